This is an optimization exercise on Yosys and OpenROAD, whose aim is small area, a short achievable clock period and few clock cycles per item, not a production implementation.
Only simulation tests tie the RTL to the original design; equivalence was not proved.
The runs stand in the order in which they began. Some may have run side by side, so a run need not build on the results above it, and the first need not be the original design.
The series may have gaps, and a smaller design here may also do less where the tests do not look.

==> flow/run.sh <==
#!/bin/bash
# synth_recipe.tcl (not shown) runs the flow's synth.tcl, then flattens the netlist and writes it again
# the make line also repeats each setting of config.mk as NAME=value (left out here)
make -C /OpenROAD-flow-scripts/flow DESIGN_CONFIG=/design/flow/config.mk WORK_HOME=/design/flow/orfs CLKGATE_MAP_FILE= SYNTH_SCRIPT=/design/flow/synth_recipe.tcl finish
==> flow/config.mk <==
export PLATFORM = sky130hd
export DESIGN_NAME = vector_multiplier
export DESIGN_NICKNAME = vector_multiplier
export VERILOG_FILES = /design/flow/design.v
export SDC_FILE = /design/flow/constraint.sdc
export NUM_CORES = 4
export LEC_CHECK = 0
export CAP_MARGIN = 20
export CORE_MARGIN = 2
export CORE_UTILIZATION = 40
export SETUP_SLACK_MARGIN = 0.2
export SLEW_MARGIN = 20
==> flow/constraint.sdc <==
create_clock -name core_clock -period 12.0 [get_ports {clk}]
set_input_delay 2.4000 -clock core_clock [delete_from_list [all_inputs] [get_ports {clk}]]
set_output_delay 2.4000 -clock core_clock [all_outputs]
set_load 0.01 [all_outputs]
==> flow/design.v <==
module vmul_lane (
    input  logic [31:0] a,
    input  logic [31:0] b,
    input  logic [63:0] r,
    input  logic        sm,
    input  logic        m8,
    input  logic        m16,
    input  logic        s0,
    input  logic        s1,
    output logic [63:0] f
);
    logic [15:0] mx, my;
    assign mx = s0 ? b[31:16] : b[15:0];
    assign my = s0 ? b[15:0]  : b[31:16];
    logic nm8, sm8, sm16, ss0, ss1;
    assign nm8  = ~m8;
    assign sm8  = sm & m8;
    assign sm16 = sm & m16;
    assign ss0  = sm & s0;
    assign ss1  = sm & s1;
    wire px_0_0 = a[0] & mx[0];
    wire px_0_1 = a[0] & mx[1];
    wire px_0_2 = a[0] & mx[2];
    wire px_0_3 = a[0] & mx[3];
    wire px_0_4 = a[0] & mx[4];
    wire px_0_5 = a[0] & mx[5];
    wire px_0_6 = a[0] & mx[6];
    wire px_0_7 = (a[0] & mx[7]) ^ (sm8);
    wire px_0_8 = a[0] & mx[8] & nm8;
    wire px_0_9 = a[0] & mx[9] & nm8;
    wire px_0_10 = a[0] & mx[10] & nm8;
    wire px_0_11 = a[0] & mx[11] & nm8;
    wire px_0_12 = a[0] & mx[12] & nm8;
    wire px_0_13 = a[0] & mx[13] & nm8;
    wire px_0_14 = a[0] & mx[14] & nm8;
    wire px_0_15 = (a[0] & mx[15] & nm8) ^ (sm16 | ss0);
    wire px_1_0 = a[1] & mx[0];
    wire px_1_1 = a[1] & mx[1];
    wire px_1_2 = a[1] & mx[2];
    wire px_1_3 = a[1] & mx[3];
    wire px_1_4 = a[1] & mx[4];
    wire px_1_5 = a[1] & mx[5];
    wire px_1_6 = a[1] & mx[6];
    wire px_1_7 = (a[1] & mx[7]) ^ (sm8);
    wire px_1_8 = a[1] & mx[8] & nm8;
    wire px_1_9 = a[1] & mx[9] & nm8;
    wire px_1_10 = a[1] & mx[10] & nm8;
    wire px_1_11 = a[1] & mx[11] & nm8;
    wire px_1_12 = a[1] & mx[12] & nm8;
    wire px_1_13 = a[1] & mx[13] & nm8;
    wire px_1_14 = a[1] & mx[14] & nm8;
    wire px_1_15 = (a[1] & mx[15] & nm8) ^ (sm16 | ss0);
    wire px_2_0 = a[2] & mx[0];
    wire px_2_1 = a[2] & mx[1];
    wire px_2_2 = a[2] & mx[2];
    wire px_2_3 = a[2] & mx[3];
    wire px_2_4 = a[2] & mx[4];
    wire px_2_5 = a[2] & mx[5];
    wire px_2_6 = a[2] & mx[6];
    wire px_2_7 = (a[2] & mx[7]) ^ (sm8);
    wire px_2_8 = a[2] & mx[8] & nm8;
    wire px_2_9 = a[2] & mx[9] & nm8;
    wire px_2_10 = a[2] & mx[10] & nm8;
    wire px_2_11 = a[2] & mx[11] & nm8;
    wire px_2_12 = a[2] & mx[12] & nm8;
    wire px_2_13 = a[2] & mx[13] & nm8;
    wire px_2_14 = a[2] & mx[14] & nm8;
    wire px_2_15 = (a[2] & mx[15] & nm8) ^ (sm16 | ss0);
    wire px_3_0 = a[3] & mx[0];
    wire px_3_1 = a[3] & mx[1];
    wire px_3_2 = a[3] & mx[2];
    wire px_3_3 = a[3] & mx[3];
    wire px_3_4 = a[3] & mx[4];
    wire px_3_5 = a[3] & mx[5];
    wire px_3_6 = a[3] & mx[6];
    wire px_3_7 = (a[3] & mx[7]) ^ (sm8);
    wire px_3_8 = a[3] & mx[8] & nm8;
    wire px_3_9 = a[3] & mx[9] & nm8;
    wire px_3_10 = a[3] & mx[10] & nm8;
    wire px_3_11 = a[3] & mx[11] & nm8;
    wire px_3_12 = a[3] & mx[12] & nm8;
    wire px_3_13 = a[3] & mx[13] & nm8;
    wire px_3_14 = a[3] & mx[14] & nm8;
    wire px_3_15 = (a[3] & mx[15] & nm8) ^ (sm16 | ss0);
    wire px_4_0 = a[4] & mx[0];
    wire px_4_1 = a[4] & mx[1];
    wire px_4_2 = a[4] & mx[2];
    wire px_4_3 = a[4] & mx[3];
    wire px_4_4 = a[4] & mx[4];
    wire px_4_5 = a[4] & mx[5];
    wire px_4_6 = a[4] & mx[6];
    wire px_4_7 = (a[4] & mx[7]) ^ (sm8);
    wire px_4_8 = a[4] & mx[8] & nm8;
    wire px_4_9 = a[4] & mx[9] & nm8;
    wire px_4_10 = a[4] & mx[10] & nm8;
    wire px_4_11 = a[4] & mx[11] & nm8;
    wire px_4_12 = a[4] & mx[12] & nm8;
    wire px_4_13 = a[4] & mx[13] & nm8;
    wire px_4_14 = a[4] & mx[14] & nm8;
    wire px_4_15 = (a[4] & mx[15] & nm8) ^ (sm16 | ss0);
    wire px_5_0 = a[5] & mx[0];
    wire px_5_1 = a[5] & mx[1];
    wire px_5_2 = a[5] & mx[2];
    wire px_5_3 = a[5] & mx[3];
    wire px_5_4 = a[5] & mx[4];
    wire px_5_5 = a[5] & mx[5];
    wire px_5_6 = a[5] & mx[6];
    wire px_5_7 = (a[5] & mx[7]) ^ (sm8);
    wire px_5_8 = a[5] & mx[8] & nm8;
    wire px_5_9 = a[5] & mx[9] & nm8;
    wire px_5_10 = a[5] & mx[10] & nm8;
    wire px_5_11 = a[5] & mx[11] & nm8;
    wire px_5_12 = a[5] & mx[12] & nm8;
    wire px_5_13 = a[5] & mx[13] & nm8;
    wire px_5_14 = a[5] & mx[14] & nm8;
    wire px_5_15 = (a[5] & mx[15] & nm8) ^ (sm16 | ss0);
    wire px_6_0 = a[6] & mx[0];
    wire px_6_1 = a[6] & mx[1];
    wire px_6_2 = a[6] & mx[2];
    wire px_6_3 = a[6] & mx[3];
    wire px_6_4 = a[6] & mx[4];
    wire px_6_5 = a[6] & mx[5];
    wire px_6_6 = a[6] & mx[6];
    wire px_6_7 = (a[6] & mx[7]) ^ (sm8);
    wire px_6_8 = a[6] & mx[8] & nm8;
    wire px_6_9 = a[6] & mx[9] & nm8;
    wire px_6_10 = a[6] & mx[10] & nm8;
    wire px_6_11 = a[6] & mx[11] & nm8;
    wire px_6_12 = a[6] & mx[12] & nm8;
    wire px_6_13 = a[6] & mx[13] & nm8;
    wire px_6_14 = a[6] & mx[14] & nm8;
    wire px_6_15 = (a[6] & mx[15] & nm8) ^ (sm16 | ss0);
    wire px_7_0 = (a[7] & mx[0]) ^ (sm8);
    wire px_7_1 = (a[7] & mx[1]) ^ (sm8);
    wire px_7_2 = (a[7] & mx[2]) ^ (sm8);
    wire px_7_3 = (a[7] & mx[3]) ^ (sm8);
    wire px_7_4 = (a[7] & mx[4]) ^ (sm8);
    wire px_7_5 = (a[7] & mx[5]) ^ (sm8);
    wire px_7_6 = (a[7] & mx[6]) ^ (sm8);
    wire px_7_7 = a[7] & mx[7];
    wire px_7_8 = a[7] & mx[8] & nm8;
    wire px_7_9 = a[7] & mx[9] & nm8;
    wire px_7_10 = a[7] & mx[10] & nm8;
    wire px_7_11 = a[7] & mx[11] & nm8;
    wire px_7_12 = a[7] & mx[12] & nm8;
    wire px_7_13 = a[7] & mx[13] & nm8;
    wire px_7_14 = a[7] & mx[14] & nm8;
    wire px_7_15 = (a[7] & mx[15] & nm8) ^ (sm16 | ss0);
    wire px_8_0 = a[8] & mx[0] & nm8;
    wire px_8_1 = a[8] & mx[1] & nm8;
    wire px_8_2 = a[8] & mx[2] & nm8;
    wire px_8_3 = a[8] & mx[3] & nm8;
    wire px_8_4 = a[8] & mx[4] & nm8;
    wire px_8_5 = a[8] & mx[5] & nm8;
    wire px_8_6 = a[8] & mx[6] & nm8;
    wire px_8_7 = a[8] & mx[7] & nm8;
    wire px_8_8 = a[8] & mx[8];
    wire px_8_9 = a[8] & mx[9];
    wire px_8_10 = a[8] & mx[10];
    wire px_8_11 = a[8] & mx[11];
    wire px_8_12 = a[8] & mx[12];
    wire px_8_13 = a[8] & mx[13];
    wire px_8_14 = a[8] & mx[14];
    wire px_8_15 = (a[8] & mx[15]) ^ (sm8 | sm16 | ss0);
    wire px_9_0 = a[9] & mx[0] & nm8;
    wire px_9_1 = a[9] & mx[1] & nm8;
    wire px_9_2 = a[9] & mx[2] & nm8;
    wire px_9_3 = a[9] & mx[3] & nm8;
    wire px_9_4 = a[9] & mx[4] & nm8;
    wire px_9_5 = a[9] & mx[5] & nm8;
    wire px_9_6 = a[9] & mx[6] & nm8;
    wire px_9_7 = a[9] & mx[7] & nm8;
    wire px_9_8 = a[9] & mx[8];
    wire px_9_9 = a[9] & mx[9];
    wire px_9_10 = a[9] & mx[10];
    wire px_9_11 = a[9] & mx[11];
    wire px_9_12 = a[9] & mx[12];
    wire px_9_13 = a[9] & mx[13];
    wire px_9_14 = a[9] & mx[14];
    wire px_9_15 = (a[9] & mx[15]) ^ (sm8 | sm16 | ss0);
    wire px_10_0 = a[10] & mx[0] & nm8;
    wire px_10_1 = a[10] & mx[1] & nm8;
    wire px_10_2 = a[10] & mx[2] & nm8;
    wire px_10_3 = a[10] & mx[3] & nm8;
    wire px_10_4 = a[10] & mx[4] & nm8;
    wire px_10_5 = a[10] & mx[5] & nm8;
    wire px_10_6 = a[10] & mx[6] & nm8;
    wire px_10_7 = a[10] & mx[7] & nm8;
    wire px_10_8 = a[10] & mx[8];
    wire px_10_9 = a[10] & mx[9];
    wire px_10_10 = a[10] & mx[10];
    wire px_10_11 = a[10] & mx[11];
    wire px_10_12 = a[10] & mx[12];
    wire px_10_13 = a[10] & mx[13];
    wire px_10_14 = a[10] & mx[14];
    wire px_10_15 = (a[10] & mx[15]) ^ (sm8 | sm16 | ss0);
    wire px_11_0 = a[11] & mx[0] & nm8;
    wire px_11_1 = a[11] & mx[1] & nm8;
    wire px_11_2 = a[11] & mx[2] & nm8;
    wire px_11_3 = a[11] & mx[3] & nm8;
    wire px_11_4 = a[11] & mx[4] & nm8;
    wire px_11_5 = a[11] & mx[5] & nm8;
    wire px_11_6 = a[11] & mx[6] & nm8;
    wire px_11_7 = a[11] & mx[7] & nm8;
    wire px_11_8 = a[11] & mx[8];
    wire px_11_9 = a[11] & mx[9];
    wire px_11_10 = a[11] & mx[10];
    wire px_11_11 = a[11] & mx[11];
    wire px_11_12 = a[11] & mx[12];
    wire px_11_13 = a[11] & mx[13];
    wire px_11_14 = a[11] & mx[14];
    wire px_11_15 = (a[11] & mx[15]) ^ (sm8 | sm16 | ss0);
    wire px_12_0 = a[12] & mx[0] & nm8;
    wire px_12_1 = a[12] & mx[1] & nm8;
    wire px_12_2 = a[12] & mx[2] & nm8;
    wire px_12_3 = a[12] & mx[3] & nm8;
    wire px_12_4 = a[12] & mx[4] & nm8;
    wire px_12_5 = a[12] & mx[5] & nm8;
    wire px_12_6 = a[12] & mx[6] & nm8;
    wire px_12_7 = a[12] & mx[7] & nm8;
    wire px_12_8 = a[12] & mx[8];
    wire px_12_9 = a[12] & mx[9];
    wire px_12_10 = a[12] & mx[10];
    wire px_12_11 = a[12] & mx[11];
    wire px_12_12 = a[12] & mx[12];
    wire px_12_13 = a[12] & mx[13];
    wire px_12_14 = a[12] & mx[14];
    wire px_12_15 = (a[12] & mx[15]) ^ (sm8 | sm16 | ss0);
    wire px_13_0 = a[13] & mx[0] & nm8;
    wire px_13_1 = a[13] & mx[1] & nm8;
    wire px_13_2 = a[13] & mx[2] & nm8;
    wire px_13_3 = a[13] & mx[3] & nm8;
    wire px_13_4 = a[13] & mx[4] & nm8;
    wire px_13_5 = a[13] & mx[5] & nm8;
    wire px_13_6 = a[13] & mx[6] & nm8;
    wire px_13_7 = a[13] & mx[7] & nm8;
    wire px_13_8 = a[13] & mx[8];
    wire px_13_9 = a[13] & mx[9];
    wire px_13_10 = a[13] & mx[10];
    wire px_13_11 = a[13] & mx[11];
    wire px_13_12 = a[13] & mx[12];
    wire px_13_13 = a[13] & mx[13];
    wire px_13_14 = a[13] & mx[14];
    wire px_13_15 = (a[13] & mx[15]) ^ (sm8 | sm16 | ss0);
    wire px_14_0 = a[14] & mx[0] & nm8;
    wire px_14_1 = a[14] & mx[1] & nm8;
    wire px_14_2 = a[14] & mx[2] & nm8;
    wire px_14_3 = a[14] & mx[3] & nm8;
    wire px_14_4 = a[14] & mx[4] & nm8;
    wire px_14_5 = a[14] & mx[5] & nm8;
    wire px_14_6 = a[14] & mx[6] & nm8;
    wire px_14_7 = a[14] & mx[7] & nm8;
    wire px_14_8 = a[14] & mx[8];
    wire px_14_9 = a[14] & mx[9];
    wire px_14_10 = a[14] & mx[10];
    wire px_14_11 = a[14] & mx[11];
    wire px_14_12 = a[14] & mx[12];
    wire px_14_13 = a[14] & mx[13];
    wire px_14_14 = a[14] & mx[14];
    wire px_14_15 = (a[14] & mx[15]) ^ (sm8 | sm16 | ss0);
    wire px_15_0 = (a[15] & mx[0] & nm8) ^ (sm16);
    wire px_15_1 = (a[15] & mx[1] & nm8) ^ (sm16);
    wire px_15_2 = (a[15] & mx[2] & nm8) ^ (sm16);
    wire px_15_3 = (a[15] & mx[3] & nm8) ^ (sm16);
    wire px_15_4 = (a[15] & mx[4] & nm8) ^ (sm16);
    wire px_15_5 = (a[15] & mx[5] & nm8) ^ (sm16);
    wire px_15_6 = (a[15] & mx[6] & nm8) ^ (sm16);
    wire px_15_7 = (a[15] & mx[7] & nm8) ^ (sm16);
    wire px_15_8 = (a[15] & mx[8]) ^ (sm8 | sm16);
    wire px_15_9 = (a[15] & mx[9]) ^ (sm8 | sm16);
    wire px_15_10 = (a[15] & mx[10]) ^ (sm8 | sm16);
    wire px_15_11 = (a[15] & mx[11]) ^ (sm8 | sm16);
    wire px_15_12 = (a[15] & mx[12]) ^ (sm8 | sm16);
    wire px_15_13 = (a[15] & mx[13]) ^ (sm8 | sm16);
    wire px_15_14 = (a[15] & mx[14]) ^ (sm8 | sm16);
    wire px_15_15 = (a[15] & mx[15]) ^ (ss0);
    wire py_0_0 = a[16] & my[0];
    wire py_0_1 = a[16] & my[1];
    wire py_0_2 = a[16] & my[2];
    wire py_0_3 = a[16] & my[3];
    wire py_0_4 = a[16] & my[4];
    wire py_0_5 = a[16] & my[5];
    wire py_0_6 = a[16] & my[6];
    wire py_0_7 = (a[16] & my[7]) ^ (sm8);
    wire py_0_8 = a[16] & my[8] & nm8;
    wire py_0_9 = a[16] & my[9] & nm8;
    wire py_0_10 = a[16] & my[10] & nm8;
    wire py_0_11 = a[16] & my[11] & nm8;
    wire py_0_12 = a[16] & my[12] & nm8;
    wire py_0_13 = a[16] & my[13] & nm8;
    wire py_0_14 = a[16] & my[14] & nm8;
    wire py_0_15 = (a[16] & my[15] & nm8) ^ (sm16 | ss1);
    wire py_1_0 = a[17] & my[0];
    wire py_1_1 = a[17] & my[1];
    wire py_1_2 = a[17] & my[2];
    wire py_1_3 = a[17] & my[3];
    wire py_1_4 = a[17] & my[4];
    wire py_1_5 = a[17] & my[5];
    wire py_1_6 = a[17] & my[6];
    wire py_1_7 = (a[17] & my[7]) ^ (sm8);
    wire py_1_8 = a[17] & my[8] & nm8;
    wire py_1_9 = a[17] & my[9] & nm8;
    wire py_1_10 = a[17] & my[10] & nm8;
    wire py_1_11 = a[17] & my[11] & nm8;
    wire py_1_12 = a[17] & my[12] & nm8;
    wire py_1_13 = a[17] & my[13] & nm8;
    wire py_1_14 = a[17] & my[14] & nm8;
    wire py_1_15 = (a[17] & my[15] & nm8) ^ (sm16 | ss1);
    wire py_2_0 = a[18] & my[0];
    wire py_2_1 = a[18] & my[1];
    wire py_2_2 = a[18] & my[2];
    wire py_2_3 = a[18] & my[3];
    wire py_2_4 = a[18] & my[4];
    wire py_2_5 = a[18] & my[5];
    wire py_2_6 = a[18] & my[6];
    wire py_2_7 = (a[18] & my[7]) ^ (sm8);
    wire py_2_8 = a[18] & my[8] & nm8;
    wire py_2_9 = a[18] & my[9] & nm8;
    wire py_2_10 = a[18] & my[10] & nm8;
    wire py_2_11 = a[18] & my[11] & nm8;
    wire py_2_12 = a[18] & my[12] & nm8;
    wire py_2_13 = a[18] & my[13] & nm8;
    wire py_2_14 = a[18] & my[14] & nm8;
    wire py_2_15 = (a[18] & my[15] & nm8) ^ (sm16 | ss1);
    wire py_3_0 = a[19] & my[0];
    wire py_3_1 = a[19] & my[1];
    wire py_3_2 = a[19] & my[2];
    wire py_3_3 = a[19] & my[3];
    wire py_3_4 = a[19] & my[4];
    wire py_3_5 = a[19] & my[5];
    wire py_3_6 = a[19] & my[6];
    wire py_3_7 = (a[19] & my[7]) ^ (sm8);
    wire py_3_8 = a[19] & my[8] & nm8;
    wire py_3_9 = a[19] & my[9] & nm8;
    wire py_3_10 = a[19] & my[10] & nm8;
    wire py_3_11 = a[19] & my[11] & nm8;
    wire py_3_12 = a[19] & my[12] & nm8;
    wire py_3_13 = a[19] & my[13] & nm8;
    wire py_3_14 = a[19] & my[14] & nm8;
    wire py_3_15 = (a[19] & my[15] & nm8) ^ (sm16 | ss1);
    wire py_4_0 = a[20] & my[0];
    wire py_4_1 = a[20] & my[1];
    wire py_4_2 = a[20] & my[2];
    wire py_4_3 = a[20] & my[3];
    wire py_4_4 = a[20] & my[4];
    wire py_4_5 = a[20] & my[5];
    wire py_4_6 = a[20] & my[6];
    wire py_4_7 = (a[20] & my[7]) ^ (sm8);
    wire py_4_8 = a[20] & my[8] & nm8;
    wire py_4_9 = a[20] & my[9] & nm8;
    wire py_4_10 = a[20] & my[10] & nm8;
    wire py_4_11 = a[20] & my[11] & nm8;
    wire py_4_12 = a[20] & my[12] & nm8;
    wire py_4_13 = a[20] & my[13] & nm8;
    wire py_4_14 = a[20] & my[14] & nm8;
    wire py_4_15 = (a[20] & my[15] & nm8) ^ (sm16 | ss1);
    wire py_5_0 = a[21] & my[0];
    wire py_5_1 = a[21] & my[1];
    wire py_5_2 = a[21] & my[2];
    wire py_5_3 = a[21] & my[3];
    wire py_5_4 = a[21] & my[4];
    wire py_5_5 = a[21] & my[5];
    wire py_5_6 = a[21] & my[6];
    wire py_5_7 = (a[21] & my[7]) ^ (sm8);
    wire py_5_8 = a[21] & my[8] & nm8;
    wire py_5_9 = a[21] & my[9] & nm8;
    wire py_5_10 = a[21] & my[10] & nm8;
    wire py_5_11 = a[21] & my[11] & nm8;
    wire py_5_12 = a[21] & my[12] & nm8;
    wire py_5_13 = a[21] & my[13] & nm8;
    wire py_5_14 = a[21] & my[14] & nm8;
    wire py_5_15 = (a[21] & my[15] & nm8) ^ (sm16 | ss1);
    wire py_6_0 = a[22] & my[0];
    wire py_6_1 = a[22] & my[1];
    wire py_6_2 = a[22] & my[2];
    wire py_6_3 = a[22] & my[3];
    wire py_6_4 = a[22] & my[4];
    wire py_6_5 = a[22] & my[5];
    wire py_6_6 = a[22] & my[6];
    wire py_6_7 = (a[22] & my[7]) ^ (sm8);
    wire py_6_8 = a[22] & my[8] & nm8;
    wire py_6_9 = a[22] & my[9] & nm8;
    wire py_6_10 = a[22] & my[10] & nm8;
    wire py_6_11 = a[22] & my[11] & nm8;
    wire py_6_12 = a[22] & my[12] & nm8;
    wire py_6_13 = a[22] & my[13] & nm8;
    wire py_6_14 = a[22] & my[14] & nm8;
    wire py_6_15 = (a[22] & my[15] & nm8) ^ (sm16 | ss1);
    wire py_7_0 = (a[23] & my[0]) ^ (sm8);
    wire py_7_1 = (a[23] & my[1]) ^ (sm8);
    wire py_7_2 = (a[23] & my[2]) ^ (sm8);
    wire py_7_3 = (a[23] & my[3]) ^ (sm8);
    wire py_7_4 = (a[23] & my[4]) ^ (sm8);
    wire py_7_5 = (a[23] & my[5]) ^ (sm8);
    wire py_7_6 = (a[23] & my[6]) ^ (sm8);
    wire py_7_7 = a[23] & my[7];
    wire py_7_8 = a[23] & my[8] & nm8;
    wire py_7_9 = a[23] & my[9] & nm8;
    wire py_7_10 = a[23] & my[10] & nm8;
    wire py_7_11 = a[23] & my[11] & nm8;
    wire py_7_12 = a[23] & my[12] & nm8;
    wire py_7_13 = a[23] & my[13] & nm8;
    wire py_7_14 = a[23] & my[14] & nm8;
    wire py_7_15 = (a[23] & my[15] & nm8) ^ (sm16 | ss1);
    wire py_8_0 = a[24] & my[0] & nm8;
    wire py_8_1 = a[24] & my[1] & nm8;
    wire py_8_2 = a[24] & my[2] & nm8;
    wire py_8_3 = a[24] & my[3] & nm8;
    wire py_8_4 = a[24] & my[4] & nm8;
    wire py_8_5 = a[24] & my[5] & nm8;
    wire py_8_6 = a[24] & my[6] & nm8;
    wire py_8_7 = a[24] & my[7] & nm8;
    wire py_8_8 = a[24] & my[8];
    wire py_8_9 = a[24] & my[9];
    wire py_8_10 = a[24] & my[10];
    wire py_8_11 = a[24] & my[11];
    wire py_8_12 = a[24] & my[12];
    wire py_8_13 = a[24] & my[13];
    wire py_8_14 = a[24] & my[14];
    wire py_8_15 = (a[24] & my[15]) ^ (sm8 | sm16 | ss1);
    wire py_9_0 = a[25] & my[0] & nm8;
    wire py_9_1 = a[25] & my[1] & nm8;
    wire py_9_2 = a[25] & my[2] & nm8;
    wire py_9_3 = a[25] & my[3] & nm8;
    wire py_9_4 = a[25] & my[4] & nm8;
    wire py_9_5 = a[25] & my[5] & nm8;
    wire py_9_6 = a[25] & my[6] & nm8;
    wire py_9_7 = a[25] & my[7] & nm8;
    wire py_9_8 = a[25] & my[8];
    wire py_9_9 = a[25] & my[9];
    wire py_9_10 = a[25] & my[10];
    wire py_9_11 = a[25] & my[11];
    wire py_9_12 = a[25] & my[12];
    wire py_9_13 = a[25] & my[13];
    wire py_9_14 = a[25] & my[14];
    wire py_9_15 = (a[25] & my[15]) ^ (sm8 | sm16 | ss1);
    wire py_10_0 = a[26] & my[0] & nm8;
    wire py_10_1 = a[26] & my[1] & nm8;
    wire py_10_2 = a[26] & my[2] & nm8;
    wire py_10_3 = a[26] & my[3] & nm8;
    wire py_10_4 = a[26] & my[4] & nm8;
    wire py_10_5 = a[26] & my[5] & nm8;
    wire py_10_6 = a[26] & my[6] & nm8;
    wire py_10_7 = a[26] & my[7] & nm8;
    wire py_10_8 = a[26] & my[8];
    wire py_10_9 = a[26] & my[9];
    wire py_10_10 = a[26] & my[10];
    wire py_10_11 = a[26] & my[11];
    wire py_10_12 = a[26] & my[12];
    wire py_10_13 = a[26] & my[13];
    wire py_10_14 = a[26] & my[14];
    wire py_10_15 = (a[26] & my[15]) ^ (sm8 | sm16 | ss1);
    wire py_11_0 = a[27] & my[0] & nm8;
    wire py_11_1 = a[27] & my[1] & nm8;
    wire py_11_2 = a[27] & my[2] & nm8;
    wire py_11_3 = a[27] & my[3] & nm8;
    wire py_11_4 = a[27] & my[4] & nm8;
    wire py_11_5 = a[27] & my[5] & nm8;
    wire py_11_6 = a[27] & my[6] & nm8;
    wire py_11_7 = a[27] & my[7] & nm8;
    wire py_11_8 = a[27] & my[8];
    wire py_11_9 = a[27] & my[9];
    wire py_11_10 = a[27] & my[10];
    wire py_11_11 = a[27] & my[11];
    wire py_11_12 = a[27] & my[12];
    wire py_11_13 = a[27] & my[13];
    wire py_11_14 = a[27] & my[14];
    wire py_11_15 = (a[27] & my[15]) ^ (sm8 | sm16 | ss1);
    wire py_12_0 = a[28] & my[0] & nm8;
    wire py_12_1 = a[28] & my[1] & nm8;
    wire py_12_2 = a[28] & my[2] & nm8;
    wire py_12_3 = a[28] & my[3] & nm8;
    wire py_12_4 = a[28] & my[4] & nm8;
    wire py_12_5 = a[28] & my[5] & nm8;
    wire py_12_6 = a[28] & my[6] & nm8;
    wire py_12_7 = a[28] & my[7] & nm8;
    wire py_12_8 = a[28] & my[8];
    wire py_12_9 = a[28] & my[9];
    wire py_12_10 = a[28] & my[10];
    wire py_12_11 = a[28] & my[11];
    wire py_12_12 = a[28] & my[12];
    wire py_12_13 = a[28] & my[13];
    wire py_12_14 = a[28] & my[14];
    wire py_12_15 = (a[28] & my[15]) ^ (sm8 | sm16 | ss1);
    wire py_13_0 = a[29] & my[0] & nm8;
    wire py_13_1 = a[29] & my[1] & nm8;
    wire py_13_2 = a[29] & my[2] & nm8;
    wire py_13_3 = a[29] & my[3] & nm8;
    wire py_13_4 = a[29] & my[4] & nm8;
    wire py_13_5 = a[29] & my[5] & nm8;
    wire py_13_6 = a[29] & my[6] & nm8;
    wire py_13_7 = a[29] & my[7] & nm8;
    wire py_13_8 = a[29] & my[8];
    wire py_13_9 = a[29] & my[9];
    wire py_13_10 = a[29] & my[10];
    wire py_13_11 = a[29] & my[11];
    wire py_13_12 = a[29] & my[12];
    wire py_13_13 = a[29] & my[13];
    wire py_13_14 = a[29] & my[14];
    wire py_13_15 = (a[29] & my[15]) ^ (sm8 | sm16 | ss1);
    wire py_14_0 = a[30] & my[0] & nm8;
    wire py_14_1 = a[30] & my[1] & nm8;
    wire py_14_2 = a[30] & my[2] & nm8;
    wire py_14_3 = a[30] & my[3] & nm8;
    wire py_14_4 = a[30] & my[4] & nm8;
    wire py_14_5 = a[30] & my[5] & nm8;
    wire py_14_6 = a[30] & my[6] & nm8;
    wire py_14_7 = a[30] & my[7] & nm8;
    wire py_14_8 = a[30] & my[8];
    wire py_14_9 = a[30] & my[9];
    wire py_14_10 = a[30] & my[10];
    wire py_14_11 = a[30] & my[11];
    wire py_14_12 = a[30] & my[12];
    wire py_14_13 = a[30] & my[13];
    wire py_14_14 = a[30] & my[14];
    wire py_14_15 = (a[30] & my[15]) ^ (sm8 | sm16 | ss1);
    wire py_15_0 = (a[31] & my[0] & nm8) ^ (sm16 | ss0 | ss1);
    wire py_15_1 = (a[31] & my[1] & nm8) ^ (sm16 | ss0 | ss1);
    wire py_15_2 = (a[31] & my[2] & nm8) ^ (sm16 | ss0 | ss1);
    wire py_15_3 = (a[31] & my[3] & nm8) ^ (sm16 | ss0 | ss1);
    wire py_15_4 = (a[31] & my[4] & nm8) ^ (sm16 | ss0 | ss1);
    wire py_15_5 = (a[31] & my[5] & nm8) ^ (sm16 | ss0 | ss1);
    wire py_15_6 = (a[31] & my[6] & nm8) ^ (sm16 | ss0 | ss1);
    wire py_15_7 = (a[31] & my[7] & nm8) ^ (sm16 | ss0 | ss1);
    wire py_15_8 = (a[31] & my[8]) ^ (sm8 | sm16 | ss0 | ss1);
    wire py_15_9 = (a[31] & my[9]) ^ (sm8 | sm16 | ss0 | ss1);
    wire py_15_10 = (a[31] & my[10]) ^ (sm8 | sm16 | ss0 | ss1);
    wire py_15_11 = (a[31] & my[11]) ^ (sm8 | sm16 | ss0 | ss1);
    wire py_15_12 = (a[31] & my[12]) ^ (sm8 | sm16 | ss0 | ss1);
    wire py_15_13 = (a[31] & my[13]) ^ (sm8 | sm16 | ss0 | ss1);
    wire py_15_14 = (a[31] & my[14]) ^ (sm8 | sm16 | ss0 | ss1);
    wire py_15_15 = (a[31] & my[15]) ^ (ss0);
    wire rr0_0 = r[0] & s1;
    wire rr0_1 = r[1] & s1;
    wire rr0_2 = r[2] & s1;
    wire rr0_3 = r[3] & s1;
    wire rr0_4 = r[4] & s1;
    wire rr0_5 = r[5] & s1;
    wire rr0_6 = r[6] & s1;
    wire rr0_7 = r[7] & s1;
    wire rr0_8 = r[8] & s1;
    wire rr0_9 = r[9] & s1;
    wire rr0_10 = r[10] & s1;
    wire rr0_11 = r[11] & s1;
    wire rr0_12 = r[12] & s1;
    wire rr0_13 = r[13] & s1;
    wire rr0_14 = r[14] & s1;
    wire rr0_15 = r[15] & s1;
    wire rr0_16 = r[16] & s1;
    wire rr0_17 = r[17] & s1;
    wire rr0_18 = r[18] & s1;
    wire rr0_19 = r[19] & s1;
    wire rr0_20 = r[20] & s1;
    wire rr0_21 = r[21] & s1;
    wire rr0_22 = r[22] & s1;
    wire rr0_23 = r[23] & s1;
    wire rr0_24 = r[24] & s1;
    wire rr0_25 = r[25] & s1;
    wire rr0_26 = r[26] & s1;
    wire rr0_27 = r[27] & s1;
    wire rr0_28 = r[28] & s1;
    wire rr0_29 = r[29] & s1;
    wire rr0_30 = r[30] & s1;
    wire rr0_31 = (r[31] ^ sm) & s1;
    wire rr1_0 = r[32] & s1;
    wire rr1_1 = r[33] & s1;
    wire rr1_2 = r[34] & s1;
    wire rr1_3 = r[35] & s1;
    wire rr1_4 = r[36] & s1;
    wire rr1_5 = r[37] & s1;
    wire rr1_6 = r[38] & s1;
    wire rr1_7 = r[39] & s1;
    wire rr1_8 = r[40] & s1;
    wire rr1_9 = r[41] & s1;
    wire rr1_10 = r[42] & s1;
    wire rr1_11 = r[43] & s1;
    wire rr1_12 = r[44] & s1;
    wire rr1_13 = r[45] & s1;
    wire rr1_14 = r[46] & s1;
    wire rr1_15 = r[47] & s1;
    wire rr1_16 = r[48] & s1;
    wire rr1_17 = r[49] & s1;
    wire rr1_18 = r[50] & s1;
    wire rr1_19 = r[51] & s1;
    wire rr1_20 = r[52] & s1;
    wire rr1_21 = r[53] & s1;
    wire rr1_22 = r[54] & s1;
    wire rr1_23 = r[55] & s1;
    wire rr1_24 = r[56] & s1;
    wire rr1_25 = r[57] & s1;
    wire rr1_26 = r[58] & s1;
    wire rr1_27 = r[59] & s1;
    wire rr1_28 = r[60] & s1;
    wire rr1_29 = r[61] & s1;
    wire rr1_30 = r[62] & s1;
    wire rr1_31 = (r[63] ^ sm) & s1;
    wire k_8 = sm8;
    wire k_15 = sm8 | ss0;
    wire k_16 = sm16;
    wire k_24 = sm8;
    wire k_31 = sm8 | sm16 | ss0;
    wire k_40 = sm8;
    wire k_47 = sm8 | ss0;
    wire k_48 = sm16;
    wire k_56 = sm8;
    wire k_63 = sm8 | sm16 | ss0 | ss1;
    logic e16, e32;
    assign e16 = nm8;
    assign e32 = s1;
    wire fs_1, fc_2;
    assign fs_1 = px_0_2 ^ px_1_1 ^ px_2_0;
    assign fc_2 = (px_0_2 & px_1_1) | (px_0_2 & px_2_0) | (px_1_1 & px_2_0);
    wire fs_3, fc_4;
    assign fs_3 = px_0_3 ^ px_1_2 ^ px_2_1;
    assign fc_4 = (px_0_3 & px_1_2) | (px_0_3 & px_2_1) | (px_1_2 & px_2_1);
    wire fs_5, fc_6;
    assign fs_5 = px_3_0 ^ fc_2 ^ fs_3;
    assign fc_6 = (px_3_0 & fc_2) | (px_3_0 & fs_3) | (fc_2 & fs_3);
    wire fs_7, fc_8;
    assign fs_7 = px_0_4 ^ px_1_3 ^ px_2_2;
    assign fc_8 = (px_0_4 & px_1_3) | (px_0_4 & px_2_2) | (px_1_3 & px_2_2);
    wire fs_9, fc_10;
    assign fs_9 = px_3_1 ^ px_4_0 ^ fc_4;
    assign fc_10 = (px_3_1 & px_4_0) | (px_3_1 & fc_4) | (px_4_0 & fc_4);
    wire fs_11, fc_12;
    assign fs_11 = fs_7 ^ fc_6 ^ fs_9;
    assign fc_12 = (fs_7 & fc_6) | (fs_7 & fs_9) | (fc_6 & fs_9);
    wire fs_13, fc_14;
    assign fs_13 = px_0_5 ^ px_1_4 ^ px_2_3;
    assign fc_14 = (px_0_5 & px_1_4) | (px_0_5 & px_2_3) | (px_1_4 & px_2_3);
    wire fs_15, fc_16;
    assign fs_15 = px_3_2 ^ px_4_1 ^ px_5_0;
    assign fc_16 = (px_3_2 & px_4_1) | (px_3_2 & px_5_0) | (px_4_1 & px_5_0);
    wire fs_17, fc_18;
    assign fs_17 = fc_8 ^ fs_13 ^ fs_15;
    assign fc_18 = (fc_8 & fs_13) | (fc_8 & fs_15) | (fs_13 & fs_15);
    wire fs_19, fc_20;
    assign fs_19 = fc_10 ^ fs_17 ^ fc_12;
    assign fc_20 = (fc_10 & fs_17) | (fc_10 & fc_12) | (fs_17 & fc_12);
    wire fs_21, fc_22;
    assign fs_21 = px_0_6 ^ px_1_5 ^ px_2_4;
    assign fc_22 = (px_0_6 & px_1_5) | (px_0_6 & px_2_4) | (px_1_5 & px_2_4);
    wire fs_23, fc_24;
    assign fs_23 = px_3_3 ^ px_4_2 ^ px_5_1;
    assign fc_24 = (px_3_3 & px_4_2) | (px_3_3 & px_5_1) | (px_4_2 & px_5_1);
    wire fs_25, fc_26;
    assign fs_25 = px_6_0 ^ fc_14 ^ fc_16;
    assign fc_26 = (px_6_0 & fc_14) | (px_6_0 & fc_16) | (fc_14 & fc_16);
    wire fs_27, fc_28;
    assign fs_27 = fs_21 ^ fs_23 ^ fc_18;
    assign fc_28 = (fs_21 & fs_23) | (fs_21 & fc_18) | (fs_23 & fc_18);
    wire fs_29, fc_30;
    assign fs_29 = fs_25 ^ fs_27 ^ fc_20;
    assign fc_30 = (fs_25 & fs_27) | (fs_25 & fc_20) | (fs_27 & fc_20);
    wire fs_31, fc_32;
    assign fs_31 = px_1_6 ^ px_2_5 ^ px_3_4;
    assign fc_32 = (px_1_6 & px_2_5) | (px_1_6 & px_3_4) | (px_2_5 & px_3_4);
    wire fs_33, fc_34;
    assign fs_33 = px_4_3 ^ px_5_2 ^ px_6_1;
    assign fc_34 = (px_4_3 & px_5_2) | (px_4_3 & px_6_1) | (px_5_2 & px_6_1);
    wire fs_35, fc_36;
    assign fs_35 = px_0_7 ^ px_7_0 ^ fc_22;
    assign fc_36 = (px_0_7 & px_7_0) | (px_0_7 & fc_22) | (px_7_0 & fc_22);
    wire fs_37, fc_38;
    assign fs_37 = fc_24 ^ fs_31 ^ fs_33;
    assign fc_38 = (fc_24 & fs_31) | (fc_24 & fs_33) | (fs_31 & fs_33);
    wire fs_39, fc_40;
    assign fs_39 = fc_26 ^ fs_35 ^ fs_37;
    assign fc_40 = (fc_26 & fs_35) | (fc_26 & fs_37) | (fs_35 & fs_37);
    wire fs_41, fc_42;
    assign fs_41 = fc_28 ^ fs_39 ^ fc_30;
    assign fc_42 = (fc_28 & fs_39) | (fc_28 & fc_30) | (fs_39 & fc_30);
    wire fs_43, fc_44;
    assign fs_43 = k_8 ^ px_0_8 ^ px_2_6;
    assign fc_44 = (k_8 & px_0_8) | (k_8 & px_2_6) | (px_0_8 & px_2_6);
    wire fs_45, fc_46;
    assign fs_45 = px_3_5 ^ px_4_4 ^ px_5_3;
    assign fc_46 = (px_3_5 & px_4_4) | (px_3_5 & px_5_3) | (px_4_4 & px_5_3);
    wire fs_47, fc_48;
    assign fs_47 = px_6_2 ^ px_8_0 ^ px_1_7;
    assign fc_48 = (px_6_2 & px_8_0) | (px_6_2 & px_1_7) | (px_8_0 & px_1_7);
    wire fs_49, fc_50;
    assign fs_49 = px_7_1 ^ fc_32 ^ fc_34;
    assign fc_50 = (px_7_1 & fc_32) | (px_7_1 & fc_34) | (fc_32 & fc_34);
    wire fs_51, fc_52;
    assign fs_51 = fs_43 ^ fs_45 ^ fs_47;
    assign fc_52 = (fs_43 & fs_45) | (fs_43 & fs_47) | (fs_45 & fs_47);
    wire fs_53, fc_54;
    assign fs_53 = fc_36 ^ fc_38 ^ fs_49;
    assign fc_54 = (fc_36 & fc_38) | (fc_36 & fs_49) | (fc_38 & fs_49);
    wire fs_55, fc_56;
    assign fs_55 = fs_51 ^ fc_40 ^ fs_53;
    assign fc_56 = (fs_51 & fc_40) | (fs_51 & fs_53) | (fc_40 & fs_53);
    wire fs_57, fc_58;
    assign fs_57 = px_0_9 ^ px_1_8 ^ px_3_6;
    assign fc_58 = (px_0_9 & px_1_8) | (px_0_9 & px_3_6) | (px_1_8 & px_3_6);
    wire fs_59, fc_60;
    assign fs_59 = px_4_5 ^ px_5_4 ^ px_6_3;
    assign fc_60 = (px_4_5 & px_5_4) | (px_4_5 & px_6_3) | (px_5_4 & px_6_3);
    wire fs_61, fc_62;
    assign fs_61 = px_8_1 ^ px_9_0 ^ px_2_7;
    assign fc_62 = (px_8_1 & px_9_0) | (px_8_1 & px_2_7) | (px_9_0 & px_2_7);
    wire fs_63, fc_64;
    assign fs_63 = px_7_2 ^ fc_44 ^ fc_46;
    assign fc_64 = (px_7_2 & fc_44) | (px_7_2 & fc_46) | (fc_44 & fc_46);
    wire fs_65, fc_66;
    assign fs_65 = fs_57 ^ fs_59 ^ fc_48;
    assign fc_66 = (fs_57 & fs_59) | (fs_57 & fc_48) | (fs_59 & fc_48);
    wire fs_67, fc_68;
    assign fs_67 = fs_61 ^ fc_50 ^ fs_63;
    assign fc_68 = (fs_61 & fc_50) | (fs_61 & fs_63) | (fc_50 & fs_63);
    wire fs_69, fc_70;
    assign fs_69 = fc_52 ^ fs_65 ^ fc_54;
    assign fc_70 = (fc_52 & fs_65) | (fc_52 & fc_54) | (fs_65 & fc_54);
    wire fs_71, fc_72;
    assign fs_71 = fs_67 ^ fs_69 ^ fc_56;
    assign fc_72 = (fs_67 & fs_69) | (fs_67 & fc_56) | (fs_69 & fc_56);
    wire fs_73, fc_74;
    assign fs_73 = px_0_10 ^ px_1_9 ^ px_2_8;
    assign fc_74 = (px_0_10 & px_1_9) | (px_0_10 & px_2_8) | (px_1_9 & px_2_8);
    wire fs_75, fc_76;
    assign fs_75 = px_4_6 ^ px_5_5 ^ px_6_4;
    assign fc_76 = (px_4_6 & px_5_5) | (px_4_6 & px_6_4) | (px_5_5 & px_6_4);
    wire fs_77, fc_78;
    assign fs_77 = px_8_2 ^ px_9_1 ^ px_10_0;
    assign fc_78 = (px_8_2 & px_9_1) | (px_8_2 & px_10_0) | (px_9_1 & px_10_0);
    wire fs_79, fc_80;
    assign fs_79 = px_3_7 ^ px_7_3 ^ fc_58;
    assign fc_80 = (px_3_7 & px_7_3) | (px_3_7 & fc_58) | (px_7_3 & fc_58);
    wire fs_81, fc_82;
    assign fs_81 = fc_60 ^ fs_73 ^ fs_75;
    assign fc_82 = (fc_60 & fs_73) | (fc_60 & fs_75) | (fs_73 & fs_75);
    wire fs_83, fc_84;
    assign fs_83 = fs_77 ^ fc_62 ^ fc_64;
    assign fc_84 = (fs_77 & fc_62) | (fs_77 & fc_64) | (fc_62 & fc_64);
    wire fs_85, fc_86;
    assign fs_85 = fs_79 ^ fs_81 ^ fc_66;
    assign fc_86 = (fs_79 & fs_81) | (fs_79 & fc_66) | (fs_81 & fc_66);
    wire fs_87, fc_88;
    assign fs_87 = fc_68 ^ fs_83 ^ fs_85;
    assign fc_88 = (fc_68 & fs_83) | (fc_68 & fs_85) | (fs_83 & fs_85);
    wire fs_89, fc_90;
    assign fs_89 = fc_70 ^ fs_87 ^ fc_72;
    assign fc_90 = (fc_70 & fs_87) | (fc_70 & fc_72) | (fs_87 & fc_72);
    wire fs_91, fc_92;
    assign fs_91 = px_0_11 ^ px_1_10 ^ px_2_9;
    assign fc_92 = (px_0_11 & px_1_10) | (px_0_11 & px_2_9) | (px_1_10 & px_2_9);
    wire fs_93, fc_94;
    assign fs_93 = px_3_8 ^ px_5_6 ^ px_6_5;
    assign fc_94 = (px_3_8 & px_5_6) | (px_3_8 & px_6_5) | (px_5_6 & px_6_5);
    wire fs_95, fc_96;
    assign fs_95 = px_8_3 ^ px_9_2 ^ px_10_1;
    assign fc_96 = (px_8_3 & px_9_2) | (px_8_3 & px_10_1) | (px_9_2 & px_10_1);
    wire fs_97, fc_98;
    assign fs_97 = px_11_0 ^ px_4_7 ^ px_7_4;
    assign fc_98 = (px_11_0 & px_4_7) | (px_11_0 & px_7_4) | (px_4_7 & px_7_4);
    wire fs_99, fc_100;
    assign fs_99 = fc_74 ^ fc_76 ^ fc_78;
    assign fc_100 = (fc_74 & fc_76) | (fc_74 & fc_78) | (fc_76 & fc_78);
    wire fs_101, fc_102;
    assign fs_101 = fs_91 ^ fs_93 ^ fs_95;
    assign fc_102 = (fs_91 & fs_93) | (fs_91 & fs_95) | (fs_93 & fs_95);
    wire fs_103, fc_104;
    assign fs_103 = fs_97 ^ fc_80 ^ fc_82;
    assign fc_104 = (fs_97 & fc_80) | (fs_97 & fc_82) | (fc_80 & fc_82);
    wire fs_105, fc_106;
    assign fs_105 = fs_99 ^ fs_101 ^ fc_84;
    assign fc_106 = (fs_99 & fs_101) | (fs_99 & fc_84) | (fs_101 & fc_84);
    wire fs_107, fc_108;
    assign fs_107 = fs_103 ^ fc_86 ^ fs_105;
    assign fc_108 = (fs_103 & fc_86) | (fs_103 & fs_105) | (fc_86 & fs_105);
    wire fs_109, fc_110;
    assign fs_109 = fc_88 ^ fs_107 ^ fc_90;
    assign fc_110 = (fc_88 & fs_107) | (fc_88 & fc_90) | (fs_107 & fc_90);
    wire fs_111, fc_112;
    assign fs_111 = px_0_12 ^ px_1_11 ^ px_2_10;
    assign fc_112 = (px_0_12 & px_1_11) | (px_0_12 & px_2_10) | (px_1_11 & px_2_10);
    wire fs_113, fc_114;
    assign fs_113 = px_3_9 ^ px_4_8 ^ px_6_6;
    assign fc_114 = (px_3_9 & px_4_8) | (px_3_9 & px_6_6) | (px_4_8 & px_6_6);
    wire fs_115, fc_116;
    assign fs_115 = px_8_4 ^ px_9_3 ^ px_10_2;
    assign fc_116 = (px_8_4 & px_9_3) | (px_8_4 & px_10_2) | (px_9_3 & px_10_2);
    wire fs_117, fc_118;
    assign fs_117 = px_11_1 ^ px_12_0 ^ px_5_7;
    assign fc_118 = (px_11_1 & px_12_0) | (px_11_1 & px_5_7) | (px_12_0 & px_5_7);
    wire fs_119, fc_120;
    assign fs_119 = px_7_5 ^ fc_92 ^ fc_94;
    assign fc_120 = (px_7_5 & fc_92) | (px_7_5 & fc_94) | (fc_92 & fc_94);
    wire fs_121, fc_122;
    assign fs_121 = fc_96 ^ fs_111 ^ fs_113;
    assign fc_122 = (fc_96 & fs_111) | (fc_96 & fs_113) | (fs_111 & fs_113);
    wire fs_123, fc_124;
    assign fs_123 = fs_115 ^ fc_98 ^ fs_117;
    assign fc_124 = (fs_115 & fc_98) | (fs_115 & fs_117) | (fc_98 & fs_117);
    wire fs_125, fc_126;
    assign fs_125 = fc_100 ^ fc_102 ^ fs_119;
    assign fc_126 = (fc_100 & fc_102) | (fc_100 & fs_119) | (fc_102 & fs_119);
    wire fs_127, fc_128;
    assign fs_127 = fs_121 ^ fs_123 ^ fc_104;
    assign fc_128 = (fs_121 & fs_123) | (fs_121 & fc_104) | (fs_123 & fc_104);
    wire fs_129, fc_130;
    assign fs_129 = fs_125 ^ fc_106 ^ fs_127;
    assign fc_130 = (fs_125 & fc_106) | (fs_125 & fs_127) | (fc_106 & fs_127);
    wire fs_131, fc_132;
    assign fs_131 = fc_108 ^ fs_129 ^ fc_110;
    assign fc_132 = (fc_108 & fs_129) | (fc_108 & fc_110) | (fs_129 & fc_110);
    wire fs_133, fc_134;
    assign fs_133 = px_0_13 ^ px_1_12 ^ px_2_11;
    assign fc_134 = (px_0_13 & px_1_12) | (px_0_13 & px_2_11) | (px_1_12 & px_2_11);
    wire fs_135, fc_136;
    assign fs_135 = px_3_10 ^ px_4_9 ^ px_5_8;
    assign fc_136 = (px_3_10 & px_4_9) | (px_3_10 & px_5_8) | (px_4_9 & px_5_8);
    wire fs_137, fc_138;
    assign fs_137 = px_8_5 ^ px_9_4 ^ px_10_3;
    assign fc_138 = (px_8_5 & px_9_4) | (px_8_5 & px_10_3) | (px_9_4 & px_10_3);
    wire fs_139, fc_140;
    assign fs_139 = px_11_2 ^ px_12_1 ^ px_13_0;
    assign fc_140 = (px_11_2 & px_12_1) | (px_11_2 & px_13_0) | (px_12_1 & px_13_0);
    wire fs_141, fc_142;
    assign fs_141 = px_6_7 ^ px_7_6 ^ fc_112;
    assign fc_142 = (px_6_7 & px_7_6) | (px_6_7 & fc_112) | (px_7_6 & fc_112);
    wire fs_143, fc_144;
    assign fs_143 = fc_114 ^ fc_116 ^ fs_133;
    assign fc_144 = (fc_114 & fc_116) | (fc_114 & fs_133) | (fc_116 & fs_133);
    wire fs_145, fc_146;
    assign fs_145 = fs_135 ^ fs_137 ^ fs_139;
    assign fc_146 = (fs_135 & fs_137) | (fs_135 & fs_139) | (fs_137 & fs_139);
    wire fs_147, fc_148;
    assign fs_147 = fc_118 ^ fc_120 ^ fc_122;
    assign fc_148 = (fc_118 & fc_120) | (fc_118 & fc_122) | (fc_120 & fc_122);
    wire fs_149, fc_150;
    assign fs_149 = fs_141 ^ fs_143 ^ fs_145;
    assign fc_150 = (fs_141 & fs_143) | (fs_141 & fs_145) | (fs_143 & fs_145);
    wire fs_151, fc_152;
    assign fs_151 = fc_124 ^ fc_126 ^ fs_147;
    assign fc_152 = (fc_124 & fc_126) | (fc_124 & fs_147) | (fc_126 & fs_147);
    wire fs_153, fc_154;
    assign fs_153 = fs_149 ^ fc_128 ^ fs_151;
    assign fc_154 = (fs_149 & fc_128) | (fs_149 & fs_151) | (fc_128 & fs_151);
    wire fs_155, fc_156;
    assign fs_155 = fc_130 ^ fs_153 ^ fc_132;
    assign fc_156 = (fc_130 & fs_153) | (fc_130 & fc_132) | (fs_153 & fc_132);
    wire fs_157, fc_158;
    assign fs_157 = px_0_14 ^ px_1_13 ^ px_2_12;
    assign fc_158 = (px_0_14 & px_1_13) | (px_0_14 & px_2_12) | (px_1_13 & px_2_12);
    wire fs_159, fc_160;
    assign fs_159 = px_3_11 ^ px_4_10 ^ px_5_9;
    assign fc_160 = (px_3_11 & px_4_10) | (px_3_11 & px_5_9) | (px_4_10 & px_5_9);
    wire fs_161, fc_162;
    assign fs_161 = px_6_8 ^ px_7_7 ^ px_8_6;
    assign fc_162 = (px_6_8 & px_7_7) | (px_6_8 & px_8_6) | (px_7_7 & px_8_6);
    wire fs_163, fc_164;
    assign fs_163 = px_9_5 ^ px_10_4 ^ px_11_3;
    assign fc_164 = (px_9_5 & px_10_4) | (px_9_5 & px_11_3) | (px_10_4 & px_11_3);
    wire fs_165, fc_166;
    assign fs_165 = px_12_2 ^ px_13_1 ^ px_14_0;
    assign fc_166 = (px_12_2 & px_13_1) | (px_12_2 & px_14_0) | (px_13_1 & px_14_0);
    wire fs_167, fc_168;
    assign fs_167 = fc_134 ^ fc_136 ^ fc_138;
    assign fc_168 = (fc_134 & fc_136) | (fc_134 & fc_138) | (fc_136 & fc_138);
    wire fs_169, fc_170;
    assign fs_169 = fc_140 ^ fs_157 ^ fs_159;
    assign fc_170 = (fc_140 & fs_157) | (fc_140 & fs_159) | (fs_157 & fs_159);
    wire fs_171, fc_172;
    assign fs_171 = fs_161 ^ fs_163 ^ fs_165;
    assign fc_172 = (fs_161 & fs_163) | (fs_161 & fs_165) | (fs_163 & fs_165);
    wire fs_173, fc_174;
    assign fs_173 = fc_142 ^ fc_144 ^ fc_146;
    assign fc_174 = (fc_142 & fc_144) | (fc_142 & fc_146) | (fc_144 & fc_146);
    wire fs_175, fc_176;
    assign fs_175 = fs_167 ^ fs_169 ^ fs_171;
    assign fc_176 = (fs_167 & fs_169) | (fs_167 & fs_171) | (fs_169 & fs_171);
    wire fs_177, fc_178;
    assign fs_177 = fc_148 ^ fc_150 ^ fs_173;
    assign fc_178 = (fc_148 & fc_150) | (fc_148 & fs_173) | (fc_150 & fs_173);
    wire fs_179, fc_180;
    assign fs_179 = fs_175 ^ fc_152 ^ fs_177;
    assign fc_180 = (fs_175 & fc_152) | (fs_175 & fs_177) | (fc_152 & fs_177);
    wire fs_181, fc_182;
    assign fs_181 = fc_154 ^ fs_179 ^ fc_156;
    assign fc_182 = (fc_154 & fs_179) | (fc_154 & fc_156) | (fs_179 & fc_156);
    wire fs_183, fc_184;
    assign fs_183 = k_15 ^ px_1_14 ^ px_2_13;
    assign fc_184 = (k_15 & px_1_14) | (k_15 & px_2_13) | (px_1_14 & px_2_13);
    wire fg_185 = fc_184 & e16;
    wire fs_186, fc_187;
    assign fs_186 = px_3_12 ^ px_4_11 ^ px_5_10;
    assign fc_187 = (px_3_12 & px_4_11) | (px_3_12 & px_5_10) | (px_4_11 & px_5_10);
    wire fg_188 = fc_187 & e16;
    wire fs_189, fc_190;
    assign fs_189 = px_6_9 ^ px_7_8 ^ px_8_7;
    assign fc_190 = (px_6_9 & px_7_8) | (px_6_9 & px_8_7) | (px_7_8 & px_8_7);
    wire fg_191 = fc_190 & e16;
    wire fs_192, fc_193;
    assign fs_192 = px_9_6 ^ px_10_5 ^ px_11_4;
    assign fc_193 = (px_9_6 & px_10_5) | (px_9_6 & px_11_4) | (px_10_5 & px_11_4);
    wire fg_194 = fc_193 & e16;
    wire fs_195, fc_196;
    assign fs_195 = px_12_3 ^ px_13_2 ^ px_14_1;
    assign fc_196 = (px_12_3 & px_13_2) | (px_12_3 & px_14_1) | (px_13_2 & px_14_1);
    wire fg_197 = fc_196 & e16;
    wire fs_198, fc_199;
    assign fs_198 = px_0_15 ^ px_15_0 ^ fc_158;
    assign fc_199 = (px_0_15 & px_15_0) | (px_0_15 & fc_158) | (px_15_0 & fc_158);
    wire fg_200 = fc_199 & e16;
    wire fs_201, fc_202;
    assign fs_201 = fc_160 ^ fc_162 ^ fc_164;
    assign fc_202 = (fc_160 & fc_162) | (fc_160 & fc_164) | (fc_162 & fc_164);
    wire fg_203 = fc_202 & e16;
    wire fs_204, fc_205;
    assign fs_204 = fc_166 ^ fs_183 ^ fs_186;
    assign fc_205 = (fc_166 & fs_183) | (fc_166 & fs_186) | (fs_183 & fs_186);
    wire fg_206 = fc_205 & e16;
    wire fs_207, fc_208;
    assign fs_207 = fs_189 ^ fs_192 ^ fs_195;
    assign fc_208 = (fs_189 & fs_192) | (fs_189 & fs_195) | (fs_192 & fs_195);
    wire fg_209 = fc_208 & e16;
    wire fs_210, fc_211;
    assign fs_210 = fc_168 ^ fc_170 ^ fc_172;
    assign fc_211 = (fc_168 & fc_170) | (fc_168 & fc_172) | (fc_170 & fc_172);
    wire fg_212 = fc_211 & e16;
    wire fs_213, fc_214;
    assign fs_213 = fs_198 ^ fs_201 ^ fs_204;
    assign fc_214 = (fs_198 & fs_201) | (fs_198 & fs_204) | (fs_201 & fs_204);
    wire fg_215 = fc_214 & e16;
    wire fs_216, fc_217;
    assign fs_216 = fs_207 ^ fc_174 ^ fc_176;
    assign fc_217 = (fs_207 & fc_174) | (fs_207 & fc_176) | (fc_174 & fc_176);
    wire fg_218 = fc_217 & e16;
    wire fs_219, fc_220;
    assign fs_219 = fs_210 ^ fs_213 ^ fc_178;
    assign fc_220 = (fs_210 & fs_213) | (fs_210 & fc_178) | (fs_213 & fc_178);
    wire fg_221 = fc_220 & e16;
    wire fs_222, fc_223;
    assign fs_222 = fs_216 ^ fc_180 ^ fs_219;
    assign fc_223 = (fs_216 & fc_180) | (fs_216 & fs_219) | (fc_180 & fs_219);
    wire fg_224 = fc_223 & e16;
    wire fs_225, fc_226;
    assign fs_225 = k_16 ^ rr0_0 ^ rr1_0;
    assign fc_226 = (k_16 & rr0_0) | (k_16 & rr1_0) | (rr0_0 & rr1_0);
    wire fs_227, fc_228;
    assign fs_227 = px_2_14 ^ px_3_13 ^ px_4_12;
    assign fc_228 = (px_2_14 & px_3_13) | (px_2_14 & px_4_12) | (px_3_13 & px_4_12);
    wire fs_229, fc_230;
    assign fs_229 = px_5_11 ^ px_6_10 ^ px_7_9;
    assign fc_230 = (px_5_11 & px_6_10) | (px_5_11 & px_7_9) | (px_6_10 & px_7_9);
    wire fs_231, fc_232;
    assign fs_231 = px_8_8 ^ px_9_7 ^ px_10_6;
    assign fc_232 = (px_8_8 & px_9_7) | (px_8_8 & px_10_6) | (px_9_7 & px_10_6);
    wire fs_233, fc_234;
    assign fs_233 = px_11_5 ^ px_12_4 ^ px_13_3;
    assign fc_234 = (px_11_5 & px_12_4) | (px_11_5 & px_13_3) | (px_12_4 & px_13_3);
    wire fs_235, fc_236;
    assign fs_235 = px_14_2 ^ px_1_15 ^ px_15_1;
    assign fc_236 = (px_14_2 & px_1_15) | (px_14_2 & px_15_1) | (px_1_15 & px_15_1);
    wire fs_237, fc_238;
    assign fs_237 = fs_225 ^ fs_227 ^ fs_229;
    assign fc_238 = (fs_225 & fs_227) | (fs_225 & fs_229) | (fs_227 & fs_229);
    wire fs_239, fc_240;
    assign fs_239 = fs_231 ^ fs_233 ^ fg_185;
    assign fc_240 = (fs_231 & fs_233) | (fs_231 & fg_185) | (fs_233 & fg_185);
    wire fs_241, fc_242;
    assign fs_241 = fg_188 ^ fg_191 ^ fg_194;
    assign fc_242 = (fg_188 & fg_191) | (fg_188 & fg_194) | (fg_191 & fg_194);
    wire fs_243, fc_244;
    assign fs_243 = fg_197 ^ fs_235 ^ fs_237;
    assign fc_244 = (fg_197 & fs_235) | (fg_197 & fs_237) | (fs_235 & fs_237);
    wire fs_245, fc_246;
    assign fs_245 = fg_200 ^ fg_203 ^ fg_206;
    assign fc_246 = (fg_200 & fg_203) | (fg_200 & fg_206) | (fg_203 & fg_206);
    wire fs_247, fc_248;
    assign fs_247 = fg_209 ^ fs_239 ^ fs_241;
    assign fc_248 = (fg_209 & fs_239) | (fg_209 & fs_241) | (fs_239 & fs_241);
    wire fs_249, fc_250;
    assign fs_249 = fs_243 ^ fg_212 ^ fg_215;
    assign fc_250 = (fs_243 & fg_212) | (fs_243 & fg_215) | (fg_212 & fg_215);
    wire fs_251, fc_252;
    assign fs_251 = fs_245 ^ fs_247 ^ fg_218;
    assign fc_252 = (fs_245 & fs_247) | (fs_245 & fg_218) | (fs_247 & fg_218);
    wire fs_253, fc_254;
    assign fs_253 = fs_249 ^ fg_221 ^ fs_251;
    assign fc_254 = (fs_249 & fg_221) | (fs_249 & fs_251) | (fg_221 & fs_251);
    wire fs_255, fc_256;
    assign fs_255 = rr0_1 ^ rr1_1 ^ px_3_14;
    assign fc_256 = (rr0_1 & rr1_1) | (rr0_1 & px_3_14) | (rr1_1 & px_3_14);
    wire fs_257, fc_258;
    assign fs_257 = px_4_13 ^ px_5_12 ^ px_6_11;
    assign fc_258 = (px_4_13 & px_5_12) | (px_4_13 & px_6_11) | (px_5_12 & px_6_11);
    wire fs_259, fc_260;
    assign fs_259 = px_7_10 ^ px_8_9 ^ px_9_8;
    assign fc_260 = (px_7_10 & px_8_9) | (px_7_10 & px_9_8) | (px_8_9 & px_9_8);
    wire fs_261, fc_262;
    assign fs_261 = px_10_7 ^ px_11_6 ^ px_12_5;
    assign fc_262 = (px_10_7 & px_11_6) | (px_10_7 & px_12_5) | (px_11_6 & px_12_5);
    wire fs_263, fc_264;
    assign fs_263 = px_13_4 ^ px_14_3 ^ px_2_15;
    assign fc_264 = (px_13_4 & px_14_3) | (px_13_4 & px_2_15) | (px_14_3 & px_2_15);
    wire fs_265, fc_266;
    assign fs_265 = px_15_2 ^ fc_226 ^ fc_228;
    assign fc_266 = (px_15_2 & fc_226) | (px_15_2 & fc_228) | (fc_226 & fc_228);
    wire fs_267, fc_268;
    assign fs_267 = fc_230 ^ fc_232 ^ fc_234;
    assign fc_268 = (fc_230 & fc_232) | (fc_230 & fc_234) | (fc_232 & fc_234);
    wire fs_269, fc_270;
    assign fs_269 = fs_255 ^ fs_257 ^ fs_259;
    assign fc_270 = (fs_255 & fs_257) | (fs_255 & fs_259) | (fs_257 & fs_259);
    wire fs_271, fc_272;
    assign fs_271 = fs_261 ^ fc_236 ^ fs_263;
    assign fc_272 = (fs_261 & fc_236) | (fs_261 & fs_263) | (fc_236 & fs_263);
    wire fs_273, fc_274;
    assign fs_273 = fc_238 ^ fs_265 ^ fs_267;
    assign fc_274 = (fc_238 & fs_265) | (fc_238 & fs_267) | (fs_265 & fs_267);
    wire fs_275, fc_276;
    assign fs_275 = fs_269 ^ fc_240 ^ fc_242;
    assign fc_276 = (fs_269 & fc_240) | (fs_269 & fc_242) | (fc_240 & fc_242);
    wire fs_277, fc_278;
    assign fs_277 = fs_271 ^ fc_244 ^ fs_273;
    assign fc_278 = (fs_271 & fc_244) | (fs_271 & fs_273) | (fc_244 & fs_273);
    wire fs_279, fc_280;
    assign fs_279 = fc_246 ^ fc_248 ^ fs_275;
    assign fc_280 = (fc_246 & fc_248) | (fc_246 & fs_275) | (fc_248 & fs_275);
    wire fs_281, fc_282;
    assign fs_281 = fs_277 ^ fc_250 ^ fs_279;
    assign fc_282 = (fs_277 & fc_250) | (fs_277 & fs_279) | (fc_250 & fs_279);
    wire fs_283, fc_284;
    assign fs_283 = fc_252 ^ fs_281 ^ fc_254;
    assign fc_284 = (fc_252 & fs_281) | (fc_252 & fc_254) | (fs_281 & fc_254);
    wire fs_285, fc_286;
    assign fs_285 = rr0_2 ^ rr1_2 ^ px_4_14;
    assign fc_286 = (rr0_2 & rr1_2) | (rr0_2 & px_4_14) | (rr1_2 & px_4_14);
    wire fs_287, fc_288;
    assign fs_287 = px_5_13 ^ px_6_12 ^ px_7_11;
    assign fc_288 = (px_5_13 & px_6_12) | (px_5_13 & px_7_11) | (px_6_12 & px_7_11);
    wire fs_289, fc_290;
    assign fs_289 = px_8_10 ^ px_9_9 ^ px_10_8;
    assign fc_290 = (px_8_10 & px_9_9) | (px_8_10 & px_10_8) | (px_9_9 & px_10_8);
    wire fs_291, fc_292;
    assign fs_291 = px_11_7 ^ px_12_6 ^ px_13_5;
    assign fc_292 = (px_11_7 & px_12_6) | (px_11_7 & px_13_5) | (px_12_6 & px_13_5);
    wire fs_293, fc_294;
    assign fs_293 = px_14_4 ^ px_3_15 ^ px_15_3;
    assign fc_294 = (px_14_4 & px_3_15) | (px_14_4 & px_15_3) | (px_3_15 & px_15_3);
    wire fs_295, fc_296;
    assign fs_295 = fc_256 ^ fc_258 ^ fc_260;
    assign fc_296 = (fc_256 & fc_258) | (fc_256 & fc_260) | (fc_258 & fc_260);
    wire fs_297, fc_298;
    assign fs_297 = fc_262 ^ fs_285 ^ fs_287;
    assign fc_298 = (fc_262 & fs_285) | (fc_262 & fs_287) | (fs_285 & fs_287);
    wire fs_299, fc_300;
    assign fs_299 = fs_289 ^ fs_291 ^ fc_264;
    assign fc_300 = (fs_289 & fs_291) | (fs_289 & fc_264) | (fs_291 & fc_264);
    wire fs_301, fc_302;
    assign fs_301 = fs_293 ^ fc_266 ^ fc_268;
    assign fc_302 = (fs_293 & fc_266) | (fs_293 & fc_268) | (fc_266 & fc_268);
    wire fs_303, fc_304;
    assign fs_303 = fc_270 ^ fs_295 ^ fs_297;
    assign fc_304 = (fc_270 & fs_295) | (fc_270 & fs_297) | (fs_295 & fs_297);
    wire fs_305, fc_306;
    assign fs_305 = fc_272 ^ fs_299 ^ fc_274;
    assign fc_306 = (fc_272 & fs_299) | (fc_272 & fc_274) | (fs_299 & fc_274);
    wire fs_307, fc_308;
    assign fs_307 = fs_301 ^ fc_276 ^ fs_303;
    assign fc_308 = (fs_301 & fc_276) | (fs_301 & fs_303) | (fc_276 & fs_303);
    wire fs_309, fc_310;
    assign fs_309 = fs_305 ^ fc_278 ^ fc_280;
    assign fc_310 = (fs_305 & fc_278) | (fs_305 & fc_280) | (fc_278 & fc_280);
    wire fs_311, fc_312;
    assign fs_311 = fs_307 ^ fs_309 ^ fc_282;
    assign fc_312 = (fs_307 & fs_309) | (fs_307 & fc_282) | (fs_309 & fc_282);
    wire fs_313, fc_314;
    assign fs_313 = rr0_3 ^ rr1_3 ^ px_5_14;
    assign fc_314 = (rr0_3 & rr1_3) | (rr0_3 & px_5_14) | (rr1_3 & px_5_14);
    wire fs_315, fc_316;
    assign fs_315 = px_6_13 ^ px_7_12 ^ px_8_11;
    assign fc_316 = (px_6_13 & px_7_12) | (px_6_13 & px_8_11) | (px_7_12 & px_8_11);
    wire fs_317, fc_318;
    assign fs_317 = px_9_10 ^ px_10_9 ^ px_11_8;
    assign fc_318 = (px_9_10 & px_10_9) | (px_9_10 & px_11_8) | (px_10_9 & px_11_8);
    wire fs_319, fc_320;
    assign fs_319 = px_12_7 ^ px_13_6 ^ px_14_5;
    assign fc_320 = (px_12_7 & px_13_6) | (px_12_7 & px_14_5) | (px_13_6 & px_14_5);
    wire fs_321, fc_322;
    assign fs_321 = px_4_15 ^ px_15_4 ^ fc_286;
    assign fc_322 = (px_4_15 & px_15_4) | (px_4_15 & fc_286) | (px_15_4 & fc_286);
    wire fs_323, fc_324;
    assign fs_323 = fc_288 ^ fc_290 ^ fc_292;
    assign fc_324 = (fc_288 & fc_290) | (fc_288 & fc_292) | (fc_290 & fc_292);
    wire fs_325, fc_326;
    assign fs_325 = fs_313 ^ fs_315 ^ fs_317;
    assign fc_326 = (fs_313 & fs_315) | (fs_313 & fs_317) | (fs_315 & fs_317);
    wire fs_327, fc_328;
    assign fs_327 = fs_319 ^ fc_294 ^ fc_296;
    assign fc_328 = (fs_319 & fc_294) | (fs_319 & fc_296) | (fc_294 & fc_296);
    wire fs_329, fc_330;
    assign fs_329 = fc_298 ^ fs_321 ^ fs_323;
    assign fc_330 = (fc_298 & fs_321) | (fc_298 & fs_323) | (fs_321 & fs_323);
    wire fs_331, fc_332;
    assign fs_331 = fs_325 ^ fc_300 ^ fc_302;
    assign fc_332 = (fs_325 & fc_300) | (fs_325 & fc_302) | (fc_300 & fc_302);
    wire fs_333, fc_334;
    assign fs_333 = fs_327 ^ fc_304 ^ fs_329;
    assign fc_334 = (fs_327 & fc_304) | (fs_327 & fs_329) | (fc_304 & fs_329);
    wire fs_335, fc_336;
    assign fs_335 = fc_306 ^ fs_331 ^ fc_308;
    assign fc_336 = (fc_306 & fs_331) | (fc_306 & fc_308) | (fs_331 & fc_308);
    wire fs_337, fc_338;
    assign fs_337 = fs_333 ^ fc_310 ^ fs_335;
    assign fc_338 = (fs_333 & fc_310) | (fs_333 & fs_335) | (fc_310 & fs_335);
    wire fs_339, fc_340;
    assign fs_339 = rr0_4 ^ rr1_4 ^ px_6_14;
    assign fc_340 = (rr0_4 & rr1_4) | (rr0_4 & px_6_14) | (rr1_4 & px_6_14);
    wire fs_341, fc_342;
    assign fs_341 = px_7_13 ^ px_8_12 ^ px_9_11;
    assign fc_342 = (px_7_13 & px_8_12) | (px_7_13 & px_9_11) | (px_8_12 & px_9_11);
    wire fs_343, fc_344;
    assign fs_343 = px_10_10 ^ px_11_9 ^ px_12_8;
    assign fc_344 = (px_10_10 & px_11_9) | (px_10_10 & px_12_8) | (px_11_9 & px_12_8);
    wire fs_345, fc_346;
    assign fs_345 = px_13_7 ^ px_14_6 ^ px_5_15;
    assign fc_346 = (px_13_7 & px_14_6) | (px_13_7 & px_5_15) | (px_14_6 & px_5_15);
    wire fs_347, fc_348;
    assign fs_347 = px_15_5 ^ fc_314 ^ fc_316;
    assign fc_348 = (px_15_5 & fc_314) | (px_15_5 & fc_316) | (fc_314 & fc_316);
    wire fs_349, fc_350;
    assign fs_349 = fc_318 ^ fc_320 ^ fs_339;
    assign fc_350 = (fc_318 & fc_320) | (fc_318 & fs_339) | (fc_320 & fs_339);
    wire fs_351, fc_352;
    assign fs_351 = fs_341 ^ fs_343 ^ fs_345;
    assign fc_352 = (fs_341 & fs_343) | (fs_341 & fs_345) | (fs_343 & fs_345);
    wire fs_353, fc_354;
    assign fs_353 = fc_322 ^ fc_324 ^ fc_326;
    assign fc_354 = (fc_322 & fc_324) | (fc_322 & fc_326) | (fc_324 & fc_326);
    wire fs_355, fc_356;
    assign fs_355 = fs_347 ^ fs_349 ^ fs_351;
    assign fc_356 = (fs_347 & fs_349) | (fs_347 & fs_351) | (fs_349 & fs_351);
    wire fs_357, fc_358;
    assign fs_357 = fc_328 ^ fc_330 ^ fs_353;
    assign fc_358 = (fc_328 & fc_330) | (fc_328 & fs_353) | (fc_330 & fs_353);
    wire fs_359, fc_360;
    assign fs_359 = fs_355 ^ fc_332 ^ fc_334;
    assign fc_360 = (fs_355 & fc_332) | (fs_355 & fc_334) | (fc_332 & fc_334);
    wire fs_361, fc_362;
    assign fs_361 = fs_357 ^ fc_336 ^ fs_359;
    assign fc_362 = (fs_357 & fc_336) | (fs_357 & fs_359) | (fc_336 & fs_359);
    wire fs_363, fc_364;
    assign fs_363 = rr0_5 ^ rr1_5 ^ px_7_14;
    assign fc_364 = (rr0_5 & rr1_5) | (rr0_5 & px_7_14) | (rr1_5 & px_7_14);
    wire fs_365, fc_366;
    assign fs_365 = px_8_13 ^ px_9_12 ^ px_10_11;
    assign fc_366 = (px_8_13 & px_9_12) | (px_8_13 & px_10_11) | (px_9_12 & px_10_11);
    wire fs_367, fc_368;
    assign fs_367 = px_11_10 ^ px_12_9 ^ px_13_8;
    assign fc_368 = (px_11_10 & px_12_9) | (px_11_10 & px_13_8) | (px_12_9 & px_13_8);
    wire fs_369, fc_370;
    assign fs_369 = px_14_7 ^ px_6_15 ^ px_15_6;
    assign fc_370 = (px_14_7 & px_6_15) | (px_14_7 & px_15_6) | (px_6_15 & px_15_6);
    wire fs_371, fc_372;
    assign fs_371 = fc_340 ^ fc_342 ^ fc_344;
    assign fc_372 = (fc_340 & fc_342) | (fc_340 & fc_344) | (fc_342 & fc_344);
    wire fs_373, fc_374;
    assign fs_373 = fs_363 ^ fs_365 ^ fs_367;
    assign fc_374 = (fs_363 & fs_365) | (fs_363 & fs_367) | (fs_365 & fs_367);
    wire fs_375, fc_376;
    assign fs_375 = fc_346 ^ fs_369 ^ fc_348;
    assign fc_376 = (fc_346 & fs_369) | (fc_346 & fc_348) | (fs_369 & fc_348);
    wire fs_377, fc_378;
    assign fs_377 = fc_350 ^ fs_371 ^ fs_373;
    assign fc_378 = (fc_350 & fs_371) | (fc_350 & fs_373) | (fs_371 & fs_373);
    wire fs_379, fc_380;
    assign fs_379 = fc_352 ^ fc_354 ^ fs_375;
    assign fc_380 = (fc_352 & fc_354) | (fc_352 & fs_375) | (fc_354 & fs_375);
    wire fs_381, fc_382;
    assign fs_381 = fs_377 ^ fc_356 ^ fs_379;
    assign fc_382 = (fs_377 & fc_356) | (fs_377 & fs_379) | (fc_356 & fs_379);
    wire fs_383, fc_384;
    assign fs_383 = fc_358 ^ fc_360 ^ fs_381;
    assign fc_384 = (fc_358 & fc_360) | (fc_358 & fs_381) | (fc_360 & fs_381);
    wire fs_385, fc_386;
    assign fs_385 = rr0_6 ^ rr1_6 ^ px_8_14;
    assign fc_386 = (rr0_6 & rr1_6) | (rr0_6 & px_8_14) | (rr1_6 & px_8_14);
    wire fs_387, fc_388;
    assign fs_387 = px_9_13 ^ px_10_12 ^ px_11_11;
    assign fc_388 = (px_9_13 & px_10_12) | (px_9_13 & px_11_11) | (px_10_12 & px_11_11);
    wire fs_389, fc_390;
    assign fs_389 = px_12_10 ^ px_13_9 ^ px_14_8;
    assign fc_390 = (px_12_10 & px_13_9) | (px_12_10 & px_14_8) | (px_13_9 & px_14_8);
    wire fs_391, fc_392;
    assign fs_391 = px_7_15 ^ px_15_7 ^ fc_364;
    assign fc_392 = (px_7_15 & px_15_7) | (px_7_15 & fc_364) | (px_15_7 & fc_364);
    wire fs_393, fc_394;
    assign fs_393 = fc_366 ^ fc_368 ^ fs_385;
    assign fc_394 = (fc_366 & fc_368) | (fc_366 & fs_385) | (fc_368 & fs_385);
    wire fs_395, fc_396;
    assign fs_395 = fs_387 ^ fs_389 ^ fc_370;
    assign fc_396 = (fs_387 & fs_389) | (fs_387 & fc_370) | (fs_389 & fc_370);
    wire fs_397, fc_398;
    assign fs_397 = fc_372 ^ fc_374 ^ fs_391;
    assign fc_398 = (fc_372 & fc_374) | (fc_372 & fs_391) | (fc_374 & fs_391);
    wire fs_399, fc_400;
    assign fs_399 = fs_393 ^ fs_395 ^ fc_376;
    assign fc_400 = (fs_393 & fs_395) | (fs_393 & fc_376) | (fs_395 & fc_376);
    wire fs_401, fc_402;
    assign fs_401 = fc_378 ^ fs_397 ^ fc_380;
    assign fc_402 = (fc_378 & fs_397) | (fc_378 & fc_380) | (fs_397 & fc_380);
    wire fs_403, fc_404;
    assign fs_403 = fs_399 ^ fc_382 ^ fs_401;
    assign fc_404 = (fs_399 & fc_382) | (fs_399 & fs_401) | (fc_382 & fs_401);
    wire fs_405, fc_406;
    assign fs_405 = rr0_7 ^ rr1_7 ^ px_9_14;
    assign fc_406 = (rr0_7 & rr1_7) | (rr0_7 & px_9_14) | (rr1_7 & px_9_14);
    wire fs_407, fc_408;
    assign fs_407 = px_10_13 ^ px_11_12 ^ px_12_11;
    assign fc_408 = (px_10_13 & px_11_12) | (px_10_13 & px_12_11) | (px_11_12 & px_12_11);
    wire fs_409, fc_410;
    assign fs_409 = px_13_10 ^ px_14_9 ^ px_8_15;
    assign fc_410 = (px_13_10 & px_14_9) | (px_13_10 & px_8_15) | (px_14_9 & px_8_15);
    wire fs_411, fc_412;
    assign fs_411 = px_15_8 ^ fc_386 ^ fc_388;
    assign fc_412 = (px_15_8 & fc_386) | (px_15_8 & fc_388) | (fc_386 & fc_388);
    wire fs_413, fc_414;
    assign fs_413 = fc_390 ^ fs_405 ^ fs_407;
    assign fc_414 = (fc_390 & fs_405) | (fc_390 & fs_407) | (fs_405 & fs_407);
    wire fs_415, fc_416;
    assign fs_415 = fs_409 ^ fc_392 ^ fc_394;
    assign fc_416 = (fs_409 & fc_392) | (fs_409 & fc_394) | (fc_392 & fc_394);
    wire fs_417, fc_418;
    assign fs_417 = fs_411 ^ fs_413 ^ fc_396;
    assign fc_418 = (fs_411 & fs_413) | (fs_411 & fc_396) | (fs_413 & fc_396);
    wire fs_419, fc_420;
    assign fs_419 = fc_398 ^ fs_415 ^ fs_417;
    assign fc_420 = (fc_398 & fs_415) | (fc_398 & fs_417) | (fs_415 & fs_417);
    wire fs_421, fc_422;
    assign fs_421 = fc_400 ^ fs_419 ^ fc_402;
    assign fc_422 = (fc_400 & fs_419) | (fc_400 & fc_402) | (fs_419 & fc_402);
    wire fs_423, fc_424;
    assign fs_423 = k_24 ^ rr0_8 ^ rr1_8;
    assign fc_424 = (k_24 & rr0_8) | (k_24 & rr1_8) | (rr0_8 & rr1_8);
    wire fs_425, fc_426;
    assign fs_425 = px_10_14 ^ px_11_13 ^ px_12_12;
    assign fc_426 = (px_10_14 & px_11_13) | (px_10_14 & px_12_12) | (px_11_13 & px_12_12);
    wire fs_427, fc_428;
    assign fs_427 = px_13_11 ^ px_14_10 ^ px_9_15;
    assign fc_428 = (px_13_11 & px_14_10) | (px_13_11 & px_9_15) | (px_14_10 & px_9_15);
    wire fs_429, fc_430;
    assign fs_429 = px_15_9 ^ fc_406 ^ fc_408;
    assign fc_430 = (px_15_9 & fc_406) | (px_15_9 & fc_408) | (fc_406 & fc_408);
    wire fs_431, fc_432;
    assign fs_431 = fs_423 ^ fs_425 ^ fc_410;
    assign fc_432 = (fs_423 & fs_425) | (fs_423 & fc_410) | (fs_425 & fc_410);
    wire fs_433, fc_434;
    assign fs_433 = fs_427 ^ fc_412 ^ fc_414;
    assign fc_434 = (fs_427 & fc_412) | (fs_427 & fc_414) | (fc_412 & fc_414);
    wire fs_435, fc_436;
    assign fs_435 = fs_429 ^ fs_431 ^ fc_416;
    assign fc_436 = (fs_429 & fs_431) | (fs_429 & fc_416) | (fs_431 & fc_416);
    wire fs_437, fc_438;
    assign fs_437 = fs_433 ^ fc_418 ^ fs_435;
    assign fc_438 = (fs_433 & fc_418) | (fs_433 & fs_435) | (fc_418 & fs_435);
    wire fs_439, fc_440;
    assign fs_439 = fc_420 ^ fs_437 ^ fc_422;
    assign fc_440 = (fc_420 & fs_437) | (fc_420 & fc_422) | (fs_437 & fc_422);
    wire fs_441, fc_442;
    assign fs_441 = rr0_9 ^ rr1_9 ^ px_11_14;
    assign fc_442 = (rr0_9 & rr1_9) | (rr0_9 & px_11_14) | (rr1_9 & px_11_14);
    wire fs_443, fc_444;
    assign fs_443 = px_12_13 ^ px_13_12 ^ px_14_11;
    assign fc_444 = (px_12_13 & px_13_12) | (px_12_13 & px_14_11) | (px_13_12 & px_14_11);
    wire fs_445, fc_446;
    assign fs_445 = px_10_15 ^ px_15_10 ^ fc_424;
    assign fc_446 = (px_10_15 & px_15_10) | (px_10_15 & fc_424) | (px_15_10 & fc_424);
    wire fs_447, fc_448;
    assign fs_447 = fc_426 ^ fs_441 ^ fs_443;
    assign fc_448 = (fc_426 & fs_441) | (fc_426 & fs_443) | (fs_441 & fs_443);
    wire fs_449, fc_450;
    assign fs_449 = fc_428 ^ fc_430 ^ fs_445;
    assign fc_450 = (fc_428 & fc_430) | (fc_428 & fs_445) | (fc_430 & fs_445);
    wire fs_451, fc_452;
    assign fs_451 = fs_447 ^ fc_432 ^ fc_434;
    assign fc_452 = (fs_447 & fc_432) | (fs_447 & fc_434) | (fc_432 & fc_434);
    wire fs_453, fc_454;
    assign fs_453 = fs_449 ^ fc_436 ^ fs_451;
    assign fc_454 = (fs_449 & fc_436) | (fs_449 & fs_451) | (fc_436 & fs_451);
    wire fs_455, fc_456;
    assign fs_455 = fc_438 ^ fs_453 ^ fc_440;
    assign fc_456 = (fc_438 & fs_453) | (fc_438 & fc_440) | (fs_453 & fc_440);
    wire fs_457, fc_458;
    assign fs_457 = rr0_10 ^ rr1_10 ^ px_12_14;
    assign fc_458 = (rr0_10 & rr1_10) | (rr0_10 & px_12_14) | (rr1_10 & px_12_14);
    wire fs_459, fc_460;
    assign fs_459 = px_13_13 ^ px_14_12 ^ px_11_15;
    assign fc_460 = (px_13_13 & px_14_12) | (px_13_13 & px_11_15) | (px_14_12 & px_11_15);
    wire fs_461, fc_462;
    assign fs_461 = px_15_11 ^ fc_442 ^ fc_444;
    assign fc_462 = (px_15_11 & fc_442) | (px_15_11 & fc_444) | (fc_442 & fc_444);
    wire fs_463, fc_464;
    assign fs_463 = fs_457 ^ fs_459 ^ fc_446;
    assign fc_464 = (fs_457 & fs_459) | (fs_457 & fc_446) | (fs_459 & fc_446);
    wire fs_465, fc_466;
    assign fs_465 = fc_448 ^ fs_461 ^ fc_450;
    assign fc_466 = (fc_448 & fs_461) | (fc_448 & fc_450) | (fs_461 & fc_450);
    wire fs_467, fc_468;
    assign fs_467 = fs_463 ^ fc_452 ^ fs_465;
    assign fc_468 = (fs_463 & fc_452) | (fs_463 & fs_465) | (fc_452 & fs_465);
    wire fs_469, fc_470;
    assign fs_469 = fc_454 ^ fs_467 ^ fc_456;
    assign fc_470 = (fc_454 & fs_467) | (fc_454 & fc_456) | (fs_467 & fc_456);
    wire fs_471, fc_472;
    assign fs_471 = rr0_11 ^ rr1_11 ^ px_13_14;
    assign fc_472 = (rr0_11 & rr1_11) | (rr0_11 & px_13_14) | (rr1_11 & px_13_14);
    wire fs_473, fc_474;
    assign fs_473 = px_14_13 ^ px_12_15 ^ px_15_12;
    assign fc_474 = (px_14_13 & px_12_15) | (px_14_13 & px_15_12) | (px_12_15 & px_15_12);
    wire fs_475, fc_476;
    assign fs_475 = fc_458 ^ fs_471 ^ fc_460;
    assign fc_476 = (fc_458 & fs_471) | (fc_458 & fc_460) | (fs_471 & fc_460);
    wire fs_477, fc_478;
    assign fs_477 = fs_473 ^ fc_462 ^ fs_475;
    assign fc_478 = (fs_473 & fc_462) | (fs_473 & fs_475) | (fc_462 & fs_475);
    wire fs_479, fc_480;
    assign fs_479 = fc_464 ^ fs_477 ^ fc_466;
    assign fc_480 = (fc_464 & fs_477) | (fc_464 & fc_466) | (fs_477 & fc_466);
    wire fs_481, fc_482;
    assign fs_481 = fc_468 ^ fs_479 ^ fc_470;
    assign fc_482 = (fc_468 & fs_479) | (fc_468 & fc_470) | (fs_479 & fc_470);
    wire fs_483, fc_484;
    assign fs_483 = rr0_12 ^ rr1_12 ^ px_14_14;
    assign fc_484 = (rr0_12 & rr1_12) | (rr0_12 & px_14_14) | (rr1_12 & px_14_14);
    wire fs_485, fc_486;
    assign fs_485 = px_13_15 ^ px_15_13 ^ fc_472;
    assign fc_486 = (px_13_15 & px_15_13) | (px_13_15 & fc_472) | (px_15_13 & fc_472);
    wire fs_487, fc_488;
    assign fs_487 = fs_483 ^ fc_474 ^ fs_485;
    assign fc_488 = (fs_483 & fc_474) | (fs_483 & fs_485) | (fc_474 & fs_485);
    wire fs_489, fc_490;
    assign fs_489 = fc_476 ^ fs_487 ^ fc_478;
    assign fc_490 = (fc_476 & fs_487) | (fc_476 & fc_478) | (fs_487 & fc_478);
    wire fs_491, fc_492;
    assign fs_491 = fs_489 ^ fc_480 ^ fc_482;
    assign fc_492 = (fs_489 & fc_480) | (fs_489 & fc_482) | (fc_480 & fc_482);
    wire fs_493, fc_494;
    assign fs_493 = rr0_13 ^ rr1_13 ^ px_14_15;
    assign fc_494 = (rr0_13 & rr1_13) | (rr0_13 & px_14_15) | (rr1_13 & px_14_15);
    wire fs_495, fc_496;
    assign fs_495 = px_15_14 ^ fc_484 ^ fs_493;
    assign fc_496 = (px_15_14 & fc_484) | (px_15_14 & fs_493) | (fc_484 & fs_493);
    wire fs_497, fc_498;
    assign fs_497 = fc_486 ^ fs_495 ^ fc_488;
    assign fc_498 = (fc_486 & fs_495) | (fc_486 & fc_488) | (fs_495 & fc_488);
    wire fs_499, fc_500;
    assign fs_499 = fs_497 ^ fc_490 ^ fc_492;
    assign fc_500 = (fs_497 & fc_490) | (fs_497 & fc_492) | (fc_490 & fc_492);
    wire fs_501, fc_502;
    assign fs_501 = rr0_14 ^ rr1_14 ^ px_15_15;
    assign fc_502 = (rr0_14 & rr1_14) | (rr0_14 & px_15_15) | (rr1_14 & px_15_15);
    wire fs_503, fc_504;
    assign fs_503 = fc_494 ^ fs_501 ^ fc_496;
    assign fc_504 = (fc_494 & fs_501) | (fc_494 & fc_496) | (fs_501 & fc_496);
    wire fs_505, fc_506;
    assign fs_505 = fs_503 ^ fc_498 ^ fc_500;
    assign fc_506 = (fs_503 & fc_498) | (fs_503 & fc_500) | (fc_498 & fc_500);
    wire fs_507, fc_508;
    assign fs_507 = k_31 ^ rr0_15 ^ rr1_15;
    assign fc_508 = (k_31 & rr0_15) | (k_31 & rr1_15) | (rr0_15 & rr1_15);
    wire fg_509 = fc_508 & e32;
    wire fs_510, fc_511;
    assign fs_510 = fs_507 ^ fc_502 ^ fc_504;
    assign fc_511 = (fs_507 & fc_502) | (fs_507 & fc_504) | (fc_502 & fc_504);
    wire fg_512 = fc_511 & e32;
    wire fs_513, fc_514;
    assign fs_513 = rr0_16 ^ rr1_16 ^ py_0_0;
    assign fc_514 = (rr0_16 & rr1_16) | (rr0_16 & py_0_0) | (rr1_16 & py_0_0);
    wire fs_515, fc_516;
    assign fs_515 = fs_513 ^ fg_509 ^ fg_512;
    assign fc_516 = (fs_513 & fg_509) | (fs_513 & fg_512) | (fg_509 & fg_512);
    wire fs_517, fc_518;
    assign fs_517 = rr0_17 ^ rr1_17 ^ py_0_1;
    assign fc_518 = (rr0_17 & rr1_17) | (rr0_17 & py_0_1) | (rr1_17 & py_0_1);
    wire fs_519, fc_520;
    assign fs_519 = py_1_0 ^ fc_514 ^ fs_517;
    assign fc_520 = (py_1_0 & fc_514) | (py_1_0 & fs_517) | (fc_514 & fs_517);
    wire fs_521, fc_522;
    assign fs_521 = rr0_18 ^ rr1_18 ^ py_0_2;
    assign fc_522 = (rr0_18 & rr1_18) | (rr0_18 & py_0_2) | (rr1_18 & py_0_2);
    wire fs_523, fc_524;
    assign fs_523 = py_1_1 ^ py_2_0 ^ fc_518;
    assign fc_524 = (py_1_1 & py_2_0) | (py_1_1 & fc_518) | (py_2_0 & fc_518);
    wire fs_525, fc_526;
    assign fs_525 = fs_521 ^ fc_520 ^ fs_523;
    assign fc_526 = (fs_521 & fc_520) | (fs_521 & fs_523) | (fc_520 & fs_523);
    wire fs_527, fc_528;
    assign fs_527 = rr0_19 ^ rr1_19 ^ py_0_3;
    assign fc_528 = (rr0_19 & rr1_19) | (rr0_19 & py_0_3) | (rr1_19 & py_0_3);
    wire fs_529, fc_530;
    assign fs_529 = py_1_2 ^ py_2_1 ^ py_3_0;
    assign fc_530 = (py_1_2 & py_2_1) | (py_1_2 & py_3_0) | (py_2_1 & py_3_0);
    wire fs_531, fc_532;
    assign fs_531 = fc_522 ^ fs_527 ^ fs_529;
    assign fc_532 = (fc_522 & fs_527) | (fc_522 & fs_529) | (fs_527 & fs_529);
    wire fs_533, fc_534;
    assign fs_533 = fc_524 ^ fs_531 ^ fc_526;
    assign fc_534 = (fc_524 & fs_531) | (fc_524 & fc_526) | (fs_531 & fc_526);
    wire fs_535, fc_536;
    assign fs_535 = rr0_20 ^ rr1_20 ^ py_0_4;
    assign fc_536 = (rr0_20 & rr1_20) | (rr0_20 & py_0_4) | (rr1_20 & py_0_4);
    wire fs_537, fc_538;
    assign fs_537 = py_1_3 ^ py_2_2 ^ py_3_1;
    assign fc_538 = (py_1_3 & py_2_2) | (py_1_3 & py_3_1) | (py_2_2 & py_3_1);
    wire fs_539, fc_540;
    assign fs_539 = py_4_0 ^ fc_528 ^ fc_530;
    assign fc_540 = (py_4_0 & fc_528) | (py_4_0 & fc_530) | (fc_528 & fc_530);
    wire fs_541, fc_542;
    assign fs_541 = fs_535 ^ fs_537 ^ fc_532;
    assign fc_542 = (fs_535 & fs_537) | (fs_535 & fc_532) | (fs_537 & fc_532);
    wire fs_543, fc_544;
    assign fs_543 = fs_539 ^ fs_541 ^ fc_534;
    assign fc_544 = (fs_539 & fs_541) | (fs_539 & fc_534) | (fs_541 & fc_534);
    wire fs_545, fc_546;
    assign fs_545 = rr0_21 ^ rr1_21 ^ py_0_5;
    assign fc_546 = (rr0_21 & rr1_21) | (rr0_21 & py_0_5) | (rr1_21 & py_0_5);
    wire fs_547, fc_548;
    assign fs_547 = py_1_4 ^ py_2_3 ^ py_3_2;
    assign fc_548 = (py_1_4 & py_2_3) | (py_1_4 & py_3_2) | (py_2_3 & py_3_2);
    wire fs_549, fc_550;
    assign fs_549 = py_4_1 ^ py_5_0 ^ fc_536;
    assign fc_550 = (py_4_1 & py_5_0) | (py_4_1 & fc_536) | (py_5_0 & fc_536);
    wire fs_551, fc_552;
    assign fs_551 = fc_538 ^ fs_545 ^ fs_547;
    assign fc_552 = (fc_538 & fs_545) | (fc_538 & fs_547) | (fs_545 & fs_547);
    wire fs_553, fc_554;
    assign fs_553 = fc_540 ^ fs_549 ^ fs_551;
    assign fc_554 = (fc_540 & fs_549) | (fc_540 & fs_551) | (fs_549 & fs_551);
    wire fs_555, fc_556;
    assign fs_555 = fc_542 ^ fs_553 ^ fc_544;
    assign fc_556 = (fc_542 & fs_553) | (fc_542 & fc_544) | (fs_553 & fc_544);
    wire fs_557, fc_558;
    assign fs_557 = rr0_22 ^ rr1_22 ^ py_0_6;
    assign fc_558 = (rr0_22 & rr1_22) | (rr0_22 & py_0_6) | (rr1_22 & py_0_6);
    wire fs_559, fc_560;
    assign fs_559 = py_1_5 ^ py_2_4 ^ py_3_3;
    assign fc_560 = (py_1_5 & py_2_4) | (py_1_5 & py_3_3) | (py_2_4 & py_3_3);
    wire fs_561, fc_562;
    assign fs_561 = py_4_2 ^ py_5_1 ^ py_6_0;
    assign fc_562 = (py_4_2 & py_5_1) | (py_4_2 & py_6_0) | (py_5_1 & py_6_0);
    wire fs_563, fc_564;
    assign fs_563 = fc_546 ^ fc_548 ^ fs_557;
    assign fc_564 = (fc_546 & fc_548) | (fc_546 & fs_557) | (fc_548 & fs_557);
    wire fs_565, fc_566;
    assign fs_565 = fs_559 ^ fs_561 ^ fc_550;
    assign fc_566 = (fs_559 & fs_561) | (fs_559 & fc_550) | (fs_561 & fc_550);
    wire fs_567, fc_568;
    assign fs_567 = fc_552 ^ fs_563 ^ fs_565;
    assign fc_568 = (fc_552 & fs_563) | (fc_552 & fs_565) | (fs_563 & fs_565);
    wire fs_569, fc_570;
    assign fs_569 = fc_554 ^ fs_567 ^ fc_556;
    assign fc_570 = (fc_554 & fs_567) | (fc_554 & fc_556) | (fs_567 & fc_556);
    wire fs_571, fc_572;
    assign fs_571 = rr0_23 ^ rr1_23 ^ py_1_6;
    assign fc_572 = (rr0_23 & rr1_23) | (rr0_23 & py_1_6) | (rr1_23 & py_1_6);
    wire fs_573, fc_574;
    assign fs_573 = py_2_5 ^ py_3_4 ^ py_4_3;
    assign fc_574 = (py_2_5 & py_3_4) | (py_2_5 & py_4_3) | (py_3_4 & py_4_3);
    wire fs_575, fc_576;
    assign fs_575 = py_5_2 ^ py_6_1 ^ py_0_7;
    assign fc_576 = (py_5_2 & py_6_1) | (py_5_2 & py_0_7) | (py_6_1 & py_0_7);
    wire fs_577, fc_578;
    assign fs_577 = py_7_0 ^ fc_558 ^ fc_560;
    assign fc_578 = (py_7_0 & fc_558) | (py_7_0 & fc_560) | (fc_558 & fc_560);
    wire fs_579, fc_580;
    assign fs_579 = fc_562 ^ fs_571 ^ fs_573;
    assign fc_580 = (fc_562 & fs_571) | (fc_562 & fs_573) | (fs_571 & fs_573);
    wire fs_581, fc_582;
    assign fs_581 = fs_575 ^ fc_564 ^ fs_577;
    assign fc_582 = (fs_575 & fc_564) | (fs_575 & fs_577) | (fc_564 & fs_577);
    wire fs_583, fc_584;
    assign fs_583 = fs_579 ^ fc_566 ^ fs_581;
    assign fc_584 = (fs_579 & fc_566) | (fs_579 & fs_581) | (fc_566 & fs_581);
    wire fs_585, fc_586;
    assign fs_585 = fc_568 ^ fs_583 ^ fc_570;
    assign fc_586 = (fc_568 & fs_583) | (fc_568 & fc_570) | (fs_583 & fc_570);
    wire fs_587, fc_588;
    assign fs_587 = k_40 ^ rr0_24 ^ rr1_24;
    assign fc_588 = (k_40 & rr0_24) | (k_40 & rr1_24) | (rr0_24 & rr1_24);
    wire fs_589, fc_590;
    assign fs_589 = py_0_8 ^ py_2_6 ^ py_3_5;
    assign fc_590 = (py_0_8 & py_2_6) | (py_0_8 & py_3_5) | (py_2_6 & py_3_5);
    wire fs_591, fc_592;
    assign fs_591 = py_4_4 ^ py_5_3 ^ py_6_2;
    assign fc_592 = (py_4_4 & py_5_3) | (py_4_4 & py_6_2) | (py_5_3 & py_6_2);
    wire fs_593, fc_594;
    assign fs_593 = py_8_0 ^ py_1_7 ^ py_7_1;
    assign fc_594 = (py_8_0 & py_1_7) | (py_8_0 & py_7_1) | (py_1_7 & py_7_1);
    wire fs_595, fc_596;
    assign fs_595 = fc_572 ^ fc_574 ^ fs_587;
    assign fc_596 = (fc_572 & fc_574) | (fc_572 & fs_587) | (fc_574 & fs_587);
    wire fs_597, fc_598;
    assign fs_597 = fs_589 ^ fs_591 ^ fc_576;
    assign fc_598 = (fs_589 & fs_591) | (fs_589 & fc_576) | (fs_591 & fc_576);
    wire fs_599, fc_600;
    assign fs_599 = fs_593 ^ fc_578 ^ fc_580;
    assign fc_600 = (fs_593 & fc_578) | (fs_593 & fc_580) | (fc_578 & fc_580);
    wire fs_601, fc_602;
    assign fs_601 = fs_595 ^ fs_597 ^ fc_582;
    assign fc_602 = (fs_595 & fs_597) | (fs_595 & fc_582) | (fs_597 & fc_582);
    wire fs_603, fc_604;
    assign fs_603 = fs_599 ^ fs_601 ^ fc_584;
    assign fc_604 = (fs_599 & fs_601) | (fs_599 & fc_584) | (fs_601 & fc_584);
    wire fs_605, fc_606;
    assign fs_605 = rr0_25 ^ rr1_25 ^ py_0_9;
    assign fc_606 = (rr0_25 & rr1_25) | (rr0_25 & py_0_9) | (rr1_25 & py_0_9);
    wire fs_607, fc_608;
    assign fs_607 = py_1_8 ^ py_3_6 ^ py_4_5;
    assign fc_608 = (py_1_8 & py_3_6) | (py_1_8 & py_4_5) | (py_3_6 & py_4_5);
    wire fs_609, fc_610;
    assign fs_609 = py_5_4 ^ py_6_3 ^ py_8_1;
    assign fc_610 = (py_5_4 & py_6_3) | (py_5_4 & py_8_1) | (py_6_3 & py_8_1);
    wire fs_611, fc_612;
    assign fs_611 = py_9_0 ^ py_2_7 ^ py_7_2;
    assign fc_612 = (py_9_0 & py_2_7) | (py_9_0 & py_7_2) | (py_2_7 & py_7_2);
    wire fs_613, fc_614;
    assign fs_613 = fc_588 ^ fc_590 ^ fc_592;
    assign fc_614 = (fc_588 & fc_590) | (fc_588 & fc_592) | (fc_590 & fc_592);
    wire fs_615, fc_616;
    assign fs_615 = fs_605 ^ fs_607 ^ fs_609;
    assign fc_616 = (fs_605 & fs_607) | (fs_605 & fs_609) | (fs_607 & fs_609);
    wire fs_617, fc_618;
    assign fs_617 = fc_594 ^ fs_611 ^ fc_596;
    assign fc_618 = (fc_594 & fs_611) | (fc_594 & fc_596) | (fs_611 & fc_596);
    wire fs_619, fc_620;
    assign fs_619 = fs_613 ^ fs_615 ^ fc_598;
    assign fc_620 = (fs_613 & fs_615) | (fs_613 & fc_598) | (fs_615 & fc_598);
    wire fs_621, fc_622;
    assign fs_621 = fc_600 ^ fs_617 ^ fs_619;
    assign fc_622 = (fc_600 & fs_617) | (fc_600 & fs_619) | (fs_617 & fs_619);
    wire fs_623, fc_624;
    assign fs_623 = fc_602 ^ fs_621 ^ fc_604;
    assign fc_624 = (fc_602 & fs_621) | (fc_602 & fc_604) | (fs_621 & fc_604);
    wire fs_625, fc_626;
    assign fs_625 = rr0_26 ^ rr1_26 ^ py_0_10;
    assign fc_626 = (rr0_26 & rr1_26) | (rr0_26 & py_0_10) | (rr1_26 & py_0_10);
    wire fs_627, fc_628;
    assign fs_627 = py_1_9 ^ py_2_8 ^ py_4_6;
    assign fc_628 = (py_1_9 & py_2_8) | (py_1_9 & py_4_6) | (py_2_8 & py_4_6);
    wire fs_629, fc_630;
    assign fs_629 = py_5_5 ^ py_6_4 ^ py_8_2;
    assign fc_630 = (py_5_5 & py_6_4) | (py_5_5 & py_8_2) | (py_6_4 & py_8_2);
    wire fs_631, fc_632;
    assign fs_631 = py_9_1 ^ py_10_0 ^ py_3_7;
    assign fc_632 = (py_9_1 & py_10_0) | (py_9_1 & py_3_7) | (py_10_0 & py_3_7);
    wire fs_633, fc_634;
    assign fs_633 = py_7_3 ^ fc_606 ^ fc_608;
    assign fc_634 = (py_7_3 & fc_606) | (py_7_3 & fc_608) | (fc_606 & fc_608);
    wire fs_635, fc_636;
    assign fs_635 = fc_610 ^ fs_625 ^ fs_627;
    assign fc_636 = (fc_610 & fs_625) | (fc_610 & fs_627) | (fs_625 & fs_627);
    wire fs_637, fc_638;
    assign fs_637 = fs_629 ^ fc_612 ^ fs_631;
    assign fc_638 = (fs_629 & fc_612) | (fs_629 & fs_631) | (fc_612 & fs_631);
    wire fs_639, fc_640;
    assign fs_639 = fc_614 ^ fc_616 ^ fs_633;
    assign fc_640 = (fc_614 & fc_616) | (fc_614 & fs_633) | (fc_616 & fs_633);
    wire fs_641, fc_642;
    assign fs_641 = fs_635 ^ fs_637 ^ fc_618;
    assign fc_642 = (fs_635 & fs_637) | (fs_635 & fc_618) | (fs_637 & fc_618);
    wire fs_643, fc_644;
    assign fs_643 = fs_639 ^ fc_620 ^ fs_641;
    assign fc_644 = (fs_639 & fc_620) | (fs_639 & fs_641) | (fc_620 & fs_641);
    wire fs_645, fc_646;
    assign fs_645 = fc_622 ^ fs_643 ^ fc_624;
    assign fc_646 = (fc_622 & fs_643) | (fc_622 & fc_624) | (fs_643 & fc_624);
    wire fs_647, fc_648;
    assign fs_647 = rr0_27 ^ rr1_27 ^ py_0_11;
    assign fc_648 = (rr0_27 & rr1_27) | (rr0_27 & py_0_11) | (rr1_27 & py_0_11);
    wire fs_649, fc_650;
    assign fs_649 = py_1_10 ^ py_2_9 ^ py_3_8;
    assign fc_650 = (py_1_10 & py_2_9) | (py_1_10 & py_3_8) | (py_2_9 & py_3_8);
    wire fs_651, fc_652;
    assign fs_651 = py_5_6 ^ py_6_5 ^ py_8_3;
    assign fc_652 = (py_5_6 & py_6_5) | (py_5_6 & py_8_3) | (py_6_5 & py_8_3);
    wire fs_653, fc_654;
    assign fs_653 = py_9_2 ^ py_10_1 ^ py_11_0;
    assign fc_654 = (py_9_2 & py_10_1) | (py_9_2 & py_11_0) | (py_10_1 & py_11_0);
    wire fs_655, fc_656;
    assign fs_655 = py_4_7 ^ py_7_4 ^ fc_626;
    assign fc_656 = (py_4_7 & py_7_4) | (py_4_7 & fc_626) | (py_7_4 & fc_626);
    wire fs_657, fc_658;
    assign fs_657 = fc_628 ^ fc_630 ^ fs_647;
    assign fc_658 = (fc_628 & fc_630) | (fc_628 & fs_647) | (fc_630 & fs_647);
    wire fs_659, fc_660;
    assign fs_659 = fs_649 ^ fs_651 ^ fs_653;
    assign fc_660 = (fs_649 & fs_651) | (fs_649 & fs_653) | (fs_651 & fs_653);
    wire fs_661, fc_662;
    assign fs_661 = fc_632 ^ fc_634 ^ fc_636;
    assign fc_662 = (fc_632 & fc_634) | (fc_632 & fc_636) | (fc_634 & fc_636);
    wire fs_663, fc_664;
    assign fs_663 = fs_655 ^ fs_657 ^ fs_659;
    assign fc_664 = (fs_655 & fs_657) | (fs_655 & fs_659) | (fs_657 & fs_659);
    wire fs_665, fc_666;
    assign fs_665 = fc_638 ^ fc_640 ^ fs_661;
    assign fc_666 = (fc_638 & fc_640) | (fc_638 & fs_661) | (fc_640 & fs_661);
    wire fs_667, fc_668;
    assign fs_667 = fs_663 ^ fc_642 ^ fs_665;
    assign fc_668 = (fs_663 & fc_642) | (fs_663 & fs_665) | (fc_642 & fs_665);
    wire fs_669, fc_670;
    assign fs_669 = fc_644 ^ fs_667 ^ fc_646;
    assign fc_670 = (fc_644 & fs_667) | (fc_644 & fc_646) | (fs_667 & fc_646);
    wire fs_671, fc_672;
    assign fs_671 = rr0_28 ^ rr1_28 ^ py_0_12;
    assign fc_672 = (rr0_28 & rr1_28) | (rr0_28 & py_0_12) | (rr1_28 & py_0_12);
    wire fs_673, fc_674;
    assign fs_673 = py_1_11 ^ py_2_10 ^ py_3_9;
    assign fc_674 = (py_1_11 & py_2_10) | (py_1_11 & py_3_9) | (py_2_10 & py_3_9);
    wire fs_675, fc_676;
    assign fs_675 = py_4_8 ^ py_6_6 ^ py_8_4;
    assign fc_676 = (py_4_8 & py_6_6) | (py_4_8 & py_8_4) | (py_6_6 & py_8_4);
    wire fs_677, fc_678;
    assign fs_677 = py_9_3 ^ py_10_2 ^ py_11_1;
    assign fc_678 = (py_9_3 & py_10_2) | (py_9_3 & py_11_1) | (py_10_2 & py_11_1);
    wire fs_679, fc_680;
    assign fs_679 = py_12_0 ^ py_5_7 ^ py_7_5;
    assign fc_680 = (py_12_0 & py_5_7) | (py_12_0 & py_7_5) | (py_5_7 & py_7_5);
    wire fs_681, fc_682;
    assign fs_681 = fc_648 ^ fc_650 ^ fc_652;
    assign fc_682 = (fc_648 & fc_650) | (fc_648 & fc_652) | (fc_650 & fc_652);
    wire fs_683, fc_684;
    assign fs_683 = fc_654 ^ fs_671 ^ fs_673;
    assign fc_684 = (fc_654 & fs_671) | (fc_654 & fs_673) | (fs_671 & fs_673);
    wire fs_685, fc_686;
    assign fs_685 = fs_675 ^ fs_677 ^ fs_679;
    assign fc_686 = (fs_675 & fs_677) | (fs_675 & fs_679) | (fs_677 & fs_679);
    wire fs_687, fc_688;
    assign fs_687 = fc_656 ^ fc_658 ^ fc_660;
    assign fc_688 = (fc_656 & fc_658) | (fc_656 & fc_660) | (fc_658 & fc_660);
    wire fs_689, fc_690;
    assign fs_689 = fs_681 ^ fs_683 ^ fs_685;
    assign fc_690 = (fs_681 & fs_683) | (fs_681 & fs_685) | (fs_683 & fs_685);
    wire fs_691, fc_692;
    assign fs_691 = fc_662 ^ fc_664 ^ fs_687;
    assign fc_692 = (fc_662 & fc_664) | (fc_662 & fs_687) | (fc_664 & fs_687);
    wire fs_693, fc_694;
    assign fs_693 = fs_689 ^ fc_666 ^ fs_691;
    assign fc_694 = (fs_689 & fc_666) | (fs_689 & fs_691) | (fc_666 & fs_691);
    wire fs_695, fc_696;
    assign fs_695 = fc_668 ^ fs_693 ^ fc_670;
    assign fc_696 = (fc_668 & fs_693) | (fc_668 & fc_670) | (fs_693 & fc_670);
    wire fs_697, fc_698;
    assign fs_697 = rr0_29 ^ rr1_29 ^ py_0_13;
    assign fc_698 = (rr0_29 & rr1_29) | (rr0_29 & py_0_13) | (rr1_29 & py_0_13);
    wire fs_699, fc_700;
    assign fs_699 = py_1_12 ^ py_2_11 ^ py_3_10;
    assign fc_700 = (py_1_12 & py_2_11) | (py_1_12 & py_3_10) | (py_2_11 & py_3_10);
    wire fs_701, fc_702;
    assign fs_701 = py_4_9 ^ py_5_8 ^ py_8_5;
    assign fc_702 = (py_4_9 & py_5_8) | (py_4_9 & py_8_5) | (py_5_8 & py_8_5);
    wire fs_703, fc_704;
    assign fs_703 = py_9_4 ^ py_10_3 ^ py_11_2;
    assign fc_704 = (py_9_4 & py_10_3) | (py_9_4 & py_11_2) | (py_10_3 & py_11_2);
    wire fs_705, fc_706;
    assign fs_705 = py_12_1 ^ py_13_0 ^ py_6_7;
    assign fc_706 = (py_12_1 & py_13_0) | (py_12_1 & py_6_7) | (py_13_0 & py_6_7);
    wire fs_707, fc_708;
    assign fs_707 = py_7_6 ^ fc_672 ^ fc_674;
    assign fc_708 = (py_7_6 & fc_672) | (py_7_6 & fc_674) | (fc_672 & fc_674);
    wire fs_709, fc_710;
    assign fs_709 = fc_676 ^ fc_678 ^ fs_697;
    assign fc_710 = (fc_676 & fc_678) | (fc_676 & fs_697) | (fc_678 & fs_697);
    wire fs_711, fc_712;
    assign fs_711 = fs_699 ^ fs_701 ^ fs_703;
    assign fc_712 = (fs_699 & fs_701) | (fs_699 & fs_703) | (fs_701 & fs_703);
    wire fs_713, fc_714;
    assign fs_713 = fc_680 ^ fs_705 ^ fc_682;
    assign fc_714 = (fc_680 & fs_705) | (fc_680 & fc_682) | (fs_705 & fc_682);
    wire fs_715, fc_716;
    assign fs_715 = fc_684 ^ fs_707 ^ fs_709;
    assign fc_716 = (fc_684 & fs_707) | (fc_684 & fs_709) | (fs_707 & fs_709);
    wire fs_717, fc_718;
    assign fs_717 = fs_711 ^ fc_686 ^ fc_688;
    assign fc_718 = (fs_711 & fc_686) | (fs_711 & fc_688) | (fc_686 & fc_688);
    wire fs_719, fc_720;
    assign fs_719 = fs_713 ^ fs_715 ^ fc_690;
    assign fc_720 = (fs_713 & fs_715) | (fs_713 & fc_690) | (fs_715 & fc_690);
    wire fs_721, fc_722;
    assign fs_721 = fs_717 ^ fc_692 ^ fs_719;
    assign fc_722 = (fs_717 & fc_692) | (fs_717 & fs_719) | (fc_692 & fs_719);
    wire fs_723, fc_724;
    assign fs_723 = fc_694 ^ fs_721 ^ fc_696;
    assign fc_724 = (fc_694 & fs_721) | (fc_694 & fc_696) | (fs_721 & fc_696);
    wire fs_725, fc_726;
    assign fs_725 = rr0_30 ^ rr1_30 ^ py_0_14;
    assign fc_726 = (rr0_30 & rr1_30) | (rr0_30 & py_0_14) | (rr1_30 & py_0_14);
    wire fs_727, fc_728;
    assign fs_727 = py_1_13 ^ py_2_12 ^ py_3_11;
    assign fc_728 = (py_1_13 & py_2_12) | (py_1_13 & py_3_11) | (py_2_12 & py_3_11);
    wire fs_729, fc_730;
    assign fs_729 = py_4_10 ^ py_5_9 ^ py_6_8;
    assign fc_730 = (py_4_10 & py_5_9) | (py_4_10 & py_6_8) | (py_5_9 & py_6_8);
    wire fs_731, fc_732;
    assign fs_731 = py_7_7 ^ py_8_6 ^ py_9_5;
    assign fc_732 = (py_7_7 & py_8_6) | (py_7_7 & py_9_5) | (py_8_6 & py_9_5);
    wire fs_733, fc_734;
    assign fs_733 = py_10_4 ^ py_11_3 ^ py_12_2;
    assign fc_734 = (py_10_4 & py_11_3) | (py_10_4 & py_12_2) | (py_11_3 & py_12_2);
    wire fs_735, fc_736;
    assign fs_735 = py_13_1 ^ py_14_0 ^ fc_698;
    assign fc_736 = (py_13_1 & py_14_0) | (py_13_1 & fc_698) | (py_14_0 & fc_698);
    wire fs_737, fc_738;
    assign fs_737 = fc_700 ^ fc_702 ^ fc_704;
    assign fc_738 = (fc_700 & fc_702) | (fc_700 & fc_704) | (fc_702 & fc_704);
    wire fs_739, fc_740;
    assign fs_739 = fs_725 ^ fs_727 ^ fs_729;
    assign fc_740 = (fs_725 & fs_727) | (fs_725 & fs_729) | (fs_727 & fs_729);
    wire fs_741, fc_742;
    assign fs_741 = fs_731 ^ fs_733 ^ fc_706;
    assign fc_742 = (fs_731 & fs_733) | (fs_731 & fc_706) | (fs_733 & fc_706);
    wire fs_743, fc_744;
    assign fs_743 = fc_708 ^ fc_710 ^ fc_712;
    assign fc_744 = (fc_708 & fc_710) | (fc_708 & fc_712) | (fc_710 & fc_712);
    wire fs_745, fc_746;
    assign fs_745 = fs_735 ^ fs_737 ^ fs_739;
    assign fc_746 = (fs_735 & fs_737) | (fs_735 & fs_739) | (fs_737 & fs_739);
    wire fs_747, fc_748;
    assign fs_747 = fs_741 ^ fc_714 ^ fc_716;
    assign fc_748 = (fs_741 & fc_714) | (fs_741 & fc_716) | (fc_714 & fc_716);
    wire fs_749, fc_750;
    assign fs_749 = fs_743 ^ fs_745 ^ fc_718;
    assign fc_750 = (fs_743 & fs_745) | (fs_743 & fc_718) | (fs_745 & fc_718);
    wire fs_751, fc_752;
    assign fs_751 = fs_747 ^ fc_720 ^ fs_749;
    assign fc_752 = (fs_747 & fc_720) | (fs_747 & fs_749) | (fc_720 & fs_749);
    wire fs_753, fc_754;
    assign fs_753 = fc_722 ^ fs_751 ^ fc_724;
    assign fc_754 = (fc_722 & fs_751) | (fc_722 & fc_724) | (fs_751 & fc_724);
    wire fs_755, fc_756;
    assign fs_755 = k_47 ^ rr0_31 ^ rr1_31;
    assign fc_756 = (k_47 & rr0_31) | (k_47 & rr1_31) | (rr0_31 & rr1_31);
    wire fg_757 = fc_756 & e16;
    wire fs_758, fc_759;
    assign fs_758 = py_1_14 ^ py_2_13 ^ py_3_12;
    assign fc_759 = (py_1_14 & py_2_13) | (py_1_14 & py_3_12) | (py_2_13 & py_3_12);
    wire fg_760 = fc_759 & e16;
    wire fs_761, fc_762;
    assign fs_761 = py_4_11 ^ py_5_10 ^ py_6_9;
    assign fc_762 = (py_4_11 & py_5_10) | (py_4_11 & py_6_9) | (py_5_10 & py_6_9);
    wire fg_763 = fc_762 & e16;
    wire fs_764, fc_765;
    assign fs_764 = py_7_8 ^ py_8_7 ^ py_9_6;
    assign fc_765 = (py_7_8 & py_8_7) | (py_7_8 & py_9_6) | (py_8_7 & py_9_6);
    wire fg_766 = fc_765 & e16;
    wire fs_767, fc_768;
    assign fs_767 = py_10_5 ^ py_11_4 ^ py_12_3;
    assign fc_768 = (py_10_5 & py_11_4) | (py_10_5 & py_12_3) | (py_11_4 & py_12_3);
    wire fg_769 = fc_768 & e16;
    wire fs_770, fc_771;
    assign fs_770 = py_13_2 ^ py_14_1 ^ py_0_15;
    assign fc_771 = (py_13_2 & py_14_1) | (py_13_2 & py_0_15) | (py_14_1 & py_0_15);
    wire fg_772 = fc_771 & e16;
    wire fs_773, fc_774;
    assign fs_773 = py_15_0 ^ fc_726 ^ fc_728;
    assign fc_774 = (py_15_0 & fc_726) | (py_15_0 & fc_728) | (fc_726 & fc_728);
    wire fg_775 = fc_774 & e16;
    wire fs_776, fc_777;
    assign fs_776 = fc_730 ^ fc_732 ^ fc_734;
    assign fc_777 = (fc_730 & fc_732) | (fc_730 & fc_734) | (fc_732 & fc_734);
    wire fg_778 = fc_777 & e16;
    wire fs_779, fc_780;
    assign fs_779 = fs_755 ^ fs_758 ^ fs_761;
    assign fc_780 = (fs_755 & fs_758) | (fs_755 & fs_761) | (fs_758 & fs_761);
    wire fg_781 = fc_780 & e16;
    wire fs_782, fc_783;
    assign fs_782 = fs_764 ^ fs_767 ^ fs_770;
    assign fc_783 = (fs_764 & fs_767) | (fs_764 & fs_770) | (fs_767 & fs_770);
    wire fg_784 = fc_783 & e16;
    wire fs_785, fc_786;
    assign fs_785 = fc_736 ^ fc_738 ^ fc_740;
    assign fc_786 = (fc_736 & fc_738) | (fc_736 & fc_740) | (fc_738 & fc_740);
    wire fg_787 = fc_786 & e16;
    wire fs_788, fc_789;
    assign fs_788 = fs_773 ^ fs_776 ^ fs_779;
    assign fc_789 = (fs_773 & fs_776) | (fs_773 & fs_779) | (fs_776 & fs_779);
    wire fg_790 = fc_789 & e16;
    wire fs_791, fc_792;
    assign fs_791 = fc_742 ^ fs_782 ^ fc_744;
    assign fc_792 = (fc_742 & fs_782) | (fc_742 & fc_744) | (fs_782 & fc_744);
    wire fg_793 = fc_792 & e16;
    wire fs_794, fc_795;
    assign fs_794 = fc_746 ^ fs_785 ^ fs_788;
    assign fc_795 = (fc_746 & fs_785) | (fc_746 & fs_788) | (fs_785 & fs_788);
    wire fg_796 = fc_795 & e16;
    wire fs_797, fc_798;
    assign fs_797 = fc_748 ^ fs_791 ^ fs_794;
    assign fc_798 = (fc_748 & fs_791) | (fc_748 & fs_794) | (fs_791 & fs_794);
    wire fg_799 = fc_798 & e16;
    wire fs_800, fc_801;
    assign fs_800 = fc_750 ^ fs_797 ^ fc_752;
    assign fc_801 = (fc_750 & fs_797) | (fc_750 & fc_752) | (fs_797 & fc_752);
    wire fg_802 = fc_801 & e16;
    wire fs_803, fc_804;
    assign fs_803 = k_48 ^ py_2_14 ^ py_3_13;
    assign fc_804 = (k_48 & py_2_14) | (k_48 & py_3_13) | (py_2_14 & py_3_13);
    wire fs_805, fc_806;
    assign fs_805 = py_4_12 ^ py_5_11 ^ py_6_10;
    assign fc_806 = (py_4_12 & py_5_11) | (py_4_12 & py_6_10) | (py_5_11 & py_6_10);
    wire fs_807, fc_808;
    assign fs_807 = py_7_9 ^ py_8_8 ^ py_9_7;
    assign fc_808 = (py_7_9 & py_8_8) | (py_7_9 & py_9_7) | (py_8_8 & py_9_7);
    wire fs_809, fc_810;
    assign fs_809 = py_10_6 ^ py_11_5 ^ py_12_4;
    assign fc_810 = (py_10_6 & py_11_5) | (py_10_6 & py_12_4) | (py_11_5 & py_12_4);
    wire fs_811, fc_812;
    assign fs_811 = py_13_3 ^ py_14_2 ^ py_1_15;
    assign fc_812 = (py_13_3 & py_14_2) | (py_13_3 & py_1_15) | (py_14_2 & py_1_15);
    wire fs_813, fc_814;
    assign fs_813 = py_15_1 ^ fs_803 ^ fs_805;
    assign fc_814 = (py_15_1 & fs_803) | (py_15_1 & fs_805) | (fs_803 & fs_805);
    wire fs_815, fc_816;
    assign fs_815 = fs_807 ^ fs_809 ^ fg_757;
    assign fc_816 = (fs_807 & fs_809) | (fs_807 & fg_757) | (fs_809 & fg_757);
    wire fs_817, fc_818;
    assign fs_817 = fg_760 ^ fg_763 ^ fg_766;
    assign fc_818 = (fg_760 & fg_763) | (fg_760 & fg_766) | (fg_763 & fg_766);
    wire fs_819, fc_820;
    assign fs_819 = fg_769 ^ fs_811 ^ fg_772;
    assign fc_820 = (fg_769 & fs_811) | (fg_769 & fg_772) | (fs_811 & fg_772);
    wire fs_821, fc_822;
    assign fs_821 = fs_813 ^ fg_775 ^ fg_778;
    assign fc_822 = (fs_813 & fg_775) | (fs_813 & fg_778) | (fg_775 & fg_778);
    wire fs_823, fc_824;
    assign fs_823 = fs_815 ^ fg_781 ^ fs_817;
    assign fc_824 = (fs_815 & fg_781) | (fs_815 & fs_817) | (fg_781 & fs_817);
    wire fs_825, fc_826;
    assign fs_825 = fg_784 ^ fs_819 ^ fg_787;
    assign fc_826 = (fg_784 & fs_819) | (fg_784 & fg_787) | (fs_819 & fg_787);
    wire fs_827, fc_828;
    assign fs_827 = fs_821 ^ fg_790 ^ fs_823;
    assign fc_828 = (fs_821 & fg_790) | (fs_821 & fs_823) | (fg_790 & fs_823);
    wire fs_829, fc_830;
    assign fs_829 = fg_793 ^ fs_825 ^ fg_796;
    assign fc_830 = (fg_793 & fs_825) | (fg_793 & fg_796) | (fs_825 & fg_796);
    wire fs_831, fc_832;
    assign fs_831 = fs_827 ^ fg_799 ^ fs_829;
    assign fc_832 = (fs_827 & fg_799) | (fs_827 & fs_829) | (fg_799 & fs_829);
    wire fs_833, fc_834;
    assign fs_833 = py_3_14 ^ py_4_13 ^ py_5_12;
    assign fc_834 = (py_3_14 & py_4_13) | (py_3_14 & py_5_12) | (py_4_13 & py_5_12);
    wire fs_835, fc_836;
    assign fs_835 = py_6_11 ^ py_7_10 ^ py_8_9;
    assign fc_836 = (py_6_11 & py_7_10) | (py_6_11 & py_8_9) | (py_7_10 & py_8_9);
    wire fs_837, fc_838;
    assign fs_837 = py_9_8 ^ py_10_7 ^ py_11_6;
    assign fc_838 = (py_9_8 & py_10_7) | (py_9_8 & py_11_6) | (py_10_7 & py_11_6);
    wire fs_839, fc_840;
    assign fs_839 = py_12_5 ^ py_13_4 ^ py_14_3;
    assign fc_840 = (py_12_5 & py_13_4) | (py_12_5 & py_14_3) | (py_13_4 & py_14_3);
    wire fs_841, fc_842;
    assign fs_841 = py_2_15 ^ py_15_2 ^ fc_804;
    assign fc_842 = (py_2_15 & py_15_2) | (py_2_15 & fc_804) | (py_15_2 & fc_804);
    wire fs_843, fc_844;
    assign fs_843 = fc_806 ^ fc_808 ^ fc_810;
    assign fc_844 = (fc_806 & fc_808) | (fc_806 & fc_810) | (fc_808 & fc_810);
    wire fs_845, fc_846;
    assign fs_845 = fs_833 ^ fs_835 ^ fs_837;
    assign fc_846 = (fs_833 & fs_835) | (fs_833 & fs_837) | (fs_835 & fs_837);
    wire fs_847, fc_848;
    assign fs_847 = fs_839 ^ fc_812 ^ fc_814;
    assign fc_848 = (fs_839 & fc_812) | (fs_839 & fc_814) | (fc_812 & fc_814);
    wire fs_849, fc_850;
    assign fs_849 = fs_841 ^ fs_843 ^ fs_845;
    assign fc_850 = (fs_841 & fs_843) | (fs_841 & fs_845) | (fs_843 & fs_845);
    wire fs_851, fc_852;
    assign fs_851 = fc_816 ^ fc_818 ^ fc_820;
    assign fc_852 = (fc_816 & fc_818) | (fc_816 & fc_820) | (fc_818 & fc_820);
    wire fs_853, fc_854;
    assign fs_853 = fs_847 ^ fc_822 ^ fs_849;
    assign fc_854 = (fs_847 & fc_822) | (fs_847 & fs_849) | (fc_822 & fs_849);
    wire fs_855, fc_856;
    assign fs_855 = fc_824 ^ fs_851 ^ fc_826;
    assign fc_856 = (fc_824 & fs_851) | (fc_824 & fc_826) | (fs_851 & fc_826);
    wire fs_857, fc_858;
    assign fs_857 = fs_853 ^ fc_828 ^ fs_855;
    assign fc_858 = (fs_853 & fc_828) | (fs_853 & fs_855) | (fc_828 & fs_855);
    wire fs_859, fc_860;
    assign fs_859 = fc_830 ^ fs_857 ^ fc_832;
    assign fc_860 = (fc_830 & fs_857) | (fc_830 & fc_832) | (fs_857 & fc_832);
    wire fs_861, fc_862;
    assign fs_861 = py_4_14 ^ py_5_13 ^ py_6_12;
    assign fc_862 = (py_4_14 & py_5_13) | (py_4_14 & py_6_12) | (py_5_13 & py_6_12);
    wire fs_863, fc_864;
    assign fs_863 = py_7_11 ^ py_8_10 ^ py_9_9;
    assign fc_864 = (py_7_11 & py_8_10) | (py_7_11 & py_9_9) | (py_8_10 & py_9_9);
    wire fs_865, fc_866;
    assign fs_865 = py_10_8 ^ py_11_7 ^ py_12_6;
    assign fc_866 = (py_10_8 & py_11_7) | (py_10_8 & py_12_6) | (py_11_7 & py_12_6);
    wire fs_867, fc_868;
    assign fs_867 = py_13_5 ^ py_14_4 ^ py_3_15;
    assign fc_868 = (py_13_5 & py_14_4) | (py_13_5 & py_3_15) | (py_14_4 & py_3_15);
    wire fs_869, fc_870;
    assign fs_869 = py_15_3 ^ fc_834 ^ fc_836;
    assign fc_870 = (py_15_3 & fc_834) | (py_15_3 & fc_836) | (fc_834 & fc_836);
    wire fs_871, fc_872;
    assign fs_871 = fc_838 ^ fc_840 ^ fs_861;
    assign fc_872 = (fc_838 & fc_840) | (fc_838 & fs_861) | (fc_840 & fs_861);
    wire fs_873, fc_874;
    assign fs_873 = fs_863 ^ fs_865 ^ fs_867;
    assign fc_874 = (fs_863 & fs_865) | (fs_863 & fs_867) | (fs_865 & fs_867);
    wire fs_875, fc_876;
    assign fs_875 = fc_842 ^ fc_844 ^ fc_846;
    assign fc_876 = (fc_842 & fc_844) | (fc_842 & fc_846) | (fc_844 & fc_846);
    wire fs_877, fc_878;
    assign fs_877 = fs_869 ^ fs_871 ^ fs_873;
    assign fc_878 = (fs_869 & fs_871) | (fs_869 & fs_873) | (fs_871 & fs_873);
    wire fs_879, fc_880;
    assign fs_879 = fc_848 ^ fc_850 ^ fs_875;
    assign fc_880 = (fc_848 & fc_850) | (fc_848 & fs_875) | (fc_850 & fs_875);
    wire fs_881, fc_882;
    assign fs_881 = fc_852 ^ fs_877 ^ fc_854;
    assign fc_882 = (fc_852 & fs_877) | (fc_852 & fc_854) | (fs_877 & fc_854);
    wire fs_883, fc_884;
    assign fs_883 = fs_879 ^ fc_856 ^ fs_881;
    assign fc_884 = (fs_879 & fc_856) | (fs_879 & fs_881) | (fc_856 & fs_881);
    wire fs_885, fc_886;
    assign fs_885 = fc_858 ^ fs_883 ^ fc_860;
    assign fc_886 = (fc_858 & fs_883) | (fc_858 & fc_860) | (fs_883 & fc_860);
    wire fs_887, fc_888;
    assign fs_887 = py_5_14 ^ py_6_13 ^ py_7_12;
    assign fc_888 = (py_5_14 & py_6_13) | (py_5_14 & py_7_12) | (py_6_13 & py_7_12);
    wire fs_889, fc_890;
    assign fs_889 = py_8_11 ^ py_9_10 ^ py_10_9;
    assign fc_890 = (py_8_11 & py_9_10) | (py_8_11 & py_10_9) | (py_9_10 & py_10_9);
    wire fs_891, fc_892;
    assign fs_891 = py_11_8 ^ py_12_7 ^ py_13_6;
    assign fc_892 = (py_11_8 & py_12_7) | (py_11_8 & py_13_6) | (py_12_7 & py_13_6);
    wire fs_893, fc_894;
    assign fs_893 = py_14_5 ^ py_4_15 ^ py_15_4;
    assign fc_894 = (py_14_5 & py_4_15) | (py_14_5 & py_15_4) | (py_4_15 & py_15_4);
    wire fs_895, fc_896;
    assign fs_895 = fc_862 ^ fc_864 ^ fc_866;
    assign fc_896 = (fc_862 & fc_864) | (fc_862 & fc_866) | (fc_864 & fc_866);
    wire fs_897, fc_898;
    assign fs_897 = fs_887 ^ fs_889 ^ fs_891;
    assign fc_898 = (fs_887 & fs_889) | (fs_887 & fs_891) | (fs_889 & fs_891);
    wire fs_899, fc_900;
    assign fs_899 = fc_868 ^ fs_893 ^ fc_870;
    assign fc_900 = (fc_868 & fs_893) | (fc_868 & fc_870) | (fs_893 & fc_870);
    wire fs_901, fc_902;
    assign fs_901 = fc_872 ^ fs_895 ^ fs_897;
    assign fc_902 = (fc_872 & fs_895) | (fc_872 & fs_897) | (fs_895 & fs_897);
    wire fs_903, fc_904;
    assign fs_903 = fc_874 ^ fc_876 ^ fs_899;
    assign fc_904 = (fc_874 & fc_876) | (fc_874 & fs_899) | (fc_876 & fs_899);
    wire fs_905, fc_906;
    assign fs_905 = fs_901 ^ fc_878 ^ fs_903;
    assign fc_906 = (fs_901 & fc_878) | (fs_901 & fs_903) | (fc_878 & fs_903);
    wire fs_907, fc_908;
    assign fs_907 = fc_880 ^ fs_905 ^ fc_882;
    assign fc_908 = (fc_880 & fs_905) | (fc_880 & fc_882) | (fs_905 & fc_882);
    wire fs_909, fc_910;
    assign fs_909 = fc_884 ^ fs_907 ^ fc_886;
    assign fc_910 = (fc_884 & fs_907) | (fc_884 & fc_886) | (fs_907 & fc_886);
    wire fs_911, fc_912;
    assign fs_911 = py_6_14 ^ py_7_13 ^ py_8_12;
    assign fc_912 = (py_6_14 & py_7_13) | (py_6_14 & py_8_12) | (py_7_13 & py_8_12);
    wire fs_913, fc_914;
    assign fs_913 = py_9_11 ^ py_10_10 ^ py_11_9;
    assign fc_914 = (py_9_11 & py_10_10) | (py_9_11 & py_11_9) | (py_10_10 & py_11_9);
    wire fs_915, fc_916;
    assign fs_915 = py_12_8 ^ py_13_7 ^ py_14_6;
    assign fc_916 = (py_12_8 & py_13_7) | (py_12_8 & py_14_6) | (py_13_7 & py_14_6);
    wire fs_917, fc_918;
    assign fs_917 = py_5_15 ^ py_15_5 ^ fc_888;
    assign fc_918 = (py_5_15 & py_15_5) | (py_5_15 & fc_888) | (py_15_5 & fc_888);
    wire fs_919, fc_920;
    assign fs_919 = fc_890 ^ fc_892 ^ fs_911;
    assign fc_920 = (fc_890 & fc_892) | (fc_890 & fs_911) | (fc_892 & fs_911);
    wire fs_921, fc_922;
    assign fs_921 = fs_913 ^ fs_915 ^ fc_894;
    assign fc_922 = (fs_913 & fs_915) | (fs_913 & fc_894) | (fs_915 & fc_894);
    wire fs_923, fc_924;
    assign fs_923 = fc_896 ^ fc_898 ^ fs_917;
    assign fc_924 = (fc_896 & fc_898) | (fc_896 & fs_917) | (fc_898 & fs_917);
    wire fs_925, fc_926;
    assign fs_925 = fs_919 ^ fs_921 ^ fc_900;
    assign fc_926 = (fs_919 & fs_921) | (fs_919 & fc_900) | (fs_921 & fc_900);
    wire fs_927, fc_928;
    assign fs_927 = fc_902 ^ fs_923 ^ fc_904;
    assign fc_928 = (fc_902 & fs_923) | (fc_902 & fc_904) | (fs_923 & fc_904);
    wire fs_929, fc_930;
    assign fs_929 = fs_925 ^ fc_906 ^ fs_927;
    assign fc_930 = (fs_925 & fc_906) | (fs_925 & fs_927) | (fc_906 & fs_927);
    wire fs_931, fc_932;
    assign fs_931 = fs_929 ^ fc_908 ^ fc_910;
    assign fc_932 = (fs_929 & fc_908) | (fs_929 & fc_910) | (fc_908 & fc_910);
    wire fs_933, fc_934;
    assign fs_933 = py_7_14 ^ py_8_13 ^ py_9_12;
    assign fc_934 = (py_7_14 & py_8_13) | (py_7_14 & py_9_12) | (py_8_13 & py_9_12);
    wire fs_935, fc_936;
    assign fs_935 = py_10_11 ^ py_11_10 ^ py_12_9;
    assign fc_936 = (py_10_11 & py_11_10) | (py_10_11 & py_12_9) | (py_11_10 & py_12_9);
    wire fs_937, fc_938;
    assign fs_937 = py_13_8 ^ py_14_7 ^ py_6_15;
    assign fc_938 = (py_13_8 & py_14_7) | (py_13_8 & py_6_15) | (py_14_7 & py_6_15);
    wire fs_939, fc_940;
    assign fs_939 = py_15_6 ^ fc_912 ^ fc_914;
    assign fc_940 = (py_15_6 & fc_912) | (py_15_6 & fc_914) | (fc_912 & fc_914);
    wire fs_941, fc_942;
    assign fs_941 = fc_916 ^ fs_933 ^ fs_935;
    assign fc_942 = (fc_916 & fs_933) | (fc_916 & fs_935) | (fs_933 & fs_935);
    wire fs_943, fc_944;
    assign fs_943 = fs_937 ^ fc_918 ^ fc_920;
    assign fc_944 = (fs_937 & fc_918) | (fs_937 & fc_920) | (fc_918 & fc_920);
    wire fs_945, fc_946;
    assign fs_945 = fs_939 ^ fs_941 ^ fc_922;
    assign fc_946 = (fs_939 & fs_941) | (fs_939 & fc_922) | (fs_941 & fc_922);
    wire fs_947, fc_948;
    assign fs_947 = fc_924 ^ fs_943 ^ fs_945;
    assign fc_948 = (fc_924 & fs_943) | (fc_924 & fs_945) | (fs_943 & fs_945);
    wire fs_949, fc_950;
    assign fs_949 = fc_926 ^ fs_947 ^ fc_928;
    assign fc_950 = (fc_926 & fs_947) | (fc_926 & fc_928) | (fs_947 & fc_928);
    wire fs_951, fc_952;
    assign fs_951 = fc_930 ^ fs_949 ^ fc_932;
    assign fc_952 = (fc_930 & fs_949) | (fc_930 & fc_932) | (fs_949 & fc_932);
    wire fs_953, fc_954;
    assign fs_953 = py_8_14 ^ py_9_13 ^ py_10_12;
    assign fc_954 = (py_8_14 & py_9_13) | (py_8_14 & py_10_12) | (py_9_13 & py_10_12);
    wire fs_955, fc_956;
    assign fs_955 = py_11_11 ^ py_12_10 ^ py_13_9;
    assign fc_956 = (py_11_11 & py_12_10) | (py_11_11 & py_13_9) | (py_12_10 & py_13_9);
    wire fs_957, fc_958;
    assign fs_957 = py_14_8 ^ py_7_15 ^ py_15_7;
    assign fc_958 = (py_14_8 & py_7_15) | (py_14_8 & py_15_7) | (py_7_15 & py_15_7);
    wire fs_959, fc_960;
    assign fs_959 = fc_934 ^ fc_936 ^ fs_953;
    assign fc_960 = (fc_934 & fc_936) | (fc_934 & fs_953) | (fc_936 & fs_953);
    wire fs_961, fc_962;
    assign fs_961 = fs_955 ^ fc_938 ^ fs_957;
    assign fc_962 = (fs_955 & fc_938) | (fs_955 & fs_957) | (fc_938 & fs_957);
    wire fs_963, fc_964;
    assign fs_963 = fc_940 ^ fc_942 ^ fs_959;
    assign fc_964 = (fc_940 & fc_942) | (fc_940 & fs_959) | (fc_942 & fs_959);
    wire fs_965, fc_966;
    assign fs_965 = fs_961 ^ fc_944 ^ fc_946;
    assign fc_966 = (fs_961 & fc_944) | (fs_961 & fc_946) | (fc_944 & fc_946);
    wire fs_967, fc_968;
    assign fs_967 = fs_963 ^ fc_948 ^ fs_965;
    assign fc_968 = (fs_963 & fc_948) | (fs_963 & fs_965) | (fc_948 & fs_965);
    wire fs_969, fc_970;
    assign fs_969 = fs_967 ^ fc_950 ^ fc_952;
    assign fc_970 = (fs_967 & fc_950) | (fs_967 & fc_952) | (fc_950 & fc_952);
    wire fs_971, fc_972;
    assign fs_971 = py_9_14 ^ py_10_13 ^ py_11_12;
    assign fc_972 = (py_9_14 & py_10_13) | (py_9_14 & py_11_12) | (py_10_13 & py_11_12);
    wire fs_973, fc_974;
    assign fs_973 = py_12_11 ^ py_13_10 ^ py_14_9;
    assign fc_974 = (py_12_11 & py_13_10) | (py_12_11 & py_14_9) | (py_13_10 & py_14_9);
    wire fs_975, fc_976;
    assign fs_975 = py_8_15 ^ py_15_8 ^ fc_954;
    assign fc_976 = (py_8_15 & py_15_8) | (py_8_15 & fc_954) | (py_15_8 & fc_954);
    wire fs_977, fc_978;
    assign fs_977 = fc_956 ^ fs_971 ^ fs_973;
    assign fc_978 = (fc_956 & fs_971) | (fc_956 & fs_973) | (fs_971 & fs_973);
    wire fs_979, fc_980;
    assign fs_979 = fc_958 ^ fc_960 ^ fs_975;
    assign fc_980 = (fc_958 & fc_960) | (fc_958 & fs_975) | (fc_960 & fs_975);
    wire fs_981, fc_982;
    assign fs_981 = fs_977 ^ fc_962 ^ fc_964;
    assign fc_982 = (fs_977 & fc_962) | (fs_977 & fc_964) | (fc_962 & fc_964);
    wire fs_983, fc_984;
    assign fs_983 = fs_979 ^ fs_981 ^ fc_966;
    assign fc_984 = (fs_979 & fs_981) | (fs_979 & fc_966) | (fs_981 & fc_966);
    wire fs_985, fc_986;
    assign fs_985 = fc_968 ^ fs_983 ^ fc_970;
    assign fc_986 = (fc_968 & fs_983) | (fc_968 & fc_970) | (fs_983 & fc_970);
    wire fs_987, fc_988;
    assign fs_987 = k_56 ^ py_10_14 ^ py_11_13;
    assign fc_988 = (k_56 & py_10_14) | (k_56 & py_11_13) | (py_10_14 & py_11_13);
    wire fs_989, fc_990;
    assign fs_989 = py_12_12 ^ py_13_11 ^ py_14_10;
    assign fc_990 = (py_12_12 & py_13_11) | (py_12_12 & py_14_10) | (py_13_11 & py_14_10);
    wire fs_991, fc_992;
    assign fs_991 = py_9_15 ^ py_15_9 ^ fc_972;
    assign fc_992 = (py_9_15 & py_15_9) | (py_9_15 & fc_972) | (py_15_9 & fc_972);
    wire fs_993, fc_994;
    assign fs_993 = fc_974 ^ fs_987 ^ fs_989;
    assign fc_994 = (fc_974 & fs_987) | (fc_974 & fs_989) | (fs_987 & fs_989);
    wire fs_995, fc_996;
    assign fs_995 = fc_976 ^ fc_978 ^ fs_991;
    assign fc_996 = (fc_976 & fc_978) | (fc_976 & fs_991) | (fc_978 & fs_991);
    wire fs_997, fc_998;
    assign fs_997 = fs_993 ^ fc_980 ^ fs_995;
    assign fc_998 = (fs_993 & fc_980) | (fs_993 & fs_995) | (fc_980 & fs_995);
    wire fs_999, fc_1000;
    assign fs_999 = fc_982 ^ fs_997 ^ fc_984;
    assign fc_1000 = (fc_982 & fs_997) | (fc_982 & fc_984) | (fs_997 & fc_984);
    wire fs_1001, fc_1002;
    assign fs_1001 = py_11_14 ^ py_12_13 ^ py_13_12;
    assign fc_1002 = (py_11_14 & py_12_13) | (py_11_14 & py_13_12) | (py_12_13 & py_13_12);
    wire fs_1003, fc_1004;
    assign fs_1003 = py_14_11 ^ py_10_15 ^ py_15_10;
    assign fc_1004 = (py_14_11 & py_10_15) | (py_14_11 & py_15_10) | (py_10_15 & py_15_10);
    wire fs_1005, fc_1006;
    assign fs_1005 = fc_988 ^ fc_990 ^ fs_1001;
    assign fc_1006 = (fc_988 & fc_990) | (fc_988 & fs_1001) | (fc_990 & fs_1001);
    wire fs_1007, fc_1008;
    assign fs_1007 = fs_1003 ^ fc_992 ^ fc_994;
    assign fc_1008 = (fs_1003 & fc_992) | (fs_1003 & fc_994) | (fc_992 & fc_994);
    wire fs_1009, fc_1010;
    assign fs_1009 = fs_1005 ^ fc_996 ^ fs_1007;
    assign fc_1010 = (fs_1005 & fc_996) | (fs_1005 & fs_1007) | (fc_996 & fs_1007);
    wire fs_1011, fc_1012;
    assign fs_1011 = fc_998 ^ fs_1009 ^ fc_1000;
    assign fc_1012 = (fc_998 & fs_1009) | (fc_998 & fc_1000) | (fs_1009 & fc_1000);
    wire fs_1013, fc_1014;
    assign fs_1013 = py_12_14 ^ py_13_13 ^ py_14_12;
    assign fc_1014 = (py_12_14 & py_13_13) | (py_12_14 & py_14_12) | (py_13_13 & py_14_12);
    wire fs_1015, fc_1016;
    assign fs_1015 = py_11_15 ^ py_15_11 ^ fc_1002;
    assign fc_1016 = (py_11_15 & py_15_11) | (py_11_15 & fc_1002) | (py_15_11 & fc_1002);
    wire fs_1017, fc_1018;
    assign fs_1017 = fs_1013 ^ fc_1004 ^ fc_1006;
    assign fc_1018 = (fs_1013 & fc_1004) | (fs_1013 & fc_1006) | (fc_1004 & fc_1006);
    wire fs_1019, fc_1020;
    assign fs_1019 = fs_1015 ^ fc_1008 ^ fs_1017;
    assign fc_1020 = (fs_1015 & fc_1008) | (fs_1015 & fs_1017) | (fc_1008 & fs_1017);
    wire fs_1021, fc_1022;
    assign fs_1021 = fc_1010 ^ fs_1019 ^ fc_1012;
    assign fc_1022 = (fc_1010 & fs_1019) | (fc_1010 & fc_1012) | (fs_1019 & fc_1012);
    wire fs_1023, fc_1024;
    assign fs_1023 = py_13_14 ^ py_14_13 ^ py_12_15;
    assign fc_1024 = (py_13_14 & py_14_13) | (py_13_14 & py_12_15) | (py_14_13 & py_12_15);
    wire fs_1025, fc_1026;
    assign fs_1025 = py_15_12 ^ fc_1014 ^ fs_1023;
    assign fc_1026 = (py_15_12 & fc_1014) | (py_15_12 & fs_1023) | (fc_1014 & fs_1023);
    wire fs_1027, fc_1028;
    assign fs_1027 = fc_1016 ^ fs_1025 ^ fc_1018;
    assign fc_1028 = (fc_1016 & fs_1025) | (fc_1016 & fc_1018) | (fs_1025 & fc_1018);
    wire fs_1029, fc_1030;
    assign fs_1029 = fs_1027 ^ fc_1020 ^ fc_1022;
    assign fc_1030 = (fs_1027 & fc_1020) | (fs_1027 & fc_1022) | (fc_1020 & fc_1022);
    wire fs_1031, fc_1032;
    assign fs_1031 = py_14_14 ^ py_13_15 ^ py_15_13;
    assign fc_1032 = (py_14_14 & py_13_15) | (py_14_14 & py_15_13) | (py_13_15 & py_15_13);
    wire fs_1033, fc_1034;
    assign fs_1033 = fc_1024 ^ fs_1031 ^ fc_1026;
    assign fc_1034 = (fc_1024 & fs_1031) | (fc_1024 & fc_1026) | (fs_1031 & fc_1026);
    wire fs_1035, fc_1036;
    assign fs_1035 = fs_1033 ^ fc_1028 ^ fc_1030;
    assign fc_1036 = (fs_1033 & fc_1028) | (fs_1033 & fc_1030) | (fc_1028 & fc_1030);
    wire fs_1037, fc_1038;
    assign fs_1037 = py_14_15 ^ py_15_14 ^ fc_1032;
    assign fc_1038 = (py_14_15 & py_15_14) | (py_14_15 & fc_1032) | (py_15_14 & fc_1032);
    wire fs_1039, fc_1040;
    assign fs_1039 = fs_1037 ^ fc_1034 ^ fc_1036;
    assign fc_1040 = (fs_1037 & fc_1034) | (fs_1037 & fc_1036) | (fc_1034 & fc_1036);
    wire fs_1041, fc_1042;
    assign fs_1041 = py_15_15 ^ fc_1038 ^ fc_1040;
    assign fc_1042 = (py_15_15 & fc_1038) | (py_15_15 & fc_1040) | (fc_1038 & fc_1040);
    logic [66:0] op, oq, os;
    assign op = {k_63, fs_1041, fs_1039, fs_1035, fs_1029, fs_1021, fs_1011, fc_986, fs_985, fs_969, fs_951, fs_931, fs_909, fs_885, fs_859, fg_802, e16, fc_754, fs_753, fs_723, fs_695, fs_669, fs_645, fs_623, fc_586, fs_585, fs_569, fs_555, fs_543, fs_533, fs_525, fc_516, fs_515, e32, fc_506, fs_505, fs_499, fs_491, fs_481, fs_469, fs_455, fs_439, fc_404, fc_384, fc_362, fc_338, fc_312, fc_284, fs_283, fg_224, e16, fc_182, fs_181, fs_155, fs_131, fs_109, fs_89, fs_71, fc_42, fs_41, fs_29, fs_19, fs_11, fs_5, fs_1, px_0_1, px_0_0};
    assign oq = {fc_1042, 1'b0, 1'b0, 1'b0, 1'b0, 1'b0, 1'b0, fs_999, 1'b0, 1'b0, 1'b0, 1'b0, 1'b0, 1'b0, 1'b0, fs_831, 1'b0, fs_800, 1'b0, 1'b0, 1'b0, 1'b0, 1'b0, 1'b0, fs_603, 1'b0, 1'b0, 1'b0, 1'b0, 1'b0, 1'b0, fs_519, 1'b0, 1'b0, fs_510, 1'b0, 1'b0, 1'b0, 1'b0, 1'b0, 1'b0, 1'b0, fs_421, fs_403, fs_383, fs_361, fs_337, fs_311, 1'b0, fs_253, 1'b0, fs_222, 1'b0, 1'b0, 1'b0, 1'b0, 1'b0, 1'b0, fs_55, 1'b0, 1'b0, 1'b0, 1'b0, 1'b0, 1'b0, px_1_0, 1'b0};
    assign os = op + oq;
    assign f = {os[66:51], os[49:34], os[32:17], os[15:0]};
endmodule
module vector_multiplier (
    input  logic         clk,
    input  logic         reset,
    input  logic         start,
    input  logic [1:0]   sew,
    input  logic         signed_mode,
    input  logic [127:0] data_in_A,
    input  logic [127:0] data_in_B,
    output logic         mult_done,
    output logic [255:0] product
);
    logic         busy2;
    logic [255:0] r;
    logic [255:0] f;
    logic m8, m16, m32, s0, s1;
    assign m32 = (sew == 2'b10);
    assign m16 = (sew == 2'b01);
    assign m8  = ~m32 & ~m16;
    assign s0  = m32 & ~busy2;
    assign s1  = m32 & busy2;
    always_ff @(posedge clk) begin
        if (!reset) busy2 <= 1'b0;
        else        busy2 <= start & s0;
    end
    always_ff @(posedge clk) r <= f;
    assign mult_done = (start & ~m32) | busy2;
    assign product   = f;
    genvar l;
    generate
        for (l = 0; l < 4; l++) begin : g_lane
            vmul_lane u_lane (
                .a  (data_in_A[32*l +: 32]),
                .b  (data_in_B[32*l +: 32]),
                .r  (r[64*l +: 64]),
                .sm (signed_mode),
                .m8 (m8),
                .m16(m16),
                .s0 (s0),
                .s1 (s1),
                .f  (f[64*l +: 64])
            );
        end
    endgenerate
endmodule
==> results of run 1 <==
[through the flow]
step,setup TNS [ns],setup slack [ns],cells
after global placement,-365.09,-2.28,13371
after CTS,-207.06,-1.49,13566
after floorplan,-54.23,-0.846,8697
after global routing,-217.71,-1.69,13763
after detailed placement,-375.08,-2.40,13371
final,-181.18,-1.48,13767
[worst paths after layout]
path,from,to,slack (ns),cells after the start
max reg2reg,busy2,r[125],3.13,36
min reg2reg,busy2,busy2,1.0,4
max,sew[0],product[126],-1.48,38
min,busy2,busy2,1.0,4
[layout make-up]
cell class | instances | area share, %
Sequential cell | 257 | 4.71
Tap cell | 2624 | 3.01
Multi-Input combinational cell | 6230 | 63.3
Timing Repair Buffer | 2690 | 21.2
Clock inverter | 25 | 0.292
Inverter | 1834 | 6.33
Antenna cell | 56 | 0.128
Clock buffer | 51 | 1.02
[kinds of logic (layout without fill, tap and decap cells)]
| logic type | count (synthesis) | in the layout | share of synthesized area [%] |
|---|---|---|---|
| AND/OR/NAND/NOR | 3080 | 3080 | 18.5 |
| buffers and inverters | 2210 | 4600 | 10.6 |
| adder cells (fa/ha/maj) | 2086 | 2086 | 52.4 |
| XOR/XNOR | 610 | 610 | 6.78 |
| flip-flops | 257 | 257 | 6.53 |
| multiplexers | 233 | 233 | 3.14 |
| AO/OA/AOI/OAI | 221 | 221 | 1.98 |
| other | 0 | 56 | 0 |
[critical path, delay by kind of cell]
family | cells | cell delay [ns]
fa+ha+maj | 13 | 5.07
buf+inv | 14 | 1.50
simple gates | 6 | 1.05
compound gates | 3 | 0.51
mux | 1 | 0.34
xor+xnor | 1 | 0.16
[sequential cells by signal, indices dropped and copies added, names as in the netlist]
name and flops:
busy2 1, r 256
[layer usage]
metal | part of all wire, % | vias up | GRT usage [%]
li1 | - | 29890 | -
met1 | 41 | 36040 | 47.6
met2 | 44 | 2963 | 51.7
met3 | 8.7 | 646 | 6.95
met4 | 5.8 | 6 | 17.0
met5 | 0.013 | - | 0
[timing repair]
action                     CTS  global route
buffers inserted           109           141
resized for setup          675           667
setup endpoints to repair  208           200
gates cloned                10             4
hold endpoints to repair     0             0
pin swaps                  185           287
[cell usage in the layout, fill, tap and decap left out, types with 240 or more instances in the layout]
master	synthesis	layout
nor2b_1	251	240
buf_4	5	1981
clkdlybuf4s50_1	0	338
dfxtp_1	257	256
and2_1	484	448
xnor2_1	386	313
nand2_1	1133	1099
nor2_1	736	683
fa_1	2016	1799
inv_1	1833	1782
[cell usage after synthesis, types with 15 or more instances]
library cell,count
clkbuf_1,297
a21oi_1,45
buf_2,53
and2_1,484
nor2b_1,251
fa_1,2016
nand3_1,99
nor2_1,736
o21ai_0,39
buf_1,20
nor3_1,25
mux2_2,112
a31oi_1,15
ha_1,70
or2_2,40
mux2i_1,121
nand2b_1,39
nand2_1,1133
and3_1,183
inv_1,1833
nor3b_1,16
dfxtp_1,257
a21o_1,29
nand4_1,21
xnor2_1,386
xor2_1,224
==> out/metrics.cfg, run 1 <==
[synth]
ys_warn_count=1
syn_area_sq_mm=0.0787
async_flop_share_pct=0
ys_ff_latch=257
synth-main-ff-cell=dfxtp_1
synth.distinct_cells=80
syn_inst=8697
synthDominantCellAreaShare_pct=51.3
synth-edff-count=0
yosysTopAreaCell=fa_1
synth_seq_area_share_pct=6.53
synth.area.top_cells=fa_1, inv_1, dfxtp_1
avgSynthCellArea_sq_um=9.05

[final_layout]
fin_area_sq_mm=0.109
final.fill_count=17721
post-route-util_pct=56.0
drive_gt1_share_pct=29.7
syn_to_final_growth_pct=38.8
fin_nets=13402
area.sequential_sq_mm=0.00515
multi_input_area_sq_mm=0.0692

[routing]
via_count=69545
routedWlPerCell_microns=24.9
dr.first_iter.drc_count=5893
drt-total-wl_microns=343000
vias_per_cell=5.05
drtPass1Iterations=8
drc_errors=0
detail-route-antenna-nets=0

[clock_tree]
root_buffer=clkbuf_16
clock_path_buffers=3
cts_tree=built
clkTransAtPathRegs_ns=0.06
ctsHoldBuffers=0
numCtsBuffers=41
htreeDepth=2
clkSinkCount=257
clock_latency_ns=0.70

[grt]
grt-ovfl-total=0
first_global_vias=74616
grt_first_pass_wirelength_microns=497000
grt_max_degree=59
grt.total_usage_pct=34.5
antenna_found_initial=70

[flow_run]
drv_cap=0

[sta]
hold-worst-slack_ns=1.00
hold_violations=0
slew_headroom_pct=44.7
rsz0062_at_grt=true
min_period_ns=13.48
finalSetupViolCount=193
timing.final.ws_setup_ns=-1.48
drv_slew=0
clock.fmax_mhz=74.2
worst_pin_slew_ns=0.829
period_share_pct=112
skew_ns=0.0383

[worst_hold_path]
hold_path_class=reg2reg

[setup_path]
cp_max_fo=6
timing.critical_path.mode_cell=fa_2
startpoint_type=input pin
critPathArrivalTime_ns=11.08
cp-end-kind=output pin
path_class=in2out
critPathMaxStageDelay_ns=0.52
required_ns=9.60
crit_slowest_cell=fa_1

[placement]
portBuffers=518
dpl_cell_area_sq_mm=0.102
dpl.hpwl_microns=295000
gp_congestion=1.08

[floorplanning]
die_w_microns=448
die_y_microns=448
start_util_pct=40.3
num_rows=162
io_pins=519
dieArea_sq_mm=0.200
core_sq_mm=0.195

[run_status]
status=failed layout checks
violations=negative setup slack

Testbench counts, summed over its fixed seeds: cycles 6,369, items 4,800.
Power of run 1 is not shown: default switching activity piles up to over one toggle a cycle in this logic, so the estimate is an artifact.
## Run 2: large edit since run 1, in outline
flow/design.v: 2206 -> 2174 lines; modules unchanged: 0
  vmul_fa: new, 4 lines
  vmul_ha: new, 4 lines
  vmul_lane: edited, 2162 -> 2127 lines, shown in part
  vector_multiplier: edited, 44 -> 39 lines
==> module vmul_fa as of run 2 <==
module vmul_fa (input logic a, input logic b, input logic c, output logic s, output logic co);
    assign s  = a ^ b ^ c;
    assign co = (a & b) | (a & c) | (b & c);
endmodule
==> module vmul_ha as of run 2 <==
module vmul_ha (input logic a, input logic b, output logic s, output logic co);
    assign s  = a ^ b;
    assign co = a & b;
endmodule
==> module vmul_lane, changes in run 2, first 52 of 3534 lines <==
@@ -3,17 +3,22 @@
     input  logic [31:0] b,
     input  logic [63:0] r,
     input  logic        sm,
-    input  logic        m8,
-    input  logic        m16,
-    input  logic        s0,
-    input  logic        s1,
+    input  logic [1:0]  sew,
+    input  logic        busy2,
     output logic [63:0] f
 );
-    logic [15:0] mx, my;
-    assign mx = s0 ? b[31:16] : b[15:0];
-    assign my = s0 ? b[15:0]  : b[31:16];
+    logic m8, m16, s0, s1;
+    assign m16 = ~sew[1] & sew[0];
+    assign m8  = ~sew[1] & ~sew[0];
+    assign s0  = sew[1] & ~busy2;
+    assign s1  = sew[1] & busy2;
     logic nm8, sm8, sm16, ss0, ss1;
     assign nm8  = ~m8;
+    logic [15:0] mx, my, mx_o, my_o;
+    assign mx = s0 ? b[31:16] : b[15:0];
+    assign my = s0 ? b[15:0]  : b[31:16];
+    assign mx_o = mx & {16{nm8}};
+    assign my_o = my & {16{nm8}};
     assign sm8  = sm & m8;
     assign sm16 = sm & m16;
     assign ss0  = sm & s0;
@@ -26,14 +31,14 @@
     wire px_0_5 = a[0] & mx[5];
     wire px_0_6 = a[0] & mx[6];
     wire px_0_7 = (a[0] & mx[7]) ^ (sm8);
-    wire px_0_8 = a[0] & mx[8] & nm8;
-    wire px_0_9 = a[0] & mx[9] & nm8;
-    wire px_0_10 = a[0] & mx[10] & nm8;
-    wire px_0_11 = a[0] & mx[11] & nm8;
-    wire px_0_12 = a[0] & mx[12] & nm8;
-    wire px_0_13 = a[0] & mx[13] & nm8;
-    wire px_0_14 = a[0] & mx[14] & nm8;
-    wire px_0_15 = (a[0] & mx[15] & nm8) ^ (sm16 | ss0);
+    wire px_0_8 = a[0] & mx_o[8];
+    wire px_0_9 = a[0] & mx_o[9];
+    wire px_0_10 = a[0] & mx_o[10];
+    wire px_0_11 = a[0] & mx_o[11];
+    wire px_0_12 = a[0] & mx_o[12];
+    wire px_0_13 = a[0] & mx_o[13];
+    wire px_0_14 = a[0] & mx_o[14];
+    wire px_0_15 = (a[0] & mx_o[15]) ^ (sm16 | ss0);
     wire px_1_0 = a[1] & mx[0];
     wire px_1_1 = a[1] & mx[1];
==> module vector_multiplier as of run 2 <==
module vector_multiplier (
    input  logic         clk,
    input  logic         reset,
    input  logic         start,
    input  logic [1:0]   sew,
    input  logic         signed_mode,
    input  logic [127:0] data_in_A,
    input  logic [127:0] data_in_B,
    output logic         mult_done,
    output logic [255:0] product
);
    logic         busy2;
    logic [255:0] r;
    logic [255:0] f;
    logic m32, s0;
    assign m32 = sew[1];
    assign s0  = m32 & ~busy2;
    always_ff @(posedge clk) begin
        if (!reset) busy2 <= 1'b0;
        else        busy2 <= start & s0;
    end
    always_ff @(posedge clk) r <= f;
    assign mult_done = (start & ~m32) | busy2;
    assign product   = f;
    genvar l;
    generate
        for (l = 0; l < 4; l++) begin : g_lane
            vmul_lane u_lane (
                .a  (data_in_A[32*l +: 32]),
                .b  (data_in_B[32*l +: 32]),
                .r  (r[64*l +: 64]),
                .sm (signed_mode),
                .sew(sew),
                .busy2(busy2),
                .f  (f[64*l +: 64])
            );
        end
    endgenerate
endmodule
--- a/flow/config.mk
+++ b/flow/config.mk
@@ -8,5 +8,8 @@
 export CAP_MARGIN = 20
 export CORE_MARGIN = 2
 export CORE_UTILIZATION = 40
+export GPL_TIMING_DRIVEN = 0
 export SETUP_SLACK_MARGIN = 0.2
 export SLEW_MARGIN = 20
+export SYNTH_HIERARCHICAL = 1
+export SYNTH_MINIMUM_KEEP_SIZE = 0
==> run 2 against run 1 <==
  * The layout still fails its checks (negative setup slack)
  * Clock-buffer cell count fell by 2
  * Critical path depth is 9 lower
  * Global-route usage shrank 5.3 points
  * Flip-flop and latch count stayed put
  * Clock skew increased by 0.0069 ns
  * Setup slack better by 1.4 ns
  * Utilization decreased by 4.9 points
  * Fmax increased by 11%
  * Non-clock buffer count decreased by 1381
  * Routed wire length is 18% lower
  * Final cell count shrank 22%
  * Critical path type unchanged
  * Highest routed layer is now met4
==> out/metrics.cfg, run 2 <==
[flow_run]
drv_cap=0  ; unchanged

[grt]
grt.total_usage_pct=29.2  ; -5.3 points
grt_max_degree=14  ; -76%
grt-ovfl-total=0  ; unchanged
grt_first_pass_wirelength_microns=420000  ; -15%
use_met3_pct=4.82  ; -2.1 points
use_met2_pct=47.1  ; -4.5 points
antenna_found_initial=22  ; -69%
gr-usage-met1_pct=38.2  ; -9.4 points
top_usage_layer=met2
first_global_vias=65098  ; -13%

[synth]
synth-main-ff-cell=dfxtp_1
synthDominantCellAreaShare_pct=48.9  ; -2.4 points
syn_area_sq_mm=0.0759  ; -3.6%
async_flop_share_pct=0  ; unchanged
synth-edff-count=0  ; unchanged
ys_ff_latch=257  ; unchanged
synth.area.top_cells=fa_1, nor2b_1, and2_1
ys_warn_count=7  ; +6
synth_seq_area_share_pct=6.78  ; +0.25 points
syn_inst=7136  ; -18%
synthMostInstantiatedCell=fa_1
yosysTopAreaCell=fa_1
yosys-top-cells-count=fa_1, nor2b_1, and2_1
avgSynthCellArea_sq_um=10.6  ; +17%
synth.distinct_cells=57  ; -29%

[placement]
dpl_cell_area_sq_mm=0.0848  ; -17%
dpl.hpwl_microns=225000  ; -24%
gp_congestion=0.952  ; -12%
portBuffers=518  ; unchanged
dp.cells=10166  ; -24%

[sta]
hold_violations=0  ; unchanged
clock.fmax_mhz=82.5  ; +11%
drv_slew=0  ; unchanged
worst_pin_slew_ns=1.04  ; +0.207 ns
rsz0062_at_grt=true
slew_headroom_pct=30.5  ; -14 points
period_share_pct=101  ; -11 points
timing.final.ws_setup_ns=-0.119  ; +1.36 ns
finalSetupViolCount=7  ; -96%
skew_ns=0.0452  ; +0.00689 ns
min_period_ns=12.12  ; -1.36 ns

[setup_path]
crit_end=product[63]
timing.rr.start=busy2
cp_max_fo=7  ; +1
required_ns=9.60  ; about the same
r2r-end=r[254]
reg2reg_depth=24  ; -33%
critPathMaxStageDelay_ns=0.60  ; +0.08 ns
setup.worst_path.start=sew[1]
startpoint_type=input pin
path_class=in2out
crit_slowest_cell=fa_1
critPathArrivalTime_ns=9.72  ; -1.36 ns
cp-end-kind=output pin
r2r_slack_ns=3.95  ; +0.82 ns

[floorplanning]
die_w_microns=440  ; -1.8%
die_y_microns=440  ; -1.8%
num_rows=159  ; -1.9%
io_pins=519  ; unchanged
dieArea_sq_mm=0.193  ; -3.6%
start_util_pct=40.3  ; about the same
core_sq_mm=0.188  ; -3.6%

[clock_tree]
clkTransAtPathRegs_ns=0.07  ; about the same
ctsHoldBuffers=0  ; unchanged
clock_path_buffers=3  ; unchanged
clock_latency_ns=0.66  ; -0.04 ns
cts_tree=built
numCtsBuffers=39  ; -4.9%
htreeDepth=2  ; unchanged
clkSinkCount=257  ; unchanged
root_buffer=clkbuf_16

[routing]
dr.first_iter.drc_count=4168  ; -29%
detail-route-antenna-nets=0  ; unchanged
via_count=58718  ; -16%
vias_per_cell=5.47  ; +8.3%
drt-total-wl_microns=281000  ; -18%
drtPass1Iterations=5  ; -3
drc_errors=0  ; unchanged
routedWlPerCell_microns=26.2  ; +5.1%

[final_layout]
mostFrequentLayoutCell=fa_1
post-route-util_pct=51.1  ; -4.9 points
area.sequential_sq_mm=0.00515  ; about the same
fin_area_sq_mm=0.0962  ; -12%
multi_input_area_sq_mm=0.0748  ; +8.1%
fin_nets=10744  ; -20%
largest_reg_flops=256  ; unchanged
layout_common_cells=fa_1, nor2b_1, and2_1
drive_gt1_share_pct=19.2  ; -10 points
top_regs=r: 256 flops, busy2: 1 flops
final.fill_count=16805  ; -5.2%
syn_to_final_growth_pct=26.8
regMostFlops=r
fin_cells=10731  ; -22%

[worst_hold_path]
hold_path_class=reg2reg

[run_status]
violations=negative setup slack
status=failed layout checks

## run 2: kinds of logic (layout without fill, tap and decap cells)
group / Yosys count / in the layout / synth area share, %
compound gates: 417 / 417 / 3.90
xor+xnor: 532 / 532 / 6.14
fa+ha+maj: 2288 / 2288 / 56.1
buf+inv: 361 / 1448 / 1.85
flops: 257 / 257 / 6.78
mux: 112 / 112 / 1.48
other cells: 0 / 13 / 0
simple gates: 3169 / 3169 / 23.8
## run 2: layer usage
metal	wire (microns)	part of all wire, %	up-vias
li1	-	-	24944
met1	113000	40	30810
met2	133000	47	2324
met3	19000	6.7	640
met4	16200	5.8	0
met5	0	0	-
## run 2: through the flow
stage                     TNS, ns  setup slack, ns  hold slack [ns]
after detailed placement  -406.75            -2.93             1.06
final                      -0.697           -0.119             1.10
after CTS                  -0.400          -0.0945             1.10
after floorplan                 0            0.267            0.749
after global placement    -905.39            -4.80             1.17
after global routing        -2.19           -0.266             1.12
## run 2: final cells by class
class	count	area share [%]
multi-input cells	6518	77.8
repair buffers	1017	10.0
flip-flops and latches	257	5.35
well taps	2495	3.25
plain buffers	292	1.90
clock buffers	49	1.15
clock inverters	21	0.271
inverters	69	0.269
diodes	13	0.0338
## run 2: what timing repair did
action                                  in CTS  in global routing
setup buffers                              269                202
cloned                                       9                  2
gates resized for setup                   1133                603
endpoints found under the setup margin     216                173
pin swaps                                  142                296
## run 2: Yosys stat by module, one instance, submodules excluded
module / flip-flops and latches / copies in the design
vector_multiplier: 257 / 1
vmul_fa: 0 / 1836
vmul_ha: 0 / 188
vmul_lane: 0 / 4
## run 2: worst min path at each step
| stage | start | endpoint | slack [ns] | depth (start not counted) |
|---|---|---|---|---|
| floorplan | busy2 | busy2 | 0.75 | 1 |
| global placement | r[112] | r[96] | 1.17 | 5 |
| detailed placement | busy2 | busy2 | 1.06 | 2 |
| CTS | busy2 | busy2 | 1.10 | 2 |
| global route | busy2 | busy2 | 1.12 | 2 |
| finish | busy2 | busy2 | 1.10 | 2 |
## run 2: critical path, delay by kind of cell
kind            cells  cell delay [ns]
buf+inv             7             0.96
mux                 1             0.21
simple gates        6             1.42
compound gates      8             1.54
fa+ha+maj           7             3.15
Testbench counts for the RTL of run 2, summed over its fixed seeds: cycles 6,369, items 4,800.
Power of run 2 is left out for the same reason.
==> run 3: changes to the inputs <==
--- a/flow/config.mk
+++ b/flow/config.mk
@@ -7,9 +7,8 @@
 export LEC_CHECK = 0
 export CAP_MARGIN = 20
 export CORE_MARGIN = 2
-export CORE_UTILIZATION = 40
-export GPL_TIMING_DRIVEN = 0
-export SETUP_SLACK_MARGIN = 0.2
+export CORE_UTILIZATION = 55
+export SETUP_SLACK_MARGIN = 0.5
 export SLEW_MARGIN = 20
 export SYNTH_HIERARCHICAL = 1
 export SYNTH_MINIMUM_KEEP_SIZE = 0
==> run 3 against run 2 <==
  * The run now finishes clean
  * Largest cell class unchanged
  * Final area increased by 0.62%
  * Fmax is 3.6% higher
  * Non-clock buffer count increased by 493
  * Critical path type unchanged
  * Routed wire length down 5.2%
  * Flip-flop and latch count unchanged
  * Clock-buffer cell count fell by 1
  * Critical endpoint is now product[191]
==> out/metrics.cfg, run 3 <==
[sta]
min_period_ns=11.70  ; -0.422 ns
slew_headroom_pct=46.1  ; +16 points
clock.fmax_mhz=85.5  ; +3.6%
rsz0062_at_grt=true
hold_violations=0  ; unchanged
tns_ns=0  ; +0.697 ns
worst_pin_slew_ns=0.807  ; -0.229 ns
period_share_pct=97.5  ; -3.5 points
skew_ns=0.0213  ; -0.0238 ns
drv_slew=0  ; unchanged
finalSetupViolCount=0  ; -7

[synth]
ys_warn_count=7  ; unchanged
synthMostInstantiatedCell=fa_1
synth.area.top_cells=fa_1, nor2b_1, and2_1
ys_ff_latch=257  ; unchanged
syn_inst=7136  ; unchanged
synth.distinct_cells=57  ; unchanged
yosys-top-cells-count=fa_1, nor2b_1, and2_1
async_flop_share_pct=0  ; unchanged
yosysTopAreaCell=fa_1
synth-main-ff-cell=dfxtp_1
synthDominantCellAreaShare_pct=48.9  ; unchanged
synth-edff-count=0  ; unchanged
avgSynthCellArea_sq_um=10.6  ; unchanged
syn_area_sq_mm=0.0759  ; unchanged
synth_seq_area_share_pct=6.78  ; unchanged

[setup_path]
startpoint_type=input pin
critPathMaxStageDelay_ns=0.56  ; -0.04 ns
cp-end-kind=output pin
crit_cells=30  ; +3.4%
crit_slowest_cell=fa_1
required_ns=9.60  ; about the same
critPathArrivalTime_ns=9.30  ; -0.42 ns
critical_path_buf_inv_count=10  ; +3
path_class=in2out
crit_family=adder cells
cp_max_fo=6  ; -1
reg2reg_depth=26  ; +8.3%

[routing]
routedWlPerCell_microns=25.4  ; -3.2%
drtPass1Iterations=5  ; unchanged
drc_errors=0  ; unchanged
vias_per_cell=5.76  ; +5.2%
drt-total-wl_microns=267000  ; -5.2%
detail-route-antenna-nets=0  ; unchanged
dr.first_iter.drc_count=4089  ; -1.9%
via_count=60508  ; +3.0%

[clock_tree]
ctsHoldBuffers=0  ; unchanged
htreeDepth=2  ; unchanged
clkSinkCount=257  ; unchanged
clock_path_buffers=3  ; unchanged
clkTransAtPathRegs_ns=0.07  ; about the same
root_buffer=clkbuf_16
numCtsBuffers=39  ; unchanged
cts_tree=built
clock_latency_ns=0.61  ; -0.05 ns

[final_layout]
regMostFlops=r
top_regs=r: 256 flops, busy2: 1 flops
drive_gt1_share_pct=22.3  ; +3.1 points
fin_cells=10512  ; -2.0%
final.fill_count=10323  ; -39%
fin_area_sq_mm=0.0968  ; +0.62%
mostFrequentLayoutCell=fa_1
fin_nets=11237  ; +4.6%
syn_to_final_growth_pct=27.6
layout_common_cells=fa_1, buf_4, nor2b_1
largest_reg_flops=256  ; unchanged

[worst_hold_path]
whs_path_depth=1  ; -1
hold_path_class=reg2reg

[grt]
grt.total_usage_pct=38.3  ; +9.1 points
grt-ovfl-total=0  ; unchanged
grt_first_pass_wirelength_microns=406000  ; -3.5%
first_global_vias=66538  ; +2.2%
grt_max_degree=72  ; +58
antenna_found_initial=23  ; +4.5%

[floorplanning]
die_y_microns=375  ; -15%
dieArea_sq_mm=0.141  ; -27%
start_util_pct=55.3  ; +15 points
num_rows=136  ; -14%
die_w_microns=375  ; -15%
core_sq_mm=0.137  ; -27%
io_pins=519  ; unchanged

[flow_run]
drv_cap=0  ; unchanged

[placement]
dpl_cell_area_sq_mm=0.0914  ; +7.7%
gp_congestion=0.980  ; +3.0%
dpl.hpwl_microns=221000  ; -1.7%
portBuffers=518  ; unchanged
dp.cells=10313  ; +1.4%

[run_status]
status=timing/DRC/antenna clean

run 3: what timing repair did:
| action | 4_1_cts | 5_1_grt |
|---|---|---|
| buffers inserted | 65 | 57 |
| endpoints found under the setup margin | 163 | 155 |
| pin swaps | 140 | 191 |
| gates resized for setup | 497 | 441 |
| gates cloned | 3 | 2 |
run 3: area by class of cell:
cell class	count	area, sq um	share of cell area [%]
multi-input combinational	6518	72200	74.6
inverter	69	259	0.268
timing repair buffer	1802	15600	16.1
sequential	257	5150	5.32
clock inverter	21	259	0.268
tap	1794	2240	2.32
antenna	3	7.51	0.00776
clock buffer	48	1080	1.12
run 3: per-module statistics from Yosys (local to each module, per instance):
module / area [sq um] / copies in the design / flip-flops and latches / cells
vmul_lane: 7900 / 4 / 0 / 1213
vector_multiplier: 5170 / 1 / 257 / 260
vmul_fa: 20.0 / 1836 / 0 / 1
vmul_ha: 12.5 / 188 / 0 / 1
run 3: cell families (layout without fill, tap and decap cells):
| family | after synthesis | in the layout | share of synthesized area (%) |
|---|---|---|---|
| XOR/XNOR | 532 | 532 | 6.14 |
| AND/OR/NAND/NOR | 3169 | 3169 | 23.8 |
| multiplexers | 112 | 112 | 1.48 |
| AO/OA/AOI/OAI | 417 | 417 | 3.90 |
| other | 0 | 3 | 0 |
| adder cells (fa/ha/maj) | 2288 | 2288 | 56.1 |
| buffers and inverters | 361 | 1940 | 1.85 |
| flip-flops | 257 | 257 | 6.78 |
run 3: worst reg2reg max path: cells and delay by family, from the launching register on:
kind | cells | cell delay, ns
adder cells (fa/ha/maj) | 8 | 3.70
AO/OA/AOI/OAI | 6 | 1.13
buffers and inverters | 6 | 0.89
flip-flops | 1 | 0.82
AND/OR/NAND/NOR | 5 | 0.79
multiplexers | 1 | 0.31
run 3: final timing paths:
path / slack, ns / start / endpoint
worst min register to register: 0.93 / busy2 / busy2
worst min-delay path: 0.93 / busy2 / busy2
worst max-delay path: 0.30 / sew[1] / product[191]
worst max register to register: 4.26 / busy2 / r[61]
run 3: stage by stage:
stage,hold slack [ns],worst slack (ns),util (%)
2_1_floorplan,0.749,0.538,-
3_3_place_gp,0.893,-0.364,66.6
3_5_place_dp,0.887,-0.373,66.6
4_1_cts,0.923,0.320,69.2
5_1_grt,0.947,0.166,70.6
6_report,0.927,0.303,70.6
run 3: metal layers:
layer  track usage [%]  vias to the layer above  wire (microns)
met4              17.1                       34           14500
met1              50.7                    31284          105000
met2              61.4                     2614          125000
met3              7.61                      661           21700
li1                  -                    25915               -
met5                 0                        -             208
Power of run 3 is left out for the same reason.
==> run 4: changes to the inputs <==
--- a/flow/design.v
+++ b/flow/design.v
@@ -6,6 +6,22 @@
     assign s  = a ^ b;
     assign co = a & b;
 endmodule
+module vmul_pg_t (input logic g1, input logic p1, input logic g0, output logic g);
+    assign g = ~(g1 | (p1 & g0));
+endmodule
+module vmul_pgp_t (input logic g1, input logic p1, input logic g0, input logic p0,
+                   output logic g, output logic p);
+    assign g = ~(g1 | (p1 & g0));
+    assign p = ~(p1 & p0);
+endmodule
+module vmul_pg_n (input logic g1, input logic p1, input logic g0, output logic g);
+    assign g = ~(g1 & (p1 | g0));
+endmodule
+module vmul_pgp_n (input logic g1, input logic p1, input logic g0, input logic p0,
+                   output logic g, output logic p);
+    assign g = ~(g1 & (p1 | g0));
+    assign p = ~(p1 | p0);
+endmodule
 module vmul_lane (
     input  logic [31:0] a,
     input  logic [31:0] b,
@@ -1670,467 +1686,492 @@
     logic [66:0] pg, pp;
     assign pg = op & oq;
     assign pp = op ^ oq;
-    wire ag_1045 = pg[1] | (pp[1] & pg[0]);
-    wire ap_1046 = pp[1] & pp[0];
-    wire ag_1047 = pg[3] | (pp[3] & pg[2]);
-    wire ap_1048 = pp[3] & pp[2];
-    wire ag_1049 = pg[5] | (pp[5] & pg[4]);
-    wire ap_1050 = pp[5] & pp[4];
-    wire ag_1051 = pg[7] | (pp[7] & pg[6]);
-    wire ap_1052 = pp[7] & pp[6];
-    wire ag_1053 = pg[9] | (pp[9] & pg[8]);
-    wire ap_1054 = pp[9] & pp[8];
-    wire ag_1055 = pg[11] | (pp[11] & pg[10]);
-    wire ap_1056 = pp[11] & pp[10];
-    wire ag_1057 = pg[13] | (pp[13] & pg[12]);
-    wire ap_1058 = pp[13] & pp[12];
-    wire ag_1059 = pg[15] | (pp[15] & pg[14]);
-    wire ap_1060 = pp[15] & pp[14];
-    wire ag_1061 = pg[17] | (pp[17] & pg[16]);
-    wire ap_1062 = pp[17] & pp[16];
-    wire ag_1063 = pg[19] | (pp[19] & pg[18]);
-    wire ap_1064 = pp[19] & pp[18];
-    wire ag_1065 = pg[21] | (pp[21] & pg[20]);
-    wire ap_1066 = pp[21] & pp[20];
-    wire ag_1067 = pg[23] | (pp[23] & pg[22]);
-    wire ap_1068 = pp[23] & pp[22];
-    wire ag_1069 = pg[25] | (pp[25] & pg[24]);
-    wire ap_1070 = pp[25] & pp[24];
-    wire ag_1071 = pg[27] | (pp[27] & pg[26]);
-    wire ap_1072 = pp[27] & pp[26];
-    wire ag_1073 = pg[29] | (pp[29] & pg[28]);
-    wire ap_1074 = pp[29] & pp[28];
-    wire ag_1075 = pg[31] | (pp[31] & pg[30]);
-    wire ap_1076 = pp[31] & pp[30];
-    wire ag_1077 = pg[33] | (pp[33] & pg[32]);
-    wire ap_1078 = pp[33] & pp[32];
-    wire ag_1079 = pg[35] | (pp[35] & pg[34]);
-    wire ap_1080 = pp[35] & pp[34];
-    wire ag_1081 = pg[37] | (pp[37] & pg[36]);
-    wire ap_1082 = pp[37] & pp[36];
-    wire ag_1083 = pg[39] | (pp[39] & pg[38]);
-    wire ap_1084 = pp[39] & pp[38];
-    wire ag_1085 = pg[41] | (pp[41] & pg[40]);
-    wire ap_1086 = pp[41] & pp[40];
-    wire ag_1087 = pg[43] | (pp[43] & pg[42]);
-    wire ap_1088 = pp[43] & pp[42];
-    wire ag_1089 = pg[45] | (pp[45] & pg[44]);
-    wire ap_1090 = pp[45] & pp[44];
-    wire ag_1091 = pg[47] | (pp[47] & pg[46]);
-    wire ap_1092 = pp[47] & pp[46];
-    wire ag_1093 = pg[49] | (pp[49] & pg[48]);
-    wire ap_1094 = pp[49] & pp[48];
-    wire ag_1095 = pg[51] | (pp[51] & pg[50]);
-    wire ap_1096 = pp[51] & pp[50];
-    wire ag_1097 = pg[53] | (pp[53] & pg[52]);
-    wire ap_1098 = pp[53] & pp[52];
-    wire ag_1099 = pg[55] | (pp[55] & pg[54]);
-    wire ap_1100 = pp[55] & pp[54];
-    wire ag_1101 = pg[57] | (pp[57] & pg[56]);
-    wire ap_1102 = pp[57] & pp[56];
-    wire ag_1103 = pg[59] | (pp[59] & pg[58]);
-    wire ap_1104 = pp[59] & pp[58];
-    wire ag_1105 = pg[61] | (pp[61] & pg[60]);
-    wire ap_1106 = pp[61] & pp[60];
-    wire ag_1107 = pg[63] | (pp[63] & pg[62]);
-    wire ap_1108 = pp[63] & pp[62];
-    wire ag_1109 = pg[65] | (pp[65] & pg[64]);
-    wire ap_1110 = pp[65] & pp[64];
-    wire ag_1111 = pg[2] | (pp[2] & ag_1045);
-    wire ap_1112 = pp[2] & ap_1046;
-    wire ag_1113 = ag_1047 | (ap_1048 & ag_1045);
-    wire ap_1114 = ap_1048 & ap_1046;
-    wire ag_1115 = pg[6] | (pp[6] & ag_1049);
-    wire ap_1116 = pp[6] & ap_1050;
-    wire ag_1117 = ag_1051 | (ap_1052 & ag_1049);
-    wire ap_1118 = ap_1052 & ap_1050;
-    wire ag_1119 = pg[10] | (pp[10] & ag_1053);
-    wire ap_1120 = pp[10] & ap_1054;
-    wire ag_1121 = ag_1055 | (ap_1056 & ag_1053);
-    wire ap_1122 = ap_1056 & ap_1054;
-    wire ag_1123 = pg[14] | (pp[14] & ag_1057);
-    wire ap_1124 = pp[14] & ap_1058;
-    wire ag_1125 = ag_1059 | (ap_1060 & ag_1057);
-    wire ap_1126 = ap_1060 & ap_1058;
-    wire ag_1127 = pg[18] | (pp[18] & ag_1061);
-    wire ap_1128 = pp[18] & ap_1062;
-    wire ag_1129 = ag_1063 | (ap_1064 & ag_1061);
-    wire ap_1130 = ap_1064 & ap_1062;
-    wire ag_1131 = pg[22] | (pp[22] & ag_1065);
-    wire ap_1132 = pp[22] & ap_1066;
-    wire ag_1133 = ag_1067 | (ap_1068 & ag_1065);
-    wire ap_1134 = ap_1068 & ap_1066;
-    wire ag_1135 = pg[26] | (pp[26] & ag_1069);
-    wire ap_1136 = pp[26] & ap_1070;
-    wire ag_1137 = ag_1071 | (ap_1072 & ag_1069);
-    wire ap_1138 = ap_1072 & ap_1070;
-    wire ag_1139 = pg[30] | (pp[30] & ag_1073);
-    wire ap_1140 = pp[30] & ap_1074;
-    wire ag_1141 = ag_1075 | (ap_1076 & ag_1073);
-    wire ap_1142 = ap_1076 & ap_1074;
-    wire ag_1143 = pg[34] | (pp[34] & ag_1077);
-    wire ap_1144 = pp[34] & ap_1078;
-    wire ag_1145 = ag_1079 | (ap_1080 & ag_1077);
-    wire ap_1146 = ap_1080 & ap_1078;
-    wire ag_1147 = pg[38] | (pp[38] & ag_1081);
-    wire ap_1148 = pp[38] & ap_1082;
-    wire ag_1149 = ag_1083 | (ap_1084 & ag_1081);
-    wire ap_1150 = ap_1084 & ap_1082;
-    wire ag_1151 = pg[42] | (pp[42] & ag_1085);
-    wire ap_1152 = pp[42] & ap_1086;
-    wire ag_1153 = ag_1087 | (ap_1088 & ag_1085);
-    wire ap_1154 = ap_1088 & ap_1086;
-    wire ag_1155 = pg[46] | (pp[46] & ag_1089);
-    wire ap_1156 = pp[46] & ap_1090;
-    wire ag_1157 = ag_1091 | (ap_1092 & ag_1089);
-    wire ap_1158 = ap_1092 & ap_1090;
-    wire ag_1159 = pg[50] | (pp[50] & ag_1093);
-    wire ap_1160 = pp[50] & ap_1094;
-    wire ag_1161 = ag_1095 | (ap_1096 & ag_1093);
-    wire ap_1162 = ap_1096 & ap_1094;
-    wire ag_1163 = pg[54] | (pp[54] & ag_1097);
-    wire ap_1164 = pp[54] & ap_1098;
-    wire ag_1165 = ag_1099 | (ap_1100 & ag_1097);
-    wire ap_1166 = ap_1100 & ap_1098;
-    wire ag_1167 = pg[58] | (pp[58] & ag_1101);
-    wire ap_1168 = pp[58] & ap_1102;
-    wire ag_1169 = ag_1103 | (ap_1104 & ag_1101);
-    wire ap_1170 = ap_1104 & ap_1102;
-    wire ag_1171 = pg[62] | (pp[62] & ag_1105);
-    wire ap_1172 = pp[62] & ap_1106;
-    wire ag_1173 = ag_1107 | (ap_1108 & ag_1105);
-    wire ap_1174 = ap_1108 & ap_1106;
-    wire ag_1175 = pg[66] | (pp[66] & ag_1109);
-    wire ap_1176 = pp[66] & ap_1110;
-    wire ag_1177 = pg[4] | (pp[4] & ag_1113);
-    wire ap_1178 = pp[4] & ap_1114;
-    wire ag_1179 = ag_1049 | (ap_1050 & ag_1113);
-    wire ap_1180 = ap_1050 & ap_1114;
-    wire ag_1181 = ag_1115 | (ap_1116 & ag_1113);
-    wire ap_1182 = ap_1116 & ap_1114;
-    wire ag_1183 = ag_1117 | (ap_1118 & ag_1113);
-    wire ap_1184 = ap_1118 & ap_1114;
-    wire ag_1185 = pg[12] | (pp[12] & ag_1121);
-    wire ap_1186 = pp[12] & ap_1122;
-    wire ag_1187 = ag_1057 | (ap_1058 & ag_1121);
-    wire ap_1188 = ap_1058 & ap_1122;
-    wire ag_1189 = ag_1123 | (ap_1124 & ag_1121);
-    wire ap_1190 = ap_1124 & ap_1122;
-    wire ag_1191 = ag_1125 | (ap_1126 & ag_1121);
-    wire ap_1192 = ap_1126 & ap_1122;
-    wire ag_1193 = pg[20] | (pp[20] & ag_1129);
-    wire ap_1194 = pp[20] & ap_1130;
-    wire ag_1195 = ag_1065 | (ap_1066 & ag_1129);
-    wire ap_1196 = ap_1066 & ap_1130;
-    wire ag_1197 = ag_1131 | (ap_1132 & ag_1129);
-    wire ap_1198 = ap_1132 & ap_1130;
-    wire ag_1199 = ag_1133 | (ap_1134 & ag_1129);
-    wire ap_1200 = ap_1134 & ap_1130;
-    wire ag_1201 = pg[28] | (pp[28] & ag_1137);
-    wire ap_1202 = pp[28] & ap_1138;
-    wire ag_1203 = ag_1073 | (ap_1074 & ag_1137);
-    wire ap_1204 = ap_1074 & ap_1138;
-    wire ag_1205 = ag_1139 | (ap_1140 & ag_1137);
-    wire ap_1206 = ap_1140 & ap_1138;
-    wire ag_1207 = ag_1141 | (ap_1142 & ag_1137);
-    wire ap_1208 = ap_1142 & ap_1138;
-    wire ag_1209 = pg[36] | (pp[36] & ag_1145);
-    wire ap_1210 = pp[36] & ap_1146;
-    wire ag_1211 = ag_1081 | (ap_1082 & ag_1145);
-    wire ap_1212 = ap_1082 & ap_1146;
-    wire ag_1213 = ag_1147 | (ap_1148 & ag_1145);
-    wire ap_1214 = ap_1148 & ap_1146;
-    wire ag_1215 = ag_1149 | (ap_1150 & ag_1145);
-    wire ap_1216 = ap_1150 & ap_1146;
-    wire ag_1217 = pg[44] | (pp[44] & ag_1153);
-    wire ap_1218 = pp[44] & ap_1154;
-    wire ag_1219 = ag_1089 | (ap_1090 & ag_1153);
-    wire ap_1220 = ap_1090 & ap_1154;
-    wire ag_1221 = ag_1155 | (ap_1156 & ag_1153);
-    wire ap_1222 = ap_1156 & ap_1154;
-    wire ag_1223 = ag_1157 | (ap_1158 & ag_1153);
-    wire ap_1224 = ap_1158 & ap_1154;
-    wire ag_1225 = pg[52] | (pp[52] & ag_1161);
-    wire ap_1226 = pp[52] & ap_1162;
-    wire ag_1227 = ag_1097 | (ap_1098 & ag_1161);
-    wire ap_1228 = ap_1098 & ap_1162;
-    wire ag_1229 = ag_1163 | (ap_1164 & ag_1161);
-    wire ap_1230 = ap_1164 & ap_1162;
-    wire ag_1231 = ag_1165 | (ap_1166 & ag_1161);
-    wire ap_1232 = ap_1166 & ap_1162;
-    wire ag_1233 = pg[60] | (pp[60] & ag_1169);
-    wire ap_1234 = pp[60] & ap_1170;
-    wire ag_1235 = ag_1105 | (ap_1106 & ag_1169);
-    wire ap_1236 = ap_1106 & ap_1170;
-    wire ag_1237 = ag_1171 | (ap_1172 & ag_1169);
-    wire ap_1238 = ap_1172 & ap_1170;
-    wire ag_1239 = ag_1173 | (ap_1174 & ag_1169);
-    wire ap_1240 = ap_1174 & ap_1170;
-    wire ag_1241 = pg[8] | (pp[8] & ag_1183);
-    wire ap_1242 = pp[8] & ap_1184;
-    wire ag_1243 = ag_1053 | (ap_1054 & ag_1183);
-    wire ap_1244 = ap_1054 & ap_1184;
-    wire ag_1245 = ag_1119 | (ap_1120 & ag_1183);
-    wire ap_1246 = ap_1120 & ap_1184;
-    wire ag_1247 = ag_1121 | (ap_1122 & ag_1183);
-    wire ap_1248 = ap_1122 & ap_1184;
-    wire ag_1249 = ag_1185 | (ap_1186 & ag_1183);
-    wire ap_1250 = ap_1186 & ap_1184;
-    wire ag_1251 = ag_1187 | (ap_1188 & ag_1183);
-    wire ap_1252 = ap_1188 & ap_1184;
-    wire ag_1253 = ag_1189 | (ap_1190 & ag_1183);
-    wire ap_1254 = ap_1190 & ap_1184;
-    wire ag_1255 = ag_1191 | (ap_1192 & ag_1183);
-    wire ap_1256 = ap_1192 & ap_1184;
-    wire ag_1257 = pg[24] | (pp[24] & ag_1199);
-    wire ap_1258 = pp[24] & ap_1200;
-    wire ag_1259 = ag_1069 | (ap_1070 & ag_1199);
-    wire ap_1260 = ap_1070 & ap_1200;
-    wire ag_1261 = ag_1135 | (ap_1136 & ag_1199);
-    wire ap_1262 = ap_1136 & ap_1200;
-    wire ag_1263 = ag_1137 | (ap_1138 & ag_1199);
-    wire ap_1264 = ap_1138 & ap_1200;
-    wire ag_1265 = ag_1201 | (ap_1202 & ag_1199);
-    wire ap_1266 = ap_1202 & ap_1200;
-    wire ag_1267 = ag_1203 | (ap_1204 & ag_1199);
-    wire ap_1268 = ap_1204 & ap_1200;
-    wire ag_1269 = ag_1205 | (ap_1206 & ag_1199);
-    wire ap_1270 = ap_1206 & ap_1200;
-    wire ag_1271 = ag_1207 | (ap_1208 & ag_1199);
-    wire ap_1272 = ap_1208 & ap_1200;
-    wire ag_1273 = pg[40] | (pp[40] & ag_1215);
-    wire ap_1274 = pp[40] & ap_1216;
-    wire ag_1275 = ag_1085 | (ap_1086 & ag_1215);
-    wire ap_1276 = ap_1086 & ap_1216;
-    wire ag_1277 = ag_1151 | (ap_1152 & ag_1215);
-    wire ap_1278 = ap_1152 & ap_1216;
-    wire ag_1279 = ag_1153 | (ap_1154 & ag_1215);
-    wire ap_1280 = ap_1154 & ap_1216;
-    wire ag_1281 = ag_1217 | (ap_1218 & ag_1215);
-    wire ap_1282 = ap_1218 & ap_1216;
-    wire ag_1283 = ag_1219 | (ap_1220 & ag_1215);
-    wire ap_1284 = ap_1220 & ap_1216;
-    wire ag_1285 = ag_1221 | (ap_1222 & ag_1215);
-    wire ap_1286 = ap_1222 & ap_1216;
-    wire ag_1287 = ag_1223 | (ap_1224 & ag_1215);
-    wire ap_1288 = ap_1224 & ap_1216;
-    wire ag_1289 = pg[56] | (pp[56] & ag_1231);
-    wire ap_1290 = pp[56] & ap_1232;
-    wire ag_1291 = ag_1101 | (ap_1102 & ag_1231);
-    wire ap_1292 = ap_1102 & ap_1232;
-    wire ag_1293 = ag_1167 | (ap_1168 & ag_1231);
-    wire ap_1294 = ap_1168 & ap_1232;
-    wire ag_1295 = ag_1169 | (ap_1170 & ag_1231);
-    wire ap_1296 = ap_1170 & ap_1232;
-    wire ag_1297 = ag_1233 | (ap_1234 & ag_1231);
-    wire ap_1298 = ap_1234 & ap_1232;
-    wire ag_1299 = ag_1235 | (ap_1236 & ag_1231);
-    wire ap_1300 = ap_1236 & ap_1232;
-    wire ag_1301 = ag_1237 | (ap_1238 & ag_1231);
-    wire ap_1302 = ap_1238 & ap_1232;
-    wire ag_1303 = ag_1239 | (ap_1240 & ag_1231);
-    wire ap_1304 = ap_1240 & ap_1232;
-    wire ag_1305 = pg[16] | (pp[16] & ag_1255);
-    wire ap_1306 = pp[16] & ap_1256;
-    wire ag_1307 = ag_1061 | (ap_1062 & ag_1255);
-    wire ap_1308 = ap_1062 & ap_1256;
-    wire ag_1309 = ag_1127 | (ap_1128 & ag_1255);
-    wire ap_1310 = ap_1128 & ap_1256;
-    wire ag_1311 = ag_1129 | (ap_1130 & ag_1255);
-    wire ap_1312 = ap_1130 & ap_1256;
-    wire ag_1313 = ag_1193 | (ap_1194 & ag_1255);
-    wire ap_1314 = ap_1194 & ap_1256;
-    wire ag_1315 = ag_1195 | (ap_1196 & ag_1255);
-    wire ap_1316 = ap_1196 & ap_1256;
-    wire ag_1317 = ag_1197 | (ap_1198 & ag_1255);
-    wire ap_1318 = ap_1198 & ap_1256;
-    wire ag_1319 = ag_1199 | (ap_1200 & ag_1255);
-    wire ap_1320 = ap_1200 & ap_1256;
-    wire ag_1321 = ag_1257 | (ap_1258 & ag_1255);
-    wire ap_1322 = ap_1258 & ap_1256;
-    wire ag_1323 = ag_1259 | (ap_1260 & ag_1255);
-    wire ap_1324 = ap_1260 & ap_1256;
-    wire ag_1325 = ag_1261 | (ap_1262 & ag_1255);
-    wire ap_1326 = ap_1262 & ap_1256;
-    wire ag_1327 = ag_1263 | (ap_1264 & ag_1255);
-    wire ap_1328 = ap_1264 & ap_1256;
-    wire ag_1329 = ag_1265 | (ap_1266 & ag_1255);
-    wire ap_1330 = ap_1266 & ap_1256;
-    wire ag_1331 = ag_1267 | (ap_1268 & ag_1255);
-    wire ap_1332 = ap_1268 & ap_1256;
-    wire ag_1333 = ag_1269 | (ap_1270 & ag_1255);
-    wire ap_1334 = ap_1270 & ap_1256;
-    wire ag_1335 = ag_1271 | (ap_1272 & ag_1255);
-    wire ap_1336 = ap_1272 & ap_1256;
-    wire ag_1337 = pg[48] | (pp[48] & ag_1287);
-    wire ap_1338 = pp[48] & ap_1288;
-    wire ag_1339 = ag_1093 | (ap_1094 & ag_1287);
-    wire ap_1340 = ap_1094 & ap_1288;
-    wire ag_1341 = ag_1159 | (ap_1160 & ag_1287);
-    wire ap_1342 = ap_1160 & ap_1288;
-    wire ag_1343 = ag_1161 | (ap_1162 & ag_1287);
-    wire ap_1344 = ap_1162 & ap_1288;
-    wire ag_1345 = ag_1225 | (ap_1226 & ag_1287);
-    wire ap_1346 = ap_1226 & ap_1288;
-    wire ag_1347 = ag_1227 | (ap_1228 & ag_1287);
-    wire ap_1348 = ap_1228 & ap_1288;
-    wire ag_1349 = ag_1229 | (ap_1230 & ag_1287);
-    wire ap_1350 = ap_1230 & ap_1288;
-    wire ag_1351 = ag_1231 | (ap_1232 & ag_1287);
-    wire ap_1352 = ap_1232 & ap_1288;
-    wire ag_1353 = ag_1289 | (ap_1290 & ag_1287);
-    wire ap_1354 = ap_1290 & ap_1288;
-    wire ag_1355 = ag_1291 | (ap_1292 & ag_1287);
-    wire ap_1356 = ap_1292 & ap_1288;
-    wire ag_1357 = ag_1293 | (ap_1294 & ag_1287);
-    wire ap_1358 = ap_1294 & ap_1288;
-    wire ag_1359 = ag_1295 | (ap_1296 & ag_1287);
-    wire ap_1360 = ap_1296 & ap_1288;
-    wire ag_1361 = ag_1297 | (ap_1298 & ag_1287);
-    wire ap_1362 = ap_1298 & ap_1288;
-    wire ag_1363 = ag_1299 | (ap_1300 & ag_1287);
-    wire ap_1364 = ap_1300 & ap_1288;
-    wire ag_1365 = ag_1301 | (ap_1302 & ag_1287);
-    wire ap_1366 = ap_1302 & ap_1288;
-    wire ag_1367 = ag_1303 | (ap_1304 & ag_1287);
-    wire ap_1368 = ap_1304 & ap_1288;
-    wire ag_1369 = pg[32] | (pp[32] & ag_1335);
-    wire ap_1370 = pp[32] & ap_1336;
-    wire ag_1371 = ag_1077 | (ap_1078 & ag_1335);
-    wire ap_1372 = ap_1078 & ap_1336;
-    wire ag_1373 = ag_1143 | (ap_1144 & ag_1335);
-    wire ap_1374 = ap_1144 & ap_1336;
-    wire ag_1375 = ag_1145 | (ap_1146 & ag_1335);
-    wire ap_1376 = ap_1146 & ap_1336;
-    wire ag_1377 = ag_1209 | (ap_1210 & ag_1335);
-    wire ap_1378 = ap_1210 & ap_1336;
-    wire ag_1379 = ag_1211 | (ap_1212 & ag_1335);
-    wire ap_1380 = ap_1212 & ap_1336;
-    wire ag_1381 = ag_1213 | (ap_1214 & ag_1335);
-    wire ap_1382 = ap_1214 & ap_1336;
-    wire ag_1383 = ag_1215 | (ap_1216 & ag_1335);
-    wire ap_1384 = ap_1216 & ap_1336;
-    wire ag_1385 = ag_1273 | (ap_1274 & ag_1335);
-    wire ap_1386 = ap_1274 & ap_1336;
-    wire ag_1387 = ag_1275 | (ap_1276 & ag_1335);
-    wire ap_1388 = ap_1276 & ap_1336;
-    wire ag_1389 = ag_1277 | (ap_1278 & ag_1335);
-    wire ap_1390 = ap_1278 & ap_1336;
-    wire ag_1391 = ag_1279 | (ap_1280 & ag_1335);
-    wire ap_1392 = ap_1280 & ap_1336;
-    wire ag_1393 = ag_1281 | (ap_1282 & ag_1335);
-    wire ap_1394 = ap_1282 & ap_1336;
-    wire ag_1395 = ag_1283 | (ap_1284 & ag_1335);
-    wire ap_1396 = ap_1284 & ap_1336;
-    wire ag_1397 = ag_1285 | (ap_1286 & ag_1335);
-    wire ap_1398 = ap_1286 & ap_1336;
-    wire ag_1399 = ag_1287 | (ap_1288 & ag_1335);
-    wire ap_1400 = ap_1288 & ap_1336;
-    wire ag_1401 = ag_1337 | (ap_1338 & ag_1335);
-    wire ap_1402 = ap_1338 & ap_1336;
-    wire ag_1403 = ag_1339 | (ap_1340 & ag_1335);
-    wire ap_1404 = ap_1340 & ap_1336;
-    wire ag_1405 = ag_1341 | (ap_1342 & ag_1335);
-    wire ap_1406 = ap_1342 & ap_1336;
-    wire ag_1407 = ag_1343 | (ap_1344 & ag_1335);
-    wire ap_1408 = ap_1344 & ap_1336;
-    wire ag_1409 = ag_1345 | (ap_1346 & ag_1335);
-    wire ap_1410 = ap_1346 & ap_1336;
-    wire ag_1411 = ag_1347 | (ap_1348 & ag_1335);
-    wire ap_1412 = ap_1348 & ap_1336;
-    wire ag_1413 = ag_1349 | (ap_1350 & ag_1335);
-    wire ap_1414 = ap_1350 & ap_1336;
-    wire ag_1415 = ag_1351 | (ap_1352 & ag_1335);
-    wire ap_1416 = ap_1352 & ap_1336;
-    wire ag_1417 = ag_1353 | (ap_1354 & ag_1335);
-    wire ap_1418 = ap_1354 & ap_1336;
-    wire ag_1419 = ag_1355 | (ap_1356 & ag_1335);
-    wire ap_1420 = ap_1356 & ap_1336;
-    wire ag_1421 = ag_1357 | (ap_1358 & ag_1335);
-    wire ap_1422 = ap_1358 & ap_1336;
-    wire ag_1423 = ag_1359 | (ap_1360 & ag_1335);
-    wire ap_1424 = ap_1360 & ap_1336;
-    wire ag_1425 = ag_1361 | (ap_1362 & ag_1335);
-    wire ap_1426 = ap_1362 & ap_1336;
-    wire ag_1427 = ag_1363 | (ap_1364 & ag_1335);
-    wire ap_1428 = ap_1364 & ap_1336;
-    wire ag_1429 = ag_1365 | (ap_1366 & ag_1335);
-    wire ap_1430 = ap_1366 & ap_1336;
-    wire ag_1431 = ag_1367 | (ap_1368 & ag_1335);
-    wire ap_1432 = ap_1368 & ap_1336;
-    wire ag_1433 = pg[64] | (pp[64] & ag_1431);
-    wire ap_1434 = pp[64] & ap_1432;
-    wire ag_1435 = ag_1109 | (ap_1110 & ag_1431);
-    wire ap_1436 = ap_1110 & ap_1432;
-    wire ag_1437 = ag_1175 | (ap_1176 & ag_1431);
-    wire ap_1438 = ap_1176 & ap_1432;
+    wire pg_1045;
+    vmul_pg_t u_pg_1045 (.g1(pg[1]), .p1(pp[1]), .g0(pg[0]), .g(pg_1045));
+    wire pg_1046, pp_1047;
+    vmul_pgp_t u_pg_1046 (.g1(pg[3]), .p1(pp[3]), .g0(pg[2]), .p0(pp[2]), .g(pg_1046), .p(pp_1047));
+    wire pg_1048, pp_1049;
+    vmul_pgp_t u_pg_1048 (.g1(pg[5]), .p1(pp[5]), .g0(pg[4]), .p0(pp[4]), .g(pg_1048), .p(pp_1049));
+    wire pg_1050, pp_1051;
+    vmul_pgp_t u_pg_1050 (.g1(pg[7]), .p1(pp[7]), .g0(pg[6]), .p0(pp[6]), .g(pg_1050), .p(pp_1051));
+    wire pg_1052, pp_1053;
+    vmul_pgp_t u_pg_1052 (.g1(pg[9]), .p1(pp[9]), .g0(pg[8]), .p0(pp[8]), .g(pg_1052), .p(pp_1053));
+    wire pg_1054, pp_1055;
+    vmul_pgp_t u_pg_1054 (.g1(pg[11]), .p1(pp[11]), .g0(pg[10]), .p0(pp[10]), .g(pg_1054), .p(pp_1055));
+    wire pg_1056, pp_1057;
+    vmul_pgp_t u_pg_1056 (.g1(pg[13]), .p1(pp[13]), .g0(pg[12]), .p0(pp[12]), .g(pg_1056), .p(pp_1057));
+    wire pg_1058, pp_1059;
+    vmul_pgp_t u_pg_1058 (.g1(pg[15]), .p1(pp[15]), .g0(pg[14]), .p0(pp[14]), .g(pg_1058), .p(pp_1059));
+    wire pg_1060, pp_1061;
+    vmul_pgp_t u_pg_1060 (.g1(pg[17]), .p1(pp[17]), .g0(pg[16]), .p0(pp[16]), .g(pg_1060), .p(pp_1061));
+    wire pg_1062, pp_1063;
+    vmul_pgp_t u_pg_1062 (.g1(pg[19]), .p1(pp[19]), .g0(pg[18]), .p0(pp[18]), .g(pg_1062), .p(pp_1063));
+    wire pg_1064, pp_1065;
+    vmul_pgp_t u_pg_1064 (.g1(pg[21]), .p1(pp[21]), .g0(pg[20]), .p0(pp[20]), .g(pg_1064), .p(pp_1065));
+    wire pg_1066, pp_1067;
+    vmul_pgp_t u_pg_1066 (.g1(pg[23]), .p1(pp[23]), .g0(pg[22]), .p0(pp[22]), .g(pg_1066), .p(pp_1067));
+    wire pg_1068, pp_1069;
+    vmul_pgp_t u_pg_1068 (.g1(pg[25]), .p1(pp[25]), .g0(pg[24]), .p0(pp[24]), .g(pg_1068), .p(pp_1069));
+    wire pg_1070, pp_1071;
+    vmul_pgp_t u_pg_1070 (.g1(pg[27]), .p1(pp[27]), .g0(pg[26]), .p0(pp[26]), .g(pg_1070), .p(pp_1071));
+    wire pg_1072, pp_1073;
+    vmul_pgp_t u_pg_1072 (.g1(pg[29]), .p1(pp[29]), .g0(pg[28]), .p0(pp[28]), .g(pg_1072), .p(pp_1073));
+    wire pg_1074, pp_1075;
+    vmul_pgp_t u_pg_1074 (.g1(pg[31]), .p1(pp[31]), .g0(pg[30]), .p0(pp[30]), .g(pg_1074), .p(pp_1075));
+    wire pg_1076, pp_1077;
+    vmul_pgp_t u_pg_1076 (.g1(pg[33]), .p1(pp[33]), .g0(pg[32]), .p0(pp[32]), .g(pg_1076), .p(pp_1077));
+    wire pg_1078, pp_1079;
+    vmul_pgp_t u_pg_1078 (.g1(pg[35]), .p1(pp[35]), .g0(pg[34]), .p0(pp[34]), .g(pg_1078), .p(pp_1079));
+    wire pg_1080, pp_1081;
+    vmul_pgp_t u_pg_1080 (.g1(pg[37]), .p1(pp[37]), .g0(pg[36]), .p0(pp[36]), .g(pg_1080), .p(pp_1081));
+    wire pg_1082, pp_1083;
+    vmul_pgp_t u_pg_1082 (.g1(pg[39]), .p1(pp[39]), .g0(pg[38]), .p0(pp[38]), .g(pg_1082), .p(pp_1083));
+    wire pg_1084, pp_1085;
+    vmul_pgp_t u_pg_1084 (.g1(pg[41]), .p1(pp[41]), .g0(pg[40]), .p0(pp[40]), .g(pg_1084), .p(pp_1085));
+    wire pg_1086, pp_1087;
+    vmul_pgp_t u_pg_1086 (.g1(pg[43]), .p1(pp[43]), .g0(pg[42]), .p0(pp[42]), .g(pg_1086), .p(pp_1087));
+    wire pg_1088, pp_1089;
+    vmul_pgp_t u_pg_1088 (.g1(pg[45]), .p1(pp[45]), .g0(pg[44]), .p0(pp[44]), .g(pg_1088), .p(pp_1089));
+    wire pg_1090, pp_1091;
+    vmul_pgp_t u_pg_1090 (.g1(pg[47]), .p1(pp[47]), .g0(pg[46]), .p0(pp[46]), .g(pg_1090), .p(pp_1091));
+    wire pg_1092, pp_1093;
+    vmul_pgp_t u_pg_1092 (.g1(pg[49]), .p1(pp[49]), .g0(pg[48]), .p0(pp[48]), .g(pg_1092), .p(pp_1093));
+    wire pg_1094, pp_1095;
+    vmul_pgp_t u_pg_1094 (.g1(pg[51]), .p1(pp[51]), .g0(pg[50]), .p0(pp[50]), .g(pg_1094), .p(pp_1095));
+    wire pg_1096, pp_1097;
+    vmul_pgp_t u_pg_1096 (.g1(pg[53]), .p1(pp[53]), .g0(pg[52]), .p0(pp[52]), .g(pg_1096), .p(pp_1097));
+    wire pg_1098, pp_1099;
+    vmul_pgp_t u_pg_1098 (.g1(pg[55]), .p1(pp[55]), .g0(pg[54]), .p0(pp[54]), .g(pg_1098), .p(pp_1099));
+    wire pg_1100, pp_1101;
+    vmul_pgp_t u_pg_1100 (.g1(pg[57]), .p1(pp[57]), .g0(pg[56]), .p0(pp[56]), .g(pg_1100), .p(pp_1101));
+    wire pg_1102, pp_1103;
+    vmul_pgp_t u_pg_1102 (.g1(pg[59]), .p1(pp[59]), .g0(pg[58]), .p0(pp[58]), .g(pg_1102), .p(pp_1103));
+    wire pg_1104, pp_1105;
+    vmul_pgp_t u_pg_1104 (.g1(pg[61]), .p1(pp[61]), .g0(pg[60]), .p0(pp[60]), .g(pg_1104), .p(pp_1105));
+    wire pg_1106, pp_1107;
+    vmul_pgp_t u_pg_1106 (.g1(pg[63]), .p1(pp[63]), .g0(pg[62]), .p0(pp[62]), .g(pg_1106), .p(pp_1107));
+    wire pg_1108, pp_1109;
+    vmul_pgp_t u_pg_1108 (.g1(pg[65]), .p1(pp[65]), .g0(pg[64]), .p0(pp[64]), .g(pg_1108), .p(pp_1109));
+    wire pg_1110;
+    vmul_pg_n u_pg_1110 (.g1(pg_1046), .p1(pp_1047), .g0(pg_1045), .g(pg_1110));
+    wire pg_1111, pp_1112;
+    vmul_pgp_n u_pg_1111 (.g1(pg_1048), .p1(pp_1049), .g0(pg_1046), .p0(pp_1047), .g(pg_1111), .p(pp_1112));
+    wire pg_1113, pp_1114;
+    vmul_pgp_n u_pg_1113 (.g1(pg_1050), .p1(pp_1051), .g0(pg_1048), .p0(pp_1049), .g(pg_1113), .p(pp_1114));
+    wire pg_1115, pp_1116;
+    vmul_pgp_n u_pg_1115 (.g1(pg_1052), .p1(pp_1053), .g0(pg_1050), .p0(pp_1051), .g(pg_1115), .p(pp_1116));
+    wire pg_1117, pp_1118;
+    vmul_pgp_n u_pg_1117 (.g1(pg_1054), .p1(pp_1055), .g0(pg_1052), .p0(pp_1053), .g(pg_1117), .p(pp_1118));
+    wire pg_1119, pp_1120;
+    vmul_pgp_n u_pg_1119 (.g1(pg_1056), .p1(pp_1057), .g0(pg_1054), .p0(pp_1055), .g(pg_1119), .p(pp_1120));
+    wire pg_1121, pp_1122;
+    vmul_pgp_n u_pg_1121 (.g1(pg_1058), .p1(pp_1059), .g0(pg_1056), .p0(pp_1057), .g(pg_1121), .p(pp_1122));
+    wire pg_1123, pp_1124;
+    vmul_pgp_n u_pg_1123 (.g1(pg_1060), .p1(pp_1061), .g0(pg_1058), .p0(pp_1059), .g(pg_1123), .p(pp_1124));
+    wire pg_1125, pp_1126;
+    vmul_pgp_n u_pg_1125 (.g1(pg_1062), .p1(pp_1063), .g0(pg_1060), .p0(pp_1061), .g(pg_1125), .p(pp_1126));
+    wire pg_1127, pp_1128;
+    vmul_pgp_n u_pg_1127 (.g1(pg_1064), .p1(pp_1065), .g0(pg_1062), .p0(pp_1063), .g(pg_1127), .p(pp_1128));
+    wire pg_1129, pp_1130;
+    vmul_pgp_n u_pg_1129 (.g1(pg_1066), .p1(pp_1067), .g0(pg_1064), .p0(pp_1065), .g(pg_1129), .p(pp_1130));
+    wire pg_1131, pp_1132;
+    vmul_pgp_n u_pg_1131 (.g1(pg_1068), .p1(pp_1069), .g0(pg_1066), .p0(pp_1067), .g(pg_1131), .p(pp_1132));
+    wire pg_1133, pp_1134;
+    vmul_pgp_n u_pg_1133 (.g1(pg_1070), .p1(pp_1071), .g0(pg_1068), .p0(pp_1069), .g(pg_1133), .p(pp_1134));
+    wire pg_1135, pp_1136;
+    vmul_pgp_n u_pg_1135 (.g1(pg_1072), .p1(pp_1073), .g0(pg_1070), .p0(pp_1071), .g(pg_1135), .p(pp_1136));
+    wire pg_1137, pp_1138;
+    vmul_pgp_n u_pg_1137 (.g1(pg_1074), .p1(pp_1075), .g0(pg_1072), .p0(pp_1073), .g(pg_1137), .p(pp_1138));
+    wire pg_1139, pp_1140;
+    vmul_pgp_n u_pg_1139 (.g1(pg_1076), .p1(pp_1077), .g0(pg_1074), .p0(pp_1075), .g(pg_1139), .p(pp_1140));
+    wire pg_1141, pp_1142;
+    vmul_pgp_n u_pg_1141 (.g1(pg_1078), .p1(pp_1079), .g0(pg_1076), .p0(pp_1077), .g(pg_1141), .p(pp_1142));
+    wire pg_1143, pp_1144;
+    vmul_pgp_n u_pg_1143 (.g1(pg_1080), .p1(pp_1081), .g0(pg_1078), .p0(pp_1079), .g(pg_1143), .p(pp_1144));
+    wire pg_1145, pp_1146;
+    vmul_pgp_n u_pg_1145 (.g1(pg_1082), .p1(pp_1083), .g0(pg_1080), .p0(pp_1081), .g(pg_1145), .p(pp_1146));
+    wire pg_1147, pp_1148;
+    vmul_pgp_n u_pg_1147 (.g1(pg_1084), .p1(pp_1085), .g0(pg_1082), .p0(pp_1083), .g(pg_1147), .p(pp_1148));
+    wire pg_1149, pp_1150;
+    vmul_pgp_n u_pg_1149 (.g1(pg_1086), .p1(pp_1087), .g0(pg_1084), .p0(pp_1085), .g(pg_1149), .p(pp_1150));
+    wire pg_1151, pp_1152;
+    vmul_pgp_n u_pg_1151 (.g1(pg_1088), .p1(pp_1089), .g0(pg_1086), .p0(pp_1087), .g(pg_1151), .p(pp_1152));
+    wire pg_1153, pp_1154;
+    vmul_pgp_n u_pg_1153 (.g1(pg_1090), .p1(pp_1091), .g0(pg_1088), .p0(pp_1089), .g(pg_1153), .p(pp_1154));
+    wire pg_1155, pp_1156;
+    vmul_pgp_n u_pg_1155 (.g1(pg_1092), .p1(pp_1093), .g0(pg_1090), .p0(pp_1091), .g(pg_1155), .p(pp_1156));
+    wire pg_1157, pp_1158;
+    vmul_pgp_n u_pg_1157 (.g1(pg_1094), .p1(pp_1095), .g0(pg_1092), .p0(pp_1093), .g(pg_1157), .p(pp_1158));
+    wire pg_1159, pp_1160;
+    vmul_pgp_n u_pg_1159 (.g1(pg_1096), .p1(pp_1097), .g0(pg_1094), .p0(pp_1095), .g(pg_1159), .p(pp_1160));
+    wire pg_1161, pp_1162;
+    vmul_pgp_n u_pg_1161 (.g1(pg_1098), .p1(pp_1099), .g0(pg_1096), .p0(pp_1097), .g(pg_1161), .p(pp_1162));
+    wire pg_1163, pp_1164;
+    vmul_pgp_n u_pg_1163 (.g1(pg_1100), .p1(pp_1101), .g0(pg_1098), .p0(pp_1099), .g(pg_1163), .p(pp_1164));
+    wire pg_1165, pp_1166;
+    vmul_pgp_n u_pg_1165 (.g1(pg_1102), .p1(pp_1103), .g0(pg_1100), .p0(pp_1101), .g(pg_1165), .p(pp_1166));
+    wire pg_1167, pp_1168;
+    vmul_pgp_n u_pg_1167 (.g1(pg_1104), .p1(pp_1105), .g0(pg_1102), .p0(pp_1103), .g(pg_1167), .p(pp_1168));
+    wire pg_1169, pp_1170;
+    vmul_pgp_n u_pg_1169 (.g1(pg_1106), .p1(pp_1107), .g0(pg_1104), .p0(pp_1105), .g(pg_1169), .p(pp_1170));
+    wire pg_1171, pp_1172;
+    vmul_pgp_n u_pg_1171 (.g1(pg_1108), .p1(pp_1109), .g0(pg_1106), .p0(pp_1107), .g(pg_1171), .p(pp_1172));
+    wire pi_1173 = ~pg_1045;
+    wire pg_1174;
+    vmul_pg_t u_pg_1174 (.g1(pg_1111), .p1(pp_1112), .g0(pi_1173), .g(pg_1174));
+    wire pg_1175;
+    vmul_pg_t u_pg_1175 (.g1(pg_1113), .p1(pp_1114), .g0(pg_1110), .g(pg_1175));
+    wire pg_1176, pp_1177;
+    vmul_pgp_t u_pg_1176 (.g1(pg_1115), .p1(pp_1116), .g0(pg_1111), .p0(pp_1112), .g(pg_1176), .p(pp_1177));
+    wire pg_1178, pp_1179;
+    vmul_pgp_t u_pg_1178 (.g1(pg_1117), .p1(pp_1118), .g0(pg_1113), .p0(pp_1114), .g(pg_1178), .p(pp_1179));
+    wire pg_1180, pp_1181;
+    vmul_pgp_t u_pg_1180 (.g1(pg_1119), .p1(pp_1120), .g0(pg_1115), .p0(pp_1116), .g(pg_1180), .p(pp_1181));
+    wire pg_1182, pp_1183;
+    vmul_pgp_t u_pg_1182 (.g1(pg_1121), .p1(pp_1122), .g0(pg_1117), .p0(pp_1118), .g(pg_1182), .p(pp_1183));
+    wire pg_1184, pp_1185;
+    vmul_pgp_t u_pg_1184 (.g1(pg_1123), .p1(pp_1124), .g0(pg_1119), .p0(pp_1120), .g(pg_1184), .p(pp_1185));
+    wire pg_1186, pp_1187;
+    vmul_pgp_t u_pg_1186 (.g1(pg_1125), .p1(pp_1126), .g0(pg_1121), .p0(pp_1122), .g(pg_1186), .p(pp_1187));
+    wire pg_1188, pp_1189;
+    vmul_pgp_t u_pg_1188 (.g1(pg_1127), .p1(pp_1128), .g0(pg_1123), .p0(pp_1124), .g(pg_1188), .p(pp_1189));
+    wire pg_1190, pp_1191;
+    vmul_pgp_t u_pg_1190 (.g1(pg_1129), .p1(pp_1130), .g0(pg_1125), .p0(pp_1126), .g(pg_1190), .p(pp_1191));
+    wire pg_1192, pp_1193;
+    vmul_pgp_t u_pg_1192 (.g1(pg_1131), .p1(pp_1132), .g0(pg_1127), .p0(pp_1128), .g(pg_1192), .p(pp_1193));
+    wire pg_1194, pp_1195;
+    vmul_pgp_t u_pg_1194 (.g1(pg_1133), .p1(pp_1134), .g0(pg_1129), .p0(pp_1130), .g(pg_1194), .p(pp_1195));
+    wire pg_1196, pp_1197;
+    vmul_pgp_t u_pg_1196 (.g1(pg_1135), .p1(pp_1136), .g0(pg_1131), .p0(pp_1132), .g(pg_1196), .p(pp_1197));
+    wire pg_1198, pp_1199;
+    vmul_pgp_t u_pg_1198 (.g1(pg_1137), .p1(pp_1138), .g0(pg_1133), .p0(pp_1134), .g(pg_1198), .p(pp_1199));
+    wire pg_1200, pp_1201;
+    vmul_pgp_t u_pg_1200 (.g1(pg_1139), .p1(pp_1140), .g0(pg_1135), .p0(pp_1136), .g(pg_1200), .p(pp_1201));
+    wire pg_1202, pp_1203;
+    vmul_pgp_t u_pg_1202 (.g1(pg_1141), .p1(pp_1142), .g0(pg_1137), .p0(pp_1138), .g(pg_1202), .p(pp_1203));
+    wire pg_1204, pp_1205;
+    vmul_pgp_t u_pg_1204 (.g1(pg_1143), .p1(pp_1144), .g0(pg_1139), .p0(pp_1140), .g(pg_1204), .p(pp_1205));
+    wire pg_1206, pp_1207;
+    vmul_pgp_t u_pg_1206 (.g1(pg_1145), .p1(pp_1146), .g0(pg_1141), .p0(pp_1142), .g(pg_1206), .p(pp_1207));
+    wire pg_1208, pp_1209;
+    vmul_pgp_t u_pg_1208 (.g1(pg_1147), .p1(pp_1148), .g0(pg_1143), .p0(pp_1144), .g(pg_1208), .p(pp_1209));
+    wire pg_1210, pp_1211;
+    vmul_pgp_t u_pg_1210 (.g1(pg_1149), .p1(pp_1150), .g0(pg_1145), .p0(pp_1146), .g(pg_1210), .p(pp_1211));
+    wire pg_1212, pp_1213;
+    vmul_pgp_t u_pg_1212 (.g1(pg_1151), .p1(pp_1152), .g0(pg_1147), .p0(pp_1148), .g(pg_1212), .p(pp_1213));
+    wire pg_1214, pp_1215;
+    vmul_pgp_t u_pg_1214 (.g1(pg_1153), .p1(pp_1154), .g0(pg_1149), .p0(pp_1150), .g(pg_1214), .p(pp_1215));
+    wire pg_1216, pp_1217;
+    vmul_pgp_t u_pg_1216 (.g1(pg_1155), .p1(pp_1156), .g0(pg_1151), .p0(pp_1152), .g(pg_1216), .p(pp_1217));
+    wire pg_1218, pp_1219;
+    vmul_pgp_t u_pg_1218 (.g1(pg_1157), .p1(pp_1158), .g0(pg_1153), .p0(pp_1154), .g(pg_1218), .p(pp_1219));
+    wire pg_1220, pp_1221;
+    vmul_pgp_t u_pg_1220 (.g1(pg_1159), .p1(pp_1160), .g0(pg_1155), .p0(pp_1156), .g(pg_1220), .p(pp_1221));
+    wire pg_1222, pp_1223;
+    vmul_pgp_t u_pg_1222 (.g1(pg_1161), .p1(pp_1162), .g0(pg_1157), .p0(pp_1158), .g(pg_1222), .p(pp_1223));
+    wire pg_1224, pp_1225;
+    vmul_pgp_t u_pg_1224 (.g1(pg_1163), .p1(pp_1164), .g0(pg_1159), .p0(pp_1160), .g(pg_1224), .p(pp_1225));
+    wire pg_1226, pp_1227;
+    vmul_pgp_t u_pg_1226 (.g1(pg_1165), .p1(pp_1166), .g0(pg_1161), .p0(pp_1162), .g(pg_1226), .p(pp_1227));
+    wire pg_1228, pp_1229;
+    vmul_pgp_t u_pg_1228 (.g1(pg_1167), .p1(pp_1168), .g0(pg_1163), .p0(pp_1164), .g(pg_1228), .p(pp_1229));
+    wire pg_1230, pp_1231;
+    vmul_pgp_t u_pg_1230 (.g1(pg_1169), .p1(pp_1170), .g0(pg_1165), .p0(pp_1166), .g(pg_1230), .p(pp_1231));
+    wire pg_1232, pp_1233;
+    vmul_pgp_t u_pg_1232 (.g1(pg_1171), .p1(pp_1172), .g0(pg_1167), .p0(pp_1168), .g(pg_1232), .p(pp_1233));
+    wire pg_1234;
+    vmul_pg_n u_pg_1234 (.g1(pg_1176), .p1(pp_1177), .g0(pg_1045), .g(pg_1234));
+    wire pi_1235 = ~pg_1110;
+    wire pg_1236;
+    vmul_pg_n u_pg_1236 (.g1(pg_1178), .p1(pp_1179), .g0(pi_1235), .g(pg_1236));
+    wire pg_1237;
+    vmul_pg_n u_pg_1237 (.g1(pg_1180), .p1(pp_1181), .g0(pg_1174), .g(pg_1237));
+    wire pg_1238;
+    vmul_pg_n u_pg_1238 (.g1(pg_1182), .p1(pp_1183), .g0(pg_1175), .g(pg_1238));
+    wire pg_1239, pp_1240;
+    vmul_pgp_n u_pg_1239 (.g1(pg_1184), .p1(pp_1185), .g0(pg_1176), .p0(pp_1177), .g(pg_1239), .p(pp_1240));
+    wire pg_1241, pp_1242;
+    vmul_pgp_n u_pg_1241 (.g1(pg_1186), .p1(pp_1187), .g0(pg_1178), .p0(pp_1179), .g(pg_1241), .p(pp_1242));
+    wire pg_1243, pp_1244;
+    vmul_pgp_n u_pg_1243 (.g1(pg_1188), .p1(pp_1189), .g0(pg_1180), .p0(pp_1181), .g(pg_1243), .p(pp_1244));
+    wire pg_1245, pp_1246;
+    vmul_pgp_n u_pg_1245 (.g1(pg_1190), .p1(pp_1191), .g0(pg_1182), .p0(pp_1183), .g(pg_1245), .p(pp_1246));
+    wire pg_1247, pp_1248;
+    vmul_pgp_n u_pg_1247 (.g1(pg_1192), .p1(pp_1193), .g0(pg_1184), .p0(pp_1185), .g(pg_1247), .p(pp_1248));
+    wire pg_1249, pp_1250;
+    vmul_pgp_n u_pg_1249 (.g1(pg_1194), .p1(pp_1195), .g0(pg_1186), .p0(pp_1187), .g(pg_1249), .p(pp_1250));
+    wire pg_1251, pp_1252;
+    vmul_pgp_n u_pg_1251 (.g1(pg_1196), .p1(pp_1197), .g0(pg_1188), .p0(pp_1189), .g(pg_1251), .p(pp_1252));
+    wire pg_1253, pp_1254;
+    vmul_pgp_n u_pg_1253 (.g1(pg_1198), .p1(pp_1199), .g0(pg_1190), .p0(pp_1191), .g(pg_1253), .p(pp_1254));
+    wire pg_1255, pp_1256;
+    vmul_pgp_n u_pg_1255 (.g1(pg_1200), .p1(pp_1201), .g0(pg_1192), .p0(pp_1193), .g(pg_1255), .p(pp_1256));
+    wire pg_1257, pp_1258;
+    vmul_pgp_n u_pg_1257 (.g1(pg_1202), .p1(pp_1203), .g0(pg_1194), .p0(pp_1195), .g(pg_1257), .p(pp_1258));
+    wire pg_1259, pp_1260;
+    vmul_pgp_n u_pg_1259 (.g1(pg_1204), .p1(pp_1205), .g0(pg_1196), .p0(pp_1197), .g(pg_1259), .p(pp_1260));
+    wire pg_1261, pp_1262;
+    vmul_pgp_n u_pg_1261 (.g1(pg_1206), .p1(pp_1207), .g0(pg_1198), .p0(pp_1199), .g(pg_1261), .p(pp_1262));
+    wire pg_1263, pp_1264;
+    vmul_pgp_n u_pg_1263 (.g1(pg_1208), .p1(pp_1209), .g0(pg_1200), .p0(pp_1201), .g(pg_1263), .p(pp_1264));
+    wire pg_1265, pp_1266;
+    vmul_pgp_n u_pg_1265 (.g1(pg_1210), .p1(pp_1211), .g0(pg_1202), .p0(pp_1203), .g(pg_1265), .p(pp_1266));
+    wire pg_1267, pp_1268;
+    vmul_pgp_n u_pg_1267 (.g1(pg_1212), .p1(pp_1213), .g0(pg_1204), .p0(pp_1205), .g(pg_1267), .p(pp_1268));
+    wire pg_1269, pp_1270;
+    vmul_pgp_n u_pg_1269 (.g1(pg_1214), .p1(pp_1215), .g0(pg_1206), .p0(pp_1207), .g(pg_1269), .p(pp_1270));
+    wire pg_1271, pp_1272;
+    vmul_pgp_n u_pg_1271 (.g1(pg_1216), .p1(pp_1217), .g0(pg_1208), .p0(pp_1209), .g(pg_1271), .p(pp_1272));
+    wire pg_1273, pp_1274;
+    vmul_pgp_n u_pg_1273 (.g1(pg_1218), .p1(pp_1219), .g0(pg_1210), .p0(pp_1211), .g(pg_1273), .p(pp_1274));
+    wire pg_1275, pp_1276;
+    vmul_pgp_n u_pg_1275 (.g1(pg_1220), .p1(pp_1221), .g0(pg_1212), .p0(pp_1213), .g(pg_1275), .p(pp_1276));
+    wire pg_1277, pp_1278;
+    vmul_pgp_n u_pg_1277 (.g1(pg_1222), .p1(pp_1223), .g0(pg_1214), .p0(pp_1215), .g(pg_1277), .p(pp_1278));
+    wire pg_1279, pp_1280;
+    vmul_pgp_n u_pg_1279 (.g1(pg_1224), .p1(pp_1225), .g0(pg_1216), .p0(pp_1217), .g(pg_1279), .p(pp_1280));
+    wire pg_1281, pp_1282;
+    vmul_pgp_n u_pg_1281 (.g1(pg_1226), .p1(pp_1227), .g0(pg_1218), .p0(pp_1219), .g(pg_1281), .p(pp_1282));
+    wire pg_1283, pp_1284;
+    vmul_pgp_n u_pg_1283 (.g1(pg_1228), .p1(pp_1229), .g0(pg_1220), .p0(pp_1221), .g(pg_1283), .p(pp_1284));
+    wire pg_1285, pp_1286;
+    vmul_pgp_n u_pg_1285 (.g1(pg_1230), .p1(pp_1231), .g0(pg_1222), .p0(pp_1223), .g(pg_1285), .p(pp_1286));
+    wire pg_1287, pp_1288;
+    vmul_pgp_n u_pg_1287 (.g1(pg_1232), .p1(pp_1233), .g0(pg_1224), .p0(pp_1225), .g(pg_1287), .p(pp_1288));
+    wire pg_1289;
+    vmul_pg_t u_pg_1289 (.g1(pg_1239), .p1(pp_1240), .g0(pi_1173), .g(pg_1289));
+    wire pg_1290;
+    vmul_pg_t u_pg_1290 (.g1(pg_1241), .p1(pp_1242), .g0(pg_1110), .g(pg_1290));
+    wire pi_1291 = ~pg_1174;
+    wire pg_1292;
+    vmul_pg_t u_pg_1292 (.g1(pg_1243), .p1(pp_1244), .g0(pi_1291), .g(pg_1292));
+    wire pi_1293 = ~pg_1175;
+    wire pg_1294;
+    vmul_pg_t u_pg_1294 (.g1(pg_1245), .p1(pp_1246), .g0(pi_1293), .g(pg_1294));
+    wire pg_1295;
+    vmul_pg_t u_pg_1295 (.g1(pg_1247), .p1(pp_1248), .g0(pg_1234), .g(pg_1295));
+    wire pg_1296;
+    vmul_pg_t u_pg_1296 (.g1(pg_1249), .p1(pp_1250), .g0(pg_1236), .g(pg_1296));
+    wire pg_1297;
+    vmul_pg_t u_pg_1297 (.g1(pg_1251), .p1(pp_1252), .g0(pg_1237), .g(pg_1297));
+    wire pg_1298;
+    vmul_pg_t u_pg_1298 (.g1(pg_1253), .p1(pp_1254), .g0(pg_1238), .g(pg_1298));
+    wire pg_1299, pp_1300;
+    vmul_pgp_t u_pg_1299 (.g1(pg_1255), .p1(pp_1256), .g0(pg_1239), .p0(pp_1240), .g(pg_1299), .p(pp_1300));
+    wire pg_1301, pp_1302;
+    vmul_pgp_t u_pg_1301 (.g1(pg_1257), .p1(pp_1258), .g0(pg_1241), .p0(pp_1242), .g(pg_1301), .p(pp_1302));
+    wire pg_1303, pp_1304;
+    vmul_pgp_t u_pg_1303 (.g1(pg_1259), .p1(pp_1260), .g0(pg_1243), .p0(pp_1244), .g(pg_1303), .p(pp_1304));
+    wire pg_1305, pp_1306;
+    vmul_pgp_t u_pg_1305 (.g1(pg_1261), .p1(pp_1262), .g0(pg_1245), .p0(pp_1246), .g(pg_1305), .p(pp_1306));
+    wire pg_1307, pp_1308;
+    vmul_pgp_t u_pg_1307 (.g1(pg_1263), .p1(pp_1264), .g0(pg_1247), .p0(pp_1248), .g(pg_1307), .p(pp_1308));
+    wire pg_1309, pp_1310;
+    vmul_pgp_t u_pg_1309 (.g1(pg_1265), .p1(pp_1266), .g0(pg_1249), .p0(pp_1250), .g(pg_1309), .p(pp_1310));
+    wire pg_1311, pp_1312;
+    vmul_pgp_t u_pg_1311 (.g1(pg_1267), .p1(pp_1268), .g0(pg_1251), .p0(pp_1252), .g(pg_1311), .p(pp_1312));
+    wire pg_1313, pp_1314;
+    vmul_pgp_t u_pg_1313 (.g1(pg_1269), .p1(pp_1270), .g0(pg_1253), .p0(pp_1254), .g(pg_1313), .p(pp_1314));
+    wire pg_1315, pp_1316;
+    vmul_pgp_t u_pg_1315 (.g1(pg_1271), .p1(pp_1272), .g0(pg_1255), .p0(pp_1256), .g(pg_1315), .p(pp_1316));
+    wire pg_1317, pp_1318;
+    vmul_pgp_t u_pg_1317 (.g1(pg_1273), .p1(pp_1274), .g0(pg_1257), .p0(pp_1258), .g(pg_1317), .p(pp_1318));
+    wire pg_1319, pp_1320;
+    vmul_pgp_t u_pg_1319 (.g1(pg_1275), .p1(pp_1276), .g0(pg_1259), .p0(pp_1260), .g(pg_1319), .p(pp_1320));
+    wire pg_1321, pp_1322;
+    vmul_pgp_t u_pg_1321 (.g1(pg_1277), .p1(pp_1278), .g0(pg_1261), .p0(pp_1262), .g(pg_1321), .p(pp_1322));
+    wire pg_1323, pp_1324;
+    vmul_pgp_t u_pg_1323 (.g1(pg_1279), .p1(pp_1280), .g0(pg_1263), .p0(pp_1264), .g(pg_1323), .p(pp_1324));
+    wire pg_1325, pp_1326;
+    vmul_pgp_t u_pg_1325 (.g1(pg_1281), .p1(pp_1282), .g0(pg_1265), .p0(pp_1266), .g(pg_1325), .p(pp_1326));
+    wire pg_1327, pp_1328;
+    vmul_pgp_t u_pg_1327 (.g1(pg_1283), .p1(pp_1284), .g0(pg_1267), .p0(pp_1268), .g(pg_1327), .p(pp_1328));
+    wire pg_1329, pp_1330;
+    vmul_pgp_t u_pg_1329 (.g1(pg_1285), .p1(pp_1286), .g0(pg_1269), .p0(pp_1270), .g(pg_1329), .p(pp_1330));
+    wire pg_1331, pp_1332;
+    vmul_pgp_t u_pg_1331 (.g1(pg_1287), .p1(pp_1288), .g0(pg_1271), .p0(pp_1272), .g(pg_1331), .p(pp_1332));
+    wire pg_1333;
+    vmul_pg_n u_pg_1333 (.g1(pg_1299), .p1(pp_1300), .g0(pg_1045), .g(pg_1333));
+    wire pg_1334;
+    vmul_pg_n u_pg_1334 (.g1(pg_1301), .p1(pp_1302), .g0(pi_1235), .g(pg_1334));
+    wire pg_1335;
+    vmul_pg_n u_pg_1335 (.g1(pg_1303), .p1(pp_1304), .g0(pg_1174), .g(pg_1335));
+    wire pg_1336;
+    vmul_pg_n u_pg_1336 (.g1(pg_1305), .p1(pp_1306), .g0(pg_1175), .g(pg_1336));
+    wire pi_1337 = ~pg_1234;
+    wire pg_1338;
+    vmul_pg_n u_pg_1338 (.g1(pg_1307), .p1(pp_1308), .g0(pi_1337), .g(pg_1338));
+    wire pi_1339 = ~pg_1236;
+    wire pg_1340;
+    vmul_pg_n u_pg_1340 (.g1(pg_1309), .p1(pp_1310), .g0(pi_1339), .g(pg_1340));
+    wire pi_1341 = ~pg_1237;
+    wire pg_1342;
+    vmul_pg_n u_pg_1342 (.g1(pg_1311), .p1(pp_1312), .g0(pi_1341), .g(pg_1342));
+    wire pi_1343 = ~pg_1238;
+    wire pg_1344;
+    vmul_pg_n u_pg_1344 (.g1(pg_1313), .p1(pp_1314), .g0(pi_1343), .g(pg_1344));
+    wire pg_1345;
+    vmul_pg_n u_pg_1345 (.g1(pg_1315), .p1(pp_1316), .g0(pg_1289), .g(pg_1345));
+    wire pg_1346;
+    vmul_pg_n u_pg_1346 (.g1(pg_1317), .p1(pp_1318), .g0(pg_1290), .g(pg_1346));
+    wire pg_1347;
+    vmul_pg_n u_pg_1347 (.g1(pg_1319), .p1(pp_1320), .g0(pg_1292), .g(pg_1347));
+    wire pg_1348;
+    vmul_pg_n u_pg_1348 (.g1(pg_1321), .p1(pp_1322), .g0(pg_1294), .g(pg_1348));
+    wire pg_1349;
+    vmul_pg_n u_pg_1349 (.g1(pg_1323), .p1(pp_1324), .g0(pg_1295), .g(pg_1349));
+    wire pg_1350;
+    vmul_pg_n u_pg_1350 (.g1(pg_1325), .p1(pp_1326), .g0(pg_1296), .g(pg_1350));
+    wire pg_1351;
+    vmul_pg_n u_pg_1351 (.g1(pg_1327), .p1(pp_1328), .g0(pg_1297), .g(pg_1351));
+    wire pg_1352;
+    vmul_pg_n u_pg_1352 (.g1(pg_1329), .p1(pp_1330), .g0(pg_1298), .g(pg_1352));
+    wire pg_1353, pp_1354;
+    vmul_pgp_n u_pg_1353 (.g1(pg_1331), .p1(pp_1332), .g0(pg_1299), .p0(pp_1300), .g(pg_1353), .p(pp_1354));
+    wire pg_1355;
+    vmul_pg_t u_pg_1355 (.g1(pg_1353), .p1(pp_1354), .g0(pi_1173), .g(pg_1355));
+    wire pg_1356;
+    vmul_pg_t u_pg_1356 (.g1(pg[2]), .p1(pp[2]), .g0(pi_1173), .g(pg_1356));
+    wire pg_1357;
+    vmul_pg_t u_pg_1357 (.g1(pg[4]), .p1(pp[4]), .g0(pg_1110), .g(pg_1357));
+    wire pg_1358;
+    vmul_pg_t u_pg_1358 (.g1(pg[6]), .p1(pp[6]), .g0(pi_1291), .g(pg_1358));
+    wire pg_1359;
+    vmul_pg_t u_pg_1359 (.g1(pg[8]), .p1(pp[8]), .g0(pi_1293), .g(pg_1359));
+    wire pg_1360;
+    vmul_pg_t u_pg_1360 (.g1(pg[10]), .p1(pp[10]), .g0(pg_1234), .g(pg_1360));
+    wire pg_1361;
+    vmul_pg_t u_pg_1361 (.g1(pg[12]), .p1(pp[12]), .g0(pg_1236), .g(pg_1361));
+    wire pg_1362;
+    vmul_pg_t u_pg_1362 (.g1(pg[14]), .p1(pp[14]), .g0(pg_1237), .g(pg_1362));
+    wire pg_1363;
+    vmul_pg_t u_pg_1363 (.g1(pg[16]), .p1(pp[16]), .g0(pg_1238), .g(pg_1363));
+    wire pi_1364 = ~pg_1289;
+    wire pg_1365;
+    vmul_pg_t u_pg_1365 (.g1(pg[18]), .p1(pp[18]), .g0(pi_1364), .g(pg_1365));
+    wire pi_1366 = ~pg_1290;
+    wire pg_1367;
+    vmul_pg_t u_pg_1367 (.g1(pg[20]), .p1(pp[20]), .g0(pi_1366), .g(pg_1367));
+    wire pi_1368 = ~pg_1292;
+    wire pg_1369;
+    vmul_pg_t u_pg_1369 (.g1(pg[22]), .p1(pp[22]), .g0(pi_1368), .g(pg_1369));
+    wire pi_1370 = ~pg_1294;
+    wire pg_1371;
+    vmul_pg_t u_pg_1371 (.g1(pg[24]), .p1(pp[24]), .g0(pi_1370), .g(pg_1371));
+    wire pi_1372 = ~pg_1295;
+    wire pg_1373;
+    vmul_pg_t u_pg_1373 (.g1(pg[26]), .p1(pp[26]), .g0(pi_1372), .g(pg_1373));
+    wire pi_1374 = ~pg_1296;
+    wire pg_1375;
+    vmul_pg_t u_pg_1375 (.g1(pg[28]), .p1(pp[28]), .g0(pi_1374), .g(pg_1375));
+    wire pi_1376 = ~pg_1297;
+    wire pg_1377;
+    vmul_pg_t u_pg_1377 (.g1(pg[30]), .p1(pp[30]), .g0(pi_1376), .g(pg_1377));
+    wire pi_1378 = ~pg_1298;
+    wire pg_1379;
+    vmul_pg_t u_pg_1379 (.g1(pg[32]), .p1(pp[32]), .g0(pi_1378), .g(pg_1379));
+    wire pg_1380;
+    vmul_pg_t u_pg_1380 (.g1(pg[34]), .p1(pp[34]), .g0(pg_1333), .g(pg_1380));
+    wire pg_1381;
+    vmul_pg_t u_pg_1381 (.g1(pg[36]), .p1(pp[36]), .g0(pg_1334), .g(pg_1381));
+    wire pg_1382;
+    vmul_pg_t u_pg_1382 (.g1(pg[38]), .p1(pp[38]), .g0(pg_1335), .g(pg_1382));
+    wire pg_1383;
+    vmul_pg_t u_pg_1383 (.g1(pg[40]), .p1(pp[40]), .g0(pg_1336), .g(pg_1383));
+    wire pg_1384;
+    vmul_pg_t u_pg_1384 (.g1(pg[42]), .p1(pp[42]), .g0(pg_1338), .g(pg_1384));
+    wire pg_1385;
+    vmul_pg_t u_pg_1385 (.g1(pg[44]), .p1(pp[44]), .g0(pg_1340), .g(pg_1385));
+    wire pg_1386;
+    vmul_pg_t u_pg_1386 (.g1(pg[46]), .p1(pp[46]), .g0(pg_1342), .g(pg_1386));
+    wire pg_1387;
+    vmul_pg_t u_pg_1387 (.g1(pg[48]), .p1(pp[48]), .g0(pg_1344), .g(pg_1387));
+    wire pg_1388;
+    vmul_pg_t u_pg_1388 (.g1(pg[50]), .p1(pp[50]), .g0(pg_1345), .g(pg_1388));
+    wire pg_1389;
+    vmul_pg_t u_pg_1389 (.g1(pg[52]), .p1(pp[52]), .g0(pg_1346), .g(pg_1389));
+    wire pg_1390;
+    vmul_pg_t u_pg_1390 (.g1(pg[54]), .p1(pp[54]), .g0(pg_1347), .g(pg_1390));
+    wire pg_1391;
+    vmul_pg_t u_pg_1391 (.g1(pg[56]), .p1(pp[56]), .g0(pg_1348), .g(pg_1391));
+    wire pg_1392;
+    vmul_pg_t u_pg_1392 (.g1(pg[58]), .p1(pp[58]), .g0(pg_1349), .g(pg_1392));
+    wire pg_1393;
+    vmul_pg_t u_pg_1393 (.g1(pg[60]), .p1(pp[60]), .g0(pg_1350), .g(pg_1393));
+    wire pg_1394;
+    vmul_pg_t u_pg_1394 (.g1(pg[62]), .p1(pp[62]), .g0(pg_1351), .g(pg_1394));
+    wire pg_1395;
+    vmul_pg_t u_pg_1395 (.g1(pg[64]), .p1(pp[64]), .g0(pg_1352), .g(pg_1395));
+    wire pi_1396 = ~pg_1355;
+    wire pg_1397;
+    vmul_pg_t u_pg_1397 (.g1(pg[66]), .p1(pp[66]), .g0(pi_1396), .g(pg_1397));
     assign os[0] = pp[0];
     assign os[1] = pp[1] ^ pg[0];
-    assign os[2] = pp[2] ^ ag_1045;
-    assign os[3] = pp[3] ^ ag_1111;
-    assign os[4] = pp[4] ^ ag_1113;
-    assign os[5] = pp[5] ^ ag_1177;
-    assign os[6] = pp[6] ^ ag_1179;
-    assign os[7] = pp[7] ^ ag_1181;
-    assign os[8] = pp[8] ^ ag_1183;
-    assign os[9] = pp[9] ^ ag_1241;
-    assign os[10] = pp[10] ^ ag_1243;
-    assign os[11] = pp[11] ^ ag_1245;
-    assign os[12] = pp[12] ^ ag_1247;
-    assign os[13] = pp[13] ^ ag_1249;
-    assign os[14] = pp[14] ^ ag_1251;
-    assign os[15] = pp[15] ^ ag_1253;
-    assign os[16] = pp[16] ^ ag_1255;
-    assign os[17] = pp[17] ^ ag_1305;
-    assign os[18] = pp[18] ^ ag_1307;
-    assign os[19] = pp[19] ^ ag_1309;
-    assign os[20] = pp[20] ^ ag_1311;
-    assign os[21] = pp[21] ^ ag_1313;
-    assign os[22] = pp[22] ^ ag_1315;
-    assign os[23] = pp[23] ^ ag_1317;
-    assign os[24] = pp[24] ^ ag_1319;
-    assign os[25] = pp[25] ^ ag_1321;
-    assign os[26] = pp[26] ^ ag_1323;
-    assign os[27] = pp[27] ^ ag_1325;
-    assign os[28] = pp[28] ^ ag_1327;
-    assign os[29] = pp[29] ^ ag_1329;
-    assign os[30] = pp[30] ^ ag_1331;
-    assign os[31] = pp[31] ^ ag_1333;
-    assign os[32] = pp[32] ^ ag_1335;
-    assign os[33] = pp[33] ^ ag_1369;
-    assign os[34] = pp[34] ^ ag_1371;
-    assign os[35] = pp[35] ^ ag_1373;
-    assign os[36] = pp[36] ^ ag_1375;
-    assign os[37] = pp[37] ^ ag_1377;
-    assign os[38] = pp[38] ^ ag_1379;
-    assign os[39] = pp[39] ^ ag_1381;
-    assign os[40] = pp[40] ^ ag_1383;
-    assign os[41] = pp[41] ^ ag_1385;
-    assign os[42] = pp[42] ^ ag_1387;
-    assign os[43] = pp[43] ^ ag_1389;
-    assign os[44] = pp[44] ^ ag_1391;
-    assign os[45] = pp[45] ^ ag_1393;
-    assign os[46] = pp[46] ^ ag_1395;
-    assign os[47] = pp[47] ^ ag_1397;
-    assign os[48] = pp[48] ^ ag_1399;
-    assign os[49] = pp[49] ^ ag_1401;
-    assign os[50] = pp[50] ^ ag_1403;
-    assign os[51] = pp[51] ^ ag_1405;
-    assign os[52] = pp[52] ^ ag_1407;
-    assign os[53] = pp[53] ^ ag_1409;
-    assign os[54] = pp[54] ^ ag_1411;
-    assign os[55] = pp[55] ^ ag_1413;
-    assign os[56] = pp[56] ^ ag_1415;
-    assign os[57] = pp[57] ^ ag_1417;
-    assign os[58] = pp[58] ^ ag_1419;
-    assign os[59] = pp[59] ^ ag_1421;
-    assign os[60] = pp[60] ^ ag_1423;
-    assign os[61] = pp[61] ^ ag_1425;
-    assign os[62] = pp[62] ^ ag_1427;
-    assign os[63] = pp[63] ^ ag_1429;
-    assign os[64] = pp[64] ^ ag_1431;
-    assign os[65] = pp[65] ^ ag_1433;
-    assign os[66] = pp[66] ^ ag_1435;
+    assign os[2] = ~(pp[2] ^ pg_1045);
+    assign os[3] = ~(pp[3] ^ pg_1356);
+    assign os[4] = pp[4] ^ pg_1110;
+    assign os[5] = ~(pp[5] ^ pg_1357);
+    assign os[6] = ~(pp[6] ^ pg_1174);
+    assign os[7] = ~(pp[7] ^ pg_1358);
+    assign os[8] = ~(pp[8] ^ pg_1175);
+    assign os[9] = ~(pp[9] ^ pg_1359);
+    assign os[10] = pp[10] ^ pg_1234;
+    assign os[11] = ~(pp[11] ^ pg_1360);
+    assign os[12] = pp[12] ^ pg_1236;
+    assign os[13] = ~(pp[13] ^ pg_1361);
+    assign os[14] = pp[14] ^ pg_1237;
+    assign os[15] = ~(pp[15] ^ pg_1362);
+    assign os[16] = pp[16] ^ pg_1238;
+    assign os[17] = ~(pp[17] ^ pg_1363);
+    assign os[18] = ~(pp[18] ^ pg_1289);
+    assign os[19] = ~(pp[19] ^ pg_1365);
+    assign os[20] = ~(pp[20] ^ pg_1290);
+    assign os[21] = ~(pp[21] ^ pg_1367);
+    assign os[22] = ~(pp[22] ^ pg_1292);
+    assign os[23] = ~(pp[23] ^ pg_1369);
+    assign os[24] = ~(pp[24] ^ pg_1294);
+    assign os[25] = ~(pp[25] ^ pg_1371);
+    assign os[26] = ~(pp[26] ^ pg_1295);
+    assign os[27] = ~(pp[27] ^ pg_1373);
+    assign os[28] = ~(pp[28] ^ pg_1296);
+    assign os[29] = ~(pp[29] ^ pg_1375);
+    assign os[30] = ~(pp[30] ^ pg_1297);
+    assign os[31] = ~(pp[31] ^ pg_1377);
+    assign os[32] = ~(pp[32] ^ pg_1298);
+    assign os[33] = ~(pp[33] ^ pg_1379);
+    assign os[34] = pp[34] ^ pg_1333;
+    assign os[35] = ~(pp[35] ^ pg_1380);
+    assign os[36] = pp[36] ^ pg_1334;
+    assign os[37] = ~(pp[37] ^ pg_1381);
+    assign os[38] = pp[38] ^ pg_1335;
+    assign os[39] = ~(pp[39] ^ pg_1382);
+    assign os[40] = pp[40] ^ pg_1336;
+    assign os[41] = ~(pp[41] ^ pg_1383);
+    assign os[42] = pp[42] ^ pg_1338;
+    assign os[43] = ~(pp[43] ^ pg_1384);
+    assign os[44] = pp[44] ^ pg_1340;
+    assign os[45] = ~(pp[45] ^ pg_1385);
+    assign os[46] = pp[46] ^ pg_1342;
+    assign os[47] = ~(pp[47] ^ pg_1386);
+    assign os[48] = pp[48] ^ pg_1344;
+    assign os[49] = ~(pp[49] ^ pg_1387);
+    assign os[50] = pp[50] ^ pg_1345;
+    assign os[51] = ~(pp[51] ^ pg_1388);
+    assign os[52] = pp[52] ^ pg_1346;
+    assign os[53] = ~(pp[53] ^ pg_1389);
+    assign os[54] = pp[54] ^ pg_1347;
+    assign os[55] = ~(pp[55] ^ pg_1390);
+    assign os[56] = pp[56] ^ pg_1348;
+    assign os[57] = ~(pp[57] ^ pg_1391);
+    assign os[58] = pp[58] ^ pg_1349;
+    assign os[59] = ~(pp[59] ^ pg_1392);
+    assign os[60] = pp[60] ^ pg_1350;
+    assign os[61] = ~(pp[61] ^ pg_1393);
+    assign os[62] = pp[62] ^ pg_1351;
+    assign os[63] = ~(pp[63] ^ pg_1394);
+    assign os[64] = pp[64] ^ pg_1352;
+    assign os[65] = ~(pp[65] ^ pg_1395);
+    assign os[66] = ~(pp[66] ^ pg_1355);
     assign f = {os[66:51], os[49:34], os[32:17], os[15:0]};
 endmodule
 module vector_multiplier (
--- a/flow/config.mk
+++ b/flow/config.mk
@@ -8,7 +8,7 @@
 export CAP_MARGIN = 20
 export CORE_MARGIN = 2
 export CORE_UTILIZATION = 55
-export SETUP_SLACK_MARGIN = 0.5
+export SETUP_SLACK_MARGIN = 0.3
 export SLEW_MARGIN = 20
 export SYNTH_HIERARCHICAL = 1
 export SYNTH_MINIMUM_KEEP_SIZE = 0
==> run 4 against run 3 <==
  * Hold slack improved by 0.28 ns
  * Critical path type unchanged
  * Utilization decreased by 5.7 points
  * Area after synthesis increased by 9.8%
  * Critical path depth decreased by 8
  * Synthesized cell count increased by 13%
  * First-iteration DRC count increased by 33%
  * Sequential share of layout area about the same
  * Critical endpoint is now product[84]
  * Final area increased by 0.69%
  * Via count increased by 8.8%
  * Clock-buffer cell count decreased by 1
==> out/metrics.cfg, run 4 <==
[run_status]
status=timing/DRC/antenna clean

[synth]
ys_warn_count=7  ; unchanged
async_flop_share_pct=0  ; unchanged
syn_area_sq_mm=0.0833  ; +9.8%
synth-simple-area-share_pct=21.9  ; -1.9 points
synth-edff-count=0  ; unchanged
synth.distinct_cells=38  ; -33%
yosysTopAreaCell=fa_1
muxShareOfSynthArea_pct=4.51  ; +3.0 points
synthMostInstantiatedCell=fa_1
yosys-top-cells-count=fa_1, and2_1, nand2_1
avgSynthCellArea_sq_um=10.4  ; -2.5%
synth_top_family_by_area=adder cells
syn_inst=8036  ; +13%
ys_ff_latch=257  ; unchanged
synth.area.top_cells=fa_1, and2_1, ha_1
synthAdderAreaFrac_pct=50.7  ; -5.4 points
synth-xor-area-share_pct=5.51  ; -0.63 points
synthDominantCellAreaShare_pct=44.1  ; -4.7 points
synth_seq_area_share_pct=6.18  ; -0.60 points
synth-main-ff-cell=dfxtp_1
synth-compound-area-share_pct=9.03  ; +5.1 points

[final_layout]
top_regs=r: 256 flops, busy2: 1 flops
fin_nets=11493  ; +2.3%
drive_gt1_share_pct=20.3  ; -1.9 points
syn_to_final_growth_pct=17.0
largest_reg_flops=256  ; unchanged
multi_input_area_sq_mm=0.0775  ; +7.3%
regMostFlops=r
fin_area_sq_mm=0.0975  ; +0.69%
layout_common_cells=fa_1, and2_1, nand2_1
mostFrequentLayoutCell=fa_1
final.fill_count=12295  ; +19%
area.sequential_sq_mm=0.00515  ; unchanged

[sta]
min_period_ns=11.61  ; -0.0873 ns
finalSetupViolCount=0  ; unchanged
rsz0062_at_grt=true
timing.final.ws_setup_ns=0.390  ; +0.0873 ns
slew_headroom_pct=24.1  ; -22 points
period_share_pct=96.7  ; -0.73 points
drv_slew=0  ; unchanged
hold_violations=0  ; unchanged
skew_ns=0.0194  ; -0.00189 ns
worst_pin_slew_ns=1.13  ; +0.324 ns
clock.fmax_mhz=86.1  ; +0.75%
hold-worst-slack_ns=1.20  ; +0.277 ns

[placement]
portBuffers=518  ; unchanged
dpl_cell_area_sq_mm=0.0946  ; +3.6%
pre_cts_ws_ns=-0.184  ; +0.190 ns
gp_congestion=1.01  ; +3.0%
dpl.hpwl_microns=261000  ; +18%

[worst_hold_path]
hold_path_startpoint=r[50]
min_to=r[35]
hold_path_class=reg2reg
whs_path_depth=5  ; +4

[clock_tree]
clkSinkCount=257  ; unchanged
htreeDepth=2  ; unchanged
root_buffer=clkbuf_16
clock_path_buffers=3  ; unchanged
clkTransAtPathRegs_ns=0.06  ; about the same
numCtsBuffers=40  ; +2.6%
clock_latency_ns=0.63  ; +0.02 ns
cts_tree=built

[setup_path]
required_ns=9.60  ; about the same
path_class=in2out
cp_max_fo=5  ; -1
timing.rr.start=busy2
r2r_slack_ns=4.68  ; +0.42 ns
critPathArrivalTime_ns=9.21  ; -0.09 ns
reg2reg_depth=26  ; unchanged
cp-end-kind=output pin
startpoint_type=input pin
r2r-end=r[239]

[routing]
via_count=65816  ; +8.8%
vias_per_cell=5.98  ; +3.9%
dr.first_iter.drc_count=5441  ; +33%
drc_errors=0  ; unchanged
detail-route-antenna-nets=0  ; unchanged
drtPass1Iterations=6  ; +1
drt-total-wl_microns=309000  ; +16%
routedWlPerCell_microns=28.1  ; +11%

[floorplanning]
core_sq_mm=0.150  ; +9.5%
die_w_microns=393  ; +4.7%
io_pins=519  ; unchanged
dieArea_sq_mm=0.155  ; +9.7%
die_y_microns=393  ; +4.7%
start_util_pct=55.5  ; +0.15 points
num_rows=142  ; +4.4%

[grt]
grt.total_usage_pct=40.6  ; +2.3 points
grt-ovfl-total=0  ; unchanged
first_global_vias=71086  ; +6.8%
grt_max_degree=75  ; +4.2%
antenna_found_initial=29  ; +26%
grt_first_pass_wirelength_microns=460000  ; +13%

[flow_run]
drv_cap=0  ; unchanged

run 4: layer usage:
layer  part of all wire, %  global-route usage (%)  up-vias
li1                      -                       -    27742
met1                    40                    54.9    34059
met2                    45                    62.6     3281
met3                   9.6                    9.53      696
met4                   5.2                    17.8       38
met5                 0.074                       0        -
run 4: cell type report:
| class | count | area share (%) |
|---|---|---|
| Sequential cell | 257 | 5.28 |
| Inverter | 65 | 0.250 |
| Clock inverter | 24 | 0.395 |
| Tap cell | 2016 | 2.59 |
| Multi-Input combinational cell | 7402 | 79.5 |
| Antenna cell | 6 | 0.0154 |
| Timing Repair Buffer | 1193 | 10.9 |
| Clock buffer | 47 | 1.12 |
run 4: logic make-up (layout without fill, tap and decap cells):
family,Yosys count,in the layout
DFF,257,257
and+or+nand+nor,3293,3293
xor gates and xnor gates,524,524
buffers and inverters,397,1329
adders and majority gates,2272,2272
muxes,340,340
other,4,30
AOI/OAI and AO/OA,949,949
run 4: worst max-delay path, stage by stage:
cell and delay [ns]:
clkdlybuf4s50_1 0.52, mux2_2 0.31, nand2_1 0.08, o21ai_2 0.12
and2_1 0.21, fa_1 0.58, fa_1 0.46, fa_1 0.49
fa_1 0.48, fa_1 0.52, fa_1 0.43, ha_1 0.33
nand2_1 0.13, buf_4 0.17, nor2_2 0.18, nand2_2 0.15
o21ai_4 0.21, a21oi_4 0.08, inv_1 0.12, a21oi_2 0.06
xnor2_1 0.51, clkdlybuf4s50_1 0.66
run 4: stage by stage:
step	cells	TNS [ns]	utilization (%)
after detailed placement	10918	-1.13	63.0
after floorplan	8056	0	-
after CTS	10992	0	64.2
final	11010	0	64.9
after global placement	10918	-1.83	63.0
after global routing	11006	0	64.9
run 4: how the worst max path moves through the flow:
stage / start / end / slack (ns)
floorplan: sew[0] / product[127] / 1.71
global placement: data_in_B[58] / product[124] / -0.22
detailed placement: sew[1] / product[239] / -0.18
CTS: sew[1] / product[228] / 0.24
global route: data_in_B[90] / product[190] / 0.25
finish: data_in_B[43] / product[84] / 0.39
run 4: modules after synthesis (local to each module, per instance):
| module | cells inside | cell area, sq um | flip-flops and latches | times used |
|---|---|---|---|---|
| vmul_lane | 1104 | 7580 | 0 | 4 |
| vmul_pgp_n | 2 | 12.5 | 0 | 228 |
| vmul_fa | 1 | 20.0 | 0 | 1836 |
| vmul_ha | 1 | 12.5 | 0 | 188 |
| vector_multiplier | 260 | 5170 | 257 | 1 |
| vmul_pg_t | 1 | 8.76 | 0 | 172 |
| vmul_pgp_t | 2 | 12.5 | 0 | 312 |
| vmul_pg_n | 1 | 5.00 | 0 | 84 |
run 4: repair_timing:
| item | in CTS | in global routing |
|---|---|---|
| hold buffers | 0 | 0 |
| gates resized for setup | 71 | 232 |
| buffers inserted | 3 | 10 |
| setup endpoints to repair | 116 | 146 |
| pin swaps | 2 | 17 |
| cloned | 0 | 2 |
Testbench counts for the RTL of run 4, summed over its fixed seeds: cycles 6,369, items 4,800.
Power of run 4 is left out for the same reason.
==> run 5: changes to the inputs <==
--- a/flow/design.v
+++ b/flow/design.v
@@ -22,6 +22,9 @@
     assign g = ~(g1 & (p1 | g0));
     assign p = ~(p1 | p0);
 endmodule
+module vmul_pp (input logic an, input logic bn, output logic p);
+    assign p = ~(an | bn);
+endmodule
 module vmul_lane (
     input  logic [31:0] a,
     input  logic [31:0] b,
@@ -38,527 +41,1133 @@
     assign s1  = sew[1] & busy2;
     logic nm8, sm8, sm16, ss0, ss1;
     assign nm8  = ~m8;
-    logic [15:0] mx, my, mx_o, my_o;
-    assign mx = s0 ? b[31:16] : b[15:0];
-    assign my = s0 ? b[15:0]  : b[31:16];
-    assign mx_o = mx & {16{nm8}};
-    assign my_o = my & {16{nm8}};
+    logic [15:0] mxn, myn, mx_on, my_on;
+    logic [31:0] an;
+    logic sl;
+    assign sl = m16 | s1;
+    assign an = ~a;
+    assign mxn = ~(s0 ? b[31:16] : b[15:0]);
+    assign myn = ~(s0 ? b[15:0]  : b[31:16]);
+    assign mx_on = ~((b[31:16] & {16{s0}}) | (b[15:0] & {16{sl}}));
+    assign my_on = ~((b[15:0] & {16{s0}}) | (b[31:16] & {16{sl}}));
     assign sm8  = sm & m8;
     assign sm16 = sm & m16;
     assign ss0  = sm & s0;
     assign ss1  = sm & s1;
-    wire px_0_0 = a[0] & mx[0];
-    wire px_0_1 = a[0] & mx[1];
-    wire px_0_2 = a[0] & mx[2];
-    wire px_0_3 = a[0] & mx[3];
-    wire px_0_4 = a[0] & mx[4];
-    wire px_0_5 = a[0] & mx[5];
-    wire px_0_6 = a[0] & mx[6];
-    wire px_0_7 = (a[0] & mx[7]) ^ (sm8);
-    wire px_0_8 = a[0] & mx_o[8];
-    wire px_0_9 = a[0] & mx_o[9];
-    wire px_0_10 = a[0] & mx_o[10];
-    wire px_0_11 = a[0] & mx_o[11];
-    wire px_0_12 = a[0] & mx_o[12];
-    wire px_0_13 = a[0] & mx_o[13];
-    wire px_0_14 = a[0] & mx_o[14];
-    wire px_0_15 = (a[0] & mx_o[15]) ^ (sm16 | ss0);
-    wire px_1_0 = a[1] & mx[0];
-    wire px_1_1 = a[1] & mx[1];
-    wire px_1_2 = a[1] & mx[2];
-    wire px_1_3 = a[1] & mx[3];
-    wire px_1_4 = a[1] & mx[4];
-    wire px_1_5 = a[1] & mx[5];
-    wire px_1_6 = a[1] & mx[6];
-    wire px_1_7 = (a[1] & mx[7]) ^ (sm8);
-    wire px_1_8 = a[1] & mx_o[8];
-    wire px_1_9 = a[1] & mx_o[9];
-    wire px_1_10 = a[1] & mx_o[10];
-    wire px_1_11 = a[1] & mx_o[11];
-    wire px_1_12 = a[1] & mx_o[12];
-    wire px_1_13 = a[1] & mx_o[13];
-    wire px_1_14 = a[1] & mx_o[14];
-    wire px_1_15 = (a[1] & mx_o[15]) ^ (sm16 | ss0);
-    wire px_2_0 = a[2] & mx[0];
-    wire px_2_1 = a[2] & mx[1];
-    wire px_2_2 = a[2] & mx[2];
-    wire px_2_3 = a[2] & mx[3];
-    wire px_2_4 = a[2] & mx[4];
-    wire px_2_5 = a[2] & mx[5];
-    wire px_2_6 = a[2] & mx[6];
-    wire px_2_7 = (a[2] & mx[7]) ^ (sm8);
-    wire px_2_8 = a[2] & mx_o[8];
-    wire px_2_9 = a[2] & mx_o[9];
-    wire px_2_10 = a[2] & mx_o[10];
-    wire px_2_11 = a[2] & mx_o[11];
-    wire px_2_12 = a[2] & mx_o[12];
-    wire px_2_13 = a[2] & mx_o[13];
-    wire px_2_14 = a[2] & mx_o[14];
-    wire px_2_15 = (a[2] & mx_o[15]) ^ (sm16 | ss0);
-    wire px_3_0 = a[3] & mx[0];
-    wire px_3_1 = a[3] & mx[1];
-    wire px_3_2 = a[3] & mx[2];
-    wire px_3_3 = a[3] & mx[3];
-    wire px_3_4 = a[3] & mx[4];
-    wire px_3_5 = a[3] & mx[5];
-    wire px_3_6 = a[3] & mx[6];
-    wire px_3_7 = (a[3] & mx[7]) ^ (sm8);
-    wire px_3_8 = a[3] & mx_o[8];
-    wire px_3_9 = a[3] & mx_o[9];
-    wire px_3_10 = a[3] & mx_o[10];
-    wire px_3_11 = a[3] & mx_o[11];
-    wire px_3_12 = a[3] & mx_o[12];
-    wire px_3_13 = a[3] & mx_o[13];
-    wire px_3_14 = a[3] & mx_o[14];
-    wire px_3_15 = (a[3] & mx_o[15]) ^ (sm16 | ss0);
-    wire px_4_0 = a[4] & mx[0];
-    wire px_4_1 = a[4] & mx[1];
-    wire px_4_2 = a[4] & mx[2];
-    wire px_4_3 = a[4] & mx[3];
-    wire px_4_4 = a[4] & mx[4];
-    wire px_4_5 = a[4] & mx[5];
-    wire px_4_6 = a[4] & mx[6];
-    wire px_4_7 = (a[4] & mx[7]) ^ (sm8);
-    wire px_4_8 = a[4] & mx_o[8];
-    wire px_4_9 = a[4] & mx_o[9];
-    wire px_4_10 = a[4] & mx_o[10];
-    wire px_4_11 = a[4] & mx_o[11];
-    wire px_4_12 = a[4] & mx_o[12];
-    wire px_4_13 = a[4] & mx_o[13];
-    wire px_4_14 = a[4] & mx_o[14];
-    wire px_4_15 = (a[4] & mx_o[15]) ^ (sm16 | ss0);
-    wire px_5_0 = a[5] & mx[0];
-    wire px_5_1 = a[5] & mx[1];
-    wire px_5_2 = a[5] & mx[2];
-    wire px_5_3 = a[5] & mx[3];
-    wire px_5_4 = a[5] & mx[4];
-    wire px_5_5 = a[5] & mx[5];
-    wire px_5_6 = a[5] & mx[6];
-    wire px_5_7 = (a[5] & mx[7]) ^ (sm8);
-    wire px_5_8 = a[5] & mx_o[8];
-    wire px_5_9 = a[5] & mx_o[9];
-    wire px_5_10 = a[5] & mx_o[10];
-    wire px_5_11 = a[5] & mx_o[11];
-    wire px_5_12 = a[5] & mx_o[12];
-    wire px_5_13 = a[5] & mx_o[13];
-    wire px_5_14 = a[5] & mx_o[14];
-    wire px_5_15 = (a[5] & mx_o[15]) ^ (sm16 | ss0);
-    wire px_6_0 = a[6] & mx[0];
-    wire px_6_1 = a[6] & mx[1];
-    wire px_6_2 = a[6] & mx[2];
-    wire px_6_3 = a[6] & mx[3];
-    wire px_6_4 = a[6] & mx[4];
-    wire px_6_5 = a[6] & mx[5];
-    wire px_6_6 = a[6] & mx[6];
-    wire px_6_7 = (a[6] & mx[7]) ^ (sm8);
-    wire px_6_8 = a[6] & mx_o[8];
-    wire px_6_9 = a[6] & mx_o[9];
-    wire px_6_10 = a[6] & mx_o[10];
-    wire px_6_11 = a[6] & mx_o[11];
-    wire px_6_12 = a[6] & mx_o[12];
-    wire px_6_13 = a[6] & mx_o[13];
-    wire px_6_14 = a[6] & mx_o[14];
-    wire px_6_15 = (a[6] & mx_o[15]) ^ (sm16 | ss0);
-    wire px_7_0 = (a[7] & mx[0]) ^ (sm8);
-    wire px_7_1 = (a[7] & mx[1]) ^ (sm8);
-    wire px_7_2 = (a[7] & mx[2]) ^ (sm8);
-    wire px_7_3 = (a[7] & mx[3]) ^ (sm8);
-    wire px_7_4 = (a[7] & mx[4]) ^ (sm8);
-    wire px_7_5 = (a[7] & mx[5]) ^ (sm8);
-    wire px_7_6 = (a[7] & mx[6]) ^ (sm8);
-    wire px_7_7 = a[7] & mx[7];
-    wire px_7_8 = a[7] & mx_o[8];
-    wire px_7_9 = a[7] & mx_o[9];
-    wire px_7_10 = a[7] & mx_o[10];
-    wire px_7_11 = a[7] & mx_o[11];
-    wire px_7_12 = a[7] & mx_o[12];
-    wire px_7_13 = a[7] & mx_o[13];
-    wire px_7_14 = a[7] & mx_o[14];
-    wire px_7_15 = (a[7] & mx_o[15]) ^ (sm16 | ss0);
-    wire px_8_0 = a[8] & mx_o[0];
-    wire px_8_1 = a[8] & mx_o[1];
-    wire px_8_2 = a[8] & mx_o[2];
-    wire px_8_3 = a[8] & mx_o[3];
-    wire px_8_4 = a[8] & mx_o[4];
-    wire px_8_5 = a[8] & mx_o[5];
-    wire px_8_6 = a[8] & mx_o[6];
-    wire px_8_7 = a[8] & mx_o[7];
-    wire px_8_8 = a[8] & mx[8];
-    wire px_8_9 = a[8] & mx[9];
-    wire px_8_10 = a[8] & mx[10];
-    wire px_8_11 = a[8] & mx[11];
-    wire px_8_12 = a[8] & mx[12];
-    wire px_8_13 = a[8] & mx[13];
-    wire px_8_14 = a[8] & mx[14];
-    wire px_8_15 = (a[8] & mx[15]) ^ (sm8 | sm16 | ss0);
-    wire px_9_0 = a[9] & mx_o[0];
-    wire px_9_1 = a[9] & mx_o[1];
-    wire px_9_2 = a[9] & mx_o[2];
-    wire px_9_3 = a[9] & mx_o[3];
-    wire px_9_4 = a[9] & mx_o[4];
-    wire px_9_5 = a[9] & mx_o[5];
-    wire px_9_6 = a[9] & mx_o[6];
-    wire px_9_7 = a[9] & mx_o[7];
-    wire px_9_8 = a[9] & mx[8];
-    wire px_9_9 = a[9] & mx[9];
-    wire px_9_10 = a[9] & mx[10];
-    wire px_9_11 = a[9] & mx[11];
-    wire px_9_12 = a[9] & mx[12];
-    wire px_9_13 = a[9] & mx[13];
-    wire px_9_14 = a[9] & mx[14];
-    wire px_9_15 = (a[9] & mx[15]) ^ (sm8 | sm16 | ss0);
-    wire px_10_0 = a[10] & mx_o[0];
-    wire px_10_1 = a[10] & mx_o[1];
-    wire px_10_2 = a[10] & mx_o[2];
-    wire px_10_3 = a[10] & mx_o[3];
-    wire px_10_4 = a[10] & mx_o[4];
-    wire px_10_5 = a[10] & mx_o[5];
-    wire px_10_6 = a[10] & mx_o[6];
-    wire px_10_7 = a[10] & mx_o[7];
-    wire px_10_8 = a[10] & mx[8];
-    wire px_10_9 = a[10] & mx[9];
-    wire px_10_10 = a[10] & mx[10];
-    wire px_10_11 = a[10] & mx[11];
-    wire px_10_12 = a[10] & mx[12];
-    wire px_10_13 = a[10] & mx[13];
-    wire px_10_14 = a[10] & mx[14];
-    wire px_10_15 = (a[10] & mx[15]) ^ (sm8 | sm16 | ss0);
-    wire px_11_0 = a[11] & mx_o[0];
-    wire px_11_1 = a[11] & mx_o[1];
-    wire px_11_2 = a[11] & mx_o[2];
-    wire px_11_3 = a[11] & mx_o[3];
-    wire px_11_4 = a[11] & mx_o[4];
-    wire px_11_5 = a[11] & mx_o[5];
-    wire px_11_6 = a[11] & mx_o[6];
-    wire px_11_7 = a[11] & mx_o[7];
-    wire px_11_8 = a[11] & mx[8];
-    wire px_11_9 = a[11] & mx[9];
-    wire px_11_10 = a[11] & mx[10];
-    wire px_11_11 = a[11] & mx[11];
-    wire px_11_12 = a[11] & mx[12];
-    wire px_11_13 = a[11] & mx[13];
-    wire px_11_14 = a[11] & mx[14];
-    wire px_11_15 = (a[11] & mx[15]) ^ (sm8 | sm16 | ss0);
-    wire px_12_0 = a[12] & mx_o[0];
-    wire px_12_1 = a[12] & mx_o[1];
-    wire px_12_2 = a[12] & mx_o[2];
-    wire px_12_3 = a[12] & mx_o[3];
-    wire px_12_4 = a[12] & mx_o[4];
-    wire px_12_5 = a[12] & mx_o[5];
-    wire px_12_6 = a[12] & mx_o[6];
-    wire px_12_7 = a[12] & mx_o[7];
-    wire px_12_8 = a[12] & mx[8];
-    wire px_12_9 = a[12] & mx[9];
-    wire px_12_10 = a[12] & mx[10];
-    wire px_12_11 = a[12] & mx[11];
-    wire px_12_12 = a[12] & mx[12];
-    wire px_12_13 = a[12] & mx[13];
-    wire px_12_14 = a[12] & mx[14];
-    wire px_12_15 = (a[12] & mx[15]) ^ (sm8 | sm16 | ss0);
-    wire px_13_0 = a[13] & mx_o[0];
-    wire px_13_1 = a[13] & mx_o[1];
-    wire px_13_2 = a[13] & mx_o[2];
-    wire px_13_3 = a[13] & mx_o[3];
-    wire px_13_4 = a[13] & mx_o[4];
-    wire px_13_5 = a[13] & mx_o[5];
-    wire px_13_6 = a[13] & mx_o[6];
-    wire px_13_7 = a[13] & mx_o[7];
-    wire px_13_8 = a[13] & mx[8];
-    wire px_13_9 = a[13] & mx[9];
-    wire px_13_10 = a[13] & mx[10];
-    wire px_13_11 = a[13] & mx[11];
-    wire px_13_12 = a[13] & mx[12];
-    wire px_13_13 = a[13] & mx[13];
-    wire px_13_14 = a[13] & mx[14];
-    wire px_13_15 = (a[13] & mx[15]) ^ (sm8 | sm16 | ss0);
-    wire px_14_0 = a[14] & mx_o[0];
-    wire px_14_1 = a[14] & mx_o[1];
-    wire px_14_2 = a[14] & mx_o[2];
-    wire px_14_3 = a[14] & mx_o[3];
-    wire px_14_4 = a[14] & mx_o[4];
-    wire px_14_5 = a[14] & mx_o[5];
-    wire px_14_6 = a[14] & mx_o[6];
-    wire px_14_7 = a[14] & mx_o[7];
-    wire px_14_8 = a[14] & mx[8];
-    wire px_14_9 = a[14] & mx[9];
-    wire px_14_10 = a[14] & mx[10];
-    wire px_14_11 = a[14] & mx[11];
-    wire px_14_12 = a[14] & mx[12];
-    wire px_14_13 = a[14] & mx[13];
-    wire px_14_14 = a[14] & mx[14];
-    wire px_14_15 = (a[14] & mx[15]) ^ (sm8 | sm16 | ss0);
-    wire px_15_0 = (a[15] & mx_o[0]) ^ (sm16);
-    wire px_15_1 = (a[15] & mx_o[1]) ^ (sm16);
-    wire px_15_2 = (a[15] & mx_o[2]) ^ (sm16);
-    wire px_15_3 = (a[15] & mx_o[3]) ^ (sm16);
-    wire px_15_4 = (a[15] & mx_o[4]) ^ (sm16);
-    wire px_15_5 = (a[15] & mx_o[5]) ^ (sm16);
-    wire px_15_6 = (a[15] & mx_o[6]) ^ (sm16);
-    wire px_15_7 = (a[15] & mx_o[7]) ^ (sm16);
-    wire px_15_8 = (a[15] & mx[8]) ^ (sm8 | sm16);
-    wire px_15_9 = (a[15] & mx[9]) ^ (sm8 | sm16);
-    wire px_15_10 = (a[15] & mx[10]) ^ (sm8 | sm16);
-    wire px_15_11 = (a[15] & mx[11]) ^ (sm8 | sm16);
-    wire px_15_12 = (a[15] & mx[12]) ^ (sm8 | sm16);
-    wire px_15_13 = (a[15] & mx[13]) ^ (sm8 | sm16);
-    wire px_15_14 = (a[15] & mx[14]) ^ (sm8 | sm16);
-    wire px_15_15 = (a[15] & mx[15]) ^ (ss0);
-    wire py_0_0 = a[16] & my[0];
-    wire py_0_1 = a[16] & my[1];
-    wire py_0_2 = a[16] & my[2];
-    wire py_0_3 = a[16] & my[3];
-    wire py_0_4 = a[16] & my[4];
-    wire py_0_5 = a[16] & my[5];
-    wire py_0_6 = a[16] & my[6];
-    wire py_0_7 = (a[16] & my[7]) ^ (sm8);
-    wire py_0_8 = a[16] & my_o[8];
-    wire py_0_9 = a[16] & my_o[9];
-    wire py_0_10 = a[16] & my_o[10];
-    wire py_0_11 = a[16] & my_o[11];
-    wire py_0_12 = a[16] & my_o[12];
-    wire py_0_13 = a[16] & my_o[13];
-    wire py_0_14 = a[16] & my_o[14];
-    wire py_0_15 = (a[16] & my_o[15]) ^ (sm16 | ss1);
-    wire py_1_0 = a[17] & my[0];
-    wire py_1_1 = a[17] & my[1];
-    wire py_1_2 = a[17] & my[2];
-    wire py_1_3 = a[17] & my[3];
-    wire py_1_4 = a[17] & my[4];
-    wire py_1_5 = a[17] & my[5];
-    wire py_1_6 = a[17] & my[6];
-    wire py_1_7 = (a[17] & my[7]) ^ (sm8);
-    wire py_1_8 = a[17] & my_o[8];
-    wire py_1_9 = a[17] & my_o[9];
-    wire py_1_10 = a[17] & my_o[10];
-    wire py_1_11 = a[17] & my_o[11];
-    wire py_1_12 = a[17] & my_o[12];
-    wire py_1_13 = a[17] & my_o[13];
-    wire py_1_14 = a[17] & my_o[14];
-    wire py_1_15 = (a[17] & my_o[15]) ^ (sm16 | ss1);
-    wire py_2_0 = a[18] & my[0];
-    wire py_2_1 = a[18] & my[1];
-    wire py_2_2 = a[18] & my[2];
-    wire py_2_3 = a[18] & my[3];
-    wire py_2_4 = a[18] & my[4];
-    wire py_2_5 = a[18] & my[5];
-    wire py_2_6 = a[18] & my[6];
-    wire py_2_7 = (a[18] & my[7]) ^ (sm8);
-    wire py_2_8 = a[18] & my_o[8];
-    wire py_2_9 = a[18] & my_o[9];
-    wire py_2_10 = a[18] & my_o[10];
-    wire py_2_11 = a[18] & my_o[11];
-    wire py_2_12 = a[18] & my_o[12];
-    wire py_2_13 = a[18] & my_o[13];
-    wire py_2_14 = a[18] & my_o[14];
-    wire py_2_15 = (a[18] & my_o[15]) ^ (sm16 | ss1);
-    wire py_3_0 = a[19] & my[0];
-    wire py_3_1 = a[19] & my[1];
-    wire py_3_2 = a[19] & my[2];
-    wire py_3_3 = a[19] & my[3];
-    wire py_3_4 = a[19] & my[4];
-    wire py_3_5 = a[19] & my[5];
-    wire py_3_6 = a[19] & my[6];
-    wire py_3_7 = (a[19] & my[7]) ^ (sm8);
-    wire py_3_8 = a[19] & my_o[8];
-    wire py_3_9 = a[19] & my_o[9];
-    wire py_3_10 = a[19] & my_o[10];
-    wire py_3_11 = a[19] & my_o[11];
-    wire py_3_12 = a[19] & my_o[12];
-    wire py_3_13 = a[19] & my_o[13];
-    wire py_3_14 = a[19] & my_o[14];
-    wire py_3_15 = (a[19] & my_o[15]) ^ (sm16 | ss1);
-    wire py_4_0 = a[20] & my[0];
-    wire py_4_1 = a[20] & my[1];
-    wire py_4_2 = a[20] & my[2];
-    wire py_4_3 = a[20] & my[3];
-    wire py_4_4 = a[20] & my[4];
-    wire py_4_5 = a[20] & my[5];
-    wire py_4_6 = a[20] & my[6];
-    wire py_4_7 = (a[20] & my[7]) ^ (sm8);
-    wire py_4_8 = a[20] & my_o[8];
-    wire py_4_9 = a[20] & my_o[9];
-    wire py_4_10 = a[20] & my_o[10];
-    wire py_4_11 = a[20] & my_o[11];
-    wire py_4_12 = a[20] & my_o[12];
-    wire py_4_13 = a[20] & my_o[13];
-    wire py_4_14 = a[20] & my_o[14];
-    wire py_4_15 = (a[20] & my_o[15]) ^ (sm16 | ss1);
-    wire py_5_0 = a[21] & my[0];
-    wire py_5_1 = a[21] & my[1];
-    wire py_5_2 = a[21] & my[2];
-    wire py_5_3 = a[21] & my[3];
-    wire py_5_4 = a[21] & my[4];
-    wire py_5_5 = a[21] & my[5];
-    wire py_5_6 = a[21] & my[6];
-    wire py_5_7 = (a[21] & my[7]) ^ (sm8);
-    wire py_5_8 = a[21] & my_o[8];
-    wire py_5_9 = a[21] & my_o[9];
-    wire py_5_10 = a[21] & my_o[10];
-    wire py_5_11 = a[21] & my_o[11];
-    wire py_5_12 = a[21] & my_o[12];
-    wire py_5_13 = a[21] & my_o[13];
-    wire py_5_14 = a[21] & my_o[14];
-    wire py_5_15 = (a[21] & my_o[15]) ^ (sm16 | ss1);
-    wire py_6_0 = a[22] & my[0];
-    wire py_6_1 = a[22] & my[1];
-    wire py_6_2 = a[22] & my[2];
-    wire py_6_3 = a[22] & my[3];
-    wire py_6_4 = a[22] & my[4];
-    wire py_6_5 = a[22] & my[5];
-    wire py_6_6 = a[22] & my[6];
-    wire py_6_7 = (a[22] & my[7]) ^ (sm8);
-    wire py_6_8 = a[22] & my_o[8];
-    wire py_6_9 = a[22] & my_o[9];
-    wire py_6_10 = a[22] & my_o[10];
-    wire py_6_11 = a[22] & my_o[11];
-    wire py_6_12 = a[22] & my_o[12];
-    wire py_6_13 = a[22] & my_o[13];
-    wire py_6_14 = a[22] & my_o[14];
-    wire py_6_15 = (a[22] & my_o[15]) ^ (sm16 | ss1);
-    wire py_7_0 = (a[23] & my[0]) ^ (sm8);
-    wire py_7_1 = (a[23] & my[1]) ^ (sm8);
-    wire py_7_2 = (a[23] & my[2]) ^ (sm8);
-    wire py_7_3 = (a[23] & my[3]) ^ (sm8);
-    wire py_7_4 = (a[23] & my[4]) ^ (sm8);
-    wire py_7_5 = (a[23] & my[5]) ^ (sm8);
-    wire py_7_6 = (a[23] & my[6]) ^ (sm8);
-    wire py_7_7 = a[23] & my[7];
-    wire py_7_8 = a[23] & my_o[8];
-    wire py_7_9 = a[23] & my_o[9];
-    wire py_7_10 = a[23] & my_o[10];
-    wire py_7_11 = a[23] & my_o[11];
-    wire py_7_12 = a[23] & my_o[12];
-    wire py_7_13 = a[23] & my_o[13];
-    wire py_7_14 = a[23] & my_o[14];
-    wire py_7_15 = (a[23] & my_o[15]) ^ (sm16 | ss1);
-    wire py_8_0 = a[24] & my_o[0];
-    wire py_8_1 = a[24] & my_o[1];
-    wire py_8_2 = a[24] & my_o[2];
-    wire py_8_3 = a[24] & my_o[3];
-    wire py_8_4 = a[24] & my_o[4];
-    wire py_8_5 = a[24] & my_o[5];
-    wire py_8_6 = a[24] & my_o[6];
-    wire py_8_7 = a[24] & my_o[7];
-    wire py_8_8 = a[24] & my[8];
-    wire py_8_9 = a[24] & my[9];
-    wire py_8_10 = a[24] & my[10];
-    wire py_8_11 = a[24] & my[11];
-    wire py_8_12 = a[24] & my[12];
-    wire py_8_13 = a[24] & my[13];
-    wire py_8_14 = a[24] & my[14];
-    wire py_8_15 = (a[24] & my[15]) ^ (sm8 | sm16 | ss1);
-    wire py_9_0 = a[25] & my_o[0];
-    wire py_9_1 = a[25] & my_o[1];
-    wire py_9_2 = a[25] & my_o[2];
-    wire py_9_3 = a[25] & my_o[3];
-    wire py_9_4 = a[25] & my_o[4];
-    wire py_9_5 = a[25] & my_o[5];
-    wire py_9_6 = a[25] & my_o[6];
-    wire py_9_7 = a[25] & my_o[7];
-    wire py_9_8 = a[25] & my[8];
-    wire py_9_9 = a[25] & my[9];
-    wire py_9_10 = a[25] & my[10];
-    wire py_9_11 = a[25] & my[11];
-    wire py_9_12 = a[25] & my[12];
-    wire py_9_13 = a[25] & my[13];
-    wire py_9_14 = a[25] & my[14];
-    wire py_9_15 = (a[25] & my[15]) ^ (sm8 | sm16 | ss1);
-    wire py_10_0 = a[26] & my_o[0];
-    wire py_10_1 = a[26] & my_o[1];
-    wire py_10_2 = a[26] & my_o[2];
-    wire py_10_3 = a[26] & my_o[3];
-    wire py_10_4 = a[26] & my_o[4];
-    wire py_10_5 = a[26] & my_o[5];
-    wire py_10_6 = a[26] & my_o[6];
-    wire py_10_7 = a[26] & my_o[7];
-    wire py_10_8 = a[26] & my[8];
-    wire py_10_9 = a[26] & my[9];
-    wire py_10_10 = a[26] & my[10];
-    wire py_10_11 = a[26] & my[11];
-    wire py_10_12 = a[26] & my[12];
-    wire py_10_13 = a[26] & my[13];
-    wire py_10_14 = a[26] & my[14];
-    wire py_10_15 = (a[26] & my[15]) ^ (sm8 | sm16 | ss1);
-    wire py_11_0 = a[27] & my_o[0];
-    wire py_11_1 = a[27] & my_o[1];
-    wire py_11_2 = a[27] & my_o[2];
-    wire py_11_3 = a[27] & my_o[3];
-    wire py_11_4 = a[27] & my_o[4];
-    wire py_11_5 = a[27] & my_o[5];
-    wire py_11_6 = a[27] & my_o[6];
-    wire py_11_7 = a[27] & my_o[7];
-    wire py_11_8 = a[27] & my[8];
-    wire py_11_9 = a[27] & my[9];
-    wire py_11_10 = a[27] & my[10];
-    wire py_11_11 = a[27] & my[11];
-    wire py_11_12 = a[27] & my[12];
-    wire py_11_13 = a[27] & my[13];
-    wire py_11_14 = a[27] & my[14];
-    wire py_11_15 = (a[27] & my[15]) ^ (sm8 | sm16 | ss1);
-    wire py_12_0 = a[28] & my_o[0];
-    wire py_12_1 = a[28] & my_o[1];
-    wire py_12_2 = a[28] & my_o[2];
-    wire py_12_3 = a[28] & my_o[3];
-    wire py_12_4 = a[28] & my_o[4];
-    wire py_12_5 = a[28] & my_o[5];
-    wire py_12_6 = a[28] & my_o[6];
-    wire py_12_7 = a[28] & my_o[7];
-    wire py_12_8 = a[28] & my[8];
-    wire py_12_9 = a[28] & my[9];
-    wire py_12_10 = a[28] & my[10];
-    wire py_12_11 = a[28] & my[11];
-    wire py_12_12 = a[28] & my[12];
-    wire py_12_13 = a[28] & my[13];
-    wire py_12_14 = a[28] & my[14];
-    wire py_12_15 = (a[28] & my[15]) ^ (sm8 | sm16 | ss1);
-    wire py_13_0 = a[29] & my_o[0];
-    wire py_13_1 = a[29] & my_o[1];
-    wire py_13_2 = a[29] & my_o[2];
-    wire py_13_3 = a[29] & my_o[3];
-    wire py_13_4 = a[29] & my_o[4];
-    wire py_13_5 = a[29] & my_o[5];
-    wire py_13_6 = a[29] & my_o[6];
-    wire py_13_7 = a[29] & my_o[7];
-    wire py_13_8 = a[29] & my[8];
-    wire py_13_9 = a[29] & my[9];
-    wire py_13_10 = a[29] & my[10];
-    wire py_13_11 = a[29] & my[11];
-    wire py_13_12 = a[29] & my[12];
-    wire py_13_13 = a[29] & my[13];
-    wire py_13_14 = a[29] & my[14];
-    wire py_13_15 = (a[29] & my[15]) ^ (sm8 | sm16 | ss1);
-    wire py_14_0 = a[30] & my_o[0];
-    wire py_14_1 = a[30] & my_o[1];
-    wire py_14_2 = a[30] & my_o[2];
-    wire py_14_3 = a[30] & my_o[3];
-    wire py_14_4 = a[30] & my_o[4];
-    wire py_14_5 = a[30] & my_o[5];
-    wire py_14_6 = a[30] & my_o[6];
-    wire py_14_7 = a[30] & my_o[7];
-    wire py_14_8 = a[30] & my[8];
-    wire py_14_9 = a[30] & my[9];
-    wire py_14_10 = a[30] & my[10];
-    wire py_14_11 = a[30] & my[11];
-    wire py_14_12 = a[30] & my[12];
-    wire py_14_13 = a[30] & my[13];
-    wire py_14_14 = a[30] & my[14];
-    wire py_14_15 = (a[30] & my[15]) ^ (sm8 | sm16 | ss1);
-    wire py_15_0 = (a[31] & my_o[0]) ^ (sm16 | ss0 | ss1);
-    wire py_15_1 = (a[31] & my_o[1]) ^ (sm16 | ss0 | ss1);
-    wire py_15_2 = (a[31] & my_o[2]) ^ (sm16 | ss0 | ss1);
-    wire py_15_3 = (a[31] & my_o[3]) ^ (sm16 | ss0 | ss1);
-    wire py_15_4 = (a[31] & my_o[4]) ^ (sm16 | ss0 | ss1);
-    wire py_15_5 = (a[31] & my_o[5]) ^ (sm16 | ss0 | ss1);
-    wire py_15_6 = (a[31] & my_o[6]) ^ (sm16 | ss0 | ss1);
-    wire py_15_7 = (a[31] & my_o[7]) ^ (sm16 | ss0 | ss1);
-    wire py_15_8 = (a[31] & my[8]) ^ (sm8 | sm16 | ss0 | ss1);
-    wire py_15_9 = (a[31] & my[9]) ^ (sm8 | sm16 | ss0 | ss1);
-    wire py_15_10 = (a[31] & my[10]) ^ (sm8 | sm16 | ss0 | ss1);
-    wire py_15_11 = (a[31] & my[11]) ^ (sm8 | sm16 | ss0 | ss1);
-    wire py_15_12 = (a[31] & my[12]) ^ (sm8 | sm16 | ss0 | ss1);
-    wire py_15_13 = (a[31] & my[13]) ^ (sm8 | sm16 | ss0 | ss1);
-    wire py_15_14 = (a[31] & my[14]) ^ (sm8 | sm16 | ss0 | ss1);
-    wire py_15_15 = (a[31] & my[15]) ^ (ss0);
+    wire px_0_0;
+    vmul_pp u_px_0_0 (.an(an[0]), .bn(mxn[0]), .p(px_0_0));
+    wire px_0_1;
+    vmul_pp u_px_0_1 (.an(an[0]), .bn(mxn[1]), .p(px_0_1));
+    wire px_0_2;
+    vmul_pp u_px_0_2 (.an(an[0]), .bn(mxn[2]), .p(px_0_2));
+    wire px_0_3;
+    vmul_pp u_px_0_3 (.an(an[0]), .bn(mxn[3]), .p(px_0_3));
+    wire px_0_4;
+    vmul_pp u_px_0_4 (.an(an[0]), .bn(mxn[4]), .p(px_0_4));
+    wire px_0_5;
+    vmul_pp u_px_0_5 (.an(an[0]), .bn(mxn[5]), .p(px_0_5));
+    wire px_0_6;
+    vmul_pp u_px_0_6 (.an(an[0]), .bn(mxn[6]), .p(px_0_6));
+    wire px_0_7_a;
+    vmul_pp u_px_0_7 (.an(an[0]), .bn(mxn[7]), .p(px_0_7_a));
+    wire px_0_7 = px_0_7_a ^ (sm8);
+    wire px_0_8;
+    vmul_pp u_px_0_8 (.an(an[0]), .bn(mx_on[8]), .p(px_0_8));
+    wire px_0_9;
+    vmul_pp u_px_0_9 (.an(an[0]), .bn(mx_on[9]), .p(px_0_9));
+    wire px_0_10;
+    vmul_pp u_px_0_10 (.an(an[0]), .bn(mx_on[10]), .p(px_0_10));
+    wire px_0_11;
+    vmul_pp u_px_0_11 (.an(an[0]), .bn(mx_on[11]), .p(px_0_11));
+    wire px_0_12;
+    vmul_pp u_px_0_12 (.an(an[0]), .bn(mx_on[12]), .p(px_0_12));
+    wire px_0_13;
+    vmul_pp u_px_0_13 (.an(an[0]), .bn(mx_on[13]), .p(px_0_13));
+    wire px_0_14;
+    vmul_pp u_px_0_14 (.an(an[0]), .bn(mx_on[14]), .p(px_0_14));
+    wire px_0_15_a;
+    vmul_pp u_px_0_15 (.an(an[0]), .bn(mx_on[15]), .p(px_0_15_a));
+    wire px_0_15 = px_0_15_a ^ (sm16 | ss0);
+    wire px_1_0;
+    vmul_pp u_px_1_0 (.an(an[1]), .bn(mxn[0]), .p(px_1_0));
+    wire px_1_1;
+    vmul_pp u_px_1_1 (.an(an[1]), .bn(mxn[1]), .p(px_1_1));
+    wire px_1_2;
+    vmul_pp u_px_1_2 (.an(an[1]), .bn(mxn[2]), .p(px_1_2));
+    wire px_1_3;
+    vmul_pp u_px_1_3 (.an(an[1]), .bn(mxn[3]), .p(px_1_3));
+    wire px_1_4;
+    vmul_pp u_px_1_4 (.an(an[1]), .bn(mxn[4]), .p(px_1_4));
+    wire px_1_5;
+    vmul_pp u_px_1_5 (.an(an[1]), .bn(mxn[5]), .p(px_1_5));
+    wire px_1_6;
+    vmul_pp u_px_1_6 (.an(an[1]), .bn(mxn[6]), .p(px_1_6));
+    wire px_1_7_a;
+    vmul_pp u_px_1_7 (.an(an[1]), .bn(mxn[7]), .p(px_1_7_a));
+    wire px_1_7 = px_1_7_a ^ (sm8);
+    wire px_1_8;
+    vmul_pp u_px_1_8 (.an(an[1]), .bn(mx_on[8]), .p(px_1_8));
+    wire px_1_9;
+    vmul_pp u_px_1_9 (.an(an[1]), .bn(mx_on[9]), .p(px_1_9));
+    wire px_1_10;
+    vmul_pp u_px_1_10 (.an(an[1]), .bn(mx_on[10]), .p(px_1_10));
+    wire px_1_11;
+    vmul_pp u_px_1_11 (.an(an[1]), .bn(mx_on[11]), .p(px_1_11));
+    wire px_1_12;
+    vmul_pp u_px_1_12 (.an(an[1]), .bn(mx_on[12]), .p(px_1_12));
+    wire px_1_13;
+    vmul_pp u_px_1_13 (.an(an[1]), .bn(mx_on[13]), .p(px_1_13));
+    wire px_1_14;
+    vmul_pp u_px_1_14 (.an(an[1]), .bn(mx_on[14]), .p(px_1_14));
+    wire px_1_15_a;
+    vmul_pp u_px_1_15 (.an(an[1]), .bn(mx_on[15]), .p(px_1_15_a));
+    wire px_1_15 = px_1_15_a ^ (sm16 | ss0);
+    wire px_2_0;
+    vmul_pp u_px_2_0 (.an(an[2]), .bn(mxn[0]), .p(px_2_0));
+    wire px_2_1;
+    vmul_pp u_px_2_1 (.an(an[2]), .bn(mxn[1]), .p(px_2_1));
+    wire px_2_2;
+    vmul_pp u_px_2_2 (.an(an[2]), .bn(mxn[2]), .p(px_2_2));
+    wire px_2_3;
+    vmul_pp u_px_2_3 (.an(an[2]), .bn(mxn[3]), .p(px_2_3));
+    wire px_2_4;
+    vmul_pp u_px_2_4 (.an(an[2]), .bn(mxn[4]), .p(px_2_4));
+    wire px_2_5;
+    vmul_pp u_px_2_5 (.an(an[2]), .bn(mxn[5]), .p(px_2_5));
+    wire px_2_6;
+    vmul_pp u_px_2_6 (.an(an[2]), .bn(mxn[6]), .p(px_2_6));
+    wire px_2_7_a;
+    vmul_pp u_px_2_7 (.an(an[2]), .bn(mxn[7]), .p(px_2_7_a));
+    wire px_2_7 = px_2_7_a ^ (sm8);
+    wire px_2_8;
+    vmul_pp u_px_2_8 (.an(an[2]), .bn(mx_on[8]), .p(px_2_8));
+    wire px_2_9;
+    vmul_pp u_px_2_9 (.an(an[2]), .bn(mx_on[9]), .p(px_2_9));
+    wire px_2_10;
+    vmul_pp u_px_2_10 (.an(an[2]), .bn(mx_on[10]), .p(px_2_10));
+    wire px_2_11;
+    vmul_pp u_px_2_11 (.an(an[2]), .bn(mx_on[11]), .p(px_2_11));
+    wire px_2_12;
+    vmul_pp u_px_2_12 (.an(an[2]), .bn(mx_on[12]), .p(px_2_12));
+    wire px_2_13;
+    vmul_pp u_px_2_13 (.an(an[2]), .bn(mx_on[13]), .p(px_2_13));
+    wire px_2_14;
+    vmul_pp u_px_2_14 (.an(an[2]), .bn(mx_on[14]), .p(px_2_14));
+    wire px_2_15_a;
+    vmul_pp u_px_2_15 (.an(an[2]), .bn(mx_on[15]), .p(px_2_15_a));
+    wire px_2_15 = px_2_15_a ^ (sm16 | ss0);
+    wire px_3_0;
+    vmul_pp u_px_3_0 (.an(an[3]), .bn(mxn[0]), .p(px_3_0));
+    wire px_3_1;
+    vmul_pp u_px_3_1 (.an(an[3]), .bn(mxn[1]), .p(px_3_1));
+    wire px_3_2;
+    vmul_pp u_px_3_2 (.an(an[3]), .bn(mxn[2]), .p(px_3_2));
+    wire px_3_3;
+    vmul_pp u_px_3_3 (.an(an[3]), .bn(mxn[3]), .p(px_3_3));
+    wire px_3_4;
+    vmul_pp u_px_3_4 (.an(an[3]), .bn(mxn[4]), .p(px_3_4));
+    wire px_3_5;
+    vmul_pp u_px_3_5 (.an(an[3]), .bn(mxn[5]), .p(px_3_5));
+    wire px_3_6;
+    vmul_pp u_px_3_6 (.an(an[3]), .bn(mxn[6]), .p(px_3_6));
+    wire px_3_7_a;
+    vmul_pp u_px_3_7 (.an(an[3]), .bn(mxn[7]), .p(px_3_7_a));
+    wire px_3_7 = px_3_7_a ^ (sm8);
+    wire px_3_8;
+    vmul_pp u_px_3_8 (.an(an[3]), .bn(mx_on[8]), .p(px_3_8));
+    wire px_3_9;
+    vmul_pp u_px_3_9 (.an(an[3]), .bn(mx_on[9]), .p(px_3_9));
+    wire px_3_10;
+    vmul_pp u_px_3_10 (.an(an[3]), .bn(mx_on[10]), .p(px_3_10));
+    wire px_3_11;
+    vmul_pp u_px_3_11 (.an(an[3]), .bn(mx_on[11]), .p(px_3_11));
+    wire px_3_12;
+    vmul_pp u_px_3_12 (.an(an[3]), .bn(mx_on[12]), .p(px_3_12));
+    wire px_3_13;
+    vmul_pp u_px_3_13 (.an(an[3]), .bn(mx_on[13]), .p(px_3_13));
+    wire px_3_14;
+    vmul_pp u_px_3_14 (.an(an[3]), .bn(mx_on[14]), .p(px_3_14));
+    wire px_3_15_a;
+    vmul_pp u_px_3_15 (.an(an[3]), .bn(mx_on[15]), .p(px_3_15_a));
+    wire px_3_15 = px_3_15_a ^ (sm16 | ss0);
+    wire px_4_0;
+    vmul_pp u_px_4_0 (.an(an[4]), .bn(mxn[0]), .p(px_4_0));
+    wire px_4_1;
+    vmul_pp u_px_4_1 (.an(an[4]), .bn(mxn[1]), .p(px_4_1));
+    wire px_4_2;
+    vmul_pp u_px_4_2 (.an(an[4]), .bn(mxn[2]), .p(px_4_2));
+    wire px_4_3;
+    vmul_pp u_px_4_3 (.an(an[4]), .bn(mxn[3]), .p(px_4_3));
+    wire px_4_4;
+    vmul_pp u_px_4_4 (.an(an[4]), .bn(mxn[4]), .p(px_4_4));
+    wire px_4_5;
+    vmul_pp u_px_4_5 (.an(an[4]), .bn(mxn[5]), .p(px_4_5));
+    wire px_4_6;
+    vmul_pp u_px_4_6 (.an(an[4]), .bn(mxn[6]), .p(px_4_6));
+    wire px_4_7_a;
+    vmul_pp u_px_4_7 (.an(an[4]), .bn(mxn[7]), .p(px_4_7_a));
+    wire px_4_7 = px_4_7_a ^ (sm8);
+    wire px_4_8;
+    vmul_pp u_px_4_8 (.an(an[4]), .bn(mx_on[8]), .p(px_4_8));
+    wire px_4_9;
+    vmul_pp u_px_4_9 (.an(an[4]), .bn(mx_on[9]), .p(px_4_9));
+    wire px_4_10;
+    vmul_pp u_px_4_10 (.an(an[4]), .bn(mx_on[10]), .p(px_4_10));
+    wire px_4_11;
+    vmul_pp u_px_4_11 (.an(an[4]), .bn(mx_on[11]), .p(px_4_11));
+    wire px_4_12;
+    vmul_pp u_px_4_12 (.an(an[4]), .bn(mx_on[12]), .p(px_4_12));
+    wire px_4_13;
+    vmul_pp u_px_4_13 (.an(an[4]), .bn(mx_on[13]), .p(px_4_13));
+    wire px_4_14;
+    vmul_pp u_px_4_14 (.an(an[4]), .bn(mx_on[14]), .p(px_4_14));
+    wire px_4_15_a;
+    vmul_pp u_px_4_15 (.an(an[4]), .bn(mx_on[15]), .p(px_4_15_a));
+    wire px_4_15 = px_4_15_a ^ (sm16 | ss0);
+    wire px_5_0;
+    vmul_pp u_px_5_0 (.an(an[5]), .bn(mxn[0]), .p(px_5_0));
+    wire px_5_1;
+    vmul_pp u_px_5_1 (.an(an[5]), .bn(mxn[1]), .p(px_5_1));
+    wire px_5_2;
+    vmul_pp u_px_5_2 (.an(an[5]), .bn(mxn[2]), .p(px_5_2));
+    wire px_5_3;
+    vmul_pp u_px_5_3 (.an(an[5]), .bn(mxn[3]), .p(px_5_3));
+    wire px_5_4;
+    vmul_pp u_px_5_4 (.an(an[5]), .bn(mxn[4]), .p(px_5_4));
+    wire px_5_5;
+    vmul_pp u_px_5_5 (.an(an[5]), .bn(mxn[5]), .p(px_5_5));
+    wire px_5_6;
+    vmul_pp u_px_5_6 (.an(an[5]), .bn(mxn[6]), .p(px_5_6));
+    wire px_5_7_a;
+    vmul_pp u_px_5_7 (.an(an[5]), .bn(mxn[7]), .p(px_5_7_a));
+    wire px_5_7 = px_5_7_a ^ (sm8);
+    wire px_5_8;
+    vmul_pp u_px_5_8 (.an(an[5]), .bn(mx_on[8]), .p(px_5_8));
+    wire px_5_9;
+    vmul_pp u_px_5_9 (.an(an[5]), .bn(mx_on[9]), .p(px_5_9));
+    wire px_5_10;
+    vmul_pp u_px_5_10 (.an(an[5]), .bn(mx_on[10]), .p(px_5_10));
+    wire px_5_11;
+    vmul_pp u_px_5_11 (.an(an[5]), .bn(mx_on[11]), .p(px_5_11));
+    wire px_5_12;
+    vmul_pp u_px_5_12 (.an(an[5]), .bn(mx_on[12]), .p(px_5_12));
+    wire px_5_13;
+    vmul_pp u_px_5_13 (.an(an[5]), .bn(mx_on[13]), .p(px_5_13));
+    wire px_5_14;
+    vmul_pp u_px_5_14 (.an(an[5]), .bn(mx_on[14]), .p(px_5_14));
+    wire px_5_15_a;
+    vmul_pp u_px_5_15 (.an(an[5]), .bn(mx_on[15]), .p(px_5_15_a));
+    wire px_5_15 = px_5_15_a ^ (sm16 | ss0);
+    wire px_6_0;
+    vmul_pp u_px_6_0 (.an(an[6]), .bn(mxn[0]), .p(px_6_0));
+    wire px_6_1;
+    vmul_pp u_px_6_1 (.an(an[6]), .bn(mxn[1]), .p(px_6_1));
+    wire px_6_2;
+    vmul_pp u_px_6_2 (.an(an[6]), .bn(mxn[2]), .p(px_6_2));
+    wire px_6_3;
+    vmul_pp u_px_6_3 (.an(an[6]), .bn(mxn[3]), .p(px_6_3));
+    wire px_6_4;
+    vmul_pp u_px_6_4 (.an(an[6]), .bn(mxn[4]), .p(px_6_4));
+    wire px_6_5;
+    vmul_pp u_px_6_5 (.an(an[6]), .bn(mxn[5]), .p(px_6_5));
+    wire px_6_6;
+    vmul_pp u_px_6_6 (.an(an[6]), .bn(mxn[6]), .p(px_6_6));
+    wire px_6_7_a;
+    vmul_pp u_px_6_7 (.an(an[6]), .bn(mxn[7]), .p(px_6_7_a));
+    wire px_6_7 = px_6_7_a ^ (sm8);
+    wire px_6_8;
+    vmul_pp u_px_6_8 (.an(an[6]), .bn(mx_on[8]), .p(px_6_8));
+    wire px_6_9;
+    vmul_pp u_px_6_9 (.an(an[6]), .bn(mx_on[9]), .p(px_6_9));
+    wire px_6_10;
+    vmul_pp u_px_6_10 (.an(an[6]), .bn(mx_on[10]), .p(px_6_10));
+    wire px_6_11;
+    vmul_pp u_px_6_11 (.an(an[6]), .bn(mx_on[11]), .p(px_6_11));
+    wire px_6_12;
+    vmul_pp u_px_6_12 (.an(an[6]), .bn(mx_on[12]), .p(px_6_12));
+    wire px_6_13;
+    vmul_pp u_px_6_13 (.an(an[6]), .bn(mx_on[13]), .p(px_6_13));
+    wire px_6_14;
+    vmul_pp u_px_6_14 (.an(an[6]), .bn(mx_on[14]), .p(px_6_14));
+    wire px_6_15_a;
+    vmul_pp u_px_6_15 (.an(an[6]), .bn(mx_on[15]), .p(px_6_15_a));
+    wire px_6_15 = px_6_15_a ^ (sm16 | ss0);
+    wire px_7_0_a;
+    vmul_pp u_px_7_0 (.an(an[7]), .bn(mxn[0]), .p(px_7_0_a));
+    wire px_7_0 = px_7_0_a ^ (sm8);
+    wire px_7_1_a;
+    vmul_pp u_px_7_1 (.an(an[7]), .bn(mxn[1]), .p(px_7_1_a));
+    wire px_7_1 = px_7_1_a ^ (sm8);
+    wire px_7_2_a;
+    vmul_pp u_px_7_2 (.an(an[7]), .bn(mxn[2]), .p(px_7_2_a));
+    wire px_7_2 = px_7_2_a ^ (sm8);
+    wire px_7_3_a;
+    vmul_pp u_px_7_3 (.an(an[7]), .bn(mxn[3]), .p(px_7_3_a));
+    wire px_7_3 = px_7_3_a ^ (sm8);
+    wire px_7_4_a;
+    vmul_pp u_px_7_4 (.an(an[7]), .bn(mxn[4]), .p(px_7_4_a));
+    wire px_7_4 = px_7_4_a ^ (sm8);
+    wire px_7_5_a;
+    vmul_pp u_px_7_5 (.an(an[7]), .bn(mxn[5]), .p(px_7_5_a));
+    wire px_7_5 = px_7_5_a ^ (sm8);
+    wire px_7_6_a;
+    vmul_pp u_px_7_6 (.an(an[7]), .bn(mxn[6]), .p(px_7_6_a));
+    wire px_7_6 = px_7_6_a ^ (sm8);
+    wire px_7_7;
+    vmul_pp u_px_7_7 (.an(an[7]), .bn(mxn[7]), .p(px_7_7));
+    wire px_7_8;
+    vmul_pp u_px_7_8 (.an(an[7]), .bn(mx_on[8]), .p(px_7_8));
+    wire px_7_9;
+    vmul_pp u_px_7_9 (.an(an[7]), .bn(mx_on[9]), .p(px_7_9));
+    wire px_7_10;
+    vmul_pp u_px_7_10 (.an(an[7]), .bn(mx_on[10]), .p(px_7_10));
+    wire px_7_11;
+    vmul_pp u_px_7_11 (.an(an[7]), .bn(mx_on[11]), .p(px_7_11));
+    wire px_7_12;
+    vmul_pp u_px_7_12 (.an(an[7]), .bn(mx_on[12]), .p(px_7_12));
+    wire px_7_13;
+    vmul_pp u_px_7_13 (.an(an[7]), .bn(mx_on[13]), .p(px_7_13));
+    wire px_7_14;
+    vmul_pp u_px_7_14 (.an(an[7]), .bn(mx_on[14]), .p(px_7_14));
+    wire px_7_15_a;
+    vmul_pp u_px_7_15 (.an(an[7]), .bn(mx_on[15]), .p(px_7_15_a));
+    wire px_7_15 = px_7_15_a ^ (sm16 | ss0);
+    wire px_8_0;
+    vmul_pp u_px_8_0 (.an(an[8]), .bn(mx_on[0]), .p(px_8_0));
+    wire px_8_1;
+    vmul_pp u_px_8_1 (.an(an[8]), .bn(mx_on[1]), .p(px_8_1));
+    wire px_8_2;
+    vmul_pp u_px_8_2 (.an(an[8]), .bn(mx_on[2]), .p(px_8_2));
+    wire px_8_3;
+    vmul_pp u_px_8_3 (.an(an[8]), .bn(mx_on[3]), .p(px_8_3));
+    wire px_8_4;
+    vmul_pp u_px_8_4 (.an(an[8]), .bn(mx_on[4]), .p(px_8_4));
+    wire px_8_5;
+    vmul_pp u_px_8_5 (.an(an[8]), .bn(mx_on[5]), .p(px_8_5));
+    wire px_8_6;
+    vmul_pp u_px_8_6 (.an(an[8]), .bn(mx_on[6]), .p(px_8_6));
+    wire px_8_7;
+    vmul_pp u_px_8_7 (.an(an[8]), .bn(mx_on[7]), .p(px_8_7));
+    wire px_8_8;
+    vmul_pp u_px_8_8 (.an(an[8]), .bn(mxn[8]), .p(px_8_8));
+    wire px_8_9;
+    vmul_pp u_px_8_9 (.an(an[8]), .bn(mxn[9]), .p(px_8_9));
+    wire px_8_10;
+    vmul_pp u_px_8_10 (.an(an[8]), .bn(mxn[10]), .p(px_8_10));
+    wire px_8_11;
+    vmul_pp u_px_8_11 (.an(an[8]), .bn(mxn[11]), .p(px_8_11));
+    wire px_8_12;
+    vmul_pp u_px_8_12 (.an(an[8]), .bn(mxn[12]), .p(px_8_12));
+    wire px_8_13;
+    vmul_pp u_px_8_13 (.an(an[8]), .bn(mxn[13]), .p(px_8_13));
+    wire px_8_14;
+    vmul_pp u_px_8_14 (.an(an[8]), .bn(mxn[14]), .p(px_8_14));
+    wire px_8_15_a;
+    vmul_pp u_px_8_15 (.an(an[8]), .bn(mxn[15]), .p(px_8_15_a));
+    wire px_8_15 = px_8_15_a ^ (sm8 | sm16 | ss0);
+    wire px_9_0;
+    vmul_pp u_px_9_0 (.an(an[9]), .bn(mx_on[0]), .p(px_9_0));
+    wire px_9_1;
+    vmul_pp u_px_9_1 (.an(an[9]), .bn(mx_on[1]), .p(px_9_1));
+    wire px_9_2;
+    vmul_pp u_px_9_2 (.an(an[9]), .bn(mx_on[2]), .p(px_9_2));
+    wire px_9_3;
+    vmul_pp u_px_9_3 (.an(an[9]), .bn(mx_on[3]), .p(px_9_3));
+    wire px_9_4;
+    vmul_pp u_px_9_4 (.an(an[9]), .bn(mx_on[4]), .p(px_9_4));
+    wire px_9_5;
+    vmul_pp u_px_9_5 (.an(an[9]), .bn(mx_on[5]), .p(px_9_5));
+    wire px_9_6;
+    vmul_pp u_px_9_6 (.an(an[9]), .bn(mx_on[6]), .p(px_9_6));
+    wire px_9_7;
+    vmul_pp u_px_9_7 (.an(an[9]), .bn(mx_on[7]), .p(px_9_7));
+    wire px_9_8;
+    vmul_pp u_px_9_8 (.an(an[9]), .bn(mxn[8]), .p(px_9_8));
+    wire px_9_9;
+    vmul_pp u_px_9_9 (.an(an[9]), .bn(mxn[9]), .p(px_9_9));
+    wire px_9_10;
+    vmul_pp u_px_9_10 (.an(an[9]), .bn(mxn[10]), .p(px_9_10));
+    wire px_9_11;
+    vmul_pp u_px_9_11 (.an(an[9]), .bn(mxn[11]), .p(px_9_11));
+    wire px_9_12;
+    vmul_pp u_px_9_12 (.an(an[9]), .bn(mxn[12]), .p(px_9_12));
+    wire px_9_13;
+    vmul_pp u_px_9_13 (.an(an[9]), .bn(mxn[13]), .p(px_9_13));
+    wire px_9_14;
+    vmul_pp u_px_9_14 (.an(an[9]), .bn(mxn[14]), .p(px_9_14));
+    wire px_9_15_a;
+    vmul_pp u_px_9_15 (.an(an[9]), .bn(mxn[15]), .p(px_9_15_a));
+    wire px_9_15 = px_9_15_a ^ (sm8 | sm16 | ss0);
+    wire px_10_0;
+    vmul_pp u_px_10_0 (.an(an[10]), .bn(mx_on[0]), .p(px_10_0));
+    wire px_10_1;
+    vmul_pp u_px_10_1 (.an(an[10]), .bn(mx_on[1]), .p(px_10_1));
+    wire px_10_2;
+    vmul_pp u_px_10_2 (.an(an[10]), .bn(mx_on[2]), .p(px_10_2));
+    wire px_10_3;
+    vmul_pp u_px_10_3 (.an(an[10]), .bn(mx_on[3]), .p(px_10_3));
+    wire px_10_4;
+    vmul_pp u_px_10_4 (.an(an[10]), .bn(mx_on[4]), .p(px_10_4));
+    wire px_10_5;
+    vmul_pp u_px_10_5 (.an(an[10]), .bn(mx_on[5]), .p(px_10_5));
+    wire px_10_6;
+    vmul_pp u_px_10_6 (.an(an[10]), .bn(mx_on[6]), .p(px_10_6));
+    wire px_10_7;
+    vmul_pp u_px_10_7 (.an(an[10]), .bn(mx_on[7]), .p(px_10_7));
+    wire px_10_8;
+    vmul_pp u_px_10_8 (.an(an[10]), .bn(mxn[8]), .p(px_10_8));
+    wire px_10_9;
+    vmul_pp u_px_10_9 (.an(an[10]), .bn(mxn[9]), .p(px_10_9));
+    wire px_10_10;
+    vmul_pp u_px_10_10 (.an(an[10]), .bn(mxn[10]), .p(px_10_10));
+    wire px_10_11;
+    vmul_pp u_px_10_11 (.an(an[10]), .bn(mxn[11]), .p(px_10_11));
+    wire px_10_12;
+    vmul_pp u_px_10_12 (.an(an[10]), .bn(mxn[12]), .p(px_10_12));
+    wire px_10_13;
+    vmul_pp u_px_10_13 (.an(an[10]), .bn(mxn[13]), .p(px_10_13));
+    wire px_10_14;
+    vmul_pp u_px_10_14 (.an(an[10]), .bn(mxn[14]), .p(px_10_14));
+    wire px_10_15_a;
+    vmul_pp u_px_10_15 (.an(an[10]), .bn(mxn[15]), .p(px_10_15_a));
+    wire px_10_15 = px_10_15_a ^ (sm8 | sm16 | ss0);
+    wire px_11_0;
+    vmul_pp u_px_11_0 (.an(an[11]), .bn(mx_on[0]), .p(px_11_0));
+    wire px_11_1;
+    vmul_pp u_px_11_1 (.an(an[11]), .bn(mx_on[1]), .p(px_11_1));
+    wire px_11_2;
+    vmul_pp u_px_11_2 (.an(an[11]), .bn(mx_on[2]), .p(px_11_2));
+    wire px_11_3;
+    vmul_pp u_px_11_3 (.an(an[11]), .bn(mx_on[3]), .p(px_11_3));
+    wire px_11_4;
+    vmul_pp u_px_11_4 (.an(an[11]), .bn(mx_on[4]), .p(px_11_4));
+    wire px_11_5;
+    vmul_pp u_px_11_5 (.an(an[11]), .bn(mx_on[5]), .p(px_11_5));
+    wire px_11_6;
+    vmul_pp u_px_11_6 (.an(an[11]), .bn(mx_on[6]), .p(px_11_6));
+    wire px_11_7;
+    vmul_pp u_px_11_7 (.an(an[11]), .bn(mx_on[7]), .p(px_11_7));
+    wire px_11_8;
+    vmul_pp u_px_11_8 (.an(an[11]), .bn(mxn[8]), .p(px_11_8));
+    wire px_11_9;
+    vmul_pp u_px_11_9 (.an(an[11]), .bn(mxn[9]), .p(px_11_9));
+    wire px_11_10;
+    vmul_pp u_px_11_10 (.an(an[11]), .bn(mxn[10]), .p(px_11_10));
+    wire px_11_11;
+    vmul_pp u_px_11_11 (.an(an[11]), .bn(mxn[11]), .p(px_11_11));
+    wire px_11_12;
+    vmul_pp u_px_11_12 (.an(an[11]), .bn(mxn[12]), .p(px_11_12));
+    wire px_11_13;
+    vmul_pp u_px_11_13 (.an(an[11]), .bn(mxn[13]), .p(px_11_13));
+    wire px_11_14;
+    vmul_pp u_px_11_14 (.an(an[11]), .bn(mxn[14]), .p(px_11_14));
+    wire px_11_15_a;
+    vmul_pp u_px_11_15 (.an(an[11]), .bn(mxn[15]), .p(px_11_15_a));
+    wire px_11_15 = px_11_15_a ^ (sm8 | sm16 | ss0);
+    wire px_12_0;
+    vmul_pp u_px_12_0 (.an(an[12]), .bn(mx_on[0]), .p(px_12_0));
+    wire px_12_1;
+    vmul_pp u_px_12_1 (.an(an[12]), .bn(mx_on[1]), .p(px_12_1));
+    wire px_12_2;
+    vmul_pp u_px_12_2 (.an(an[12]), .bn(mx_on[2]), .p(px_12_2));
+    wire px_12_3;
+    vmul_pp u_px_12_3 (.an(an[12]), .bn(mx_on[3]), .p(px_12_3));
+    wire px_12_4;
+    vmul_pp u_px_12_4 (.an(an[12]), .bn(mx_on[4]), .p(px_12_4));
+    wire px_12_5;
+    vmul_pp u_px_12_5 (.an(an[12]), .bn(mx_on[5]), .p(px_12_5));
+    wire px_12_6;
+    vmul_pp u_px_12_6 (.an(an[12]), .bn(mx_on[6]), .p(px_12_6));
+    wire px_12_7;
+    vmul_pp u_px_12_7 (.an(an[12]), .bn(mx_on[7]), .p(px_12_7));
+    wire px_12_8;
+    vmul_pp u_px_12_8 (.an(an[12]), .bn(mxn[8]), .p(px_12_8));
+    wire px_12_9;
+    vmul_pp u_px_12_9 (.an(an[12]), .bn(mxn[9]), .p(px_12_9));
+    wire px_12_10;
+    vmul_pp u_px_12_10 (.an(an[12]), .bn(mxn[10]), .p(px_12_10));
+    wire px_12_11;
+    vmul_pp u_px_12_11 (.an(an[12]), .bn(mxn[11]), .p(px_12_11));
+    wire px_12_12;
+    vmul_pp u_px_12_12 (.an(an[12]), .bn(mxn[12]), .p(px_12_12));
+    wire px_12_13;
+    vmul_pp u_px_12_13 (.an(an[12]), .bn(mxn[13]), .p(px_12_13));
+    wire px_12_14;
+    vmul_pp u_px_12_14 (.an(an[12]), .bn(mxn[14]), .p(px_12_14));
+    wire px_12_15_a;
+    vmul_pp u_px_12_15 (.an(an[12]), .bn(mxn[15]), .p(px_12_15_a));
+    wire px_12_15 = px_12_15_a ^ (sm8 | sm16 | ss0);
+    wire px_13_0;
+    vmul_pp u_px_13_0 (.an(an[13]), .bn(mx_on[0]), .p(px_13_0));
+    wire px_13_1;
+    vmul_pp u_px_13_1 (.an(an[13]), .bn(mx_on[1]), .p(px_13_1));
+    wire px_13_2;
+    vmul_pp u_px_13_2 (.an(an[13]), .bn(mx_on[2]), .p(px_13_2));
+    wire px_13_3;
+    vmul_pp u_px_13_3 (.an(an[13]), .bn(mx_on[3]), .p(px_13_3));
+    wire px_13_4;
+    vmul_pp u_px_13_4 (.an(an[13]), .bn(mx_on[4]), .p(px_13_4));
+    wire px_13_5;
+    vmul_pp u_px_13_5 (.an(an[13]), .bn(mx_on[5]), .p(px_13_5));
+    wire px_13_6;
+    vmul_pp u_px_13_6 (.an(an[13]), .bn(mx_on[6]), .p(px_13_6));
+    wire px_13_7;
+    vmul_pp u_px_13_7 (.an(an[13]), .bn(mx_on[7]), .p(px_13_7));
+    wire px_13_8;
+    vmul_pp u_px_13_8 (.an(an[13]), .bn(mxn[8]), .p(px_13_8));
+    wire px_13_9;
+    vmul_pp u_px_13_9 (.an(an[13]), .bn(mxn[9]), .p(px_13_9));
+    wire px_13_10;
+    vmul_pp u_px_13_10 (.an(an[13]), .bn(mxn[10]), .p(px_13_10));
+    wire px_13_11;
+    vmul_pp u_px_13_11 (.an(an[13]), .bn(mxn[11]), .p(px_13_11));
+    wire px_13_12;
+    vmul_pp u_px_13_12 (.an(an[13]), .bn(mxn[12]), .p(px_13_12));
+    wire px_13_13;
+    vmul_pp u_px_13_13 (.an(an[13]), .bn(mxn[13]), .p(px_13_13));
+    wire px_13_14;
+    vmul_pp u_px_13_14 (.an(an[13]), .bn(mxn[14]), .p(px_13_14));
+    wire px_13_15_a;
+    vmul_pp u_px_13_15 (.an(an[13]), .bn(mxn[15]), .p(px_13_15_a));
+    wire px_13_15 = px_13_15_a ^ (sm8 | sm16 | ss0);
+    wire px_14_0;
+    vmul_pp u_px_14_0 (.an(an[14]), .bn(mx_on[0]), .p(px_14_0));
+    wire px_14_1;
+    vmul_pp u_px_14_1 (.an(an[14]), .bn(mx_on[1]), .p(px_14_1));
+    wire px_14_2;
+    vmul_pp u_px_14_2 (.an(an[14]), .bn(mx_on[2]), .p(px_14_2));
+    wire px_14_3;
+    vmul_pp u_px_14_3 (.an(an[14]), .bn(mx_on[3]), .p(px_14_3));
+    wire px_14_4;
+    vmul_pp u_px_14_4 (.an(an[14]), .bn(mx_on[4]), .p(px_14_4));
+    wire px_14_5;
+    vmul_pp u_px_14_5 (.an(an[14]), .bn(mx_on[5]), .p(px_14_5));
+    wire px_14_6;
+    vmul_pp u_px_14_6 (.an(an[14]), .bn(mx_on[6]), .p(px_14_6));
+    wire px_14_7;
+    vmul_pp u_px_14_7 (.an(an[14]), .bn(mx_on[7]), .p(px_14_7));
+    wire px_14_8;
+    vmul_pp u_px_14_8 (.an(an[14]), .bn(mxn[8]), .p(px_14_8));
+    wire px_14_9;
+    vmul_pp u_px_14_9 (.an(an[14]), .bn(mxn[9]), .p(px_14_9));
+    wire px_14_10;
+    vmul_pp u_px_14_10 (.an(an[14]), .bn(mxn[10]), .p(px_14_10));
+    wire px_14_11;
+    vmul_pp u_px_14_11 (.an(an[14]), .bn(mxn[11]), .p(px_14_11));
+    wire px_14_12;
+    vmul_pp u_px_14_12 (.an(an[14]), .bn(mxn[12]), .p(px_14_12));
+    wire px_14_13;
+    vmul_pp u_px_14_13 (.an(an[14]), .bn(mxn[13]), .p(px_14_13));
+    wire px_14_14;
+    vmul_pp u_px_14_14 (.an(an[14]), .bn(mxn[14]), .p(px_14_14));
+    wire px_14_15_a;
+    vmul_pp u_px_14_15 (.an(an[14]), .bn(mxn[15]), .p(px_14_15_a));
+    wire px_14_15 = px_14_15_a ^ (sm8 | sm16 | ss0);
+    wire px_15_0_a;
+    vmul_pp u_px_15_0 (.an(an[15]), .bn(mx_on[0]), .p(px_15_0_a));
+    wire px_15_0 = px_15_0_a ^ (sm16);
+    wire px_15_1_a;
+    vmul_pp u_px_15_1 (.an(an[15]), .bn(mx_on[1]), .p(px_15_1_a));
+    wire px_15_1 = px_15_1_a ^ (sm16);
+    wire px_15_2_a;
+    vmul_pp u_px_15_2 (.an(an[15]), .bn(mx_on[2]), .p(px_15_2_a));
+    wire px_15_2 = px_15_2_a ^ (sm16);
+    wire px_15_3_a;
+    vmul_pp u_px_15_3 (.an(an[15]), .bn(mx_on[3]), .p(px_15_3_a));
+    wire px_15_3 = px_15_3_a ^ (sm16);
+    wire px_15_4_a;
+    vmul_pp u_px_15_4 (.an(an[15]), .bn(mx_on[4]), .p(px_15_4_a));
+    wire px_15_4 = px_15_4_a ^ (sm16);
+    wire px_15_5_a;
+    vmul_pp u_px_15_5 (.an(an[15]), .bn(mx_on[5]), .p(px_15_5_a));
+    wire px_15_5 = px_15_5_a ^ (sm16);
+    wire px_15_6_a;
+    vmul_pp u_px_15_6 (.an(an[15]), .bn(mx_on[6]), .p(px_15_6_a));
+    wire px_15_6 = px_15_6_a ^ (sm16);
+    wire px_15_7_a;
+    vmul_pp u_px_15_7 (.an(an[15]), .bn(mx_on[7]), .p(px_15_7_a));
+    wire px_15_7 = px_15_7_a ^ (sm16);
+    wire px_15_8_a;
+    vmul_pp u_px_15_8 (.an(an[15]), .bn(mxn[8]), .p(px_15_8_a));
+    wire px_15_8 = px_15_8_a ^ (sm8 | sm16);
+    wire px_15_9_a;
+    vmul_pp u_px_15_9 (.an(an[15]), .bn(mxn[9]), .p(px_15_9_a));
+    wire px_15_9 = px_15_9_a ^ (sm8 | sm16);
+    wire px_15_10_a;
+    vmul_pp u_px_15_10 (.an(an[15]), .bn(mxn[10]), .p(px_15_10_a));
+    wire px_15_10 = px_15_10_a ^ (sm8 | sm16);
+    wire px_15_11_a;
+    vmul_pp u_px_15_11 (.an(an[15]), .bn(mxn[11]), .p(px_15_11_a));
+    wire px_15_11 = px_15_11_a ^ (sm8 | sm16);
+    wire px_15_12_a;
+    vmul_pp u_px_15_12 (.an(an[15]), .bn(mxn[12]), .p(px_15_12_a));
+    wire px_15_12 = px_15_12_a ^ (sm8 | sm16);
+    wire px_15_13_a;
+    vmul_pp u_px_15_13 (.an(an[15]), .bn(mxn[13]), .p(px_15_13_a));
+    wire px_15_13 = px_15_13_a ^ (sm8 | sm16);
+    wire px_15_14_a;
+    vmul_pp u_px_15_14 (.an(an[15]), .bn(mxn[14]), .p(px_15_14_a));
+    wire px_15_14 = px_15_14_a ^ (sm8 | sm16);
+    wire px_15_15_a;
+    vmul_pp u_px_15_15 (.an(an[15]), .bn(mxn[15]), .p(px_15_15_a));
+    wire px_15_15 = px_15_15_a ^ (ss0);
+    wire py_0_0;
+    vmul_pp u_py_0_0 (.an(an[16]), .bn(myn[0]), .p(py_0_0));
+    wire py_0_1;
+    vmul_pp u_py_0_1 (.an(an[16]), .bn(myn[1]), .p(py_0_1));
+    wire py_0_2;
+    vmul_pp u_py_0_2 (.an(an[16]), .bn(myn[2]), .p(py_0_2));
+    wire py_0_3;
+    vmul_pp u_py_0_3 (.an(an[16]), .bn(myn[3]), .p(py_0_3));
+    wire py_0_4;
+    vmul_pp u_py_0_4 (.an(an[16]), .bn(myn[4]), .p(py_0_4));
+    wire py_0_5;
+    vmul_pp u_py_0_5 (.an(an[16]), .bn(myn[5]), .p(py_0_5));
+    wire py_0_6;
+    vmul_pp u_py_0_6 (.an(an[16]), .bn(myn[6]), .p(py_0_6));
+    wire py_0_7_a;
+    vmul_pp u_py_0_7 (.an(an[16]), .bn(myn[7]), .p(py_0_7_a));
+    wire py_0_7 = py_0_7_a ^ (sm8);
+    wire py_0_8;
+    vmul_pp u_py_0_8 (.an(an[16]), .bn(my_on[8]), .p(py_0_8));
+    wire py_0_9;
+    vmul_pp u_py_0_9 (.an(an[16]), .bn(my_on[9]), .p(py_0_9));
+    wire py_0_10;
+    vmul_pp u_py_0_10 (.an(an[16]), .bn(my_on[10]), .p(py_0_10));
+    wire py_0_11;
+    vmul_pp u_py_0_11 (.an(an[16]), .bn(my_on[11]), .p(py_0_11));
+    wire py_0_12;
+    vmul_pp u_py_0_12 (.an(an[16]), .bn(my_on[12]), .p(py_0_12));
+    wire py_0_13;
+    vmul_pp u_py_0_13 (.an(an[16]), .bn(my_on[13]), .p(py_0_13));
+    wire py_0_14;
+    vmul_pp u_py_0_14 (.an(an[16]), .bn(my_on[14]), .p(py_0_14));
+    wire py_0_15_a;
+    vmul_pp u_py_0_15 (.an(an[16]), .bn(my_on[15]), .p(py_0_15_a));
+    wire py_0_15 = py_0_15_a ^ (sm16 | ss1);
+    wire py_1_0;
+    vmul_pp u_py_1_0 (.an(an[17]), .bn(myn[0]), .p(py_1_0));
+    wire py_1_1;
+    vmul_pp u_py_1_1 (.an(an[17]), .bn(myn[1]), .p(py_1_1));
+    wire py_1_2;
+    vmul_pp u_py_1_2 (.an(an[17]), .bn(myn[2]), .p(py_1_2));
+    wire py_1_3;
+    vmul_pp u_py_1_3 (.an(an[17]), .bn(myn[3]), .p(py_1_3));
+    wire py_1_4;
+    vmul_pp u_py_1_4 (.an(an[17]), .bn(myn[4]), .p(py_1_4));
+    wire py_1_5;
+    vmul_pp u_py_1_5 (.an(an[17]), .bn(myn[5]), .p(py_1_5));
+    wire py_1_6;
+    vmul_pp u_py_1_6 (.an(an[17]), .bn(myn[6]), .p(py_1_6));
+    wire py_1_7_a;
+    vmul_pp u_py_1_7 (.an(an[17]), .bn(myn[7]), .p(py_1_7_a));
+    wire py_1_7 = py_1_7_a ^ (sm8);
+    wire py_1_8;
+    vmul_pp u_py_1_8 (.an(an[17]), .bn(my_on[8]), .p(py_1_8));
+    wire py_1_9;
+    vmul_pp u_py_1_9 (.an(an[17]), .bn(my_on[9]), .p(py_1_9));
+    wire py_1_10;
+    vmul_pp u_py_1_10 (.an(an[17]), .bn(my_on[10]), .p(py_1_10));
+    wire py_1_11;
+    vmul_pp u_py_1_11 (.an(an[17]), .bn(my_on[11]), .p(py_1_11));
+    wire py_1_12;
+    vmul_pp u_py_1_12 (.an(an[17]), .bn(my_on[12]), .p(py_1_12));
+    wire py_1_13;
+    vmul_pp u_py_1_13 (.an(an[17]), .bn(my_on[13]), .p(py_1_13));
+    wire py_1_14;
+    vmul_pp u_py_1_14 (.an(an[17]), .bn(my_on[14]), .p(py_1_14));
+    wire py_1_15_a;
+    vmul_pp u_py_1_15 (.an(an[17]), .bn(my_on[15]), .p(py_1_15_a));
+    wire py_1_15 = py_1_15_a ^ (sm16 | ss1);
+    wire py_2_0;
+    vmul_pp u_py_2_0 (.an(an[18]), .bn(myn[0]), .p(py_2_0));
+    wire py_2_1;
+    vmul_pp u_py_2_1 (.an(an[18]), .bn(myn[1]), .p(py_2_1));
+    wire py_2_2;
+    vmul_pp u_py_2_2 (.an(an[18]), .bn(myn[2]), .p(py_2_2));
+    wire py_2_3;
+    vmul_pp u_py_2_3 (.an(an[18]), .bn(myn[3]), .p(py_2_3));
+    wire py_2_4;
+    vmul_pp u_py_2_4 (.an(an[18]), .bn(myn[4]), .p(py_2_4));
+    wire py_2_5;
+    vmul_pp u_py_2_5 (.an(an[18]), .bn(myn[5]), .p(py_2_5));
+    wire py_2_6;
+    vmul_pp u_py_2_6 (.an(an[18]), .bn(myn[6]), .p(py_2_6));
+    wire py_2_7_a;
+    vmul_pp u_py_2_7 (.an(an[18]), .bn(myn[7]), .p(py_2_7_a));
+    wire py_2_7 = py_2_7_a ^ (sm8);
+    wire py_2_8;
+    vmul_pp u_py_2_8 (.an(an[18]), .bn(my_on[8]), .p(py_2_8));
+    wire py_2_9;
+    vmul_pp u_py_2_9 (.an(an[18]), .bn(my_on[9]), .p(py_2_9));
+    wire py_2_10;
+    vmul_pp u_py_2_10 (.an(an[18]), .bn(my_on[10]), .p(py_2_10));
+    wire py_2_11;
+    vmul_pp u_py_2_11 (.an(an[18]), .bn(my_on[11]), .p(py_2_11));
+    wire py_2_12;
+    vmul_pp u_py_2_12 (.an(an[18]), .bn(my_on[12]), .p(py_2_12));
+    wire py_2_13;
+    vmul_pp u_py_2_13 (.an(an[18]), .bn(my_on[13]), .p(py_2_13));
+    wire py_2_14;
+    vmul_pp u_py_2_14 (.an(an[18]), .bn(my_on[14]), .p(py_2_14));
+    wire py_2_15_a;
+    vmul_pp u_py_2_15 (.an(an[18]), .bn(my_on[15]), .p(py_2_15_a));
+    wire py_2_15 = py_2_15_a ^ (sm16 | ss1);
+    wire py_3_0;
+    vmul_pp u_py_3_0 (.an(an[19]), .bn(myn[0]), .p(py_3_0));
+    wire py_3_1;
+    vmul_pp u_py_3_1 (.an(an[19]), .bn(myn[1]), .p(py_3_1));
+    wire py_3_2;
+    vmul_pp u_py_3_2 (.an(an[19]), .bn(myn[2]), .p(py_3_2));
+    wire py_3_3;
+    vmul_pp u_py_3_3 (.an(an[19]), .bn(myn[3]), .p(py_3_3));
+    wire py_3_4;
+    vmul_pp u_py_3_4 (.an(an[19]), .bn(myn[4]), .p(py_3_4));
+    wire py_3_5;
+    vmul_pp u_py_3_5 (.an(an[19]), .bn(myn[5]), .p(py_3_5));
+    wire py_3_6;
+    vmul_pp u_py_3_6 (.an(an[19]), .bn(myn[6]), .p(py_3_6));
+    wire py_3_7_a;
+    vmul_pp u_py_3_7 (.an(an[19]), .bn(myn[7]), .p(py_3_7_a));
+    wire py_3_7 = py_3_7_a ^ (sm8);
+    wire py_3_8;
+    vmul_pp u_py_3_8 (.an(an[19]), .bn(my_on[8]), .p(py_3_8));
+    wire py_3_9;
+    vmul_pp u_py_3_9 (.an(an[19]), .bn(my_on[9]), .p(py_3_9));
+    wire py_3_10;
+    vmul_pp u_py_3_10 (.an(an[19]), .bn(my_on[10]), .p(py_3_10));
+    wire py_3_11;
+    vmul_pp u_py_3_11 (.an(an[19]), .bn(my_on[11]), .p(py_3_11));
+    wire py_3_12;
+    vmul_pp u_py_3_12 (.an(an[19]), .bn(my_on[12]), .p(py_3_12));
+    wire py_3_13;
+    vmul_pp u_py_3_13 (.an(an[19]), .bn(my_on[13]), .p(py_3_13));
+    wire py_3_14;
+    vmul_pp u_py_3_14 (.an(an[19]), .bn(my_on[14]), .p(py_3_14));
+    wire py_3_15_a;
+    vmul_pp u_py_3_15 (.an(an[19]), .bn(my_on[15]), .p(py_3_15_a));
+    wire py_3_15 = py_3_15_a ^ (sm16 | ss1);
+    wire py_4_0;
+    vmul_pp u_py_4_0 (.an(an[20]), .bn(myn[0]), .p(py_4_0));
+    wire py_4_1;
+    vmul_pp u_py_4_1 (.an(an[20]), .bn(myn[1]), .p(py_4_1));
+    wire py_4_2;
+    vmul_pp u_py_4_2 (.an(an[20]), .bn(myn[2]), .p(py_4_2));
+    wire py_4_3;
+    vmul_pp u_py_4_3 (.an(an[20]), .bn(myn[3]), .p(py_4_3));
+    wire py_4_4;
+    vmul_pp u_py_4_4 (.an(an[20]), .bn(myn[4]), .p(py_4_4));
+    wire py_4_5;
+    vmul_pp u_py_4_5 (.an(an[20]), .bn(myn[5]), .p(py_4_5));
+    wire py_4_6;
+    vmul_pp u_py_4_6 (.an(an[20]), .bn(myn[6]), .p(py_4_6));
+    wire py_4_7_a;
+    vmul_pp u_py_4_7 (.an(an[20]), .bn(myn[7]), .p(py_4_7_a));
+    wire py_4_7 = py_4_7_a ^ (sm8);
+    wire py_4_8;
+    vmul_pp u_py_4_8 (.an(an[20]), .bn(my_on[8]), .p(py_4_8));
+    wire py_4_9;
+    vmul_pp u_py_4_9 (.an(an[20]), .bn(my_on[9]), .p(py_4_9));
+    wire py_4_10;
+    vmul_pp u_py_4_10 (.an(an[20]), .bn(my_on[10]), .p(py_4_10));
+    wire py_4_11;
+    vmul_pp u_py_4_11 (.an(an[20]), .bn(my_on[11]), .p(py_4_11));
+    wire py_4_12;
+    vmul_pp u_py_4_12 (.an(an[20]), .bn(my_on[12]), .p(py_4_12));
+    wire py_4_13;
+    vmul_pp u_py_4_13 (.an(an[20]), .bn(my_on[13]), .p(py_4_13));
+    wire py_4_14;
+    vmul_pp u_py_4_14 (.an(an[20]), .bn(my_on[14]), .p(py_4_14));
+    wire py_4_15_a;
+    vmul_pp u_py_4_15 (.an(an[20]), .bn(my_on[15]), .p(py_4_15_a));
+    wire py_4_15 = py_4_15_a ^ (sm16 | ss1);
+    wire py_5_0;
+    vmul_pp u_py_5_0 (.an(an[21]), .bn(myn[0]), .p(py_5_0));
+    wire py_5_1;
+    vmul_pp u_py_5_1 (.an(an[21]), .bn(myn[1]), .p(py_5_1));
+    wire py_5_2;
+    vmul_pp u_py_5_2 (.an(an[21]), .bn(myn[2]), .p(py_5_2));
+    wire py_5_3;
+    vmul_pp u_py_5_3 (.an(an[21]), .bn(myn[3]), .p(py_5_3));
+    wire py_5_4;
+    vmul_pp u_py_5_4 (.an(an[21]), .bn(myn[4]), .p(py_5_4));
+    wire py_5_5;
+    vmul_pp u_py_5_5 (.an(an[21]), .bn(myn[5]), .p(py_5_5));
+    wire py_5_6;
+    vmul_pp u_py_5_6 (.an(an[21]), .bn(myn[6]), .p(py_5_6));
+    wire py_5_7_a;
+    vmul_pp u_py_5_7 (.an(an[21]), .bn(myn[7]), .p(py_5_7_a));
+    wire py_5_7 = py_5_7_a ^ (sm8);
+    wire py_5_8;
+    vmul_pp u_py_5_8 (.an(an[21]), .bn(my_on[8]), .p(py_5_8));
+    wire py_5_9;
+    vmul_pp u_py_5_9 (.an(an[21]), .bn(my_on[9]), .p(py_5_9));
+    wire py_5_10;
+    vmul_pp u_py_5_10 (.an(an[21]), .bn(my_on[10]), .p(py_5_10));
+    wire py_5_11;
+    vmul_pp u_py_5_11 (.an(an[21]), .bn(my_on[11]), .p(py_5_11));
+    wire py_5_12;
+    vmul_pp u_py_5_12 (.an(an[21]), .bn(my_on[12]), .p(py_5_12));
+    wire py_5_13;
+    vmul_pp u_py_5_13 (.an(an[21]), .bn(my_on[13]), .p(py_5_13));
+    wire py_5_14;
+    vmul_pp u_py_5_14 (.an(an[21]), .bn(my_on[14]), .p(py_5_14));
+    wire py_5_15_a;
+    vmul_pp u_py_5_15 (.an(an[21]), .bn(my_on[15]), .p(py_5_15_a));
+    wire py_5_15 = py_5_15_a ^ (sm16 | ss1);
+    wire py_6_0;
+    vmul_pp u_py_6_0 (.an(an[22]), .bn(myn[0]), .p(py_6_0));
+    wire py_6_1;
+    vmul_pp u_py_6_1 (.an(an[22]), .bn(myn[1]), .p(py_6_1));
+    wire py_6_2;
+    vmul_pp u_py_6_2 (.an(an[22]), .bn(myn[2]), .p(py_6_2));
+    wire py_6_3;
+    vmul_pp u_py_6_3 (.an(an[22]), .bn(myn[3]), .p(py_6_3));
+    wire py_6_4;
+    vmul_pp u_py_6_4 (.an(an[22]), .bn(myn[4]), .p(py_6_4));
+    wire py_6_5;
+    vmul_pp u_py_6_5 (.an(an[22]), .bn(myn[5]), .p(py_6_5));
+    wire py_6_6;
+    vmul_pp u_py_6_6 (.an(an[22]), .bn(myn[6]), .p(py_6_6));
+    wire py_6_7_a;
+    vmul_pp u_py_6_7 (.an(an[22]), .bn(myn[7]), .p(py_6_7_a));
+    wire py_6_7 = py_6_7_a ^ (sm8);
+    wire py_6_8;
+    vmul_pp u_py_6_8 (.an(an[22]), .bn(my_on[8]), .p(py_6_8));
+    wire py_6_9;
+    vmul_pp u_py_6_9 (.an(an[22]), .bn(my_on[9]), .p(py_6_9));
+    wire py_6_10;
+    vmul_pp u_py_6_10 (.an(an[22]), .bn(my_on[10]), .p(py_6_10));
+    wire py_6_11;
+    vmul_pp u_py_6_11 (.an(an[22]), .bn(my_on[11]), .p(py_6_11));
+    wire py_6_12;
+    vmul_pp u_py_6_12 (.an(an[22]), .bn(my_on[12]), .p(py_6_12));
+    wire py_6_13;
+    vmul_pp u_py_6_13 (.an(an[22]), .bn(my_on[13]), .p(py_6_13));
+    wire py_6_14;
+    vmul_pp u_py_6_14 (.an(an[22]), .bn(my_on[14]), .p(py_6_14));
+    wire py_6_15_a;
+    vmul_pp u_py_6_15 (.an(an[22]), .bn(my_on[15]), .p(py_6_15_a));
+    wire py_6_15 = py_6_15_a ^ (sm16 | ss1);
+    wire py_7_0_a;
+    vmul_pp u_py_7_0 (.an(an[23]), .bn(myn[0]), .p(py_7_0_a));
+    wire py_7_0 = py_7_0_a ^ (sm8);
+    wire py_7_1_a;
+    vmul_pp u_py_7_1 (.an(an[23]), .bn(myn[1]), .p(py_7_1_a));
+    wire py_7_1 = py_7_1_a ^ (sm8);
+    wire py_7_2_a;
+    vmul_pp u_py_7_2 (.an(an[23]), .bn(myn[2]), .p(py_7_2_a));
+    wire py_7_2 = py_7_2_a ^ (sm8);
+    wire py_7_3_a;
+    vmul_pp u_py_7_3 (.an(an[23]), .bn(myn[3]), .p(py_7_3_a));
+    wire py_7_3 = py_7_3_a ^ (sm8);
+    wire py_7_4_a;
+    vmul_pp u_py_7_4 (.an(an[23]), .bn(myn[4]), .p(py_7_4_a));
+    wire py_7_4 = py_7_4_a ^ (sm8);
+    wire py_7_5_a;
+    vmul_pp u_py_7_5 (.an(an[23]), .bn(myn[5]), .p(py_7_5_a));
+    wire py_7_5 = py_7_5_a ^ (sm8);
+    wire py_7_6_a;
+    vmul_pp u_py_7_6 (.an(an[23]), .bn(myn[6]), .p(py_7_6_a));
+    wire py_7_6 = py_7_6_a ^ (sm8);
+    wire py_7_7;
+    vmul_pp u_py_7_7 (.an(an[23]), .bn(myn[7]), .p(py_7_7));
+    wire py_7_8;
+    vmul_pp u_py_7_8 (.an(an[23]), .bn(my_on[8]), .p(py_7_8));
+    wire py_7_9;
+    vmul_pp u_py_7_9 (.an(an[23]), .bn(my_on[9]), .p(py_7_9));
+    wire py_7_10;
+    vmul_pp u_py_7_10 (.an(an[23]), .bn(my_on[10]), .p(py_7_10));
+    wire py_7_11;
+    vmul_pp u_py_7_11 (.an(an[23]), .bn(my_on[11]), .p(py_7_11));
+    wire py_7_12;
+    vmul_pp u_py_7_12 (.an(an[23]), .bn(my_on[12]), .p(py_7_12));
+    wire py_7_13;
+    vmul_pp u_py_7_13 (.an(an[23]), .bn(my_on[13]), .p(py_7_13));
+    wire py_7_14;
+    vmul_pp u_py_7_14 (.an(an[23]), .bn(my_on[14]), .p(py_7_14));
+    wire py_7_15_a;
+    vmul_pp u_py_7_15 (.an(an[23]), .bn(my_on[15]), .p(py_7_15_a));
+    wire py_7_15 = py_7_15_a ^ (sm16 | ss1);
+    wire py_8_0;
+    vmul_pp u_py_8_0 (.an(an[24]), .bn(my_on[0]), .p(py_8_0));
+    wire py_8_1;
+    vmul_pp u_py_8_1 (.an(an[24]), .bn(my_on[1]), .p(py_8_1));
+    wire py_8_2;
+    vmul_pp u_py_8_2 (.an(an[24]), .bn(my_on[2]), .p(py_8_2));
+    wire py_8_3;
+    vmul_pp u_py_8_3 (.an(an[24]), .bn(my_on[3]), .p(py_8_3));
+    wire py_8_4;
+    vmul_pp u_py_8_4 (.an(an[24]), .bn(my_on[4]), .p(py_8_4));
+    wire py_8_5;
+    vmul_pp u_py_8_5 (.an(an[24]), .bn(my_on[5]), .p(py_8_5));
+    wire py_8_6;
+    vmul_pp u_py_8_6 (.an(an[24]), .bn(my_on[6]), .p(py_8_6));
+    wire py_8_7;
+    vmul_pp u_py_8_7 (.an(an[24]), .bn(my_on[7]), .p(py_8_7));
+    wire py_8_8;
+    vmul_pp u_py_8_8 (.an(an[24]), .bn(myn[8]), .p(py_8_8));
+    wire py_8_9;
+    vmul_pp u_py_8_9 (.an(an[24]), .bn(myn[9]), .p(py_8_9));
+    wire py_8_10;
+    vmul_pp u_py_8_10 (.an(an[24]), .bn(myn[10]), .p(py_8_10));
+    wire py_8_11;
+    vmul_pp u_py_8_11 (.an(an[24]), .bn(myn[11]), .p(py_8_11));
+    wire py_8_12;
+    vmul_pp u_py_8_12 (.an(an[24]), .bn(myn[12]), .p(py_8_12));
+    wire py_8_13;
+    vmul_pp u_py_8_13 (.an(an[24]), .bn(myn[13]), .p(py_8_13));
+    wire py_8_14;
+    vmul_pp u_py_8_14 (.an(an[24]), .bn(myn[14]), .p(py_8_14));
+    wire py_8_15_a;
+    vmul_pp u_py_8_15 (.an(an[24]), .bn(myn[15]), .p(py_8_15_a));
+    wire py_8_15 = py_8_15_a ^ (sm8 | sm16 | ss1);
+    wire py_9_0;
+    vmul_pp u_py_9_0 (.an(an[25]), .bn(my_on[0]), .p(py_9_0));
+    wire py_9_1;
+    vmul_pp u_py_9_1 (.an(an[25]), .bn(my_on[1]), .p(py_9_1));
+    wire py_9_2;
+    vmul_pp u_py_9_2 (.an(an[25]), .bn(my_on[2]), .p(py_9_2));
+    wire py_9_3;
+    vmul_pp u_py_9_3 (.an(an[25]), .bn(my_on[3]), .p(py_9_3));
+    wire py_9_4;
+    vmul_pp u_py_9_4 (.an(an[25]), .bn(my_on[4]), .p(py_9_4));
+    wire py_9_5;
+    vmul_pp u_py_9_5 (.an(an[25]), .bn(my_on[5]), .p(py_9_5));
+    wire py_9_6;
+    vmul_pp u_py_9_6 (.an(an[25]), .bn(my_on[6]), .p(py_9_6));
+    wire py_9_7;
+    vmul_pp u_py_9_7 (.an(an[25]), .bn(my_on[7]), .p(py_9_7));
+    wire py_9_8;
+    vmul_pp u_py_9_8 (.an(an[25]), .bn(myn[8]), .p(py_9_8));
+    wire py_9_9;
+    vmul_pp u_py_9_9 (.an(an[25]), .bn(myn[9]), .p(py_9_9));
+    wire py_9_10;
+    vmul_pp u_py_9_10 (.an(an[25]), .bn(myn[10]), .p(py_9_10));
+    wire py_9_11;
+    vmul_pp u_py_9_11 (.an(an[25]), .bn(myn[11]), .p(py_9_11));
+    wire py_9_12;
+    vmul_pp u_py_9_12 (.an(an[25]), .bn(myn[12]), .p(py_9_12));
+    wire py_9_13;
+    vmul_pp u_py_9_13 (.an(an[25]), .bn(myn[13]), .p(py_9_13));
+    wire py_9_14;
+    vmul_pp u_py_9_14 (.an(an[25]), .bn(myn[14]), .p(py_9_14));
+    wire py_9_15_a;
+    vmul_pp u_py_9_15 (.an(an[25]), .bn(myn[15]), .p(py_9_15_a));
+    wire py_9_15 = py_9_15_a ^ (sm8 | sm16 | ss1);
+    wire py_10_0;
+    vmul_pp u_py_10_0 (.an(an[26]), .bn(my_on[0]), .p(py_10_0));
+    wire py_10_1;
+    vmul_pp u_py_10_1 (.an(an[26]), .bn(my_on[1]), .p(py_10_1));
+    wire py_10_2;
+    vmul_pp u_py_10_2 (.an(an[26]), .bn(my_on[2]), .p(py_10_2));
+    wire py_10_3;
+    vmul_pp u_py_10_3 (.an(an[26]), .bn(my_on[3]), .p(py_10_3));
+    wire py_10_4;
+    vmul_pp u_py_10_4 (.an(an[26]), .bn(my_on[4]), .p(py_10_4));
+    wire py_10_5;
+    vmul_pp u_py_10_5 (.an(an[26]), .bn(my_on[5]), .p(py_10_5));
+    wire py_10_6;
+    vmul_pp u_py_10_6 (.an(an[26]), .bn(my_on[6]), .p(py_10_6));
+    wire py_10_7;
+    vmul_pp u_py_10_7 (.an(an[26]), .bn(my_on[7]), .p(py_10_7));
+    wire py_10_8;
+    vmul_pp u_py_10_8 (.an(an[26]), .bn(myn[8]), .p(py_10_8));
+    wire py_10_9;
+    vmul_pp u_py_10_9 (.an(an[26]), .bn(myn[9]), .p(py_10_9));
+    wire py_10_10;
+    vmul_pp u_py_10_10 (.an(an[26]), .bn(myn[10]), .p(py_10_10));
+    wire py_10_11;
+    vmul_pp u_py_10_11 (.an(an[26]), .bn(myn[11]), .p(py_10_11));
+    wire py_10_12;
+    vmul_pp u_py_10_12 (.an(an[26]), .bn(myn[12]), .p(py_10_12));
+    wire py_10_13;
+    vmul_pp u_py_10_13 (.an(an[26]), .bn(myn[13]), .p(py_10_13));
+    wire py_10_14;
+    vmul_pp u_py_10_14 (.an(an[26]), .bn(myn[14]), .p(py_10_14));
+    wire py_10_15_a;
+    vmul_pp u_py_10_15 (.an(an[26]), .bn(myn[15]), .p(py_10_15_a));
+    wire py_10_15 = py_10_15_a ^ (sm8 | sm16 | ss1);
+    wire py_11_0;
+    vmul_pp u_py_11_0 (.an(an[27]), .bn(my_on[0]), .p(py_11_0));
+    wire py_11_1;
+    vmul_pp u_py_11_1 (.an(an[27]), .bn(my_on[1]), .p(py_11_1));
+    wire py_11_2;
+    vmul_pp u_py_11_2 (.an(an[27]), .bn(my_on[2]), .p(py_11_2));
+    wire py_11_3;
+    vmul_pp u_py_11_3 (.an(an[27]), .bn(my_on[3]), .p(py_11_3));
+    wire py_11_4;
+    vmul_pp u_py_11_4 (.an(an[27]), .bn(my_on[4]), .p(py_11_4));
+    wire py_11_5;
+    vmul_pp u_py_11_5 (.an(an[27]), .bn(my_on[5]), .p(py_11_5));
+    wire py_11_6;
+    vmul_pp u_py_11_6 (.an(an[27]), .bn(my_on[6]), .p(py_11_6));
+    wire py_11_7;
+    vmul_pp u_py_11_7 (.an(an[27]), .bn(my_on[7]), .p(py_11_7));
+    wire py_11_8;
+    vmul_pp u_py_11_8 (.an(an[27]), .bn(myn[8]), .p(py_11_8));
+    wire py_11_9;
+    vmul_pp u_py_11_9 (.an(an[27]), .bn(myn[9]), .p(py_11_9));
+    wire py_11_10;
+    vmul_pp u_py_11_10 (.an(an[27]), .bn(myn[10]), .p(py_11_10));
+    wire py_11_11;
+    vmul_pp u_py_11_11 (.an(an[27]), .bn(myn[11]), .p(py_11_11));
+    wire py_11_12;
+    vmul_pp u_py_11_12 (.an(an[27]), .bn(myn[12]), .p(py_11_12));
+    wire py_11_13;
+    vmul_pp u_py_11_13 (.an(an[27]), .bn(myn[13]), .p(py_11_13));
+    wire py_11_14;
+    vmul_pp u_py_11_14 (.an(an[27]), .bn(myn[14]), .p(py_11_14));
+    wire py_11_15_a;
+    vmul_pp u_py_11_15 (.an(an[27]), .bn(myn[15]), .p(py_11_15_a));
+    wire py_11_15 = py_11_15_a ^ (sm8 | sm16 | ss1);
+    wire py_12_0;
+    vmul_pp u_py_12_0 (.an(an[28]), .bn(my_on[0]), .p(py_12_0));
+    wire py_12_1;
+    vmul_pp u_py_12_1 (.an(an[28]), .bn(my_on[1]), .p(py_12_1));
+    wire py_12_2;
+    vmul_pp u_py_12_2 (.an(an[28]), .bn(my_on[2]), .p(py_12_2));
+    wire py_12_3;
+    vmul_pp u_py_12_3 (.an(an[28]), .bn(my_on[3]), .p(py_12_3));
+    wire py_12_4;
+    vmul_pp u_py_12_4 (.an(an[28]), .bn(my_on[4]), .p(py_12_4));
+    wire py_12_5;
+    vmul_pp u_py_12_5 (.an(an[28]), .bn(my_on[5]), .p(py_12_5));
+    wire py_12_6;
+    vmul_pp u_py_12_6 (.an(an[28]), .bn(my_on[6]), .p(py_12_6));
+    wire py_12_7;
+    vmul_pp u_py_12_7 (.an(an[28]), .bn(my_on[7]), .p(py_12_7));
+    wire py_12_8;
+    vmul_pp u_py_12_8 (.an(an[28]), .bn(myn[8]), .p(py_12_8));
+    wire py_12_9;
+    vmul_pp u_py_12_9 (.an(an[28]), .bn(myn[9]), .p(py_12_9));
+    wire py_12_10;
+    vmul_pp u_py_12_10 (.an(an[28]), .bn(myn[10]), .p(py_12_10));
+    wire py_12_11;
+    vmul_pp u_py_12_11 (.an(an[28]), .bn(myn[11]), .p(py_12_11));
+    wire py_12_12;
+    vmul_pp u_py_12_12 (.an(an[28]), .bn(myn[12]), .p(py_12_12));
+    wire py_12_13;
+    vmul_pp u_py_12_13 (.an(an[28]), .bn(myn[13]), .p(py_12_13));
+    wire py_12_14;
+    vmul_pp u_py_12_14 (.an(an[28]), .bn(myn[14]), .p(py_12_14));
+    wire py_12_15_a;
+    vmul_pp u_py_12_15 (.an(an[28]), .bn(myn[15]), .p(py_12_15_a));
+    wire py_12_15 = py_12_15_a ^ (sm8 | sm16 | ss1);
+    wire py_13_0;
+    vmul_pp u_py_13_0 (.an(an[29]), .bn(my_on[0]), .p(py_13_0));
+    wire py_13_1;
+    vmul_pp u_py_13_1 (.an(an[29]), .bn(my_on[1]), .p(py_13_1));
+    wire py_13_2;
+    vmul_pp u_py_13_2 (.an(an[29]), .bn(my_on[2]), .p(py_13_2));
+    wire py_13_3;
+    vmul_pp u_py_13_3 (.an(an[29]), .bn(my_on[3]), .p(py_13_3));
+    wire py_13_4;
+    vmul_pp u_py_13_4 (.an(an[29]), .bn(my_on[4]), .p(py_13_4));
+    wire py_13_5;
+    vmul_pp u_py_13_5 (.an(an[29]), .bn(my_on[5]), .p(py_13_5));
+    wire py_13_6;
+    vmul_pp u_py_13_6 (.an(an[29]), .bn(my_on[6]), .p(py_13_6));
+    wire py_13_7;
+    vmul_pp u_py_13_7 (.an(an[29]), .bn(my_on[7]), .p(py_13_7));
+    wire py_13_8;
+    vmul_pp u_py_13_8 (.an(an[29]), .bn(myn[8]), .p(py_13_8));
+    wire py_13_9;
+    vmul_pp u_py_13_9 (.an(an[29]), .bn(myn[9]), .p(py_13_9));
+    wire py_13_10;
+    vmul_pp u_py_13_10 (.an(an[29]), .bn(myn[10]), .p(py_13_10));
+    wire py_13_11;
+    vmul_pp u_py_13_11 (.an(an[29]), .bn(myn[11]), .p(py_13_11));
+    wire py_13_12;
+    vmul_pp u_py_13_12 (.an(an[29]), .bn(myn[12]), .p(py_13_12));
+    wire py_13_13;
+    vmul_pp u_py_13_13 (.an(an[29]), .bn(myn[13]), .p(py_13_13));
+    wire py_13_14;
+    vmul_pp u_py_13_14 (.an(an[29]), .bn(myn[14]), .p(py_13_14));
+    wire py_13_15_a;
+    vmul_pp u_py_13_15 (.an(an[29]), .bn(myn[15]), .p(py_13_15_a));
+    wire py_13_15 = py_13_15_a ^ (sm8 | sm16 | ss1);
+    wire py_14_0;
+    vmul_pp u_py_14_0 (.an(an[30]), .bn(my_on[0]), .p(py_14_0));
+    wire py_14_1;
+    vmul_pp u_py_14_1 (.an(an[30]), .bn(my_on[1]), .p(py_14_1));
+    wire py_14_2;
+    vmul_pp u_py_14_2 (.an(an[30]), .bn(my_on[2]), .p(py_14_2));
+    wire py_14_3;
+    vmul_pp u_py_14_3 (.an(an[30]), .bn(my_on[3]), .p(py_14_3));
+    wire py_14_4;
+    vmul_pp u_py_14_4 (.an(an[30]), .bn(my_on[4]), .p(py_14_4));
+    wire py_14_5;
+    vmul_pp u_py_14_5 (.an(an[30]), .bn(my_on[5]), .p(py_14_5));
+    wire py_14_6;
+    vmul_pp u_py_14_6 (.an(an[30]), .bn(my_on[6]), .p(py_14_6));
+    wire py_14_7;
+    vmul_pp u_py_14_7 (.an(an[30]), .bn(my_on[7]), .p(py_14_7));
+    wire py_14_8;
+    vmul_pp u_py_14_8 (.an(an[30]), .bn(myn[8]), .p(py_14_8));
+    wire py_14_9;
+    vmul_pp u_py_14_9 (.an(an[30]), .bn(myn[9]), .p(py_14_9));
+    wire py_14_10;
+    vmul_pp u_py_14_10 (.an(an[30]), .bn(myn[10]), .p(py_14_10));
+    wire py_14_11;
+    vmul_pp u_py_14_11 (.an(an[30]), .bn(myn[11]), .p(py_14_11));
+    wire py_14_12;
+    vmul_pp u_py_14_12 (.an(an[30]), .bn(myn[12]), .p(py_14_12));
+    wire py_14_13;
+    vmul_pp u_py_14_13 (.an(an[30]), .bn(myn[13]), .p(py_14_13));
+    wire py_14_14;
+    vmul_pp u_py_14_14 (.an(an[30]), .bn(myn[14]), .p(py_14_14));
+    wire py_14_15_a;
+    vmul_pp u_py_14_15 (.an(an[30]), .bn(myn[15]), .p(py_14_15_a));
+    wire py_14_15 = py_14_15_a ^ (sm8 | sm16 | ss1);
+    wire py_15_0_a;
+    vmul_pp u_py_15_0 (.an(an[31]), .bn(my_on[0]), .p(py_15_0_a));
+    wire py_15_0 = py_15_0_a ^ (sm16 | ss0 | ss1);
+    wire py_15_1_a;
+    vmul_pp u_py_15_1 (.an(an[31]), .bn(my_on[1]), .p(py_15_1_a));
+    wire py_15_1 = py_15_1_a ^ (sm16 | ss0 | ss1);
+    wire py_15_2_a;
+    vmul_pp u_py_15_2 (.an(an[31]), .bn(my_on[2]), .p(py_15_2_a));
+    wire py_15_2 = py_15_2_a ^ (sm16 | ss0 | ss1);
+    wire py_15_3_a;
+    vmul_pp u_py_15_3 (.an(an[31]), .bn(my_on[3]), .p(py_15_3_a));
+    wire py_15_3 = py_15_3_a ^ (sm16 | ss0 | ss1);
+    wire py_15_4_a;
+    vmul_pp u_py_15_4 (.an(an[31]), .bn(my_on[4]), .p(py_15_4_a));
+    wire py_15_4 = py_15_4_a ^ (sm16 | ss0 | ss1);
+    wire py_15_5_a;
+    vmul_pp u_py_15_5 (.an(an[31]), .bn(my_on[5]), .p(py_15_5_a));
+    wire py_15_5 = py_15_5_a ^ (sm16 | ss0 | ss1);
+    wire py_15_6_a;
+    vmul_pp u_py_15_6 (.an(an[31]), .bn(my_on[6]), .p(py_15_6_a));
+    wire py_15_6 = py_15_6_a ^ (sm16 | ss0 | ss1);
+    wire py_15_7_a;
+    vmul_pp u_py_15_7 (.an(an[31]), .bn(my_on[7]), .p(py_15_7_a));
+    wire py_15_7 = py_15_7_a ^ (sm16 | ss0 | ss1);
+    wire py_15_8_a;
+    vmul_pp u_py_15_8 (.an(an[31]), .bn(myn[8]), .p(py_15_8_a));
+    wire py_15_8 = py_15_8_a ^ (sm8 | sm16 | ss0 | ss1);
+    wire py_15_9_a;
+    vmul_pp u_py_15_9 (.an(an[31]), .bn(myn[9]), .p(py_15_9_a));
+    wire py_15_9 = py_15_9_a ^ (sm8 | sm16 | ss0 | ss1);
+    wire py_15_10_a;
+    vmul_pp u_py_15_10 (.an(an[31]), .bn(myn[10]), .p(py_15_10_a));
+    wire py_15_10 = py_15_10_a ^ (sm8 | sm16 | ss0 | ss1);
+    wire py_15_11_a;
+    vmul_pp u_py_15_11 (.an(an[31]), .bn(myn[11]), .p(py_15_11_a));
+    wire py_15_11 = py_15_11_a ^ (sm8 | sm16 | ss0 | ss1);
+    wire py_15_12_a;
+    vmul_pp u_py_15_12 (.an(an[31]), .bn(myn[12]), .p(py_15_12_a));
+    wire py_15_12 = py_15_12_a ^ (sm8 | sm16 | ss0 | ss1);
+    wire py_15_13_a;
+    vmul_pp u_py_15_13 (.an(an[31]), .bn(myn[13]), .p(py_15_13_a));
+    wire py_15_13 = py_15_13_a ^ (sm8 | sm16 | ss0 | ss1);
+    wire py_15_14_a;
+    vmul_pp u_py_15_14 (.an(an[31]), .bn(myn[14]), .p(py_15_14_a));
+    wire py_15_14 = py_15_14_a ^ (sm8 | sm16 | ss0 | ss1);
+    wire py_15_15_a;
+    vmul_pp u_py_15_15 (.an(an[31]), .bn(myn[15]), .p(py_15_15_a));
+    wire py_15_15 = py_15_15_a ^ (ss0);
     wire rr0_0 = r[0] & s1;
     wire rr0_1 = r[1] & s1;
     wire rr0_2 = r[2] & s1;
--- a/flow/config.mk
+++ b/flow/config.mk
@@ -8,6 +8,7 @@
 export CAP_MARGIN = 20
 export CORE_MARGIN = 2
 export CORE_UTILIZATION = 55
+export GPL_TIMING_DRIVEN = 0
 export SETUP_SLACK_MARGIN = 0.3
 export SLEW_MARGIN = 20
 export SYNTH_HIERARCHICAL = 1
==> run 5 against run 4 <==
  * Still clean
  * Clock skew rose by 0.0075 ns
  * First-iteration DRC count rose by 15%
  * Die area fell by 7.4%
  * Sequential share of layout area rose by 0.20 points
  * Synthesized cell count fell by 4.0%
  * Routed wire length fell by 5.1%
  * Register-to-register slack got worse by 0.10 ns
  * Fmax fell by 0.60%
  * Setup slack got worse by 0.070 ns
  * Flip-flop and latch count did not move
  * Critical path type unchanged
==> out/metrics.cfg, run 5 <==
[run_status]
status=timing/DRC/antenna clean

[worst_hold_path]
whs_path_depth=1  ; -4
hold_path_startpoint=busy2
hold_path_class=reg2reg
min_to=busy2

[clock_tree]
clock_latency_ns=0.58  ; -0.05 ns
clock_path_buffers=3  ; unchanged
ctsHoldBuffers=0  ; unchanged
root_buffer=clkbuf_16
numCtsBuffers=36  ; -10%
cts_tree=built
htreeDepth=2  ; unchanged
clkTransAtPathRegs_ns=0.06  ; about the same
clkSinkCount=257  ; unchanged

[placement]
dpl_cell_area_sq_mm=0.0850  ; -10%
dpl.hpwl_microns=238000  ; -8.5%
portBuffers=517  ; -0.19%
gp_congestion=1.01  ; +0.50%

[floorplanning]
die_y_microns=378  ; -3.7%
core_sq_mm=0.139  ; -7.2%
dieArea_sq_mm=0.143  ; -7.4%
die_w_microns=378  ; -3.7%
start_util_pct=55.3  ; -0.15 points
io_pins=519  ; unchanged
num_rows=137  ; -3.5%

[flow_run]
drv_cap=0  ; unchanged

[setup_path]
cp-end-kind=output pin
r2r-end=r[169]
timing.rr.start=busy2
crit_slowest_cell=mux2i_2
required_ns=9.60  ; about the same
startpoint_type=input pin
cp_max_fo=16  ; +11
critPathArrivalTime_ns=9.28  ; +0.07 ns
worstPathCellList=buf_8, buf_16, nor2b_4, buf_6, mux2i_2, nor2_1, fa_1, fa_1, fa_1, fa_1, ha_1, nand2_1, nor2_1, nand2_1, o21ai_1, inv_1, o21ai_4, a21oi_2, xnor2_2, buf_4, clkdlybuf4s50_1
timing.critical_path.mode_cell=fa_1
path_class=in2out
critPathMaxStageDelay_ns=0.67  ; about the same
setup.worst_path.start=sew[1]
r2r_slack_ns=4.58  ; -0.10 ns
reg2reg_depth=23  ; -12%

[sta]
slew_headroom_pct=13.6  ; -11 points
min_period_ns=11.68  ; +0.0701 ns
skew_ns=0.0270  ; +0.00754 ns
rsz0062_at_grt=true
period_share_pct=97.3  ; +0.58 points
hold_violations=0  ; unchanged
worst_pin_slew_ns=1.26  ; +0.130 ns
drv_slew=0  ; unchanged
finalSetupViolCount=0  ; unchanged
clock.fmax_mhz=85.6  ; -0.60%

[routing]
dr.first_iter.drc_count=6275  ; +15%
drc_errors=0  ; unchanged
routedWlPerCell_microns=27.8  ; -1.1%
drtPass1Iterations=8  ; +2
vias_per_cell=6.15  ; +2.8%
detail-route-antenna-nets=0  ; unchanged
via_count=64921  ; -1.4%
drt-total-wl_microns=293000  ; -5.1%

[final_layout]
largest_reg_flops=256  ; unchanged
syn_to_final_growth_pct=21.6
top_regs=r: 256 flops, busy2: 1 flops
mostFrequentLayoutCell=nor2_1
regMostFlops=r
drive_gt1_share_pct=22.7  ; +2.4 points
layout_common_cells=nor2_1, fa_1, a21oi_2
fin_nets=11186  ; -2.7%
fin_area_sq_mm=0.0938  ; -3.8%

[synth]
yosysTopAreaCell=fa_1
synth-main-ff-cell=dfxtp_1
ys_ff_latch=257  ; unchanged
syn_inst=7712  ; -4.0%
async_flop_share_pct=0  ; unchanged
yosys-top-cells-count=nor2_1, fa_1, a21oi_2
synth.distinct_cells=30  ; -21%
synthDominantCellAreaShare_pct=47.7  ; +3.5 points
ys_warn_count=7  ; unchanged
synth_seq_area_share_pct=6.67  ; +0.50 points
syn_area_sq_mm=0.0771  ; -7.4%
synth-edff-count=0  ; unchanged
synth.area.top_cells=fa_1, nor2_1, ha_1
avgSynthCellArea_sq_um=10.0  ; -3.5%
synthMostInstantiatedCell=nor2_1

[grt]
grt_first_pass_wirelength_microns=437000  ; -5.0%
grt_max_degree=17  ; -77%
first_global_vias=70044  ; -1.5%
antenna_found_initial=7  ; -76%
grt.total_usage_pct=41.4  ; +0.76 points
grt-ovfl-total=0  ; unchanged

==> run 5: cell types whose count changed in the layout (fill, tap and decap cells not counted), sizes merged, moves of 124 or more <==
cell | before | now
and2b | 124 | 0
buf | 676 | 446
and2 | 976 | 120
nor2b | 756 | 8
inv | 68 | 200
o21ai | 452 | 312
nor2 | 236 | 2292
nand2 | 776 | 336
==> run 5: cell families after synthesis <==
kind of cell	count (synthesis)	share of synthesized area (%)
buffers and inverters	365	2.12
DFF	257	6.67
and+or+nand+nor	3029	16.2
adders and majority gates	2272	54.7
xor gates and xnor gates	620	7.04
other	4	0.0195
AOI/OAI and AO/OA	925	9.89
muxes	240	3.30
==> run 5: per-module statistics from Yosys, one instance, submodules excluded <==
module | flip-flops and latches | cell area [sq um] | cells inside
vmul_ha | 0 | 12.5 | 1
vmul_pg_t | 0 | 8.76 | 1
vmul_pgp_n | 0 | 12.5 | 2
vmul_lane | 0 | 4110 | 511
vector_multiplier | 257 | 5170 | 260
vmul_pp | 0 | 3.75 | 1
vmul_pgp_t | 0 | 12.5 | 2
vmul_fa | 0 | 20.0 | 1
vmul_pg_n | 0 | 5.00 | 1
==> run 5: worst max-delay path by stage <==
stage                               to  slack [ns]  cells past startpoint
after floorplan           product[127]        1.68                     21
after global placement    product[118]       -2.78                     22
after detailed placement  product[118]       -1.37                     24
after CTS                 product[122]        0.22                     24
after global routing       product[63]        0.14                     27
final                      product[41]        0.32                     21
==> run 5: final cells by class <==
class / count / area, sq um
Antenna cell: 6 / 15.0
Inverter: 205 / 803
Timing Repair Buffer: 882 / 8450
Fill cell: 11116 / 45600
Clock buffer: 48 / 1020
Sequential cell: 257 / 5150
Tap cell: 1876 / 2350
Clock inverter: 18 / 223
Buffer: 160 / 1090
Multi-Input combinational cell: 7110 / 74700
==> run 5: worst max-delay path, delay by kind of cell <==
family	cells	cell delay (ns)
xor gates and xnor gates	1	0.16
and+or+nand+nor	5	1.24
buffers and inverters	6	1.50
muxes	1	0.67
AOI/OAI and AO/OA	3	0.96
adders and majority gates	5	2.31
==> run 5: layer usage <==
metal	part of all wire [%]	up-vias	GRT usage (%)
met3	11	879	9.59
met2	46	3993	64.3
met5	0.025	-	0
met4	6.2	14	21.1
met1	37	33221	54.5
li1	-	26814	-
==> run 5: per-stage QoR <==
stage	hold slack, ns	std cells	TNS, ns	setup WS [ns]	util, %
floorplan	0.695	7732	0	1.68	-
global placement	1.18	10125	-452.29	-2.78	60.8
detailed placement	0.723	10150	-119.74	-1.37	61.0
CTS	0.756	10462	0	0.221	65.5
global route	0.761	10556	0	0.143	67.3
finish	0.755	10562	0	0.320	67.3
==> run 5: timing repair <==
action / in CTS / in global routing
resized for setup: 555 / 411
endpoints found under the setup margin: 209 / 185
setup buffers: 245 / 94
pin swaps: 90 / 73
gates cloned: 1 / 0
Testbench counts for the RTL of run 5, summed over its fixed seeds: cycles 6,369, items 4,800.
Power of run 5 is left out for the same reason.

## separate check: timing with driven ports
The flow's constraints put no driver on any port. The routed layouts listed below were extracted and timed again, unchanged, in two steps.
Step 1 (the two cells are an assumption about what drives the block):
set clk [get_ports {clk}]
set_driving_cell -lib_cell sky130_fd_sc_hd__clkbuf_16 $clk
set_driving_cell -lib_cell sky130_fd_sc_hd__buf_2 [delete_from_list [all_inputs] $clk]
Step 2, shift: input delay + t, output delay - t, t = (earliest + latest rising clock arrival at the registers) / 2. This alone moves slack from input paths to output paths.
a / b / c = ideal ports / drivers / drivers and shift; a / b = the first two.
| run | t (ns) | setup slack, ns | clock arrival spread, ns |
|---|---|---|---|
| run 1 | 0.778 | -1.479 / -1.514 / -1.514 | 0.051 / 0.051 |
| run 2 | 0.712 | -0.119 / -0.157 / -0.157 | 0.045 / 0.045 |
| run 3 | 0.668 | 0.303 / 0.059 / 0.059 | 0.030 / 0.030 |
| run 4 | 0.713 | 0.390 / 0.268 / 0.268 | 0.028 / 0.028 |
| run 5 | 0.653 | 0.320 / 0.261 / 0.261 | 0.042 / 0.041 |
For run 3, which loses most, drivers alone change the setup slack by -0.244 ns; drivers and shift together by -0.244 ns.
